Source: an optimization exercise on an open RTL-to-GDS flow (aim: small area). Production flows keep margins and buffers that such runs may drop.
Where RTL was checked, it was by simulation tests only, not by an equivalence proof against the original.
Runs are listed by start time; runs that overlapped did not see each other's results, and the first one shown may already differ from the original design.
Not every run is shown, and edits may drop behaviour that the tests do not exercise.
Only the layout flow was run in runs 2, 10, 12 to 14, 18, 19, 26 and 29; the RTL was not checked for function there.
Power and IR drop assume default switching activity.

$ cat flow/config.mk
export PLATFORM = sky130hd
export DESIGN_NAME = pe_array
export DESIGN_NICKNAME = pe_array
export VERILOG_FILES = /design/flow/design.v
export SDC_FILE = /design/flow/constraint.sdc
export NUM_CORES = 4
export LEC_CHECK = 0
export CAP_MARGIN = 20
export CORE_MARGIN = 2
export CORE_UTILIZATION = 40
export SLEW_MARGIN = 20
$ cat flow/constraint.sdc
create_clock -name core_clock -period 6.0 [get_ports {clk_i}]
set_input_delay 1.2000 -clock core_clock [delete_from_list [all_inputs] [get_ports {clk_i}]]
set_output_delay 1.2000 -clock core_clock [all_outputs]
set_load 0.01 [all_outputs]
$ cat flow/design.v
module pe (
  input  clk_i,
  input  rst_ni,
  input  clr_i,   
  output clr_o,   
  input  [1:0] mode_i,  
  input  signed [8-1:0] srca_i,
  input  signed [8-1:0] srcb_i,
  output signed [8-1:0] srca_o,
  output signed [8-1:0] srcb_o,
  output signed [8-1:0] psum_o
);
  localparam STATE_IDLE    = 2'b00;
  localparam STATE_COMPUTE = 2'b01;
  localparam STATE_ACCUM   = 2'b10;
  reg [1:0] state_q, state_d;
  reg                     clr_q;
  reg [8-1:0]   srca_q, srcb_q;
  reg [8*2-1:0] ab_q;
  reg [8*2-1:0] psum_q;
  wire                     clr_d  = clr_i;
  wire [8-1:0]   srca_d = srca_i;
  wire [8-1:0]   srcb_d = srcb_i;
  wire [8*2-1:0] mult_result = srca_i * srcb_i;
  wire [8*2-1:0] srca_ext    = {{8{srca_i[8-1]}}, srca_i};  
  wire [8*2-1:0] max_result  = ($signed(psum_q) > $signed(srca_ext)) ? psum_q : srca_ext;
  reg [8*2-1:0] ab_d;
  reg [8*2-1:0] psum_d;
  always @(*) begin
    state_d = state_q;
    case (state_q)
      STATE_IDLE: begin
        state_d = STATE_COMPUTE;
      end
      STATE_COMPUTE: begin
        state_d = STATE_ACCUM;
      end
      STATE_ACCUM: begin
        state_d = STATE_COMPUTE;
      end
      default: state_d = STATE_IDLE;
    endcase
  end
  always @(*) begin
    ab_d   = 'd0;
    psum_d = psum_q;
    case (state_q)
      STATE_IDLE: begin
        ab_d   = 'd0;
        psum_d = 'd0;
      end
      STATE_COMPUTE: begin
        case (mode_i)
          2'b00: begin
            ab_d = mult_result;
          end
          2'b01: begin
            ab_d = max_result;
          end
          default: begin
            ab_d = mult_result;
          end
        endcase
        psum_d = clr_q ? 'd0 : psum_q;
      end
      STATE_ACCUM: begin
        case (mode_i)
          2'b00: begin
            ab_d   = ab_q;
            psum_d = ab_q + (clr_q ? 'd0 : psum_q);
          end
          2'b01: begin
            ab_d   = ab_q;
            psum_d = ab_q;  
          end
          default: begin
            ab_d   = ab_q;
            psum_d = ab_q + (clr_q ? 'd0 : psum_q);
          end
        endcase
      end
      default: begin
        ab_d   = 'd0;
        psum_d = 'd0;
      end
    endcase
  end
  assign clr_o  = clr_q;
  assign srca_o = srca_q;
  assign srcb_o = srcb_q;
  assign psum_o = psum_q[8+8-1:8];   
  always @(posedge clk_i or negedge rst_ni) begin
    if (!rst_ni) begin
      state_q <= STATE_IDLE;
    end else begin
      state_q <= state_d;
    end
  end
  always @(posedge clk_i or negedge rst_ni) begin
    if (!rst_ni) begin
      srca_q <= 'd0;
      srcb_q <= 'd0;
    end else begin
      srca_q <= srca_d;
      srcb_q <= srcb_d;
    end
  end
  always @(posedge clk_i or negedge rst_ni) begin
    if (!rst_ni) begin
      clr_q <= 1'b0;
    end else begin
      clr_q <= clr_d;
    end
  end
  always @(posedge clk_i or negedge rst_ni) begin
    if (!rst_ni) begin
      ab_q   <= 'd0;
      psum_q <= 'd0;
    end else begin
      ab_q   <= ab_d;
      psum_q <= psum_d;
    end
  end
endmodule
module pe_array(
  input  clk_i,
  input  rst_ni,
  input  clr_i,
  output clr_o,
  input  we_i,
  output we_o,
  input  [1:0] mode_i,
  input  [64-1:0] srca_word_i,
  output [64-1:0] srca_word_o,
  input  [8-1:0] srcb_i,
  output [64-1:0] wordp_o
);
  wire clr_q1, clr_q2, clr_q3, clr_q4, clr_q5, clr_q6, clr_q7;
  wire [8-1:0] srcb_q1, srcb_q2, srcb_q3, srcb_q4,
                         srcb_q5, srcb_q6, srcb_q7;
  reg  [64-1:0] wordp_q;
  wire [64-1:0] wordp_d;
  reg  [8+2-1:0] we_shift_reg_q;
  wire we0 = we_shift_reg_q[2+0];
  wire we1 = we_shift_reg_q[2+1];
  wire we2 = we_shift_reg_q[2+2];
  wire we3 = we_shift_reg_q[2+3];
  wire we4 = we_shift_reg_q[2+4];
  wire we5 = we_shift_reg_q[2+5];
  wire we6 = we_shift_reg_q[2+6];
  wire we7 = we_shift_reg_q[2+7];
  assign clr_o   = clr_q1;              
  assign we_o    = we_shift_reg_q[0];   
  assign wordp_o = wordp_q;             
  always @(posedge clk_i or negedge rst_ni) begin
    if (!rst_ni) begin
      we_shift_reg_q <= 'd0;
    end else begin
      we_shift_reg_q <= { we_shift_reg_q[8+2-2:0], we_i };   
    end
  end
  always @(posedge clk_i or negedge rst_ni) begin
    if (!rst_ni) begin
      wordp_q <= 'd0;
    end else begin
      if (we0) wordp_q[7:0] <= wordp_d[7:0];
      if (we1) wordp_q[15:8] <= wordp_d[15:8];
      if (we2) wordp_q[23:16] <= wordp_d[23:16];
      if (we3) wordp_q[31:24] <= wordp_d[31:24];
      if (we4) wordp_q[39:32] <= wordp_d[39:32];
      if (we5) wordp_q[47:40] <= wordp_d[47:40];
      if (we6) wordp_q[55:48] <= wordp_d[55:48];
      if (we7) wordp_q[63:56] <= wordp_d[63:56];
    end
  end
  pe pe0 (
    .clk_i (clk_i),
    .rst_ni(rst_ni),
    .clr_i (clr_i),
    .clr_o (clr_q1),
    .mode_i(mode_i),
    .srca_i(srca_word_i[7:0]),
    .srca_o(srca_word_o[7:0]),
    .srcb_i(srcb_i),
    .srcb_o(srcb_q1),
    .psum_o(wordp_d[7:0])
  );
  pe pe1 (
    .clk_i (clk_i),
    .rst_ni(rst_ni),
    .clr_i (clr_q1),
    .clr_o (clr_q2),
    .mode_i(mode_i),
    .srca_i(srca_word_i[15:8]),
    .srca_o(srca_word_o[15:8]),
    .srcb_i(srcb_q1),
    .srcb_o(srcb_q2),
    .psum_o(wordp_d[15:8])
  );
  pe pe2 (
    .clk_i (clk_i),
    .rst_ni(rst_ni),
    .clr_i (clr_q2),
    .clr_o (clr_q3),
    .mode_i(mode_i),
    .srca_i(srca_word_i[23:16]),
    .srca_o(srca_word_o[23:16]),
    .srcb_i(srcb_q2),
    .srcb_o(srcb_q3),
    .psum_o(wordp_d[23:16])
  );
  pe pe3 (
    .clk_i (clk_i),
    .rst_ni(rst_ni),
    .clr_i (clr_q3),
    .clr_o (clr_q4),
    .mode_i(mode_i),
    .srca_i(srca_word_i[31:24]),
    .srca_o(srca_word_o[31:24]),
    .srcb_i(srcb_q3),
    .srcb_o(srcb_q4),
    .psum_o(wordp_d[31:24])
  );
  pe pe4 (
    .clk_i (clk_i),
    .rst_ni(rst_ni),
    .clr_i (clr_q4),
    .clr_o (clr_q5),
    .mode_i(mode_i),
    .srca_i(srca_word_i[39:32]),
    .srca_o(srca_word_o[39:32]),
    .srcb_i(srcb_q4),
    .srcb_o(srcb_q5),
    .psum_o(wordp_d[39:32])
  );
  pe pe5 (
    .clk_i (clk_i),
    .rst_ni(rst_ni),
    .clr_i (clr_q5),
    .clr_o (clr_q6),
    .mode_i(mode_i),
    .srca_i(srca_word_i[47:40]),
    .srca_o(srca_word_o[47:40]),
    .srcb_i(srcb_q5),
    .srcb_o(srcb_q6),
    .psum_o(wordp_d[47:40])
  );
  pe pe6 (
    .clk_i (clk_i),
    .rst_ni(rst_ni),
    .clr_i (clr_q6),
    .clr_o (clr_q7),
    .mode_i(mode_i),
    .srca_i(srca_word_i[55:48]),
    .srca_o(srca_word_o[55:48]),
    .srcb_i(srcb_q6),
    .srcb_o(srcb_q7),
    .psum_o(wordp_d[55:48])
  );
  pe pe7 (
    .clk_i (clk_i),
    .rst_ni(rst_ni),
    .clr_i (clr_q7),
    .clr_o (),
    .mode_i(mode_i),
    .srca_i(srca_word_i[63:56]),
    .srca_o(srca_word_o[63:56]),
    .srcb_i(srcb_q7),
    .srcb_o(),
    .psum_o(wordp_d[63:56])
  );
endmodule
$ cat flow/run.sh
#!/bin/bash
# synth_recipe.tcl (not shown) runs the flow's synth.tcl, then flattens the netlist and writes it again
# the make line also repeats each setting of config.mk as NAME=value (left out here)
make -C /OpenROAD-flow-scripts/flow DESIGN_CONFIG=/design/flow/config.mk WORK_HOME=/design/flow/orfs CLKGATE_MAP_FILE= SYNTH_SCRIPT=/design/flow/synth_recipe.tcl finish
==> results of run 1 <==
worst register-to-register path, cell delays in order (launching register included):
cell and delay, ns:
dfrtp_1 0.56, and2_1 0.31, fa_1 0.49, inv_1 0.05, fa_1 0.50, inv_1 0.05, fa_1 0.55, inv_1 0.05
fa_1 0.48, inv_1 0.04, ha_1 0.28, a21oi_1 0.20, nor2b_1 0.07, o21a_1 0.18, o41ai_1 0.31, buf_4 0.19
nor3_1 0.05, o41ai_1 0.26, buf_4 0.17, o21ai_0 0.06
registers in the layout, indices dropped and copies added, names as in the netlist, 10 cells and up:
name	cells
pe7.ab_q	16
pe0.ab_q	16
pe3.ab_q	16
we_shift_reg_q	10
pe0.psum_q	16
pe5.ab_q	16
pe5.psum_q	16
pe3.psum_q	16
pe2.ab_q	16
pe1.psum_q	16
wordp_q	64
pe2.psum_q	16
pe7.psum_q	16
pe4.psum_q	16
pe6.psum_q	16
pe4.ab_q	16
pe6.ab_q	16
pe1.ab_q	16
area by class of cell:
cell class              instances  share of cell area
repair buffers                403              0.0654
inverters                     763              0.0514
clock inverters                33             0.00644
well taps                    1612              0.0362
clock buffers                  91              0.0352
multi-input cells            3802               0.593
flip-flops and latches        474               0.213
diodes                          3            0.000135
logic make-up (layout without fill, tap and decap cells):
group | count (synthesis) | in the layout
AO/OA/AOI/OAI | 1047 | 1047
XOR/XNOR | 234 | 234
adder cells (fa/ha/maj) | 958 | 958
buffers and inverters | 930 | 1290
flip-flops | 474 | 474
multiplexers | 105 | 105
other | 0 | 3
AND/OR/NAND/NOR | 1458 | 1458
cells in the final DEF, fill, tap and decap left out, types with 20 or more instances in the layout:
master	netlist	final
a211o_1	20	20
a211oi_1	30	30
a21o_1	126	126
a21oi_1	240	240
a22o_1	23	23
a22oi_1	95	95
a31oi_1	22	21
and2_1	342	342
buf_4	2	188
clkbuf_16	0	71
clkdlybuf4s50_1	0	206
dfrtp_1	474	474
fa_1	448	448
ha_1	510	510
inv_1	763	763
mux2_2	66	66
mux2i_1	39	39
nand2_1	434	434
nand2b_1	26	25
nand3_1	74	74
nand4_1	22	22
nor2_1	149	149
nor2b_1	281	280
nor3_1	42	42
o211ai_1	32	32
o21a_1	29	29
o21ai_0	233	233
o21bai_1	28	28
o31ai_1	21	21
or3_1	21	21
xnor2_1	161	161
xor2_1	73	73
power breakdown:
group | total (uW) | switching [uW] | internal [uW]
registers | 5600 | 1330 | 4270
clock network | 4210 | 1710 | 2500
logic | 15100 | 7800 | 7300
routing by layer:
layer | vias up | GRT usage
met3 | 167 | 0.0338
met2 | 637 | 0.337
met5 | - | 0
met4 | 0 | 0.0561
met1 | 17993 | 0.271
li1 | 17867 | -
stage by stage:
step                worst slack [ns]  instances
finish                         0.512       7181
global route                   0.252       7178
CTS                            0.560       7178
detailed placement            -0.148       7054
global placement              -0.119       7054
floorplan                      0.393       5206
worst min-delay path by stage:
stage / cells past startpoint / start / slack, ns / end
2_1_floorplan: 0 / we_shift_reg_q[1] / 0.33 / we_shift_reg_q[2]
6_report: 0 / we_shift_reg_q[1] / 0.35 / we_shift_reg_q[2]
3_5_place_dp: 0 / we_shift_reg_q[1] / 0.34 / we_shift_reg_q[2]
4_1_cts: 0 / we_shift_reg_q[1] / 0.35 / we_shift_reg_q[2]
3_3_place_gp: 0 / we_shift_reg_q[1] / 0.33 / we_shift_reg_q[2]
5_1_grt: 0 / we_shift_reg_q[1] / 0.36 / we_shift_reg_q[2]
==> impl_metrics.prom, run 1 <==
# TYPE chip_impl_metric gauge
chip_impl_info{name="outcome",value="complete, no violations"} 1
chip_impl_metric{name="placementRows",unit=""} 127
chip_impl_metric{name="wire_per_inst",unit="um"} 16.9
chip_impl_metric{name="grt_max_degree",unit=""} 138
chip_impl_metric{name="post_synth_xor_area_fraction",unit=""} 0.0423
chip_impl_metric{name="path_length_in_cells_of_the_critical_path",unit=""} 19
chip_impl_info{name="critPathTopFamily",value="adder cells"} 1
chip_impl_info{name="critical_path.endpoint",value="pe3.ab_q[15]"} 1
chip_impl_metric{name="synth.ff_latch_count",unit=""} 474
chip_impl_info{name="cts_tree",value="yes"} 1
chip_impl_metric{name="yosys.cell_types.count",unit=""} 82
chip_impl_metric{name="grt_first_pass_wirelength",unit="um"} 202000
chip_impl_metric{name="critical_path.max_stage_delay",unit="ns"} 0.55
chip_impl_metric{name="drt_first_iter_violations",unit=""} 1767
chip_impl_metric{name="synthAdderAreaFrac",unit=""} 0.317
chip_impl_metric{name="wl",unit="um"} 121000
chip_impl_metric{name="die_w",unit="um"} 352
chip_impl_metric{name="vias_per_cell",unit=""} 5.11
chip_impl_info{name="synth_top_flop_cell",value="dfrtp_1"} 1
chip_impl_metric{name="p_total",unit="uW"} 24900
chip_impl_metric{name="htree_num_levels",unit=""} 3
chip_impl_metric{name="p_leak",unit="uW"} 0.0269
chip_impl_info{name="timing.critical_path.to_type",value="flip-flop"} 1
chip_impl_metric{name="max_slew.worst_pin.slew",unit="ns"} 0.959
chip_impl_metric{name="final_hold_viol_count",unit=""} 0
chip_impl_metric{name="setup_tns",unit="ns"} 0
chip_impl_metric{name="timing.final.crit_share",unit=""} 0.915
chip_impl_metric{name="grt-ovfl-total",unit=""} 0
chip_impl_metric{name="cts_setup_buffers",unit=""} 0
chip_impl_metric{name="core_area",unit="sq mm"} 0.120
chip_impl_metric{name="drv_slew",unit=""} 0
chip_impl_info{name="highest-signal-layer",value="met4"} 1
chip_impl_info{name="post_synth_main_area_contributors",value="dfrtp_1, fa_1, ha_1"} 1
chip_impl_info{name="setup_repair_after_global_routing_missed_its_margin",value="false"} 1
chip_impl_metric{name="globalRouteTotalUtil",unit=""} 0.202
chip_impl_metric{name="detailed_place.area",unit="sq mm"} 0.0534
chip_impl_info{name="library_cell_with_the_highest_instance_count_after_synthesis",value="inv_1"} 1
chip_impl_metric{name="synth_async_sr_flop_share",unit=""} 1.00
chip_impl_metric{name="synth_compound_gate_area_share",unit=""} 0.142
chip_impl_metric{name="clk-insertion-delay-late",unit="ns"} 0.66
chip_impl_metric{name="cts_buffer_depth",unit=""} 3
chip_impl_metric{name="hpwl",unit="um"} 92200
chip_impl_metric{name="setup_violations",unit=""} 0
chip_impl_metric{name="design.die.area",unit="sq mm"} 0.124
chip_impl_info{name="timing.rr.start",value="pe5.srcb_q[0]"} 1
chip_impl_metric{name="rrSetupSlack",unit="ns"} 1.01
chip_impl_metric{name="fmaxAchievable",unit="MHz"} 182
chip_impl_metric{name="ff_latch_area",unit="sq mm"} 0.0119
chip_impl_metric{name="critical_path.n_buffers_inverters",unit=""} 6
chip_impl_metric{name="synth_top_area_share",unit=""} 0.245
chip_impl_metric{name="drive_gt1_frac",unit=""} 0.0738
chip_impl_info{name="crit_path_cell_trace",value="clkdlybuf4s50_1 > buf_4 > nand2_1 > fa_1 > inv_1 > fa_1 > fa_1 > inv_1 > fa_1 > inv_1 > ha_1 > or3_1 > o211a_1 > and4_1 > a2111oi_1 > buf_4 > o21ai_0 > xnor2_1 > o31ai_1"} 1
chip_impl_metric{name="clock_sinks",unit=""} 474
chip_impl_info{name="standard_cell_with_the_maximum_stage_delay_on_the_critical_path",value="fa_1"} 1
chip_impl_metric{name="whs",unit="ns"} 0.350
chip_impl_metric{name="finish.utilization",unit=""} 0.465
chip_impl_metric{name="required",unit="ns"} 6.55
chip_impl_metric{name="die_h",unit="um"} 352
chip_impl_info{name="setup.worst_path.start",value="srca_word_i[30]"} 1
chip_impl_metric{name="synthToLayoutAreaGrowth",unit="%"} 15.2
chip_impl_metric{name="total_drc_errors_in_the_routed_layout",unit=""} 0
chip_impl_metric{name="initial_drt_pass_iterations",unit=""} 7
chip_impl_metric{name="peakVddDrop",unit="uV"} 225
chip_impl_info{name="largest_family_of_logic_cells_by_synthesized_area",value="adder cells"} 1
chip_impl_metric{name="rr_worst_depth",unit=""} 19
chip_impl_info{name="synth.cells.most_frequent",value="inv_1, ha_1, dfrtp_1, fa_1, nand2_1"} 1
chip_impl_metric{name="cts_hold_buffers",unit=""} 0
chip_impl_metric{name="nFillCells",unit=""} 11394
chip_impl_info{name="ctsRootBufferMaster",value="clkbuf_16"} 1
chip_impl_metric{name="cts_inserted_buffers",unit=""} 68
chip_impl_metric{name="initial_antenna_violation_count",unit=""} 1
chip_impl_metric{name="synth_seq_area_share",unit=""} 0.245
chip_impl_info{name="worst_path_most_repeated_cell",value="fa_1"} 1
chip_impl_metric{name="cellPowerDensity",unit="mW/mm^2"} 447
chip_impl_metric{name="syn-instance-count",unit=""} 5206
chip_impl_metric{name="start_util",unit=""} 0.404
chip_impl_metric{name="slew_headroom",unit=""} 0.358
chip_impl_metric{name="multiInputGateArea",unit="sq mm"} 0.0330
chip_impl_metric{name="synth_simple_gate_area_share",unit=""} 0.157
chip_impl_metric{name="synth_mux_area_frac",unit=""} 0.0234
chip_impl_metric{name="clk_pin_slew_worst_paths",unit="ns"} 0.05
chip_impl_info{name="crit_type",value="in2reg"} 1
chip_impl_metric{name="synth_enable_flop_cells",unit=""} 0
chip_impl_info{name="synth_top_cell_by_area",value="dfrtp_1"} 1
chip_impl_metric{name="via_count",unit=""} 36664
chip_impl_metric{name="post_cts_resize_count",unit=""} 0
chip_impl_metric{name="num-nets-final",unit=""} 6548
chip_impl_metric{name="yosys_warnings",unit=""} 2
chip_impl_metric{name="dr_wl_met3",unit="um"} 5580
chip_impl_metric{name="drt-met1-wl",unit="um"} 55700
chip_impl_metric{name="fin_worst_skew",unit="ns"} 0.0360
chip_impl_metric{name="syn-mean-instance-area",unit="sq um"} 9.30
chip_impl_metric{name="worst_ep_arrival_time",unit="ns"} 6.04
chip_impl_metric{name="antenna_left",unit=""} 0
chip_impl_metric{name="critPathMaxFanout",unit=""} 6
chip_impl_info{name="hold_class",value="reg2reg"} 1
chip_impl_metric{name="syn_area",unit="sq mm"} 0.0484
chip_impl_metric{name="dr_wl_met2",unit="um"} 56800
chip_impl_metric{name="ios",unit=""} 208
chip_impl_metric{name="grt_pass1_vias",unit=""} 38031
chip_impl_metric{name="fin_area",unit="sq mm"} 0.0558
chip_impl_metric{name="final.min_clock_period",unit="ns"} 5.49
chip_impl_metric{name="place_congestion",unit=""} 0.834
chip_impl_info{name="critical_path.startpoint_type",value="input pin"} 1
chip_impl_metric{name="port-buffer-count",unit=""} 207
chip_impl_metric{name="max-cap-violations",unit=""} 0
chip_impl_info{name="regToRegEndpoint",value="pe6.ab_q[14]"} 1
==> inputs of run 2 (changes only) <==
==> flow/design.v (replaced) <==
module fa (input a, input b, input c, output s, output co);
  assign s  = a ^ b ^ c;
  assign co = (a & b) | (c & (a ^ b));
endmodule
module ha (input a, input b, output s, output co);
  assign s  = a ^ b;
  assign co = a & b;
endmodule
module pe (
  input         clk_i,
  input         comp_i,    
  input         acc_i,     
  input         accm_i,    
  input         accc_i,    
  input         add_i,     
  input         f_i,       
  input  [7:0]  a_i,       
  input  [7:0]  b_i,       
  output [7:0]  psum_o
);
  reg  [15:0] p_q;
  wire hi0 = ~|p_q[15:7];
  wire hi1 = &p_q[15:7];
  wire [7:0] x = {~p_q[7], p_q[6:0]};
  wire [7:0] y = {~a_i[7], a_i[6:0]};
  wire [8:0] lgt;
  assign lgt[0] = 1'b0;
  genvar i;
  generate for (i = 0; i < 8; i = i + 1) begin : g_cmp
    assign lgt[i+1] = (x[i] & ~y[i]) | (~(x[i] ^ y[i]) & lgt[i]);
  end endgenerate
  wire gt = (~p_q[15] & ~hi0) | ((hi0 | hi1) & lgt[8]);
  wire mgt = accm_i & gt;
  wire [7:0] bb = {{7{accc_i}} & b_i[7:1], (accc_i & b_i[0]) | (accm_i & ~gt)};
  wire z2 = mgt & add_i;
  wire z1 = comp_i | (acc_i & (add_i ^ mgt));
  wire [15:0] z = ({16{z1}} & p_q) | ({16{z2}} & {p_q[14:0], 1'b0});
  wire [15:0] sum;
  wire pp1;
  wire pp2;
  wire pp3;
  wire pp4;
  wire pp5;
  wire pp6;
  wire pp7;
  wire pp8;
  wire pp9;
  wire pp10;
  wire pp11;
  wire pp12;
  wire pp13;
  wire pp14;
  wire pp15;
  wire pp16;
  wire pp17;
  wire pp18;
  wire pp19;
  wire pp20;
  wire pp21;
  wire pp22;
  wire pp23;
  wire pp24;
  wire pp25;
  wire pp26;
  wire pp27;
  wire pp28;
  wire pp29;
  wire pp30;
  wire pp31;
  wire pp32;
  wire pp33;
  wire pp34;
  wire pp35;
  wire pp36;
  wire pp37;
  wire pp38;
  wire pp39;
  wire pp40;
  wire pp41;
  wire pp42;
  wire pp43;
  wire pp44;
  wire pp45;
  wire pp46;
  wire pp47;
  wire pp48;
  wire pp49;
  wire pp50;
  wire pp51;
  wire pp52;
  wire pp53;
  wire pp54;
  wire pp55;
  wire pp56;
  wire pp57;
  wire pp58;
  wire pp59;
  wire pp60;
  wire pp61;
  wire pp62;
  wire pp63;
  wire pp64;
  wire s65;
  wire c66;
  wire s67;
  wire c68;
  wire s69;
  wire c70;
  wire s71;
  wire c72;
  wire s73;
  wire c74;
  wire s75;
  wire c76;
  wire s77;
  wire c78;
  wire s79;
  wire c80;
  wire s81;
  wire c82;
  wire s83;
  wire c84;
  wire s85;
  wire c86;
  wire s87;
  wire c88;
  wire s89;
  wire c90;
  wire s91;
  wire c92;
  wire s93;
  wire c94;
  wire s95;
  wire c96;
  wire s97;
  wire c98;
  wire s99;
  wire c100;
  wire s101;
  wire c102;
  wire s103;
  wire c104;
  wire s105;
  wire c106;
  wire s107;
  wire c108;
  wire s109;
  wire c110;
  wire s111;
  wire c112;
  wire s113;
  wire c114;
  wire s115;
  wire c116;
  wire s117;
  wire c118;
  wire s119;
  wire c120;
  wire s121;
  wire c122;
  wire s123;
  wire c124;
  wire s125;
  wire c126;
  wire s127;
  wire c128;
  wire s129;
  wire c130;
  wire s131;
  wire c132;
  wire s133;
  wire c134;
  wire s135;
  wire c136;
  wire s137;
  wire c138;
  wire s139;
  wire c140;
  wire s141;
  wire c142;
  wire s143;
  wire c144;
  wire s145;
  wire c146;
  wire s147;
  wire c148;
  wire s149;
  wire c150;
  wire s151;
  wire c152;
  wire s153;
  wire c154;
  wire s155;
  wire c156;
  wire s157;
  wire c158;
  wire s159;
  wire c160;
  wire s161;
  wire c162;
  wire s163;
  wire c164;
  wire s165;
  wire c166;
  wire s167;
  wire c168;
  wire s169;
  wire c170;
  wire s171;
  wire c172;
  wire s173;
  wire c174;
  wire s175;
  wire c176;
  wire s177;
  wire c178;
  wire s179;
  wire c180;
  wire s181;
  wire c182;
  wire s183;
  wire c184;
  wire s185;
  wire c186;
  wire s187;
  wire c188;
  wire s189;
  wire c190;
  wire s191;
  wire c192;
  wire s193;
  wire c194;
  wire s195;
  wire c196;
  wire s197;
  wire c198;
  wire s199;
  wire c200;
  wire s201;
  wire c202;
  wire s203;
  wire c204;
  wire s205;
  wire c206;
  wire s207;
  wire c208;
  wire s209;
  wire c210;
  assign pp1 = (a_i[0] & bb[0]);
  assign pp2 = (a_i[0] & bb[1]);
  assign pp3 = (a_i[0] & bb[2]);
  assign pp4 = (a_i[0] & bb[3]);
  assign pp5 = (a_i[0] & bb[4]);
  assign pp6 = (a_i[0] & bb[5]);
  assign pp7 = (a_i[0] & bb[6]);
  assign pp8 = ~(a_i[0] & bb[7]);
  assign pp9 = (a_i[1] & bb[0]);
  assign pp10 = (a_i[1] & bb[1]);
  assign pp11 = (a_i[1] & bb[2]);
  assign pp12 = (a_i[1] & bb[3]);
  assign pp13 = (a_i[1] & bb[4]);
  assign pp14 = (a_i[1] & bb[5]);
  assign pp15 = (a_i[1] & bb[6]);
  assign pp16 = ~(a_i[1] & bb[7]);
  assign pp17 = (a_i[2] & bb[0]);
  assign pp18 = (a_i[2] & bb[1]);
  assign pp19 = (a_i[2] & bb[2]);
  assign pp20 = (a_i[2] & bb[3]);
  assign pp21 = (a_i[2] & bb[4]);
  assign pp22 = (a_i[2] & bb[5]);
  assign pp23 = (a_i[2] & bb[6]);
  assign pp24 = ~(a_i[2] & bb[7]);
  assign pp25 = (a_i[3] & bb[0]);
  assign pp26 = (a_i[3] & bb[1]);
  assign pp27 = (a_i[3] & bb[2]);
  assign pp28 = (a_i[3] & bb[3]);
  assign pp29 = (a_i[3] & bb[4]);
  assign pp30 = (a_i[3] & bb[5]);
  assign pp31 = (a_i[3] & bb[6]);
  assign pp32 = ~(a_i[3] & bb[7]);
  assign pp33 = (a_i[4] & bb[0]);
  assign pp34 = (a_i[4] & bb[1]);
  assign pp35 = (a_i[4] & bb[2]);
  assign pp36 = (a_i[4] & bb[3]);
  assign pp37 = (a_i[4] & bb[4]);
  assign pp38 = (a_i[4] & bb[5]);
  assign pp39 = (a_i[4] & bb[6]);
  assign pp40 = ~(a_i[4] & bb[7]);
  assign pp41 = (a_i[5] & bb[0]);
  assign pp42 = (a_i[5] & bb[1]);
  assign pp43 = (a_i[5] & bb[2]);
  assign pp44 = (a_i[5] & bb[3]);
  assign pp45 = (a_i[5] & bb[4]);
  assign pp46 = (a_i[5] & bb[5]);
  assign pp47 = (a_i[5] & bb[6]);
  assign pp48 = ~(a_i[5] & bb[7]);
  assign pp49 = (a_i[6] & bb[0]);
  assign pp50 = (a_i[6] & bb[1]);
  assign pp51 = (a_i[6] & bb[2]);
  assign pp52 = (a_i[6] & bb[3]);
  assign pp53 = (a_i[6] & bb[4]);
  assign pp54 = (a_i[6] & bb[5]);
  assign pp55 = (a_i[6] & bb[6]);
  assign pp56 = ~(a_i[6] & bb[7]);
  assign pp57 = ~(a_i[7] & bb[0]);
  assign pp58 = ~(a_i[7] & bb[1]);
  assign pp59 = ~(a_i[7] & bb[2]);
  assign pp60 = ~(a_i[7] & bb[3]);
  assign pp61 = ~(a_i[7] & bb[4]);
  assign pp62 = ~(a_i[7] & bb[5]);
  assign pp63 = ~(a_i[7] & bb[6]);
  assign pp64 = (a_i[7] & bb[7]);
  ha u_s65 (.a(pp6), .b(pp13), .s(s65), .co(c66));
  fa u_s67 (.a(pp7), .b(pp14), .c(pp21), .s(s67), .co(c68));
  ha u_s69 (.a(pp28), .b(pp35), .s(s69), .co(c70));
  fa u_s71 (.a(pp8), .b(pp15), .c(pp22), .s(s71), .co(c72));
  fa u_s73 (.a(pp29), .b(pp36), .c(pp43), .s(s73), .co(c74));
  ha u_s75 (.a(pp50), .b(pp57), .s(s75), .co(c76));
  fa u_s77 (.a(pp16), .b(pp23), .c(pp30), .s(s77), .co(c78));
  fa u_s79 (.a(pp37), .b(pp44), .c(pp51), .s(s79), .co(c80));
  fa u_s81 (.a(pp58), .b(1'b1), .c(z[8]), .s(s81), .co(c82));
  fa u_s83 (.a(pp24), .b(pp31), .c(pp38), .s(s83), .co(c84));
  fa u_s85 (.a(pp45), .b(pp52), .c(pp59), .s(s85), .co(c86));
  fa u_s87 (.a(pp32), .b(pp39), .c(pp46), .s(s87), .co(c88));
  ha u_s89 (.a(pp4), .b(pp11), .s(s89), .co(c90));
  fa u_s91 (.a(pp5), .b(pp12), .c(pp19), .s(s91), .co(c92));
  ha u_s93 (.a(pp26), .b(pp33), .s(s93), .co(c94));
  fa u_s95 (.a(s65), .b(pp20), .c(pp27), .s(s95), .co(c96));
  fa u_s97 (.a(pp34), .b(pp41), .c(z[5]), .s(s97), .co(c98));
  fa u_s99 (.a(s67), .b(s69), .c(pp42), .s(s99), .co(c100));
  fa u_s101 (.a(pp49), .b(z[6]), .c(c66), .s(s101), .co(c102));
  fa u_s103 (.a(s71), .b(s73), .c(s75), .s(s103), .co(c104));
  fa u_s105 (.a(z[7]), .b(c68), .c(c70), .s(s105), .co(c106));
  fa u_s107 (.a(s77), .b(s79), .c(s81), .s(s107), .co(c108));
  fa u_s109 (.a(c72), .b(c74), .c(c76), .s(s109), .co(c110));
  fa u_s111 (.a(s83), .b(s85), .c(z[9]), .s(s111), .co(c112));
  fa u_s113 (.a(c78), .b(c80), .c(c82), .s(s113), .co(c114));
  fa u_s115 (.a(s87), .b(pp53), .c(pp60), .s(s115), .co(c116));
  fa u_s117 (.a(z[10]), .b(c84), .c(c86), .s(s117), .co(c118));
  fa u_s119 (.a(pp40), .b(pp47), .c(pp54), .s(s119), .co(c120));
  fa u_s121 (.a(pp61), .b(z[11]), .c(c88), .s(s121), .co(c122));
  fa u_s123 (.a(pp48), .b(pp55), .c(pp62), .s(s123), .co(c124));
  ha u_s125 (.a(pp3), .b(pp10), .s(s125), .co(c126));
  fa u_s127 (.a(s89), .b(pp18), .c(pp25), .s(s127), .co(c128));
  fa u_s129 (.a(s91), .b(s93), .c(z[4]), .s(s129), .co(c130));
  fa u_s131 (.a(s95), .b(s97), .c(c92), .s(s131), .co(c132));
  fa u_s133 (.a(s99), .b(s101), .c(c96), .s(s133), .co(c134));
  fa u_s135 (.a(s103), .b(s105), .c(c100), .s(s135), .co(c136));
  fa u_s137 (.a(s107), .b(s109), .c(c104), .s(s137), .co(c138));
  fa u_s139 (.a(s111), .b(s113), .c(c108), .s(s139), .co(c140));
  fa u_s141 (.a(s115), .b(s117), .c(c112), .s(s141), .co(c142));
  fa u_s143 (.a(s119), .b(s121), .c(c116), .s(s143), .co(c144));
  fa u_s145 (.a(s123), .b(z[12]), .c(c120), .s(s145), .co(c146));
  fa u_s147 (.a(pp56), .b(pp63), .c(z[13]), .s(s147), .co(c148));
  ha u_s149 (.a(pp2), .b(pp9), .s(s149), .co(c150));
  fa u_s151 (.a(s125), .b(pp17), .c(z[2]), .s(s151), .co(c152));
  fa u_s153 (.a(s127), .b(z[3]), .c(c126), .s(s153), .co(c154));
  fa u_s155 (.a(s129), .b(c90), .c(c128), .s(s155), .co(c156));
  fa u_s157 (.a(s131), .b(c94), .c(c130), .s(s157), .co(c158));
  fa u_s159 (.a(s133), .b(c98), .c(c132), .s(s159), .co(c160));
  fa u_s161 (.a(s135), .b(c102), .c(c134), .s(s161), .co(c162));
  fa u_s163 (.a(s137), .b(c106), .c(c136), .s(s163), .co(c164));
  fa u_s165 (.a(s139), .b(c110), .c(c138), .s(s165), .co(c166));
  fa u_s167 (.a(s141), .b(c114), .c(c140), .s(s167), .co(c168));
  fa u_s169 (.a(s143), .b(c118), .c(c142), .s(s169), .co(c170));
  fa u_s171 (.a(s145), .b(c122), .c(c144), .s(s171), .co(c172));
  fa u_s173 (.a(s147), .b(c124), .c(c146), .s(s173), .co(c174));
  fa u_s175 (.a(pp64), .b(z[14]), .c(c148), .s(s175), .co(c176));
  assign s177 = 1'b1 ^ z[15];
  ha u_s179 (.a(pp1), .b(z[0]), .s(s179), .co(c180));
  fa u_s181 (.a(s149), .b(z[1]), .c(c180), .s(s181), .co(c182));
  fa u_s183 (.a(s151), .b(c150), .c(c182), .s(s183), .co(c184));
  fa u_s185 (.a(s153), .b(c152), .c(c184), .s(s185), .co(c186));
  fa u_s187 (.a(s155), .b(c154), .c(c186), .s(s187), .co(c188));
  fa u_s189 (.a(s157), .b(c156), .c(c188), .s(s189), .co(c190));
  fa u_s191 (.a(s159), .b(c158), .c(c190), .s(s191), .co(c192));
  fa u_s193 (.a(s161), .b(c160), .c(c192), .s(s193), .co(c194));
  fa u_s195 (.a(s163), .b(c162), .c(c194), .s(s195), .co(c196));
  fa u_s197 (.a(s165), .b(c164), .c(c196), .s(s197), .co(c198));
  fa u_s199 (.a(s167), .b(c166), .c(c198), .s(s199), .co(c200));
  fa u_s201 (.a(s169), .b(c168), .c(c200), .s(s201), .co(c202));
  fa u_s203 (.a(s171), .b(c170), .c(c202), .s(s203), .co(c204));
  fa u_s205 (.a(s173), .b(c172), .c(c204), .s(s205), .co(c206));
  fa u_s207 (.a(s175), .b(c174), .c(c206), .s(s207), .co(c208));
  assign s209 = s177 ^ c176 ^ c208;
  assign sum = {s209, s207, s205, s203, s201, s199, s197, s195, s193, s191, s189, s187, s185, s183, s181, s179};
  always @(posedge clk_i) p_q <= sum;
  assign psum_o = p_q[15:8] & {8{~(acc_i & f_i)}};
endmodule
module pe_array(
  input  clk_i,
  input  rst_ni,
  input  clr_i,
  output clr_o,
  input  we_i,
  output we_o,
  input  [1:0] mode_i,
  input  [64-1:0] srca_word_i,
  output [64-1:0] srca_word_o,
  input  [8-1:0] srcb_i,
  output [64-1:0] wordp_o
);
  reg         run_q, acc_q, m_q;
  reg  [63:0] srca_q;
  reg  [55:0] b_q;       
  reg  [7:0]  b8_q;
  reg  [8:1]  c_q;       
  reg         c9_q;
  reg  [9:0]  we_q;
  reg  [63:0] wordp_q;
  always @(posedge clk_i or negedge rst_ni) begin
    if (!rst_ni) begin
      run_q <= 1'b0; acc_q <= 1'b0; m_q <= 1'b0;
      srca_q <= 64'd0; b_q <= 56'd0; c_q <= 8'd0; we_q <= 10'd0;
    end else begin
      run_q  <= 1'b1;
      acc_q  <= run_q & ~acc_q;
      m_q    <= (mode_i == 2'b01);
      srca_q <= srca_word_i;
      b_q    <= {b_q[47:0], srcb_i};
      c_q    <= {c_q[7:1], clr_i};
      we_q   <= {we_q[8:0], we_i};
    end
  end
  always @(posedge clk_i) begin
    b8_q <= b_q[55:48];
    c9_q <= c_q[8];
  end
  wire [71:0] bop = {b8_q, b_q};
  wire [9:1]  cc  = {c9_q, c_q};
  wire [63:0] psum;
  wire comp = run_q & ~acc_q;
  wire accm = acc_q & m_q;
  wire accc = acc_q & ~m_q;
  wire accmax = (mode_i == 2'b01);
  genvar k;
  generate for (k = 0; k < 8; k = k + 1) begin : g_pe
    pe u_pe (
      .clk_i   (clk_i),
      .comp_i  (comp),
      .acc_i   (acc_q),
      .accm_i  (accm),
      .accc_i  (accc),
      .add_i   (~accmax & ~(cc[k+1] | cc[k+2])),
      .f_i     (cc[k+2]),
      .a_i     (srca_q[8*k+7:8*k]),
      .b_i     (bop[8*k+7:8*k]),
      .psum_o  (psum[8*k+7:8*k])
    );
    always @(posedge clk_i or negedge rst_ni) begin
      if (!rst_ni) wordp_q[8*k+7:8*k] <= 8'd0;
      else if (we_q[2+k]) wordp_q[8*k+7:8*k] <= psum[8*k+7:8*k];
    end
  end endgenerate
  assign clr_o       = c_q[1];
  assign we_o        = we_q[0];
  assign srca_word_o = srca_q;
  assign wordp_o     = wordp_q;
endmodule
--- a/flow/config.mk
+++ b/flow/config.mk
@@ -5,7 +5,9 @@
 export SDC_FILE = /design/flow/constraint.sdc
 export NUM_CORES = 4
 export LEC_CHECK = 0
+export ABC_AREA = 1
 export CAP_MARGIN = 20
 export CORE_MARGIN = 2
 export CORE_UTILIZATION = 40
 export SLEW_MARGIN = 20
+export SYNTH_HIERARCHICAL = 1
==> run 2 against run 1 <==
  * The layout now fails its checks (negative setup slack)
  * Combinational power down about 60%
  * Wire length down 39%
  * Highest routed layer unchanged
  * Cell count down 43%
  * Sequential share of layout area up 1.1 points
  * Clock skew down 0.024 ns
  * Non-clock buffer count up 257
  * Clock-buffer cell count down 34
  * Hold slack worse by 0.0044 ns
  * Power down 51%
  * Critical path depth up 20
  * Synthesized cell count down 52%
==> impl_metrics.prom, run 2 <==
# TYPE chip_impl_metric gauge
chip_impl_metric{name="slew_headroom",unit=""} 0.442
chip_impl_metric{name="fmaxAchievable",unit="MHz"} 129
chip_impl_info{name="synth_top_cell_by_area",value="fa_1"} 1
chip_impl_metric{name="die_h",unit="um"} 261
chip_impl_metric{name="design.die.area",unit="sq mm"} 0.0679
chip_impl_metric{name="peakVddDrop",unit="uV"} 264
chip_impl_metric{name="finish.utilization",unit=""} 0.538
chip_impl_metric{name="power.share.combinational",unit=""} 0.491
chip_impl_info{name="layout.cells.most_common",value="buf_4"} 1
chip_impl_metric{name="num-nets-final",unit=""} 3895
chip_impl_metric{name="worst_setup_slack_post_dpl",unit="ns"} -2.25
chip_impl_info{name="outcome",value="finished with violations"} 1
chip_impl_metric{name="synth.ff_latch_count",unit=""} 342
chip_impl_metric{name="cts_inserted_buffers",unit=""} 43
chip_impl_metric{name="grt_first_pass_wirelength",unit="um"} 119000
chip_impl_metric{name="p_seq_frac",unit=""} 0.280
chip_impl_info{name="critical_path.startpoint_type",value="flip-flop"} 1
chip_impl_metric{name="rrSetupSlack",unit="ns"} -1.74
chip_impl_metric{name="required",unit="ns"} 6.46
chip_impl_info{name="cts_tree",value="yes"} 1
chip_impl_metric{name="cellPowerDensity",unit="mW/mm^2"} 349
chip_impl_info{name="standard_cell_with_the_maximum_stage_delay_on_the_critical_path",value="dfrtp_1"} 1
chip_impl_metric{name="placed_cells_incl_taps",unit=""} 3980
chip_impl_metric{name="placementRows",unit=""} 94
chip_impl_metric{name="final_hold_viol_count",unit=""} 0
chip_impl_metric{name="critical_path.max_stage_delay",unit="ns"} 0.37
chip_impl_info{name="worst_path_most_repeated_cell",value="fa_2"} 1
chip_impl_metric{name="grt-ovfl-total",unit=""} 0
chip_impl_metric{name="worst_ep_arrival_time",unit="ns"} 8.20
chip_impl_metric{name="cell_depth_of_the_worst_hold_path",unit=""} 0
chip_impl_info{name="crit_type",value="reg2reg"} 1
chip_impl_info{name="synth.cells.most_frequent",value="fa_1, nor2_1, nand2_1, inv_1, dfrtp_1"} 1
chip_impl_metric{name="start_util",unit=""} 0.402
chip_impl_metric{name="yosys_warnings",unit=""} 8
chip_impl_info{name="post_synth_main_area_contributors",value="fa_1, dfrtp_1, dfxtp_1"} 1
chip_impl_metric{name="syn-instance-count",unit=""} 2520
chip_impl_metric{name="clock_sinks",unit=""} 342
chip_impl_metric{name="p_int",unit="uW"} 7630
chip_impl_metric{name="via_count",unit=""} 19943
chip_impl_info{name="failed_checks",value="negative setup slack"} 1
chip_impl_metric{name="place_congestion",unit=""} 0.952
chip_impl_metric{name="max-cap-violations",unit=""} 0
chip_impl_info{name="library_cell_with_the_highest_instance_count_after_synthesis",value="fa_1"} 1
chip_impl_metric{name="syn-mean-instance-area",unit="sq um"} 10.4
chip_impl_metric{name="synth_enable_flop_cells",unit=""} 0
chip_impl_info{name="synth_top_flop_cell",value="dfrtp_1"} 1
chip_impl_metric{name="globalRouteTotalUtil",unit=""} 0.227
chip_impl_metric{name="drt_first_iter_violations",unit=""} 1088
chip_impl_info{name="top_register",value="g_pe.u_pe.p_q"} 1
chip_impl_metric{name="ios",unit=""} 208
chip_impl_metric{name="final.min_clock_period",unit="ns"} 7.74
chip_impl_metric{name="wl",unit="um"} 74300
chip_impl_metric{name="largest_reg_flops",unit=""} 128
chip_impl_info{name="biggestRegsByFlops",value="g_pe.u_pe.p_q: 128 flops, srca_q: 64 flops, wordp_q: 64 flops"} 1
chip_impl_metric{name="htree_num_levels",unit=""} 2
chip_impl_metric{name="max_slew.worst_pin.slew",unit="ns"} 0.837
chip_impl_metric{name="die_w",unit="um"} 261
chip_impl_metric{name="drive_gt1_frac",unit=""} 0.239
chip_impl_metric{name="critPathMaxFanout",unit=""} 4
chip_impl_info{name="layout_common_cells",value="buf_4, nor2_1, fa_1"} 1
chip_impl_metric{name="switching_share",unit=""} 0.378
chip_impl_metric{name="vias_per_cell",unit=""} 4.88
chip_impl_metric{name="grt_max_degree",unit=""} 104
chip_impl_metric{name="cts_buffer_depth",unit=""} 3
chip_impl_metric{name="synth_seq_area_share",unit=""} 0.299
chip_impl_metric{name="timing.final.crit_share",unit=""} 1.29
chip_impl_metric{name="syn_area",unit="sq mm"} 0.0263
chip_impl_metric{name="netSwitchingPower",unit="uW"} 4640
chip_impl_metric{name="antenna_left",unit=""} 0
chip_impl_metric{name="fin_worst_skew",unit="ns"} 0.0124
chip_impl_metric{name="core_area",unit="sq mm"} 0.0654
chip_impl_metric{name="initial_antenna_violation_count",unit=""} 1
chip_impl_metric{name="worst_slack",unit="ns"} -1.74
chip_impl_metric{name="synth_async_sr_flop_share",unit=""} 0.599
chip_impl_metric{name="yosys.cell_types.count",unit=""} 26
chip_impl_info{name="timing.critical_path.to_type",value="flip-flop"} 1
chip_impl_metric{name="port-buffer-count",unit=""} 207
chip_impl_metric{name="clk_pin_slew_worst_paths",unit="ns"} 0.06
chip_impl_metric{name="p_leak",unit="uW"} 0.0165
chip_impl_metric{name="initial_drt_pass_iterations",unit=""} 7
chip_impl_info{name="setup_repair_after_global_routing_missed_its_margin",value="true"} 1
chip_impl_metric{name="diodes",unit=""} 0
chip_impl_metric{name="cts_hold_buffers",unit=""} 0
chip_impl_metric{name="power.share.clock",unit=""} 0.230
chip_impl_metric{name="hpwl",unit="um"} 62400
chip_impl_metric{name="rr_worst_depth",unit=""} 39
chip_impl_metric{name="total_drc_errors_in_the_routed_layout",unit=""} 0
chip_impl_info{name="hold_class",value="reg2reg"} 1
chip_impl_metric{name="synth_top_area_share",unit=""} 0.383
chip_impl_metric{name="drv_slew",unit=""} 0
chip_impl_info{name="ctsRootBufferMaster",value="clkbuf_16"} 1
chip_impl_metric{name="wire_per_inst",unit="um"} 18.2
chip_impl_metric{name="synthToLayoutAreaGrowth",unit="%"} 33.6
chip_impl_metric{name="finish.cell_count_without_fillers",unit=""} 4084
chip_impl_metric{name="grt_pass1_vias",unit=""} 21928
chip_impl_metric{name="setup_violations",unit=""} 48
chip_impl_metric{name="clk-insertion-delay-late",unit="ns"} 0.58
[run 2: worst paths after layout]
kind / from / to
min: we_q[1] / we_q[2]
min in group asynchronous: rst_ni / srca_q[49]
max: srca_q[17] / g_pe[2].u_pe.p_q[15]
max reg2reg: srca_q[17] / g_pe[2].u_pe.p_q[15]
max in group asynchronous: rst_ni / srca_q[47]
min reg2reg: we_q[1] / we_q[2]
[run 2: Yosys stat by module, one instance, submodules excluded]
module / area, sq um / flops+latches
pe_array: 6330 / 214
pe: 1140 / 16
fa: 20.0 / 0
ha: 12.5 / 0
[run 2: kinds of logic (layout without fill, tap and decap cells)]
| group | count (synthesis) | after routing | share of synthesized area |
|---|---|---|---|
| simple gates | 868 | 868 | 0.136 |
| fa+ha+maj | 632 | 632 | 0.444 |
| buf+inv | 389 | 1089 | 0.0578 |
| flops | 342 | 342 | 0.299 |
| compound gates | 264 | 264 | 0.0559 |
| xor+xnor | 16 | 16 | 0.00532 |
| other cells | 9 | 9 | 0.00128 |
[run 2: power groups by stage]
| stage | Sequential (uW) | Clock [uW] | Combinational (uW) |
|---|---|---|---|
| after floorplan | 3420 | 0 | 3600 |
| after global placement | 3450 | 0 | 5760 |
| after detailed placement | 3460 | 0 | 5960 |
| after CTS | 3430 | 2900 | 6050 |
| after global routing | 3500 | 2990 | 6820 |
| final | 3430 | 2820 | 6020 |
[run 2: area by class of cell]
class                      count  area [sq um]
timing repair buffer         660          5590
multi-input combinational   1789         17700
inverter                     349          1330
sequential                   342          7880
fill                        5783         30200
clock inverter                23           330
clock buffer                  57          1210
tap                          864          1080
[run 2: stage by stage]
step,power [uW],hold slack [ns],setup TNS [ns],cell area (sq um)
floorplan,7030,0.331,-42.26,26900
global placement,9200,0.336,-69.27,33100
detailed placement,9420,0.336,-72.37,33100
CTS,12400,0.349,-49.28,34900
global route,13300,0.367,-62.12,35200
finish,12300,0.346,-46.93,35200
[run 2: critical path, delay by kind of cell, from the launching register on]
family	cells	cell delay [ns]
adder cells (fa/ha/maj)	17	5.49
flip-flops	1	0.37
AND/OR/NAND/NOR	17	0.94
buffers and inverters	2	0.24
XOR/XNOR	2	0.30
AO/OA/AOI/OAI	1	0.24
[run 2: layer usage]
layer | share of wire | GRT usage | routed length [um] | vias up
li1 | - | - | - | 9218
met1 | 0.42 | 0.302 | 31500 | 9941
met2 | 0.49 | 0.384 | 36300 | 623
met3 | 0.048 | 0.0279 | 3590 | 161
met4 | 0.040 | 0.0825 | 2960 | 0
met5 | 0 | 0 | 0 | -
[run 2: what timing repair did]
item	in CTS	in global routing
pin swaps	14	27
setup buffers	16	8
gates resized for setup	35	33
setup endpoints to repair	48	56
==> inputs of run 3 (changes only) <==
==> flow/design.v (replaced) <==
module fa (input a, input b, input c, output s, output co);
  assign s  = a ^ b ^ c;
  assign co = (a & b) | (c & (a ^ b));
endmodule
module ha (input a, input b, output s, output co);
  assign s  = a ^ b;
  assign co = a & b;
endmodule
module pe (
  input         clk_i,
  input         comp_i,    
  input         acc_i,     
  input         accm_i,    
  input         accc_i,    
  input         max_i,     
  input         add_i,     
  input         f_i,       
  input  [7:0]  an_i,      
  input  [7:0]  a_i,       
  input  [7:0]  b_i,       
  output [7:0]  psum_o
);
  reg  [15:0] p_q;
  reg         gtm_q;       
  wire hi0 = ~|p_q[15:7];
  wire hi1 = &p_q[15:7];
  wire [7:0] x = {~p_q[7], p_q[6:0]};
  wire [7:0] y = {~an_i[7], an_i[6:0]};
  wire [8:0] lgt;
  assign lgt[0] = 1'b0;
  genvar i;
  generate for (i = 0; i < 8; i = i + 1) begin : g_cmp
    assign lgt[i+1] = (x[i] & ~y[i]) | (~(x[i] ^ y[i]) & lgt[i]);
  end endgenerate
  wire gt = (~p_q[15] & ~hi0) | ((hi0 | hi1) & lgt[8]);
  always @(posedge clk_i) gtm_q <= max_i & gt;
  wire [7:0] bb = {{7{accc_i}} & b_i[7:1], (accc_i & b_i[0]) | (accm_i & ~gtm_q)};
  wire z2 = acc_i & gtm_q & add_i;
  wire z1 = comp_i | (acc_i & (add_i ^ gtm_q));
  wire [15:0] z = ({16{z1}} & p_q) | ({16{z2}} & {p_q[14:0], 1'b0});
  wire [15:0] sum;
  wire pp1;
  wire pp2;
  wire pp3;
  wire pp4;
  wire pp5;
  wire pp6;
  wire pp7;
  wire pp8;
  wire pp9;
  wire pp10;
  wire pp11;
  wire pp12;
  wire pp13;
  wire pp14;
  wire pp15;
  wire pp16;
  wire pp17;
  wire pp18;
  wire pp19;
  wire pp20;
  wire pp21;
  wire pp22;
  wire pp23;
  wire pp24;
  wire pp25;
  wire pp26;
  wire pp27;
  wire pp28;
  wire pp29;
  wire pp30;
  wire pp31;
  wire pp32;
  wire pp33;
  wire pp34;
  wire pp35;
  wire pp36;
  wire pp37;
  wire pp38;
  wire pp39;
  wire pp40;
  wire pp41;
  wire pp42;
  wire pp43;
  wire pp44;
  wire pp45;
  wire pp46;
  wire pp47;
  wire pp48;
  wire pp49;
  wire pp50;
  wire pp51;
  wire pp52;
  wire pp53;
  wire pp54;
  wire pp55;
  wire pp56;
  wire pp57;
  wire pp58;
  wire pp59;
  wire pp60;
  wire pp61;
  wire pp62;
  wire pp63;
  wire pp64;
  wire s65;
  wire c66;
  wire s67;
  wire c68;
  wire s69;
  wire c70;
  wire s71;
  wire c72;
  wire s73;
  wire c74;
  wire s75;
  wire c76;
  wire s77;
  wire c78;
  wire s79;
  wire c80;
  wire s81;
  wire c82;
  wire s83;
  wire c84;
  wire s85;
  wire c86;
  wire s87;
  wire c88;
  wire s89;
  wire c90;
  wire s91;
  wire c92;
  wire s93;
  wire c94;
  wire s95;
  wire c96;
  wire s97;
  wire c98;
  wire s99;
  wire c100;
  wire s101;
  wire c102;
  wire s103;
  wire c104;
  wire s105;
  wire c106;
  wire s107;
  wire c108;
  wire s109;
  wire c110;
  wire s111;
  wire c112;
  wire s113;
  wire c114;
  wire s115;
  wire c116;
  wire s117;
  wire c118;
  wire s119;
  wire c120;
  wire s121;
  wire c122;
  wire s123;
  wire c124;
  wire s125;
  wire c126;
  wire s127;
  wire c128;
  wire s129;
  wire c130;
  wire s131;
  wire c132;
  wire s133;
  wire c134;
  wire s135;
  wire c136;
  wire s137;
  wire c138;
  wire s139;
  wire c140;
  wire s141;
  wire c142;
  wire s143;
  wire c144;
  wire s145;
  wire c146;
  wire s147;
  wire c148;
  wire s149;
  wire c150;
  wire s151;
  wire c152;
  wire s153;
  wire c154;
  wire s155;
  wire c156;
  wire s157;
  wire c158;
  wire s159;
  wire c160;
  wire s161;
  wire c162;
  wire s163;
  wire c164;
  wire s165;
  wire c166;
  wire s167;
  wire c168;
  wire s169;
  wire c170;
  wire s171;
  wire c172;
  wire s173;
  wire c174;
  wire s175;
  wire c176;
  wire s177;
  wire c178;
  wire s179;
  wire c180;
  wire s181;
  wire c182;
  wire s183;
  wire c184;
  wire s185;
  wire c186;
  wire s187;
  wire c188;
  wire s189;
  wire c190;
  wire s191;
  wire c192;
  wire o193;
  wire o194;
  wire p195;
  wire o196;
  wire p197;
  wire o198;
  wire p199;
  wire k200;
  wire s201;
  wire c202;
  wire s203;
  wire c204;
  wire s205;
  wire c206;
  wire s207;
  wire c208;
  wire o209;
  wire o210;
  wire p211;
  wire o212;
  wire p213;
  wire o214;
  wire p215;
  wire k216;
  wire s217;
  wire c218;
  wire s219;
  wire c220;
  wire s221;
  wire c222;
  wire s223;
  wire o224;
  wire o225;
  wire p226;
  wire o227;
  wire p228;
  wire o229;
  wire p230;
  wire o231;
  assign pp1 = a_i[0] & bb[0];
  assign pp2 = a_i[0] & bb[1];
  assign pp3 = a_i[0] & bb[2];
  assign pp4 = a_i[0] & bb[3];
  assign pp5 = a_i[0] & bb[4];
  assign pp6 = a_i[0] & bb[5];
  assign pp7 = a_i[0] & bb[6];
  assign pp8 = ~(a_i[0] & bb[7]);
  assign pp9 = a_i[1] & bb[0];
  assign pp10 = a_i[1] & bb[1];
  assign pp11 = a_i[1] & bb[2];
  assign pp12 = a_i[1] & bb[3];
  assign pp13 = a_i[1] & bb[4];
  assign pp14 = a_i[1] & bb[5];
  assign pp15 = a_i[1] & bb[6];
  assign pp16 = ~(a_i[1] & bb[7]);
  assign pp17 = a_i[2] & bb[0];
  assign pp18 = a_i[2] & bb[1];
  assign pp19 = a_i[2] & bb[2];
  assign pp20 = a_i[2] & bb[3];
  assign pp21 = a_i[2] & bb[4];
  assign pp22 = a_i[2] & bb[5];
  assign pp23 = a_i[2] & bb[6];
  assign pp24 = ~(a_i[2] & bb[7]);
  assign pp25 = a_i[3] & bb[0];
  assign pp26 = a_i[3] & bb[1];
  assign pp27 = a_i[3] & bb[2];
  assign pp28 = a_i[3] & bb[3];
  assign pp29 = a_i[3] & bb[4];
  assign pp30 = a_i[3] & bb[5];
  assign pp31 = a_i[3] & bb[6];
  assign pp32 = ~(a_i[3] & bb[7]);
  assign pp33 = a_i[4] & bb[0];
  assign pp34 = a_i[4] & bb[1];
  assign pp35 = a_i[4] & bb[2];
  assign pp36 = a_i[4] & bb[3];
  assign pp37 = a_i[4] & bb[4];
  assign pp38 = a_i[4] & bb[5];
  assign pp39 = a_i[4] & bb[6];
  assign pp40 = ~(a_i[4] & bb[7]);
  assign pp41 = a_i[5] & bb[0];
  assign pp42 = a_i[5] & bb[1];
  assign pp43 = a_i[5] & bb[2];
  assign pp44 = a_i[5] & bb[3];
  assign pp45 = a_i[5] & bb[4];
  assign pp46 = a_i[5] & bb[5];
  assign pp47 = a_i[5] & bb[6];
  assign pp48 = ~(a_i[5] & bb[7]);
  assign pp49 = a_i[6] & bb[0];
  assign pp50 = a_i[6] & bb[1];
  assign pp51 = a_i[6] & bb[2];
  assign pp52 = a_i[6] & bb[3];
  assign pp53 = a_i[6] & bb[4];
  assign pp54 = a_i[6] & bb[5];
  assign pp55 = a_i[6] & bb[6];
  assign pp56 = ~(a_i[6] & bb[7]);
  assign pp57 = ~(a_i[7] & bb[0]);
  assign pp58 = ~(a_i[7] & bb[1]);
  assign pp59 = ~(a_i[7] & bb[2]);
  assign pp60 = ~(a_i[7] & bb[3]);
  assign pp61 = ~(a_i[7] & bb[4]);
  assign pp62 = ~(a_i[7] & bb[5]);
  assign pp63 = ~(a_i[7] & bb[6]);
  assign pp64 = a_i[7] & bb[7];
  ha u_s65 (.a(pp14), .b(pp21), .s(s65), .co(c66));
  fa u_s67 (.a(pp15), .b(pp22), .c(pp29), .s(s67), .co(c68));
  ha u_s69 (.a(pp36), .b(pp43), .s(s69), .co(c70));
  fa u_s71 (.a(1'b1), .b(pp16), .c(pp23), .s(s71), .co(c72));
  fa u_s73 (.a(pp30), .b(pp37), .c(pp44), .s(s73), .co(c74));
  fa u_s75 (.a(pp24), .b(pp31), .c(pp38), .s(s75), .co(c76));
  ha u_s77 (.a(pp12), .b(pp19), .s(s77), .co(c78));
  fa u_s79 (.a(pp13), .b(pp20), .c(pp27), .s(s79), .co(c80));
  ha u_s81 (.a(pp34), .b(pp41), .s(s81), .co(c82));
  fa u_s83 (.a(pp28), .b(pp35), .c(pp42), .s(s83), .co(c84));
  fa u_s85 (.a(pp49), .b(pp7), .c(s65), .s(s85), .co(c86));
  fa u_s87 (.a(pp50), .b(pp57), .c(pp8), .s(s87), .co(c88));
  fa u_s89 (.a(c66), .b(s69), .c(s67), .s(s89), .co(c90));
  fa u_s91 (.a(pp51), .b(pp58), .c(c70), .s(s91), .co(c92));
  fa u_s93 (.a(c68), .b(s71), .c(s73), .s(s93), .co(c94));
  fa u_s95 (.a(pp45), .b(pp52), .c(pp59), .s(s95), .co(c96));
  fa u_s97 (.a(c72), .b(c74), .c(s75), .s(s97), .co(c98));
  fa u_s99 (.a(pp32), .b(pp39), .c(pp46), .s(s99), .co(c100));
  fa u_s101 (.a(pp53), .b(pp60), .c(c76), .s(s101), .co(c102));
  fa u_s103 (.a(pp40), .b(pp47), .c(pp54), .s(s103), .co(c104));
  ha u_s105 (.a(pp11), .b(pp18), .s(s105), .co(c106));
  fa u_s107 (.a(pp26), .b(pp33), .c(pp5), .s(s107), .co(c108));
  fa u_s109 (.a(pp6), .b(c78), .c(s81), .s(s109), .co(c110));
  fa u_s111 (.a(c82), .b(c80), .c(s83), .s(s111), .co(c112));
  fa u_s113 (.a(c84), .b(s87), .c(c86), .s(s113), .co(c114));
  fa u_s115 (.a(c88), .b(s91), .c(c90), .s(s115), .co(c116));
  fa u_s117 (.a(s95), .b(c92), .c(c94), .s(s117), .co(c118));
  fa u_s119 (.a(c96), .b(s99), .c(s101), .s(s119), .co(c120));
  fa u_s121 (.a(pp61), .b(c100), .c(s103), .s(s121), .co(c122));
  fa u_s123 (.a(pp48), .b(pp55), .c(pp62), .s(s123), .co(c124));
  ha u_s125 (.a(pp10), .b(pp17), .s(s125), .co(c126));
  fa u_s127 (.a(pp25), .b(pp4), .c(s105), .s(s127), .co(c128));
  fa u_s129 (.a(c106), .b(s77), .c(s107), .s(s129), .co(c130));
  fa u_s131 (.a(c108), .b(s79), .c(s109), .s(s131), .co(c132));
  fa u_s133 (.a(c110), .b(s85), .c(s111), .s(s133), .co(c134));
  fa u_s135 (.a(c112), .b(s89), .c(s113), .s(s135), .co(c136));
  fa u_s137 (.a(s93), .b(c114), .c(s115), .s(s137), .co(c138));
  fa u_s139 (.a(s97), .b(c116), .c(s117), .s(s139), .co(c140));
  fa u_s141 (.a(c98), .b(c118), .c(s119), .s(s141), .co(c142));
  fa u_s143 (.a(c102), .b(s121), .c(c120), .s(s143), .co(c144));
  fa u_s145 (.a(c104), .b(s123), .c(c122), .s(s145), .co(c146));
  fa u_s147 (.a(pp56), .b(pp63), .c(c124), .s(s147), .co(c148));
  fa u_s149 (.a(pp2), .b(pp9), .c(z[1]), .s(s149), .co(c150));
  fa u_s151 (.a(pp3), .b(s125), .c(z[2]), .s(s151), .co(c152));
  fa u_s153 (.a(c126), .b(s127), .c(z[3]), .s(s153), .co(c154));
  fa u_s155 (.a(c128), .b(s129), .c(z[4]), .s(s155), .co(c156));
  fa u_s157 (.a(c130), .b(s131), .c(z[5]), .s(s157), .co(c158));
  fa u_s159 (.a(c132), .b(s133), .c(z[6]), .s(s159), .co(c160));
  fa u_s161 (.a(c134), .b(s135), .c(z[7]), .s(s161), .co(c162));
  fa u_s163 (.a(c136), .b(s137), .c(z[8]), .s(s163), .co(c164));
  fa u_s165 (.a(c138), .b(s139), .c(z[9]), .s(s165), .co(c166));
  fa u_s167 (.a(c140), .b(s141), .c(z[10]), .s(s167), .co(c168));
  fa u_s169 (.a(c142), .b(s143), .c(z[11]), .s(s169), .co(c170));
  fa u_s171 (.a(s145), .b(c144), .c(z[12]), .s(s171), .co(c172));
  fa u_s173 (.a(s147), .b(c146), .c(z[13]), .s(s173), .co(c174));
  fa u_s175 (.a(pp64), .b(c148), .c(z[14]), .s(s175), .co(c176));
  ha u_s177 (.a(pp1), .b(z[0]), .s(s177), .co(c178));
  ha u_s179 (.a(s149), .b(c178), .s(s179), .co(c180));
  fa u_s181 (.a(c150), .b(s151), .c(c180), .s(s181), .co(c182));
  fa u_s183 (.a(c152), .b(s153), .c(c182), .s(s183), .co(c184));
  ha u_s185 (.a(c154), .b(s155), .s(s185), .co(c186));
  fa u_s187 (.a(c156), .b(s157), .c(c186), .s(s187), .co(c188));
  fa u_s189 (.a(c158), .b(s159), .c(c188), .s(s189), .co(c190));
  fa u_s191 (.a(c160), .b(s161), .c(c190), .s(s191), .co(c192));
  assign o193 = s185 ^ c184;
  assign o194 = s187 ^ (c184 & s185);
  assign p195 = s185 & s187;
  assign o196 = s189 ^ (c184 & p195);
  assign p197 = p195 & s189;
  assign o198 = s191 ^ (c184 & p197);
  assign p199 = p197 & s191;
  assign k200 = c192 | (c184 & p199);
  ha u_s201 (.a(c162), .b(s163), .s(s201), .co(c202));
  fa u_s203 (.a(c164), .b(s165), .c(c202), .s(s203), .co(c204));
  fa u_s205 (.a(c166), .b(s167), .c(c204), .s(s205), .co(c206));
  fa u_s207 (.a(c168), .b(s169), .c(c206), .s(s207), .co(c208));
  assign o209 = s201 ^ k200;
  assign o210 = s203 ^ (k200 & s201);
  assign p211 = s201 & s203;
  assign o212 = s205 ^ (k200 & p211);
  assign p213 = p211 & s205;
  assign o214 = s207 ^ (k200 & p213);
  assign p215 = p213 & s207;
  assign k216 = c208 | (k200 & p215);
  ha u_s217 (.a(c170), .b(s171), .s(s217), .co(c218));
  fa u_s219 (.a(c172), .b(s173), .c(c218), .s(s219), .co(c220));
  fa u_s221 (.a(c174), .b(s175), .c(c220), .s(s221), .co(c222));
  assign s223 = z[15] ^ c176 ^ c222;
  assign o224 = s217 ^ k216;
  assign o225 = s219 ^ (k216 & s217);
  assign p226 = s217 & s219;
  assign o227 = s221 ^ (k216 & p226);
  assign p228 = p226 & s221;
  assign o229 = s223 ^ (k216 & p228);
  assign p230 = p228 & s223;
  assign o231 = ~o229;
  assign sum = {o231, o227, o225, o224, o214, o212, o210, o209, o198, o196, o194, o193, s183, s181, s179, s177};
  always @(posedge clk_i) p_q <= sum;
  assign psum_o = p_q[15:8] & {8{~(acc_i & f_i)}};
endmodule
module pe_array(
  input  clk_i,
  input  rst_ni,
  input  clr_i,
  output clr_o,
  input  we_i,
  output we_o,
  input  [1:0] mode_i,
  input  [64-1:0] srca_word_i,
  output [64-1:0] srca_word_o,
  input  [8-1:0] srcb_i,
  output [64-1:0] wordp_o
);
  reg         run_q, acc_q, m_q;
  reg  [63:0] srca_q;
  reg  [55:0] b_q;       
  reg  [7:0]  b8_q;
  reg  [8:1]  c_q;       
  reg         c9_q;
  reg  [9:0]  we_q;
  reg  [63:0] wordp_q;
  always @(posedge clk_i or negedge rst_ni) begin
    if (!rst_ni) begin
      run_q <= 1'b0; acc_q <= 1'b0; m_q <= 1'b0;
      srca_q <= 64'd0; b_q <= 56'd0; c_q <= 8'd0; we_q <= 10'd0;
    end else begin
      run_q  <= 1'b1;
      acc_q  <= run_q & ~acc_q;
      m_q    <= (mode_i == 2'b01);
      srca_q <= srca_word_i;
      b_q    <= {b_q[47:0], srcb_i};
      c_q    <= {c_q[7:1], clr_i};
      we_q   <= {we_q[8:0], we_i};
    end
  end
  always @(posedge clk_i) begin
    b8_q <= b_q[55:48];
    c9_q <= c_q[8];
  end
  wire [71:0] bop = {b8_q, b_q};
  wire [9:1]  cc  = {c9_q, c_q};
  wire [63:0] psum;
  wire comp = run_q & ~acc_q;
  wire accm = acc_q & m_q;
  wire accc = acc_q & ~m_q;
  wire accmax = (mode_i == 2'b01);
  genvar k;
  generate for (k = 0; k < 8; k = k + 1) begin : g_pe
    pe u_pe (
      .clk_i   (clk_i),
      .comp_i  (comp),
      .acc_i   (acc_q),
      .accm_i  (accm),
      .accc_i  (accc),
      .max_i   (accmax),
      .add_i   (~accmax & ~(cc[k+1] | cc[k+2])),
      .f_i     (cc[k+2]),
      .an_i    (srca_word_i[8*k+7:8*k]),
      .a_i     (srca_q[8*k+7:8*k]),
      .b_i     (bop[8*k+7:8*k]),
      .psum_o  (psum[8*k+7:8*k])
    );
    always @(posedge clk_i or negedge rst_ni) begin
      if (!rst_ni) wordp_q[8*k+7:8*k] <= 8'd0;
      else if (we_q[2+k]) wordp_q[8*k+7:8*k] <= psum[8*k+7:8*k];
    end
  end endgenerate
  assign clr_o       = c_q[1];
  assign we_o        = we_q[0];
  assign srca_word_o = srca_q;
  assign wordp_o     = wordp_q;
endmodule
==> run 3 against run 2 <==
  * The run now finishes clean
  * Highest routed layer unchanged
  * Largest cell class unchanged
  * Die area grew 6.8%
  * Critical path type unchanged
  * Cell count shrank 0.98%
  * Non-clock buffer count shrank 404
  * Sequential cell count is 8 higher
  * Critical endpoint is now g_pe[3].u_pe.p_q[13]
  * Hold slack is essentially flat
  * Synthesized cell count grew 11%
  * Cell area shrank 5.7%
  * Clock-buffer cell count fell by 5
==> impl_metrics.prom, run 3 <==
# TYPE chip_impl_metric gauge
chip_impl_metric{name="grt-ovfl-total",unit=""} 0
chip_impl_metric{name="fin_worst_skew",unit="ns"} 0.0268
chip_impl_info{name="biggestRegsByFlops",value="g_pe.u_pe.p_q: 128 flops, srca_q: 64 flops, wordp_q: 64 flops"} 1
chip_impl_metric{name="placed_cells_incl_taps",unit=""} 3964
chip_impl_metric{name="max_slew.worst_pin.slew",unit="ns"} 0.859
chip_impl_metric{name="cts_inserted_buffers",unit=""} 43
chip_impl_metric{name="initial_antenna_violation_count",unit=""} 0
chip_impl_metric{name="initial_drt_pass_iterations",unit=""} 5
chip_impl_metric{name="fin_area",unit="sq mm"} 0.0332
chip_impl_info{name="hold_class",value="reg2reg"} 1
chip_impl_metric{name="start_util",unit=""} 0.403
chip_impl_metric{name="yosys_warnings",unit=""} 8
chip_impl_metric{name="slew_headroom",unit=""} 0.427
chip_impl_metric{name="critPathMaxFanout",unit=""} 57
chip_impl_metric{name="fmaxAchievable",unit="MHz"} 175
chip_impl_metric{name="synth_seq_area_share",unit=""} 0.286
chip_impl_metric{name="final.min_clock_period",unit="ns"} 5.73
chip_impl_metric{name="rr_worst_depth",unit=""} 17
chip_impl_info{name="critical_path.startpoint_type",value="flip-flop"} 1
chip_impl_info{name="hold_start",value="we_q[1]"} 1
chip_impl_metric{name="final_hold_viol_count",unit=""} 0
chip_impl_metric{name="synth_enable_flop_cells",unit=""} 0
chip_impl_metric{name="cell_depth_of_the_worst_hold_path",unit=""} 0
chip_impl_metric{name="placementRows",unit=""} 97
chip_impl_metric{name="via_count",unit=""} 19571
chip_impl_metric{name="wl",unit="um"} 69100
chip_impl_metric{name="htree_num_levels",unit=""} 2
chip_impl_metric{name="cts_setup_buffers",unit=""} 0
chip_impl_metric{name="clk-insertion-delay-late",unit="ns"} 0.59
chip_impl_metric{name="setup_violations",unit=""} 0
chip_impl_info{name="cts_tree",value="yes"} 1
chip_impl_metric{name="grt_max_degree",unit=""} 113
chip_impl_metric{name="setup_tns",unit="ns"} 0
chip_impl_metric{name="drv_slew",unit=""} 0
chip_impl_metric{name="required",unit="ns"} 6.47
chip_impl_info{name="timing.critical_path.to_type",value="flip-flop"} 1
chip_impl_metric{name="timing.final.crit_share",unit=""} 0.955
chip_impl_metric{name="synth.ff_latch_count",unit=""} 350
chip_impl_metric{name="place_congestion",unit=""} 0.902
chip_impl_metric{name="diodes",unit=""} 0
chip_impl_metric{name="power.share.clock",unit=""} 0.240
chip_impl_metric{name="syn_area",unit="sq mm"} 0.0281
chip_impl_metric{name="post_cts_resize_count",unit=""} 0
chip_impl_info{name="layout_common_cells",value="nor2_1, fa_1, inv_1"} 1
chip_impl_metric{name="globalRouteTotalUtil",unit=""} 0.200
chip_impl_info{name="worst_hold_path.endpoint",value="we_q[2]"} 1
chip_impl_metric{name="hpwl",unit="um"} 56400
chip_impl_metric{name="total_drc_errors_in_the_routed_layout",unit=""} 0
chip_impl_metric{name="cellPowerDensity",unit="mW/mm^2"} 360
chip_impl_metric{name="largest_reg_flops",unit=""} 128
chip_impl_metric{name="grt_pass1_vias",unit=""} 21505
chip_impl_metric{name="yosys.cell_types.count",unit=""} 28
chip_impl_metric{name="cts_hold_buffers",unit=""} 0
chip_impl_metric{name="die_h",unit="um"} 269
chip_impl_metric{name="synthToLayoutAreaGrowth",unit="%"} 17.9
chip_impl_info{name="outcome",value="complete, no violations"} 1
chip_impl_metric{name="syn-instance-count",unit=""} 2808
chip_impl_metric{name="design.die.area",unit="sq mm"} 0.0725
chip_impl_info{name="timing.rr.start",value="acc_q"} 1
chip_impl_metric{name="netSwitchingPower",unit="uW"} 4700
chip_impl_metric{name="wire_per_inst",unit="um"} 17.1
chip_impl_info{name="layout.cells.most_common",value="nor2_1"} 1
chip_impl_metric{name="grt_first_pass_wirelength",unit="um"} 115000
chip_impl_metric{name="vias_per_cell",unit=""} 4.84
chip_impl_metric{name="peakVddDrop",unit="uV"} 347
chip_impl_metric{name="synth_top_area_share",unit=""} 0.342
chip_impl_metric{name="clk_pin_slew_worst_paths",unit="ns"} 0.06
chip_impl_metric{name="cts_buffer_depth",unit=""} 3
chip_impl_info{name="library_cell_with_the_highest_instance_count_after_synthesis",value="nor2_1"} 1
chip_impl_metric{name="finish.cell_count_without_fillers",unit=""} 4044
chip_impl_metric{name="antenna_left",unit=""} 0
chip_impl_metric{name="p_int",unit="uW"} 7240
chip_impl_metric{name="power.share.combinational",unit=""} 0.465
chip_impl_info{name="top_register",value="g_pe.u_pe.p_q"} 1
chip_impl_metric{name="num-nets-final",unit=""} 3795
chip_impl_info{name="crit_type",value="reg2reg"} 1
chip_impl_info{name="regToRegEndpoint",value="g_pe[3].u_pe.p_q[13]"} 1
chip_impl_metric{name="detailed_place.area",unit="sq mm"} 0.0316
chip_impl_info{name="ctsRootBufferMaster",value="clkbuf_16"} 1
chip_impl_metric{name="drive_gt1_frac",unit=""} 0.0609
chip_impl_metric{name="clock_sinks",unit=""} 350
chip_impl_info{name="synth_top_flop_cell",value="dfrtp_1"} 1
chip_impl_metric{name="p_leak",unit="uW"} 0.0163
chip_impl_metric{name="syn-mean-instance-area",unit="sq um"} 10.0
chip_impl_metric{name="synth_async_sr_flop_share",unit=""} 0.586
chip_impl_info{name="synth_top_cell_by_area",value="fa_1"} 1
chip_impl_metric{name="ios",unit=""} 208
chip_impl_info{name="synth.cells.most_frequent",value="nor2_1, fa_1, inv_1, nand2_1, dfrtp_1"} 1
chip_impl_metric{name="finish.utilization",unit=""} 0.475
chip_impl_metric{name="worst_ep_arrival_time",unit="ns"} 6.20
chip_impl_metric{name="p_seq_frac",unit=""} 0.295
chip_impl_metric{name="max-cap-violations",unit=""} 0
chip_impl_info{name="post_synth_main_area_contributors",value="fa_1, dfrtp_1, dfxtp_1"} 1
chip_impl_metric{name="port-buffer-count",unit=""} 207
chip_impl_metric{name="switching_share",unit=""} 0.393
chip_impl_metric{name="core_area",unit="sq mm"} 0.0698
chip_impl_info{name="setup_repair_after_global_routing_missed_its_margin",value="false"} 1
chip_impl_metric{name="drt_first_iter_violations",unit=""} 1179
chip_impl_metric{name="rrSetupSlack",unit="ns"} 0.27
chip_impl_metric{name="die_w",unit="um"} 269
## run 3: worst max-delay path by stage
stage / cells after the start / start / slack, ns / to
global placement: 21 / mode_i[0] / 0.30 / g_pe[4].u_pe.p_q[13]
finish: 17 / acc_q / 0.27 / g_pe[3].u_pe.p_q[13]
global route: 17 / acc_q / 0.003 / g_pe[5].u_pe.p_q[13]
detailed placement: 17 / acc_q / 0.18 / g_pe[7].u_pe.p_q[13]
CTS: 17 / acc_q / 0.14 / g_pe[7].u_pe.p_q[13]
floorplan: 17 / acc_q / -0.02 / g_pe[0].u_pe.p_q[13]
## run 3: power groups by stage
| stage | Sequential, uW | Combinational, uW | Clock [uW] |
|---|---|---|---|
| after floorplan | 3470 | 4050 | 0 |
| after global placement | 3560 | 5520 | 0 |
| after detailed placement | 3550 | 5600 | 0 |
| after CTS | 3520 | 5660 | 2960 |
| after global routing | 3610 | 6380 | 3040 |
| final | 3520 | 5550 | 2860 |
## run 3: per-module statistics from Yosys, one instance, submodules excluded
| module | flops+latches | area (sq um) | cells | times used |
|---|---|---|---|---|
| ha | 0 | 12.5 | 1 | 88 |
| fa | 0 | 20.0 | 1 | 480 |
| pe | 17 | 1390 | 224 | 8 |
| pe_array | 214 | 6330 | 448 | 1 |
## run 3: layout make-up
| class | count | area (sq um) |
|---|---|---|
| flip-flops and latches | 350 | 8040 |
| repair buffers | 256 | 2490 |
| well taps | 940 | 1180 |
| clock inverters | 28 | 385 |
| inverters | 445 | 1670 |
| clock buffers | 52 | 1170 |
| fillers | 6553 | 36600 |
| multi-input cells | 1973 | 18200 |
## run 3: cells by family (layout without fill, tap and decap cells)
group                    after synthesis  in the layout  synth area share
AND/OR/NAND/NOR                      996            996             0.149
adder cells (fa/ha/maj)              648            648             0.416
buffers and inverters                485            781            0.0672
flip-flops                           350            350             0.286
AO/OA/AOI/OAI                        240            240            0.0559
XOR/XNOR                              80             80            0.0249
other                                  9              9           0.00120
## run 3: layer usage
| layer | global-route usage | share of wire | up-vias |
|---|---|---|---|
| met3 | 0.0398 | 0.058 | 99 |
| met1 | 0.254 | 0.41 | 9747 |
| met2 | 0.346 | 0.50 | 488 |
| li1 | - | - | 9237 |
| met5 | 0 | 0 | - |
| met4 | 0.0594 | 0.028 | 0 |
## run 3: per-stage QoR
step	hold slack [ns]	power, uW	worst slack, ns
3_5_place_dp	0.336	9150	0.177
2_1_floorplan	0.331	7520	-0.0167
3_3_place_gp	0.336	9080	0.300
5_1_grt	0.354	13000	0.00284
4_1_cts	0.350	12100	0.140
6_report	0.346	11900	0.271
## run 3: worst max-delay path, cell delays in order, from the launching register on
cell     delay (ns)
dfrtp_4        0.40
inv_1          0.06
nor2_4         0.18
buf_12         0.27
nand2_1        0.22
nor2_1         0.18
fa_1           0.45
fa_1           0.39
fa_1           0.50
fa_1           0.44
fa_1           0.47
ha_1           0.21
fa_1           0.38
fa_1           0.38
fa_1           0.50
a21o_4         0.25
ha_1           0.18
xor2_1         0.13
==> inputs of run 4 (changes only) <==
--- a/flow/config.mk
+++ b/flow/config.mk
@@ -8,6 +8,7 @@
 export ABC_AREA = 1
 export CAP_MARGIN = 20
 export CORE_MARGIN = 2
-export CORE_UTILIZATION = 40
+export CORE_UTILIZATION = 60
+export CTS_BUF_LIST = sky130_fd_sc_hd__clkbuf_4
 export SLEW_MARGIN = 20
 export SYNTH_HIERARCHICAL = 1
==> run 4 against run 3 <==
  * Core utilization rose by 22 points
  * Register-to-register slack got worse by 0.11 ns
  * Cell area fell by 2.2%
  * Clock-buffer cell count rose by 92
  * Still clean
  * Power fell by 4.0%
  * Combinational power rose by 0.7%
  * Largest power group unchanged
==> impl_metrics.prom, run 4 <==
# TYPE chip_impl_metric gauge
chip_impl_metric{name="cellPowerDensity",unit="mW/mm^2"} 353
chip_impl_metric{name="fmaxAchievable",unit="MHz"} 171
chip_impl_info{name="crit_path_cell_trace",value="inv_1 > nor2_4 > buf_12 > nand2_1 > nor2_1 > fa_1 > fa_1 > fa_1 > fa_1 > fa_1 > ha_1 > fa_1 > fa_1 > fa_1 > a21o_4 > ha_1 > xor2_1"} 1
chip_impl_info{name="outcome",value="complete, no violations"} 1
chip_impl_metric{name="grt_first_pass_wirelength",unit="um"} 114000
chip_impl_metric{name="clock_sinks",unit=""} 350
chip_impl_metric{name="slew_headroom",unit=""} 0.456
chip_impl_info{name="library_cell_with_the_highest_instance_count_after_synthesis",value="nor2_1"} 1
chip_impl_metric{name="hpwl",unit="um"} 55000
chip_impl_info{name="cts_tree",value="yes"} 1
chip_impl_metric{name="p_int",unit="uW"} 6740
chip_impl_metric{name="die_w",unit="um"} 221
chip_impl_metric{name="cts_inserted_buffers",unit=""} 97
chip_impl_metric{name="synth_enable_flop_cells",unit=""} 0
chip_impl_metric{name="clk-insertion-delay-late",unit="ns"} 0.87
chip_impl_info{name="layout_common_cells",value="nor2_1, fa_1, inv_1"} 1
chip_impl_metric{name="vias_per_cell",unit=""} 5.35
chip_impl_metric{name="start_util",unit=""} 0.606
chip_impl_info{name="hold_class",value="reg2reg"} 1
chip_impl_metric{name="placementRows",unit=""} 79
chip_impl_metric{name="max_slew.worst_pin.slew",unit="ns"} 0.816
chip_impl_metric{name="ios",unit=""} 208
chip_impl_metric{name="synth_seq_area_share",unit=""} 0.286
chip_impl_metric{name="max-cap-violations",unit=""} 0
chip_impl_metric{name="design.die.area",unit="sq mm"} 0.0486
chip_impl_metric{name="syn-mean-instance-area",unit="sq um"} 10.0
chip_impl_metric{name="wire_per_inst",unit="um"} 18.0
chip_impl_metric{name="grt_pass1_vias",unit=""} 22361
chip_impl_metric{name="yosys.cell_types.count",unit=""} 28
chip_impl_metric{name="grt-ovfl-total",unit=""} 0
chip_impl_metric{name="whs",unit="ns"} 0.356
chip_impl_info{name="synth_top_flop_cell",value="dfrtp_1"} 1
chip_impl_metric{name="timing.final.crit_share",unit=""} 0.973
chip_impl_info{name="post_synth_main_area_contributors",value="fa_1, dfrtp_1, dfxtp_1"} 1
chip_impl_metric{name="required",unit="ns"} 6.72
chip_impl_info{name="ctsRootBufferMaster",value="clkbuf_4"} 1
chip_impl_info{name="setup_repair_after_global_routing_missed_its_margin",value="true"} 1
chip_impl_metric{name="drive_gt1_frac",unit=""} 0.0839
chip_impl_metric{name="critPathMaxFanout",unit=""} 56
chip_impl_metric{name="core_area",unit="sq mm"} 0.0465
chip_impl_metric{name="initial_drt_pass_iterations",unit=""} 8
chip_impl_metric{name="place_congestion",unit=""} 0.998
chip_impl_metric{name="globalRouteTotalUtil",unit=""} 0.302
chip_impl_metric{name="switching_share",unit=""} 0.412
chip_impl_info{name="top_register",value="g_pe.u_pe.p_q"} 1
chip_impl_metric{name="antenna_left",unit=""} 0
chip_impl_metric{name="synth_async_sr_flop_share",unit=""} 0.586
chip_impl_metric{name="power.share.clock",unit=""} 0.204
chip_impl_metric{name="synth_top_area_share",unit=""} 0.342
chip_impl_metric{name="setup_violations",unit=""} 0
chip_impl_metric{name="yosys_warnings",unit=""} 8
chip_impl_metric{name="final_hold_viol_count",unit=""} 0
chip_impl_metric{name="worst_ep_arrival_time",unit="ns"} 6.56
chip_impl_metric{name="clk_pin_slew_worst_paths",unit="ns"} 0.06
chip_impl_metric{name="fin_area",unit="sq mm"} 0.0324
chip_impl_info{name="crit_type",value="reg2reg"} 1
chip_impl_metric{name="via_count",unit=""} 20348
chip_impl_info{name="synth.cells.most_frequent",value="nor2_1, fa_1, inv_1, nand2_1, dfrtp_1"} 1
chip_impl_metric{name="wl",unit="um"} 68300
chip_impl_metric{name="initial_antenna_violation_count",unit=""} 2
chip_impl_info{name="biggestRegsByFlops",value="g_pe.u_pe.p_q: 128 flops, srca_q: 64 flops, wordp_q: 64 flops"} 1
chip_impl_metric{name="critical_path.max_stage_delay",unit="ns"} 0.57
chip_impl_metric{name="die_h",unit="um"} 221
chip_impl_metric{name="drv_slew",unit=""} 0
chip_impl_info{name="synth_top_cell_by_area",value="fa_1"} 1
chip_impl_metric{name="finish.utilization",unit=""} 0.698
chip_impl_metric{name="peakVddDrop",unit="uV"} 336
chip_impl_metric{name="num-nets-final",unit=""} 3837
chip_impl_metric{name="synth.ff_latch_count",unit=""} 350
chip_impl_metric{name="fin_worst_skew",unit="ns"} 0.0559
chip_impl_metric{name="detailed_place.area",unit="sq mm"} 0.0311
chip_impl_metric{name="p_seq_frac",unit=""} 0.308
chip_impl_info{name="standard_cell_with_the_maximum_stage_delay_on_the_critical_path",value="fa_1"} 1
chip_impl_metric{name="total_drc_errors_in_the_routed_layout",unit=""} 0
chip_impl_metric{name="power.share.combinational",unit=""} 0.488
chip_impl_metric{name="largest_reg_flops",unit=""} 128
chip_impl_metric{name="setup_tns",unit="ns"} 0
chip_impl_metric{name="syn-instance-count",unit=""} 2808
chip_impl_info{name="critical_path.startpoint_type",value="flip-flop"} 1
chip_impl_metric{name="drt_first_iter_violations",unit=""} 1346
chip_impl_metric{name="cts_buffer_depth",unit=""} 3
chip_impl_metric{name="worst_slack",unit="ns"} 0.163
chip_impl_metric{name="p_leak",unit="uW"} 0.0162
chip_impl_metric{name="grt_max_degree",unit=""} 100
chip_impl_metric{name="htree_num_levels",unit=""} 3
chip_impl_metric{name="syn_area",unit="sq mm"} 0.0281
chip_impl_metric{name="worst_setup_slack_post_dpl",unit="ns"} 0.199
chip_impl_metric{name="multiInputGateArea",unit="sq mm"} 0.0182
chip_impl_info{name="worst_path_most_repeated_cell",value="fa_1"} 1
chip_impl_metric{name="nFillCells",unit=""} 3625
chip_impl_metric{name="final.min_clock_period",unit="ns"} 5.84
chip_impl_info{name="timing.critical_path.to_type",value="flip-flop"} 1
chip_impl_info{name="layout.cells.most_common",value="nor2_1"} 1
chip_impl_metric{name="netSwitchingPower",unit="uW"} 4720
chip_impl_metric{name="port-buffer-count",unit=""} 207
chip_impl_metric{name="synthToLayoutAreaGrowth",unit="%"} 15.3
chip_impl_metric{name="ff_latch_area",unit="sq mm"} 0.00804
[run 4: kinds of logic after synthesis]
group                      count (synthesis)  share of synthesized area
and+or+nand+nor                          996                      0.149
adders and majority gates                648                      0.416
xor gates and xnor gates                  80                     0.0249
other                                      9                    0.00120
buffers and inverters                    485                     0.0672
AOI/OAI and AO/OA                        240                     0.0559
DFF                                      350                      0.286
[run 4: metrics by stage]
step,instances,power (uW)
floorplan,2808,7520
global placement,3619,8960
detailed placement,3619,9160
CTS,3802,11600
global route,3805,12500
finish,3805,11500
[run 4: routing by layer]
metal | wire length (um) | GRT usage
met5 | 0 | 0
met4 | 2110 | 0.102
met3 | 3540 | 0.0561
met2 | 34900 | 0.515
met1 | 27800 | 0.390
[run 4: path summary, 6_finish.rpt]
kind,start,end,slack (ns),depth (start not counted)
setup reg to reg,acc_q,g_pe[1].u_pe.p_q[13],0.16,17
setup / recovery,acc_q,g_pe[1].u_pe.p_q[13],0.16,17
min in group asynchronous,rst_ni,srca_q[49],0.37,1
hold / removal,b_q[47],b_q[55],0.36,0
max in group asynchronous,rst_ni,b_q[20],4.28,2
hold reg to reg,b_q[47],b_q[55],0.36,0
[run 4: final cells by class]
| type | instances | area share |
|---|---|---|
| multi-input cells | 1973 | 0.562 |
| flip-flops and latches | 350 | 0.248 |
| repair buffers | 244 | 0.0738 |
| inverters | 445 | 0.0515 |
| clock buffers | 144 | 0.0333 |
| well taps | 607 | 0.0234 |
| clock inverters | 39 | 0.00775 |
| diodes | 3 | 0.000231 |
[run 4: critical path: cells and delay by family, from the launching register on]
family | cells | cell delay (ns)
AOI/OAI and AO/OA | 1 | 0.25
adders and majority gates | 10 | 4.02
buffers and inverters | 2 | 0.34
and+or+nand+nor | 3 | 0.51
xor gates and xnor gates | 1 | 0.14
DFF | 1 | 0.41
[run 4: power groups by stage]
stage,combinational (uW),clock [uW],sequential [uW]
CTS,5670,2400,3520
global route,6400,2530,3600
finish,5590,2330,3530
global placement,5410,0,3550
floorplan,4050,0,3470
detailed placement,5600,0,3560
[run 4: Yosys stat by module (local to each module, per instance)]
module    times used  flip-flops and latches  cell area (sq um)  cells inside
fa               480                       0               20.0             1
ha                88                       0               12.5             1
pe                 8                      17               1390           224
pe_array           1                     214               6330           448
[run 4: repair_timing]
action,CTS,global route
setup endpoints to repair,0,7
buffers inserted,0,0
hold buffers,0,0
gates resized for setup,0,10
==> inputs of run 5 (changes only) <==
--- a/flow/config.mk
+++ b/flow/config.mk
@@ -9,6 +9,7 @@
 export CAP_MARGIN = 20
 export CORE_MARGIN = 2
 export CORE_UTILIZATION = 60
-export CTS_BUF_LIST = sky130_fd_sc_hd__clkbuf_4
+export CTS_CLUSTER_DIAMETER = 100
+export CTS_CLUSTER_SIZE = 30
 export SLEW_MARGIN = 20
 export SYNTH_HIERARCHICAL = 1
==> run 5 against run 4 <==
  * Sequential power hardly changed
  * Synthesized area unchanged
  * Via count down 2.8%
  * Clock skew down 0.031 ns
  * First-iteration DRC count down 2.7%
  * Still clean
  * Die area stayed put
  * Hold slack got worse by 0.00059 ns
  * Wire length shrank 2.1%
==> impl_metrics.prom, run 5 <==
# TYPE chip_impl_metric gauge
chip_impl_metric{name="largest_reg_flops",unit=""} 128
chip_impl_metric{name="worst_slack",unit="ns"} 0.186
chip_impl_metric{name="ios",unit=""} 208
chip_impl_metric{name="hpwl",unit="um"} 55000
chip_impl_info{name="layout_common_cells",value="nor2_1, fa_1, inv_1"} 1
chip_impl_metric{name="syn-instance-count",unit=""} 2808
chip_impl_info{name="hold_class",value="reg2reg"} 1
chip_impl_info{name="outcome",value="complete, no violations"} 1
chip_impl_info{name="setup.worst_path.start",value="acc_q"} 1
chip_impl_metric{name="slew_headroom",unit=""} 0.454
chip_impl_info{name="biggestRegsByFlops",value="g_pe.u_pe.p_q: 128 flops, srca_q: 64 flops, wordp_q: 64 flops"} 1
chip_impl_metric{name="clk-insertion-delay-late",unit="ns"} 0.56
chip_impl_metric{name="synth.ff_latch_count",unit=""} 350
chip_impl_metric{name="wire_per_inst",unit="um"} 18.3
chip_impl_metric{name="htree_num_levels",unit=""} 1
chip_impl_metric{name="worst_ep_arrival_time",unit="ns"} 6.28
chip_impl_metric{name="cts_setup_buffers",unit=""} 0
chip_impl_metric{name="worst_setup_slack_post_dpl",unit="ns"} 0.199
chip_impl_metric{name="synth_seq_area_share",unit=""} 0.286
chip_impl_metric{name="grt_max_degree",unit=""} 100
chip_impl_metric{name="final.min_clock_period",unit="ns"} 5.81
chip_impl_info{name="layout.cells.most_common",value="nor2_1"} 1
chip_impl_metric{name="cts_hold_buffers",unit=""} 0
chip_impl_metric{name="grt_first_pass_wirelength",unit="um"} 111000
chip_impl_metric{name="synthToLayoutAreaGrowth",unit="%"} 12.6
chip_impl_info{name="regToRegEndpoint",value="g_pe[1].u_pe.p_q[13]"} 1
chip_impl_metric{name="whs",unit="ns"} 0.355
chip_impl_metric{name="synth_enable_flop_cells",unit=""} 0
chip_impl_metric{name="yosys.cell_types.count",unit=""} 28
chip_impl_metric{name="post_cts_resize_count",unit=""} 0
chip_impl_metric{name="critPathMaxFanout",unit=""} 56
chip_impl_metric{name="required",unit="ns"} 6.46
chip_impl_metric{name="power.share.combinational",unit=""} 0.526
chip_impl_metric{name="setup_violations",unit=""} 0
chip_impl_metric{name="start_util",unit=""} 0.606
chip_impl_info{name="synth_top_flop_cell",value="dfrtp_1"} 1
chip_impl_metric{name="fin_area",unit="sq mm"} 0.0317
chip_impl_metric{name="design.die.area",unit="sq mm"} 0.0486
chip_impl_metric{name="cellPowerDensity",unit="mW/mm^2"} 335
chip_impl_metric{name="peakVddDrop",unit="uV"} 368
chip_impl_info{name="setup_repair_after_global_routing_missed_its_margin",value="false"} 1
chip_impl_metric{name="grt-ovfl-total",unit=""} 0
chip_impl_metric{name="yosys_warnings",unit=""} 8
chip_impl_metric{name="via_count",unit=""} 19779
chip_impl_metric{name="initial_antenna_violation_count",unit=""} 0
chip_impl_metric{name="synth_top_area_share",unit=""} 0.342
chip_impl_metric{name="diodes",unit=""} 0
chip_impl_metric{name="clock_sinks",unit=""} 350
chip_impl_metric{name="timing.final.crit_share",unit=""} 0.969
chip_impl_info{name="cts_tree",value="yes"} 1
chip_impl_metric{name="rr_worst_depth",unit=""} 17
chip_impl_metric{name="drv_slew",unit=""} 0
chip_impl_info{name="timing.critical_path.to_type",value="flip-flop"} 1
chip_impl_metric{name="drt_first_iter_violations",unit=""} 1309
chip_impl_metric{name="core_area",unit="sq mm"} 0.0465
chip_impl_metric{name="antenna_left",unit=""} 0
chip_impl_metric{name="clk_pin_slew_worst_paths",unit="ns"} 0.11
chip_impl_info{name="post_synth_main_area_contributors",value="fa_1, dfrtp_1, dfxtp_1"} 1
chip_impl_metric{name="fin_worst_skew",unit="ns"} 0.0247
chip_impl_metric{name="total_drc_errors_in_the_routed_layout",unit=""} 0
chip_impl_info{name="ctsRootBufferMaster",value="clkbuf_16"} 1
chip_impl_metric{name="power.share.clock",unit=""} 0.142
chip_impl_metric{name="detailed_place.area",unit="sq mm"} 0.0311
chip_impl_metric{name="switching_share",unit=""} 0.423
chip_impl_metric{name="synth_async_sr_flop_share",unit=""} 0.586
chip_impl_metric{name="vias_per_cell",unit=""} 5.42
chip_impl_metric{name="max-cap-violations",unit=""} 0
chip_impl_metric{name="globalRouteTotalUtil",unit=""} 0.293
chip_impl_info{name="critical_path.endpoint",value="g_pe[1].u_pe.p_q[13]"} 1
chip_impl_metric{name="wl",unit="um"} 66900
chip_impl_metric{name="max_slew.worst_pin.slew",unit="ns"} 0.818
chip_impl_metric{name="placementRows",unit=""} 79
chip_impl_metric{name="p_total",unit="uW"} 10600
chip_impl_info{name="crit_type",value="reg2reg"} 1
chip_impl_metric{name="drive_gt1_frac",unit=""} 0.0420
chip_impl_metric{name="port-buffer-count",unit=""} 207
chip_impl_metric{name="p_int",unit="uW"} 6120
chip_impl_info{name="timing.rr.start",value="acc_q"} 1
chip_impl_metric{name="initial_drt_pass_iterations",unit=""} 6
chip_impl_metric{name="rrSetupSlack",unit="ns"} 0.19
chip_impl_metric{name="fmaxAchievable",unit="MHz"} 172
chip_impl_info{name="synth.cells.most_frequent",value="nor2_1, fa_1, inv_1, nand2_1, dfrtp_1"} 1
chip_impl_info{name="synth_top_cell_by_area",value="fa_1"} 1
chip_impl_metric{name="grt_pass1_vias",unit=""} 21565
chip_impl_metric{name="syn_area",unit="sq mm"} 0.0281
chip_impl_metric{name="die_h",unit="um"} 221
chip_impl_metric{name="die_w",unit="um"} 221
chip_impl_metric{name="place_congestion",unit=""} 0.998
chip_impl_metric{name="p_seq_frac",unit=""} 0.332
chip_impl_metric{name="netSwitchingPower",unit="uW"} 4490
chip_impl_info{name="library_cell_with_the_highest_instance_count_after_synthesis",value="nor2_1"} 1
chip_impl_metric{name="cts_buffer_depth",unit=""} 3
chip_impl_metric{name="cts_inserted_buffers",unit=""} 18
chip_impl_metric{name="syn-mean-instance-area",unit="sq um"} 10.0
chip_impl_metric{name="p_leak",unit="uW"} 0.0158
chip_impl_metric{name="num-nets-final",unit=""} 3758
chip_impl_info{name="top_register",value="g_pe.u_pe.p_q"} 1
chip_impl_metric{name="nFillCells",unit=""} 3672
chip_impl_metric{name="final_hold_viol_count",unit=""} 0
chip_impl_info{name="critical_path.startpoint_type",value="flip-flop"} 1
[run 5: kinds of logic (layout without fill, tap and decap cells)]
| group | after synthesis | count (layout) | synth area share |
|---|---|---|---|
| buffers and inverters | 485 | 721 | 0.0672 |
| xor gates and xnor gates | 80 | 80 | 0.0249 |
| adders and majority gates | 648 | 648 | 0.416 |
| other | 9 | 9 | 0.00120 |
| AOI/OAI and AO/OA | 240 | 240 | 0.0559 |
| DFF | 350 | 350 | 0.286 |
| and+or+nand+nor | 996 | 996 | 0.149 |
[run 5: metal layers]
metal,part of all wire,global-route usage,vias up
li1,-,-,9140
met1,0.41,0.386,9958
met2,0.51,0.502,554
met3,0.052,0.0437,127
met4,0.036,0.0929,0
met5,0,0,-
[run 5: how the worst min path moves through the flow]
stage	end	depth (start not counted)	start
floorplan	we_q[2]	0	we_q[1]
global placement	we_q[2]	0	we_q[1]
detailed placement	we_q[2]	0	we_q[1]
CTS	we_q[2]	0	we_q[1]
global route	we_q[2]	0	we_q[1]
finish	we_q[2]	0	we_q[1]
[run 5: layout make-up]
type | instances | area, sq um | share of cell area
clock buffer | 23 | 490 | 0.0155
clock inverter | 9 | 113 | 0.00355
inverter | 445 | 1670 | 0.0527
multi-input combinational | 1973 | 18200 | 0.575
sequential | 350 | 8040 | 0.254
tap | 607 | 759 | 0.0240
timing repair buffer | 244 | 2390 | 0.0755
[run 5: critical path, cell delays in order (launching register included)]
cell	delay (ns)
dfrtp_4	0.42
inv_1	0.06
nor2_4	0.17
buf_12	0.27
nand2_1	0.20
nor2_1	0.19
fa_1	0.42
fa_1	0.41
fa_1	0.46
fa_1	0.57
fa_1	0.45
ha_1	0.21
fa_1	0.39
fa_1	0.39
fa_1	0.50
a21o_4	0.25
ha_1	0.18
xor2_1	0.14
[run 5: Yosys stat by module (local to each module, per instance)]
module | cells inside | flip-flops and latches | cell area (sq um)
fa | 1 | 0 | 20.0
pe | 224 | 17 | 1390
pe_array | 448 | 214 | 6330
ha | 1 | 0 | 12.5
[run 5: per-stage QoR]
step / TNS, ns / util / cells
final: 0 / 0.682 / 3651
after CTS: 0 / 0.682 / 3651
after floorplan: -0.134 / - / 2808
after detailed placement: 0 / 0.669 / 3619
after global placement: 0 / 0.669 / 3619
after global routing: 0 / 0.682 / 3651
[run 5: power groups by stage]
stage | Sequential [uW] | Clock, uW | Combinational [uW]
after global routing | 3600 | 1630 | 6390
after floorplan | 3470 | 0 | 4050
after CTS | 3520 | 1550 | 5660
final | 3520 | 1510 | 5580
after global placement | 3550 | 0 | 5410
after detailed placement | 3560 | 0 | 5600
==> inputs of run 6 (changes only) <==
==> flow/flow/run.sh (new file) <==
#!/bin/bash
# The standard layout (standard synthesis, floorplan, placement, CTS, routing)
# with two changes in how the layout is made: the port buffers use the
# smallest buffer cell, and after global routing the resizer recovers area
# (downsizes cells) on paths with timing slack.
set -o pipefail
bash standard.sh "BUFFER_PORTS_ARGS=-buffer_cell sky130_fd_sc_hd__buf_1" RECOVER_POWER=100 finish > standard.log 2>&1
==> flow/standard.sh (new file) <==
#!/bin/bash
# synth_recipe.tcl (not shown) runs the flow's synth.tcl, then flattens the netlist and writes it again
# the make line also repeats each setting of config.mk as NAME=value (left out here)
make -C /OpenROAD-flow-scripts/flow DESIGN_CONFIG=/design/flow/config.mk WORK_HOME=/design/flow/orfs CLKGATE_MAP_FILE= SYNTH_SCRIPT=/design/flow/synth_recipe.tcl "${@:-finish}"
--- a/flow/config.mk
+++ b/flow/config.mk
@@ -9,7 +9,5 @@
 export CAP_MARGIN = 20
 export CORE_MARGIN = 2
 export CORE_UTILIZATION = 60
-export CTS_CLUSTER_DIAMETER = 100
-export CTS_CLUSTER_SIZE = 30
 export SLEW_MARGIN = 20
 export SYNTH_HIERARCHICAL = 1
removed: flow/run.sh
==> run 6 against run 5 <==
  * The layout now fails its checks (max-capacitance violations, max-slew violations)
  * Clock skew rose by 0.0045 ns
  * Die area unchanged
  * Combinational power fell by 4.8%
  * Worst setup slack improved by 0.063 ns
  * Critical path type unchanged
  * Critical endpoint unchanged
==> impl_metrics.prom, run 6 <==
# TYPE chip_impl_metric gauge
chip_impl_metric{name="cts_inserted_buffers",unit=""} 42
chip_impl_metric{name="synth_top_area_share",unit=""} 0.342
chip_impl_metric{name="start_util",unit=""} 0.606
chip_impl_info{name="top_register",value="g_pe.u_pe.p_q"} 1
chip_impl_metric{name="htree_num_levels",unit=""} 2
chip_impl_metric{name="drt_first_iter_violations",unit=""} 1215
chip_impl_info{name="post_synth_main_area_contributors",value="fa_1, dfrtp_1, dfxtp_1"} 1
chip_impl_metric{name="port-buffer-count",unit=""} 207
chip_impl_metric{name="detailed_place.area",unit="sq mm"} 0.0297
chip_impl_metric{name="worst_ep_arrival_time",unit="ns"} 6.21
chip_impl_metric{name="placementRows",unit=""} 79
chip_impl_info{name="synth_top_flop_cell",value="dfrtp_1"} 1
chip_impl_metric{name="whs",unit="ns"} 0.353
chip_impl_metric{name="place_congestion",unit=""} 0.966
chip_impl_metric{name="required",unit="ns"} 6.46
chip_impl_metric{name="grt-ovfl-total",unit=""} 0
chip_impl_metric{name="final.min_clock_period",unit="ns"} 5.75
chip_impl_metric{name="power.share.clock",unit=""} 0.239
chip_impl_metric{name="ios",unit=""} 208
chip_impl_metric{name="clock_sinks",unit=""} 350
chip_impl_metric{name="diodes",unit=""} 0
chip_impl_metric{name="largest_reg_flops",unit=""} 128
chip_impl_metric{name="cts_hold_buffers",unit=""} 0
chip_impl_info{name="layout_common_cells",value="nor2_1, fa_1, inv_1"} 1
chip_impl_metric{name="drv_slew",unit=""} 192
chip_impl_info{name="setup_repair_after_global_routing_missed_its_margin",value="true"} 1
chip_impl_info{name="failed_checks",value="max-capacitance violations, max-slew violations"} 1
chip_impl_metric{name="antenna_left",unit=""} 0
chip_impl_info{name="timing.critical_path.to_type",value="flip-flop"} 1
chip_impl_info{name="synth_top_cell_by_area",value="fa_1"} 1
chip_impl_metric{name="cts_setup_buffers",unit=""} 0
chip_impl_metric{name="core_area",unit="sq mm"} 0.0465
chip_impl_metric{name="via_count",unit=""} 19956
chip_impl_metric{name="netSwitchingPower",unit="uW"} 4670
chip_impl_metric{name="p_seq_frac",unit=""} 0.304
chip_impl_metric{name="p_leak",unit="uW"} 0.0156
chip_impl_metric{name="design.die.area",unit="sq mm"} 0.0486
chip_impl_info{name="standard_cell_with_the_maximum_stage_delay_on_the_critical_path",value="fa_1"} 1
chip_impl_metric{name="fin_area",unit="sq mm"} 0.0312
chip_impl_metric{name="p_total",unit="uW"} 11600
chip_impl_metric{name="slew_headroom",unit=""} -1.23
chip_impl_metric{name="peakVddDrop",unit="uV"} 322
chip_impl_info{name="worst_path_most_repeated_cell",value="fa_1"} 1
chip_impl_metric{name="initial_antenna_violation_count",unit=""} 1
chip_impl_metric{name="setup_violations",unit=""} 0
chip_impl_metric{name="synth_enable_flop_cells",unit=""} 0
chip_impl_metric{name="power.share.combinational",unit=""} 0.457
chip_impl_metric{name="wl",unit="um"} 67400
chip_impl_metric{name="grt_pass1_vias",unit=""} 21486
chip_impl_metric{name="grt_first_pass_wirelength",unit="um"} 111000
chip_impl_metric{name="globalRouteTotalUtil",unit=""} 0.294
chip_impl_info{name="crit_type",value="reg2reg"} 1
chip_impl_metric{name="timing.final.crit_share",unit=""} 0.958
chip_impl_metric{name="initial_drt_pass_iterations",unit=""} 5
chip_impl_metric{name="max-cap-violations",unit=""} 2
chip_impl_info{name="library_cell_with_the_highest_instance_count_after_synthesis",value="nor2_1"} 1
chip_impl_metric{name="num-nets-final",unit=""} 3778
chip_impl_info{name="ctsRootBufferMaster",value="clkbuf_16"} 1
chip_impl_info{name="synth.cells.most_frequent",value="nor2_1, fa_1, inv_1, nand2_1, dfrtp_1"} 1
chip_impl_metric{name="yosys.cell_types.count",unit=""} 28
chip_impl_metric{name="p_int",unit="uW"} 6950
chip_impl_metric{name="switching_share",unit=""} 0.402
chip_impl_metric{name="synthToLayoutAreaGrowth",unit="%"} 11.0
chip_impl_metric{name="wire_per_inst",unit="um"} 18.3
chip_impl_metric{name="critical_path.max_stage_delay",unit="ns"} 0.51
chip_impl_info{name="biggestRegsByFlops",value="g_pe.u_pe.p_q: 128 flops, srca_q: 64 flops, wordp_q: 64 flops"} 1
chip_impl_metric{name="die_w",unit="um"} 221
chip_impl_info{name="layout.cells.most_common",value="nor2_1"} 1
chip_impl_metric{name="nFillCells",unit=""} 3730
chip_impl_metric{name="clk_pin_slew_worst_paths",unit="ns"} 0.06
chip_impl_metric{name="syn-mean-instance-area",unit="sq um"} 10.0
chip_impl_metric{name="cts_buffer_depth",unit=""} 3
chip_impl_metric{name="synth.ff_latch_count",unit=""} 350
chip_impl_metric{name="drive_gt1_frac",unit=""} 0.0493
chip_impl_info{name="crit_path_cell_trace",value="inv_1 > nor2_4 > buf_12 > nand2_1 > nor2_1 > fa_1 > fa_1 > fa_1 > fa_1 > fa_1 > ha_1 > fa_1 > fa_1 > fa_1 > a21o_4 > ha_1 > xor2_1"} 1
chip_impl_metric{name="multiInputGateArea",unit="sq mm"} 0.0182
chip_impl_metric{name="final_hold_viol_count",unit=""} 0
chip_impl_metric{name="setup_tns",unit="ns"} 0
chip_impl_metric{name="syn-instance-count",unit=""} 2808
chip_impl_metric{name="hpwl",unit="um"} 54400
chip_impl_metric{name="die_h",unit="um"} 221
chip_impl_metric{name="synth_async_sr_flop_share",unit=""} 0.586
chip_impl_metric{name="ff_latch_area",unit="sq mm"} 0.00804
chip_impl_info{name="hold_class",value="reg2reg"} 1
chip_impl_metric{name="vias_per_cell",unit=""} 5.40
chip_impl_metric{name="grt_max_degree",unit=""} 129
chip_impl_metric{name="placed_cells_incl_taps",unit=""} 3613
chip_impl_metric{name="finish.cell_count_without_fillers",unit=""} 3693
chip_impl_metric{name="fmaxAchievable",unit="MHz"} 174
chip_impl_metric{name="clk-insertion-delay-late",unit="ns"} 0.59
chip_impl_metric{name="max_slew.worst_pin.slew",unit="ns"} 3.34
chip_impl_metric{name="fin_worst_skew",unit="ns"} 0.0293
chip_impl_metric{name="cellPowerDensity",unit="mW/mm^2"} 372
chip_impl_metric{name="yosys_warnings",unit=""} 8
chip_impl_info{name="outcome",value="finished with violations"} 1
chip_impl_metric{name="syn_area",unit="sq mm"} 0.0281
chip_impl_metric{name="synth_seq_area_share",unit=""} 0.286
chip_impl_metric{name="critPathMaxFanout",unit=""} 18
chip_impl_metric{name="total_drc_errors_in_the_routed_layout",unit=""} 0
chip_impl_info{name="cts_tree",value="yes"} 1
chip_impl_info{name="critical_path.startpoint_type",value="flip-flop"} 1
## run 6: cells by family after synthesis
logic type               after synthesis  synth area share
AO/OA/AOI/OAI                        240            0.0559
XOR/XNOR                              80            0.0249
adder cells (fa/ha/maj)              648             0.416
buffers and inverters                485            0.0672
flip-flops                           350             0.286
other                                  9           0.00120
AND/OR/NAND/NOR                      996             0.149
## run 6: per-module statistics from Yosys, one instance, submodules excluded
module	cell area, sq um	flops+latches	cells
pe	1390	17	224
pe_array	6330	214	448
fa	20.0	0	1
ha	12.5	0	1
## run 6: critical path: cells and delay by family (launching register included)
kind / cells / cell delay [ns]
and+or+nand+nor: 3 / 0.61
DFF: 1 / 0.41
buffers and inverters: 2 / 0.28
xor gates and xnor gates: 1 / 0.13
adders and majority gates: 10 / 3.94
AOI/OAI and AO/OA: 1 / 0.25
## run 6: cell type report
cell class                 count  share of cell area
multi-input combinational   1973               0.583
sequential                   350               0.257
inverter                     445              0.0535
clock buffer                  57              0.0371
timing repair buffer         240              0.0347
tap                          607              0.0243
clock inverter                21              0.0106
## run 6: path summary, 6_finish.rpt
kind                          from  slack [ns]  cells past startpoint              endpoint
max                          acc_q        0.25                     17  g_pe[1].u_pe.p_q[13]
min                        we_q[1]        0.35                      0               we_q[2]
max reg2reg                  acc_q        0.25                     17  g_pe[1].u_pe.p_q[13]
min reg2reg                we_q[1]        0.35                      0               we_q[2]
max in group asynchronous   rst_ni        1.18                      2                 acc_q
min in group asynchronous   rst_ni        0.73                      1            srca_q[33]
## run 6: routing by layer
metal,up-vias,part of all wire,global-route usage
met5,-,0.00019,0
met4,2,0.033,0.0969
li1,9191,-,-
met2,609,0.50,0.499
met3,138,0.057,0.0473
met1,10016,0.41,0.390
## run 6: power by group through the flow
| stage | combinational (uW) | clock (uW) | sequential, uW |
|---|---|---|---|
| after floorplan | 4050 | 0 | 3470 |
| after global placement | 5130 | 0 | 3550 |
| after detailed placement | 5320 | 0 | 3560 |
| after CTS | 5390 | 2830 | 3530 |
| after global routing | 6130 | 2930 | 3610 |
| final | 5310 | 2770 | 3530 |
## run 6: timing repair
action / 4_1_cts / 5_1_grt
hold endpoints to repair: 0 / 0
endpoints found under the setup margin: 0 / 7
gates resized for setup: 0 / 5
## run 6: metrics by stage
stage          setup slack [ns]   util
2_1_floorplan           -0.0167      -
4_1_cts                   0.129  0.672
6_report                  0.249  0.672
3_3_place_gp              0.244  0.640
3_5_place_dp              0.125  0.640
5_1_grt                 -0.0211  0.672
==> inputs of run 7 (changes only) <==
==> flow/run.sh (new file) <==
#!/bin/bash
# synth_recipe.tcl (not shown) runs the flow's synth.tcl, then flattens the netlist and writes it again
# the make line also repeats each setting of config.mk as NAME=value (left out here)
make -C /OpenROAD-flow-scripts/flow DESIGN_CONFIG=/design/flow/config.mk WORK_HOME=/design/flow/orfs CLKGATE_MAP_FILE= SYNTH_SCRIPT=/design/flow/synth_recipe.tcl finish
--- a/flow/config.mk
+++ b/flow/config.mk
@@ -9,5 +9,7 @@
 export CAP_MARGIN = 20
 export CORE_MARGIN = 2
 export CORE_UTILIZATION = 60
+export CTS_CLUSTER_DIAMETER = 70
+export CTS_CLUSTER_SIZE = 20
 export SLEW_MARGIN = 20
 export SYNTH_HIERARCHICAL = 1
removed: flow/flow/run.sh
removed: flow/standard.sh
==> run 7 against run 6 <==
  * The run now finishes clean
  * Hold slack better by 0.0049 ns
  * Combinational power up 5.3%
  * Die area unchanged
==> impl_metrics.prom, run 7 <==
# TYPE chip_impl_metric gauge
chip_impl_metric{name="rr_worst_depth",unit=""} 17
chip_impl_info{name="setup.worst_path.start",value="acc_q"} 1
chip_impl_info{name="post_synth_main_area_contributors",value="fa_1, dfrtp_1, dfxtp_1"} 1
chip_impl_metric{name="drt_first_iter_violations",unit=""} 1343
chip_impl_info{name="critical_path.endpoint",value="g_pe[1].u_pe.p_q[13]"} 1
chip_impl_metric{name="diodes",unit=""} 0
chip_impl_metric{name="p_leak",unit="uW"} 0.0160
chip_impl_metric{name="synth_seq_area_share",unit=""} 0.286
chip_impl_metric{name="via_count",unit=""} 19882
chip_impl_metric{name="largest_reg_flops",unit=""} 128
chip_impl_metric{name="syn-instance-count",unit=""} 2808
chip_impl_metric{name="fin_worst_skew",unit="ns"} 0.0205
chip_impl_metric{name="grt_max_degree",unit=""} 100
chip_impl_metric{name="max-cap-violations",unit=""} 0
chip_impl_info{name="layout.cells.most_common",value="nor2_1"} 1
chip_impl_metric{name="synth_enable_flop_cells",unit=""} 0
chip_impl_metric{name="placed_cells_incl_taps",unit=""} 3619
chip_impl_metric{name="start_util",unit=""} 0.606
chip_impl_info{name="setup_repair_after_global_routing_missed_its_margin",value="false"} 1
chip_impl_metric{name="design.die.area",unit="sq mm"} 0.0486
chip_impl_metric{name="finish.cell_count_without_fillers",unit=""} 3675
chip_impl_info{name="synth_top_cell_by_area",value="fa_1"} 1
chip_impl_metric{name="rrSetupSlack",unit="ns"} 0.17
chip_impl_metric{name="die_h",unit="um"} 221
chip_impl_metric{name="total_drc_errors_in_the_routed_layout",unit=""} 0
chip_impl_metric{name="globalRouteTotalUtil",unit=""} 0.294
chip_impl_metric{name="place_congestion",unit=""} 0.998
chip_impl_metric{name="num-nets-final",unit=""} 3770
chip_impl_metric{name="cts_hold_buffers",unit=""} 0
chip_impl_info{name="grt_busiest_layer",value="met2"} 1
chip_impl_metric{name="die_w",unit="um"} 221
chip_impl_metric{name="placementRows",unit=""} 79
chip_impl_info{name="synth_top_flop_cell",value="dfrtp_1"} 1
chip_impl_info{name="ctsRootBufferMaster",value="clkbuf_16"} 1
chip_impl_metric{name="grt-ovfl-total",unit=""} 0
chip_impl_metric{name="slew_headroom",unit=""} 0.458
chip_impl_metric{name="grt.met1_usage",unit=""} 0.382
chip_impl_metric{name="wl",unit="um"} 67400
chip_impl_metric{name="synth_top_area_share",unit=""} 0.342
chip_impl_metric{name="peakVddDrop",unit="uV"} 342
chip_impl_info{name="hold_class",value="reg2reg"} 1
chip_impl_info{name="library_cell_with_the_highest_instance_count_after_synthesis",value="nor2_1"} 1
chip_impl_info{name="cts_tree",value="yes"} 1
chip_impl_metric{name="synth_async_sr_flop_share",unit=""} 0.586
chip_impl_metric{name="port-buffer-count",unit=""} 207
chip_impl_metric{name="core_area",unit="sq mm"} 0.0465
chip_impl_metric{name="synthToLayoutAreaGrowth",unit="%"} 14.3
chip_impl_metric{name="final_hold_viol_count",unit=""} 0
chip_impl_metric{name="yosys_warnings",unit=""} 8
chip_impl_info{name="top_register",value="g_pe.u_pe.p_q"} 1
chip_impl_metric{name="worst_ep_arrival_time",unit="ns"} 6.32
chip_impl_metric{name="htree_num_levels",unit=""} 1
chip_impl_info{name="regToRegEndpoint",value="g_pe[1].u_pe.p_q[13]"} 1
chip_impl_metric{name="syn-mean-instance-area",unit="sq um"} 10.0
chip_impl_metric{name="hpwl",unit="um"} 55000
chip_impl_info{name="biggestRegsByFlops",value="g_pe.u_pe.p_q: 128 flops, srca_q: 64 flops, wordp_q: 64 flops"} 1
chip_impl_metric{name="initial_drt_pass_iterations",unit=""} 9
chip_impl_metric{name="grt_first_pass_wirelength",unit="um"} 112000
chip_impl_metric{name="ios",unit=""} 208
chip_impl_metric{name="critPathMaxFanout",unit=""} 56
chip_impl_metric{name="drive_gt1_frac",unit=""} 0.0495
chip_impl_metric{name="setup_violations",unit=""} 0
chip_impl_metric{name="clk_pin_slew_worst_paths",unit="ns"} 0.08
chip_impl_info{name="synth.cells.most_frequent",value="nor2_1, fa_1, inv_1, nand2_1, dfrtp_1"} 1
chip_impl_info{name="layout_common_cells",value="nor2_1, fa_1, inv_1"} 1
chip_impl_metric{name="cts_buffer_depth",unit=""} 3
chip_impl_metric{name="clk-insertion-delay-late",unit="ns"} 0.61
chip_impl_info{name="timing.rr.start",value="acc_q"} 1
chip_impl_info{name="crit_type",value="reg2reg"} 1
chip_impl_metric{name="final.min_clock_period",unit="ns"} 5.83
chip_impl_metric{name="fmaxAchievable",unit="MHz"} 172
chip_impl_metric{name="grt_pass1_vias",unit=""} 21770
chip_impl_metric{name="vias_per_cell",unit=""} 5.41
chip_impl_info{name="timing.critical_path.to_type",value="flip-flop"} 1
chip_impl_metric{name="timing.final.crit_share",unit=""} 0.972
chip_impl_metric{name="cellPowerDensity",unit="mW/mm^2"} 350
chip_impl_metric{name="synth.ff_latch_count",unit=""} 350
chip_impl_metric{name="antenna_left",unit=""} 0
chip_impl_metric{name="drv_slew",unit=""} 0
chip_impl_metric{name="gr_layer_usage_met2",unit=""} 0.506
chip_impl_metric{name="whs",unit="ns"} 0.358
chip_impl_info{name="outcome",value="complete, no violations"} 1
chip_impl_info{name="critical_path.startpoint_type",value="flip-flop"} 1
chip_impl_metric{name="grtUsageMet3",unit=""} 0.0488
chip_impl_metric{name="cts_inserted_buffers",unit=""} 30
chip_impl_metric{name="wire_per_inst",unit="um"} 18.3
chip_impl_metric{name="max_slew.worst_pin.slew",unit="ns"} 0.814
chip_impl_metric{name="required",unit="ns"} 6.49
chip_impl_metric{name="initial_antenna_violation_count",unit=""} 0
chip_impl_metric{name="syn_area",unit="sq mm"} 0.0281
chip_impl_metric{name="yosys.cell_types.count",unit=""} 28
chip_impl_metric{name="clock_sinks",unit=""} 350
## run 7: what timing repair did
action                                  CTS  global route
resized for setup                         0             3
endpoints found under the setup margin    0             2
setup buffers                             0             0
## run 7: critical path, cell delays in order (launching register included)
cell     delay [ns]
dfrtp_4        0.42
inv_1          0.06
nor2_4         0.17
buf_12         0.26
nand2_1        0.19
nor2_1         0.19
fa_1           0.42
fa_1           0.41
fa_1           0.46
fa_1           0.57
fa_1           0.45
ha_1           0.21
fa_1           0.39
fa_1           0.39
fa_1           0.50
a21o_4         0.25
ha_1           0.19
xor2_1         0.14
## run 7: metal layers
| metal | vias to the layer above | part of all wire |
|---|---|---|
| li1 | 9180 | - |
| met1 | 9981 | 0.40 |
| met4 | 0 | 0.038 |
| met5 | - | 0 |
| met2 | 578 | 0.50 |
| met3 | 143 | 0.057 |
## run 7: logic make-up after synthesis
family                     synth area share
xor gates and xnor gates             0.0249
buffers and inverters                0.0672
AOI/OAI and AO/OA                    0.0559
DFF                                   0.286
other                               0.00120
and+or+nand+nor                       0.149
adders and majority gates             0.416
## run 7: report_power, final
group	switching (uW)	internal [uW]
sequential	502	3030
clock	1040	1090
combinational	3120	2470
## run 7: final cells by class
class	count	area, sq um
fill	3607	14300
multi-input combinational	1973	18200
clock buffer	38	832
clock inverter	18	240
tap	607	759
timing repair buffer	244	2390
sequential	350	8040
inverter	445	1670
## run 7: through the flow
| step | total power, uW | util | worst slack [ns] | cell area (sq um) | TNS, ns |
|---|---|---|---|---|---|
| after floorplan | 7520 | - | -0.0167 | 28200 | -0.134 |
| after global placement | 8960 | 0.669 | 0.287 | 31100 | 0 |
| after global routing | 12300 | 0.692 | 0.000814 | 32200 | 0 |
| final | 11200 | 0.692 | 0.170 | 32200 | 0 |
| after detailed placement | 9160 | 0.669 | 0.199 | 31100 | 0 |
| after CTS | 11400 | 0.692 | 0.174 | 32100 | 0 |
## run 7: worst min path at each step
| stage | startpoint | to | slack (ns) | cells past startpoint |
|---|---|---|---|---|
| 2_1_floorplan | we_q[1] | we_q[2] | 0.33 | 0 |
| 3_3_place_gp | we_q[1] | we_q[2] | 0.33 | 0 |
| 3_5_place_dp | we_q[1] | we_q[2] | 0.34 | 0 |
| 4_1_cts | we_q[1] | we_q[2] | 0.36 | 0 |
| 5_1_grt | we_q[1] | we_q[2] | 0.36 | 0 |
| 6_report | we_q[1] | we_q[2] | 0.36 | 0 |
## run 7: Yosys stat by module (local to each module, per instance)
module | flops+latches | cells | times used
fa | 0 | 1 | 480
ha | 0 | 1 | 88
pe | 17 | 224 | 8
pe_array | 214 | 448 | 1
==> inputs of run 8 (changes only) <==
==> flow/flow/run.sh (new file) <==
#!/bin/bash
# The standard layout (standard synthesis, floorplan, placement, CTS, routing)
# with one change in how the layout is made: the port buffers use the
# smallest buffer cell (the resizer still upsizes any that need it).
set -o pipefail
bash standard.sh "BUFFER_PORTS_ARGS=-buffer_cell sky130_fd_sc_hd__buf_1" finish > standard.log 2>&1
==> flow/standard.sh (new file) <==
#!/bin/bash
# synth_recipe.tcl (not shown) runs the flow's synth.tcl, then flattens the netlist and writes it again
# the make line also repeats each setting of config.mk as NAME=value (left out here)
make -C /OpenROAD-flow-scripts/flow DESIGN_CONFIG=/design/flow/config.mk WORK_HOME=/design/flow/orfs CLKGATE_MAP_FILE= SYNTH_SCRIPT=/design/flow/synth_recipe.tcl "${@:-finish}"
removed: flow/run.sh
==> run 8 against run 7 <==
  * Clock power increased by 12%
  * Clock-buffer cell count unchanged
  * Still clean
  * Maximum frequency increased by 0.34%
  * Synthesized area unchanged
  * Sequential power about the same
  * Core utilization decreased by 2.4 points
  * Die area unchanged
  * Wire length decreased by 0.88%
==> impl_metrics.prom, run 8 <==
# TYPE chip_impl_metric gauge
chip_impl_metric{name="antenna_left",unit=""} 0
chip_impl_metric{name="fmaxAchievable",unit="MHz"} 172
chip_impl_info{name="library_cell_with_the_highest_instance_count_after_synthesis",value="nor2_1"} 1
chip_impl_info{name="synth_top_flop_cell",value="dfrtp_1"} 1
chip_impl_metric{name="syn-instance-count",unit=""} 2808
chip_impl_metric{name="cts_buffer_depth",unit=""} 3
chip_impl_metric{name="globalRouteTotalUtil",unit=""} 0.293
chip_impl_metric{name="drt_first_iter_violations",unit=""} 1318
chip_impl_metric{name="fin_worst_skew",unit="ns"} 0.0265
chip_impl_info{name="biggestRegsByFlops",value="g_pe.u_pe.p_q: 128 flops, srca_q: 64 flops, wordp_q: 64 flops"} 1
chip_impl_metric{name="place_congestion",unit=""} 0.966
chip_impl_metric{name="setup_tns",unit="ns"} 0
chip_impl_metric{name="worst_slack",unit="ns"} 0.189
chip_impl_info{name="top_register",value="g_pe.u_pe.p_q"} 1
chip_impl_info{name="cts_tree",value="yes"} 1
chip_impl_metric{name="p_leak",unit="uW"} 0.0155
chip_impl_metric{name="nFillCells",unit=""} 3736
chip_impl_metric{name="clk_pin_slew_worst_paths",unit="ns"} 0.08
chip_impl_metric{name="yosys_warnings",unit=""} 8
chip_impl_metric{name="ff_latch_area",unit="sq mm"} 0.00804
chip_impl_info{name="ctsRootBufferMaster",value="clkbuf_16"} 1
chip_impl_metric{name="via_count",unit=""} 19979
chip_impl_info{name="critical_path.startpoint_type",value="flip-flop"} 1
chip_impl_metric{name="p_seq_frac",unit=""} 0.314
chip_impl_metric{name="wire_per_inst",unit="um"} 18.2
chip_impl_info{name="outcome",value="complete, no violations"} 1
chip_impl_metric{name="clk-insertion-delay-late",unit="ns"} 0.57
chip_impl_metric{name="grt.met1_usage",unit=""} 0.390
chip_impl_metric{name="initial_antenna_violation_count",unit=""} 1
chip_impl_metric{name="power.share.clock",unit=""} 0.213
chip_impl_metric{name="timing.final.crit_share",unit=""} 0.968
chip_impl_metric{name="largest_reg_flops",unit=""} 128
chip_impl_info{name="layout.cells.most_common",value="nor2_1"} 1
chip_impl_metric{name="total_drc_errors_in_the_routed_layout",unit=""} 0
chip_impl_metric{name="grtUsageMet3",unit=""} 0.0454
chip_impl_metric{name="slew_headroom",unit=""} 0.454
chip_impl_metric{name="synth.ff_latch_count",unit=""} 350
chip_impl_metric{name="grt_first_pass_wirelength",unit="um"} 110000
chip_impl_info{name="crit_type",value="reg2reg"} 1
chip_impl_metric{name="syn_area",unit="sq mm"} 0.0281
chip_impl_metric{name="drv_slew",unit=""} 0
chip_impl_metric{name="syn-mean-instance-area",unit="sq um"} 10.0
chip_impl_metric{name="grt_pass1_vias",unit=""} 21432
chip_impl_info{name="post_synth_main_area_contributors",value="fa_1, dfrtp_1, dfxtp_1"} 1
chip_impl_metric{name="switching_share",unit=""} 0.422
chip_impl_metric{name="cellPowerDensity",unit="mW/mm^2"} 362
chip_impl_metric{name="cts_hold_buffers",unit=""} 0
chip_impl_metric{name="cts_setup_buffers",unit=""} 0
chip_impl_info{name="synth_top_cell_by_area",value="fa_1"} 1
chip_impl_metric{name="critPathMaxFanout",unit=""} 35
chip_impl_metric{name="final_hold_viol_count",unit=""} 0
chip_impl_info{name="grt_busiest_layer",value="met2"} 1
chip_impl_metric{name="die_w",unit="um"} 221
chip_impl_metric{name="die_h",unit="um"} 221
chip_impl_metric{name="post_cts_resize_count",unit=""} 0
chip_impl_metric{name="worst_ep_arrival_time",unit="ns"} 6.26
chip_impl_metric{name="multiInputGateArea",unit="sq mm"} 0.0182
chip_impl_metric{name="final.min_clock_period",unit="ns"} 5.81
chip_impl_metric{name="synthToLayoutAreaGrowth",unit="%"} 10.4
chip_impl_metric{name="synth_top_area_share",unit=""} 0.342
chip_impl_metric{name="clock_sinks",unit=""} 350
chip_impl_metric{name="detailed_place.area",unit="sq mm"} 0.0297
chip_impl_info{name="setup_repair_after_global_routing_missed_its_margin",value="true"} 1
chip_impl_metric{name="power.share.combinational",unit=""} 0.473
chip_impl_metric{name="grt-ovfl-total",unit=""} 0
chip_impl_metric{name="wl",unit="um"} 66800
chip_impl_metric{name="num-nets-final",unit=""} 3770
chip_impl_metric{name="drive_gt1_frac",unit=""} 0.0531
chip_impl_metric{name="placementRows",unit=""} 79
chip_impl_metric{name="synth_async_sr_flop_share",unit=""} 0.586
chip_impl_metric{name="p_int",unit="uW"} 6490
chip_impl_metric{name="grt_max_degree",unit=""} 129
chip_impl_metric{name="fin_area",unit="sq mm"} 0.0310
chip_impl_metric{name="vias_per_cell",unit=""} 5.43
chip_impl_metric{name="start_util",unit=""} 0.606
chip_impl_metric{name="max_slew.worst_pin.slew",unit="ns"} 0.819
chip_impl_metric{name="initial_drt_pass_iterations",unit=""} 8
chip_impl_info{name="timing.critical_path.to_type",value="flip-flop"} 1
chip_impl_metric{name="diodes",unit=""} 0
chip_impl_metric{name="gr_layer_usage_met2",unit=""} 0.496
chip_impl_metric{name="setup_violations",unit=""} 0
chip_impl_metric{name="cts_inserted_buffers",unit=""} 35
chip_impl_metric{name="port-buffer-count",unit=""} 207
chip_impl_metric{name="required",unit="ns"} 6.45
chip_impl_metric{name="synth_enable_flop_cells",unit=""} 0
chip_impl_metric{name="hpwl",unit="um"} 54400
chip_impl_metric{name="peakVddDrop",unit="uV"} 388
chip_impl_metric{name="yosys.cell_types.count",unit=""} 28
chip_impl_metric{name="synth_seq_area_share",unit=""} 0.286
chip_impl_metric{name="design.die.area",unit="sq mm"} 0.0486
chip_impl_metric{name="worst_setup_slack_post_dpl",unit="ns"} 0.125
chip_impl_info{name="hold_class",value="reg2reg"} 1
chip_impl_info{name="synth.cells.most_frequent",value="nor2_1, fa_1, inv_1, nand2_1, dfrtp_1"} 1
chip_impl_metric{name="ios",unit=""} 208
chip_impl_info{name="layout_common_cells",value="nor2_1, fa_1, inv_1"} 1
chip_impl_metric{name="core_area",unit="sq mm"} 0.0465
chip_impl_metric{name="max-cap-violations",unit=""} 0
chip_impl_metric{name="htree_num_levels",unit=""} 2
chip_impl_metric{name="netSwitchingPower",unit="uW"} 4740
[run 8: cell counts after synthesis]
No cell type changed its count.
[run 8: per-stage QoR]
stage	hold WS [ns]	utilization	power [uW]	std cells
floorplan	0.331	-	7520	2808
global placement	0.333	0.640	8680	3613
detailed placement	0.339	0.640	8870	3613
CTS	0.357	0.667	11300	3676
global route	0.373	0.668	12300	3677
finish	0.356	0.668	11200	3677
[run 8: worst paths after layout]
| check | slack (ns) | depth (start not counted) | from | end |
|---|---|---|---|---|
| setup / recovery | 0.19 | 17 | acc_q | g_pe[1].u_pe.p_q[13] |
| hold / removal | 0.36 | 0 | we_q[1] | we_q[2] |
| setup reg to reg | 0.19 | 17 | acc_q | g_pe[1].u_pe.p_q[13] |
| hold reg to reg | 0.36 | 0 | we_q[1] | we_q[2] |
| max in group asynchronous | 4.38 | 2 | rst_ni | b_q[19] |
| min in group asynchronous | 0.53 | 1 | rst_ni | srca_q[54] |
[run 8: layout make-up]
class | count | area share
Clock buffer | 38 | 0.0299
Inverter | 445 | 0.0538
Clock inverter | 25 | 0.0104
Multi-Input combinational cell | 1973 | 0.587
Timing Repair Buffer | 239 | 0.0351
Tap cell | 607 | 0.0245
Sequential cell | 350 | 0.259
[run 8: per-layer routing]
metal,vias to the layer above,routed length [um]
met4,2,2340
li1,9173,-
met5,-,13
met3,151,3650
met1,10057,27100
met2,596,33700
[run 8: power groups by stage]
stage / Sequential (uW) / Clock [uW] / Combinational, uW
after floorplan: 3470 / 0 / 4050
after global placement: 3550 / 0 / 5130
after detailed placement: 3560 / 0 / 5320
after CTS: 3520 / 2450 / 5370
after global routing: 3610 / 2540 / 6130
final: 3530 / 2390 / 5310
[run 8: per-module statistics from Yosys, one instance, submodules excluded]
module    cells  flops+latches  area, sq um
ha            1              0         12.5
pe_array    448            214         6330
pe          224             17         1390
fa            1              0         20.0
[run 8: critical path: stages (launching register included)]
cell	delay, ns
dfrtp_4	0.42
inv_1	0.06
nor2_4	0.24
buf_12	0.26
nand2_1	0.20
nor2_1	0.17
fa_1	0.47
fa_1	0.40
fa_1	0.51
fa_1	0.43
fa_1	0.48
ha_1	0.21
fa_1	0.38
fa_1	0.39
fa_1	0.50
a21o_4	0.25
ha_1	0.19
xor2_1	0.13
[run 8: kinds of logic after synthesis]
group	Yosys count	share of synthesized area
xor gates and xnor gates	80	0.0249
AOI/OAI and AO/OA	240	0.0559
buffers and inverters	485	0.0672
other	9	0.00120
DFF	350	0.286
adders and majority gates	648	0.416
and+or+nand+nor	996	0.149
==> inputs of run 9 (changes only) <==
==> flow/design.v (replaced) <==
module fa (input a, input b, input c, output s, output co);
  assign s  = a ^ b ^ c;
  assign co = (a & b) | (c & (a ^ b));
endmodule
module ha (input a, input b, output s, output co);
  assign s  = a ^ b;
  assign co = a & b;
endmodule
module pgt (input [15:0] p, input [7:0] a, output gt);
  wire hi0 = ~|p[15:7];
  wire hi1 = &p[15:7];
  wire [7:0] x = {~p[7], p[6:0]};
  wire [7:0] y = {~a[7], a[6:0]};
  wire [8:0] lgt;
  assign lgt[0] = 1'b0;
  genvar i;
  generate for (i = 0; i < 8; i = i + 1) begin : g_cmp
    assign lgt[i+1] = (x[i] & ~y[i]) | (x[i] & lgt[i]) | (~y[i] & lgt[i]);
  end endgenerate
  assign gt = (~p[15] & ~hi0) | ((hi0 | hi1) & lgt[8]);
endmodule
module pe_pair (
  input         clk_i,
  input         comp_i,    
  input         acc_i,     
  input         accm_i,    
  input         accc_i,    
  input         max_i,     
  input         adde_i,    
  input         addl_i,
  input         fe_i,      
  input         fl_i,
  input  [7:0]  ane_i,     
  input  [7:0]  anl_i,
  input  [7:0]  ae_i,      
  input  [7:0]  al_i,
  input  [7:0]  be_i,      
  input  [7:0]  bl_i,      
  output [7:0]  psume_o,
  output [7:0]  psuml_o
);
  reg  [15:0] pe_q, r1_q, r2_q;
  reg         gtme_q, gtml_q;  
  wire gte, gtl;
  pgt u_gte (.p(pe_q), .a(ane_i), .gt(gte));
  pgt u_gtl (.p(r1_q), .a(anl_i), .gt(gtl));
  always @(posedge clk_i) begin
    gtme_q <= max_i & gte;
    gtml_q <= max_i & gtl;
  end
  wire [7:0]  at = acc_i ? al_i : ane_i;
  wire [7:0]  bt = {({7{accc_i}} & bl_i[7:1]) | ({7{comp_i}} & be_i[7:1]),
                    (accc_i & bl_i[0]) | (accm_i & ~gtml_q) | (comp_i & be_i[0])};
  wire        z2l = acc_i & gtml_q & addl_i;
  wire        z1l = acc_i & (addl_i ^ gtml_q);
  wire [15:0] zt = ({16{z1l}} & r2_q) | ({16{z2l}} & {r2_q[14:0], 1'b0});
  wire [15:0] t;
  wire m_pp1;
  wire m_pp2;
  wire m_pp3;
  wire m_pp4;
  wire m_pp5;
  wire m_pp6;
  wire m_pp7;
  wire m_pp8;
  wire m_pp9;
  wire m_pp10;
  wire m_pp11;
  wire m_pp12;
  wire m_pp13;
  wire m_pp14;
  wire m_pp15;
  wire m_pp16;
  wire m_pp17;
  wire m_pp18;
  wire m_pp19;
  wire m_pp20;
  wire m_pp21;
  wire m_pp22;
  wire m_pp23;
  wire m_pp24;
  wire m_pp25;
  wire m_pp26;
  wire m_pp27;
  wire m_pp28;
  wire m_pp29;
  wire m_pp30;
  wire m_pp31;
  wire m_pp32;
  wire m_pp33;
  wire m_pp34;
  wire m_pp35;
  wire m_pp36;
  wire m_pp37;
  wire m_pp38;
  wire m_pp39;
  wire m_pp40;
  wire m_pp41;
  wire m_pp42;
  wire m_pp43;
  wire m_pp44;
  wire m_pp45;
  wire m_pp46;
  wire m_pp47;
  wire m_pp48;
  wire m_pp49;
  wire m_pp50;
  wire m_pp51;
  wire m_pp52;
  wire m_pp53;
  wire m_pp54;
  wire m_pp55;
  wire m_pp56;
  wire m_pp57;
  wire m_pp58;
  wire m_pp59;
  wire m_pp60;
  wire m_pp61;
  wire m_pp62;
  wire m_pp63;
  wire m_pp64;
  wire m_s65;
  wire m_c66;
  wire m_s67;
  wire m_c68;
  wire m_s69;
  wire m_c70;
  wire m_s71;
  wire m_c72;
  wire m_s73;
  wire m_c74;
  wire m_s75;
  wire m_c76;
  wire m_s77;
  wire m_c78;
  wire m_s79;
  wire m_c80;
  wire m_s81;
  wire m_c82;
  wire m_s83;
  wire m_c84;
  wire m_s85;
  wire m_c86;
  wire m_s87;
  wire m_c88;
  wire m_s89;
  wire m_c90;
  wire m_s91;
  wire m_c92;
  wire m_s93;
  wire m_c94;
  wire m_s95;
  wire m_c96;
  wire m_s97;
  wire m_c98;
  wire m_s99;
  wire m_c100;
  wire m_s101;
  wire m_c102;
  wire m_s103;
  wire m_c104;
  wire m_s105;
  wire m_c106;
  wire m_s107;
  wire m_c108;
  wire m_s109;
  wire m_c110;
  wire m_s111;
  wire m_c112;
  wire m_s113;
  wire m_c114;
  wire m_s115;
  wire m_c116;
  wire m_s117;
  wire m_c118;
  wire m_s119;
  wire m_c120;
  wire m_s121;
  wire m_c122;
  wire m_s123;
  wire m_c124;
  wire m_s125;
  wire m_c126;
  wire m_s127;
  wire m_c128;
  wire m_s129;
  wire m_c130;
  wire m_s131;
  wire m_c132;
  wire m_s133;
  wire m_c134;
  wire m_s135;
  wire m_c136;
  wire m_s137;
  wire m_c138;
  wire m_s139;
  wire m_c140;
  wire m_s141;
  wire m_c142;
  wire m_s143;
  wire m_c144;
  wire m_s145;
  wire m_c146;
  wire m_s147;
  wire m_c148;
  wire m_s149;
  wire m_c150;
  wire m_s151;
  wire m_c152;
  wire m_s153;
  wire m_c154;
  wire m_s155;
  wire m_c156;
  wire m_s157;
  wire m_c158;
  wire m_s159;
  wire m_c160;
  wire m_s161;
  wire m_c162;
  wire m_s163;
  wire m_c164;
  wire m_s165;
  wire m_c166;
  wire m_s167;
  wire m_c168;
  wire m_s169;
  wire m_c170;
  wire m_s171;
  wire m_c172;
  wire m_s173;
  wire m_c174;
  wire m_s175;
  wire m_c176;
  wire m_s177;
  wire m_c178;
  wire m_s179;
  wire m_c180;
  wire m_s181;
  wire m_c182;
  wire m_s183;
  wire m_c184;
  wire m_s185;
  wire m_c186;
  wire m_s187;
  wire m_c188;
  wire m_s189;
  wire m_c190;
  wire m_s191;
  wire m_c192;
  wire m_o193;
  wire m_o194;
  wire m_p195;
  wire m_o196;
  wire m_p197;
  wire m_o198;
  wire m_p199;
  wire m_k200;
  wire m_s201;
  wire m_c202;
  wire m_s203;
  wire m_c204;
  wire m_s205;
  wire m_c206;
  wire m_s207;
  wire m_c208;
  wire m_o209;
  wire m_o210;
  wire m_p211;
  wire m_o212;
  wire m_p213;
  wire m_o214;
  wire m_p215;
  wire m_k216;
  wire m_s217;
  wire m_c218;
  wire m_s219;
  wire m_c220;
  wire m_s221;
  wire m_c222;
  wire m_s223;
  wire m_o224;
  wire m_o225;
  wire m_p226;
  wire m_o227;
  wire m_p228;
  wire m_o229;
  wire m_p230;
  wire m_o231;
  assign m_pp1 = at[0] & bt[0];
  assign m_pp2 = at[0] & bt[1];
  assign m_pp3 = at[0] & bt[2];
  assign m_pp4 = at[0] & bt[3];
  assign m_pp5 = at[0] & bt[4];
  assign m_pp6 = at[0] & bt[5];
  assign m_pp7 = at[0] & bt[6];
  assign m_pp8 = ~(at[0] & bt[7]);
  assign m_pp9 = at[1] & bt[0];
  assign m_pp10 = at[1] & bt[1];
  assign m_pp11 = at[1] & bt[2];
  assign m_pp12 = at[1] & bt[3];
  assign m_pp13 = at[1] & bt[4];
  assign m_pp14 = at[1] & bt[5];
  assign m_pp15 = at[1] & bt[6];
  assign m_pp16 = ~(at[1] & bt[7]);
  assign m_pp17 = at[2] & bt[0];
  assign m_pp18 = at[2] & bt[1];
  assign m_pp19 = at[2] & bt[2];
  assign m_pp20 = at[2] & bt[3];
  assign m_pp21 = at[2] & bt[4];
  assign m_pp22 = at[2] & bt[5];
  assign m_pp23 = at[2] & bt[6];
  assign m_pp24 = ~(at[2] & bt[7]);
  assign m_pp25 = at[3] & bt[0];
  assign m_pp26 = at[3] & bt[1];
  assign m_pp27 = at[3] & bt[2];
  assign m_pp28 = at[3] & bt[3];
  assign m_pp29 = at[3] & bt[4];
  assign m_pp30 = at[3] & bt[5];
  assign m_pp31 = at[3] & bt[6];
  assign m_pp32 = ~(at[3] & bt[7]);
  assign m_pp33 = at[4] & bt[0];
  assign m_pp34 = at[4] & bt[1];
  assign m_pp35 = at[4] & bt[2];
  assign m_pp36 = at[4] & bt[3];
  assign m_pp37 = at[4] & bt[4];
  assign m_pp38 = at[4] & bt[5];
  assign m_pp39 = at[4] & bt[6];
  assign m_pp40 = ~(at[4] & bt[7]);
  assign m_pp41 = at[5] & bt[0];
  assign m_pp42 = at[5] & bt[1];
  assign m_pp43 = at[5] & bt[2];
  assign m_pp44 = at[5] & bt[3];
  assign m_pp45 = at[5] & bt[4];
  assign m_pp46 = at[5] & bt[5];
  assign m_pp47 = at[5] & bt[6];
  assign m_pp48 = ~(at[5] & bt[7]);
  assign m_pp49 = at[6] & bt[0];
  assign m_pp50 = at[6] & bt[1];
  assign m_pp51 = at[6] & bt[2];
  assign m_pp52 = at[6] & bt[3];
  assign m_pp53 = at[6] & bt[4];
  assign m_pp54 = at[6] & bt[5];
  assign m_pp55 = at[6] & bt[6];
  assign m_pp56 = ~(at[6] & bt[7]);
  assign m_pp57 = ~(at[7] & bt[0]);
  assign m_pp58 = ~(at[7] & bt[1]);
  assign m_pp59 = ~(at[7] & bt[2]);
  assign m_pp60 = ~(at[7] & bt[3]);
  assign m_pp61 = ~(at[7] & bt[4]);
  assign m_pp62 = ~(at[7] & bt[5]);
  assign m_pp63 = ~(at[7] & bt[6]);
  assign m_pp64 = at[7] & bt[7];
  ha u_m_s65 (.a(m_pp14), .b(m_pp21), .s(m_s65), .co(m_c66));
  fa u_m_s67 (.a(m_pp15), .b(m_pp22), .c(m_pp29), .s(m_s67), .co(m_c68));
  ha u_m_s69 (.a(m_pp36), .b(m_pp43), .s(m_s69), .co(m_c70));
  fa u_m_s71 (.a(1'b1), .b(m_pp16), .c(m_pp23), .s(m_s71), .co(m_c72));
  fa u_m_s73 (.a(m_pp30), .b(m_pp37), .c(m_pp44), .s(m_s73), .co(m_c74));
  fa u_m_s75 (.a(m_pp24), .b(m_pp31), .c(m_pp38), .s(m_s75), .co(m_c76));
  ha u_m_s77 (.a(m_pp12), .b(m_pp19), .s(m_s77), .co(m_c78));
  fa u_m_s79 (.a(m_pp13), .b(m_pp20), .c(m_pp27), .s(m_s79), .co(m_c80));
  ha u_m_s81 (.a(m_pp34), .b(m_pp41), .s(m_s81), .co(m_c82));
  fa u_m_s83 (.a(m_pp28), .b(m_pp35), .c(m_pp42), .s(m_s83), .co(m_c84));
  fa u_m_s85 (.a(m_pp49), .b(m_pp7), .c(m_s65), .s(m_s85), .co(m_c86));
  fa u_m_s87 (.a(m_pp50), .b(m_pp57), .c(m_pp8), .s(m_s87), .co(m_c88));
  fa u_m_s89 (.a(m_c66), .b(m_s69), .c(m_s67), .s(m_s89), .co(m_c90));
  fa u_m_s91 (.a(m_pp51), .b(m_pp58), .c(m_c70), .s(m_s91), .co(m_c92));
  fa u_m_s93 (.a(m_c68), .b(m_s71), .c(m_s73), .s(m_s93), .co(m_c94));
  fa u_m_s95 (.a(m_pp45), .b(m_pp52), .c(m_pp59), .s(m_s95), .co(m_c96));
  fa u_m_s97 (.a(m_c72), .b(m_c74), .c(m_s75), .s(m_s97), .co(m_c98));
  fa u_m_s99 (.a(m_pp32), .b(m_pp39), .c(m_pp46), .s(m_s99), .co(m_c100));
  fa u_m_s101 (.a(m_pp53), .b(m_pp60), .c(m_c76), .s(m_s101), .co(m_c102));
  fa u_m_s103 (.a(m_pp40), .b(m_pp47), .c(m_pp54), .s(m_s103), .co(m_c104));
  ha u_m_s105 (.a(m_pp11), .b(m_pp18), .s(m_s105), .co(m_c106));
  fa u_m_s107 (.a(m_pp26), .b(m_pp33), .c(m_pp5), .s(m_s107), .co(m_c108));
  fa u_m_s109 (.a(m_pp6), .b(m_c78), .c(m_s81), .s(m_s109), .co(m_c110));
  fa u_m_s111 (.a(m_c82), .b(m_c80), .c(m_s83), .s(m_s111), .co(m_c112));
  fa u_m_s113 (.a(m_c84), .b(m_s87), .c(m_c86), .s(m_s113), .co(m_c114));
  fa u_m_s115 (.a(m_c88), .b(m_s91), .c(m_c90), .s(m_s115), .co(m_c116));
  fa u_m_s117 (.a(m_s95), .b(m_c92), .c(m_c94), .s(m_s117), .co(m_c118));
  fa u_m_s119 (.a(m_c96), .b(m_s99), .c(m_s101), .s(m_s119), .co(m_c120));
  fa u_m_s121 (.a(m_pp61), .b(m_c100), .c(m_s103), .s(m_s121), .co(m_c122));
  fa u_m_s123 (.a(m_pp48), .b(m_pp55), .c(m_pp62), .s(m_s123), .co(m_c124));
  ha u_m_s125 (.a(m_pp10), .b(m_pp17), .s(m_s125), .co(m_c126));
  fa u_m_s127 (.a(m_pp25), .b(m_pp4), .c(m_s105), .s(m_s127), .co(m_c128));
  fa u_m_s129 (.a(m_c106), .b(m_s77), .c(m_s107), .s(m_s129), .co(m_c130));
  fa u_m_s131 (.a(m_c108), .b(m_s79), .c(m_s109), .s(m_s131), .co(m_c132));
  fa u_m_s133 (.a(m_c110), .b(m_s85), .c(m_s111), .s(m_s133), .co(m_c134));
  fa u_m_s135 (.a(m_c112), .b(m_s89), .c(m_s113), .s(m_s135), .co(m_c136));
  fa u_m_s137 (.a(m_s93), .b(m_c114), .c(m_s115), .s(m_s137), .co(m_c138));
  fa u_m_s139 (.a(m_s97), .b(m_c116), .c(m_s117), .s(m_s139), .co(m_c140));
  fa u_m_s141 (.a(m_c98), .b(m_c118), .c(m_s119), .s(m_s141), .co(m_c142));
  fa u_m_s143 (.a(m_c102), .b(m_s121), .c(m_c120), .s(m_s143), .co(m_c144));
  fa u_m_s145 (.a(m_c104), .b(m_s123), .c(m_c122), .s(m_s145), .co(m_c146));
  fa u_m_s147 (.a(m_pp56), .b(m_pp63), .c(m_c124), .s(m_s147), .co(m_c148));
  fa u_m_s149 (.a(m_pp2), .b(m_pp9), .c(zt[1]), .s(m_s149), .co(m_c150));
  fa u_m_s151 (.a(m_pp3), .b(m_s125), .c(zt[2]), .s(m_s151), .co(m_c152));
  fa u_m_s153 (.a(m_c126), .b(m_s127), .c(zt[3]), .s(m_s153), .co(m_c154));
  fa u_m_s155 (.a(m_c128), .b(m_s129), .c(zt[4]), .s(m_s155), .co(m_c156));
  fa u_m_s157 (.a(m_c130), .b(m_s131), .c(zt[5]), .s(m_s157), .co(m_c158));
  fa u_m_s159 (.a(m_c132), .b(m_s133), .c(zt[6]), .s(m_s159), .co(m_c160));
  fa u_m_s161 (.a(m_c134), .b(m_s135), .c(zt[7]), .s(m_s161), .co(m_c162));
  fa u_m_s163 (.a(m_c136), .b(m_s137), .c(zt[8]), .s(m_s163), .co(m_c164));
  fa u_m_s165 (.a(m_c138), .b(m_s139), .c(zt[9]), .s(m_s165), .co(m_c166));
  fa u_m_s167 (.a(m_c140), .b(m_s141), .c(zt[10]), .s(m_s167), .co(m_c168));
  fa u_m_s169 (.a(m_c142), .b(m_s143), .c(zt[11]), .s(m_s169), .co(m_c170));
  fa u_m_s171 (.a(m_s145), .b(m_c144), .c(zt[12]), .s(m_s171), .co(m_c172));
  fa u_m_s173 (.a(m_s147), .b(m_c146), .c(zt[13]), .s(m_s173), .co(m_c174));
  fa u_m_s175 (.a(m_pp64), .b(m_c148), .c(zt[14]), .s(m_s175), .co(m_c176));
  ha u_m_s177 (.a(m_pp1), .b(zt[0]), .s(m_s177), .co(m_c178));
  ha u_m_s179 (.a(m_s149), .b(m_c178), .s(m_s179), .co(m_c180));
  fa u_m_s181 (.a(m_c150), .b(m_s151), .c(m_c180), .s(m_s181), .co(m_c182));
  fa u_m_s183 (.a(m_c152), .b(m_s153), .c(m_c182), .s(m_s183), .co(m_c184));
  ha u_m_s185 (.a(m_c154), .b(m_s155), .s(m_s185), .co(m_c186));
  fa u_m_s187 (.a(m_c156), .b(m_s157), .c(m_c186), .s(m_s187), .co(m_c188));
  fa u_m_s189 (.a(m_c158), .b(m_s159), .c(m_c188), .s(m_s189), .co(m_c190));
  fa u_m_s191 (.a(m_c160), .b(m_s161), .c(m_c190), .s(m_s191), .co(m_c192));
  assign m_o193 = m_s185 ^ m_c184;
  assign m_o194 = m_s187 ^ (m_c184 & m_s185);
  assign m_p195 = m_s185 & m_s187;
  assign m_o196 = m_s189 ^ (m_c184 & m_p195);
  assign m_p197 = m_p195 & m_s189;
  assign m_o198 = m_s191 ^ (m_c184 & m_p197);
  assign m_p199 = m_p197 & m_s191;
  assign m_k200 = m_c192 | (m_c184 & m_p199);
  ha u_m_s201 (.a(m_c162), .b(m_s163), .s(m_s201), .co(m_c202));
  fa u_m_s203 (.a(m_c164), .b(m_s165), .c(m_c202), .s(m_s203), .co(m_c204));
  fa u_m_s205 (.a(m_c166), .b(m_s167), .c(m_c204), .s(m_s205), .co(m_c206));
  fa u_m_s207 (.a(m_c168), .b(m_s169), .c(m_c206), .s(m_s207), .co(m_c208));
  assign m_o209 = m_s201 ^ m_k200;
  assign m_o210 = m_s203 ^ (m_k200 & m_s201);
  assign m_p211 = m_s201 & m_s203;
  assign m_o212 = m_s205 ^ (m_k200 & m_p211);
  assign m_p213 = m_p211 & m_s205;
  assign m_o214 = m_s207 ^ (m_k200 & m_p213);
  assign m_p215 = m_p213 & m_s207;
  assign m_k216 = m_c208 | (m_k200 & m_p215);
  ha u_m_s217 (.a(m_c170), .b(m_s171), .s(m_s217), .co(m_c218));
  fa u_m_s219 (.a(m_c172), .b(m_s173), .c(m_c218), .s(m_s219), .co(m_c220));
  fa u_m_s221 (.a(m_c174), .b(m_s175), .c(m_c220), .s(m_s221), .co(m_c222));
  assign m_s223 = zt[15] ^ m_c176 ^ m_c222;
  assign m_o224 = m_s217 ^ m_k216;
  assign m_o225 = m_s219 ^ (m_k216 & m_s217);
  assign m_p226 = m_s217 & m_s219;
  assign m_o227 = m_s221 ^ (m_k216 & m_p226);
  assign m_p228 = m_p226 & m_s221;
  assign m_o229 = m_s223 ^ (m_k216 & m_p228);
  assign m_p230 = m_p228 & m_s223;
  assign m_o231 = ~m_o229;
  assign t = {m_o231, m_o227, m_o225, m_o224, m_o214, m_o212, m_o210, m_o209, m_o198, m_o196, m_o194, m_o193, m_s183, m_s181, m_s179, m_s177};
  wire        z2e = acc_i & gtme_q & adde_i;
  wire        z1e = comp_i | (acc_i & (adde_i ^ gtme_q));
  wire [15:0] ze = ({16{z1e}} & pe_q) | ({16{z2e}} & {pe_q[14:0], 1'b0});
  wire        mxe = accm_i & ~gtme_q;
  wire [15:0] xe = ({16{accc_i}} & r1_q) | ({16{mxe}} & {{8{ae_i[7]}}, ae_i});
  wire [15:0] pe_d;
  wire a_s1;
  wire a_c2;
  wire a_s3;
  wire a_c4;
  wire a_s5;
  wire a_c6;
  wire a_s7;
  wire a_c8;
  wire a_s9;
  wire a_c10;
  wire a_s11;
  wire a_c12;
  wire a_s13;
  wire a_c14;
  wire a_s15;
  wire a_c16;
  wire a_s17;
  wire a_c18;
  wire a_s19;
  wire a_c20;
  wire a_s21;
  wire a_c22;
  wire a_o23;
  wire a_o24;
  wire a_p25;
  wire a_o26;
  wire a_p27;
  wire a_o28;
  wire a_p29;
  wire a_o30;
  wire a_p31;
  wire a_k32;
  wire a_s33;
  wire a_c34;
  wire a_s35;
  wire a_c36;
  wire a_s37;
  wire a_c38;
  wire a_s39;
  wire a_c40;
  wire a_s41;
  wire a_o42;
  wire a_o43;
  wire a_p44;
  wire a_o45;
  wire a_p46;
  wire a_o47;
  wire a_p48;
  wire a_o49;
  wire a_p50;
  ha u_a_s1 (.a(xe[0]), .b(ze[0]), .s(a_s1), .co(a_c2));
  fa u_a_s3 (.a(xe[1]), .b(ze[1]), .c(a_c2), .s(a_s3), .co(a_c4));
  fa u_a_s5 (.a(xe[2]), .b(ze[2]), .c(a_c4), .s(a_s5), .co(a_c6));
  fa u_a_s7 (.a(xe[3]), .b(ze[3]), .c(a_c6), .s(a_s7), .co(a_c8));
  fa u_a_s9 (.a(xe[4]), .b(ze[4]), .c(a_c8), .s(a_s9), .co(a_c10));
  fa u_a_s11 (.a(xe[5]), .b(ze[5]), .c(a_c10), .s(a_s11), .co(a_c12));
  ha u_a_s13 (.a(xe[6]), .b(ze[6]), .s(a_s13), .co(a_c14));
  fa u_a_s15 (.a(xe[7]), .b(ze[7]), .c(a_c14), .s(a_s15), .co(a_c16));
  fa u_a_s17 (.a(xe[8]), .b(ze[8]), .c(a_c16), .s(a_s17), .co(a_c18));
  fa u_a_s19 (.a(xe[9]), .b(ze[9]), .c(a_c18), .s(a_s19), .co(a_c20));
  fa u_a_s21 (.a(xe[10]), .b(ze[10]), .c(a_c20), .s(a_s21), .co(a_c22));
  assign a_o23 = a_s13 ^ a_c12;
  assign a_o24 = a_s15 ^ (a_c12 & a_s13);
  assign a_p25 = a_s13 & a_s15;
  assign a_o26 = a_s17 ^ (a_c12 & a_p25);
  assign a_p27 = a_p25 & a_s17;
  assign a_o28 = a_s19 ^ (a_c12 & a_p27);
  assign a_p29 = a_p27 & a_s19;
  assign a_o30 = a_s21 ^ (a_c12 & a_p29);
  assign a_p31 = a_p29 & a_s21;
  assign a_k32 = a_c22 | (a_c12 & a_p31);
  ha u_a_s33 (.a(xe[11]), .b(ze[11]), .s(a_s33), .co(a_c34));
  fa u_a_s35 (.a(xe[12]), .b(ze[12]), .c(a_c34), .s(a_s35), .co(a_c36));
  fa u_a_s37 (.a(xe[13]), .b(ze[13]), .c(a_c36), .s(a_s37), .co(a_c38));
  fa u_a_s39 (.a(xe[14]), .b(ze[14]), .c(a_c38), .s(a_s39), .co(a_c40));
  assign a_s41 = xe[15] ^ ze[15] ^ a_c40;
  assign a_o42 = a_s33 ^ a_k32;
  assign a_o43 = a_s35 ^ (a_k32 & a_s33);
  assign a_p44 = a_s33 & a_s35;
  assign a_o45 = a_s37 ^ (a_k32 & a_p44);
  assign a_p46 = a_p44 & a_s37;
  assign a_o47 = a_s39 ^ (a_k32 & a_p46);
  assign a_p48 = a_p46 & a_s39;
  assign a_o49 = a_s41 ^ (a_k32 & a_p48);
  assign a_p50 = a_p48 & a_s41;
  assign pe_d = {a_o49, a_o47, a_o45, a_o43, a_o42, a_o30, a_o28, a_o26, a_o24, a_o23, a_s11, a_s9, a_s7, a_s5, a_s3, a_s1};
  always @(posedge clk_i) begin
    pe_q <= pe_d;
    r1_q <= t;
    r2_q <= r1_q;
  end
  wire [7:0] pl = acc_i ? r2_q[15:8] : r1_q[15:8];
  assign psume_o = pe_q[15:8] & {8{~(acc_i & fe_i)}};
  assign psuml_o = pl & {8{~(acc_i & fl_i)}};
endmodule
module pe_array(
  input  clk_i,
  input  rst_ni,
  input  clr_i,
  output clr_o,
  input  we_i,
  output we_o,
  input  [1:0] mode_i,
  input  [64-1:0] srca_word_i,
  output [64-1:0] srca_word_o,
  input  [8-1:0] srcb_i,
  output [64-1:0] wordp_o
);
  reg         run_q, acc_q, m_q;
  reg  [63:0] srca_q;
  reg  [55:0] b_q;       
  reg  [7:0]  b8_q;      
  reg  [8:1]  c_q;       
  reg         c9_q;
  reg  [9:0]  we_q;
  reg  [63:0] wordp_q;
  always @(posedge clk_i or negedge rst_ni) begin
    if (!rst_ni) begin
      run_q <= 1'b0; acc_q <= 1'b0; m_q <= 1'b0;
      srca_q <= 64'd0; b_q <= 56'd0; c_q <= 8'd0; we_q <= 10'd0;
    end else begin
      run_q  <= 1'b1;
      acc_q  <= run_q & ~acc_q;
      m_q    <= (mode_i == 2'b01);
      srca_q <= srca_word_i;
      b_q    <= {b_q[47:0], srcb_i};
      c_q    <= {c_q[7:1], clr_i};
      we_q   <= {we_q[8:0], we_i};
    end
  end
  always @(posedge clk_i) begin
    b8_q <= b_q[55:48];
    c9_q <= c_q[8];
  end
  wire [79:0] bop = {b8_q, b_q, srcb_i};   
  wire [9:1]  cc  = {c9_q, c_q};
  wire [63:0] psum;
  wire comp   = run_q & ~acc_q;
  wire accm   = acc_q & m_q;
  wire accc   = acc_q & ~m_q;
  wire accmax = (mode_i == 2'b01);
  genvar j, k;
  generate for (j = 0; j < 4; j = j + 1) begin : g_pair
    localparam E = 2 * j;
    localparam L = 2 * j + 1;
    pe_pair u_pair (
      .clk_i  (clk_i),
      .comp_i (comp),
      .acc_i  (acc_q),
      .accm_i (accm),
      .accc_i (accc),
      .max_i  (accmax),
      .adde_i (~accmax & ~(cc[E+1] | cc[E+2])),
      .addl_i (~accmax & ~(cc[L+1] | cc[L+2])),
      .fe_i   (cc[E+2]),
      .fl_i   (cc[L+2]),
      .ane_i  (srca_word_i[8*E+7:8*E]),
      .anl_i  (srca_word_i[8*L+7:8*L]),
      .ae_i   (srca_q[8*E+7:8*E]),
      .al_i   (srca_q[8*L+7:8*L]),
      .be_i   (bop[8*E+7:8*E]),
      .bl_i   (bop[8*L+15:8*L+8]),
      .psume_o(psum[8*E+7:8*E]),
      .psuml_o(psum[8*L+7:8*L])
    );
  end endgenerate
  generate for (k = 0; k < 8; k = k + 1) begin : g_out
    always @(posedge clk_i or negedge rst_ni) begin
      if (!rst_ni) wordp_q[8*k+7:8*k] <= 8'd0;
      else if (we_q[2+k]) wordp_q[8*k+7:8*k] <= psum[8*k+7:8*k];
    end
  end endgenerate
  assign clr_o       = c_q[1];
  assign we_o        = we_q[0];
  assign srca_word_o = srca_q;
  assign wordp_o     = wordp_q;
endmodule
==> flow/run.sh (new file) <==
#!/bin/bash
# synth_recipe.tcl (not shown) runs the flow's synth.tcl, then flattens the netlist and writes it again
# the make line also repeats each setting of config.mk as NAME=value (left out here)
make -C /OpenROAD-flow-scripts/flow DESIGN_CONFIG=/design/flow/config.mk WORK_HOME=/design/flow/orfs CLKGATE_MAP_FILE= SYNTH_SCRIPT=/design/flow/synth_recipe.tcl finish
removed: flow/flow/run.sh
removed: flow/standard.sh
==> run 9 against run 8 <==
  * Largest cell class unchanged
  * Critical endpoint is now g_pair[1].u_pair.r1_q[13]
  * Hold slack lost 0.014 ns
  * Combinational power grew 11%
  * Cell count grew 0.73%
  * Largest power group unchanged
  * Non-clock buffer count grew 148
  * Clock-buffer cell count shrank 2
  * Critical path type unchanged
==> impl_metrics.prom, run 9 <==
# TYPE chip_impl_metric gauge
chip_impl_metric{name="peakVddDrop",unit="uV"} 307
chip_impl_info{name="outcome",value="complete, no violations"} 1
chip_impl_metric{name="p_leak",unit="uW"} 0.0152
chip_impl_metric{name="drv_slew",unit=""} 0
chip_impl_metric{name="grt-ovfl-total",unit=""} 0
chip_impl_metric{name="nFillCells",unit=""} 3194
chip_impl_metric{name="antenna_left",unit=""} 0
chip_impl_metric{name="max_slew.worst_pin.slew",unit="ns"} 0.819
chip_impl_metric{name="synth_async_sr_flop_share",unit=""} 0.495
chip_impl_metric{name="yosys_warnings",unit=""} 8
chip_impl_metric{name="total_drc_errors_in_the_routed_layout",unit=""} 0
chip_impl_metric{name="rr_worst_depth",unit=""} 22
chip_impl_info{name="timing.rr.start",value="acc_q"} 1
chip_impl_metric{name="clk_pin_slew_worst_paths",unit="ns"} 0.09
chip_impl_metric{name="syn_area",unit="sq mm"} 0.0257
chip_impl_metric{name="detailed_place.area",unit="sq mm"} 0.0293
chip_impl_metric{name="cell_depth_of_the_worst_hold_path",unit=""} 0
chip_impl_info{name="synth.cells.most_frequent",value="inv_1, nand2_1, fa_1, nor2_1, dfxtp_1"} 1
chip_impl_info{name="cts_tree",value="yes"} 1
chip_impl_metric{name="fmaxAchievable",unit="MHz"} 171
chip_impl_metric{name="required",unit="ns"} 6.52
chip_impl_metric{name="start_util",unit=""} 0.610
chip_impl_info{name="critical_path.startpoint_type",value="flip-flop"} 1
chip_impl_metric{name="final.min_clock_period",unit="ns"} 5.83
chip_impl_metric{name="cts_buffer_depth",unit=""} 3
chip_impl_metric{name="design.die.area",unit="sq mm"} 0.0445
chip_impl_metric{name="htree_num_levels",unit=""} 1
chip_impl_metric{name="core_area",unit="sq mm"} 0.0421
chip_impl_info{name="setup_repair_after_global_routing_missed_its_margin",value="true"} 1
chip_impl_metric{name="yosys.cell_types.count",unit=""} 37
chip_impl_metric{name="timing.final.crit_share",unit=""} 0.972
chip_impl_metric{name="synthToLayoutAreaGrowth",unit="%"} 20.1
chip_impl_info{name="regToRegEndpoint",value="g_pair[1].u_pair.r1_q[13]"} 1
chip_impl_info{name="ctsRootBufferMaster",value="clkbuf_16"} 1
chip_impl_metric{name="hpwl",unit="um"} 51900
chip_impl_metric{name="finish.utilization",unit=""} 0.733
chip_impl_metric{name="cts_inserted_buffers",unit=""} 29
chip_impl_metric{name="place_congestion",unit=""} 0.954
chip_impl_metric{name="grt_pass1_vias",unit=""} 20702
chip_impl_metric{name="drt_first_iter_violations",unit=""} 1288
chip_impl_metric{name="fin_worst_skew",unit="ns"} 0.0209
chip_impl_metric{name="synth.ff_latch_count",unit=""} 414
chip_impl_metric{name="grt_first_pass_wirelength",unit="um"} 106000
chip_impl_metric{name="final_hold_viol_count",unit=""} 0
chip_impl_info{name="worst_hold_path.endpoint",value="b8_q[7]"} 1
chip_impl_metric{name="vias_per_cell",unit=""} 5.33
chip_impl_metric{name="die_h",unit="um"} 211
chip_impl_metric{name="initial_drt_pass_iterations",unit=""} 6
chip_impl_info{name="hold_start",value="b_q[55]"} 1
chip_impl_metric{name="clock_sinks",unit=""} 414
chip_impl_metric{name="clk-insertion-delay-late",unit="ns"} 0.60
chip_impl_metric{name="worst_ep_arrival_time",unit="ns"} 6.36
chip_impl_metric{name="grt_max_degree",unit=""} 95
chip_impl_metric{name="synth_seq_area_share",unit=""} 0.362
chip_impl_metric{name="initial_antenna_violation_count",unit=""} 3
chip_impl_metric{name="syn-instance-count",unit=""} 2780
chip_impl_metric{name="ios",unit=""} 208
chip_impl_metric{name="fin_area",unit="sq mm"} 0.0309
chip_impl_metric{name="wl",unit="um"} 65300
chip_impl_metric{name="die_w",unit="um"} 211
chip_impl_metric{name="drive_gt1_frac",unit=""} 0.157
chip_impl_info{name="layout_common_cells",value="inv_1, nand2_1, fa_1"} 1
chip_impl_metric{name="globalRouteTotalUtil",unit=""} 0.301
chip_impl_metric{name="cellPowerDensity",unit="mW/mm^2"} 400
chip_impl_metric{name="critPathMaxFanout",unit=""} 8
chip_impl_metric{name="wire_per_inst",unit="um"} 17.6
chip_impl_metric{name="num-nets-final",unit=""} 3584
chip_impl_info{name="library_cell_with_the_highest_instance_count_after_synthesis",value="inv_1"} 1
chip_impl_metric{name="synth_top_area_share",unit=""} 0.224
chip_impl_metric{name="port-buffer-count",unit=""} 207
chip_impl_metric{name="rrSetupSlack",unit="ns"} 0.17
chip_impl_metric{name="setup_violations",unit=""} 0
chip_impl_metric{name="via_count",unit=""} 19758
chip_impl_info{name="synth_top_flop_cell",value="dfxtp_1"} 1
chip_impl_info{name="crit_type",value="reg2reg"} 1
chip_impl_metric{name="slew_headroom",unit=""} 0.454
chip_impl_info{name="layout.cells.most_common",value="inv_1"} 1
chip_impl_info{name="synth_top_cell_by_area",value="fa_1"} 1
chip_impl_metric{name="synth_enable_flop_cells",unit=""} 0
chip_impl_metric{name="syn-mean-instance-area",unit="sq um"} 9.25
chip_impl_info{name="timing.critical_path.to_type",value="flip-flop"} 1
chip_impl_info{name="post_synth_main_area_contributors",value="fa_1, dfrtp_1, dfxtp_1"} 1
chip_impl_info{name="hold_class",value="reg2reg"} 1
chip_impl_metric{name="placementRows",unit=""} 75
chip_impl_metric{name="max-cap-violations",unit=""} 0
-- run 9: cells by family after synthesis --
logic type	after synthesis	share of synthesized area
other	5	0.000730
AO/OA/AOI/OAI	408	0.101
adder cells (fa/ha/maj)	364	0.261
buffers and inverters	641	0.102
XOR/XNOR	52	0.0177
multiplexers	4	0.00214
AND/OR/NAND/NOR	892	0.153
flip-flops	414	0.362
-- run 9: power breakdown --
part           total (uW)  internal, uW  switching [uW]
Combinational        5920          2660            3260
Clock                2150          1110            1040
Sequential           4280          3630             649
Total               12300          7400            4950
-- run 9: per-layer routing --
layer / vias up / GRT usage / part of all wire
met2: 523 / 0.513 / 0.49
met3: 114 / 0.0287 / 0.043
li1: 9390 / - / -
met1: 9727 / 0.410 / 0.43
met4: 4 / 0.0923 / 0.035
met5: - / 0 / 0.00038
-- run 9: critical path: stages (launching register included) --
cell     delay, ns
dfrtp_4       0.48
inv_2         0.06
nor2_4        0.20
buf_12        0.15
inv_2         0.08
o22ai_2       0.20
inv_1         0.11
buf_4         0.18
nor2_2        0.11
fa_1          0.43
fa_2          0.39
fa_1          0.49
fa_1          0.53
fa_1          0.52
fa_2          0.36
fa_2          0.37
fa_1          0.53
inv_1         0.05
nor2_2        0.11
nand2_2       0.08
nand2_4       0.10
ha_4          0.13
xor2_1        0.14
-- run 9: how the worst max path moves through the flow --
stage	from	endpoint	slack [ns]
after floorplan	srcb_i[5]	g_pair[0].u_pair.r1_q[13]	0.07
after global placement	srcb_i[6]	g_pair[0].u_pair.r1_q[13]	-0.65
after detailed placement	srca_word_i[33]	g_pair[2].u_pair.r1_q[13]	-0.74
after CTS	srca_word_i[35]	g_pair[2].u_pair.r1_q[13]	-0.0006
after global routing	acc_q	g_pair[2].u_pair.r1_q[13]	-0.06
final	acc_q	g_pair[1].u_pair.r1_q[13]	0.17
-- run 9: what timing repair did --
item,in CTS,in global routing
pin swaps,4,68
endpoints found under the setup margin,10,16
buffers inserted,1,21
resized for setup,20,102
hold buffers,0,0
gates cloned,0,2
-- run 9: through the flow --
step	worst slack, ns	hold slack (ns)	std cells	power (uW)	setup TNS, ns
after floorplan	0.0697	0.324	2780	8010	0
after global placement	-0.651	0.326	3627	9760	-10.46
after detailed placement	-0.744	0.329	3627	9940	-12.04
after CTS	-0.000614	0.344	3681	12200	-0.000614
after global routing	-0.0553	0.352	3703	13400	-0.187
final	0.166	0.342	3704	12300	0
-- run 9: final cells by class --
| class | instances | area [sq um] | share of cell area |
|---|---|---|---|
| Multi-Input combinational cell | 1725 | 14100 | 0.457 |
| Sequential cell | 414 | 9320 | 0.302 |
| Timing Repair Buffer | 387 | 3570 | 0.116 |
| Inverter | 585 | 2200 | 0.0713 |
| Clock buffer | 36 | 772 | 0.0250 |
| Tap cell | 539 | 674 | 0.0218 |
| Clock inverter | 17 | 233 | 0.00753 |
| Antenna cell | 1 | 2.50 | 0.0000810 |
-- run 9: modules after synthesis (local to each module, per instance) --
module    copies in the design  area [sq um]  flip-flops and latches  cells inside
ha                          56          12.5                       0             1
pe_pair                      4          2830                      50           407
pe_array                     1          6330                     214           448
fa                         288          20.0                       0             1
pgt                          8           201                       0            45
==> inputs of run 10 (changes only) <==
--- a/flow/design.v
+++ b/flow/design.v
@@ -21,10 +21,9 @@
 endmodule
 module pe_pair (
   input         clk_i,
-  input         comp_i,    
+  input         rst_ni,
+  input         run_i,     
   input         acc_i,     
-  input         accm_i,    
-  input         accc_i,    
   input         max_i,     
   input         adde_i,    
   input         addl_i,
@@ -40,6 +39,19 @@
   output [7:0]  psuml_o
 );
   reg  [15:0] pe_q, r1_q, r2_q;
+  reg         acc_q, comp_q, accc_q;
+  always @(posedge clk_i or negedge rst_ni) begin
+    if (!rst_ni) begin
+      acc_q <= 1'b0; comp_q <= 1'b0; accc_q <= 1'b0;
+    end else begin
+      acc_q  <= run_i & ~acc_i;
+      comp_q <= ~run_i | acc_i;
+      accc_q <= run_i & ~acc_i & ~max_i;
+    end
+  end
+  wire        comp = comp_q;
+  wire        accc = accc_q;
+  wire        accm = acc_q & ~accc_q;
   reg         gtme_q, gtml_q;  
   wire gte, gtl;
   pgt u_gte (.p(pe_q), .a(ane_i), .gt(gte));
@@ -48,11 +60,11 @@
     gtme_q <= max_i & gte;
     gtml_q <= max_i & gtl;
   end
-  wire [7:0]  at = acc_i ? al_i : ane_i;
-  wire [7:0]  bt = {({7{accc_i}} & bl_i[7:1]) | ({7{comp_i}} & be_i[7:1]),
-                    (accc_i & bl_i[0]) | (accm_i & ~gtml_q) | (comp_i & be_i[0])};
-  wire        z2l = acc_i & gtml_q & addl_i;
-  wire        z1l = acc_i & (addl_i ^ gtml_q);
+  wire [7:0]  at = acc_q ? al_i : ane_i;
+  wire [7:0]  bt = {({7{accc}} & bl_i[7:1]) | ({7{comp}} & be_i[7:1]),
+                    (accc & bl_i[0]) | (accm & ~gtml_q) | (comp & be_i[0])};
+  wire        z2l = acc_q & gtml_q & addl_i;
+  wire        z1l = acc_q & (addl_i ^ gtml_q);
   wire [15:0] zt = ({16{z1l}} & r2_q) | ({16{z2l}} & {r2_q[14:0], 1'b0});
   wire [15:0] t;
   wire m_pp1;
@@ -447,11 +459,11 @@
   assign m_p230 = m_p228 & m_s223;
   assign m_o231 = ~m_o229;
   assign t = {m_o231, m_o227, m_o225, m_o224, m_o214, m_o212, m_o210, m_o209, m_o198, m_o196, m_o194, m_o193, m_s183, m_s181, m_s179, m_s177};
-  wire        z2e = acc_i & gtme_q & adde_i;
-  wire        z1e = comp_i | (acc_i & (adde_i ^ gtme_q));
+  wire        z2e = acc_q & gtme_q & adde_i;
+  wire        z1e = comp | (acc_q & (adde_i ^ gtme_q));
   wire [15:0] ze = ({16{z1e}} & pe_q) | ({16{z2e}} & {pe_q[14:0], 1'b0});
-  wire        mxe = accm_i & ~gtme_q;
-  wire [15:0] xe = ({16{accc_i}} & r1_q) | ({16{mxe}} & {{8{ae_i[7]}}, ae_i});
+  wire        mxe = accm & ~gtme_q;
+  wire [15:0] xe = ({16{accc}} & r1_q) | ({16{mxe}} & {{8{ae_i[7]}}, ae_i});
   wire [15:0] pe_d;
   wire a_s1;
   wire a_c2;
@@ -544,9 +556,9 @@
     r1_q <= t;
     r2_q <= r1_q;
   end
-  wire [7:0] pl = acc_i ? r2_q[15:8] : r1_q[15:8];
-  assign psume_o = pe_q[15:8] & {8{~(acc_i & fe_i)}};
-  assign psuml_o = pl & {8{~(acc_i & fl_i)}};
+  wire [7:0] pl = acc_q ? r2_q[15:8] : r1_q[15:8];
+  assign psume_o = pe_q[15:8] & {8{~(acc_q & fe_i)}};
+  assign psuml_o = pl & {8{~(acc_q & fl_i)}};
 endmodule
 module pe_array(
   input  clk_i,
@@ -561,7 +573,7 @@
   input  [8-1:0] srcb_i,
   output [64-1:0] wordp_o
 );
-  reg         run_q, acc_q, m_q;
+  reg         run_q, acc_q;
   reg  [63:0] srca_q;
   reg  [55:0] b_q;       
   reg  [7:0]  b8_q;      
@@ -571,12 +583,11 @@
   reg  [63:0] wordp_q;
   always @(posedge clk_i or negedge rst_ni) begin
     if (!rst_ni) begin
-      run_q <= 1'b0; acc_q <= 1'b0; m_q <= 1'b0;
+      run_q <= 1'b0; acc_q <= 1'b0;
       srca_q <= 64'd0; b_q <= 56'd0; c_q <= 8'd0; we_q <= 10'd0;
     end else begin
       run_q  <= 1'b1;
       acc_q  <= run_q & ~acc_q;
-      m_q    <= (mode_i == 2'b01);
       srca_q <= srca_word_i;
       b_q    <= {b_q[47:0], srcb_i};
       c_q    <= {c_q[7:1], clr_i};
@@ -590,9 +601,6 @@
   wire [79:0] bop = {b8_q, b_q, srcb_i};   
   wire [9:1]  cc  = {c9_q, c_q};
   wire [63:0] psum;
-  wire comp   = run_q & ~acc_q;
-  wire accm   = acc_q & m_q;
-  wire accc   = acc_q & ~m_q;
   wire accmax = (mode_i == 2'b01);
   genvar j, k;
   generate for (j = 0; j < 4; j = j + 1) begin : g_pair
@@ -600,10 +608,9 @@
     localparam L = 2 * j + 1;
     pe_pair u_pair (
       .clk_i  (clk_i),
-      .comp_i (comp),
+      .rst_ni (rst_ni),
+      .run_i  (run_q),
       .acc_i  (acc_q),
-      .accm_i (accm),
-      .accc_i (accc),
       .max_i  (accmax),
       .adde_i (~accmax & ~(cc[E+1] | cc[E+2])),
       .addl_i (~accmax & ~(cc[L+1] | cc[L+2])),
==> flow/flow/run.sh (new file) <==
#!/bin/bash
# The standard layout (standard synthesis, floorplan, placement, CTS, routing)
# with one change in how the layout is made: the port buffers use the
# smallest buffer cell (the resizer still upsizes any that need it).
set -o pipefail
bash standard.sh "BUFFER_PORTS_ARGS=-buffer_cell sky130_fd_sc_hd__buf_1" finish > standard.log 2>&1
==> flow/standard.sh (new file) <==
#!/bin/bash
# synth_recipe.tcl (not shown) runs the flow's synth.tcl, then flattens the netlist and writes it again
# the make line also repeats each setting of config.mk as NAME=value (left out here)
make -C /OpenROAD-flow-scripts/flow DESIGN_CONFIG=/design/flow/config.mk WORK_HOME=/design/flow/orfs CLKGATE_MAP_FILE= SYNTH_SCRIPT=/design/flow/synth_recipe.tcl "${@:-finish}"
removed: flow/run.sh
==> run 10 against run 9 <==
  * Synthesized area is 0.25% higher
  * Hold slack better by 0.0022 ns
  * Clock skew is 0.0037 ns higher
  * Synthesized cell count increased by 2.4%
  * Critical path depth down 2
  * Non-clock buffer count is 39 lower
  * Register-to-register slack better by 0.12 ns
  * Via count decreased by 0.33%
  * Worst setup slack better by 0.061 ns
  * Wire length decreased by 5.0%
==> impl_metrics.prom, run 10 <==
# TYPE chip_impl_metric gauge
chip_impl_metric{name="cts_buffer_depth",unit=""} 3
chip_impl_info{name="critPathTopFamily",value="adder cells"} 1
chip_impl_metric{name="critical_path.n_buffers_inverters",unit=""} 4
chip_impl_info{name="timing.critical_path.to_type",value="flip-flop"} 1
chip_impl_metric{name="power.share.clock",unit=""} 0.162
chip_impl_metric{name="placed_cells_incl_taps",unit=""} 3682
chip_impl_metric{name="cts_hold_buffers",unit=""} 0
chip_impl_metric{name="htree_num_levels",unit=""} 1
chip_impl_metric{name="cts_inserted_buffers",unit=""} 31
chip_impl_info{name="synth_top_cell_by_area",value="fa_1"} 1
chip_impl_metric{name="grt-ovfl-total",unit=""} 0
chip_impl_metric{name="start_util",unit=""} 0.612
chip_impl_metric{name="critPathMaxFanout",unit=""} 5
chip_impl_info{name="ctsRootBufferMaster",value="clkbuf_16"} 1
chip_impl_metric{name="syn_area",unit="sq mm"} 0.0258
chip_impl_metric{name="final_hold_viol_count",unit=""} 0
chip_impl_metric{name="setup_violations",unit=""} 0
chip_impl_metric{name="drv_slew",unit=""} 0
chip_impl_metric{name="synth_enable_flop_cells",unit=""} 0
chip_impl_info{name="worst_path_most_repeated_cell",value="fa_1"} 1
chip_impl_metric{name="clk_pin_slew_worst_paths",unit="ns"} 0.08
chip_impl_info{name="layout.cells.most_common",value="inv_1"} 1
chip_impl_metric{name="antenna_left",unit=""} 0
chip_impl_metric{name="final.min_clock_period",unit="ns"} 5.77
chip_impl_metric{name="yosys_warnings",unit=""} 8
chip_impl_metric{name="netSwitchingPower",unit="uW"} 5700
chip_impl_metric{name="critical_path.max_stage_delay",unit="ns"} 0.51
chip_impl_metric{name="multiInputGateArea",unit="sq mm"} 0.0136
chip_impl_info{name="post_synth_main_area_contributors",value="fa_1, dfrtp_1, dfxtp_1"} 1
chip_impl_metric{name="p_leak",unit="uW"} 0.0148
chip_impl_metric{name="yosys.cell_types.count",unit=""} 37
chip_impl_metric{name="whs",unit="ns"} 0.345
chip_impl_metric{name="finish.cell_count_without_fillers",unit=""} 3740
chip_impl_metric{name="syn-mean-instance-area",unit="sq um"} 9.06
chip_impl_metric{name="drive_gt1_frac",unit=""} 0.0903
chip_impl_metric{name="syn-instance-count",unit=""} 2847
chip_impl_metric{name="placementRows",unit=""} 75
chip_impl_metric{name="grt_pass1_vias",unit=""} 20458
chip_impl_metric{name="fmaxAchievable",unit="MHz"} 173
chip_impl_metric{name="via_count",unit=""} 19693
chip_impl_metric{name="required",unit="ns"} 6.52
chip_impl_metric{name="wl",unit="um"} 62100
chip_impl_info{name="critical_path.startpoint_type",value="input pin"} 1
chip_impl_metric{name="wire_per_inst",unit="um"} 16.6
chip_impl_metric{name="peakVddDrop",unit="uV"} 334
chip_impl_info{name="crit_path_cell_trace",value="buf_1 > inv_1 > o21ai_1 > inv_1 > nor2_1 > fa_1 > fa_1 > fa_1 > fa_1 > fa_1 > ha_1 > fa_1 > fa_1 > fa_1 > inv_1 > nor2_1 > nand2_1 > nand2_2 > ha_1 > xor2_1"} 1
chip_impl_metric{name="fin_worst_skew",unit="ns"} 0.0246
chip_impl_metric{name="cellPowerDensity",unit="mW/mm^2"} 462
chip_impl_metric{name="worst_ep_arrival_time",unit="ns"} 6.29
chip_impl_metric{name="synth_seq_area_share",unit=""} 0.372
chip_impl_metric{name="drt_first_iter_violations",unit=""} 1381
chip_impl_info{name="synth.cells.most_frequent",value="inv_1, nand2_1, nor2_1, fa_1, dfrtp_1"} 1
chip_impl_info{name="library_cell_with_the_highest_instance_count_after_synthesis",value="inv_1"} 1
chip_impl_metric{name="clock_sinks",unit=""} 425
chip_impl_metric{name="slew_headroom",unit=""} 0.537
chip_impl_info{name="hold_class",value="reg2reg"} 1
chip_impl_metric{name="die_w",unit="um"} 211
chip_impl_metric{name="ff_latch_area",unit="sq mm"} 0.00960
chip_impl_info{name="synth_top_flop_cell",value="dfrtp_1"} 1
chip_impl_metric{name="initial_drt_pass_iterations",unit=""} 5
chip_impl_metric{name="timing.final.crit_share",unit=""} 0.962
chip_impl_metric{name="hpwl",unit="um"} 49800
chip_impl_metric{name="power.share.combinational",unit=""} 0.502
chip_impl_metric{name="num-nets-final",unit=""} 3618
chip_impl_metric{name="cts_setup_buffers",unit=""} 0
chip_impl_metric{name="initial_antenna_violation_count",unit=""} 3
chip_impl_metric{name="grt_first_pass_wirelength",unit="um"} 102000
chip_impl_metric{name="p_seq_frac",unit=""} 0.336
chip_impl_metric{name="ios",unit=""} 208
chip_impl_info{name="standard_cell_with_the_maximum_stage_delay_on_the_critical_path",value="fa_1"} 1
chip_impl_info{name="crit_type",value="in2reg"} 1
chip_impl_metric{name="design.die.area",unit="sq mm"} 0.0446
chip_impl_metric{name="nFillCells",unit=""} 3515
chip_impl_metric{name="vias_per_cell",unit=""} 5.27
chip_impl_metric{name="synthToLayoutAreaGrowth",unit="%"} 12.9
chip_impl_info{name="outcome",value="complete, no violations"} 1
chip_impl_metric{name="die_h",unit="um"} 211
chip_impl_metric{name="core_area",unit="sq mm"} 0.0421
chip_impl_metric{name="setup_tns",unit="ns"} 0
chip_impl_metric{name="switching_share",unit=""} 0.424
chip_impl_metric{name="port-buffer-count",unit=""} 207
chip_impl_metric{name="synth_async_sr_flop_share",unit=""} 0.508
chip_impl_metric{name="max-cap-violations",unit=""} 0
chip_impl_metric{name="max_slew.worst_pin.slew",unit="ns"} 0.693
chip_impl_metric{name="grt_max_degree",unit=""} 133
chip_impl_metric{name="synth_top_area_share",unit=""} 0.224
chip_impl_metric{name="place_congestion",unit=""} 0.903
chip_impl_metric{name="synth.ff_latch_count",unit=""} 425
chip_impl_metric{name="globalRouteTotalUtil",unit=""} 0.289
chip_impl_metric{name="clk-insertion-delay-late",unit="ns"} 0.61
chip_impl_metric{name="total_drc_errors_in_the_routed_layout",unit=""} 0
chip_impl_info{name="cts_tree",value="yes"} 1
chip_impl_info{name="layout_common_cells",value="inv_1, nand2_1, fa_1"} 1
chip_impl_metric{name="p_int",unit="uW"} 7740
run 10: cell types whose count changed in the layout (fill, tap and decap cells not counted), sizes merged, moves of 12 or more:
cell	before	now
o21ai	172	204
buf	179	347
clkdlybuf4s50	186	0
a21oi	24	12
inv	592	613
a32o	28	0
dlymetal6s2s	17	0
run 10: final cells by class:
class	count	share of cell area
flip-flops and latches	425	0.330
inverters	607	0.0784
repair buffers	348	0.0649
well taps	539	0.0232
clock buffers	41	0.0286
diodes	1	0.0000860
clock inverters	16	0.00675
multi-input cells	1763	0.468
run 10: cell families (layout without fill, tap and decap cells):
kind of cell,after synthesis,after routing,share of synthesized area
XOR/XNOR,48,48,0.0163
multiplexers,4,4,0.00155
other,5,6,0.000728
flip-flops,425,425,0.372
buffers and inverters,659,1012,0.102
AND/OR/NAND/NOR,926,926,0.150
adder cells (fa/ha/maj),364,364,0.261
AO/OA/AOI/OAI,416,416,0.0967
run 10: Yosys stat by module, one instance, submodules excluded:
module | cells | flops+latches | times used | area [sq um]
pe_array | 443 | 213 | 1 | 6290
pe_pair | 425 | 53 | 4 | 2850
pgt | 45 | 0 | 8 | 201
fa | 1 | 0 | 288 | 20.0
ha | 1 | 0 | 56 | 12.5
run 10: what timing repair did:
| item | in CTS | in global routing |
|---|---|---|
| gates resized for setup | 0 | 22 |
| endpoints found under the hold margin | 0 | 0 |
| endpoints found under the setup margin | 0 | 12 |
run 10: path summary, 6_finish.rpt:
kind	start	endpoint	slack, ns	depth (start not counted)
worst max-delay path	srca_word_i[50]	g_pair[3].u_pair.r1_q[13]	0.23	20
worst max register to register	g_pair[3].u_pair.accc_q	g_pair[3].u_pair.r1_q[13]	0.29	19
max in group asynchronous	rst_ni	g_pair[2].u_pair.acc_q	4.45	2
worst min-delay path	b_q[53]	b8_q[5]	0.34	0
worst min register to register	b_q[53]	b8_q[5]	0.34	0
min in group asynchronous	rst_ni	srca_q[35]	0.52	1
run 10: per-layer routing:
layer	wire, um	up-vias	GRT usage
met5	16	-	0
met2	29700	464	0.481
met4	1960	2	0.0867
met3	3110	117	0.0360
met1	27300	9638	0.401
li1	-	9472	-
run 10: metrics by stage:
stage | total power, uW | utilization | worst slack [ns] | cell area, sq um
4_1_cts | 13500 | 0.689 | 0.159 | 29000
2_1_floorplan | 9330 | - | 0.0656 | 25800
3_5_place_dp | 11300 | 0.664 | -0.452 | 28000
6_report | 13400 | 0.691 | 0.227 | 29100
5_1_grt | 14800 | 0.691 | -0.0161 | 29100
3_3_place_gp | 11000 | 0.664 | -0.360 | 28000
run 10: power groups by stage:
stage / registers, uW / clock network [uW] / logic, uW
finish: 4520 / 2180 / 6740
global placement: 4530 / 0 / 6480
CTS: 4500 / 2230 / 6790
floorplan: 4370 / 0 / 4960
detailed placement: 4540 / 0 / 6720
global route: 4630 / 2320 / 7810
==> inputs of run 11 (changes only) <==
==> flow/design.v: back to that of run 9 <==
==> run 11 against run 10 <==
  * Clock-buffer cell count down 2
  * Maximum frequency down 1.0%
  * Sequential cell count down 11
  * Synthesized area down 0.25%
  * Sequential power down 5.1%
  * Wire length up 4.0%
  * Largest cell class unchanged
==> impl_metrics.prom, run 11 <==
# TYPE chip_impl_metric gauge
chip_impl_info{name="outcome",value="complete, no violations"} 1
chip_impl_metric{name="synth.ff_latch_count",unit=""} 414
chip_impl_metric{name="core_area",unit="sq mm"} 0.0421
chip_impl_metric{name="grt-ovfl-total",unit=""} 0
chip_impl_metric{name="placed_cells_incl_taps",unit=""} 3616
chip_impl_metric{name="ff_latch_area",unit="sq mm"} 0.00932
chip_impl_metric{name="start_util",unit=""} 0.610
chip_impl_info{name="cts_tree",value="yes"} 1
chip_impl_metric{name="ios",unit=""} 208
chip_impl_metric{name="timing.final.crit_share",unit=""} 0.972
chip_impl_metric{name="p_total",unit="uW"} 11800
chip_impl_info{name="standard_cell_with_the_maximum_stage_delay_on_the_critical_path",value="fa_1"} 1
chip_impl_metric{name="htree_num_levels",unit=""} 1
chip_impl_metric{name="slew_headroom",unit=""} 0.370
chip_impl_metric{name="worst_ep_arrival_time",unit="ns"} 6.37
chip_impl_metric{name="drv_slew",unit=""} 0
chip_impl_metric{name="antenna_left",unit=""} 0
chip_impl_metric{name="netSwitchingPower",unit="uW"} 4900
chip_impl_metric{name="switching_share",unit=""} 0.414
chip_impl_info{name="post_synth_main_area_contributors",value="fa_1, dfrtp_1, dfxtp_1"} 1
chip_impl_metric{name="drt-met1-wl",unit="um"} 27500
chip_impl_metric{name="drt_first_iter_violations",unit=""} 1354
chip_impl_metric{name="placementRows",unit=""} 75
chip_impl_metric{name="syn_area",unit="sq mm"} 0.0257
chip_impl_metric{name="multiInputGateArea",unit="sq mm"} 0.0140
chip_impl_metric{name="clk_pin_slew_worst_paths",unit="ns"} 0.09
chip_impl_metric{name="critical_path.max_stage_delay",unit="ns"} 0.52
chip_impl_metric{name="wire_per_inst",unit="um"} 17.5
chip_impl_info{name="synth_top_flop_cell",value="dfxtp_1"} 1
chip_impl_info{name="layout.cells.most_common",value="inv_1"} 1
chip_impl_metric{name="hpwl",unit="um"} 51400
chip_impl_metric{name="num-nets-final",unit=""} 3561
chip_impl_metric{name="cts_buffer_depth",unit=""} 3
chip_impl_metric{name="grt_first_pass_wirelength",unit="um"} 103000
chip_impl_metric{name="grt_pass1_vias",unit=""} 20040
chip_impl_info{name="worst_path_most_repeated_cell",value="fa_1"} 1
chip_impl_metric{name="die_w",unit="um"} 211
chip_impl_metric{name="via_count",unit=""} 19584
chip_impl_info{name="critical_path.startpoint_type",value="flip-flop"} 1
chip_impl_metric{name="finish.cell_count_without_fillers",unit=""} 3684
chip_impl_metric{name="synth_seq_area_share",unit=""} 0.362
chip_impl_metric{name="final.min_clock_period",unit="ns"} 5.83
chip_impl_metric{name="syn-mean-instance-area",unit="sq um"} 9.25
chip_impl_metric{name="setup_violations",unit=""} 0
chip_impl_info{name="hold_class",value="reg2reg"} 1
chip_impl_info{name="critPathTopFamily",value="adder cells"} 1
chip_impl_metric{name="port-buffer-count",unit=""} 207
chip_impl_metric{name="initial_antenna_violation_count",unit=""} 4
chip_impl_metric{name="initial_drt_pass_iterations",unit=""} 5
chip_impl_info{name="layout_common_cells",value="inv_1, nand2_1, fa_1"} 1
chip_impl_metric{name="synthToLayoutAreaGrowth",unit="%"} 14.1
chip_impl_metric{name="cellPowerDensity",unit="mW/mm^2"} 404
chip_impl_info{name="synth_top_cell_by_area",value="fa_1"} 1
chip_impl_metric{name="die_h",unit="um"} 211
chip_impl_metric{name="syn-instance-count",unit=""} 2780
chip_impl_metric{name="p_seq_frac",unit=""} 0.362
chip_impl_metric{name="grt_max_degree",unit=""} 132
chip_impl_metric{name="max_slew.worst_pin.slew",unit="ns"} 0.945
chip_impl_metric{name="peakVddDrop",unit="uV"} 349
chip_impl_metric{name="design.die.area",unit="sq mm"} 0.0445
chip_impl_info{name="crit_type",value="reg2reg"} 1
chip_impl_metric{name="critical_path.n_buffers_inverters",unit=""} 6
chip_impl_metric{name="vias_per_cell",unit=""} 5.32
chip_impl_info{name="timing.critical_path.to_type",value="flip-flop"} 1
chip_impl_metric{name="dr_wl_met2",unit="um"} 31400
chip_impl_metric{name="total_drc_errors_in_the_routed_layout",unit=""} 0
chip_impl_metric{name="nFillCells",unit=""} 3378
chip_impl_metric{name="p_int",unit="uW"} 6940
chip_impl_info{name="library_cell_with_the_highest_instance_count_after_synthesis",value="inv_1"} 1
chip_impl_metric{name="yosys_warnings",unit=""} 8
chip_impl_metric{name="fin_worst_skew",unit="ns"} 0.0242
chip_impl_metric{name="cts_inserted_buffers",unit=""} 30
chip_impl_metric{name="critPathMaxFanout",unit=""} 8
chip_impl_metric{name="power.share.clock",unit=""} 0.182
chip_impl_metric{name="required",unit="ns"} 6.54
chip_impl_metric{name="synth_enable_flop_cells",unit=""} 0
chip_impl_metric{name="fmaxAchievable",unit="MHz"} 171
chip_impl_metric{name="final_hold_viol_count",unit=""} 0
chip_impl_metric{name="synth_async_sr_flop_share",unit=""} 0.495
chip_impl_info{name="highest-signal-layer",value="met5"} 1
chip_impl_metric{name="p_leak",unit="uW"} 0.0144
chip_impl_metric{name="synth_top_area_share",unit=""} 0.224
chip_impl_info{name="crit_path_cell_trace",value="inv_1 > nor2_4 > buf_12 > inv_2 > o22ai_4 > inv_2 > buf_4 > nor2_1 > fa_1 > fa_1 > fa_1 > fa_1 > fa_1 > fa_2 > fa_1 > fa_1 > inv_1 > nor2_2 > nand2_2 > nand2_4 > ha_1 > xor2_1"} 1
chip_impl_metric{name="yosys.cell_types.count",unit=""} 37
chip_impl_metric{name="clk-insertion-delay-late",unit="ns"} 0.61
chip_impl_metric{name="power.share.combinational",unit=""} 0.456
chip_impl_metric{name="wl",unit="um"} 64500
chip_impl_info{name="ctsRootBufferMaster",value="clkbuf_16"} 1
chip_impl_metric{name="max-cap-violations",unit=""} 0
chip_impl_metric{name="dr_wl_met3",unit="um"} 3260
chip_impl_metric{name="globalRouteTotalUtil",unit=""} 0.295
chip_impl_metric{name="place_congestion",unit=""} 0.968
chip_impl_metric{name="clock_sinks",unit=""} 414
chip_impl_info{name="synth.cells.most_frequent",value="inv_1, nand2_1, fa_1, nor2_1, dfxtp_1"} 1
chip_impl_metric{name="drive_gt1_frac",unit=""} 0.145
==> run 11: what timing repair did <==
action | CTS | global route
resized for setup | 10 | 64
endpoints found under the setup margin | 8 | 17
pin swaps | 2 | 17
setup buffers | 3 | 5
hold buffers | 0 | 0
cloned | 0 | 2
==> run 11: layout make-up <==
type,instances,area share
diodes,2,0.000171
clock buffers,39,0.0292
clock inverters,17,0.00610
inverters,585,0.0750
multi-input cells,1725,0.478
flip-flops and latches,414,0.317
well taps,539,0.0230
repair buffers,363,0.0709
==> run 11: worst paths after layout <==
kind | from | end | slack [ns] | cells after the start
max reg2reg | acc_q | g_pair[0].u_pair.r1_q[13] | 0.17 | 22
max | acc_q | g_pair[0].u_pair.r1_q[13] | 0.17 | 22
min | b_q[39] | b_q[47] | 0.33 | 0
max in group asynchronous | rst_ni | srca_q[17] | 4.41 | 2
min reg2reg | b_q[39] | b_q[47] | 0.33 | 0
min in group asynchronous | rst_ni | srca_q[39] | 0.43 | 1
==> run 11: metrics by stage <==
step	setup TNS, ns	util	setup WS [ns]	hold WS (ns)	instance area (sq um)
2_1_floorplan	0	-	0.0697	0.324	25700
3_3_place_gp	-2.72	0.662	-0.270	0.326	27900
3_5_place_dp	-4.90	0.662	-0.417	0.329	27900
4_1_cts	-0.00845	0.689	-0.00845	0.329	29000
5_1_grt	-0.0283	0.697	-0.0229	0.351	29300
6_report	0	0.697	0.168	0.329	29400
==> run 11: per-module statistics from Yosys, one instance, submodules excluded <==
| module | times used | cells inside |
|---|---|---|
| fa | 288 | 1 |
| ha | 56 | 1 |
| pe_array | 1 | 448 |
| pe_pair | 4 | 407 |
| pgt | 8 | 45 |
==> run 11: power groups by stage <==
stage / Clock, uW / Sequential, uW / Combinational, uW
after global placement: 0 / 4290 / 5100
after floorplan: 0 / 4170 / 3840
after global routing: 2300 / 4380 / 6160
final: 2150 / 4290 / 5400
after CTS: 2200 / 4270 / 5360
after detailed placement: 0 / 4310 / 5280
==> run 11: cell families after synthesis <==
group,synth area share
compound gates,0.101
xor+xnor,0.0177
fa+ha+maj,0.261
buf+inv,0.102
flops,0.362
mux,0.00214
other cells,0.000730
simple gates,0.153
==> run 11: per-layer routing <==
layer | vias up | track usage
met5 | - | 0
met4 | 4 | 0.0925
met3 | 128 | 0.0452
met2 | 529 | 0.497
met1 | 9568 | 0.394
li1 | 9355 | -
==> inputs of run 12 (changes only) <==
--- a/flow/design.v
+++ b/flow/design.v
@@ -21,10 +21,9 @@
 endmodule
 module pe_pair (
   input         clk_i,
-  input         comp_i,    
+  input         rst_ni,
+  input         run_i,     
   input         acc_i,     
-  input         accm_i,    
-  input         accc_i,    
   input         max_i,     
   input         adde_i,    
   input         addl_i,
@@ -34,12 +33,24 @@
   input  [7:0]  anl_i,
   input  [7:0]  ae_i,      
   input  [7:0]  al_i,
-  input  [7:0]  be_i,      
-  input  [7:0]  bl_i,      
+  input  [7:0]  b_i,       
   output [7:0]  psume_o,
   output [7:0]  psuml_o
 );
   reg  [15:0] pe_q, r1_q, r2_q;
+  reg         acc_q, comp_q, accc_q;   
+  always @(posedge clk_i or negedge rst_ni) begin
+    if (!rst_ni) begin
+      acc_q <= 1'b0; comp_q <= 1'b0; accc_q <= 1'b0;
+    end else begin
+      acc_q  <= run_i & ~acc_i;
+      comp_q <= ~run_i | acc_i;
+      accc_q <= run_i & ~acc_i & ~max_i;
+    end
+  end
+  wire        comp = comp_q;
+  wire        accc = accc_q;
+  wire        accm = acc_q & ~accc_q;
   reg         gtme_q, gtml_q;  
   wire gte, gtl;
   pgt u_gte (.p(pe_q), .a(ane_i), .gt(gte));
@@ -48,11 +59,11 @@
     gtme_q <= max_i & gte;
     gtml_q <= max_i & gtl;
   end
-  wire [7:0]  at = acc_i ? al_i : ane_i;
-  wire [7:0]  bt = {({7{accc_i}} & bl_i[7:1]) | ({7{comp_i}} & be_i[7:1]),
-                    (accc_i & bl_i[0]) | (accm_i & ~gtml_q) | (comp_i & be_i[0])};
-  wire        z2l = acc_i & gtml_q & addl_i;
-  wire        z1l = acc_i & (addl_i ^ gtml_q);
+  wire [7:0]  at = acc_q ? al_i : ane_i;
+  wire        bon = accc | comp;
+  wire [7:0]  bt = {{7{bon}} & b_i[7:1], (bon & b_i[0]) | (accm & ~gtml_q)};
+  wire        z2l = acc_q & gtml_q & addl_i;
+  wire        z1l = acc_q & (addl_i ^ gtml_q);
   wire [15:0] zt = ({16{z1l}} & r2_q) | ({16{z2l}} & {r2_q[14:0], 1'b0});
   wire [15:0] t;
   wire m_pp1;
@@ -447,11 +458,11 @@
   assign m_p230 = m_p228 & m_s223;
   assign m_o231 = ~m_o229;
   assign t = {m_o231, m_o227, m_o225, m_o224, m_o214, m_o212, m_o210, m_o209, m_o198, m_o196, m_o194, m_o193, m_s183, m_s181, m_s179, m_s177};
-  wire        z2e = acc_i & gtme_q & adde_i;
-  wire        z1e = comp_i | (acc_i & (adde_i ^ gtme_q));
+  wire        z2e = acc_q & gtme_q & adde_i;
+  wire        z1e = comp | (acc_q & (adde_i ^ gtme_q));
   wire [15:0] ze = ({16{z1e}} & pe_q) | ({16{z2e}} & {pe_q[14:0], 1'b0});
-  wire        mxe = accm_i & ~gtme_q;
-  wire [15:0] xe = ({16{accc_i}} & r1_q) | ({16{mxe}} & {{8{ae_i[7]}}, ae_i});
+  wire        mxe = accm & ~gtme_q;
+  wire [15:0] xe = ({16{accc}} & r1_q) | ({16{mxe}} & {{8{ae_i[7]}}, ae_i});
   wire [15:0] pe_d;
   wire a_s1;
   wire a_c2;
@@ -544,9 +555,9 @@
     r1_q <= t;
     r2_q <= r1_q;
   end
-  wire [7:0] pl = acc_i ? r2_q[15:8] : r1_q[15:8];
-  assign psume_o = pe_q[15:8] & {8{~(acc_i & fe_i)}};
-  assign psuml_o = pl & {8{~(acc_i & fl_i)}};
+  wire [7:0] pl = acc_q ? r2_q[15:8] : r1_q[15:8];
+  assign psume_o = pe_q[15:8] & {8{~(acc_q & fe_i)}};
+  assign psuml_o = pl & {8{~(acc_q & fl_i)}};
 endmodule
 module pe_array(
   input  clk_i,
@@ -561,22 +572,20 @@
   input  [8-1:0] srcb_i,
   output [64-1:0] wordp_o
 );
-  reg         run_q, acc_q, m_q;
+  reg         run_q, acc_q;
   reg  [63:0] srca_q;
   reg  [55:0] b_q;       
-  reg  [7:0]  b8_q;      
   reg  [8:1]  c_q;       
   reg         c9_q;
   reg  [9:0]  we_q;
   reg  [63:0] wordp_q;
   always @(posedge clk_i or negedge rst_ni) begin
     if (!rst_ni) begin
-      run_q <= 1'b0; acc_q <= 1'b0; m_q <= 1'b0;
+      run_q <= 1'b0; acc_q <= 1'b0;
       srca_q <= 64'd0; b_q <= 56'd0; c_q <= 8'd0; we_q <= 10'd0;
     end else begin
       run_q  <= 1'b1;
       acc_q  <= run_q & ~acc_q;
-      m_q    <= (mode_i == 2'b01);
       srca_q <= srca_word_i;
       b_q    <= {b_q[47:0], srcb_i};
       c_q    <= {c_q[7:1], clr_i};
@@ -584,26 +593,20 @@
     end
   end
   always @(posedge clk_i) begin
-    b8_q <= b_q[55:48];
     c9_q <= c_q[8];
   end
-  wire [79:0] bop = {b8_q, b_q, srcb_i};   
   wire [9:1]  cc  = {c9_q, c_q};
   wire [63:0] psum;
-  wire comp   = run_q & ~acc_q;
-  wire accm   = acc_q & m_q;
-  wire accc   = acc_q & ~m_q;
   wire accmax = (mode_i == 2'b01);
   genvar j, k;
   generate for (j = 0; j < 4; j = j + 1) begin : g_pair
-    localparam E = 2 * j;
-    localparam L = 2 * j + 1;
+    localparam E = 2 * j + 1;
+    localparam L = 2 * j;
     pe_pair u_pair (
       .clk_i  (clk_i),
-      .comp_i (comp),
+      .rst_ni (rst_ni),
+      .run_i  (run_q),
       .acc_i  (acc_q),
-      .accm_i (accm),
-      .accc_i (accc),
       .max_i  (accmax),
       .adde_i (~accmax & ~(cc[E+1] | cc[E+2])),
       .addl_i (~accmax & ~(cc[L+1] | cc[L+2])),
@@ -613,8 +616,7 @@
       .anl_i  (srca_word_i[8*L+7:8*L]),
       .ae_i   (srca_q[8*E+7:8*E]),
       .al_i   (srca_q[8*L+7:8*L]),
-      .be_i   (bop[8*E+7:8*E]),
-      .bl_i   (bop[8*L+15:8*L+8]),
+      .b_i    (b_q[8*E-1:8*E-8]),
       .psume_o(psum[8*E+7:8*E]),
       .psuml_o(psum[8*L+7:8*L])
     );
==> run 12 against run 11 <==
  * Clock-buffer cell count rose by 3
  * First-iteration DRC count fell by 18%
  * Sequential share of layout area rose by 1.4 points
  * Highest routed layer is now met4
  * Cell count fell by 1.2%
  * Power rose by 7.2%
  * Combinational power rose by 14%
  * Sequential cell count rose by 3
  * Worst setup slack improved by 0.046 ns
  * Largest power group unchanged
  * Clock power barely moved
==> impl_metrics.prom, run 12 <==
# TYPE chip_impl_metric gauge
chip_impl_info{name="ctsRootBufferMaster",value="clkbuf_16"} 1
chip_impl_metric{name="fin_area",unit="sq mm"} 0.0285
chip_impl_info{name="critical_path.startpoint_type",value="input pin"} 1
chip_impl_metric{name="synth_enable_flop_cells",unit=""} 0
chip_impl_info{name="standard_cell_with_the_maximum_stage_delay_on_the_critical_path",value="fa_1"} 1
chip_impl_metric{name="multiInputGateArea",unit="sq mm"} 0.0136
chip_impl_metric{name="port-buffer-count",unit=""} 207
chip_impl_metric{name="syn-mean-instance-area",unit="sq um"} 9.17
chip_impl_metric{name="final.min_clock_period",unit="ns"} 5.79
chip_impl_info{name="post_synth_main_area_contributors",value="fa_1, dfrtp_1, dfxtp_1"} 1
chip_impl_metric{name="grt_max_degree",unit=""} 163
chip_impl_metric{name="grt-ovfl-total",unit=""} 0
chip_impl_metric{name="placementRows",unit=""} 75
chip_impl_metric{name="num-nets-final",unit=""} 3518
chip_impl_metric{name="initial_drt_pass_iterations",unit=""} 6
chip_impl_info{name="crit_path_cell_trace",value="buf_1 > inv_1 > o21ai_2 > inv_2 > nor2_1 > fa_1 > fa_1 > fa_1 > fa_1 > fa_1 > ha_1 > fa_1 > fa_1 > fa_1 > inv_1 > nor2_1 > nand2_2 > nand2_2 > ha_1 > xor2_1"} 1
chip_impl_metric{name="required",unit="ns"} 6.54
chip_impl_info{name="synth_top_flop_cell",value="dfrtp_1"} 1
chip_impl_metric{name="total_drc_errors_in_the_routed_layout",unit=""} 0
chip_impl_metric{name="cellPowerDensity",unit="mW/mm^2"} 446
chip_impl_metric{name="max-cap-violations",unit=""} 0
chip_impl_metric{name="die_h",unit="um"} 210
chip_impl_metric{name="critPathMaxFanout",unit=""} 5
chip_impl_metric{name="peakVddDrop",unit="uV"} 334
chip_impl_metric{name="fin_worst_skew",unit="ns"} 0.0210
chip_impl_info{name="synth.cells.most_frequent",value="nand2_1, inv_1, fa_1, nor2_1, dfrtp_1"} 1
chip_impl_metric{name="cts_hold_buffers",unit=""} 0
chip_impl_metric{name="grt_first_pass_wirelength",unit="um"} 101000
chip_impl_metric{name="p_leak",unit="uW"} 0.0143
chip_impl_metric{name="ff_latch_area",unit="sq mm"} 0.00943
chip_impl_info{name="hold_class",value="reg2reg"} 1
chip_impl_info{name="outcome",value="complete, no violations"} 1
chip_impl_info{name="crit_type",value="in2reg"} 1
chip_impl_metric{name="synthToLayoutAreaGrowth",unit="%"} 12.4
chip_impl_metric{name="yosys_warnings",unit=""} 8
chip_impl_metric{name="fmaxAchievable",unit="MHz"} 173
chip_impl_metric{name="synth_seq_area_share",unit=""} 0.372
chip_impl_metric{name="nFillCells",unit=""} 3462
chip_impl_metric{name="setup_tns",unit="ns"} 0
chip_impl_info{name="timing.critical_path.to_type",value="flip-flop"} 1
chip_impl_metric{name="wire_per_inst",unit="um"} 16.5
chip_impl_info{name="worst_path_most_repeated_cell",value="fa_1"} 1
chip_impl_info{name="synth_top_cell_by_area",value="fa_1"} 1
chip_impl_metric{name="synth.ff_latch_count",unit=""} 417
chip_impl_metric{name="wl",unit="um"} 60000
chip_impl_metric{name="yosys.cell_types.count",unit=""} 38
chip_impl_metric{name="switching_share",unit=""} 0.420
chip_impl_metric{name="design.die.area",unit="sq mm"} 0.0439
chip_impl_metric{name="drive_gt1_frac",unit=""} 0.105
chip_impl_metric{name="start_util",unit=""} 0.605
chip_impl_metric{name="via_count",unit=""} 19077
chip_impl_metric{name="syn_area",unit="sq mm"} 0.0253
chip_impl_metric{name="synth_top_area_share",unit=""} 0.228
chip_impl_metric{name="place_congestion",unit=""} 0.982
chip_impl_metric{name="whs",unit="ns"} 0.343
chip_impl_metric{name="clk_pin_slew_worst_paths",unit="ns"} 0.09
chip_impl_metric{name="antenna_left",unit=""} 0
chip_impl_metric{name="htree_num_levels",unit=""} 1
chip_impl_metric{name="power.share.clock",unit=""} 0.168
chip_impl_info{name="layout.cells.most_common",value="nand2_1"} 1
chip_impl_info{name="layout_common_cells",value="nand2_1, inv_1, fa_1"} 1
chip_impl_metric{name="hpwl",unit="um"} 48300
chip_impl_metric{name="timing.final.crit_share",unit=""} 0.964
chip_impl_metric{name="drv_slew",unit=""} 0
chip_impl_metric{name="clk-insertion-delay-late",unit="ns"} 0.61
chip_impl_metric{name="clock_sinks",unit=""} 417
chip_impl_metric{name="initial_antenna_violation_count",unit=""} 0
chip_impl_info{name="cts_tree",value="yes"} 1
chip_impl_metric{name="setup_violations",unit=""} 0
chip_impl_info{name="library_cell_with_the_highest_instance_count_after_synthesis",value="nand2_1"} 1
chip_impl_metric{name="critical_path.max_stage_delay",unit="ns"} 0.52
chip_impl_metric{name="detailed_place.area",unit="sq mm"} 0.0275
chip_impl_metric{name="syn-instance-count",unit=""} 2763
chip_impl_metric{name="globalRouteTotalUtil",unit=""} 0.287
chip_impl_metric{name="vias_per_cell",unit=""} 5.24
chip_impl_metric{name="synth_async_sr_flop_share",unit=""} 0.518
chip_impl_metric{name="p_int",unit="uW"} 7370
chip_impl_metric{name="diodes",unit=""} 0
chip_impl_metric{name="worst_ep_arrival_time",unit="ns"} 6.33
chip_impl_metric{name="max_slew.worst_pin.slew",unit="ns"} 0.881
chip_impl_metric{name="cts_inserted_buffers",unit=""} 30
chip_impl_metric{name="netSwitchingPower",unit="uW"} 5330
chip_impl_metric{name="cts_buffer_depth",unit=""} 3
chip_impl_metric{name="slew_headroom",unit=""} 0.412
chip_impl_metric{name="die_w",unit="um"} 210
chip_impl_metric{name="grt_pass1_vias",unit=""} 20034
chip_impl_metric{name="core_area",unit="sq mm"} 0.0419
chip_impl_metric{name="ios",unit=""} 208
chip_impl_metric{name="p_seq_frac",unit=""} 0.347
chip_impl_metric{name="power.share.combinational",unit=""} 0.486
chip_impl_metric{name="final_hold_viol_count",unit=""} 0
chip_impl_metric{name="drt_first_iter_violations",unit=""} 1112
[run 12: cell types whose count changed after synthesis, moves of 11 or more]
cell / before / now
buf_2: 16 / 28
inv_2: 76 / 60
o21ai_2: 28 / 4
nor2_1: 274 / 285
o21ai_0: 123 / 151
nand2_1: 469 / 484
inv_1: 509 / 471
o22ai_1: 164 / 140
a32o_1: 28 / 0
o21ai_1: 21 / 45
nand3_1: 40 / 72
dfrtp_1: 205 / 216
[run 12: cells by family (layout without fill, tap and decap cells)]
group,after synthesis,after routing,share of synthesized area
and+or+nand+nor,958,958,0.161
buffers and inverters,583,919,0.0919
DFF,417,417,0.372
AOI/OAI and AO/OA,384,384,0.0903
adders and majority gates,364,364,0.265
xor gates and xnor gates,48,48,0.0166
other,5,5,0.000741
muxes,4,4,0.00217
[run 12: timing repair]
action                                  in CTS  in global routing
endpoints found under the setup margin       0                 14
gates resized for setup                      0                 11
setup buffers                                0                  0
[run 12: power groups by stage]
stage	registers, uW	clock network (uW)	logic [uW]
2_1_floorplan	4290	0	4540
5_1_grt	4510	2260	7150
3_3_place_gp	4420	0	5920
3_5_place_dp	4440	0	6130
4_1_cts	4400	2170	6190
6_report	4400	2130	6170
[run 12: per-module statistics from Yosys (local to each module, per instance)]
module	cell area, sq um	flip-flops and latches
pgt	201	0
pe_pair	2780	53
pe_array	6130	205
ha	12.5	0
fa	20.0	0
[run 12: routing by layer]
metal | up-vias | routed length, um | track usage | part of all wire
met4 | 0 | 1430 | 0.0643 | 0.024
met2 | 450 | 29200 | 0.493 | 0.49
met5 | - | 0 | 0 | 0
met1 | 9315 | 27000 | 0.397 | 0.45
met3 | 94 | 2450 | 0.0302 | 0.041
li1 | 9218 | - | - | -
[run 12: final cells by class]
type	instances	area share
inverters	531	0.0700
well taps	539	0.0237
flip-flops and latches	417	0.331
clock buffers	42	0.0301
clock inverters	13	0.00514
multi-input cells	1763	0.477
repair buffers	333	0.0624
[run 12: worst max-delay path: cells and delay by family]
kind                     cells  cell delay [ns]
AO/OA/AOI/OAI                1             0.16
XOR/XNOR                     1             0.14
buffers and inverters        4             0.42
adder cells (fa/ha/maj)     10             3.92
AND/OR/NAND/NOR              4             0.48
[run 12: worst paths after layout]
path	cells past startpoint	to	start	slack (ns)
max in group asynchronous	2	g_pair[1].u_pair.acc_q	rst_ni	4.37
worst min-delay path	0	b_q[16]	b_q[8]	0.34
worst max register to register	19	g_pair[3].u_pair.r1_q[13]	g_pair[3].u_pair.acc_q	0.29
min in group asynchronous	1	srca_q[44]	rst_ni	0.46
worst min register to register	0	b_q[16]	b_q[8]	0.34
worst max-delay path	20	g_pair[0].u_pair.r1_q[13]	srca_word_i[10]	0.21
[run 12: through the flow]
step	total power, uW	setup slack, ns	util	instances
6_report	12700	0.214	0.680	3638
5_1_grt	13900	-0.00232	0.680	3638
4_1_cts	12700	0.127	0.680	3638
3_5_place_dp	10600	-0.463	0.656	3583
3_3_place_gp	10300	-0.378	0.656	3583
2_1_floorplan	8830	0.0714	-	2763
==> inputs of run 13 (changes only) <==
--- a/flow/config.mk
+++ b/flow/config.mk
@@ -11,5 +11,6 @@
 export CORE_UTILIZATION = 60
 export CTS_CLUSTER_DIAMETER = 70
 export CTS_CLUSTER_SIZE = 20
+export GPL_TIMING_DRIVEN = 0
 export SLEW_MARGIN = 20
 export SYNTH_HIERARCHICAL = 1
==> run 13 against run 12 <==
  * Still clean
  * Non-clock buffer count fell by 61
  * Clock skew grew 0.0020 ns
  * Register-to-register slack got worse by 0.09 ns
  * Synthesized cell count unchanged
  * Largest power group unchanged
==> impl_metrics.prom, run 13 <==
# TYPE chip_impl_metric gauge
chip_impl_metric{name="drv_slew",unit=""} 0
chip_impl_metric{name="max-cap-violations",unit=""} 0
chip_impl_metric{name="total_drc_errors_in_the_routed_layout",unit=""} 0
chip_impl_metric{name="die_h",unit="um"} 210
chip_impl_metric{name="multiInputGateArea",unit="sq mm"} 0.0138
chip_impl_metric{name="timing.final.crit_share",unit=""} 0.978
chip_impl_metric{name="diodes",unit=""} 0
chip_impl_metric{name="start_util",unit=""} 0.605
chip_impl_metric{name="port-buffer-count",unit=""} 207
chip_impl_metric{name="synth_mux_area_frac",unit=""} 0.00217
chip_impl_metric{name="synthToLayoutAreaGrowth",unit="%"} 12.5
chip_impl_metric{name="drive_gt1_frac",unit=""} 0.102
chip_impl_metric{name="nFillCells",unit=""} 3428
chip_impl_metric{name="worst_ep_arrival_time",unit="ns"} 6.37
chip_impl_info{name="synth_top_cell_by_area",value="fa_1"} 1
chip_impl_metric{name="drt_first_iter_violations",unit=""} 1199
chip_impl_info{name="layout_common_cells",value="nand2_1, inv_1, fa_1"} 1
chip_impl_info{name="outcome",value="complete, no violations"} 1
chip_impl_metric{name="p_leak",unit="uW"} 0.0142
chip_impl_info{name="synth_top_flop_cell",value="dfrtp_1"} 1
chip_impl_metric{name="synth_async_sr_flop_share",unit=""} 0.518
chip_impl_metric{name="wl",unit="um"} 60200
chip_impl_info{name="library_cell_with_the_highest_instance_count_after_synthesis",value="nand2_1"} 1
chip_impl_metric{name="p_int",unit="uW"} 7530
chip_impl_metric{name="synth_compound_gate_area_share",unit=""} 0.0903
chip_impl_metric{name="via_count",unit=""} 18946
chip_impl_metric{name="ios",unit=""} 208
chip_impl_metric{name="yosys.cell_types.count",unit=""} 38
chip_impl_metric{name="finish.cell_count_without_fillers",unit=""} 3586
chip_impl_metric{name="gr_layer_usage_met2",unit=""} 0.479
chip_impl_metric{name="syn-instance-count",unit=""} 2763
chip_impl_metric{name="antenna_left",unit=""} 0
chip_impl_info{name="synth.cells.most_frequent",value="nand2_1, inv_1, fa_1, nor2_1, dfrtp_1"} 1
chip_impl_info{name="grt_busiest_layer",value="met2"} 1
chip_impl_info{name="critical_path.startpoint_type",value="input pin"} 1
chip_impl_metric{name="hpwl",unit="um"} 48900
chip_impl_metric{name="design.die.area",unit="sq mm"} 0.0439
chip_impl_metric{name="peakVddDrop",unit="uV"} 288
chip_impl_metric{name="cell_depth_of_the_worst_hold_path",unit=""} 0
chip_impl_metric{name="ff_latch_area",unit="sq mm"} 0.00943
chip_impl_info{name="ctsRootBufferMaster",value="clkbuf_16"} 1
chip_impl_metric{name="num-nets-final",unit=""} 3463
chip_impl_metric{name="setup_violations",unit=""} 0
chip_impl_metric{name="fin_worst_skew",unit="ns"} 0.0230
chip_impl_metric{name="synth_enable_flop_cells",unit=""} 0
chip_impl_metric{name="whs",unit="ns"} 0.346
chip_impl_metric{name="power.share.clock",unit=""} 0.197
chip_impl_metric{name="vias_per_cell",unit=""} 5.28
chip_impl_metric{name="synth.ff_latch_count",unit=""} 417
chip_impl_metric{name="place_congestion",unit=""} 0.904
chip_impl_metric{name="wire_per_inst",unit="um"} 16.8
chip_impl_info{name="largest_family_of_logic_cells_by_synthesized_area",value="adder cells"} 1
chip_impl_metric{name="slew_headroom",unit=""} 0.459
chip_impl_metric{name="synthAdderAreaFrac",unit=""} 0.265
chip_impl_metric{name="initial_drt_pass_iterations",unit=""} 5
chip_impl_metric{name="p_seq_frac",unit=""} 0.339
chip_impl_info{name="hold_class",value="reg2reg"} 1
chip_impl_metric{name="globalRouteTotalUtil",unit=""} 0.285
chip_impl_metric{name="synth_simple_gate_area_share",unit=""} 0.161
chip_impl_metric{name="clk-insertion-delay-late",unit="ns"} 0.57
chip_impl_metric{name="final.min_clock_period",unit="ns"} 5.87
chip_impl_metric{name="placed_cells_incl_taps",unit=""} 3516
chip_impl_metric{name="grtUsageMet3",unit=""} 0.0397
chip_impl_info{name="crit_type",value="in2reg"} 1
chip_impl_metric{name="htree_num_levels",unit=""} 2
chip_impl_metric{name="clk_pin_slew_worst_paths",unit="ns"} 0.08
chip_impl_info{name="cts_tree",value="yes"} 1
chip_impl_metric{name="synth_top_area_share",unit=""} 0.228
chip_impl_info{name="layout.cells.most_common",value="nand2_1"} 1
chip_impl_metric{name="yosys_warnings",unit=""} 8
chip_impl_metric{name="grt_max_degree",unit=""} 33
chip_impl_metric{name="initial_antenna_violation_count",unit=""} 0
chip_impl_metric{name="grt_pass1_vias",unit=""} 19632
chip_impl_metric{name="grt_first_pass_wirelength",unit="um"} 99400
chip_impl_metric{name="cts_inserted_buffers",unit=""} 36
chip_impl_metric{name="die_w",unit="um"} 210
chip_impl_metric{name="netSwitchingPower",unit="uW"} 5370
chip_impl_info{name="timing.critical_path.to_type",value="flip-flop"} 1
chip_impl_metric{name="cellPowerDensity",unit="mW/mm^2"} 453
chip_impl_metric{name="power.share.combinational",unit=""} 0.464
chip_impl_metric{name="core_area",unit="sq mm"} 0.0419
chip_impl_metric{name="syn-mean-instance-area",unit="sq um"} 9.17
chip_impl_metric{name="fmaxAchievable",unit="MHz"} 170
chip_impl_metric{name="cts_buffer_depth",unit=""} 3
chip_impl_metric{name="syn_area",unit="sq mm"} 0.0253
chip_impl_metric{name="grt.met1_usage",unit=""} 0.392
chip_impl_metric{name="placementRows",unit=""} 75
chip_impl_metric{name="final_hold_viol_count",unit=""} 0
chip_impl_metric{name="cts_hold_buffers",unit=""} 0
chip_impl_info{name="post_synth_main_area_contributors",value="fa_1, dfrtp_1, dfxtp_1"} 1
chip_impl_metric{name="synth_seq_area_share",unit=""} 0.372
chip_impl_metric{name="switching_share",unit=""} 0.416
chip_impl_metric{name="required",unit="ns"} 6.51
chip_impl_metric{name="clock_sinks",unit=""} 417
chip_impl_metric{name="post_synth_xor_area_fraction",unit=""} 0.0166
chip_impl_metric{name="critPathMaxFanout",unit=""} 7
chip_impl_metric{name="max_slew.worst_pin.slew",unit="ns"} 0.810
chip_impl_metric{name="grt-ovfl-total",unit=""} 0
chip_impl_metric{name="rr_worst_depth",unit=""} 21
==> run 13: cell types whose count changed in the layout (fill, tap and decap cells not counted), sizes merged <==
cell | previous run | this run
bufinv | 0 | 3
clkinv | 5 | 8
clkbuf | 43 | 51
buf | 332 | 262
inv | 539 | 543
==> run 13: cell families after synthesis <==
group,Yosys count
other,5
xor gates and xnor gates,48
and+or+nand+nor,958
buffers and inverters,583
muxes,4
AOI/OAI and AO/OA,384
DFF,417
adders and majority gates,364
==> run 13: per-layer routing <==
layer | up-vias | share of wire
li1 | 9132 | -
met4 | 0 | 0.026
met2 | 464 | 0.49
met1 | 9251 | 0.44
met3 | 99 | 0.047
met5 | - | 0
==> run 13: critical path: stages <==
cell and delay [ns]:
buf_2 0.14, inv_1 0.09, o21ai_2 0.17, inv_2 0.10, nor2_1 0.17, fa_1 0.47, fa_1 0.41, fa_1 0.54
fa_1 0.45, fa_1 0.48, ha_1 0.21, fa_1 0.38, fa_1 0.39, fa_1 0.52, inv_1 0.05, nor2_2 0.13
nand2_2 0.07, nand2_2 0.10, ha_1 0.16, xor2_1 0.13
==> run 13: power by group through the flow <==
stage | combinational [uW] | clock [uW] | sequential, uW
floorplan | 4540 | 0 | 4290
global placement | 5700 | 0 | 4400
detailed placement | 5930 | 0 | 4420
CTS | 5980 | 2600 | 4370
global route | 6930 | 2700 | 4480
finish | 5980 | 2540 | 4380
==> run 13: cell type report <==
class                      instances  area share
sequential                       417       0.331
buffer                            52      0.0131
clock inverter                    23      0.0106
clock buffer                      41      0.0338
timing repair buffer             220      0.0343
multi-input combinational       1763       0.484
inverter                         531      0.0701
tap                              539      0.0237
==> run 13: path summary, 6_finish.rpt <==
path                                        start                         to  slack, ns
setup / recovery                  srca_word_i[10]  g_pair[0].u_pair.r1_q[13]       0.13
hold / removal                            b_q[44]                    b_q[52]       0.35
setup reg to reg           g_pair[0].u_pair.acc_q  g_pair[0].u_pair.r1_q[13]       0.20
hold reg to reg                           b_q[44]                    b_q[52]       0.35
max in group asynchronous                  rst_ni                    b_q[20]       4.23
min in group asynchronous                  rst_ni                 srca_q[36]       0.55
==> run 13: per-module statistics from Yosys (local to each module, per instance) <==
module	cells	area, sq um
pe_array	435	6130
pe_pair	406	2780
pgt	45	201
fa	1	20.0
ha	1	12.5
==> run 13: per-stage QoR <==
stage	setup WS [ns]	area [sq um]	setup TNS [ns]	total power [uW]	util
2_1_floorplan	0.0714	25300	0	8830	-
5_1_grt	-0.00978	28500	-0.00978	14100	0.681
3_5_place_dp	-0.696	26900	-10.45	10400	0.644
4_1_cts	0.000820	28200	0	12900	0.675
6_report	0.135	28500	0	12900	0.681
3_3_place_gp	-6.78	26800	-1470.40	10100	0.640
==> run 13: repair_timing <==
item                       in CTS  in global routing
setup endpoints to repair       7                 16
pin swaps                       0                  6
gates resized for setup         9                 64
gates cloned                    0                  0
setup buffers                   0                  6
==> inputs of run 14 (changes only) <==
==> flow/design.v (replaced) <==
module fa (input a, input b, input c, output s, output co);
  assign s  = a ^ b ^ c;
  assign co = (a & b) | (c & (a ^ b));
endmodule
module ha (input a, input b, output s, output co);
  assign s  = a ^ b;
  assign co = a & b;
endmodule
module pe_array(
  input  clk_i,
  input  rst_ni,
  input  clr_i,
  output clr_o,
  input  we_i,
  output we_o,
  input  [1:0] mode_i,
  input  [64-1:0] srca_word_i,
  output [64-1:0] srca_word_o,
  input  [8-1:0] srcb_i,
  output [64-1:0] wordp_o
);
  reg         run_q, acc_q;
  reg  [63:0] srca_q;
  reg  [55:0] b_q;       
  reg  [8:1]  c_q;       
  reg         c9_q;
  reg  [9:0]  we_q;
  reg  [63:0] wordp_q;
  always @(posedge clk_i or negedge rst_ni) begin
    if (!rst_ni) begin
      run_q <= 1'b0; acc_q <= 1'b0;
      srca_q <= 64'd0; b_q <= 56'd0; c_q <= 8'd0; we_q <= 10'd0;
    end else begin
      run_q  <= 1'b1;
      acc_q  <= run_q & ~acc_q;
      srca_q <= srca_word_i;
      b_q    <= {b_q[47:0], srcb_i};
      c_q    <= {c_q[7:1], clr_i};
      we_q   <= {we_q[8:0], we_i};
    end
  end
  always @(posedge clk_i) c9_q <= c_q[8];
  wire [9:1]  cc  = {c9_q, c_q};
  wire [63:0] psum;
  wire        maxm = (mode_i == 2'b01);   
  function automatic pgt(input [15:0] p, input [7:0] a);
    reg [7:0] x, y;
    reg       c;
    integer   i;
    begin
      x = {~p[7], p[6:0]};
      y = {~a[7], a[6:0]};
      c = 1'b0;
      for (i = 0; i < 8; i = i + 1)
        c = (x[i] & ~y[i]) | (x[i] & c) | (~y[i] & c);
      pgt = (~p[15] & |p[15:7]) | ((~|p[15:7] | &p[15:7]) & c);
    end
  endfunction
  genvar j, k;
  generate for (j = 0; j < 4; j = j + 1) begin : g_pair
    localparam E = 2 * j + 1;
    localparam L = 2 * j;
    wire [7:0] ane = srca_word_i[8*E+7:8*E];   
    wire [7:0] anl = srca_word_i[8*L+7:8*L];
    wire [7:0] ae  = srca_q[8*E+7:8*E];        
    wire [7:0] al  = srca_q[8*L+7:8*L];
    wire [7:0] b   = b_q[8*E-1:8*E-8];         
    wire       adde = ~maxm & ~(cc[E+1] | cc[E+2]);
    wire       addl = ~maxm & ~(cc[L+1] | cc[L+2]);
    reg  [15:0] pe_q, r1_q, r2_q;
    reg         acc, comp, accc;
    always @(posedge clk_i or negedge rst_ni) begin
      if (!rst_ni) begin
        acc <= 1'b0; comp <= 1'b0; accc <= 1'b0;
      end else begin
        acc  <= run_q & ~acc_q;
        comp <= ~run_q | acc_q;
        accc <= run_q & ~acc_q & ~maxm;
      end
    end
    wire        accm = acc & ~accc;
    reg         gtme_q, gtml_q;  
    always @(posedge clk_i) begin
      gtme_q <= maxm & pgt(pe_q, ane);
      gtml_q <= maxm & pgt(r1_q, anl);
    end
    wire [7:0]  at = acc ? al : ane;
    wire        bon = accc | comp;
    wire [7:0]  bt = {{7{bon}} & b[7:1], (bon & b[0]) | (accm & ~gtml_q)};
    wire        z2l = acc & gtml_q & addl;
    wire        z1l = acc & (addl ^ gtml_q);
    wire [15:0] zt = ({16{z1l}} & r2_q) | ({16{z2l}} & {r2_q[14:0], 1'b0});
    wire [15:0] t;
    wire m_pp1;
    wire m_pp2;
    wire m_pp3;
    wire m_pp4;
    wire m_pp5;
    wire m_pp6;
    wire m_pp7;
    wire m_pp8;
    wire m_pp9;
    wire m_pp10;
    wire m_pp11;
    wire m_pp12;
    wire m_pp13;
    wire m_pp14;
    wire m_pp15;
    wire m_pp16;
    wire m_pp17;
    wire m_pp18;
    wire m_pp19;
    wire m_pp20;
    wire m_pp21;
    wire m_pp22;
    wire m_pp23;
    wire m_pp24;
    wire m_pp25;
    wire m_pp26;
    wire m_pp27;
    wire m_pp28;
    wire m_pp29;
    wire m_pp30;
    wire m_pp31;
    wire m_pp32;
    wire m_pp33;
    wire m_pp34;
    wire m_pp35;
    wire m_pp36;
    wire m_pp37;
    wire m_pp38;
    wire m_pp39;
    wire m_pp40;
    wire m_pp41;
    wire m_pp42;
    wire m_pp43;
    wire m_pp44;
    wire m_pp45;
    wire m_pp46;
    wire m_pp47;
    wire m_pp48;
    wire m_pp49;
    wire m_pp50;
    wire m_pp51;
    wire m_pp52;
    wire m_pp53;
    wire m_pp54;
    wire m_pp55;
    wire m_pp56;
    wire m_pp57;
    wire m_pp58;
    wire m_pp59;
    wire m_pp60;
    wire m_pp61;
    wire m_pp62;
    wire m_pp63;
    wire m_pp64;
    wire m_s65;
    wire m_c66;
    wire m_s67;
    wire m_c68;
    wire m_s69;
    wire m_c70;
    wire m_s71;
    wire m_c72;
    wire m_s73;
    wire m_c74;
    wire m_s75;
    wire m_c76;
    wire m_s77;
    wire m_c78;
    wire m_s79;
    wire m_c80;
    wire m_s81;
    wire m_c82;
    wire m_s83;
    wire m_c84;
    wire m_s85;
    wire m_c86;
    wire m_s87;
    wire m_c88;
    wire m_s89;
    wire m_c90;
    wire m_s91;
    wire m_c92;
    wire m_s93;
    wire m_c94;
    wire m_s95;
    wire m_c96;
    wire m_s97;
    wire m_c98;
    wire m_s99;
    wire m_c100;
    wire m_s101;
    wire m_c102;
    wire m_s103;
    wire m_c104;
    wire m_s105;
    wire m_c106;
    wire m_s107;
    wire m_c108;
    wire m_s109;
    wire m_c110;
    wire m_s111;
    wire m_c112;
    wire m_s113;
    wire m_c114;
    wire m_s115;
    wire m_c116;
    wire m_s117;
    wire m_c118;
    wire m_s119;
    wire m_c120;
    wire m_s121;
    wire m_c122;
    wire m_s123;
    wire m_c124;
    wire m_s125;
    wire m_c126;
    wire m_s127;
    wire m_c128;
    wire m_s129;
    wire m_c130;
    wire m_s131;
    wire m_c132;
    wire m_s133;
    wire m_c134;
    wire m_s135;
    wire m_c136;
    wire m_s137;
    wire m_c138;
    wire m_s139;
    wire m_c140;
    wire m_s141;
    wire m_c142;
    wire m_s143;
    wire m_c144;
    wire m_s145;
    wire m_c146;
    wire m_s147;
    wire m_c148;
    wire m_s149;
    wire m_c150;
    wire m_s151;
    wire m_c152;
    wire m_s153;
    wire m_c154;
    wire m_s155;
    wire m_c156;
    wire m_s157;
    wire m_c158;
    wire m_s159;
    wire m_c160;
    wire m_s161;
    wire m_c162;
    wire m_s163;
    wire m_c164;
    wire m_s165;
    wire m_c166;
    wire m_s167;
    wire m_c168;
    wire m_s169;
    wire m_c170;
    wire m_s171;
    wire m_c172;
    wire m_s173;
    wire m_c174;
    wire m_s175;
    wire m_c176;
    wire m_s177;
    wire m_c178;
    wire m_s179;
    wire m_c180;
    wire m_s181;
    wire m_c182;
    wire m_s183;
    wire m_c184;
    wire m_s185;
    wire m_c186;
    wire m_s187;
    wire m_c188;
    wire m_s189;
    wire m_c190;
    wire m_s191;
    wire m_c192;
    wire m_s193;
    wire m_c194;
    wire m_s195;
    wire m_c196;
    wire m_o197;
    wire m_o198;
    wire m_p199;
    wire m_o200;
    wire m_p201;
    wire m_o202;
    wire m_p203;
    wire m_o204;
    wire m_p205;
    wire m_k206;
    wire m_s207;
    wire m_c208;
    wire m_s209;
    wire m_c210;
    wire m_s211;
    wire m_c212;
    wire m_s213;
    wire m_c214;
    wire m_s215;
    wire m_c216;
    wire m_s217;
    wire m_o218;
    wire m_o219;
    wire m_p220;
    wire m_o221;
    wire m_p222;
    wire m_o223;
    wire m_p224;
    wire m_o225;
    wire m_p226;
    wire m_o227;
    wire m_p228;
    wire m_o229;
    assign m_pp1 = at[0] & bt[0];
    assign m_pp2 = at[0] & bt[1];
    assign m_pp3 = at[0] & bt[2];
    assign m_pp4 = at[0] & bt[3];
    assign m_pp5 = at[0] & bt[4];
    assign m_pp6 = at[0] & bt[5];
    assign m_pp7 = at[0] & bt[6];
    assign m_pp8 = ~(at[0] & bt[7]);
    assign m_pp9 = at[1] & bt[0];
    assign m_pp10 = at[1] & bt[1];
    assign m_pp11 = at[1] & bt[2];
    assign m_pp12 = at[1] & bt[3];
    assign m_pp13 = at[1] & bt[4];
    assign m_pp14 = at[1] & bt[5];
    assign m_pp15 = at[1] & bt[6];
    assign m_pp16 = ~(at[1] & bt[7]);
    assign m_pp17 = at[2] & bt[0];
    assign m_pp18 = at[2] & bt[1];
    assign m_pp19 = at[2] & bt[2];
    assign m_pp20 = at[2] & bt[3];
    assign m_pp21 = at[2] & bt[4];
    assign m_pp22 = at[2] & bt[5];
    assign m_pp23 = at[2] & bt[6];
    assign m_pp24 = ~(at[2] & bt[7]);
    assign m_pp25 = at[3] & bt[0];
    assign m_pp26 = at[3] & bt[1];
    assign m_pp27 = at[3] & bt[2];
    assign m_pp28 = at[3] & bt[3];
    assign m_pp29 = at[3] & bt[4];
    assign m_pp30 = at[3] & bt[5];
    assign m_pp31 = at[3] & bt[6];
    assign m_pp32 = ~(at[3] & bt[7]);
    assign m_pp33 = at[4] & bt[0];
    assign m_pp34 = at[4] & bt[1];
    assign m_pp35 = at[4] & bt[2];
    assign m_pp36 = at[4] & bt[3];
    assign m_pp37 = at[4] & bt[4];
    assign m_pp38 = at[4] & bt[5];
    assign m_pp39 = at[4] & bt[6];
    assign m_pp40 = ~(at[4] & bt[7]);
    assign m_pp41 = at[5] & bt[0];
    assign m_pp42 = at[5] & bt[1];
    assign m_pp43 = at[5] & bt[2];
    assign m_pp44 = at[5] & bt[3];
    assign m_pp45 = at[5] & bt[4];
    assign m_pp46 = at[5] & bt[5];
    assign m_pp47 = at[5] & bt[6];
    assign m_pp48 = ~(at[5] & bt[7]);
    assign m_pp49 = at[6] & bt[0];
    assign m_pp50 = at[6] & bt[1];
    assign m_pp51 = at[6] & bt[2];
    assign m_pp52 = at[6] & bt[3];
    assign m_pp53 = at[6] & bt[4];
    assign m_pp54 = at[6] & bt[5];
    assign m_pp55 = at[6] & bt[6];
    assign m_pp56 = ~(at[6] & bt[7]);
    assign m_pp57 = ~(at[7] & bt[0]);
    assign m_pp58 = ~(at[7] & bt[1]);
    assign m_pp59 = ~(at[7] & bt[2]);
    assign m_pp60 = ~(at[7] & bt[3]);
    assign m_pp61 = ~(at[7] & bt[4]);
    assign m_pp62 = ~(at[7] & bt[5]);
    assign m_pp63 = ~(at[7] & bt[6]);
    assign m_pp64 = at[7] & bt[7];
    ha u_m_s65 (.a(m_pp14), .b(m_pp21), .s(m_s65), .co(m_c66));
    fa u_m_s67 (.a(m_pp15), .b(m_pp22), .c(m_pp29), .s(m_s67), .co(m_c68));
    ha u_m_s69 (.a(m_pp36), .b(m_pp43), .s(m_s69), .co(m_c70));
    fa u_m_s71 (.a(1'b1), .b(m_pp16), .c(m_pp23), .s(m_s71), .co(m_c72));
    fa u_m_s73 (.a(m_pp30), .b(m_pp37), .c(m_pp44), .s(m_s73), .co(m_c74));
    fa u_m_s75 (.a(m_pp24), .b(m_pp31), .c(m_pp38), .s(m_s75), .co(m_c76));
    ha u_m_s77 (.a(m_pp12), .b(m_pp19), .s(m_s77), .co(m_c78));
    fa u_m_s79 (.a(m_pp13), .b(m_pp20), .c(m_pp27), .s(m_s79), .co(m_c80));
    ha u_m_s81 (.a(m_pp34), .b(m_pp41), .s(m_s81), .co(m_c82));
    fa u_m_s83 (.a(m_pp28), .b(m_pp35), .c(m_pp42), .s(m_s83), .co(m_c84));
    fa u_m_s85 (.a(m_pp49), .b(m_pp7), .c(m_s65), .s(m_s85), .co(m_c86));
    fa u_m_s87 (.a(m_pp50), .b(m_pp57), .c(m_pp8), .s(m_s87), .co(m_c88));
    fa u_m_s89 (.a(m_c66), .b(m_s69), .c(m_s67), .s(m_s89), .co(m_c90));
    fa u_m_s91 (.a(m_pp51), .b(m_pp58), .c(m_c70), .s(m_s91), .co(m_c92));
    fa u_m_s93 (.a(m_c68), .b(m_s71), .c(m_s73), .s(m_s93), .co(m_c94));
    fa u_m_s95 (.a(m_pp45), .b(m_pp52), .c(m_pp59), .s(m_s95), .co(m_c96));
    fa u_m_s97 (.a(m_c72), .b(m_c74), .c(m_s75), .s(m_s97), .co(m_c98));
    fa u_m_s99 (.a(m_pp32), .b(m_pp39), .c(m_pp46), .s(m_s99), .co(m_c100));
    fa u_m_s101 (.a(m_pp53), .b(m_pp60), .c(m_c76), .s(m_s101), .co(m_c102));
    fa u_m_s103 (.a(m_pp40), .b(m_pp47), .c(m_pp54), .s(m_s103), .co(m_c104));
    ha u_m_s105 (.a(m_pp11), .b(m_pp18), .s(m_s105), .co(m_c106));
    fa u_m_s107 (.a(m_pp26), .b(m_pp33), .c(m_pp5), .s(m_s107), .co(m_c108));
    fa u_m_s109 (.a(m_pp6), .b(m_c78), .c(m_s81), .s(m_s109), .co(m_c110));
    fa u_m_s111 (.a(m_c82), .b(m_c80), .c(m_s83), .s(m_s111), .co(m_c112));
    fa u_m_s113 (.a(m_c84), .b(m_s87), .c(m_c86), .s(m_s113), .co(m_c114));
    fa u_m_s115 (.a(m_c88), .b(m_s91), .c(m_c90), .s(m_s115), .co(m_c116));
    fa u_m_s117 (.a(m_s95), .b(m_c92), .c(m_c94), .s(m_s117), .co(m_c118));
    fa u_m_s119 (.a(m_c96), .b(m_s99), .c(m_s101), .s(m_s119), .co(m_c120));
    fa u_m_s121 (.a(m_pp61), .b(m_c100), .c(m_s103), .s(m_s121), .co(m_c122));
    fa u_m_s123 (.a(m_pp48), .b(m_pp55), .c(m_pp62), .s(m_s123), .co(m_c124));
    ha u_m_s125 (.a(m_pp10), .b(m_pp17), .s(m_s125), .co(m_c126));
    fa u_m_s127 (.a(m_pp25), .b(m_pp4), .c(m_s105), .s(m_s127), .co(m_c128));
    fa u_m_s129 (.a(m_c106), .b(m_s77), .c(m_s107), .s(m_s129), .co(m_c130));
    fa u_m_s131 (.a(m_c108), .b(m_s79), .c(m_s109), .s(m_s131), .co(m_c132));
    fa u_m_s133 (.a(m_c110), .b(m_s85), .c(m_s111), .s(m_s133), .co(m_c134));
    fa u_m_s135 (.a(m_c112), .b(m_s89), .c(m_s113), .s(m_s135), .co(m_c136));
    fa u_m_s137 (.a(m_s93), .b(m_c114), .c(m_s115), .s(m_s137), .co(m_c138));
    fa u_m_s139 (.a(m_s97), .b(m_c116), .c(m_s117), .s(m_s139), .co(m_c140));
    fa u_m_s141 (.a(m_c98), .b(m_c118), .c(m_s119), .s(m_s141), .co(m_c142));
    fa u_m_s143 (.a(m_c102), .b(m_s121), .c(m_c120), .s(m_s143), .co(m_c144));
    fa u_m_s145 (.a(m_c104), .b(m_s123), .c(m_c122), .s(m_s145), .co(m_c146));
    fa u_m_s147 (.a(m_pp56), .b(m_pp63), .c(m_c124), .s(m_s147), .co(m_c148));
    fa u_m_s149 (.a(m_pp2), .b(m_pp9), .c(zt[1]), .s(m_s149), .co(m_c150));
    fa u_m_s151 (.a(m_pp3), .b(m_s125), .c(zt[2]), .s(m_s151), .co(m_c152));
    fa u_m_s153 (.a(m_c126), .b(m_s127), .c(zt[3]), .s(m_s153), .co(m_c154));
    fa u_m_s155 (.a(m_c128), .b(m_s129), .c(zt[4]), .s(m_s155), .co(m_c156));
    fa u_m_s157 (.a(m_c130), .b(m_s131), .c(zt[5]), .s(m_s157), .co(m_c158));
    fa u_m_s159 (.a(m_c132), .b(m_s133), .c(zt[6]), .s(m_s159), .co(m_c160));
    fa u_m_s161 (.a(m_c134), .b(m_s135), .c(zt[7]), .s(m_s161), .co(m_c162));
    fa u_m_s163 (.a(m_c136), .b(m_s137), .c(zt[8]), .s(m_s163), .co(m_c164));
    fa u_m_s165 (.a(m_c138), .b(m_s139), .c(zt[9]), .s(m_s165), .co(m_c166));
    fa u_m_s167 (.a(m_c140), .b(m_s141), .c(zt[10]), .s(m_s167), .co(m_c168));
    fa u_m_s169 (.a(m_c142), .b(m_s143), .c(zt[11]), .s(m_s169), .co(m_c170));
    fa u_m_s171 (.a(m_s145), .b(m_c144), .c(zt[12]), .s(m_s171), .co(m_c172));
    fa u_m_s173 (.a(m_s147), .b(m_c146), .c(zt[13]), .s(m_s173), .co(m_c174));
    fa u_m_s175 (.a(m_pp64), .b(m_c148), .c(zt[14]), .s(m_s175), .co(m_c176));
    ha u_m_s177 (.a(m_pp1), .b(zt[0]), .s(m_s177), .co(m_c178));
    ha u_m_s179 (.a(m_s149), .b(m_c178), .s(m_s179), .co(m_c180));
    fa u_m_s181 (.a(m_c150), .b(m_s151), .c(m_c180), .s(m_s181), .co(m_c182));
    fa u_m_s183 (.a(m_c152), .b(m_s153), .c(m_c182), .s(m_s183), .co(m_c184));
    fa u_m_s185 (.a(m_c154), .b(m_s155), .c(m_c184), .s(m_s185), .co(m_c186));
    ha u_m_s187 (.a(m_c156), .b(m_s157), .s(m_s187), .co(m_c188));
    fa u_m_s189 (.a(m_c158), .b(m_s159), .c(m_c188), .s(m_s189), .co(m_c190));
    fa u_m_s191 (.a(m_c160), .b(m_s161), .c(m_c190), .s(m_s191), .co(m_c192));
    fa u_m_s193 (.a(m_c162), .b(m_s163), .c(m_c192), .s(m_s193), .co(m_c194));
    fa u_m_s195 (.a(m_c164), .b(m_s165), .c(m_c194), .s(m_s195), .co(m_c196));
    assign m_o197 = m_s187 ^ m_c186;
    assign m_o198 = m_s189 ^ (m_c186 & m_s187);
    assign m_p199 = m_s187 & m_s189;
    assign m_o200 = m_s191 ^ (m_c186 & m_p199);
    assign m_p201 = m_p199 & m_s191;
    assign m_o202 = m_s193 ^ (m_c186 & m_p201);
    assign m_p203 = m_p201 & m_s193;
    assign m_o204 = m_s195 ^ (m_c186 & m_p203);
    assign m_p205 = m_p203 & m_s195;
    assign m_k206 = m_c196 | (m_c186 & m_p205);
    ha u_m_s207 (.a(m_c166), .b(m_s167), .s(m_s207), .co(m_c208));
    fa u_m_s209 (.a(m_c168), .b(m_s169), .c(m_c208), .s(m_s209), .co(m_c210));
    fa u_m_s211 (.a(m_c170), .b(m_s171), .c(m_c210), .s(m_s211), .co(m_c212));
    fa u_m_s213 (.a(m_c172), .b(m_s173), .c(m_c212), .s(m_s213), .co(m_c214));
    fa u_m_s215 (.a(m_c174), .b(m_s175), .c(m_c214), .s(m_s215), .co(m_c216));
    assign m_s217 = zt[15] ^ m_c176 ^ m_c216;
    assign m_o218 = m_s207 ^ m_k206;
    assign m_o219 = m_s209 ^ (m_k206 & m_s207);
    assign m_p220 = m_s207 & m_s209;
    assign m_o221 = m_s211 ^ (m_k206 & m_p220);
    assign m_p222 = m_p220 & m_s211;
    assign m_o223 = m_s213 ^ (m_k206 & m_p222);
    assign m_p224 = m_p222 & m_s213;
    assign m_o225 = m_s215 ^ (m_k206 & m_p224);
    assign m_p226 = m_p224 & m_s215;
    assign m_o227 = m_s217 ^ (m_k206 & m_p226);
    assign m_p228 = m_p226 & m_s217;
    assign m_o229 = ~m_o227;
    assign t = {m_o229, m_o225, m_o223, m_o221, m_o219, m_o218, m_o204, m_o202, m_o200, m_o198, m_o197, m_s185, m_s183, m_s181, m_s179, m_s177};
    wire        z2e = acc & gtme_q & adde;
    wire        z1e = comp | (acc & (adde ^ gtme_q));
    wire [15:0] ze = ({16{z1e}} & pe_q) | ({16{z2e}} & {pe_q[14:0], 1'b0});
    wire        mxe = accm & ~gtme_q;
    wire [15:0] xe = ({16{accc}} & r1_q) | ({16{mxe}} & {{8{ae[7]}}, ae});
    wire [15:0] pe_d;
    wire a_s1;
    wire a_c2;
    wire a_s3;
    wire a_c4;
    wire a_s5;
    wire a_c6;
    wire a_s7;
    wire a_c8;
    wire a_s9;
    wire a_c10;
    wire a_s11;
    wire a_c12;
    wire a_s13;
    wire a_c14;
    wire a_s15;
    wire a_c16;
    wire a_s17;
    wire a_c18;
    wire a_s19;
    wire a_c20;
    wire a_s21;
    wire a_c22;
    wire a_s23;
    wire a_c24;
    wire a_s25;
    wire a_c26;
    wire a_s27;
    wire a_c28;
    wire a_s29;
    wire a_c30;
    wire a_s31;
    wire a_o32;
    wire a_o33;
    wire a_p34;
    wire a_o35;
    wire a_p36;
    wire a_o37;
    wire a_p38;
    wire a_o39;
    wire a_p40;
    wire a_o41;
    wire a_p42;
    wire a_o43;
    wire a_p44;
    wire a_o45;
    wire a_p46;
    ha u_a_s1 (.a(xe[0]), .b(ze[0]), .s(a_s1), .co(a_c2));
    fa u_a_s3 (.a(xe[1]), .b(ze[1]), .c(a_c2), .s(a_s3), .co(a_c4));
    fa u_a_s5 (.a(xe[2]), .b(ze[2]), .c(a_c4), .s(a_s5), .co(a_c6));
    fa u_a_s7 (.a(xe[3]), .b(ze[3]), .c(a_c6), .s(a_s7), .co(a_c8));
    fa u_a_s9 (.a(xe[4]), .b(ze[4]), .c(a_c8), .s(a_s9), .co(a_c10));
    fa u_a_s11 (.a(xe[5]), .b(ze[5]), .c(a_c10), .s(a_s11), .co(a_c12));
    fa u_a_s13 (.a(xe[6]), .b(ze[6]), .c(a_c12), .s(a_s13), .co(a_c14));
    fa u_a_s15 (.a(xe[7]), .b(ze[7]), .c(a_c14), .s(a_s15), .co(a_c16));
    ha u_a_s17 (.a(xe[8]), .b(ze[8]), .s(a_s17), .co(a_c18));
    fa u_a_s19 (.a(xe[9]), .b(ze[9]), .c(a_c18), .s(a_s19), .co(a_c20));
    fa u_a_s21 (.a(xe[10]), .b(ze[10]), .c(a_c20), .s(a_s21), .co(a_c22));
    fa u_a_s23 (.a(xe[11]), .b(ze[11]), .c(a_c22), .s(a_s23), .co(a_c24));
    fa u_a_s25 (.a(xe[12]), .b(ze[12]), .c(a_c24), .s(a_s25), .co(a_c26));
    fa u_a_s27 (.a(xe[13]), .b(ze[13]), .c(a_c26), .s(a_s27), .co(a_c28));
    fa u_a_s29 (.a(xe[14]), .b(ze[14]), .c(a_c28), .s(a_s29), .co(a_c30));
    assign a_s31 = xe[15] ^ ze[15] ^ a_c30;
    assign a_o32 = a_s17 ^ a_c16;
    assign a_o33 = a_s19 ^ (a_c16 & a_s17);
    assign a_p34 = a_s17 & a_s19;
    assign a_o35 = a_s21 ^ (a_c16 & a_p34);
    assign a_p36 = a_p34 & a_s21;
    assign a_o37 = a_s23 ^ (a_c16 & a_p36);
    assign a_p38 = a_p36 & a_s23;
    assign a_o39 = a_s25 ^ (a_c16 & a_p38);
    assign a_p40 = a_p38 & a_s25;
    assign a_o41 = a_s27 ^ (a_c16 & a_p40);
    assign a_p42 = a_p40 & a_s27;
    assign a_o43 = a_s29 ^ (a_c16 & a_p42);
    assign a_p44 = a_p42 & a_s29;
    assign a_o45 = a_s31 ^ (a_c16 & a_p44);
    assign a_p46 = a_p44 & a_s31;
    assign pe_d = {a_o45, a_o43, a_o41, a_o39, a_o37, a_o35, a_o33, a_o32, a_s15, a_s13, a_s11, a_s9, a_s7, a_s5, a_s3, a_s1};
    always @(posedge clk_i) begin
      pe_q <= pe_d;
      r1_q <= t;
      r2_q <= r1_q;
    end
    wire [7:0] pl = acc ? r2_q[15:8] : r1_q[15:8];
    assign psum[8*E+7:8*E] = pe_q[15:8] & {8{~(acc & cc[E+2])}};
    assign psum[8*L+7:8*L] = pl & {8{~(acc & cc[L+2])}};
  end endgenerate
  generate for (k = 0; k < 8; k = k + 1) begin : g_out
    always @(posedge clk_i or negedge rst_ni) begin
      if (!rst_ni) wordp_q[8*k+7:8*k] <= 8'd0;
      else if (we_q[2+k]) wordp_q[8*k+7:8*k] <= psum[8*k+7:8*k];
    end
  end endgenerate
  assign clr_o       = c_q[1];
  assign we_o        = we_q[0];
  assign srca_word_o = srca_q;
  assign wordp_o     = wordp_q;
endmodule
--- a/flow/config.mk
+++ b/flow/config.mk
@@ -11,6 +11,5 @@
 export CORE_UTILIZATION = 60
 export CTS_CLUSTER_DIAMETER = 70
 export CTS_CLUSTER_SIZE = 20
-export GPL_TIMING_DRIVEN = 0
 export SLEW_MARGIN = 20
 export SYNTH_HIERARCHICAL = 1
==> run 14 against run 13 <==
  * Hold slack better by 0.0036 ns
  * Cell area is 3.2% lower
  * Largest cell class unchanged
  * Combinational power is 2% higher
  * Still clean on timing, DRC and antenna
  * Worst setup slack gained 0.029 ns
  * Critical path depth shrank 1
  * Sequential share of layout area rose by 0.22 points
  * Core utilization increased by 1.6 points
  * Register-to-register slack worse by 0.04 ns
  * Critical path type is now reg2reg
  * Die area down 5.6%
  * Power is 2.8% lower
==> impl_metrics.prom, run 14 <==
# TYPE chip_impl_metric gauge
chip_impl_metric{name="grt_max_degree",unit=""} 147
chip_impl_metric{name="initial_drt_pass_iterations",unit=""} 8
chip_impl_metric{name="drv_slew",unit=""} 0
chip_impl_info{name="layout_common_cells",value="inv_1, nand2_1, fa_1"} 1
chip_impl_metric{name="finish.utilization",unit=""} 0.697
chip_impl_metric{name="start_util",unit=""} 0.604
chip_impl_metric{name="drt_first_iter_violations",unit=""} 1354
chip_impl_metric{name="whs",unit="ns"} 0.350
chip_impl_metric{name="synth.ff_latch_count",unit=""} 407
chip_impl_metric{name="max-cap-violations",unit=""} 0
chip_impl_info{name="synth_top_flop_cell",value="dfrtp_1"} 1
chip_impl_metric{name="yosys.cell_types.count",unit=""} 42
chip_impl_info{name="crit_path_cell_trace",value="buf_12 > o21ai_0 > buf_4 > nand2_1 > fa_1 > fa_1 > fa_1 > fa_1 > fa_1 > ha_2 > fa_2 > fa_2 > fa_2 > fa_1 > xor2_1 > inv_1 > nand2_1 > nand2_1 > xnor2_1"} 1
chip_impl_info{name="post_synth_main_area_contributors",value="fa_1, dfrtp_1, dfxtp_1"} 1
chip_impl_metric{name="clk-insertion-delay-late",unit="ns"} 0.60
chip_impl_metric{name="placed_cells_incl_taps",unit=""} 3328
chip_impl_metric{name="grt_first_pass_wirelength",unit="um"} 99400
chip_impl_metric{name="diodes",unit=""} 0
chip_impl_metric{name="die_w",unit="um"} 204
chip_impl_metric{name="required",unit="ns"} 6.48
chip_impl_metric{name="cts_inserted_buffers",unit=""} 30
chip_impl_metric{name="synthToLayoutAreaGrowth",unit="%"} 15.4
chip_impl_metric{name="placementRows",unit=""} 73
chip_impl_metric{name="wl",unit="um"} 61700
chip_impl_metric{name="port-buffer-count",unit=""} 207
chip_impl_metric{name="initial_antenna_violation_count",unit=""} 1
chip_impl_metric{name="clk_pin_slew_worst_paths",unit="ns"} 0.08
chip_impl_info{name="critPathTopFamily",value="adder cells"} 1
chip_impl_metric{name="critical_path.n_buffers_inverters",unit=""} 3
chip_impl_info{name="layout.cells.most_common",value="inv_1"} 1
chip_impl_metric{name="drive_gt1_frac",unit=""} 0.109
chip_impl_metric{name="critPathMaxFanout",unit=""} 18
chip_impl_metric{name="timing.final.crit_share",unit=""} 0.973
chip_impl_metric{name="synth_enable_flop_cells",unit=""} 0
chip_impl_metric{name="vias_per_cell",unit=""} 5.47
chip_impl_metric{name="num-nets-final",unit=""} 3274
chip_impl_info{name="critical_path.startpoint_type",value="flip-flop"} 1
chip_impl_info{name="synth_top_cell_by_area",value="fa_1"} 1
chip_impl_metric{name="hpwl",unit="um"} 48300
chip_impl_info{name="crit_type",value="reg2reg"} 1
chip_impl_metric{name="final_hold_viol_count",unit=""} 0
chip_impl_metric{name="die_h",unit="um"} 204
chip_impl_info{name="outcome",value="complete, no violations"} 1
chip_impl_metric{name="cts_buffer_depth",unit=""} 3
chip_impl_metric{name="slew_headroom",unit=""} 0.439
chip_impl_metric{name="cellPowerDensity",unit="mW/mm^2"} 455
chip_impl_metric{name="detailed_place.area",unit="sq mm"} 0.0264
chip_impl_metric{name="design.die.area",unit="sq mm"} 0.0414
chip_impl_metric{name="place_congestion",unit=""} 0.895
chip_impl_metric{name="syn-mean-instance-area",unit="sq um"} 9.59
chip_impl_metric{name="clock_sinks",unit=""} 407
chip_impl_info{name="standard_cell_with_the_maximum_stage_delay_on_the_critical_path",value="dfrtp_4"} 1
chip_impl_metric{name="fin_area",unit="sq mm"} 0.0276
chip_impl_metric{name="via_count",unit=""} 18533
chip_impl_metric{name="setup_violations",unit=""} 0
chip_impl_metric{name="synth_top_area_share",unit=""} 0.248
chip_impl_info{name="synth.cells.most_frequent",value="inv_1, nand2_1, fa_1, nor2_1, dfrtp_1"} 1
chip_impl_metric{name="finish.cell_count_without_fillers",unit=""} 3389
chip_impl_info{name="library_cell_with_the_highest_instance_count_after_synthesis",value="inv_1"} 1
chip_impl_metric{name="synth_async_sr_flop_share",unit=""} 0.506
chip_impl_metric{name="grt_pass1_vias",unit=""} 18927
chip_impl_metric{name="ios",unit=""} 208
chip_impl_metric{name="final.min_clock_period",unit="ns"} 5.84
chip_impl_metric{name="critical_path.max_stage_delay",unit="ns"} 0.58
chip_impl_metric{name="max_slew.worst_pin.slew",unit="ns"} 0.842
chip_impl_metric{name="fmaxAchievable",unit="MHz"} 171
chip_impl_metric{name="wire_per_inst",unit="um"} 18.2
chip_impl_metric{name="peakVddDrop",unit="uV"} 391
chip_impl_metric{name="antenna_left",unit=""} 0
chip_impl_metric{name="syn_area",unit="sq mm"} 0.0239
chip_impl_info{name="setup_repair_after_global_routing_missed_its_margin",value="false"} 1
chip_impl_metric{name="globalRouteTotalUtil",unit=""} 0.306
chip_impl_metric{name="synth_seq_area_share",unit=""} 0.384
chip_impl_info{name="timing.critical_path.to_type",value="flip-flop"} 1
chip_impl_metric{name="syn-instance-count",unit=""} 2490
chip_impl_metric{name="core_area",unit="sq mm"} 0.0395
chip_impl_info{name="worst_path_most_repeated_cell",value="fa_1"} 1
chip_impl_info{name="cts_tree",value="yes"} 1
chip_impl_metric{name="yosys_warnings",unit=""} 7
chip_impl_metric{name="p_leak",unit="uW"} 0.0133
chip_impl_info{name="hold_class",value="reg2reg"} 1
chip_impl_info{name="ctsRootBufferMaster",value="clkbuf_16"} 1
chip_impl_metric{name="worst_ep_arrival_time",unit="ns"} 6.32
chip_impl_metric{name="fin_worst_skew",unit="ns"} 0.0213
chip_impl_metric{name="total_drc_errors_in_the_routed_layout",unit=""} 0
chip_impl_metric{name="grt-ovfl-total",unit=""} 0
chip_impl_metric{name="htree_num_levels",unit=""} 1
## run 14: changes by cell type in the layout (fill, tap and decap cells not counted), moves of 17 or more
cell     delta
nand2_1   -148
buf_6      -17
o22ai_1    +28
buf_4     +149
buf_2      -30
nand2_2    -19
inv_1      -60
inv_2      -42
nand3_1    +48
ha_1       -20
## run 14: per-module statistics from Yosys (local to each module, per instance)
module    cell area [sq um]  times used  flops+latches
fa                     20.0         296              0
pe_array              17400           1            407
ha                     12.5          48              0
## run 14: per-layer routing
| metal | part of all wire | up-vias | GRT usage |
|---|---|---|---|
| met5 | 0 | - | 0 |
| met4 | 0.029 | 0 | 0.0819 |
| met3 | 0.068 | 103 | 0.0486 |
| met2 | 0.48 | 665 | 0.504 |
| met1 | 0.42 | 9143 | 0.428 |
| li1 | - | 8622 | - |
## run 14: final cells by class
type,instances,area (sq um)
multi-input combinational,1598,12900
fill,3136,12000
sequential,407,9180
timing repair buffer,373,2140
inverter,430,1620
clock buffer,40,830
tap,525,657
clock inverter,16,213
## run 14: cell families after synthesis
family,Yosys count,share of synthesized area
simple gates,799,0.142
mux,4,0.00168
fa+ha+maj,356,0.279
buf+inv,489,0.0799
other cells,1,0.000157
flops,407,0.384
xor+xnor,44,0.0161
compound gates,390,0.0966
## run 14: worst register-to-register path: stages (launching register included)
cell,delay (ns)
dfrtp_4,0.58
buf_12,0.20
o21ai_0,0.28
buf_4,0.17
nand2_1,0.06
fa_1,0.50
fa_1,0.44
fa_1,0.46
fa_1,0.40
fa_1,0.50
ha_2,0.19
fa_2,0.33
fa_2,0.34
fa_2,0.34
fa_1,0.38
xor2_1,0.21
inv_1,0.07
nand2_1,0.07
nand2_1,0.06
xnor2_1,0.13
## run 14: timing repair
item                       in CTS  in global routing
setup endpoints to repair       0                 24
hold buffers                    0                  0
gates resized for setup         0                 30
buffers inserted                0                  3
## run 14: power breakdown
| part | internal, uW | switching [uW] |
|---|---|---|
| clock | 1100 | 1080 |
| sequential | 3640 | 616 |
| combinational | 2630 | 3480 |
| total | 7370 | 5170 |
## run 14: per-stage QoR
stage / total power (uW) / setup TNS, ns / setup slack, ns
2_1_floorplan: 8410 / 0 / 0.00192
3_3_place_gp: 10100 / -7.20 / -0.427
3_5_place_dp: 10300 / -9.95 / -0.564
4_1_cts: 12600 / 0 / 0.00661
5_1_grt: 13700 / 0 / 0.000165
6_report: 12500 / 0 / 0.163
## run 14: worst paths after layout
check                                       start                 end  slack [ns]  cells after the start
worst max-delay path                g_pair[3].acc  g_pair[2].r1_q[15]        0.16                     19
worst min-delay path            g_pair[1].r1_q[6]   g_pair[1].r2_q[6]        0.35                      0
worst max register to register      g_pair[3].acc  g_pair[2].r1_q[15]        0.16                     19
worst min register to register  g_pair[1].r1_q[6]   g_pair[1].r2_q[6]        0.35                      0
max in group asynchronous                  rst_ni       g_pair[3].acc        4.49                      2
min in group asynchronous                  rst_ni         wordp_q[35]        0.44                      1
==> inputs of run 15 (changes only) <==
--- a/flow/design.v
+++ b/flow/design.v
@@ -283,43 +283,45 @@
     wire m_c190;
     wire m_s191;
     wire m_c192;
-    wire m_s193;
-    wire m_c194;
-    wire m_s195;
-    wire m_c196;
-    wire m_o197;
+    wire m_o193;
+    wire m_o194;
+    wire m_p195;
+    wire m_o196;
+    wire m_p197;
     wire m_o198;
     wire m_p199;
-    wire m_o200;
-    wire m_p201;
-    wire m_o202;
-    wire m_p203;
-    wire m_o204;
-    wire m_p205;
-    wire m_k206;
+    wire m_k200;
+    wire m_s201;
+    wire m_c202;
+    wire m_s203;
+    wire m_c204;
+    wire m_s205;
+    wire m_c206;
     wire m_s207;
     wire m_c208;
-    wire m_s209;
-    wire m_c210;
-    wire m_s211;
-    wire m_c212;
-    wire m_s213;
-    wire m_c214;
-    wire m_s215;
-    wire m_c216;
+    wire m_o209;
+    wire m_o210;
+    wire m_p211;
+    wire m_o212;
+    wire m_p213;
+    wire m_o214;
+    wire m_p215;
+    wire m_k216;
     wire m_s217;
-    wire m_o218;
-    wire m_o219;
-    wire m_p220;
-    wire m_o221;
-    wire m_p222;
-    wire m_o223;
-    wire m_p224;
+    wire m_c218;
+    wire m_s219;
+    wire m_c220;
+    wire m_s221;
+    wire m_c222;
+    wire m_s223;
+    wire m_o224;
     wire m_o225;
     wire m_p226;
     wire m_o227;
     wire m_p228;
     wire m_o229;
+    wire m_p230;
+    wire m_o231;
     assign m_pp1 = at[0] & bt[0];
     assign m_pp2 = at[0] & bt[1];
     assign m_pp3 = at[0] & bt[2];
@@ -444,41 +446,43 @@
     ha u_m_s179 (.a(m_s149), .b(m_c178), .s(m_s179), .co(m_c180));
     fa u_m_s181 (.a(m_c150), .b(m_s151), .c(m_c180), .s(m_s181), .co(m_c182));
     fa u_m_s183 (.a(m_c152), .b(m_s153), .c(m_c182), .s(m_s183), .co(m_c184));
-    fa u_m_s185 (.a(m_c154), .b(m_s155), .c(m_c184), .s(m_s185), .co(m_c186));
-    ha u_m_s187 (.a(m_c156), .b(m_s157), .s(m_s187), .co(m_c188));
+    ha u_m_s185 (.a(m_c154), .b(m_s155), .s(m_s185), .co(m_c186));
+    fa u_m_s187 (.a(m_c156), .b(m_s157), .c(m_c186), .s(m_s187), .co(m_c188));
     fa u_m_s189 (.a(m_c158), .b(m_s159), .c(m_c188), .s(m_s189), .co(m_c190));
     fa u_m_s191 (.a(m_c160), .b(m_s161), .c(m_c190), .s(m_s191), .co(m_c192));
-    fa u_m_s193 (.a(m_c162), .b(m_s163), .c(m_c192), .s(m_s193), .co(m_c194));
-    fa u_m_s195 (.a(m_c164), .b(m_s165), .c(m_c194), .s(m_s195), .co(m_c196));
-    assign m_o197 = m_s187 ^ m_c186;
-    assign m_o198 = m_s189 ^ (m_c186 & m_s187);
-    assign m_p199 = m_s187 & m_s189;
-    assign m_o200 = m_s191 ^ (m_c186 & m_p199);
-    assign m_p201 = m_p199 & m_s191;
-    assign m_o202 = m_s193 ^ (m_c186 & m_p201);
-    assign m_p203 = m_p201 & m_s193;
-    assign m_o204 = m_s195 ^ (m_c186 & m_p203);
-    assign m_p205 = m_p203 & m_s195;
-    assign m_k206 = m_c196 | (m_c186 & m_p205);
-    ha u_m_s207 (.a(m_c166), .b(m_s167), .s(m_s207), .co(m_c208));
-    fa u_m_s209 (.a(m_c168), .b(m_s169), .c(m_c208), .s(m_s209), .co(m_c210));
-    fa u_m_s211 (.a(m_c170), .b(m_s171), .c(m_c210), .s(m_s211), .co(m_c212));
-    fa u_m_s213 (.a(m_c172), .b(m_s173), .c(m_c212), .s(m_s213), .co(m_c214));
-    fa u_m_s215 (.a(m_c174), .b(m_s175), .c(m_c214), .s(m_s215), .co(m_c216));
-    assign m_s217 = zt[15] ^ m_c176 ^ m_c216;
-    assign m_o218 = m_s207 ^ m_k206;
-    assign m_o219 = m_s209 ^ (m_k206 & m_s207);
-    assign m_p220 = m_s207 & m_s209;
-    assign m_o221 = m_s211 ^ (m_k206 & m_p220);
-    assign m_p222 = m_p220 & m_s211;
-    assign m_o223 = m_s213 ^ (m_k206 & m_p222);
-    assign m_p224 = m_p222 & m_s213;
-    assign m_o225 = m_s215 ^ (m_k206 & m_p224);
-    assign m_p226 = m_p224 & m_s215;
-    assign m_o227 = m_s217 ^ (m_k206 & m_p226);
-    assign m_p228 = m_p226 & m_s217;
-    assign m_o229 = ~m_o227;
-    assign t = {m_o229, m_o225, m_o223, m_o221, m_o219, m_o218, m_o204, m_o202, m_o200, m_o198, m_o197, m_s185, m_s183, m_s181, m_s179, m_s177};
+    assign m_o193 = m_s185 ^ m_c184;
+    assign m_o194 = m_s187 ^ (m_c184 & m_s185);
+    assign m_p195 = m_s185 & m_s187;
+    assign m_o196 = m_s189 ^ (m_c184 & m_p195);
+    assign m_p197 = m_p195 & m_s189;
+    assign m_o198 = m_s191 ^ (m_c184 & m_p197);
+    assign m_p199 = m_p197 & m_s191;
+    assign m_k200 = m_c192 | (m_c184 & m_p199);
+    ha u_m_s201 (.a(m_c162), .b(m_s163), .s(m_s201), .co(m_c202));
+    fa u_m_s203 (.a(m_c164), .b(m_s165), .c(m_c202), .s(m_s203), .co(m_c204));
+    fa u_m_s205 (.a(m_c166), .b(m_s167), .c(m_c204), .s(m_s205), .co(m_c206));
+    fa u_m_s207 (.a(m_c168), .b(m_s169), .c(m_c206), .s(m_s207), .co(m_c208));
+    assign m_o209 = m_s201 ^ m_k200;
+    assign m_o210 = m_s203 ^ (m_k200 & m_s201);
+    assign m_p211 = m_s201 & m_s203;
+    assign m_o212 = m_s205 ^ (m_k200 & m_p211);
+    assign m_p213 = m_p211 & m_s205;
+    assign m_o214 = m_s207 ^ (m_k200 & m_p213);
+    assign m_p215 = m_p213 & m_s207;
+    assign m_k216 = m_c208 | (m_k200 & m_p215);
+    ha u_m_s217 (.a(m_c170), .b(m_s171), .s(m_s217), .co(m_c218));
+    fa u_m_s219 (.a(m_c172), .b(m_s173), .c(m_c218), .s(m_s219), .co(m_c220));
+    fa u_m_s221 (.a(m_c174), .b(m_s175), .c(m_c220), .s(m_s221), .co(m_c222));
+    assign m_s223 = zt[15] ^ m_c176 ^ m_c222;
+    assign m_o224 = m_s217 ^ m_k216;
+    assign m_o225 = m_s219 ^ (m_k216 & m_s217);
+    assign m_p226 = m_s217 & m_s219;
+    assign m_o227 = m_s221 ^ (m_k216 & m_p226);
+    assign m_p228 = m_p226 & m_s221;
+    assign m_o229 = m_s223 ^ (m_k216 & m_p228);
+    assign m_p230 = m_p228 & m_s223;
+    assign m_o231 = ~m_o229;
+    assign t = {m_o231, m_o227, m_o225, m_o224, m_o214, m_o212, m_o210, m_o209, m_o198, m_o196, m_o194, m_o193, m_s183, m_s181, m_s179, m_s177};
     wire        z2e = acc & gtme_q & adde;
     wire        z1e = comp | (acc & (adde ^ gtme_q));
     wire [15:0] ze = ({16{z1e}} & pe_q) | ({16{z2e}} & {pe_q[14:0], 1'b0});
@@ -507,62 +511,70 @@
     wire a_c20;
     wire a_s21;
     wire a_c22;
-    wire a_s23;
-    wire a_c24;
-    wire a_s25;
-    wire a_c26;
-    wire a_s27;
-    wire a_c28;
-    wire a_s29;
-    wire a_c30;
-    wire a_s31;
-    wire a_o32;
-    wire a_o33;
-    wire a_p34;
-    wire a_o35;
-    wire a_p36;
-    wire a_o37;
-    wire a_p38;
-    wire a_o39;
-    wire a_p40;
-    wire a_o41;
-    wire a_p42;
+    wire a_o23;
+    wire a_o24;
+    wire a_p25;
+    wire a_o26;
+    wire a_p27;
+    wire a_o28;
+    wire a_p29;
+    wire a_o30;
+    wire a_p31;
+    wire a_k32;
+    wire a_s33;
+    wire a_c34;
+    wire a_s35;
+    wire a_c36;
+    wire a_s37;
+    wire a_c38;
+    wire a_s39;
+    wire a_c40;
+    wire a_s41;
+    wire a_o42;
     wire a_o43;
     wire a_p44;
     wire a_o45;
     wire a_p46;
+    wire a_o47;
+    wire a_p48;
+    wire a_o49;
+    wire a_p50;
     ha u_a_s1 (.a(xe[0]), .b(ze[0]), .s(a_s1), .co(a_c2));
     fa u_a_s3 (.a(xe[1]), .b(ze[1]), .c(a_c2), .s(a_s3), .co(a_c4));
     fa u_a_s5 (.a(xe[2]), .b(ze[2]), .c(a_c4), .s(a_s5), .co(a_c6));
     fa u_a_s7 (.a(xe[3]), .b(ze[3]), .c(a_c6), .s(a_s7), .co(a_c8));
     fa u_a_s9 (.a(xe[4]), .b(ze[4]), .c(a_c8), .s(a_s9), .co(a_c10));
     fa u_a_s11 (.a(xe[5]), .b(ze[5]), .c(a_c10), .s(a_s11), .co(a_c12));
-    fa u_a_s13 (.a(xe[6]), .b(ze[6]), .c(a_c12), .s(a_s13), .co(a_c14));
+    ha u_a_s13 (.a(xe[6]), .b(ze[6]), .s(a_s13), .co(a_c14));
     fa u_a_s15 (.a(xe[7]), .b(ze[7]), .c(a_c14), .s(a_s15), .co(a_c16));
-    ha u_a_s17 (.a(xe[8]), .b(ze[8]), .s(a_s17), .co(a_c18));
+    fa u_a_s17 (.a(xe[8]), .b(ze[8]), .c(a_c16), .s(a_s17), .co(a_c18));
     fa u_a_s19 (.a(xe[9]), .b(ze[9]), .c(a_c18), .s(a_s19), .co(a_c20));
     fa u_a_s21 (.a(xe[10]), .b(ze[10]), .c(a_c20), .s(a_s21), .co(a_c22));
-    fa u_a_s23 (.a(xe[11]), .b(ze[11]), .c(a_c22), .s(a_s23), .co(a_c24));
-    fa u_a_s25 (.a(xe[12]), .b(ze[12]), .c(a_c24), .s(a_s25), .co(a_c26));
-    fa u_a_s27 (.a(xe[13]), .b(ze[13]), .c(a_c26), .s(a_s27), .co(a_c28));
-    fa u_a_s29 (.a(xe[14]), .b(ze[14]), .c(a_c28), .s(a_s29), .co(a_c30));
-    assign a_s31 = xe[15] ^ ze[15] ^ a_c30;
-    assign a_o32 = a_s17 ^ a_c16;
-    assign a_o33 = a_s19 ^ (a_c16 & a_s17);
-    assign a_p34 = a_s17 & a_s19;
-    assign a_o35 = a_s21 ^ (a_c16 & a_p34);
-    assign a_p36 = a_p34 & a_s21;
-    assign a_o37 = a_s23 ^ (a_c16 & a_p36);
-    assign a_p38 = a_p36 & a_s23;
-    assign a_o39 = a_s25 ^ (a_c16 & a_p38);
-    assign a_p40 = a_p38 & a_s25;
-    assign a_o41 = a_s27 ^ (a_c16 & a_p40);
-    assign a_p42 = a_p40 & a_s27;
-    assign a_o43 = a_s29 ^ (a_c16 & a_p42);
-    assign a_p44 = a_p42 & a_s29;
-    assign a_o45 = a_s31 ^ (a_c16 & a_p44);
-    assign a_p46 = a_p44 & a_s31;
-    assign pe_d = {a_o45, a_o43, a_o41, a_o39, a_o37, a_o35, a_o33, a_o32, a_s15, a_s13, a_s11, a_s9, a_s7, a_s5, a_s3, a_s1};
+    assign a_o23 = a_s13 ^ a_c12;
+    assign a_o24 = a_s15 ^ (a_c12 & a_s13);
+    assign a_p25 = a_s13 & a_s15;
+    assign a_o26 = a_s17 ^ (a_c12 & a_p25);
+    assign a_p27 = a_p25 & a_s17;
+    assign a_o28 = a_s19 ^ (a_c12 & a_p27);
+    assign a_p29 = a_p27 & a_s19;
+    assign a_o30 = a_s21 ^ (a_c12 & a_p29);
+    assign a_p31 = a_p29 & a_s21;
+    assign a_k32 = a_c22 | (a_c12 & a_p31);
+    ha u_a_s33 (.a(xe[11]), .b(ze[11]), .s(a_s33), .co(a_c34));
+    fa u_a_s35 (.a(xe[12]), .b(ze[12]), .c(a_c34), .s(a_s35), .co(a_c36));
+    fa u_a_s37 (.a(xe[13]), .b(ze[13]), .c(a_c36), .s(a_s37), .co(a_c38));
+    fa u_a_s39 (.a(xe[14]), .b(ze[14]), .c(a_c38), .s(a_s39), .co(a_c40));
+    assign a_s41 = xe[15] ^ ze[15] ^ a_c40;
+    assign a_o42 = a_s33 ^ a_k32;
+    assign a_o43 = a_s35 ^ (a_k32 & a_s33);
+    assign a_p44 = a_s33 & a_s35;
+    assign a_o45 = a_s37 ^ (a_k32 & a_p44);
+    assign a_p46 = a_p44 & a_s37;
+    assign a_o47 = a_s39 ^ (a_k32 & a_p46);
+    assign a_p48 = a_p46 & a_s39;
+    assign a_o49 = a_s41 ^ (a_k32 & a_p48);
+    assign a_p50 = a_p48 & a_s41;
+    assign pe_d = {a_o49, a_o47, a_o45, a_o43, a_o42, a_o30, a_o28, a_o26, a_o24, a_o23, a_s11, a_s9, a_s7, a_s5, a_s3, a_s1};
     always @(posedge clk_i) begin
       pe_q <= pe_d;
       r1_q <= t;
==> run 15 against run 14 <==
  * Cell count is 1.2% lower
  * Power shrank 4.2%
  * Hold slack lost 0.0066 ns
  * Sequential power about the same
  * Still clean
==> impl_metrics.prom, run 15 <==
# TYPE chip_impl_metric gauge
chip_impl_info{name="cts_tree",value="yes"} 1
chip_impl_metric{name="critical_path.max_stage_delay",unit="ns"} 0.52
chip_impl_metric{name="wire_per_inst",unit="um"} 17.5
chip_impl_metric{name="timing.final.crit_share",unit=""} 0.963
chip_impl_metric{name="nFillCells",unit=""} 3229
chip_impl_metric{name="initial_antenna_violation_count",unit=""} 1
chip_impl_metric{name="final.min_clock_period",unit="ns"} 5.78
chip_impl_metric{name="drt_first_iter_violations",unit=""} 1115
chip_impl_metric{name="fin_worst_skew",unit="ns"} 0.0196
chip_impl_metric{name="fin_area",unit="sq mm"} 0.0271
chip_impl_metric{name="required",unit="ns"} 6.53
chip_impl_metric{name="ios",unit=""} 208
chip_impl_info{name="crit_type",value="reg2reg"} 1
chip_impl_info{name="synth_top_flop_cell",value="dfrtp_1"} 1
chip_impl_metric{name="antenna_left",unit=""} 0
chip_impl_metric{name="initial_drt_pass_iterations",unit=""} 6
chip_impl_metric{name="slew_headroom",unit=""} 0.383
chip_impl_metric{name="p_total",unit="uW"} 12000
chip_impl_metric{name="drive_gt1_frac",unit=""} 0.0832
chip_impl_metric{name="critPathMaxFanout",unit=""} 28
chip_impl_metric{name="max-cap-violations",unit=""} 0
chip_impl_metric{name="yosys_warnings",unit=""} 7
chip_impl_info{name="critical_path.startpoint_type",value="flip-flop"} 1
chip_impl_metric{name="placementRows",unit=""} 73
chip_impl_metric{name="clk-insertion-delay-late",unit="ns"} 0.59
chip_impl_info{name="standard_cell_with_the_maximum_stage_delay_on_the_critical_path",value="fa_1"} 1
chip_impl_metric{name="core_area",unit="sq mm"} 0.0397
chip_impl_info{name="critPathTopFamily",value="adder cells"} 1
chip_impl_info{name="hold_class",value="reg2reg"} 1
chip_impl_info{name="library_cell_with_the_highest_instance_count_after_synthesis",value="inv_1"} 1
chip_impl_info{name="synth_top_cell_by_area",value="fa_1"} 1
chip_impl_metric{name="fmaxAchievable",unit="MHz"} 173
chip_impl_metric{name="syn-mean-instance-area",unit="sq um"} 9.63
chip_impl_metric{name="grt-ovfl-total",unit=""} 0
chip_impl_metric{name="globalRouteTotalUtil",unit=""} 0.289
chip_impl_metric{name="yosys.cell_types.count",unit=""} 47
chip_impl_metric{name="syn-instance-count",unit=""} 2510
chip_impl_metric{name="syn_area",unit="sq mm"} 0.0242
chip_impl_metric{name="detailed_place.area",unit="sq mm"} 0.0261
chip_impl_metric{name="finish.utilization",unit=""} 0.681
chip_impl_metric{name="design.die.area",unit="sq mm"} 0.0419
chip_impl_metric{name="cts_inserted_buffers",unit=""} 29
chip_impl_info{name="synth.cells.most_frequent",value="inv_1, nand2_1, fa_1, nor2_1, dfrtp_1"} 1
chip_impl_metric{name="vias_per_cell",unit=""} 5.40
chip_impl_metric{name="wl",unit="um"} 58700
chip_impl_info{name="ctsRootBufferMaster",value="clkbuf_16"} 1
chip_impl_metric{name="synth_seq_area_share",unit=""} 0.380
chip_impl_metric{name="grt_max_degree",unit=""} 153
chip_impl_metric{name="die_h",unit="um"} 205
chip_impl_metric{name="place_congestion",unit=""} 0.939
chip_impl_info{name="worst_path_most_repeated_cell",value="fa_1"} 1
chip_impl_metric{name="num-nets-final",unit=""} 3246
chip_impl_metric{name="grt_pass1_vias",unit=""} 18633
chip_impl_metric{name="total_drc_errors_in_the_routed_layout",unit=""} 0
chip_impl_metric{name="synth_async_sr_flop_share",unit=""} 0.506
chip_impl_metric{name="port-buffer-count",unit=""} 207
chip_impl_metric{name="whs",unit="ns"} 0.343
chip_impl_info{name="timing.critical_path.to_type",value="flip-flop"} 1
chip_impl_metric{name="synthToLayoutAreaGrowth",unit="%"} 12.0
chip_impl_info{name="crit_path_cell_trace",value="nor2_1 > inv_1 > buf_4 > nand2_1 > nor2_1 > fa_1 > fa_1 > fa_1 > fa_1 > fa_1 > ha_1 > fa_1 > fa_1 > fa_1 > nand3_1 > nand2_1 > ha_1 > xor2_1"} 1
chip_impl_metric{name="setup_violations",unit=""} 0
chip_impl_metric{name="via_count",unit=""} 18078
chip_impl_info{name="setup_repair_after_global_routing_missed_its_margin",value="true"} 1
chip_impl_metric{name="synth.ff_latch_count",unit=""} 407
chip_impl_metric{name="drv_slew",unit=""} 0
chip_impl_metric{name="htree_num_levels",unit=""} 1
chip_impl_metric{name="peakVddDrop",unit="uV"} 266
chip_impl_info{name="layout_common_cells",value="inv_1, nand2_1, fa_1"} 1
chip_impl_info{name="hold_start",value="g_pair[3].r1_q[4]"} 1
chip_impl_info{name="setup.worst_path.start",value="g_pair[0].accc"} 1
chip_impl_info{name="timing.rr.start",value="g_pair[0].accc"} 1
chip_impl_metric{name="synth_enable_flop_cells",unit=""} 0
chip_impl_metric{name="grt_first_pass_wirelength",unit="um"} 96000
chip_impl_metric{name="final_hold_viol_count",unit=""} 0
chip_impl_metric{name="cts_buffer_depth",unit=""} 3
chip_impl_metric{name="critical_path.n_buffers_inverters",unit=""} 2
chip_impl_metric{name="max_slew.worst_pin.slew",unit="ns"} 0.926
chip_impl_metric{name="p_leak",unit="uW"} 0.0132
chip_impl_metric{name="cellPowerDensity",unit="mW/mm^2"} 444
chip_impl_info{name="post_synth_main_area_contributors",value="fa_1, dfrtp_1, dfxtp_1"} 1
chip_impl_metric{name="synth_top_area_share",unit=""} 0.239
chip_impl_metric{name="clk_pin_slew_worst_paths",unit="ns"} 0.09
chip_impl_metric{name="hpwl",unit="um"} 46800
chip_impl_info{name="outcome",value="complete, no violations"} 1
chip_impl_metric{name="clock_sinks",unit=""} 407
chip_impl_metric{name="start_util",unit=""} 0.608
chip_impl_info{name="layout.cells.most_common",value="inv_1"} 1
chip_impl_metric{name="die_w",unit="um"} 205
chip_impl_metric{name="worst_ep_arrival_time",unit="ns"} 6.31
[run 15: cell types whose count changed after synthesis, moves of 14 or more]
cell     change
inv_2       +18
nand3_1     -14
o21ai_0     -29
nor2_1      -20
ha_1        +16
o21ai_1     +14
inv_1       -25
buf_2       -16
nand2_1     +56
[run 15: Yosys stat by module (local to each module, per instance)]
module	cell area (sq um)	cells	copies in the design
pe_array	17700	2166	1
ha	12.5	1	56
fa	20.0	1	288
[run 15: worst paths after layout]
kind	to	slack (ns)	cells past startpoint
setup reg to reg	g_pair[0].r1_q[13]	0.22	18
max in group asynchronous	srca_q[54]	4.54	2
setup / recovery	g_pair[0].r1_q[13]	0.22	18
hold / removal	g_pair[3].r2_q[4]	0.34	0
hold reg to reg	g_pair[3].r2_q[4]	0.34	0
min in group asynchronous	srca_q[34]	0.67	2
[run 15: area by class of cell]
type                       instances  area (sq um)  area share
multi-input combinational       1629         13100       0.482
timing repair buffer             314          1630      0.0602
antenna                            1          2.50   0.0000924
inverter                         423          1590      0.0588
sequential                       407          9180       0.339
clock inverter                    13           141     0.00522
clock buffer                      37           806      0.0298
tap                              525           657      0.0243
[run 15: logic make-up (layout without fill, tap and decap cells)]
kind of cell / after synthesis / count (layout) / synth area share
AND/OR/NAND/NOR: 824 / 824 / 0.147
buffers and inverters: 478 / 787 / 0.0807
flip-flops: 407 / 407 / 0.380
AO/OA/AOI/OAI: 371 / 371 / 0.0905
adder cells (fa/ha/maj): 364 / 364 / 0.278
XOR/XNOR: 61 / 61 / 0.0221
multiplexers: 4 / 4 / 0.00228
other: 1 / 6 / 0.000155
[run 15: power breakdown]
part           internal, uW  switching (uW)
Clock                   977            1030
Sequential             3640             619
Combinational          2480            3270
Total                  7090            4920
[run 15: worst reg2reg max path: cells and delay by family (launching register included)]
kind / cells / cell delay, ns
xor gates and xnor gates: 1 / 0.16
DFF: 1 / 0.45
buffers and inverters: 2 / 0.38
adders and majority gates: 10 / 3.96
and+or+nand+nor: 5 / 0.78
[run 15: stage by stage]
step           std cells  TNS [ns]  setup WS (ns)
2_1_floorplan       2514         0          0.109
3_3_place_gp        3295     -2.14         -0.213
3_5_place_dp        3295     -3.47         -0.271
4_1_cts             3345         0          0.102
5_1_grt             3348   -0.0495        -0.0271
6_report            3349         0          0.221
[run 15: what timing repair did]
| action | 4_1_cts | 5_1_grt |
|---|---|---|
| buffers inserted | 0 | 3 |
| hold buffers | 0 | 0 |
| gates resized for setup | 0 | 5 |
| setup endpoints to repair | 0 | 12 |
[run 15: metal layers]
layer / vias to the layer above / share of wire / track usage
met5: - / 0 / 0
met4: 0 / 0.026 / 0.0704
met3: 78 / 0.051 / 0.0387
met2: 465 / 0.49 / 0.487
met1: 8966 / 0.43 / 0.400
li1: 8569 / - / -
==> inputs of run 16 (changes only) <==
--- a/flow/config.mk
+++ b/flow/config.mk
@@ -9,7 +9,8 @@
 export CAP_MARGIN = 20
 export CORE_MARGIN = 2
 export CORE_UTILIZATION = 60
-export CTS_CLUSTER_DIAMETER = 70
-export CTS_CLUSTER_SIZE = 20
+export CTS_BUF_LIST = sky130_fd_sc_hd__clkbuf_8
+export CTS_CLUSTER_DIAMETER = 50
+export CTS_CLUSTER_SIZE = 12
 export SLEW_MARGIN = 20
 export SYNTH_HIERARCHICAL = 1
==> run 16 against run 15 <==
  * Combinational power hardly changed
  * Core utilization is essentially flat
  * Synthesized area unchanged
  * Clock skew increased by 0.0025 ns
  * Power about the same
  * Critical path type unchanged
==> impl_metrics.prom, run 16 <==
# TYPE chip_impl_metric gauge
chip_impl_metric{name="initial_antenna_violation_count",unit=""} 1
chip_impl_metric{name="total_drc_errors_in_the_routed_layout",unit=""} 0
chip_impl_metric{name="grt-ovfl-total",unit=""} 0
chip_impl_metric{name="critPathMaxFanout",unit=""} 13
chip_impl_info{name="timing.critical_path.to_type",value="flip-flop"} 1
chip_impl_metric{name="clock_sinks",unit=""} 407
chip_impl_metric{name="synth_async_sr_flop_share",unit=""} 0.506
chip_impl_info{name="layout_common_cells",value="inv_1, nand2_1, fa_1"} 1
chip_impl_metric{name="start_util",unit=""} 0.608
chip_impl_metric{name="clk-insertion-delay-late",unit="ns"} 0.64
chip_impl_metric{name="synth_top_area_share",unit=""} 0.239
chip_impl_metric{name="port-buffer-count",unit=""} 207
chip_impl_metric{name="worst_setup_slack_post_dpl",unit="ns"} -0.271
chip_impl_metric{name="peakVddDrop",unit="uV"} 325
chip_impl_metric{name="slew_headroom",unit=""} 0.413
chip_impl_metric{name="syn-instance-count",unit=""} 2510
chip_impl_info{name="outcome",value="complete, no violations"} 1
chip_impl_metric{name="design.die.area",unit="sq mm"} 0.0419
chip_impl_metric{name="placementRows",unit=""} 73
chip_impl_metric{name="drive_gt1_frac",unit=""} 0.0872
chip_impl_metric{name="gr_layer_usage_met2",unit=""} 0.479
chip_impl_metric{name="ff_latch_area",unit="sq mm"} 0.00918
chip_impl_metric{name="initial_drt_pass_iterations",unit=""} 7
chip_impl_metric{name="globalRouteTotalUtil",unit=""} 0.293
chip_impl_metric{name="place_congestion",unit=""} 0.939
chip_impl_metric{name="cellPowerDensity",unit="mW/mm^2"} 444
chip_impl_metric{name="path_length_in_cells_of_the_critical_path",unit=""} 18
chip_impl_metric{name="drv_slew",unit=""} 0
chip_impl_metric{name="die_h",unit="um"} 205
chip_impl_metric{name="hpwl",unit="um"} 46800
chip_impl_info{name="crit_path_cell_trace",value="buf_4 > o21ai_0 > buf_4 > inv_2 > nor2_1 > fa_1 > fa_1 > fa_1 > fa_1 > fa_1 > ha_1 > fa_1 > fa_1 > fa_1 > nand3_1 > nand2_1 > ha_1 > xor2_1"} 1
chip_impl_metric{name="grtUsageMet3",unit=""} 0.0449
chip_impl_metric{name="nFillCells",unit=""} 3238
chip_impl_metric{name="max_slew.worst_pin.slew",unit="ns"} 0.881
chip_impl_metric{name="synthToLayoutAreaGrowth",unit="%"} 12.1
chip_impl_metric{name="via_count",unit=""} 18203
chip_impl_info{name="worst_path_most_repeated_cell",value="fa_1"} 1
chip_impl_metric{name="fmaxAchievable",unit="MHz"} 173
chip_impl_metric{name="syn_area",unit="sq mm"} 0.0242
chip_impl_metric{name="final_hold_viol_count",unit=""} 0
chip_impl_metric{name="rr_worst_depth",unit=""} 18
chip_impl_metric{name="multiInputGateArea",unit="sq mm"} 0.0131
chip_impl_metric{name="htree_num_levels",unit=""} 2
chip_impl_metric{name="critical_path.n_buffers_inverters",unit=""} 3
chip_impl_metric{name="drt_first_iter_violations",unit=""} 928
chip_impl_metric{name="p_leak",unit="uW"} 0.0133
chip_impl_metric{name="die_w",unit="um"} 205
chip_impl_metric{name="grt_max_degree",unit=""} 153
chip_impl_metric{name="timing.final.crit_share",unit=""} 0.963
chip_impl_metric{name="fin_worst_skew",unit="ns"} 0.0221
chip_impl_metric{name="wl",unit="um"} 59200
chip_impl_info{name="crit_type",value="reg2reg"} 1
chip_impl_info{name="post_synth_main_area_contributors",value="fa_1, dfrtp_1, dfxtp_1"} 1
chip_impl_metric{name="num-nets-final",unit=""} 3261
chip_impl_metric{name="synth_enable_flop_cells",unit=""} 0
chip_impl_info{name="critPathTopFamily",value="adder cells"} 1
chip_impl_metric{name="finish.utilization",unit=""} 0.682
chip_impl_metric{name="critical_path.max_stage_delay",unit="ns"} 0.65
chip_impl_metric{name="antenna_left",unit=""} 0
chip_impl_metric{name="setup_violations",unit=""} 0
chip_impl_metric{name="synth_seq_area_share",unit=""} 0.380
chip_impl_info{name="grt_busiest_layer",value="met2"} 1
chip_impl_metric{name="ios",unit=""} 208
chip_impl_info{name="synth.cells.most_frequent",value="inv_1, nand2_1, fa_1, nor2_1, dfrtp_1"} 1
chip_impl_info{name="ctsRootBufferMaster",value="clkbuf_8"} 1
chip_impl_metric{name="cell_depth_of_the_worst_hold_path",unit=""} 0
chip_impl_metric{name="cts_inserted_buffers",unit=""} 46
chip_impl_info{name="library_cell_with_the_highest_instance_count_after_synthesis",value="inv_1"} 1
chip_impl_metric{name="setup_tns",unit="ns"} 0
chip_impl_metric{name="clk_pin_slew_worst_paths",unit="ns"} 0.09
chip_impl_metric{name="cts_hold_buffers",unit=""} 0
chip_impl_metric{name="synth.ff_latch_count",unit=""} 407
chip_impl_metric{name="grt_first_pass_wirelength",unit="um"} 96100
chip_impl_metric{name="required",unit="ns"} 6.51
chip_impl_metric{name="wire_per_inst",unit="um"} 17.5
chip_impl_info{name="synth_top_cell_by_area",value="fa_1"} 1
chip_impl_metric{name="syn-mean-instance-area",unit="sq um"} 9.63
chip_impl_metric{name="final.min_clock_period",unit="ns"} 5.78
chip_impl_info{name="synth_top_flop_cell",value="dfrtp_1"} 1
chip_impl_metric{name="vias_per_cell",unit=""} 5.38
chip_impl_metric{name="max-cap-violations",unit=""} 0
chip_impl_info{name="hold_class",value="reg2reg"} 1
chip_impl_metric{name="yosys.cell_types.count",unit=""} 47
chip_impl_metric{name="core_area",unit="sq mm"} 0.0397
chip_impl_metric{name="whs",unit="ns"} 0.340
chip_impl_metric{name="cts_buffer_depth",unit=""} 3
chip_impl_info{name="layout.cells.most_common",value="inv_1"} 1
chip_impl_info{name="cts_tree",value="yes"} 1
chip_impl_metric{name="grt.met1_usage",unit=""} 0.399
chip_impl_metric{name="grt_pass1_vias",unit=""} 18790
chip_impl_metric{name="worst_slack",unit="ns"} 0.224
chip_impl_metric{name="worst_ep_arrival_time",unit="ns"} 6.29
chip_impl_info{name="critical_path.startpoint_type",value="flip-flop"} 1
chip_impl_metric{name="yosys_warnings",unit=""} 7
chip_impl_metric{name="p_total",unit="uW"} 12000
chip_impl_info{name="standard_cell_with_the_maximum_stage_delay_on_the_critical_path",value="dfrtp_4"} 1
[run 16: cell counts after synthesis]
No cell type changed its count.
[run 16: Yosys stat by module, one instance, submodules excluded]
module,flip-flops and latches,times used,area [sq um]
fa,0,288,20.0
pe_array,407,1,17700
ha,0,56,12.5
[run 16: per-stage QoR]
stage / std cells / area, sq um
final: 3383 / 27100
after floorplan: 2514 / 24200
after CTS: 3381 / 27000
after global routing: 3382 / 27100
after global placement: 3295 / 26100
after detailed placement: 3295 / 26100
[run 16: worst paths after layout]
check                                endpoint  slack (ns)         startpoint
setup reg to reg           g_pair[3].r1_q[13]        0.22      g_pair[3].acc
min in group asynchronous          srca_q[34]        0.66             rst_ni
setup / recovery           g_pair[3].r1_q[13]        0.22      g_pair[3].acc
max in group asynchronous       g_pair[3].acc        4.60             rst_ni
hold / removal              g_pair[0].r2_q[1]        0.34  g_pair[0].r1_q[1]
hold reg to reg             g_pair[0].r2_q[1]        0.34  g_pair[0].r1_q[1]
[run 16: cells by family (layout without fill, tap and decap cells)]
kind of cell,count (synthesis),count (layout),synth area share
adders and majority gates,364,364,0.278
DFF,407,407,0.380
and+or+nand+nor,824,824,0.147
buffers and inverters,478,821,0.0807
muxes,4,4,0.00228
xor gates and xnor gates,61,61,0.0221
other,1,6,0.000155
AOI/OAI and AO/OA,371,371,0.0905
[run 16: worst reg2reg max path: cells and delay by family, from the launching register on]
family,cells,cell delay [ns]
fa+ha+maj,10,3.89
flops,1,0.65
buf+inv,3,0.46
simple gates,3,0.32
compound gates,1,0.22
xor+xnor,1,0.14
[run 16: final cells by class]
class,count,area share
antenna,1,0.0000924
tap,525,0.0243
sequential,407,0.339
inverter,423,0.0588
clock buffer,53,0.0269
clock inverter,33,0.00901
multi-input combinational,1629,0.482
timing repair buffer,312,0.0596
[run 16: layer usage]
metal,up-vias,share of wire
met5,-,0
li1,8605,-
met2,478,0.48
met3,115,0.050
met1,9005,0.43
met4,0,0.035
[run 16: where the power goes]
| group | internal [uW] | total, uW | switching (uW) | leakage (uW) |
|---|---|---|---|---|
| Sequential | 3640 | 4260 | 622 | 0.00414 |
| Clock | 957 | 2000 | 1050 | 0.000578 |
| Combinational | 2480 | 5750 | 3270 | 0.00860 |
| Total | 7070 | 12000 | 4940 | 0.0133 |
[run 16: timing repair]
action / in CTS / in global routing
setup buffers: 0 / 1
hold endpoints to repair: 0 / 0
gates resized for setup: 0 / 6
endpoints found under the setup margin: 0 / 12
==> inputs of run 17 (changes only) <==
--- a/flow/config.mk
+++ b/flow/config.mk
@@ -8,9 +8,8 @@
 export ABC_AREA = 1
 export CAP_MARGIN = 20
 export CORE_MARGIN = 2
-export CORE_UTILIZATION = 60
-export CTS_BUF_LIST = sky130_fd_sc_hd__clkbuf_8
-export CTS_CLUSTER_DIAMETER = 50
-export CTS_CLUSTER_SIZE = 12
+export CORE_UTILIZATION = 75
+export CTS_CLUSTER_DIAMETER = 70
+export CTS_CLUSTER_SIZE = 20
 export SLEW_MARGIN = 20
 export SYNTH_HIERARCHICAL = 1
==> run 17 against run 16 <==
  * Still clean on timing, DRC and antenna
  * Cell area fell by 1.4%
  * Sequential power rose by 0.9%
  * First-iteration DRC count rose by 70%
  * Critical endpoint is now g_pair[0].r1_q[13]
==> impl_metrics.prom, run 17 <==
# TYPE chip_impl_metric gauge
chip_impl_metric{name="p_total",unit="uW"} 12100
chip_impl_metric{name="drive_gt1_frac",unit=""} 0.0755
chip_impl_metric{name="synth_enable_flop_cells",unit=""} 0
chip_impl_metric{name="fmaxAchievable",unit="MHz"} 173
chip_impl_info{name="ctsRootBufferMaster",value="clkbuf_16"} 1
chip_impl_metric{name="ios",unit=""} 208
chip_impl_metric{name="power.share.combinational",unit=""} 0.485
chip_impl_metric{name="initial_drt_pass_iterations",unit=""} 5
chip_impl_metric{name="rrSetupSlack",unit="ns"} 0.22
chip_impl_metric{name="setup_violations",unit=""} 0
chip_impl_metric{name="yosys.cell_types.count",unit=""} 47
chip_impl_metric{name="die_w",unit="um"} 184
chip_impl_info{name="setup.worst_path.start",value="g_pair[0].accc"} 1
chip_impl_metric{name="synth_simple_gate_area_share",unit=""} 0.147
chip_impl_metric{name="max_slew.worst_pin.slew",unit="ns"} 0.876
chip_impl_info{name="crit_type",value="reg2reg"} 1
chip_impl_metric{name="clk_pin_slew_worst_paths",unit="ns"} 0.08
chip_impl_metric{name="drt_first_iter_violations",unit=""} 1573
chip_impl_metric{name="clk-insertion-delay-late",unit="ns"} 0.59
chip_impl_info{name="layout_common_cells",value="inv_1, nand2_1, fa_1"} 1
chip_impl_metric{name="worst_setup_slack_post_dpl",unit="ns"} -0.333
chip_impl_metric{name="cts_buffer_depth",unit=""} 3
chip_impl_metric{name="grt_max_degree",unit=""} 160
chip_impl_metric{name="whs",unit="ns"} 0.353
chip_impl_metric{name="peakVddDrop",unit="uV"} 356
chip_impl_metric{name="slew_headroom",unit=""} 0.416
chip_impl_metric{name="wl",unit="um"} 60400
chip_impl_metric{name="placementRows",unit=""} 65
chip_impl_metric{name="grt-ovfl-total",unit=""} 0
chip_impl_metric{name="hpwl",unit="um"} 46300
chip_impl_metric{name="fin_worst_skew",unit="ns"} 0.0181
chip_impl_metric{name="port-buffer-count",unit=""} 207
chip_impl_metric{name="clock_sinks",unit=""} 407
chip_impl_metric{name="p_leak",unit="uW"} 0.0131
chip_impl_metric{name="htree_num_levels",unit=""} 1
chip_impl_metric{name="core_area",unit="sq mm"} 0.0316
chip_impl_metric{name="worst_ep_arrival_time",unit="ns"} 6.25
chip_impl_metric{name="place_congestion",unit=""} 0.939
chip_impl_metric{name="synth_compound_gate_area_share",unit=""} 0.0905
chip_impl_metric{name="cts_inserted_buffers",unit=""} 27
chip_impl_metric{name="finish.utilization",unit=""} 0.844
chip_impl_metric{name="synth_seq_area_share",unit=""} 0.380
chip_impl_metric{name="grt_first_pass_wirelength",unit="um"} 99200
chip_impl_metric{name="vias_per_cell",unit=""} 5.88
chip_impl_metric{name="antenna_left",unit=""} 0
chip_impl_info{name="hold_class",value="reg2reg"} 1
chip_impl_metric{name="syn_area",unit="sq mm"} 0.0242
chip_impl_metric{name="netSwitchingPower",unit="uW"} 5040
chip_impl_metric{name="drv_slew",unit=""} 0
chip_impl_metric{name="synth_async_sr_flop_share",unit=""} 0.506
chip_impl_metric{name="cellPowerDensity",unit="mW/mm^2"} 454
chip_impl_info{name="synth_top_cell_by_area",value="fa_1"} 1
chip_impl_metric{name="post_synth_xor_area_fraction",unit=""} 0.0221
chip_impl_metric{name="diodes",unit=""} 0
chip_impl_metric{name="synth_top_area_share",unit=""} 0.239
chip_impl_metric{name="grt_pass1_vias",unit=""} 20060
chip_impl_metric{name="worst_slack",unit="ns"} 0.225
chip_impl_metric{name="syn-instance-count",unit=""} 2510
chip_impl_metric{name="wire_per_inst",unit="um"} 18.8
chip_impl_metric{name="final_hold_viol_count",unit=""} 0
chip_impl_metric{name="initial_antenna_violation_count",unit=""} 0
chip_impl_metric{name="fin_area",unit="sq mm"} 0.0267
chip_impl_metric{name="start_util",unit=""} 0.764
chip_impl_metric{name="total_drc_errors_in_the_routed_layout",unit=""} 0
chip_impl_info{name="layout.cells.most_common",value="inv_1"} 1
chip_impl_metric{name="die_h",unit="um"} 184
chip_impl_metric{name="switching_share",unit=""} 0.416
chip_impl_metric{name="timing.final.crit_share",unit=""} 0.963
chip_impl_metric{name="cell_depth_of_the_worst_hold_path",unit=""} 0
chip_impl_info{name="timing.critical_path.to_type",value="flip-flop"} 1
chip_impl_info{name="regToRegEndpoint",value="g_pair[0].r1_q[13]"} 1
chip_impl_info{name="critical_path.startpoint_type",value="flip-flop"} 1
chip_impl_metric{name="required",unit="ns"} 6.47
chip_impl_metric{name="synth.ff_latch_count",unit=""} 407
chip_impl_metric{name="synthToLayoutAreaGrowth",unit="%"} 10.5
chip_impl_metric{name="critPathMaxFanout",unit=""} 27
chip_impl_info{name="timing.rr.start",value="g_pair[0].accc"} 1
chip_impl_metric{name="max-cap-violations",unit=""} 0
chip_impl_info{name="cts_tree",value="yes"} 1
chip_impl_info{name="synth_top_flop_cell",value="dfrtp_1"} 1
chip_impl_metric{name="power.share.clock",unit=""} 0.160
chip_impl_metric{name="synth_mux_area_frac",unit=""} 0.00228
chip_impl_metric{name="num-nets-final",unit=""} 3229
chip_impl_metric{name="design.die.area",unit="sq mm"} 0.0337
chip_impl_metric{name="final.min_clock_period",unit="ns"} 5.78
chip_impl_metric{name="p_seq_frac",unit=""} 0.355
chip_impl_info{name="largest_family_of_logic_cells_by_synthesized_area",value="adder cells"} 1
chip_impl_metric{name="p_int",unit="uW"} 7080
chip_impl_metric{name="detailed_place.area",unit="sq mm"} 0.0258
chip_impl_info{name="critical_path.endpoint",value="g_pair[0].r1_q[13]"} 1
chip_impl_metric{name="via_count",unit=""} 18862
chip_impl_info{name="post_synth_main_area_contributors",value="fa_1, dfrtp_1, dfxtp_1"} 1
chip_impl_info{name="outcome",value="complete, no violations"} 1
chip_impl_metric{name="rr_worst_depth",unit=""} 18
chip_impl_metric{name="globalRouteTotalUtil",unit=""} 0.374
chip_impl_metric{name="syn-mean-instance-area",unit="sq um"} 9.63
chip_impl_metric{name="synthAdderAreaFrac",unit=""} 0.278
chip_impl_info{name="library_cell_with_the_highest_instance_count_after_synthesis",value="inv_1"} 1
chip_impl_info{name="synth.cells.most_frequent",value="inv_1, nand2_1, fa_1, nor2_1, dfrtp_1"} 1
chip_impl_metric{name="yosys_warnings",unit=""} 7
chip_impl_info{name="setup_repair_after_global_routing_missed_its_margin",value="true"} 1
run 17: logic make-up (layout without fill, tap and decap cells):
logic type | Yosys count | count (layout)
compound gates | 371 | 371
xor+xnor | 61 | 61
fa+ha+maj | 364 | 364
buf+inv | 478 | 771
flops | 407 | 407
mux | 4 | 4
other cells | 1 | 5
simple gates | 824 | 824
run 17: cell type report:
| type | instances | area, sq um |
|---|---|---|
| well taps | 402 | 503 |
| inverters | 423 | 1590 |
| flip-flops and latches | 407 | 9180 |
| clock inverters | 10 | 114 |
| clock buffers | 39 | 751 |
| multi-input cells | 1629 | 13100 |
| fillers | 1843 | 4930 |
| repair buffers | 299 | 1500 |
run 17: worst min path at each step:
| stage | end | slack (ns) | startpoint |
|---|---|---|---|
| floorplan | g_pair[0].r2_q[1] | 0.33 | g_pair[0].r1_q[1] |
| global placement | b_q[54] | 0.33 | b_q[46] |
| detailed placement | we_q[2] | 0.34 | we_q[1] |
| CTS | we_q[2] | 0.35 | we_q[1] |
| global route | g_pair[1].r2_q[4] | 0.36 | g_pair[1].r1_q[4] |
| finish | g_pair[1].r2_q[4] | 0.35 | g_pair[1].r1_q[4] |
run 17: power groups by stage:
stage	Sequential (uW)	Combinational, uW	Clock, uW
finish	4300	5880	1940
global route	4390	6640	2040
CTS	4280	5850	1940
detailed placement	4310	5770	0
global placement	4280	5390	0
floorplan	4180	4070	0
run 17: metrics by stage:
stage,cells,TNS [ns]
after floorplan,2514,0
after global placement,3160,-1.80
after detailed placement,3160,-4.21
after CTS,3209,0
after global routing,3209,-0.00773
final,3209,0
run 17: timing repair:
| item | in CTS | in global routing |
|---|---|---|
| setup endpoints to repair | 0 | 6 |
| resized for setup | 0 | 7 |
| buffers inserted | 0 | 0 |
| hold buffers | 0 | 0 |
run 17: per-module statistics from Yosys (local to each module, per instance):
module / cells inside / flip-flops and latches
pe_array: 2166 / 407
fa: 1 / 0
ha: 1 / 0
run 17: metal layers:
layer  track usage  vias up  part of all wire
met4         0.159        0             0.048
li1              -     8534                 -
met1         0.483     9283              0.39
met2         0.639      842              0.50
met3        0.0543      203             0.067
met5             0        -                 0
run 17: critical path: stages (launching register included):
cell and delay (ns):
dfrtp_1 0.45, nor2_1 0.08, inv_1 0.09, buf_4 0.30, nand2_1 0.26, nor2_1 0.22, fa_1 0.46, fa_1 0.40
fa_1 0.51, fa_1 0.43, fa_1 0.48, ha_1 0.21, fa_1 0.38, fa_1 0.40, fa_1 0.47, nand3_1 0.10
nand2_1 0.09, ha_1 0.20, xor2_1 0.13
==> inputs of run 18 (changes only) <==
--- a/flow/design.v
+++ b/flow/design.v
@@ -68,25 +68,24 @@
     wire       adde = ~maxm & ~(cc[E+1] | cc[E+2]);
     wire       addl = ~maxm & ~(cc[L+1] | cc[L+2]);
     reg  [15:0] pe_q, r1_q, r2_q;
-    reg         acc, comp, accc;
+    reg         acc, comp, accm;
     always @(posedge clk_i or negedge rst_ni) begin
       if (!rst_ni) begin
-        acc <= 1'b0; comp <= 1'b0; accc <= 1'b0;
+        acc <= 1'b0; comp <= 1'b0; accm <= 1'b0;
       end else begin
         acc  <= run_q & ~acc_q;
         comp <= ~run_q | acc_q;
-        accc <= run_q & ~acc_q & ~maxm;
+        accm <= run_q & ~acc_q & maxm;
       end
     end
-    wire        accm = acc & ~accc;
+    wire        accc = acc & ~accm;
     reg         gtme_q, gtml_q;  
     always @(posedge clk_i) begin
       gtme_q <= maxm & pgt(pe_q, ane);
       gtml_q <= maxm & pgt(r1_q, anl);
     end
-    wire [7:0]  at = acc ? al : ane;
-    wire        bon = accc | comp;
-    wire [7:0]  bt = {{7{bon}} & b[7:1], (bon & b[0]) | (accm & ~gtml_q)};
+    wire [7:0]  at = ({8{acc}} & al) | ({8{comp}} & ane);
+    wire [7:0]  bt = {{7{~accm}} & b[7:1], accm ? ~gtml_q : b[0]};
     wire        z2l = acc & gtml_q & addl;
     wire        z1l = acc & (addl ^ gtml_q);
     wire [15:0] zt = ({16{z1l}} & r2_q) | ({16{z2l}} & {r2_q[14:0], 1'b0});
--- a/flow/config.mk
+++ b/flow/config.mk
@@ -8,7 +8,7 @@
 export ABC_AREA = 1
 export CAP_MARGIN = 20
 export CORE_MARGIN = 2
-export CORE_UTILIZATION = 75
+export CORE_UTILIZATION = 85
 export CTS_CLUSTER_DIAMETER = 70
 export CTS_CLUSTER_SIZE = 20
 export SLEW_MARGIN = 20
==> run 18 against run 17 <==
  * The flow now stops in global routing (5_1_grt)
  * Synthesized cell count up 0.40%
  * Synthesized area down 0.12%
==> impl_metrics.prom, run 18 <==
# TYPE chip_impl_metric gauge
chip_impl_info{name="outcome",value="stopped before the end"} 1
chip_impl_info{name="stop_stage",value="global routing (5_1_grt)"} 1
chip_impl_info{name="run.stop_error",value="[ERROR GRT-0116] Global routing finished with congestion. Check the congestion regions in the DRC Viewer."} 1
chip_impl_metric{name="htree_num_levels",unit=""} 1
chip_impl_metric{name="syn-mean-instance-area",unit="sq um"} 9.58
chip_impl_metric{name="cts_buffer_depth",unit=""} 3
chip_impl_metric{name="grt_first_pass_wirelength",unit="um"} 166000
chip_impl_metric{name="start_util",unit=""} 0.866
chip_impl_info{name="post_synth_main_area_contributors",value="fa_1, dfrtp_1, dfxtp_1"} 1
chip_impl_metric{name="syn-instance-count",unit=""} 2520
chip_impl_info{name="synth.cells.most_frequent",value="inv_1, nand2_1, fa_1, nor2_1, dfrtp_1"} 1
chip_impl_metric{name="synth.ff_latch_count",unit=""} 407
chip_impl_metric{name="placementRows",unit=""} 61
chip_impl_metric{name="synth_top_area_share",unit=""} 0.239
chip_impl_info{name="ctsRootBufferMaster",value="clkbuf_16"} 1
chip_impl_metric{name="cts_inserted_buffers",unit=""} 26
chip_impl_metric{name="synth_async_sr_flop_share",unit=""} 0.506
chip_impl_metric{name="die_h",unit="um"} 173
chip_impl_metric{name="place_congestion",unit=""} 0.962
chip_impl_metric{name="worst_setup_slack_post_dpl",unit="ns"} -0.438
chip_impl_metric{name="grt-ovfl-total",unit=""} 91
chip_impl_info{name="synth_top_flop_cell",value="dfrtp_1"} 1
chip_impl_metric{name="grt_max_degree",unit=""} 134
chip_impl_metric{name="die_w",unit="um"} 173
chip_impl_metric{name="syn_area",unit="sq mm"} 0.0241
chip_impl_metric{name="clock_sinks",unit=""} 407
chip_impl_metric{name="port-buffer-count",unit=""} 207
chip_impl_metric{name="synth_seq_area_share",unit=""} 0.380
chip_impl_metric{name="ios",unit=""} 208
chip_impl_metric{name="yosys_warnings",unit=""} 7
chip_impl_metric{name="synth_enable_flop_cells",unit=""} 0
chip_impl_metric{name="grt_pass1_vias",unit=""} 28246
chip_impl_info{name="library_cell_with_the_highest_instance_count_after_synthesis",value="inv_1"} 1
chip_impl_info{name="synth_top_cell_by_area",value="fa_1"} 1
chip_impl_metric{name="yosys.cell_types.count",unit=""} 44
chip_impl_metric{name="detailed_place.area",unit="sq mm"} 0.0260
chip_impl_metric{name="globalRouteTotalUtil",unit=""} 0.743
chip_impl_metric{name="hpwl",unit="um"} 53100
## run 18: kinds of logic after synthesis
family | share of synthesized area
compound gates | 0.0950
xor+xnor | 0.0235
fa+ha+maj | 0.278
buf+inv | 0.0858
flops | 0.380
other cells | 0.000155
simple gates | 0.137
## run 18: worst min path at each step
stage                                 start                 to  slack (ns)
after floorplan           g_pair[0].r1_q[1]  g_pair[0].r2_q[1]        0.33
after global placement              b_q[27]            b_q[35]        0.33
after detailed placement            b_q[45]            b_q[53]        0.33
after CTS                           b_q[45]            b_q[53]        0.35
## run 18: through the flow
stage                     total power [uW]  instances  hold slack, ns
after CTS                            12700       3211           0.353
after detailed placement             10300       3164           0.335
after global placement                9520       3164           0.331
after floorplan                       8230       2524           0.331
## run 18: per-module statistics from Yosys (local to each module, per instance)
| module | copies in the design | flip-flops and latches | cells inside |
|---|---|---|---|
| fa | 288 | 0 | 1 |
| ha | 56 | 0 | 1 |
| pe_array | 1 | 407 | 2176 |
## run 18: power groups by stage
| stage | logic (uW) | clock network (uW) | registers [uW] |
|---|---|---|---|
| 2_1_floorplan | 4080 | 0 | 4150 |
| 3_3_place_gp | 5290 | 0 | 4230 |
| 3_5_place_dp | 5980 | 0 | 4290 |
| 4_1_cts | 6530 | 1870 | 4320 |
## run 18: what timing repair did
action | CTS
buffers inserted | 0
resized for setup | 5
endpoints found under the hold margin | 0
endpoints found under the setup margin | 11
hold buffers | 0
gates cloned | 0
## run 18: metal layers
layer,global-route usage,overflow
met3,0.516,3
met1,0.757,0
met4,0.796,48
met5,0.0673,0
met2,0.944,40
==> inputs of run 19 (changes only) <==
--- a/flow/config.mk
+++ b/flow/config.mk
@@ -8,7 +8,7 @@
 export ABC_AREA = 1
 export CAP_MARGIN = 20
 export CORE_MARGIN = 2
-export CORE_UTILIZATION = 85
+export CORE_UTILIZATION = 75
 export CTS_CLUSTER_DIAMETER = 70
 export CTS_CLUSTER_SIZE = 20
 export SLEW_MARGIN = 20
==> run 19 against run 18 <==
  * The run now finishes clean
  * Synthesized cell count is the same
  * Synthesized area did not move
==> impl_metrics.prom, run 19 <==
# TYPE chip_impl_metric gauge
chip_impl_metric{name="port-buffer-count",unit=""} 207
chip_impl_metric{name="finish.cell_count_without_fillers",unit=""} 3237
chip_impl_metric{name="nFillCells",unit=""} 1802
chip_impl_metric{name="die_w",unit="um"} 183
chip_impl_metric{name="final.min_clock_period",unit="ns"} 5.78
chip_impl_metric{name="cts_inserted_buffers",unit=""} 29
chip_impl_metric{name="htree_num_levels",unit=""} 1
chip_impl_info{name="cts_tree",value="yes"} 1
chip_impl_metric{name="syn-mean-instance-area",unit="sq um"} 9.58
chip_impl_metric{name="grt_pass1_vias",unit=""} 19878
chip_impl_info{name="regToRegEndpoint",value="g_pair[1].r1_q[13]"} 1
chip_impl_metric{name="timing.final.crit_share",unit=""} 0.964
chip_impl_metric{name="fmaxAchievable",unit="MHz"} 173
chip_impl_info{name="synth_top_cell_by_area",value="fa_1"} 1
chip_impl_metric{name="wire_per_inst",unit="um"} 18.6
chip_impl_metric{name="ios",unit=""} 208
chip_impl_metric{name="worst_ep_arrival_time",unit="ns"} 6.27
chip_impl_metric{name="synth_async_sr_flop_share",unit=""} 0.506
chip_impl_info{name="hold_start",value="g_pair[0].r1_q[1]"} 1
chip_impl_info{name="worst_hold_path.endpoint",value="g_pair[0].r2_q[1]"} 1
chip_impl_metric{name="required",unit="ns"} 6.49
chip_impl_info{name="critical_path.startpoint_type",value="flip-flop"} 1
chip_impl_metric{name="globalRouteTotalUtil",unit=""} 0.369
chip_impl_metric{name="synth_enable_flop_cells",unit=""} 0
chip_impl_metric{name="max_slew.worst_pin.slew",unit="ns"} 1.04
chip_impl_info{name="highest-signal-layer",value="met4"} 1
chip_impl_info{name="setup.worst_path.start",value="g_pair[0].accm"} 1
chip_impl_metric{name="critPathMaxFanout",unit=""} 68
chip_impl_info{name="library_cell_with_the_highest_instance_count_after_synthesis",value="inv_1"} 1
chip_impl_metric{name="cts_buffer_depth",unit=""} 3
chip_impl_metric{name="ff_latch_area",unit="sq mm"} 0.00918
chip_impl_metric{name="final_hold_viol_count",unit=""} 0
chip_impl_metric{name="initial_antenna_violation_count",unit=""} 0
chip_impl_metric{name="drv_slew",unit=""} 0
chip_impl_metric{name="yosys_warnings",unit=""} 7
chip_impl_metric{name="yosys.cell_types.count",unit=""} 44
chip_impl_info{name="crit_type",value="reg2reg"} 1
chip_impl_info{name="timing.rr.start",value="g_pair[0].accm"} 1
chip_impl_metric{name="place_congestion",unit=""} 0.942
chip_impl_metric{name="rr_worst_depth",unit=""} 16
chip_impl_metric{name="synthToLayoutAreaGrowth",unit="%"} 11.6
chip_impl_metric{name="drive_gt1_frac",unit=""} 0.0695
chip_impl_metric{name="clock_sinks",unit=""} 407
chip_impl_metric{name="syn_area",unit="sq mm"} 0.0241
chip_impl_metric{name="cts_setup_buffers",unit=""} 0
chip_impl_info{name="post_synth_main_area_contributors",value="fa_1, dfrtp_1, dfxtp_1"} 1
chip_impl_metric{name="placed_cells_incl_taps",unit=""} 3185
chip_impl_metric{name="cellPowerDensity",unit="mW/mm^2"} 451
chip_impl_metric{name="design.die.area",unit="sq mm"} 0.0336
chip_impl_info{name="layout_common_cells",value="inv_1, nand2_1, fa_1"} 1
chip_impl_metric{name="placementRows",unit=""} 65
chip_impl_metric{name="syn-instance-count",unit=""} 2520
chip_impl_metric{name="total_drc_errors_in_the_routed_layout",unit=""} 0
chip_impl_metric{name="clk_pin_slew_worst_paths",unit="ns"} 0.08
chip_impl_metric{name="drt-met1-wl",unit="um"} 23000
chip_impl_metric{name="core_area",unit="sq mm"} 0.0316
chip_impl_metric{name="setup_violations",unit=""} 0
chip_impl_metric{name="rrSetupSlack",unit="ns"} 0.22
chip_impl_metric{name="vias_per_cell",unit=""} 5.93
chip_impl_metric{name="diodes",unit=""} 0
chip_impl_info{name="setup_repair_after_global_routing_missed_its_margin",value="false"} 1
chip_impl_info{name="timing.critical_path.to_type",value="flip-flop"} 1
chip_impl_metric{name="cts_hold_buffers",unit=""} 0
chip_impl_metric{name="antenna_left",unit=""} 0
chip_impl_metric{name="grt_first_pass_wirelength",unit="um"} 97800
chip_impl_metric{name="via_count",unit=""} 19180
chip_impl_metric{name="fin_worst_skew",unit="ns"} 0.0189
chip_impl_metric{name="grt_max_degree",unit=""} 176
chip_impl_metric{name="max-cap-violations",unit=""} 0
chip_impl_info{name="synth_top_flop_cell",value="dfrtp_1"} 1
chip_impl_metric{name="cell_depth_of_the_worst_hold_path",unit=""} 0
chip_impl_metric{name="slew_headroom",unit=""} 0.304
chip_impl_metric{name="start_util",unit=""} 0.763
chip_impl_metric{name="drt_first_iter_violations",unit=""} 1514
chip_impl_info{name="layout.cells.most_common",value="inv_1"} 1
chip_impl_metric{name="synth_seq_area_share",unit=""} 0.380
chip_impl_info{name="synth.cells.most_frequent",value="inv_1, nand2_1, fa_1, nor2_1, dfrtp_1"} 1
chip_impl_metric{name="wl",unit="um"} 60100
chip_impl_metric{name="die_h",unit="um"} 183
chip_impl_info{name="ctsRootBufferMaster",value="clkbuf_16"} 1
chip_impl_info{name="outcome",value="complete, no violations"} 1
chip_impl_metric{name="num-nets-final",unit=""} 3256
chip_impl_metric{name="synth_top_area_share",unit=""} 0.239
chip_impl_metric{name="synth.ff_latch_count",unit=""} 407
chip_impl_metric{name="dr_wl_met3",unit="um"} 4750
chip_impl_metric{name="multiInputGateArea",unit="sq mm"} 0.0129
chip_impl_info{name="hold_class",value="reg2reg"} 1
chip_impl_metric{name="peakVddDrop",unit="uV"} 391
chip_impl_metric{name="p_leak",unit="uW"} 0.0134
chip_impl_metric{name="hpwl",unit="um"} 45600
chip_impl_metric{name="grt-ovfl-total",unit=""} 0
chip_impl_metric{name="dr_wl_met2",unit="um"} 29500
chip_impl_metric{name="initial_drt_pass_iterations",unit=""} 6
chip_impl_metric{name="post_cts_resize_count",unit=""} 0
chip_impl_metric{name="clk-insertion-delay-late",unit="ns"} 0.59
chip_impl_metric{name="p_total",unit="uW"} 12200
==> run 19: cell counts after synthesis <==
No cell type changed its count.
==> run 19: cell families (layout without fill, tap and decap cells) <==
group                      Yosys count  after routing  synth area share
AOI/OAI and AO/OA                  384            384            0.0950
xor gates and xnor gates            63             63            0.0235
and+or+nand+nor                    774            774             0.137
adders and majority gates          364            364             0.278
DFF                                407            407             0.380
other                                1              5          0.000155
buffers and inverters              527            838            0.0858
==> run 19: layout make-up <==
| class | count | share of cell area |
|---|---|---|
| clock buffers | 38 | 0.0289 |
| repair buffers | 315 | 0.0600 |
| well taps | 402 | 0.0187 |
| multi-input cells | 1590 | 0.479 |
| inverters | 471 | 0.0666 |
| flip-flops and latches | 407 | 0.341 |
| clock inverters | 14 | 0.00618 |
==> run 19: per-stage QoR <==
step | hold slack (ns) | setup WS, ns | instance area (sq um) | util | TNS [ns]
after floorplan | 0.331 | 0.175 | 24200 | - | 0
after global placement | 0.332 | -0.238 | 26000 | 0.821 | -1.54
after detailed placement | 0.335 | -0.357 | 26000 | 0.821 | -3.99
after CTS | 0.345 | 0.220 | 26900 | 0.851 | 0
after global routing | 0.352 | 0.0107 | 26900 | 0.852 | 0
final | 0.342 | 0.216 | 26900 | 0.852 | 0
==> run 19: worst max-delay path by stage <==
stage | slack (ns) | to
after global routing | 0.01 | g_pair[1].r1_q[13]
after CTS | 0.22 | g_pair[3].r1_q[13]
final | 0.22 | g_pair[1].r1_q[13]
after global placement | -0.24 | g_pair[3].r1_q[13]
after floorplan | 0.17 | g_pair[0].r1_q[13]
after detailed placement | -0.36 | g_pair[3].r1_q[13]
==> run 19: power breakdown <==
part,internal (uW),leakage (uW),total [uW],switching (uW)
Sequential,3630,0.00415,4250,620
Clock,995,0.000460,2030,1040
Combinational,2510,0.00875,5890,3380
Total,7130,0.0134,12200,5040
==> run 19: routing by layer <==
metal  vias up  track usage
li1       8594            -
met1      9362        0.480
met2      1018        0.619
met3       206       0.0594
met4         0        0.159
met5         -            0
==> run 19: Yosys stat by module, one instance, submodules excluded <==
module / cells / flops+latches
pe_array: 2176 / 407
fa: 1 / 0
ha: 1 / 0
==> run 19: worst max-delay path: stages, from the launching register on <==
cell and delay, ns:
dfrtp_1 0.41, bufinv_16 0.41, nand2_1 0.28, nor2_1 0.22, fa_1 0.43, fa_1 0.42
fa_1 0.52, fa_1 0.46, fa_1 0.49, ha_1 0.21, fa_1 0.39, fa_1 0.39
fa_1 0.48, nand3_1 0.12, nand2_1 0.10, ha_1 0.20, xor2_1 0.14
==> inputs of run 20 (changes only) <==
--- a/flow/design.v
+++ b/flow/design.v
@@ -67,7 +67,10 @@
     wire [7:0] b   = b_q[8*E-1:8*E-8];         
     wire       adde = ~maxm & ~(cc[E+1] | cc[E+2]);
     wire       addl = ~maxm & ~(cc[L+1] | cc[L+2]);
-    reg  [15:0] pe_q, r1_q, r2_q;
+    reg  [15:0] pe_n, r1_n, r2_n;
+    wire [15:0] pe_q = ~pe_n;
+    wire [15:0] r1_q = ~r1_n;
+    wire [15:0] r2_q = ~r2_n;
     reg         acc, comp, accm;
     always @(posedge clk_i or negedge rst_ni) begin
       if (!rst_ni) begin
@@ -575,9 +578,9 @@
     assign a_p50 = a_p48 & a_s41;
     assign pe_d = {a_o49, a_o47, a_o45, a_o43, a_o42, a_o30, a_o28, a_o26, a_o24, a_o23, a_s11, a_s9, a_s7, a_s5, a_s3, a_s1};
     always @(posedge clk_i) begin
-      pe_q <= pe_d;
-      r1_q <= t;
-      r2_q <= r1_q;
+      pe_n <= ~pe_d;
+      r1_n <= ~t;
+      r2_n <= r1_n;
     end
     wire [7:0] pl = acc ? r2_q[15:8] : r1_q[15:8];
     assign psum[8*E+7:8*E] = pe_q[15:8] & {8{~(acc & cc[E+2])}};
--- a/flow/config.mk
+++ b/flow/config.mk
@@ -6,10 +6,10 @@
 export NUM_CORES = 4
 export LEC_CHECK = 0
 export ABC_AREA = 1
-export CAP_MARGIN = 20
+export CAP_MARGIN = 0
 export CORE_MARGIN = 2
 export CORE_UTILIZATION = 75
 export CTS_CLUSTER_DIAMETER = 70
 export CTS_CLUSTER_SIZE = 20
-export SLEW_MARGIN = 20
+export SLEW_MARGIN = 0
 export SYNTH_HIERARCHICAL = 1
==> run 20 against run 19 <==
  * Still clean on timing, DRC and antenna
  * Die area is 0.86% lower
  * Cell area down 0.32%
  * Clock skew is 0.0032 ns lower
  * Global-route usage is 0.81 points higher
  * Sequential power is 4.9% higher
  * Power rose by 0.29%
  * First-iteration DRC count grew 7.4%
  * Sequential share of layout area grew 0.10 points
  * Hold slack improved by 0.0098 ns
  * Critical path depth rose by 2
  * Sequential cell count is the same
  * Largest cell class unchanged
==> impl_metrics.prom, run 20 <==
# TYPE chip_impl_metric gauge
chip_impl_metric{name="drive_gt1_frac",unit=""} 0.0692
chip_impl_metric{name="peakVddDrop",unit="uV"} 313
chip_impl_info{name="layout_common_cells",value="nand2_1, inv_1, fa_1"} 1
chip_impl_metric{name="hpwl",unit="um"} 45900
chip_impl_info{name="standard_cell_with_the_maximum_stage_delay_on_the_critical_path",value="fa_1"} 1
chip_impl_metric{name="worst_ep_arrival_time",unit="ns"} 6.22
chip_impl_info{name="synth_top_cell_by_area",value="fa_1"} 1
chip_impl_info{name="critPathTopFamily",value="adder cells"} 1
chip_impl_metric{name="synth_top_area_share",unit=""} 0.241
chip_impl_metric{name="synth_seq_area_share",unit=""} 0.384
chip_impl_metric{name="finish.utilization",unit=""} 0.853
chip_impl_metric{name="drv_slew",unit=""} 0
chip_impl_metric{name="fin_worst_skew",unit="ns"} 0.0158
chip_impl_metric{name="placementRows",unit=""} 65
chip_impl_metric{name="via_count",unit=""} 19064
chip_impl_info{name="regToRegEndpoint",value="g_pair[0].r1_n[13]"} 1
chip_impl_metric{name="clock_sinks",unit=""} 407
chip_impl_metric{name="power.share.combinational",unit=""} 0.471
chip_impl_metric{name="synth.ff_latch_count",unit=""} 407
chip_impl_metric{name="switching_share",unit=""} 0.408
chip_impl_metric{name="finish.cell_count_without_fillers",unit=""} 3233
chip_impl_metric{name="globalRouteTotalUtil",unit=""} 0.377
chip_impl_info{name="crit_type",value="reg2reg"} 1
chip_impl_info{name="timing.critical_path.to_type",value="flip-flop"} 1
chip_impl_metric{name="critical_path.max_stage_delay",unit="ns"} 0.52
chip_impl_info{name="outcome",value="complete, no violations"} 1
chip_impl_metric{name="power.share.clock",unit=""} 0.163
chip_impl_metric{name="drt_first_iter_violations",unit=""} 1626
chip_impl_metric{name="total_drc_errors_in_the_routed_layout",unit=""} 0
chip_impl_metric{name="syn-mean-instance-area",unit="sq um"} 9.55
chip_impl_info{name="ctsRootBufferMaster",value="clkbuf_16"} 1
chip_impl_metric{name="clk-insertion-delay-late",unit="ns"} 0.58
chip_impl_metric{name="die_w",unit="um"} 183
chip_impl_metric{name="initial_antenna_violation_count",unit=""} 0
chip_impl_metric{name="vias_per_cell",unit=""} 5.90
chip_impl_metric{name="critical_path.n_buffers_inverters",unit=""} 3
chip_impl_metric{name="p_total",unit="uW"} 12200
chip_impl_info{name="setup_repair_after_global_routing_missed_its_margin",value="false"} 1
chip_impl_metric{name="worst_slack",unit="ns"} 0.244
chip_impl_info{name="synth_top_flop_cell",value="dfrtp_1"} 1
chip_impl_metric{name="required",unit="ns"} 6.46
chip_impl_metric{name="synth_enable_flop_cells",unit=""} 0
chip_impl_metric{name="clk_pin_slew_worst_paths",unit="ns"} 0.08
chip_impl_metric{name="start_util",unit=""} 0.760
chip_impl_metric{name="die_h",unit="um"} 183
chip_impl_metric{name="p_leak",unit="uW"} 0.0132
chip_impl_info{name="crit_path_cell_trace",value="clkinv_1 > buf_4 > o22ai_1 > inv_1 > nor2_1 > fa_1 > fa_1 > fa_1 > fa_1 > fa_1 > ha_1 > fa_1 > fa_1 > fa_1 > nand3_1 > nand2_1 > ha_1 > xnor2_1"} 1
chip_impl_metric{name="ios",unit=""} 208
chip_impl_metric{name="syn_area",unit="sq mm"} 0.0239
chip_impl_metric{name="cts_hold_buffers",unit=""} 0
chip_impl_metric{name="place_congestion",unit=""} 0.937
chip_impl_metric{name="design.die.area",unit="sq mm"} 0.0333
chip_impl_metric{name="grt_first_pass_wirelength",unit="um"} 99300
chip_impl_metric{name="synth_async_sr_flop_share",unit=""} 0.506
chip_impl_metric{name="yosys_warnings",unit=""} 7
chip_impl_metric{name="diodes",unit=""} 0
chip_impl_metric{name="grt_max_degree",unit=""} 80
chip_impl_info{name="hold_class",value="reg2reg"} 1
chip_impl_metric{name="final_hold_viol_count",unit=""} 0
chip_impl_info{name="library_cell_with_the_highest_instance_count_after_synthesis",value="nand2_1"} 1
chip_impl_metric{name="grt-ovfl-total",unit=""} 0
chip_impl_info{name="cts_tree",value="yes"} 1
chip_impl_info{name="worst_hold_path.endpoint",value="b_q[55]"} 1
chip_impl_metric{name="wire_per_inst",unit="um"} 18.6
chip_impl_metric{name="p_seq_frac",unit=""} 0.365
chip_impl_metric{name="fmaxAchievable",unit="MHz"} 174
chip_impl_metric{name="yosys.cell_types.count",unit=""} 41
chip_impl_metric{name="num-nets-final",unit=""} 3252
chip_impl_metric{name="syn-instance-count",unit=""} 2505
chip_impl_metric{name="fin_area",unit="sq mm"} 0.0269
chip_impl_metric{name="max-cap-violations",unit=""} 0
chip_impl_info{name="synth.cells.most_frequent",value="nand2_1, inv_1, fa_1, nor2_1, dfrtp_1"} 1
chip_impl_metric{name="cellPowerDensity",unit="mW/mm^2"} 454
chip_impl_info{name="critical_path.startpoint_type",value="flip-flop"} 1
chip_impl_metric{name="core_area",unit="sq mm"} 0.0315
chip_impl_metric{name="setup_violations",unit=""} 0
chip_impl_metric{name="initial_drt_pass_iterations",unit=""} 5
chip_impl_metric{name="p_int",unit="uW"} 7220
chip_impl_metric{name="final.min_clock_period",unit="ns"} 5.76
chip_impl_info{name="timing.rr.start",value="g_pair[3].comp"} 1
chip_impl_metric{name="detailed_place.area",unit="sq mm"} 0.0259
chip_impl_info{name="layout.cells.most_common",value="nand2_1"} 1
chip_impl_metric{name="cell_depth_of_the_worst_hold_path",unit=""} 0
chip_impl_metric{name="htree_num_levels",unit=""} 1
chip_impl_metric{name="grt_pass1_vias",unit=""} 20147
chip_impl_metric{name="timing.final.crit_share",unit=""} 0.959
chip_impl_metric{name="cts_buffer_depth",unit=""} 3
chip_impl_info{name="worst_path_most_repeated_cell",value="fa_1"} 1
chip_impl_metric{name="critPathMaxFanout",unit=""} 18
chip_impl_metric{name="antenna_left",unit=""} 0
chip_impl_info{name="post_synth_main_area_contributors",value="fa_1, dfrtp_1, dfxtp_1"} 1
chip_impl_metric{name="synthToLayoutAreaGrowth",unit="%"} 12.3
chip_impl_metric{name="cts_inserted_buffers",unit=""} 28
chip_impl_metric{name="netSwitchingPower",unit="uW"} 4980
chip_impl_metric{name="rr_worst_depth",unit=""} 18
chip_impl_metric{name="port-buffer-count",unit=""} 207
chip_impl_metric{name="slew_headroom",unit=""} 0.347
chip_impl_metric{name="placed_cells_incl_taps",unit=""} 3182
chip_impl_metric{name="max_slew.worst_pin.slew",unit="ns"} 0.980
chip_impl_metric{name="wl",unit="um"} 60300
chip_impl_metric{name="worst_setup_slack_post_dpl",unit="ns"} -0.279
chip_impl_metric{name="rrSetupSlack",unit="ns"} 0.24
chip_impl_info{name="hold_start",value="b_q[47]"} 1
==> run 20: cell count changes in the layout (fill, tap and decap cells not counted), moves of 8 or more <==
cell | previous run | this run
a32o_1 | 8 | 0
and3_1 | 0 | 8
buf_4 | 106 | 114
inv_1 | 466 | 385
nand2_1 | 349 | 436
nand3_1 | 113 | 87
nand3b_1 | 0 | 26
nor2_1 | 250 | 265
nor4_1 | 5 | 14
o21ai_0 | 144 | 129
o22ai_1 | 196 | 175
or2_2 | 0 | 11
xnor2_1 | 8 | 28
xor2_1 | 53 | 28
==> run 20: how the worst max path moves through the flow <==
| stage | end | slack [ns] | from | depth (start not counted) |
|---|---|---|---|---|
| global placement | g_pair[2].r1_n[13] | -0.13 | srca_word_i[42] | 18 |
| finish | g_pair[0].r1_n[13] | 0.24 | g_pair[3].comp | 18 |
| floorplan | g_pair[0].r1_n[13] | 0.19 | srca_word_i[10] | 17 |
| detailed placement | g_pair[1].r1_n[13] | -0.28 | srca_word_i[27] | 18 |
| global route | g_pair[2].r1_n[15] | 0.005 | srca_word_i[41] | 20 |
| CTS | g_pair[2].r1_n[15] | 0.15 | g_pair[0].accm | 17 |
==> run 20: cells by family (layout without fill, tap and decap cells) <==
group,Yosys count,in the layout,share of synthesized area
buf+inv,443,765,0.0725
flops,407,407,0.384
fa+ha+maj,364,364,0.281
simple gates,886,886,0.158
other cells,1,5,0.000157
xor+xnor,56,56,0.0205
compound gates,348,348,0.0844
==> run 20: what timing repair did <==
item | CTS | global route
gates resized for setup | 0 | 4
setup buffers | 0 | 0
setup endpoints to repair | 0 | 15
==> run 20: area by class of cell <==
class / instances / area (sq um)
fillers: 1754 / 4610
clock buffers: 43 / 840
repair buffers: 326 / 1740
clock inverters: 8 / 103
multi-input cells: 1659 / 13000
flip-flops and latches: 407 / 9180
inverters: 388 / 1470
well taps: 402 / 503
==> run 20: per-module statistics from Yosys (local to each module, per instance) <==
module    cell area, sq um  flops+latches
ha                    12.5              0
pe_array             17500            407
fa                    20.0              0
==> run 20: power groups by stage <==
stage	Sequential [uW]	Clock [uW]	Combinational, uW
final	4460	1990	5750
after floorplan	4270	0	4010
after CTS	4420	2010	5720
after detailed placement	4460	0	5640
after global placement	4420	0	5240
after global routing	4550	2110	6540
==> run 20: per-stage QoR <==
stage	TNS (ns)	hold WS, ns
2_1_floorplan	0	0.331
6_report	0	0.352
3_5_place_dp	-3.48	0.335
4_1_cts	0	0.353
5_1_grt	0	0.362
3_3_place_gp	-0.907	0.331
==> run 20: routing by layer <==
metal,vias to the layer above,track usage,part of all wire
li1,8600,-,-
met3,188,0.0537,0.082
met4,0,0.139,0.039
met5,-,0,0
met1,9340,0.496,0.39
met2,936,0.645,0.49
==> inputs of run 21 (changes only) <==
--- a/flow/config.mk
+++ b/flow/config.mk
@@ -6,10 +6,10 @@
 export NUM_CORES = 4
 export LEC_CHECK = 0
 export ABC_AREA = 1
-export CAP_MARGIN = 0
+export CAP_MARGIN = 20
 export CORE_MARGIN = 2
 export CORE_UTILIZATION = 75
 export CTS_CLUSTER_DIAMETER = 70
 export CTS_CLUSTER_SIZE = 20
-export SLEW_MARGIN = 0
+export SLEW_MARGIN = 20
 export SYNTH_HIERARCHICAL = 1
==> run 21 against run 20 <==
  * Clock power is essentially flat
  * Non-clock buffer count is the same
  * Critical path depth is the same
  * Die area is the same
  * Largest cell class unchanged
  * Wire length is the same
  * Largest power group unchanged
  * Maximum frequency is the same
  * Still clean on timing, DRC and antenna
==> impl_metrics.prom, run 21 <==
# TYPE chip_impl_metric gauge
chip_impl_info{name="critical_path.startpoint_type",value="flip-flop"} 1
chip_impl_metric{name="yosys_warnings",unit=""} 7
chip_impl_metric{name="place_congestion",unit=""} 0.937
chip_impl_metric{name="vias_per_cell",unit=""} 5.90
chip_impl_metric{name="p_leak",unit="uW"} 0.0132
chip_impl_metric{name="syn_area",unit="sq mm"} 0.0239
chip_impl_metric{name="start_util",unit=""} 0.760
chip_impl_metric{name="max_slew.worst_pin.slew",unit="ns"} 0.980
chip_impl_info{name="outcome",value="complete, no violations"} 1
chip_impl_metric{name="required",unit="ns"} 6.46
chip_impl_metric{name="clk-insertion-delay-late",unit="ns"} 0.58
chip_impl_info{name="synth_top_cell_by_area",value="fa_1"} 1
chip_impl_metric{name="cts_setup_buffers",unit=""} 0
chip_impl_metric{name="num-nets-final",unit=""} 3252
chip_impl_info{name="layout.cells.most_common",value="nand2_1"} 1
chip_impl_info{name="timing.critical_path.to_type",value="flip-flop"} 1
chip_impl_metric{name="worst_ep_arrival_time",unit="ns"} 6.22
chip_impl_metric{name="setup_violations",unit=""} 0
chip_impl_metric{name="fin_area",unit="sq mm"} 0.0269
chip_impl_metric{name="synthToLayoutAreaGrowth",unit="%"} 12.3
chip_impl_info{name="hold_start",value="b_q[47]"} 1
chip_impl_metric{name="ff_latch_area",unit="sq mm"} 0.00918
chip_impl_info{name="worst_hold_path.endpoint",value="b_q[55]"} 1
chip_impl_metric{name="grt-ovfl-total",unit=""} 0
chip_impl_metric{name="initial_drt_pass_iterations",unit=""} 5
chip_impl_info{name="ctsRootBufferMaster",value="clkbuf_16"} 1
chip_impl_metric{name="finish.utilization",unit=""} 0.853
chip_impl_metric{name="drive_gt1_frac",unit=""} 0.0692
chip_impl_metric{name="globalRouteTotalUtil",unit=""} 0.377
chip_impl_metric{name="die_h",unit="um"} 183
chip_impl_metric{name="yosys.cell_types.count",unit=""} 41
chip_impl_metric{name="finish.cell_count_without_fillers",unit=""} 3233
chip_impl_metric{name="synth_enable_flop_cells",unit=""} 0
chip_impl_metric{name="drv_slew",unit=""} 0
chip_impl_metric{name="whs",unit="ns"} 0.352
chip_impl_metric{name="core_area",unit="sq mm"} 0.0315
chip_impl_metric{name="grt_pass1_vias",unit=""} 20147
chip_impl_metric{name="grt_max_degree",unit=""} 80
chip_impl_metric{name="max-cap-violations",unit=""} 0
chip_impl_metric{name="hpwl",unit="um"} 45900
chip_impl_info{name="synth.cells.most_frequent",value="nand2_1, inv_1, fa_1, nor2_1, dfrtp_1"} 1
chip_impl_metric{name="port-buffer-count",unit=""} 207
chip_impl_metric{name="fmaxAchievable",unit="MHz"} 174
chip_impl_metric{name="final_hold_viol_count",unit=""} 0
chip_impl_metric{name="critPathMaxFanout",unit=""} 18
chip_impl_metric{name="fin_worst_skew",unit="ns"} 0.0158
chip_impl_metric{name="synth_seq_area_share",unit=""} 0.384
chip_impl_metric{name="cellPowerDensity",unit="mW/mm^2"} 454
chip_impl_metric{name="antenna_left",unit=""} 0
chip_impl_metric{name="timing.final.crit_share",unit=""} 0.959
chip_impl_metric{name="rrSetupSlack",unit="ns"} 0.24
chip_impl_metric{name="multiInputGateArea",unit="sq mm"} 0.0130
chip_impl_metric{name="ios",unit=""} 208
chip_impl_metric{name="design.die.area",unit="sq mm"} 0.0333
chip_impl_metric{name="synth_async_sr_flop_share",unit=""} 0.506
chip_impl_metric{name="slew_headroom",unit=""} 0.347
chip_impl_info{name="layout_common_cells",value="nand2_1, inv_1, fa_1"} 1
chip_impl_metric{name="total_drc_errors_in_the_routed_layout",unit=""} 0
chip_impl_metric{name="placementRows",unit=""} 65
chip_impl_metric{name="htree_num_levels",unit=""} 1
chip_impl_info{name="crit_type",value="reg2reg"} 1
chip_impl_info{name="post_synth_main_area_contributors",value="fa_1, dfrtp_1, dfxtp_1"} 1
chip_impl_metric{name="die_w",unit="um"} 183
chip_impl_metric{name="clk_pin_slew_worst_paths",unit="ns"} 0.08
chip_impl_metric{name="synth_top_area_share",unit=""} 0.241
chip_impl_info{name="timing.rr.start",value="g_pair[3].comp"} 1
chip_impl_metric{name="cts_buffer_depth",unit=""} 3
chip_impl_metric{name="via_count",unit=""} 19064
chip_impl_info{name="synth_top_flop_cell",value="dfrtp_1"} 1
chip_impl_metric{name="synth.ff_latch_count",unit=""} 407
chip_impl_metric{name="cell_depth_of_the_worst_hold_path",unit=""} 0
chip_impl_info{name="setup_repair_after_global_routing_missed_its_margin",value="false"} 1
chip_impl_metric{name="grt_first_pass_wirelength",unit="um"} 99300
chip_impl_info{name="cts_tree",value="yes"} 1
chip_impl_metric{name="syn-instance-count",unit=""} 2505
chip_impl_metric{name="placed_cells_incl_taps",unit=""} 3182
chip_impl_metric{name="syn-mean-instance-area",unit="sq um"} 9.55
chip_impl_metric{name="final.min_clock_period",unit="ns"} 5.76
chip_impl_metric{name="cts_inserted_buffers",unit=""} 28
chip_impl_metric{name="wl",unit="um"} 60300
chip_impl_info{name="library_cell_with_the_highest_instance_count_after_synthesis",value="nand2_1"} 1
chip_impl_metric{name="nFillCells",unit=""} 1754
chip_impl_info{name="regToRegEndpoint",value="g_pair[0].r1_n[13]"} 1
chip_impl_metric{name="setup_tns",unit="ns"} 0
chip_impl_info{name="hold_class",value="reg2reg"} 1
chip_impl_metric{name="diodes",unit=""} 0
chip_impl_metric{name="initial_antenna_violation_count",unit=""} 0
chip_impl_metric{name="peakVddDrop",unit="uV"} 313
chip_impl_metric{name="drt_first_iter_violations",unit=""} 1626
chip_impl_metric{name="clock_sinks",unit=""} 407
chip_impl_metric{name="wire_per_inst",unit="um"} 18.6
chip_impl_metric{name="detailed_place.area",unit="sq mm"} 0.0259
chip_impl_metric{name="rr_worst_depth",unit=""} 18
[run 21: cell counts after synthesis]
Identical to the previous run, type by type.
[run 21: where the power goes]
part | leakage, uW | internal, uW | switching [uW]
logic | 0.00862 | 2590 | 3160
registers | 0.00415 | 3630 | 825
clock network | 0.000455 | 995 | 998
[run 21: critical path: stages, from the launching register on]
cell and delay [ns]:
dfrtp_1 0.36, clkinv_1 0.17, buf_4 0.29, o22ai_1 0.24, inv_1 0.11, nor2_1 0.14, fa_1 0.47, fa_1 0.41
fa_1 0.52, fa_1 0.45, fa_1 0.48, ha_1 0.20, fa_1 0.39, fa_1 0.40, fa_1 0.46, nand3_1 0.10
nand2_1 0.11, ha_1 0.22, xnor2_1 0.12
[run 21: repair_timing]
item / CTS / global route
hold buffers: 0 / 0
endpoints found under the hold margin: 0 / 0
endpoints found under the setup margin: 0 / 15
gates resized for setup: 0 / 4
[run 21: modules after synthesis (local to each module, per instance)]
module	flip-flops and latches	cells inside	copies in the design	area, sq um
fa	0	1	288	20.0
pe_array	407	2161	1	17500
ha	0	1	56	12.5
[run 21: how the worst max path moves through the flow]
stage / startpoint / to / slack [ns] / cells after the start
after floorplan: srca_word_i[10] / g_pair[0].r1_n[13] / 0.19 / 17
after global placement: srca_word_i[42] / g_pair[2].r1_n[13] / -0.13 / 18
after detailed placement: srca_word_i[27] / g_pair[1].r1_n[13] / -0.28 / 18
after CTS: g_pair[0].accm / g_pair[2].r1_n[15] / 0.15 / 17
after global routing: srca_word_i[41] / g_pair[2].r1_n[15] / 0.005 / 20
final: g_pair[3].comp / g_pair[0].r1_n[13] / 0.24 / 18
[run 21: cell families after synthesis]
kind of cell | synth area share
xor+xnor | 0.0205
compound gates | 0.0844
flops | 0.384
other cells | 0.000157
fa+ha+maj | 0.281
simple gates | 0.158
buf+inv | 0.0725
[run 21: cell type report]
type                       instances  area share
timing repair buffer             326      0.0647
clock inverter                     8     0.00382
sequential                       407       0.342
clock buffer                      43      0.0313
multi-input combinational       1659       0.485
inverter                         388      0.0547
tap                              402      0.0187
[run 21: through the flow]
step / power [uW] / setup WS [ns]
6_report: 12200 / 0.244
5_1_grt: 13200 / 0.00461
4_1_cts: 12200 / 0.151
3_5_place_dp: 10100 / -0.279
3_3_place_gp: 9670 / -0.129
2_1_floorplan: 8290 / 0.193
[run 21: metal layers]
| layer | global-route usage | routed length, um | share of wire |
|---|---|---|---|
| met1 | 0.496 | 23500 | 0.39 |
| met2 | 0.645 | 29500 | 0.49 |
| met3 | 0.0537 | 4940 | 0.082 |
| met4 | 0.139 | 2350 | 0.039 |
| met5 | 0 | 0 | 0 |
==> inputs of run 22 (changes only) <==
--- a/flow/config.mk
+++ b/flow/config.mk
@@ -9,7 +9,7 @@
 export CAP_MARGIN = 20
 export CORE_MARGIN = 2
 export CORE_UTILIZATION = 75
-export CTS_CLUSTER_DIAMETER = 70
-export CTS_CLUSTER_SIZE = 20
+export CTS_CLUSTER_DIAMETER = 60
+export CTS_CLUSTER_SIZE = 26
 export SLEW_MARGIN = 20
 export SYNTH_HIERARCHICAL = 1
==> run 22 against run 21 <==
  * Still clean on timing, DRC and antenna
  * Core utilization rose by 0.26 points
  * Critical path depth rose by 1
  * Clock-buffer cell count fell by 10
  * Synthesized cell count did not move
  * Synthesized area did not move
  * Combinational power barely moved
  * Wire length fell by 0.66%
  * Cell area rose by 0.31%
  * Clock power rose by 6%
==> impl_metrics.prom, run 22 <==
# TYPE chip_impl_metric gauge
chip_impl_info{name="outcome",value="complete, no violations"} 1
chip_impl_metric{name="core_area",unit="sq mm"} 0.0315
chip_impl_metric{name="synthToLayoutAreaGrowth",unit="%"} 12.6
chip_impl_metric{name="grt-ovfl-total",unit=""} 0
chip_impl_metric{name="cts_hold_buffers",unit=""} 0
chip_impl_metric{name="place_congestion",unit=""} 0.937
chip_impl_metric{name="timing.final.crit_share",unit=""} 0.962
chip_impl_metric{name="max_slew.worst_pin.slew",unit="ns"} 0.990
chip_impl_metric{name="fin_worst_skew",unit="ns"} 0.0212
chip_impl_info{name="layout.cells.most_common",value="nand2_1"} 1
chip_impl_info{name="cts_tree",value="yes"} 1
chip_impl_metric{name="worst_ep_arrival_time",unit="ns"} 6.31
chip_impl_metric{name="globalRouteTotalUtil",unit=""} 0.375
chip_impl_metric{name="syn-mean-instance-area",unit="sq um"} 9.55
chip_impl_metric{name="critPathMaxFanout",unit=""} 18
chip_impl_metric{name="power.share.combinational",unit=""} 0.467
chip_impl_metric{name="placed_cells_incl_taps",unit=""} 3182
chip_impl_metric{name="finish.cell_count_without_fillers",unit=""} 3236
chip_impl_metric{name="yosys.cell_types.count",unit=""} 41
chip_impl_info{name="crit_path_cell_trace",value="clkinv_1 > buf_4 > o22ai_1 > inv_1 > nor2_1 > fa_1 > fa_1 > fa_1 > fa_1 > fa_1 > fa_1 > fa_1 > fa_1 > nand3_1 > nand2_1 > nand2_1 > inv_1 > nand2_1 > nand2_1"} 1
chip_impl_metric{name="clk_pin_slew_worst_paths",unit="ns"} 0.09
chip_impl_metric{name="design.die.area",unit="sq mm"} 0.0333
chip_impl_metric{name="initial_drt_pass_iterations",unit=""} 7
chip_impl_metric{name="peakVddDrop",unit="uV"} 313
chip_impl_metric{name="port-buffer-count",unit=""} 207
chip_impl_metric{name="p_leak",unit="uW"} 0.0133
chip_impl_metric{name="total_drc_errors_in_the_routed_layout",unit=""} 0
chip_impl_metric{name="slew_headroom",unit=""} 0.340
chip_impl_metric{name="htree_num_levels",unit=""} 1
chip_impl_info{name="ctsRootBufferMaster",value="clkbuf_16"} 1
chip_impl_metric{name="synth.ff_latch_count",unit=""} 407
chip_impl_info{name="timing.critical_path.to_type",value="flip-flop"} 1
chip_impl_metric{name="final_hold_viol_count",unit=""} 0
chip_impl_info{name="layout_common_cells",value="nand2_1, inv_1, fa_1"} 1
chip_impl_info{name="post_synth_main_area_contributors",value="fa_1, dfrtp_1, dfxtp_1"} 1
chip_impl_metric{name="worst_slack",unit="ns"} 0.225
chip_impl_metric{name="fmaxAchievable",unit="MHz"} 173
chip_impl_metric{name="cell_depth_of_the_worst_hold_path",unit=""} 0
chip_impl_metric{name="vias_per_cell",unit=""} 5.91
chip_impl_metric{name="wl",unit="um"} 59900
chip_impl_info{name="library_cell_with_the_highest_instance_count_after_synthesis",value="nand2_1"} 1
chip_impl_metric{name="placementRows",unit=""} 65
chip_impl_metric{name="via_count",unit=""} 19137
chip_impl_metric{name="final.min_clock_period",unit="ns"} 5.77
chip_impl_info{name="worst_path_most_repeated_cell",value="fa_1"} 1
chip_impl_metric{name="switching_share",unit=""} 0.412
chip_impl_metric{name="setup_tns",unit="ns"} 0
chip_impl_metric{name="setup_violations",unit=""} 0
chip_impl_metric{name="synth_top_area_share",unit=""} 0.241
chip_impl_metric{name="wire_per_inst",unit="um"} 18.5
chip_impl_metric{name="cts_inserted_buffers",unit=""} 29
chip_impl_info{name="setup_repair_after_global_routing_missed_its_margin",value="false"} 1
chip_impl_metric{name="yosys_warnings",unit=""} 7
chip_impl_metric{name="power.share.clock",unit=""} 0.171
chip_impl_metric{name="initial_antenna_violation_count",unit=""} 0
chip_impl_metric{name="hpwl",unit="um"} 45900
chip_impl_metric{name="ff_latch_area",unit="sq mm"} 0.00918
chip_impl_metric{name="max-cap-violations",unit=""} 0
chip_impl_metric{name="synth_async_sr_flop_share",unit=""} 0.506
chip_impl_metric{name="required",unit="ns"} 6.53
chip_impl_metric{name="start_util",unit=""} 0.760
chip_impl_info{name="hold_class",value="reg2reg"} 1
chip_impl_info{name="synth_top_flop_cell",value="dfrtp_1"} 1
chip_impl_info{name="synth.cells.most_frequent",value="nand2_1, inv_1, fa_1, nor2_1, dfrtp_1"} 1
chip_impl_metric{name="syn_area",unit="sq mm"} 0.0239
chip_impl_metric{name="synth_enable_flop_cells",unit=""} 0
chip_impl_metric{name="drive_gt1_frac",unit=""} 0.0723
chip_impl_metric{name="multiInputGateArea",unit="sq mm"} 0.0130
chip_impl_metric{name="die_h",unit="um"} 183
chip_impl_metric{name="clock_sinks",unit=""} 407
chip_impl_metric{name="cellPowerDensity",unit="mW/mm^2"} 458
chip_impl_info{name="synth_top_cell_by_area",value="fa_1"} 1
chip_impl_metric{name="grt_pass1_vias",unit=""} 20246
chip_impl_metric{name="grt_max_degree",unit=""} 80
chip_impl_metric{name="critical_path.max_stage_delay",unit="ns"} 0.53
chip_impl_metric{name="num-nets-final",unit=""} 3253
chip_impl_metric{name="grt_first_pass_wirelength",unit="um"} 99000
chip_impl_metric{name="rr_worst_depth",unit=""} 19
chip_impl_metric{name="synth_seq_area_share",unit=""} 0.384
chip_impl_metric{name="ios",unit=""} 208
chip_impl_metric{name="syn-instance-count",unit=""} 2505
chip_impl_metric{name="diodes",unit=""} 0
chip_impl_metric{name="finish.utilization",unit=""} 0.856
chip_impl_info{name="critical_path.startpoint_type",value="flip-flop"} 1
chip_impl_info{name="standard_cell_with_the_maximum_stage_delay_on_the_critical_path",value="fa_1"} 1
chip_impl_metric{name="worst_setup_slack_post_dpl",unit="ns"} -0.279
chip_impl_metric{name="p_seq_frac",unit=""} 0.362
chip_impl_metric{name="cts_buffer_depth",unit=""} 3
chip_impl_metric{name="p_int",unit="uW"} 7260
chip_impl_metric{name="clk-insertion-delay-late",unit="ns"} 0.59
chip_impl_info{name="crit_type",value="reg2reg"} 1
chip_impl_metric{name="drt_first_iter_violations",unit=""} 1494
chip_impl_metric{name="die_w",unit="um"} 183
chip_impl_metric{name="drv_slew",unit=""} 0
chip_impl_metric{name="antenna_left",unit=""} 0
chip_impl_metric{name="netSwitchingPower",unit="uW"} 5080
chip_impl_metric{name="nFillCells",unit=""} 1753
run 22: cell counts after synthesis:
Identical to the previous run, type by type.
run 22: logic make-up (layout without fill, tap and decap cells):
| kind of cell | count (synthesis) | in the layout | synth area share |
|---|---|---|---|
| other | 1 | 5 | 0.000157 |
| adder cells (fa/ha/maj) | 364 | 364 | 0.281 |
| XOR/XNOR | 56 | 56 | 0.0205 |
| AND/OR/NAND/NOR | 886 | 886 | 0.158 |
| buffers and inverters | 443 | 768 | 0.0725 |
| flip-flops | 407 | 407 | 0.384 |
| AO/OA/AOI/OAI | 348 | 348 | 0.0844 |
run 22: metrics by stage:
step	hold slack, ns	instance area [sq um]	power [uW]
floorplan	0.331	23900	8290
global placement	0.331	25900	9670
detailed placement	0.335	25900	10100
CTS	0.352	26900	12300
global route	0.357	26900	13300
finish	0.346	26900	12300
run 22: path summary, 6_finish.rpt:
| kind | start | endpoint | slack, ns |
|---|---|---|---|
| max in group asynchronous | rst_ni | g_pair[3].acc | 4.28 |
| worst min register to register | b_q[44] | b_q[52] | 0.35 |
| min in group asynchronous | rst_ni | srca_q[44] | 0.77 |
| worst max-delay path | g_pair[3].comp | g_pair[1].r1_n[15] | 0.23 |
| worst min-delay path | b_q[44] | b_q[52] | 0.35 |
| worst max register to register | g_pair[3].comp | g_pair[1].r1_n[15] | 0.23 |
run 22: critical path, delay by kind of cell (launching register included):
family	cells	cell delay, ns
buffers and inverters	4	0.70
AOI/OAI and AO/OA	1	0.35
and+or+nand+nor	6	0.63
adders and majority gates	8	3.67
DFF	1	0.36
run 22: what timing repair did:
item                                    4_1_cts  5_1_grt
setup buffers                                 0        0
gates resized for setup                       0        5
endpoints found under the setup margin        0       13
run 22: cell type report:
type | instances | area share
repair buffers | 326 | 0.0645
clock inverters | 21 | 0.0103
inverters | 388 | 0.0545
multi-input cells | 1659 | 0.484
flip-flops and latches | 407 | 0.341
clock buffers | 33 | 0.0275
well taps | 402 | 0.0187
run 22: layer usage:
metal	up-vias	GRT usage	routed length (um)
li1	8608	-	-
met1	9363	0.498	23700
met2	983	0.641	29400
met3	183	0.0505	4520
met4	0	0.137	2360
met5	-	0	0
run 22: power by group through the flow:
stage                     clock [uW]  combinational [uW]  sequential [uW]
after global routing            2220                6540             4550
after global placement             0                5240             4420
after floorplan                    0                4010             4270
after detailed placement           0                5640             4460
final                           2110                5760             4460
after CTS                       2120                5750             4420
run 22: Yosys stat by module (local to each module, per instance):
module,times used,flip-flops and latches,cells inside,area (sq um)
ha,56,0,1,12.5
fa,288,0,1,20.0
pe_array,1,407,2161,17500
==> inputs of run 23 (changes only) <==
==> flow/config.mk (replaced) <==
export PLATFORM = sky130hd
export DESIGN_NAME = pe_array
export DESIGN_NICKNAME = pe_array
export VERILOG_FILES = /design/flow/design.v
export SDC_FILE = /design/flow/constraint.sdc
export NUM_CORES = 4
export LEC_CHECK = 0
export ABC_AREA = 0
export CAP_MARGIN = 20
export CORE_MARGIN = 2
export CORE_UTILIZATION = 75
export CTS_CLUSTER_DIAMETER = 70
export CTS_CLUSTER_SIZE = 20
export SLEW_MARGIN = 20
export SYNTH_HIERARCHICAL = 1
==> run 23 against run 22 <==
  * Critical path depth unchanged
  * Synthesized cell count decreased by 19%
  * Non-clock buffer count increased by 15
  * Clock-buffer cell count increased by 4
  * Sequential share of layout area increased by 0.86 points
  * Largest power group unchanged
  * Synthesized area decreased by 2.1%
  * Still clean on timing, DRC and antenna
  * Cell count decreased by 15%
  * Core utilization increased by 0.12 points
  * Maximum frequency decreased by 2.7%
  * Power increased by 1.2%
  * First-iteration DRC count decreased by 2.5%
==> impl_metrics.prom, run 23 <==
# TYPE chip_impl_metric gauge
chip_impl_metric{name="wire_per_inst",unit="um"} 22.3
chip_impl_metric{name="max_slew.worst_pin.slew",unit="ns"} 0.943
chip_impl_metric{name="start_util",unit=""} 0.764
chip_impl_metric{name="grt_pass1_vias",unit=""} 18702
chip_impl_metric{name="synth_enable_flop_cells",unit=""} 0
chip_impl_metric{name="drive_gt1_frac",unit=""} 0.126
chip_impl_metric{name="synthToLayoutAreaGrowth",unit="%"} 12.3
chip_impl_info{name="layout_common_cells",value="nor2_1, fa_1, buf_1"} 1
chip_impl_metric{name="die_w",unit="um"} 181
chip_impl_metric{name="gr_layer_usage_met2",unit=""} 0.642
chip_impl_metric{name="globalRouteTotalUtil",unit=""} 0.388
chip_impl_metric{name="hpwl",unit="um"} 46200
chip_impl_metric{name="power.share.clock",unit=""} 0.158
chip_impl_metric{name="clk_pin_slew_worst_paths",unit="ns"} 0.08
chip_impl_metric{name="worst_setup_slack_post_dpl",unit="ns"} -0.403
chip_impl_info{name="layout.cells.most_common",value="nor2_1"} 1
chip_impl_info{name="synth_top_flop_cell",value="dfrtp_1"} 1
chip_impl_metric{name="cts_buffer_depth",unit=""} 3
chip_impl_metric{name="syn_area",unit="sq mm"} 0.0234
chip_impl_metric{name="cts_inserted_buffers",unit=""} 28
chip_impl_metric{name="max-cap-violations",unit=""} 0
chip_impl_info{name="cts_tree",value="yes"} 1
chip_impl_metric{name="wl",unit="um"} 61100
chip_impl_info{name="outcome",value="complete, no violations"} 1
chip_impl_metric{name="ios",unit=""} 208
chip_impl_metric{name="fin_worst_skew",unit="ns"} 0.0195
chip_impl_info{name="crit_type",value="reg2reg"} 1
chip_impl_metric{name="num-nets-final",unit=""} 2761
chip_impl_metric{name="critPathMaxFanout",unit=""} 6
chip_impl_info{name="largest_family_of_logic_cells_by_synthesized_area",value="adder cells"} 1
chip_impl_metric{name="cellPowerDensity",unit="mW/mm^2"} 475
chip_impl_metric{name="diodes",unit=""} 0
chip_impl_metric{name="drv_slew",unit=""} 0
chip_impl_metric{name="synth.ff_latch_count",unit=""} 407
chip_impl_metric{name="fmaxAchievable",unit="MHz"} 168
chip_impl_metric{name="yosys.cell_types.count",unit=""} 58
chip_impl_metric{name="antenna_left",unit=""} 0
chip_impl_info{name="setup_repair_after_global_routing_missed_its_margin",value="true"} 1
chip_impl_metric{name="port-buffer-count",unit=""} 207
chip_impl_metric{name="detailed_place.area",unit="sq mm"} 0.0252
chip_impl_metric{name="yosys_warnings",unit=""} 7
chip_impl_info{name="ctsRootBufferMaster",value="clkbuf_16"} 1
chip_impl_metric{name="timing.final.crit_share",unit=""} 0.989
chip_impl_metric{name="final_hold_viol_count",unit=""} 0
chip_impl_metric{name="total_drc_errors_in_the_routed_layout",unit=""} 0
chip_impl_metric{name="post_synth_xor_area_fraction",unit=""} 0.0344
chip_impl_metric{name="synth_mux_area_frac",unit=""} 0.0188
chip_impl_metric{name="fin_area",unit="sq mm"} 0.0263
chip_impl_metric{name="drt_first_iter_violations",unit=""} 1457
chip_impl_metric{name="clk-insertion-delay-late",unit="ns"} 0.58
chip_impl_metric{name="p_total",unit="uW"} 12500
chip_impl_metric{name="peakVddDrop",unit="uV"} 386
chip_impl_metric{name="power.share.combinational",unit=""} 0.472
chip_impl_metric{name="htree_num_levels",unit=""} 1
chip_impl_metric{name="synth_top_area_share",unit=""} 0.246
chip_impl_metric{name="clock_sinks",unit=""} 407
chip_impl_info{name="synth.cells.most_frequent",value="nor2_1, fa_1, dfrtp_1, dfxtp_1, o22ai_1"} 1
chip_impl_info{name="library_cell_with_the_highest_instance_count_after_synthesis",value="nor2_1"} 1
chip_impl_metric{name="synth_async_sr_flop_share",unit=""} 0.506
chip_impl_metric{name="syn-mean-instance-area",unit="sq um"} 11.5
chip_impl_info{name="timing.rr.start",value="g_pair[3].acc"} 1
chip_impl_metric{name="setup_violations",unit=""} 0
chip_impl_metric{name="rrSetupSlack",unit="ns"} 0.06
chip_impl_metric{name="grtUsageMet3",unit=""} 0.0683
chip_impl_metric{name="initial_drt_pass_iterations",unit=""} 5
chip_impl_metric{name="synth_seq_area_share",unit=""} 0.392
chip_impl_info{name="setup.worst_path.start",value="g_pair[3].acc"} 1
chip_impl_info{name="hold_start",value="b_q[47]"} 1
chip_impl_metric{name="p_seq_frac",unit=""} 0.370
chip_impl_metric{name="grt_first_pass_wirelength",unit="um"} 99700
chip_impl_metric{name="final.min_clock_period",unit="ns"} 5.94
chip_impl_metric{name="die_h",unit="um"} 181
chip_impl_metric{name="worst_slack",unit="ns"} 0.0648
chip_impl_metric{name="grt_max_degree",unit=""} 98
chip_impl_info{name="hold_class",value="reg2reg"} 1
chip_impl_metric{name="cts_hold_buffers",unit=""} 0
chip_impl_metric{name="worst_ep_arrival_time",unit="ns"} 6.41
chip_impl_metric{name="place_congestion",unit=""} 0.965
chip_impl_metric{name="syn-instance-count",unit=""} 2035
chip_impl_info{name="timing.critical_path.to_type",value="flip-flop"} 1
chip_impl_metric{name="synthAdderAreaFrac",unit=""} 0.289
chip_impl_metric{name="synth_compound_gate_area_share",unit=""} 0.115
chip_impl_metric{name="required",unit="ns"} 6.47
chip_impl_info{name="grt_busiest_layer",value="met2"} 1
chip_impl_metric{name="initial_antenna_violation_count",unit=""} 1
chip_impl_metric{name="via_count",unit=""} 17559
chip_impl_metric{name="grt.met1_usage",unit=""} 0.522
chip_impl_metric{name="netSwitchingPower",unit="uW"} 5010
chip_impl_metric{name="p_leak",unit="uW"} 0.0113
chip_impl_info{name="critical_path.startpoint_type",value="flip-flop"} 1
chip_impl_metric{name="switching_share",unit=""} 0.401
chip_impl_metric{name="core_area",unit="sq mm"} 0.0307
chip_impl_metric{name="p_int",unit="uW"} 7470
chip_impl_metric{name="synth_simple_gate_area_share",unit=""} 0.119
chip_impl_metric{name="slew_headroom",unit=""} 0.372
chip_impl_metric{name="grt-ovfl-total",unit=""} 0
chip_impl_info{name="synth_top_cell_by_area",value="fa_1"} 1
chip_impl_metric{name="design.die.area",unit="sq mm"} 0.0327
chip_impl_info{name="post_synth_main_area_contributors",value="fa_1, dfrtp_1, dfxtp_1"} 1
chip_impl_metric{name="placementRows",unit=""} 64
chip_impl_metric{name="vias_per_cell",unit=""} 6.42
[run 23: changes by cell type in the layout (fill, tap and decap cells not counted), moves of 18 or more]
cell	change
nand3_1	-79
o21a_1	+21
nand3b_1	-18
a21oi_1	+23
nor2_1	+35
mux2_2	+32
o221ai_1	+21
o22ai_1	-46
o21ai_0	-45
inv_1	-315
xnor2_1	+30
a22oi_2	+28
nand2_1	-376
nand2b_1	+78
[run 23: path summary, 6_finish.rpt]
check / to / cells after the start
min in group asynchronous: srca_q[40] / 1
min: b_q[55] / 0
min reg2reg: b_q[55] / 0
max in group asynchronous: wordp_q[23] / 2
max: g_pair[2].r1_n[12] / 19
max reg2reg: g_pair[2].r1_n[12] / 19
[run 23: through the flow]
| step | instances | utilization | hold WS (ns) | setup TNS [ns] |
|---|---|---|---|---|
| floorplan | 2039 | - | 0.331 | 0 |
| global placement | 2675 | 0.823 | 0.331 | -2.04 |
| detailed placement | 2675 | 0.823 | 0.335 | -4.32 |
| CTS | 2727 | 0.852 | 0.340 | 0 |
| global route | 2737 | 0.857 | 0.347 | -0.176 |
| finish | 2737 | 0.857 | 0.350 | 0 |
[run 23: metal layers]
layer,part of all wire,up-vias,routed length (um)
met5,0.00025,-,15
met4,0.041,2,2480
met3,0.088,198,5370
met2,0.49,981,30200
met1,0.38,8834,23100
li1,-,7544,-
[run 23: Yosys stat by module (local to each module, per instance)]
module / copies in the design / flip-flops and latches
pe_array: 1 / 407
ha: 56 / 0
fa: 288 / 0
[run 23: logic make-up after synthesis]
| group | after synthesis |
|---|---|
| other | 1 |
| adder cells (fa/ha/maj) | 368 |
| XOR/XNOR | 84 |
| AND/OR/NAND/NOR | 574 |
| buffers and inverters | 161 |
| AO/OA/AOI/OAI | 400 |
| flip-flops | 407 |
| multiplexers | 40 |
[run 23: critical path, cell delays in order, from the launching register on]
cell	delay [ns]
dfrtp_4	0.55
buf_12	0.17
buf_4	0.13
a22oi_2	0.29
buf_4	0.17
nor2_2	0.03
fa_1	0.47
fa_2	0.36
fa_1	0.46
fa_1	0.52
fa_1	0.52
ha_2	0.20
fa_2	0.34
fa_2	0.35
fa_1	0.49
and4_1	0.19
a21oi_2	0.21
inv_1	0.10
ha_4	0.26
inv_1	0.03
[run 23: power by group through the flow]
stage / clock [uW] / sequential, uW / combinational, uW
6_report: 1980 / 4610 / 5890
5_1_grt: 2090 / 4700 / 6620
4_1_cts: 1980 / 4560 / 5720
3_5_place_dp: 0 / 4590 / 5570
3_3_place_gp: 0 / 4550 / 5250
2_1_floorplan: 0 / 4340 / 3980
[run 23: layout make-up]
cell class	count	area (sq um)
timing repair buffer	341	1850
fill	1609	4380
multi-input combinational	1471	13600
sequential	407	9180
clock buffer	37	754
tap	396	495
inverter	70	263
clock inverter	15	156
[run 23: timing repair]
action | CTS | global route
buffers inserted | 0 | 10
setup endpoints to repair | 0 | 8
endpoints found under the hold margin | 0 | 0
resized for setup | 0 | 22
==> inputs of run 24 (changes only) <==
--- a/flow/config.mk
+++ b/flow/config.mk
@@ -11,5 +11,6 @@
 export CORE_UTILIZATION = 75
 export CTS_CLUSTER_DIAMETER = 70
 export CTS_CLUSTER_SIZE = 20
+export GPL_TIMING_DRIVEN = 0
 export SLEW_MARGIN = 20
 export SYNTH_HIERARCHICAL = 1
==> run 24 against run 23 <==
  * The layout now fails its checks (negative setup slack)
  * Die area stayed put
  * Sequential share of layout area down 0.36 points
  * Via count up 2.2%
  * Register-to-register slack lost 0.09 ns
  * Sequential power shrank 1%
  * Combinational power shrank 4.1%
  * Critical path depth down 1
  * Critical endpoint is now g_pair[1].r1_n[13]
==> impl_metrics.prom, run 24 <==
# TYPE chip_impl_metric gauge
chip_impl_info{name="outcome",value="finished with violations"} 1
chip_impl_info{name="failed_checks",value="negative setup slack"} 1
chip_impl_metric{name="required",unit="ns"} 6.46
chip_impl_metric{name="cts_inserted_buffers",unit=""} 28
chip_impl_metric{name="grt_pass1_vias",unit=""} 18435
chip_impl_metric{name="worst_ep_arrival_time",unit="ns"} 6.49
chip_impl_metric{name="clk-insertion-delay-late",unit="ns"} 0.58
chip_impl_info{name="layout_common_cells",value="nor2_1, fa_1, buf_1"} 1
chip_impl_metric{name="globalRouteTotalUtil",unit=""} 0.396
chip_impl_metric{name="total_drc_errors_in_the_routed_layout",unit=""} 0
chip_impl_info{name="synth.cells.most_frequent",value="nor2_1, fa_1, dfrtp_1, dfxtp_1, o22ai_1"} 1
chip_impl_metric{name="slew_headroom",unit=""} 0.574
chip_impl_metric{name="die_h",unit="um"} 181
chip_impl_metric{name="cts_hold_buffers",unit=""} 0
chip_impl_metric{name="worst_setup_slack_post_dpl",unit="ns"} -0.752
chip_impl_metric{name="fmaxAchievable",unit="MHz"} 166
chip_impl_metric{name="antenna_left",unit=""} 0
chip_impl_info{name="setup_repair_after_global_routing_missed_its_margin",value="true"} 1
chip_impl_metric{name="syn-mean-instance-area",unit="sq um"} 11.5
chip_impl_info{name="ctsRootBufferMaster",value="clkbuf_16"} 1
chip_impl_metric{name="synth_seq_area_share",unit=""} 0.392
chip_impl_info{name="post_synth_main_area_contributors",value="fa_1, dfrtp_1, dfxtp_1"} 1
chip_impl_metric{name="ios",unit=""} 208
chip_impl_metric{name="critPathMaxFanout",unit=""} 10
chip_impl_metric{name="die_w",unit="um"} 181
chip_impl_metric{name="final_hold_viol_count",unit=""} 0
chip_impl_info{name="synth_top_cell_by_area",value="fa_1"} 1
chip_impl_metric{name="drt_first_iter_violations",unit=""} 1666
chip_impl_metric{name="worst_slack",unit="ns"} -0.0262
chip_impl_info{name="layout.cells.most_common",value="nor2_1"} 1
chip_impl_info{name="library_cell_with_the_highest_instance_count_after_synthesis",value="nor2_1"} 1
chip_impl_metric{name="vias_per_cell",unit=""} 6.54
chip_impl_metric{name="max_slew.worst_pin.slew",unit="ns"} 0.640
chip_impl_metric{name="setup_violations",unit=""} 1
chip_impl_metric{name="ff_latch_area",unit="sq mm"} 0.00918
chip_impl_metric{name="htree_num_levels",unit=""} 1
chip_impl_metric{name="timing.final.crit_share",unit=""} 1.00
chip_impl_info{name="crit_path_cell_trace",value="buf_12 > buf_12 > a22oi_2 > nor2_2 > fa_1 > fa_2 > fa_1 > fa_1 > fa_1 > ha_2 > fa_2 > fa_2 > fa_1 > and4_1 > a21oi_2 > inv_1 > ha_1 > xnor2_1"} 1
chip_impl_metric{name="grt_first_pass_wirelength",unit="um"} 100000
chip_impl_info{name="standard_cell_with_the_maximum_stage_delay_on_the_critical_path",value="fa_1"} 1
chip_impl_info{name="timing.critical_path.to_type",value="flip-flop"} 1
chip_impl_metric{name="start_util",unit=""} 0.764
chip_impl_metric{name="critical_path.max_stage_delay",unit="ns"} 0.55
chip_impl_metric{name="p_total",unit="uW"} 12400
chip_impl_metric{name="core_area",unit="sq mm"} 0.0307
chip_impl_metric{name="peakVddDrop",unit="uV"} 438
chip_impl_metric{name="clock_sinks",unit=""} 407
chip_impl_metric{name="yosys_warnings",unit=""} 7
chip_impl_metric{name="drive_gt1_frac",unit=""} 0.124
chip_impl_metric{name="fin_worst_skew",unit="ns"} 0.0165
chip_impl_metric{name="grt-ovfl-total",unit=""} 0
chip_impl_metric{name="nFillCells",unit=""} 1551
chip_impl_metric{name="multiInputGateArea",unit="sq mm"} 0.0137
chip_impl_metric{name="grt_max_degree",unit=""} 36
chip_impl_metric{name="synth_async_sr_flop_share",unit=""} 0.506
chip_impl_metric{name="cellPowerDensity",unit="mW/mm^2"} 466
chip_impl_metric{name="synthToLayoutAreaGrowth",unit="%"} 13.4
chip_impl_info{name="worst_path_most_repeated_cell",value="fa_1"} 1
chip_impl_metric{name="design.die.area",unit="sq mm"} 0.0327
chip_impl_metric{name="num-nets-final",unit=""} 2771
chip_impl_metric{name="syn-instance-count",unit=""} 2035
chip_impl_metric{name="max-cap-violations",unit=""} 0
chip_impl_metric{name="diodes",unit=""} 0
chip_impl_info{name="critical_path.startpoint_type",value="flip-flop"} 1
chip_impl_metric{name="cts_buffer_depth",unit=""} 3
chip_impl_metric{name="wire_per_inst",unit="um"} 23.5
chip_impl_metric{name="clk_pin_slew_worst_paths",unit="ns"} 0.08
chip_impl_info{name="cts_tree",value="yes"} 1
chip_impl_metric{name="wl",unit="um"} 64600
chip_impl_metric{name="whs",unit="ns"} 0.349
chip_impl_info{name="hold_class",value="reg2reg"} 1
chip_impl_metric{name="p_leak",unit="uW"} 0.0114
chip_impl_metric{name="syn_area",unit="sq mm"} 0.0234
chip_impl_metric{name="finish.cell_count_without_fillers",unit=""} 2747
chip_impl_metric{name="synth_enable_flop_cells",unit=""} 0
chip_impl_metric{name="placementRows",unit=""} 64
chip_impl_metric{name="drv_slew",unit=""} 0
chip_impl_info{name="crit_type",value="reg2reg"} 1
chip_impl_metric{name="place_congestion",unit=""} 0.908
chip_impl_metric{name="via_count",unit=""} 17953
chip_impl_metric{name="synth.ff_latch_count",unit=""} 407
chip_impl_metric{name="hpwl",unit="um"} 46100
chip_impl_metric{name="port-buffer-count",unit=""} 207
chip_impl_metric{name="yosys.cell_types.count",unit=""} 58
chip_impl_metric{name="synth_top_area_share",unit=""} 0.246
chip_impl_metric{name="placed_cells_incl_taps",unit=""} 2648
chip_impl_metric{name="setup_tns",unit="ns"} -0.0262
chip_impl_metric{name="final.min_clock_period",unit="ns"} 6.03
chip_impl_metric{name="initial_drt_pass_iterations",unit=""} 8
chip_impl_info{name="synth_top_flop_cell",value="dfrtp_1"} 1
chip_impl_metric{name="initial_antenna_violation_count",unit=""} 0
[run 24: modules after synthesis, one instance, submodules excluded]
module	cells	times used	flops+latches	area, sq um
fa	1	288	0	20.0
ha	1	56	0	12.5
pe_array	1691	1	407	17000
[run 24: worst paths after layout]
path,to,cells past startpoint,slack (ns),from
hold reg to reg,b_q[51],0,0.35,b_q[43]
setup / recovery,g_pair[1].r1_n[13],18,-0.03,g_pair[3].acc
min in group asynchronous,srca_q[44],1,0.61,rst_ni
max in group asynchronous,srca_q[15],4,4.31,rst_ni
setup reg to reg,g_pair[1].r1_n[13],18,-0.03,g_pair[3].acc
hold / removal,b_q[51],0,0.35,b_q[43]
[run 24: where the power goes]
group | internal [uW] | leakage [uW] | switching, uW
combinational | 2700 | 0.00676 | 2950
sequential | 3650 | 0.00412 | 912
clock | 1130 | 0.000486 | 1020
[run 24: area by class of cell]
type	instances	area share
tap	396	0.0187
inverter	70	0.00990
timing repair buffer	279	0.0531
clock inverter	13	0.00787
buffer	72	0.0191
multi-input combinational	1471	0.516
sequential	407	0.346
clock buffer	39	0.0299
[run 24: metrics by stage]
step,area [sq um],util
6_report,26600,0.866
4_1_cts,26100,0.850
2_1_floorplan,23400,-
3_3_place_gp,24700,0.806
5_1_grt,26600,0.866
3_5_place_dp,24800,0.810
[run 24: kinds of logic after synthesis]
kind of cell,share of synthesized area
AND/OR/NAND/NOR,0.119
flip-flops,0.392
AO/OA/AOI/OAI,0.115
adder cells (fa/ha/maj),0.289
buffers and inverters,0.0319
XOR/XNOR,0.0344
multiplexers,0.0188
other,0.000160
[run 24: repair_timing]
item | in CTS | in global routing
pin swaps | 16 | 33
endpoints found under the setup margin | 20 | 16
gates resized for setup | 26 | 56
buffers inserted | 25 | 41
[run 24: per-layer routing]
metal  share of wire  track usage  up-vias
li1                -            -     7587
met1            0.37        0.525     8952
met2            0.47        0.622     1155
met3           0.096       0.0877      259
met4           0.056        0.204        0
met5               0            0        -
[run 24: worst max-delay path, delay by kind of cell (launching register included)]
| family | cells | cell delay [ns] |
|---|---|---|
| buf+inv | 3 | 0.40 |
| xor+xnor | 1 | 0.12 |
| fa+ha+maj | 10 | 4.16 |
| compound gates | 2 | 0.51 |
| simple gates | 2 | 0.27 |
| flops | 1 | 0.44 |
==> inputs of run 25 (changes only) <==
--- a/flow/config.mk
+++ b/flow/config.mk
@@ -11,6 +11,6 @@
 export CORE_UTILIZATION = 75
 export CTS_CLUSTER_DIAMETER = 70
 export CTS_CLUSTER_SIZE = 20
-export GPL_TIMING_DRIVEN = 0
+export SETUP_SLACK_MARGIN = 0.1
 export SLEW_MARGIN = 20
 export SYNTH_HIERARCHICAL = 1
==> run 25 against run 24 <==
  * Now clean on timing, DRC and antenna
  * Wire length fell by 7.8%
  * Die area is the same
  * Power fell by 2.3%
  * Clock skew increased by 0.0033 ns
  * Largest cell class unchanged
  * Largest power group unchanged
  * Highest routed layer is now met5
==> impl_metrics.prom, run 25 <==
# TYPE chip_impl_metric gauge
chip_impl_metric{name="via_count",unit=""} 17375
chip_impl_metric{name="hpwl",unit="um"} 45700
chip_impl_info{name="library_cell_with_the_highest_instance_count_after_synthesis",value="nor2_1"} 1
chip_impl_metric{name="cellPowerDensity",unit="mW/mm^2"} 464
chip_impl_metric{name="fmaxAchievable",unit="MHz"} 175
chip_impl_metric{name="clock_sinks",unit=""} 407
chip_impl_metric{name="grt_pass1_vias",unit=""} 18332
chip_impl_info{name="layout.cells.most_common",value="nor2_1"} 1
chip_impl_metric{name="drv_slew",unit=""} 0
chip_impl_info{name="post_synth_main_area_contributors",value="fa_1, dfrtp_1, dfxtp_1"} 1
chip_impl_info{name="cts_tree",value="yes"} 1
chip_impl_metric{name="cts_inserted_buffers",unit=""} 26
chip_impl_metric{name="drt_first_iter_violations",unit=""} 1682
chip_impl_metric{name="grt-ovfl-total",unit=""} 0
chip_impl_metric{name="drive_gt1_frac",unit=""} 0.114
chip_impl_metric{name="nFillCells",unit=""} 1690
chip_impl_info{name="worst_path_most_repeated_cell",value="fa_1"} 1
chip_impl_metric{name="synthToLayoutAreaGrowth",unit="%"} 11.1
chip_impl_metric{name="vias_per_cell",unit=""} 6.40
chip_impl_metric{name="fin_worst_skew",unit="ns"} 0.0198
chip_impl_metric{name="synth_async_sr_flop_share",unit=""} 0.506
chip_impl_metric{name="worst_ep_arrival_time",unit="ns"} 6.17
chip_impl_metric{name="syn-mean-instance-area",unit="sq um"} 11.5
chip_impl_metric{name="placementRows",unit=""} 64
chip_impl_metric{name="synth.ff_latch_count",unit=""} 407
chip_impl_metric{name="synth_enable_flop_cells",unit=""} 0
chip_impl_metric{name="whs",unit="ns"} 0.353
chip_impl_metric{name="design.die.area",unit="sq mm"} 0.0327
chip_impl_info{name="crit_type",value="in2reg"} 1
chip_impl_metric{name="num-nets-final",unit=""} 2741
chip_impl_metric{name="yosys_warnings",unit=""} 7
chip_impl_metric{name="placed_cells_incl_taps",unit=""} 2664
chip_impl_info{name="timing.critical_path.to_type",value="flip-flop"} 1
chip_impl_metric{name="core_area",unit="sq mm"} 0.0307
chip_impl_metric{name="total_drc_errors_in_the_routed_layout",unit=""} 0
chip_impl_metric{name="htree_num_levels",unit=""} 1
chip_impl_metric{name="slew_headroom",unit=""} 0.368
chip_impl_info{name="crit_path_cell_trace",value="buf_1 > a22oi_2 > nor2_1 > fa_1 > fa_2 > fa_1 > fa_1 > fa_1 > ha_2 > fa_2 > fa_2 > fa_1 > and4_1 > a21oi_2 > inv_1 > ha_1 > xnor2_1"} 1
chip_impl_metric{name="peakVddDrop",unit="uV"} 385
chip_impl_metric{name="yosys.cell_types.count",unit=""} 58
chip_impl_metric{name="wl",unit="um"} 59500
chip_impl_metric{name="power.share.combinational",unit=""} 0.468
chip_impl_metric{name="clk-insertion-delay-late",unit="ns"} 0.57
chip_impl_metric{name="grt.met1_usage",unit=""} 0.522
chip_impl_metric{name="port-buffer-count",unit=""} 207
chip_impl_metric{name="place_congestion",unit=""} 0.965
chip_impl_metric{name="antenna_left",unit=""} 0
chip_impl_metric{name="grt_max_degree",unit=""} 98
chip_impl_metric{name="final_hold_viol_count",unit=""} 0
chip_impl_metric{name="initial_antenna_violation_count",unit=""} 1
chip_impl_metric{name="diodes",unit=""} 0
chip_impl_info{name="synth_top_cell_by_area",value="fa_1"} 1
chip_impl_metric{name="final.min_clock_period",unit="ns"} 5.71
chip_impl_metric{name="worst_setup_slack_post_dpl",unit="ns"} -0.286
chip_impl_info{name="grt_busiest_layer",value="met2"} 1
chip_impl_metric{name="syn-instance-count",unit=""} 2035
chip_impl_info{name="layout_common_cells",value="nor2_1, fa_1, buf_1"} 1
chip_impl_metric{name="p_total",unit="uW"} 12100
chip_impl_metric{name="die_h",unit="um"} 181
chip_impl_metric{name="max_slew.worst_pin.slew",unit="ns"} 0.948
chip_impl_info{name="critical_path.startpoint_type",value="input pin"} 1
chip_impl_metric{name="syn_area",unit="sq mm"} 0.0234
chip_impl_info{name="synth.cells.most_frequent",value="nor2_1, fa_1, dfrtp_1, dfxtp_1, o22ai_1"} 1
chip_impl_metric{name="finish.cell_count_without_fillers",unit=""} 2715
chip_impl_metric{name="wire_per_inst",unit="um"} 21.9
chip_impl_info{name="hold_class",value="reg2reg"} 1
chip_impl_metric{name="setup_violations",unit=""} 0
chip_impl_metric{name="p_seq_frac",unit=""} 0.380
chip_impl_metric{name="p_leak",unit="uW"} 0.0111
chip_impl_info{name="ctsRootBufferMaster",value="clkbuf_16"} 1
chip_impl_metric{name="switching_share",unit=""} 0.398
chip_impl_metric{name="clk_pin_slew_worst_paths",unit="ns"} 0.09
chip_impl_metric{name="die_w",unit="um"} 181
chip_impl_metric{name="globalRouteTotalUtil",unit=""} 0.381
chip_impl_metric{name="power.share.clock",unit=""} 0.152
chip_impl_metric{name="grtUsageMet3",unit=""} 0.0627
chip_impl_metric{name="p_int",unit="uW"} 7270
chip_impl_metric{name="synth_top_area_share",unit=""} 0.246
chip_impl_metric{name="setup_tns",unit="ns"} 0
chip_impl_info{name="synth_top_flop_cell",value="dfrtp_1"} 1
chip_impl_metric{name="gr_layer_usage_met2",unit=""} 0.619
chip_impl_metric{name="synth_seq_area_share",unit=""} 0.392
chip_impl_metric{name="timing.final.crit_share",unit=""} 0.952
chip_impl_metric{name="grt_first_pass_wirelength",unit="um"} 98200
chip_impl_metric{name="cts_buffer_depth",unit=""} 3
chip_impl_info{name="standard_cell_with_the_maximum_stage_delay_on_the_critical_path",value="fa_1"} 1
chip_impl_info{name="outcome",value="complete, no violations"} 1
chip_impl_metric{name="ios",unit=""} 208
chip_impl_metric{name="max-cap-violations",unit=""} 0
chip_impl_metric{name="worst_slack",unit="ns"} 0.289
chip_impl_metric{name="critical_path.max_stage_delay",unit="ns"} 0.54
chip_impl_metric{name="required",unit="ns"} 6.46
chip_impl_metric{name="netSwitchingPower",unit="uW"} 4800
chip_impl_metric{name="initial_drt_pass_iterations",unit=""} 7
chip_impl_metric{name="critPathMaxFanout",unit=""} 5
chip_impl_info{name="setup_repair_after_global_routing_missed_its_margin",value="true"} 1
chip_impl_metric{name="start_util",unit=""} 0.764
-- run 25: cell count changes in the layout (fill, tap and decap cells not counted), sizes merged --
cell,change
clkinv,-1
clkinvlp,-1
bufinv,-4
clkbuf,-25
inv,-1
-- run 25: routing by layer --
layer | vias up | part of all wire
met5 | - | 0.00022
met4 | 2 | 0.046
met3 | 202 | 0.085
met2 | 953 | 0.49
met1 | 8712 | 0.38
li1 | 7506 | -
-- run 25: through the flow --
stage	utilization	cell area, sq um
after floorplan	-	23500
after global routing	0.848	26000
after detailed placement	0.821	25200
after CTS	0.848	26000
final	0.848	26000
after global placement	0.821	25200
-- run 25: layout make-up --
cell class                      count  area, sq um  share of cell area
Multi-Input combinational cell   1471        13600               0.521
Sequential cell                   407         9190               0.353
Timing Repair Buffer              323         1700              0.0654
Clock buffer                       42          753              0.0289
Tap cell                          396          495              0.0190
Inverter                           70          263              0.0101
Clock inverter                      6         56.3             0.00216
-- run 25: power groups by stage --
stage	combinational, uW	sequential (uW)	clock, uW
finish	5650	4590	1840
global route	6340	4680	1960
CTS	5630	4550	1850
detailed placement	5530	4580	0
global placement	5240	4550	0
floorplan	4030	4340	0
-- run 25: per-module statistics from Yosys, one instance, submodules excluded --
module / times used / flip-flops and latches
pe_array: 1 / 407
fa: 288 / 0
ha: 56 / 0
-- run 25: timing repair --
action | 4_1_cts | 5_1_grt
hold buffers | 0 | 0
gates resized for setup | 0 | 2
setup endpoints to repair | 0 | 8
buffers inserted | 0 | 3
-- run 25: critical path: cells and delay by family --
kind	cells	cell delay [ns]
simple gates	2	0.30
compound gates	2	0.49
buf+inv	2	0.19
fa+ha+maj	10	3.85
xor+xnor	1	0.12
-- run 25: logic make-up (layout without fill, tap and decap cells) --
| family | count (synthesis) | count (layout) | share of synthesized area |
|---|---|---|---|
| AND/OR/NAND/NOR | 574 | 574 | 0.119 |
| flip-flops | 407 | 407 | 0.392 |
| AO/OA/AOI/OAI | 400 | 400 | 0.115 |
| adder cells (fa/ha/maj) | 368 | 368 | 0.289 |
| buffers and inverters | 161 | 441 | 0.0319 |
| XOR/XNOR | 84 | 84 | 0.0344 |
| multiplexers | 40 | 40 | 0.0188 |
| other | 1 | 5 | 0.000160 |
-- run 25: worst paths after layout --
path | start | to | slack, ns | cells past startpoint
worst max-delay path | srca_word_i[27] | g_pair[1].r1_n[13] | 0.29 | 17
worst min-delay path | b_q[9] | b_q[17] | 0.35 | 0
worst max register to register | g_pair[3].acc | g_pair[1].r1_n[13] | 0.32 | 17
worst min register to register | b_q[9] | b_q[17] | 0.35 | 0
max in group asynchronous | rst_ni | wordp_q[27] | 3.98 | 2
min in group asynchronous | rst_ni | srca_q[32] | 0.73 | 1
==> inputs of run 26 (changes only) <==
--- a/flow/design.v
+++ b/flow/design.v
@@ -285,32 +285,32 @@
     wire m_c190;
     wire m_s191;
     wire m_c192;
-    wire m_o193;
-    wire m_o194;
-    wire m_p195;
+    wire m_s193;
+    wire m_c194;
+    wire m_o195;
     wire m_o196;
     wire m_p197;
     wire m_o198;
     wire m_p199;
-    wire m_k200;
-    wire m_s201;
-    wire m_c202;
+    wire m_o200;
+    wire m_p201;
+    wire m_k202;
     wire m_s203;
     wire m_c204;
     wire m_s205;
     wire m_c206;
     wire m_s207;
     wire m_c208;
-    wire m_o209;
-    wire m_o210;
-    wire m_p211;
+    wire m_s209;
+    wire m_c210;
+    wire m_o211;
     wire m_o212;
     wire m_p213;
     wire m_o214;
     wire m_p215;
-    wire m_k216;
-    wire m_s217;
-    wire m_c218;
+    wire m_o216;
+    wire m_p217;
+    wire m_k218;
     wire m_s219;
     wire m_c220;
     wire m_s221;
@@ -322,8 +322,6 @@
     wire m_o227;
     wire m_p228;
     wire m_o229;
-    wire m_p230;
-    wire m_o231;
     assign m_pp1 = at[0] & bt[0];
     assign m_pp2 = at[0] & bt[1];
     assign m_pp3 = at[0] & bt[2];
@@ -448,43 +446,41 @@
     ha u_m_s179 (.a(m_s149), .b(m_c178), .s(m_s179), .co(m_c180));
     fa u_m_s181 (.a(m_c150), .b(m_s151), .c(m_c180), .s(m_s181), .co(m_c182));
     fa u_m_s183 (.a(m_c152), .b(m_s153), .c(m_c182), .s(m_s183), .co(m_c184));
-    ha u_m_s185 (.a(m_c154), .b(m_s155), .s(m_s185), .co(m_c186));
-    fa u_m_s187 (.a(m_c156), .b(m_s157), .c(m_c186), .s(m_s187), .co(m_c188));
+    fa u_m_s185 (.a(m_c154), .b(m_s155), .c(m_c184), .s(m_s185), .co(m_c186));
+    ha u_m_s187 (.a(m_c156), .b(m_s157), .s(m_s187), .co(m_c188));
     fa u_m_s189 (.a(m_c158), .b(m_s159), .c(m_c188), .s(m_s189), .co(m_c190));
     fa u_m_s191 (.a(m_c160), .b(m_s161), .c(m_c190), .s(m_s191), .co(m_c192));
-    assign m_o193 = m_s185 ^ m_c184;
-    assign m_o194 = m_s187 ^ (m_c184 & m_s185);
-    assign m_p195 = m_s185 & m_s187;
-    assign m_o196 = m_s189 ^ (m_c184 & m_p195);
-    assign m_p197 = m_p195 & m_s189;
-    assign m_o198 = m_s191 ^ (m_c184 & m_p197);
+    fa u_m_s193 (.a(m_c162), .b(m_s163), .c(m_c192), .s(m_s193), .co(m_c194));
+    assign m_o195 = m_s187 ^ m_c186;
+    assign m_o196 = m_s189 ^ (m_c186 & m_s187);
+    assign m_p197 = m_s187 & m_s189;
+    assign m_o198 = m_s191 ^ (m_c186 & m_p197);
     assign m_p199 = m_p197 & m_s191;
-    assign m_k200 = m_c192 | (m_c184 & m_p199);
-    ha u_m_s201 (.a(m_c162), .b(m_s163), .s(m_s201), .co(m_c202));
-    fa u_m_s203 (.a(m_c164), .b(m_s165), .c(m_c202), .s(m_s203), .co(m_c204));
+    assign m_o200 = m_s193 ^ (m_c186 & m_p199);
+    assign m_p201 = m_p199 & m_s193;
+    assign m_k202 = m_c194 | (m_c186 & m_p201);
+    ha u_m_s203 (.a(m_c164), .b(m_s165), .s(m_s203), .co(m_c204));
     fa u_m_s205 (.a(m_c166), .b(m_s167), .c(m_c204), .s(m_s205), .co(m_c206));
     fa u_m_s207 (.a(m_c168), .b(m_s169), .c(m_c206), .s(m_s207), .co(m_c208));
-    assign m_o209 = m_s201 ^ m_k200;
-    assign m_o210 = m_s203 ^ (m_k200 & m_s201);
-    assign m_p211 = m_s201 & m_s203;
-    assign m_o212 = m_s205 ^ (m_k200 & m_p211);
-    assign m_p213 = m_p211 & m_s205;
-    assign m_o214 = m_s207 ^ (m_k200 & m_p213);
+    fa u_m_s209 (.a(m_c170), .b(m_s171), .c(m_c208), .s(m_s209), .co(m_c210));
+    assign m_o211 = m_s203 ^ m_k202;
+    assign m_o212 = m_s205 ^ (m_k202 & m_s203);
+    assign m_p213 = m_s203 & m_s205;
+    assign m_o214 = m_s207 ^ (m_k202 & m_p213);
     assign m_p215 = m_p213 & m_s207;
-    assign m_k216 = m_c208 | (m_k200 & m_p215);
-    ha u_m_s217 (.a(m_c170), .b(m_s171), .s(m_s217), .co(m_c218));
-    fa u_m_s219 (.a(m_c172), .b(m_s173), .c(m_c218), .s(m_s219), .co(m_c220));
+    assign m_o216 = m_s209 ^ (m_k202 & m_p215);
+    assign m_p217 = m_p215 & m_s209;
+    assign m_k218 = m_c210 | (m_k202 & m_p217);
+    ha u_m_s219 (.a(m_c172), .b(m_s173), .s(m_s219), .co(m_c220));
     fa u_m_s221 (.a(m_c174), .b(m_s175), .c(m_c220), .s(m_s221), .co(m_c222));
     assign m_s223 = zt[15] ^ m_c176 ^ m_c222;
-    assign m_o224 = m_s217 ^ m_k216;
-    assign m_o225 = m_s219 ^ (m_k216 & m_s217);
-    assign m_p226 = m_s217 & m_s219;
-    assign m_o227 = m_s221 ^ (m_k216 & m_p226);
-    assign m_p228 = m_p226 & m_s221;
-    assign m_o229 = m_s223 ^ (m_k216 & m_p228);
-    assign m_p230 = m_p228 & m_s223;
-    assign m_o231 = ~m_o229;
-    assign t = {m_o231, m_o227, m_o225, m_o224, m_o214, m_o212, m_o210, m_o209, m_o198, m_o196, m_o194, m_o193, m_s183, m_s181, m_s179, m_s177};
+    assign m_o224 = m_s219 ^ m_k218;
+    assign m_o225 = m_s221 ^ (m_k218 & m_s219);
+    assign m_p226 = m_s219 & m_s221;
+    assign m_o227 = m_s223 ^ (m_k218 & m_p226);
+    assign m_p228 = m_p226 & m_s223;
+    assign m_o229 = ~m_o227;
+    assign t = {m_o229, m_o225, m_o224, m_o216, m_o214, m_o212, m_o211, m_o200, m_o198, m_o196, m_o195, m_s185, m_s183, m_s181, m_s179, m_s177};
     wire        z2e = acc & gtme_q & adde;
     wire        z1e = comp | (acc & (adde ^ gtme_q));
     wire [15:0] ze = ({16{z1e}} & pe_q) | ({16{z2e}} & {pe_q[14:0], 1'b0});
@@ -513,28 +509,28 @@
     wire a_c20;
     wire a_s21;
     wire a_c22;
-    wire a_o23;
-    wire a_o24;
-    wire a_p25;
+    wire a_s23;
+    wire a_c24;
+    wire a_o25;
     wire a_o26;
     wire a_p27;
     wire a_o28;
     wire a_p29;
     wire a_o30;
     wire a_p31;
-    wire a_k32;
-    wire a_s33;
-    wire a_c34;
-    wire a_s35;
-    wire a_c36;
+    wire a_o32;
+    wire a_p33;
+    wire a_o34;
+    wire a_p35;
+    wire a_k36;
     wire a_s37;
     wire a_c38;
     wire a_s39;
     wire a_c40;
     wire a_s41;
-    wire a_o42;
-    wire a_o43;
-    wire a_p44;
+    wire a_c42;
+    wire a_s43;
+    wire a_o44;
     wire a_o45;
     wire a_p46;
     wire a_o47;
@@ -552,31 +548,31 @@
     fa u_a_s17 (.a(xe[8]), .b(ze[8]), .c(a_c16), .s(a_s17), .co(a_c18));
     fa u_a_s19 (.a(xe[9]), .b(ze[9]), .c(a_c18), .s(a_s19), .co(a_c20));
     fa u_a_s21 (.a(xe[10]), .b(ze[10]), .c(a_c20), .s(a_s21), .co(a_c22));
-    assign a_o23 = a_s13 ^ a_c12;
-    assign a_o24 = a_s15 ^ (a_c12 & a_s13);
-    assign a_p25 = a_s13 & a_s15;
-    assign a_o26 = a_s17 ^ (a_c12 & a_p25);
-    assign a_p27 = a_p25 & a_s17;
-    assign a_o28 = a_s19 ^ (a_c12 & a_p27);
-    assign a_p29 = a_p27 & a_s19;
-    assign a_o30 = a_s21 ^ (a_c12 & a_p29);
-    assign a_p31 = a_p29 & a_s21;
-    assign a_k32 = a_c22 | (a_c12 & a_p31);
-    ha u_a_s33 (.a(xe[11]), .b(ze[11]), .s(a_s33), .co(a_c34));
-    fa u_a_s35 (.a(xe[12]), .b(ze[12]), .c(a_c34), .s(a_s35), .co(a_c36));
-    fa u_a_s37 (.a(xe[13]), .b(ze[13]), .c(a_c36), .s(a_s37), .co(a_c38));
-    fa u_a_s39 (.a(xe[14]), .b(ze[14]), .c(a_c38), .s(a_s39), .co(a_c40));
-    assign a_s41 = xe[15] ^ ze[15] ^ a_c40;
-    assign a_o42 = a_s33 ^ a_k32;
-    assign a_o43 = a_s35 ^ (a_k32 & a_s33);
-    assign a_p44 = a_s33 & a_s35;
-    assign a_o45 = a_s37 ^ (a_k32 & a_p44);
-    assign a_p46 = a_p44 & a_s37;
-    assign a_o47 = a_s39 ^ (a_k32 & a_p46);
-    assign a_p48 = a_p46 & a_s39;
-    assign a_o49 = a_s41 ^ (a_k32 & a_p48);
-    assign a_p50 = a_p48 & a_s41;
-    assign pe_d = {a_o49, a_o47, a_o45, a_o43, a_o42, a_o30, a_o28, a_o26, a_o24, a_o23, a_s11, a_s9, a_s7, a_s5, a_s3, a_s1};
+    fa u_a_s23 (.a(xe[11]), .b(ze[11]), .c(a_c22), .s(a_s23), .co(a_c24));
+    assign a_o25 = a_s13 ^ a_c12;
+    assign a_o26 = a_s15 ^ (a_c12 & a_s13);
+    assign a_p27 = a_s13 & a_s15;
+    assign a_o28 = a_s17 ^ (a_c12 & a_p27);
+    assign a_p29 = a_p27 & a_s17;
+    assign a_o30 = a_s19 ^ (a_c12 & a_p29);
+    assign a_p31 = a_p29 & a_s19;
+    assign a_o32 = a_s21 ^ (a_c12 & a_p31);
+    assign a_p33 = a_p31 & a_s21;
+    assign a_o34 = a_s23 ^ (a_c12 & a_p33);
+    assign a_p35 = a_p33 & a_s23;
+    assign a_k36 = a_c24 | (a_c12 & a_p35);
+    ha u_a_s37 (.a(xe[12]), .b(ze[12]), .s(a_s37), .co(a_c38));
+    fa u_a_s39 (.a(xe[13]), .b(ze[13]), .c(a_c38), .s(a_s39), .co(a_c40));
+    fa u_a_s41 (.a(xe[14]), .b(ze[14]), .c(a_c40), .s(a_s41), .co(a_c42));
+    assign a_s43 = xe[15] ^ ze[15] ^ a_c42;
+    assign a_o44 = a_s37 ^ a_k36;
+    assign a_o45 = a_s39 ^ (a_k36 & a_s37);
+    assign a_p46 = a_s37 & a_s39;
+    assign a_o47 = a_s41 ^ (a_k36 & a_p46);
+    assign a_p48 = a_p46 & a_s41;
+    assign a_o49 = a_s43 ^ (a_k36 & a_p48);
+    assign a_p50 = a_p48 & a_s43;
+    assign pe_d = {a_o49, a_o47, a_o45, a_o44, a_o34, a_o32, a_o30, a_o28, a_o26, a_o25, a_s11, a_s9, a_s7, a_s5, a_s3, a_s1};
     always @(posedge clk_i) begin
       pe_n <= ~pe_d;
       r1_n <= ~t;
==> run 26 against run 25 <==
  * Still clean on timing, DRC and antenna
  * Sequential share of layout area decreased by 0.22 points
  * Critical path depth unchanged
  * Synthesized cell count unchanged
  * Sequential cell count unchanged
  * Synthesized area shrank 0.19%
  * Cell area up 0.59%
==> impl_metrics.prom, run 26 <==
# TYPE chip_impl_metric gauge
chip_impl_info{name="synth.cells.most_frequent",value="nor2_1, fa_1, dfrtp_1, dfxtp_1, o22ai_1"} 1
chip_impl_info{name="outcome",value="complete, no violations"} 1
chip_impl_metric{name="max-cap-violations",unit=""} 0
chip_impl_metric{name="synth_top_area_share",unit=""} 0.247
chip_impl_metric{name="initial_drt_pass_iterations",unit=""} 5
chip_impl_metric{name="synth.ff_latch_count",unit=""} 407
chip_impl_metric{name="fin_worst_skew",unit="ns"} 0.0186
chip_impl_metric{name="syn-mean-instance-area",unit="sq um"} 11.5
chip_impl_metric{name="p_int",unit="uW"} 7300
chip_impl_metric{name="initial_antenna_violation_count",unit=""} 1
chip_impl_metric{name="finish.utilization",unit=""} 0.853
chip_impl_metric{name="grt_pass1_vias",unit=""} 18748
chip_impl_metric{name="timing.final.crit_share",unit=""} 0.973
chip_impl_metric{name="yosys.cell_types.count",unit=""} 57
chip_impl_metric{name="syn-instance-count",unit=""} 2035
chip_impl_info{name="crit_type",value="reg2reg"} 1
chip_impl_metric{name="p_seq_frac",unit=""} 0.375
chip_impl_metric{name="switching_share",unit=""} 0.405
chip_impl_metric{name="antenna_left",unit=""} 0
chip_impl_metric{name="cellPowerDensity",unit="mW/mm^2"} 468
chip_impl_metric{name="diodes",unit=""} 0
chip_impl_metric{name="port-buffer-count",unit=""} 207
chip_impl_metric{name="netSwitchingPower",unit="uW"} 4960
chip_impl_info{name="critPathTopFamily",value="adder cells"} 1
chip_impl_metric{name="critical_path.n_buffers_inverters",unit=""} 3
chip_impl_metric{name="max_slew.worst_pin.slew",unit="ns"} 0.909
chip_impl_metric{name="design.die.area",unit="sq mm"} 0.0326
chip_impl_metric{name="wire_per_inst",unit="um"} 22.1
chip_impl_metric{name="vias_per_cell",unit=""} 6.41
chip_impl_metric{name="die_h",unit="um"} 181
chip_impl_metric{name="clk_pin_slew_worst_paths",unit="ns"} 0.08
chip_impl_metric{name="power.share.combinational",unit=""} 0.474
chip_impl_metric{name="slew_headroom",unit=""} 0.394
chip_impl_info{name="standard_cell_with_the_maximum_stage_delay_on_the_critical_path",value="dfrtp_4"} 1
chip_impl_metric{name="clock_sinks",unit=""} 407
chip_impl_metric{name="drt_first_iter_violations",unit=""} 1513
chip_impl_metric{name="synth_async_sr_flop_share",unit=""} 0.506
chip_impl_info{name="synth_top_cell_by_area",value="fa_1"} 1
chip_impl_metric{name="fmaxAchievable",unit="MHz"} 171
chip_impl_metric{name="worst_slack",unit="ns"} 0.161
chip_impl_metric{name="power.share.clock",unit=""} 0.151
chip_impl_metric{name="drv_slew",unit=""} 0
chip_impl_metric{name="grt_max_degree",unit=""} 169
chip_impl_metric{name="start_util",unit=""} 0.762
chip_impl_metric{name="synthToLayoutAreaGrowth",unit="%"} 12.0
chip_impl_metric{name="critPathMaxFanout",unit=""} 6
chip_impl_info{name="library_cell_with_the_highest_instance_count_after_synthesis",value="nor2_1"} 1
chip_impl_info{name="worst_path_most_repeated_cell",value="fa_1"} 1
chip_impl_info{name="hold_class",value="reg2reg"} 1
chip_impl_info{name="crit_path_cell_trace",value="buf_2 > a22oi_2 > buf_4 > buf_4 > nor2_1 > fa_1 > fa_1 > fa_1 > fa_1 > fa_1 > fa_2 > fa_2 > fa_1 > nand2_1 > o31ai_4 > nand3_1 > xnor2_1"} 1
chip_impl_metric{name="detailed_place.area",unit="sq mm"} 0.0253
chip_impl_metric{name="setup_violations",unit=""} 0
chip_impl_metric{name="final_hold_viol_count",unit=""} 0
chip_impl_metric{name="place_congestion",unit=""} 0.931
chip_impl_metric{name="cts_hold_buffers",unit=""} 0
chip_impl_metric{name="cts_buffer_depth",unit=""} 3
chip_impl_info{name="synth_top_flop_cell",value="dfrtp_1"} 1
chip_impl_metric{name="worst_ep_arrival_time",unit="ns"} 6.29
chip_impl_metric{name="yosys_warnings",unit=""} 7
chip_impl_metric{name="core_area",unit="sq mm"} 0.0307
chip_impl_metric{name="num-nets-final",unit=""} 2753
chip_impl_metric{name="final.min_clock_period",unit="ns"} 5.84
chip_impl_metric{name="wl",unit="um"} 60200
chip_impl_metric{name="worst_setup_slack_post_dpl",unit="ns"} -0.410
chip_impl_info{name="cts_tree",value="yes"} 1
chip_impl_metric{name="drive_gt1_frac",unit=""} 0.122
chip_impl_info{name="critical_path.startpoint_type",value="flip-flop"} 1
chip_impl_metric{name="grt_first_pass_wirelength",unit="um"} 98600
chip_impl_metric{name="globalRouteTotalUtil",unit=""} 0.383
chip_impl_metric{name="fin_area",unit="sq mm"} 0.0262
chip_impl_metric{name="htree_num_levels",unit=""} 1
chip_impl_metric{name="critical_path.max_stage_delay",unit="ns"} 0.57
chip_impl_info{name="post_synth_main_area_contributors",value="fa_1, dfrtp_1, dfxtp_1"} 1
chip_impl_metric{name="grt-ovfl-total",unit=""} 0
chip_impl_metric{name="peakVddDrop",unit="uV"} 558
chip_impl_metric{name="die_w",unit="um"} 181
chip_impl_metric{name="hpwl",unit="um"} 45700
chip_impl_info{name="layout_common_cells",value="nor2_1, fa_1, buf_1"} 1
chip_impl_metric{name="synth_seq_area_share",unit=""} 0.393
chip_impl_metric{name="required",unit="ns"} 6.45
chip_impl_metric{name="placementRows",unit=""} 64
chip_impl_metric{name="ios",unit=""} 208
chip_impl_info{name="ctsRootBufferMaster",value="clkbuf_16"} 1
chip_impl_info{name="setup_repair_after_global_routing_missed_its_margin",value="true"} 1
chip_impl_metric{name="clk-insertion-delay-late",unit="ns"} 0.57
chip_impl_metric{name="p_leak",unit="uW"} 0.0112
chip_impl_info{name="layout.cells.most_common",value="nor2_1"} 1
chip_impl_info{name="timing.critical_path.to_type",value="flip-flop"} 1
chip_impl_metric{name="via_count",unit=""} 17464
chip_impl_metric{name="syn_area",unit="sq mm"} 0.0234
chip_impl_metric{name="synth_enable_flop_cells",unit=""} 0
chip_impl_metric{name="cts_inserted_buffers",unit=""} 27
chip_impl_metric{name="total_drc_errors_in_the_routed_layout",unit=""} 0
==> run 26: cell families (layout without fill, tap and decap cells) <==
kind of cell               count (synthesis)  after routing  synth area share
xor gates and xnor gates                  80             80            0.0330
other                                      1              5          0.000160
AOI/OAI and AO/OA                        400            400             0.115
DFF                                      407            407             0.393
muxes                                     40             40            0.0188
buffers and inverters                    169            460            0.0332
and+or+nand+nor                          570            570             0.118
adders and majority gates                368            368             0.289
==> run 26: routing by layer <==
metal  wire [um]  track usage
met5           0            0
met2       29800        0.635
met4        2680        0.163
met1       23000        0.517
met3        4600       0.0532
==> run 26: timing repair <==
action	in CTS	in global routing
hold endpoints to repair	0	0
endpoints found under the setup margin	3	12
resized for setup	0	5
buffers inserted	1	6
cloned	0	1
pin swaps	1	7
==> run 26: Yosys stat by module (local to each module, per instance) <==
module,flops+latches,cell area [sq um]
fa,0,20.0
ha,0,12.5
pe_array,407,16900
==> run 26: final timing paths <==
path / from / endpoint / slack (ns) / cells after the start
max in group asynchronous: rst_ni / g_pair[3].acc / 3.99 / 2
min in group asynchronous: rst_ni / srca_q[47] / 0.64 / 1
worst max-delay path: g_pair[3].acc / g_pair[1].r1_n[15] / 0.16 / 17
worst min-delay path: b_q[41] / b_q[49] / 0.35 / 0
worst min register to register: b_q[41] / b_q[49] / 0.35 / 0
worst max register to register: g_pair[3].acc / g_pair[1].r1_n[15] / 0.16 / 17
==> run 26: stage by stage <==
step           cells  total power [uW]  hold slack, ns  setup TNS, ns
3_5_place_dp    2670             10200           0.335          -3.12
2_1_floorplan   2039              8380           0.331              0
4_1_cts         2719             12200           0.351              0
3_3_place_gp    2670              9820           0.331          -1.39
5_1_grt         2726             13200           0.357              0
6_report        2726             12300           0.352              0
==> run 26: power groups by stage <==
| stage | combinational, uW | clock, uW | sequential (uW) |
|---|---|---|---|
| after CTS | 5740 | 1860 | 4560 |
| final | 5810 | 1850 | 4600 |
| after global placement | 5280 | 0 | 4540 |
| after detailed placement | 5600 | 0 | 4590 |
| after global routing | 6500 | 1960 | 4690 |
| after floorplan | 4040 | 0 | 4340 |
==> run 26: final cells by class <==
class | instances | area, sq um
multi-input cells | 1463 | 13600
flip-flops and latches | 407 | 9180
fillers | 1690 | 4490
repair buffers | 334 | 1810
clock buffers | 38 | 727
well taps | 396 | 495
inverters | 78 | 293
clock inverters | 10 | 90.1
==> inputs of run 27 (changes only) <==
==> flow/design.v: back to that of run 20 <==
--- a/flow/config.mk
+++ b/flow/config.mk
@@ -11,6 +11,6 @@
 export CORE_UTILIZATION = 75
 export CTS_CLUSTER_DIAMETER = 70
 export CTS_CLUSTER_SIZE = 20
-export SETUP_SLACK_MARGIN = 0.1
+export SETUP_SLACK_MARGIN = 0.2
 export SLEW_MARGIN = 20
 export SYNTH_HIERARCHICAL = 1
==> run 27 against run 26 <==
  * Largest power group unchanged
  * Hold slack improved by 0.0010 ns
  * Still clean on timing, DRC and antenna
  * Critical path depth stayed put
  * Highest routed layer is now met5
  * Sequential cell count is the same
  * Sequential power is essentially flat
  * Via count fell by 0.10%
  * Largest cell class unchanged
  * Wire length is 0.48% lower
==> impl_metrics.prom, run 27 <==
# TYPE chip_impl_metric gauge
chip_impl_metric{name="synth_enable_flop_cells",unit=""} 0
chip_impl_metric{name="post_synth_xor_area_fraction",unit=""} 0.0344
chip_impl_metric{name="p_total",unit="uW"} 12100
chip_impl_metric{name="clk-insertion-delay-late",unit="ns"} 0.58
chip_impl_metric{name="finish.cell_count_without_fillers",unit=""} 2727
chip_impl_info{name="synth_top_flop_cell",value="dfrtp_1"} 1
chip_impl_metric{name="globalRouteTotalUtil",unit=""} 0.381
chip_impl_metric{name="clock_sinks",unit=""} 407
chip_impl_metric{name="initial_drt_pass_iterations",unit=""} 5
chip_impl_metric{name="diodes",unit=""} 0
chip_impl_metric{name="timing.final.crit_share",unit=""} 0.945
chip_impl_metric{name="synthAdderAreaFrac",unit=""} 0.289
chip_impl_metric{name="worst_slack",unit="ns"} 0.328
chip_impl_info{name="outcome",value="complete, no violations"} 1
chip_impl_metric{name="cellPowerDensity",unit="mW/mm^2"} 465
chip_impl_metric{name="die_w",unit="um"} 181
chip_impl_metric{name="critical_path.max_stage_delay",unit="ns"} 0.53
chip_impl_info{name="layout.cells.most_common",value="nor2_1"} 1
chip_impl_metric{name="synth_mux_area_frac",unit=""} 0.0188
chip_impl_metric{name="yosys.cell_types.count",unit=""} 58
chip_impl_metric{name="wire_per_inst",unit="um"} 22.0
chip_impl_metric{name="wl",unit="um"} 59900
chip_impl_info{name="synth.cells.most_frequent",value="nor2_1, fa_1, dfrtp_1, dfxtp_1, o22ai_1"} 1
chip_impl_info{name="layout_common_cells",value="nor2_1, fa_1, buf_1"} 1
chip_impl_metric{name="place_congestion",unit=""} 0.965
chip_impl_metric{name="peakVddDrop",unit="uV"} 388
chip_impl_metric{name="rrSetupSlack",unit="ns"} 0.33
chip_impl_metric{name="port-buffer-count",unit=""} 207
chip_impl_metric{name="setup_violations",unit=""} 0
chip_impl_metric{name="synthToLayoutAreaGrowth",unit="%"} 11.6
chip_impl_metric{name="grt-ovfl-total",unit=""} 0
chip_impl_metric{name="start_util",unit=""} 0.764
chip_impl_metric{name="synth_seq_area_share",unit=""} 0.392
chip_impl_metric{name="synth_async_sr_flop_share",unit=""} 0.506
chip_impl_info{name="cts_tree",value="yes"} 1
chip_impl_metric{name="syn-instance-count",unit=""} 2035
chip_impl_metric{name="fin_worst_skew",unit="ns"} 0.0204
chip_impl_info{name="setup_repair_after_global_routing_missed_its_margin",value="true"} 1
chip_impl_metric{name="drv_slew",unit=""} 0
chip_impl_info{name="timing.critical_path.to_type",value="flip-flop"} 1
chip_impl_info{name="largest_family_of_logic_cells_by_synthesized_area",value="adder cells"} 1
chip_impl_metric{name="critPathMaxFanout",unit=""} 15
chip_impl_info{name="standard_cell_with_the_maximum_stage_delay_on_the_critical_path",value="dfrtp_4"} 1
chip_impl_metric{name="final.min_clock_period",unit="ns"} 5.67
chip_impl_metric{name="syn_area",unit="sq mm"} 0.0234
chip_impl_info{name="worst_hold_path.endpoint",value="we_q[2]"} 1
chip_impl_metric{name="grt_max_degree",unit=""} 98
chip_impl_info{name="synth_top_cell_by_area",value="fa_1"} 1
chip_impl_info{name="ctsRootBufferMaster",value="clkbuf_16"} 1
chip_impl_info{name="critical_path.startpoint_type",value="flip-flop"} 1
chip_impl_metric{name="worst_setup_slack_post_dpl",unit="ns"} -0.286
chip_impl_metric{name="die_h",unit="um"} 181
chip_impl_info{name="crit_type",value="reg2reg"} 1
chip_impl_metric{name="synth_top_area_share",unit=""} 0.246
chip_impl_metric{name="ios",unit=""} 208
chip_impl_metric{name="placed_cells_incl_taps",unit=""} 2664
chip_impl_metric{name="design.die.area",unit="sq mm"} 0.0327
chip_impl_metric{name="cts_inserted_buffers",unit=""} 26
chip_impl_metric{name="cell_depth_of_the_worst_hold_path",unit=""} 0
chip_impl_info{name="post_synth_main_area_contributors",value="fa_1, dfrtp_1, dfxtp_1"} 1
chip_impl_metric{name="grt_pass1_vias",unit=""} 18332
chip_impl_info{name="regToRegEndpoint",value="g_pair[3].r1_n[13]"} 1
chip_impl_metric{name="nFillCells",unit=""} 1652
chip_impl_metric{name="via_count",unit=""} 17446
chip_impl_metric{name="synth_simple_gate_area_share",unit=""} 0.119
chip_impl_info{name="hold_class",value="reg2reg"} 1
chip_impl_metric{name="placementRows",unit=""} 64
chip_impl_metric{name="final_hold_viol_count",unit=""} 0
chip_impl_metric{name="htree_num_levels",unit=""} 1
chip_impl_metric{name="synth_compound_gate_area_share",unit=""} 0.115
chip_impl_metric{name="hpwl",unit="um"} 45700
chip_impl_metric{name="syn-mean-instance-area",unit="sq um"} 11.5
chip_impl_metric{name="required",unit="ns"} 6.47
chip_impl_metric{name="yosys_warnings",unit=""} 7
chip_impl_metric{name="vias_per_cell",unit=""} 6.40
chip_impl_metric{name="grt_first_pass_wirelength",unit="um"} 98200
chip_impl_metric{name="drt_first_iter_violations",unit=""} 1646
chip_impl_metric{name="max_slew.worst_pin.slew",unit="ns"} 0.933
chip_impl_info{name="library_cell_with_the_highest_instance_count_after_synthesis",value="nor2_1"} 1
chip_impl_metric{name="drive_gt1_frac",unit=""} 0.124
chip_impl_metric{name="num-nets-final",unit=""} 2753
chip_impl_info{name="crit_path_cell_trace",value="buf_12 > a22oi_2 > nor2_2 > fa_1 > fa_2 > fa_1 > fa_1 > fa_1 > ha_2 > fa_2 > fa_2 > fa_1 > and4_1 > a21oi_2 > inv_1 > ha_1 > xnor2_1"} 1
chip_impl_metric{name="max-cap-violations",unit=""} 0
chip_impl_metric{name="clk_pin_slew_worst_paths",unit="ns"} 0.09
chip_impl_info{name="timing.rr.start",value="g_pair[3].acc"} 1
chip_impl_metric{name="cts_buffer_depth",unit=""} 3
chip_impl_info{name="worst_path_most_repeated_cell",value="fa_1"} 1
chip_impl_metric{name="fmaxAchievable",unit="MHz"} 176
chip_impl_metric{name="total_drc_errors_in_the_routed_layout",unit=""} 0
chip_impl_metric{name="antenna_left",unit=""} 0
chip_impl_metric{name="p_leak",unit="uW"} 0.0112
chip_impl_info{name="hold_start",value="we_q[1]"} 1
chip_impl_metric{name="synth.ff_latch_count",unit=""} 407
chip_impl_metric{name="worst_ep_arrival_time",unit="ns"} 6.14
chip_impl_metric{name="slew_headroom",unit=""} 0.378
chip_impl_metric{name="core_area",unit="sq mm"} 0.0307
chip_impl_metric{name="rr_worst_depth",unit=""} 17
chip_impl_metric{name="initial_antenna_violation_count",unit=""} 1
## run 27: changes by cell type in the layout (fill, tap and decap cells not counted), moves of 8 or more
cell / previous run / this run
a31o_2: 0 / 8
nand3_1: 16 / 8
nand2b_2: 2 / 10
inv_1: 78 / 70
and3_1: 8 / 16
xnor2_1: 50 / 58
## run 27: kinds of logic (layout without fill, tap and decap cells)
logic type | Yosys count | count (layout)
AO/OA/AOI/OAI | 400 | 400
AND/OR/NAND/NOR | 574 | 574
XOR/XNOR | 84 | 84
other | 1 | 5
multiplexers | 40 | 40
buffers and inverters | 161 | 453
flip-flops | 407 | 407
adder cells (fa/ha/maj) | 368 | 368
## run 27: report_power, final
part	switching, uW	internal, uW	total [uW]
registers	933	3650	4590
clock network	962	881	1840
logic	2930	2790	5720
## run 27: Yosys stat by module (local to each module, per instance)
module,times used,flip-flops and latches,cells inside
pe_array,1,407,1691
fa,288,0,1
ha,56,0,1
## run 27: how the worst max path moves through the flow
stage          cells after the start                  to  slack [ns]       startpoint
3_5_place_dp                      17  g_pair[1].r1_n[13]       -0.29  srca_word_i[27]
6_report                          17  g_pair[3].r1_n[13]        0.33    g_pair[3].acc
3_3_place_gp                      17  g_pair[1].r1_n[13]       -0.16  srca_word_i[27]
5_1_grt                           17  g_pair[3].r1_n[13]        0.15    g_pair[3].acc
2_1_floorplan                     16  g_pair[0].r1_n[13]        0.08  srca_word_i[11]
4_1_cts                           17  g_pair[1].r1_n[13]        0.23    g_pair[3].acc
## run 27: what timing repair did
action / 4_1_cts / 5_1_grt
setup endpoints to repair: 0 / 13
buffers inserted: 0 / 15
hold buffers: 0 / 0
gates resized for setup: 0 / 14
## run 27: final cells by class
cell class	instances	area, sq um	area share
clock buffer	42	753	0.0288
clock inverter	6	56.3	0.00215
inverter	70	263	0.0101
multi-input combinational	1471	13600	0.520
sequential	407	9190	0.351
tap	396	495	0.0190
timing repair buffer	335	1790	0.0685
## run 27: stage by stage
| stage | setup TNS, ns | util | hold slack [ns] | cell area [sq um] |
|---|---|---|---|---|
| floorplan | 0 | - | 0.331 | 23500 |
| global placement | -0.826 | 0.821 | 0.332 | 25200 |
| detailed placement | -2.35 | 0.821 | 0.335 | 25200 |
| CTS | 0 | 0.848 | 0.354 | 26000 |
| global route | 0 | 0.852 | 0.358 | 26100 |
| finish | 0 | 0.852 | 0.353 | 26100 |
## run 27: critical path, delay by kind of cell, from the launching register on
| kind | cells | cell delay (ns) |
|---|---|---|
| adder cells (fa/ha/maj) | 10 | 3.86 |
| AO/OA/AOI/OAI | 2 | 0.54 |
| flip-flops | 1 | 0.53 |
| AND/OR/NAND/NOR | 2 | 0.25 |
| buffers and inverters | 2 | 0.24 |
| XOR/XNOR | 1 | 0.13 |
## run 27: metal layers
layer | track usage | up-vias | wire (um)
li1 | - | 7522 | -
met1 | 0.522 | 8794 | 22600
met2 | 0.619 | 930 | 29300
met3 | 0.0627 | 198 | 5210
met4 | 0.151 | 2 | 2740
met5 | 0 | - | 13
==> inputs of run 28 (changes only) <==
==> flow/flow/run.sh (replaced) <==
#!/bin/bash
# The standard layout (standard synthesis, floorplan, placement, CTS, routing)
# with two changes in how the layout is made: the port buffers use the
# smallest buffer cell (the resizer still upsizes any that need it), and
# clock tree synthesis adds no dummy loads for balancing.
set -o pipefail
bash standard.sh "BUFFER_PORTS_ARGS=-buffer_cell sky130_fd_sc_hd__buf_1" \
  "CTS_ARGS=-sink_clustering_enable -repair_clock_nets -sink_clustering_size 20 -sink_clustering_max_diameter 70 -dont_use_dummy_load" \
  finish > standard.log 2>&1
--- a/flow/config.mk
+++ b/flow/config.mk
@@ -11,6 +11,6 @@
 export CORE_UTILIZATION = 75
 export CTS_CLUSTER_DIAMETER = 70
 export CTS_CLUSTER_SIZE = 20
-export SETUP_SLACK_MARGIN = 0.2
+export SETUP_SLACK_MARGIN = 0.1
 export SLEW_MARGIN = 20
 export SYNTH_HIERARCHICAL = 1
==> run 28 against run 27 <==
  * First-iteration DRC count shrank 3.1%
  * Wire length fell by 1.2%
  * Global-route usage down 0.47 points
  * Register-to-register slack about the same
  * Maximum frequency shrank 0.54%
  * Via count shrank 0.48%
  * Critical path type is now in2reg
  * Largest cell class unchanged
==> impl_metrics.prom, run 28 <==
# TYPE chip_impl_metric gauge
chip_impl_info{name="outcome",value="complete, no violations"} 1
chip_impl_metric{name="globalRouteTotalUtil",unit=""} 0.376
chip_impl_metric{name="placed_cells_incl_taps",unit=""} 2664
chip_impl_metric{name="final.min_clock_period",unit="ns"} 5.70
chip_impl_metric{name="critPathMaxFanout",unit=""} 5
chip_impl_metric{name="die_w",unit="um"} 181
chip_impl_info{name="critical_path.startpoint_type",value="input pin"} 1
chip_impl_metric{name="final_hold_viol_count",unit=""} 0
chip_impl_metric{name="cell_depth_of_the_worst_hold_path",unit=""} 0
chip_impl_metric{name="drt-met1-wl",unit="um"} 23000
chip_impl_info{name="synth.cells.most_frequent",value="nor2_1, fa_1, dfrtp_1, dfxtp_1, o22ai_1"} 1
chip_impl_metric{name="yosys.cell_types.count",unit=""} 58
chip_impl_info{name="crit_type",value="in2reg"} 1
chip_impl_metric{name="htree_num_levels",unit=""} 1
chip_impl_metric{name="wl",unit="um"} 59200
chip_impl_metric{name="synth_seq_area_share",unit=""} 0.392
chip_impl_metric{name="diodes",unit=""} 0
chip_impl_metric{name="required",unit="ns"} 6.46
chip_impl_metric{name="syn-mean-instance-area",unit="sq um"} 11.5
chip_impl_info{name="hold_class",value="reg2reg"} 1
chip_impl_metric{name="clock_sinks",unit=""} 407
chip_impl_info{name="layout_common_cells",value="nor2_1, fa_1, buf_1"} 1
chip_impl_info{name="ctsRootBufferMaster",value="clkbuf_16"} 1
chip_impl_info{name="worst_hold_path.endpoint",value="b_q[50]"} 1
chip_impl_metric{name="peakVddDrop",unit="uV"} 388
chip_impl_metric{name="drt_first_iter_violations",unit=""} 1595
chip_impl_info{name="cts_tree",value="yes"} 1
chip_impl_metric{name="vias_per_cell",unit=""} 6.45
chip_impl_metric{name="via_count",unit=""} 17362
chip_impl_metric{name="max-cap-violations",unit=""} 0
chip_impl_metric{name="fmaxAchievable",unit="MHz"} 175
chip_impl_metric{name="synth_enable_flop_cells",unit=""} 0
chip_impl_metric{name="setup_violations",unit=""} 0
chip_impl_metric{name="grt_first_pass_wirelength",unit="um"} 97200
chip_impl_metric{name="worst_setup_slack_post_dpl",unit="ns"} -0.286
chip_impl_metric{name="cts_buffer_depth",unit=""} 3
chip_impl_metric{name="die_h",unit="um"} 181
chip_impl_info{name="timing.critical_path.to_type",value="flip-flop"} 1
chip_impl_metric{name="rr_worst_depth",unit=""} 17
chip_impl_metric{name="max_slew.worst_pin.slew",unit="ns"} 0.913
chip_impl_metric{name="synth_top_area_share",unit=""} 0.246
chip_impl_info{name="synth_top_flop_cell",value="dfrtp_1"} 1
chip_impl_metric{name="p_total",unit="uW"} 11900
chip_impl_metric{name="start_util",unit=""} 0.764
chip_impl_metric{name="total_drc_errors_in_the_routed_layout",unit=""} 0
chip_impl_metric{name="grt-ovfl-total",unit=""} 0
chip_impl_metric{name="core_area",unit="sq mm"} 0.0307
chip_impl_info{name="setup_repair_after_global_routing_missed_its_margin",value="false"} 1
chip_impl_info{name="layout.cells.most_common",value="nor2_1"} 1
chip_impl_metric{name="synthToLayoutAreaGrowth",unit="%"} 10.4
chip_impl_metric{name="cts_inserted_buffers",unit=""} 26
chip_impl_metric{name="port-buffer-count",unit=""} 207
chip_impl_metric{name="synth_async_sr_flop_share",unit=""} 0.506
chip_impl_metric{name="hpwl",unit="um"} 45700
chip_impl_metric{name="yosys_warnings",unit=""} 7
chip_impl_metric{name="fin_worst_skew",unit="ns"} 0.0426
chip_impl_metric{name="worst_slack",unit="ns"} 0.297
chip_impl_metric{name="timing.final.crit_share",unit=""} 0.951
chip_impl_metric{name="place_congestion",unit=""} 0.965
chip_impl_metric{name="grt_max_degree",unit=""} 98
chip_impl_metric{name="antenna_left",unit=""} 0
chip_impl_metric{name="grt_pass1_vias",unit=""} 18272
chip_impl_metric{name="finish.cell_count_without_fillers",unit=""} 2692
chip_impl_info{name="library_cell_with_the_highest_instance_count_after_synthesis",value="nor2_1"} 1
chip_impl_metric{name="rrSetupSlack",unit="ns"} 0.32
chip_impl_metric{name="placementRows",unit=""} 64
chip_impl_metric{name="cellPowerDensity",unit="mW/mm^2"} 459
chip_impl_metric{name="setup_tns",unit="ns"} 0
chip_impl_info{name="synth_top_cell_by_area",value="fa_1"} 1
chip_impl_metric{name="clk-insertion-delay-late",unit="ns"} 0.57
chip_impl_info{name="highest-signal-layer",value="met5"} 1
chip_impl_info{name="regToRegEndpoint",value="g_pair[2].r1_n[13]"} 1
chip_impl_metric{name="initial_antenna_violation_count",unit=""} 2
chip_impl_metric{name="cts_hold_buffers",unit=""} 0
chip_impl_info{name="timing.rr.start",value="g_pair[0].accm"} 1
chip_impl_metric{name="worst_ep_arrival_time",unit="ns"} 6.16
chip_impl_metric{name="design.die.area",unit="sq mm"} 0.0327
chip_impl_metric{name="clk_pin_slew_worst_paths",unit="ns"} 0.08
chip_impl_metric{name="ios",unit=""} 208
chip_impl_metric{name="syn-instance-count",unit=""} 2035
chip_impl_metric{name="drive_gt1_frac",unit=""} 0.111
chip_impl_metric{name="drv_slew",unit=""} 0
chip_impl_metric{name="num-nets-final",unit=""} 2740
chip_impl_info{name="hold_start",value="b_q[42]"} 1
chip_impl_metric{name="dr_wl_met2",unit="um"} 28600
chip_impl_metric{name="dr_wl_met3",unit="um"} 4800
chip_impl_metric{name="synth.ff_latch_count",unit=""} 407
chip_impl_metric{name="p_leak",unit="uW"} 0.0111
chip_impl_metric{name="wire_per_inst",unit="um"} 22.0
chip_impl_metric{name="syn_area",unit="sq mm"} 0.0234
chip_impl_metric{name="initial_drt_pass_iterations",unit=""} 5
chip_impl_info{name="post_synth_main_area_contributors",value="fa_1, dfrtp_1, dfxtp_1"} 1
chip_impl_metric{name="slew_headroom",unit=""} 0.390
-- run 28: cell count changes in the layout (fill, tap and decap cells not counted), moves of 2 or more --
cell and change:
clkbuf_1 -14, buf_4 -13, nand2b_1 +8, nand2b_2 -8
clkbuf_16 -2, inv_6 -2, nor2_1 +2, nor2_2 -2
-- run 28: critical path, cell delays in order --
cell and delay, ns:
buf_1 0.13, a22oi_2 0.30, nor2_1 0.12, fa_1 0.51, fa_2 0.37, fa_1 0.47
fa_1 0.54, fa_1 0.43, ha_2 0.19, fa_2 0.34, fa_2 0.34, fa_1 0.46
and4_1 0.18, a21oi_2 0.19, inv_1 0.06, ha_1 0.19, xnor2_1 0.12
-- run 28: modules after synthesis (local to each module, per instance) --
module | cells | times used | area [sq um] | flops+latches
pe_array | 1691 | 1 | 17000 | 407
fa | 1 | 288 | 20.0 | 0
ha | 1 | 56 | 12.5 | 0
-- run 28: final cells by class --
type / count / area (sq um)
clock buffers: 26 / 651
fillers: 1721 / 4810
inverters: 70 / 263
multi-input cells: 1471 / 13600
flip-flops and latches: 407 / 9190
well taps: 396 / 495
repair buffers: 322 / 1690
-- run 28: what timing repair did --
action	4_1_cts	5_1_grt
resized for setup	0	2
setup endpoints to repair	0	8
buffers inserted	0	2
endpoints found under the hold margin	0	0
-- run 28: how the worst max path moves through the flow --
stage                    start            endpoint  slack (ns)  cells past startpoint
2_1_floorplan  srca_word_i[11]  g_pair[0].r1_n[13]        0.08                     16
3_3_place_gp   srca_word_i[27]  g_pair[1].r1_n[13]       -0.16                     17
3_5_place_dp   srca_word_i[27]  g_pair[1].r1_n[13]       -0.29                     17
4_1_cts          g_pair[3].acc  g_pair[1].r1_n[13]        0.24                     17
5_1_grt         g_pair[0].accm  g_pair[2].r1_n[15]        0.10                     16
6_report       srca_word_i[27]  g_pair[1].r1_n[13]        0.30                     17
-- run 28: power by group --
part           internal, uW  switching [uW]  leakage [uW]
Clock                   765             885      0.000320
Combinational          2740            2900       0.00662
Sequential             3650             924       0.00412
Total                  7160            4700        0.0111
-- run 28: routing by layer --
layer,vias up,global-route usage
met3,188,0.0629
met1,8760,0.515
met4,4,0.158
met2,934,0.606
met5,-,0
li1,7476,-
-- run 28: kinds of logic after synthesis --
group | Yosys count | share of synthesized area
buffers and inverters | 161 | 0.0319
other | 1 | 0.000160
AO/OA/AOI/OAI | 400 | 0.115
AND/OR/NAND/NOR | 574 | 0.119
multiplexers | 40 | 0.0188
XOR/XNOR | 84 | 0.0344
flip-flops | 407 | 0.392
adder cells (fa/ha/maj) | 368 | 0.289
-- run 28: through the flow --
stage / hold WS, ns / cell area [sq um] / util
after CTS: 0.353 / 25800 / 0.842
after floorplan: 0.331 / 23500 / -
final: 0.351 / 25900 / 0.843
after global placement: 0.332 / 25200 / 0.821
after detailed placement: 0.335 / 25200 / 0.821
after global routing: 0.358 / 25900 / 0.843
==> inputs of run 29 (changes only) <==
==> flow/design.v: back to that of run 26 <==
==> run 29 against run 28 <==
  * Critical path depth did not move
  * Maximum frequency is 2.6% lower
  * Synthesized cell count is the same
  * Non-clock buffer count rose by 14
  * Sequential power about the same
  * Register-to-register slack worse by 0.18 ns
  * First-iteration DRC count down 5.4%
  * Critical path type is now reg2reg
  * Largest power group unchanged
==> impl_metrics.prom, run 29 <==
# TYPE chip_impl_metric gauge
chip_impl_info{name="synth_top_flop_cell",value="dfrtp_1"} 1
chip_impl_info{name="crit_path_cell_trace",value="buf_2 > a22oi_2 > buf_4 > buf_4 > nor2_1 > fa_1 > fa_1 > fa_1 > fa_1 > fa_1 > fa_2 > fa_2 > fa_1 > nand2_1 > o31ai_4 > ha_2 > inv_1"} 1
chip_impl_metric{name="num-nets-final",unit=""} 2755
chip_impl_metric{name="synth_async_sr_flop_share",unit=""} 0.506
chip_impl_metric{name="diodes",unit=""} 0
chip_impl_info{name="hold_class",value="reg2reg"} 1
chip_impl_metric{name="fin_area",unit="sq mm"} 0.0261
chip_impl_metric{name="synthToLayoutAreaGrowth",unit="%"} 11.5
chip_impl_metric{name="detailed_place.area",unit="sq mm"} 0.0253
chip_impl_metric{name="critical_path.n_buffers_inverters",unit=""} 4
chip_impl_info{name="setup_repair_after_global_routing_missed_its_margin",value="true"} 1
chip_impl_metric{name="via_count",unit=""} 17454
chip_impl_metric{name="setup_tns",unit="ns"} 0
chip_impl_metric{name="fin_worst_skew",unit="ns"} 0.0434
chip_impl_metric{name="ios",unit=""} 208
chip_impl_metric{name="place_congestion",unit=""} 0.931
chip_impl_metric{name="initial_drt_pass_iterations",unit=""} 6
chip_impl_metric{name="max-cap-violations",unit=""} 0
chip_impl_info{name="cts_tree",value="yes"} 1
chip_impl_metric{name="wire_per_inst",unit="um"} 22.2
chip_impl_info{name="library_cell_with_the_highest_instance_count_after_synthesis",value="nor2_1"} 1
chip_impl_metric{name="antenna_left",unit=""} 0
chip_impl_metric{name="max_slew.worst_pin.slew",unit="ns"} 0.898
chip_impl_metric{name="total_drc_errors_in_the_routed_layout",unit=""} 0
chip_impl_metric{name="final.min_clock_period",unit="ns"} 5.86
chip_impl_metric{name="cts_inserted_buffers",unit=""} 27
chip_impl_metric{name="drv_slew",unit=""} 0
chip_impl_info{name="ctsRootBufferMaster",value="clkbuf_16"} 1
chip_impl_metric{name="worst_setup_slack_post_dpl",unit="ns"} -0.410
chip_impl_info{name="synth_top_cell_by_area",value="fa_1"} 1
chip_impl_metric{name="setup_violations",unit=""} 0
chip_impl_metric{name="final_hold_viol_count",unit=""} 0
chip_impl_metric{name="p_total",unit="uW"} 12100
chip_impl_metric{name="port-buffer-count",unit=""} 207
chip_impl_metric{name="worst_slack",unit="ns"} 0.144
chip_impl_metric{name="synth_enable_flop_cells",unit=""} 0
chip_impl_metric{name="core_area",unit="sq mm"} 0.0307
chip_impl_metric{name="vias_per_cell",unit=""} 6.45
chip_impl_info{name="crit_type",value="reg2reg"} 1
chip_impl_metric{name="syn-mean-instance-area",unit="sq um"} 11.5
chip_impl_metric{name="die_h",unit="um"} 181
chip_impl_metric{name="whs",unit="ns"} 0.325
chip_impl_metric{name="peakVddDrop",unit="uV"} 564
chip_impl_metric{name="grt-ovfl-total",unit=""} 0
chip_impl_metric{name="nFillCells",unit=""} 1690
chip_impl_metric{name="syn_area",unit="sq mm"} 0.0234
chip_impl_metric{name="cellPowerDensity",unit="mW/mm^2"} 464
chip_impl_info{name="layout_common_cells",value="nor2_1, fa_1, buf_1"} 1
chip_impl_metric{name="hpwl",unit="um"} 45700
chip_impl_metric{name="critPathMaxFanout",unit=""} 6
chip_impl_metric{name="p_leak",unit="uW"} 0.0112
chip_impl_info{name="layout.cells.most_common",value="nor2_1"} 1
chip_impl_metric{name="globalRouteTotalUtil",unit=""} 0.380
chip_impl_info{name="timing.critical_path.to_type",value="flip-flop"} 1
chip_impl_metric{name="start_util",unit=""} 0.762
chip_impl_metric{name="yosys.cell_types.count",unit=""} 57
chip_impl_metric{name="cts_hold_buffers",unit=""} 0
chip_impl_metric{name="drt-met1-wl",unit="um"} 22900
chip_impl_metric{name="cts_buffer_depth",unit=""} 3
chip_impl_metric{name="grt_pass1_vias",unit=""} 18670
chip_impl_info{name="post_synth_main_area_contributors",value="fa_1, dfrtp_1, dfxtp_1"} 1
chip_impl_info{name="worst_path_most_repeated_cell",value="fa_1"} 1
chip_impl_info{name="highest-signal-layer",value="met4"} 1
chip_impl_metric{name="wl",unit="um"} 60100
chip_impl_metric{name="synth_seq_area_share",unit=""} 0.393
chip_impl_metric{name="critical_path.max_stage_delay",unit="ns"} 0.57
chip_impl_metric{name="drt_first_iter_violations",unit=""} 1509
chip_impl_metric{name="dr_wl_met3",unit="um"} 4790
chip_impl_metric{name="htree_num_levels",unit=""} 1
chip_impl_info{name="standard_cell_with_the_maximum_stage_delay_on_the_critical_path",value="dfrtp_4"} 1
chip_impl_metric{name="required",unit="ns"} 6.51
chip_impl_metric{name="clk-insertion-delay-late",unit="ns"} 0.57
chip_impl_metric{name="die_w",unit="um"} 181
chip_impl_metric{name="grt_max_degree",unit=""} 169
chip_impl_metric{name="grt_first_pass_wirelength",unit="um"} 97700
chip_impl_metric{name="clock_sinks",unit=""} 407
chip_impl_metric{name="syn-instance-count",unit=""} 2035
chip_impl_metric{name="initial_antenna_violation_count",unit=""} 1
chip_impl_metric{name="synth_top_area_share",unit=""} 0.247
chip_impl_info{name="critPathTopFamily",value="adder cells"} 1
chip_impl_info{name="synth.cells.most_frequent",value="nor2_1, fa_1, dfrtp_1, dfxtp_1, o22ai_1"} 1
chip_impl_metric{name="drive_gt1_frac",unit=""} 0.120
chip_impl_metric{name="placementRows",unit=""} 64
chip_impl_info{name="critical_path.startpoint_type",value="flip-flop"} 1
chip_impl_metric{name="slew_headroom",unit=""} 0.402
chip_impl_metric{name="design.die.area",unit="sq mm"} 0.0326
chip_impl_metric{name="synth.ff_latch_count",unit=""} 407
chip_impl_metric{name="dr_wl_met2",unit="um"} 29500
chip_impl_metric{name="fmaxAchievable",unit="MHz"} 171
chip_impl_metric{name="timing.final.crit_share",unit=""} 0.976
chip_impl_info{name="outcome",value="complete, no violations"} 1
chip_impl_metric{name="yosys_warnings",unit=""} 7
chip_impl_metric{name="worst_ep_arrival_time",unit="ns"} 6.37
chip_impl_metric{name="clk_pin_slew_worst_paths",unit="ns"} 0.08
==> run 29: kinds of logic (layout without fill, tap and decap cells) <==
group                    count (synthesis)  in the layout  share of synthesized area
AO/OA/AOI/OAI                          400            400                      0.115
multiplexers                            40             40                     0.0188
XOR/XNOR                                80             80                     0.0330
adder cells (fa/ha/maj)                368            368                      0.289
flip-flops                             407            407                      0.393
buffers and inverters                  169            441                     0.0332
other                                    1              5                   0.000160
AND/OR/NAND/NOR                        570            570                      0.118
==> run 29: cell type report <==
cell class / count / area (sq um) / area share
Clock buffer: 27 / 676 / 0.0259
Inverter: 78 / 293 / 0.0112
Multi-Input combinational cell: 1463 / 13600 / 0.521
Tap cell: 396 / 495 / 0.0190
Sequential cell: 407 / 9190 / 0.353
Timing Repair Buffer: 336 / 1830 / 0.0701
==> run 29: metrics by stage <==
stage	cells	utilization
6_report	2707	0.850
5_1_grt	2707	0.850
4_1_cts	2698	0.846
3_5_place_dp	2670	0.823
3_3_place_gp	2670	0.823
2_1_floorplan	2039	-
==> run 29: power breakdown <==
group	switching (uW)	internal (uW)	total, uW	leakage, uW
clock network	890	793	1680	0.000333
logic	3040	2770	5810	0.00674
registers	951	3650	4600	0.00412
total	4880	7220	12100	0.0112
==> run 29: repair_timing <==
| action | CTS | global route |
|---|---|---|
| pin swaps | 1 | 3 |
| gates cloned | 0 | 1 |
| hold endpoints to repair | 0 | 0 |
| setup endpoints to repair | 3 | 12 |
| buffers inserted | 1 | 8 |
| resized for setup | 0 | 7 |
==> run 29: worst reg2reg max path: stages (launching register included) <==
cell     delay [ns]
dfrtp_4        0.57
buf_2          0.21
a22oi_2        0.16
buf_4          0.17
buf_4          0.12
nor2_1         0.04
fa_1           0.47
fa_1           0.55
fa_1           0.45
fa_1           0.55
fa_1           0.47
fa_2           0.38
fa_2           0.36
fa_1           0.56
nand2_1        0.10
o31ai_4        0.27
ha_2           0.31
inv_1          0.05
==> run 29: final timing paths <==
kind / startpoint / endpoint / slack (ns) / cells after the start
max in group asynchronous: rst_ni / g_pair[3].comp / 4.00 / 2
min in group asynchronous: rst_ni / srca_q[47] / 0.63 / 1
min: b_q[44] / b_q[52] / 0.32 / 0
min reg2reg: b_q[44] / b_q[52] / 0.32 / 0
max reg2reg: g_pair[3].acc / g_pair[1].r1_n[13] / 0.14 / 17
max: g_pair[3].acc / g_pair[1].r1_n[13] / 0.14 / 17
==> run 29: per-layer routing <==
metal	track usage	up-vias
met5	0	-
met1	0.510	8760
li1	-	7506
met3	0.0548	219
met4	0.159	0
met2	0.630	969
==> run 29: modules after synthesis (local to each module, per instance) <==
module / cell area [sq um] / cells inside
fa: 20.0 / 1
pe_array: 16900 / 1691
ha: 12.5 / 1
==> inputs of run 30 (changes only) <==
==> flow/design.v: back to that of run 20 <==
--- a/flow/flow/run.sh
+++ b/flow/flow/run.sh
@@ -5,5 +5,5 @@
 # clock tree synthesis adds no dummy loads for balancing.
 set -o pipefail
 bash standard.sh "BUFFER_PORTS_ARGS=-buffer_cell sky130_fd_sc_hd__buf_1" \
-  "CTS_ARGS=-sink_clustering_enable -repair_clock_nets -sink_clustering_size 20 -sink_clustering_max_diameter 70 -dont_use_dummy_load" \
+  "CTS_ARGS=-sink_clustering_enable -repair_clock_nets -sink_clustering_size 30 -sink_clustering_max_diameter 60 -dont_use_dummy_load" \
   finish > standard.log 2>&1
==> run 30 against run 29 <==
  * Hold slack better by 0.022 ns
  * Power is 0.94% lower
  * Sequential power hardly changed
  * Register-to-register slack better by 0.15 ns
  * Critical endpoint unchanged
  * Largest power group unchanged
==> impl_metrics.prom, run 30 <==
# TYPE chip_impl_metric gauge
chip_impl_metric{name="detailed_place.area",unit="sq mm"} 0.0252
chip_impl_metric{name="clk_pin_slew_worst_paths",unit="ns"} 0.06
chip_impl_metric{name="ios",unit=""} 208
chip_impl_metric{name="placementRows",unit=""} 64
chip_impl_metric{name="globalRouteTotalUtil",unit=""} 0.375
chip_impl_metric{name="yosys.cell_types.count",unit=""} 58
chip_impl_metric{name="place_congestion",unit=""} 0.965
chip_impl_metric{name="setup_tns",unit="ns"} 0
chip_impl_metric{name="p_leak",unit="uW"} 0.0111
chip_impl_metric{name="syn-mean-instance-area",unit="sq um"} 11.5
chip_impl_metric{name="initial_drt_pass_iterations",unit=""} 6
chip_impl_metric{name="final.min_clock_period",unit="ns"} 5.73
chip_impl_metric{name="via_count",unit=""} 17318
chip_impl_metric{name="grt_first_pass_wirelength",unit="um"} 97100
chip_impl_metric{name="num-nets-final",unit=""} 2745
chip_impl_metric{name="drv_slew",unit=""} 0
chip_impl_info{name="hold_class",value="reg2reg"} 1
chip_impl_metric{name="finish.utilization",unit=""} 0.846
chip_impl_metric{name="clock_sinks",unit=""} 407
chip_impl_info{name="setup_repair_after_global_routing_missed_its_margin",value="false"} 1
chip_impl_metric{name="fin_worst_skew",unit="ns"} 0.0502
chip_impl_metric{name="max_slew.worst_pin.slew",unit="ns"} 0.956
chip_impl_info{name="post_synth_main_area_contributors",value="fa_1, dfrtp_1, dfxtp_1"} 1
chip_impl_metric{name="slew_headroom",unit=""} 0.363
chip_impl_metric{name="synthToLayoutAreaGrowth",unit="%"} 10.9
chip_impl_info{name="cts_tree",value="yes"} 1
chip_impl_metric{name="grt_pass1_vias",unit=""} 18371
chip_impl_metric{name="peakVddDrop",unit="uV"} 382
chip_impl_metric{name="syn-instance-count",unit=""} 2035
chip_impl_metric{name="wl",unit="um"} 58800
chip_impl_info{name="timing.critical_path.to_type",value="flip-flop"} 1
chip_impl_metric{name="synth_async_sr_flop_share",unit=""} 0.506
chip_impl_info{name="outcome",value="complete, no violations"} 1
chip_impl_metric{name="die_w",unit="um"} 181
chip_impl_info{name="crit_type",value="in2reg"} 1
chip_impl_metric{name="start_util",unit=""} 0.764
chip_impl_metric{name="yosys_warnings",unit=""} 7
chip_impl_metric{name="required",unit="ns"} 6.46
chip_impl_info{name="synth_top_cell_by_area",value="fa_1"} 1
chip_impl_metric{name="worst_slack",unit="ns"} 0.267
chip_impl_metric{name="syn_area",unit="sq mm"} 0.0234
chip_impl_metric{name="final_hold_viol_count",unit=""} 0
chip_impl_metric{name="worst_ep_arrival_time",unit="ns"} 6.19
chip_impl_info{name="ctsRootBufferMaster",value="clkbuf_16"} 1
chip_impl_info{name="library_cell_with_the_highest_instance_count_after_synthesis",value="nor2_1"} 1
chip_impl_info{name="synth.cells.most_frequent",value="nor2_1, fa_1, dfrtp_1, dfxtp_1, o22ai_1"} 1
chip_impl_info{name="layout_common_cells",value="nor2_1, fa_1, buf_1"} 1
chip_impl_metric{name="worst_setup_slack_post_dpl",unit="ns"} -0.286
chip_impl_metric{name="die_h",unit="um"} 181
chip_impl_metric{name="synth_seq_area_share",unit=""} 0.392
chip_impl_metric{name="diodes",unit=""} 0
chip_impl_metric{name="clk-insertion-delay-late",unit="ns"} 0.59
chip_impl_metric{name="htree_num_levels",unit=""} 1
chip_impl_metric{name="cts_buffer_depth",unit=""} 3
chip_impl_metric{name="timing.final.crit_share",unit=""} 0.955
chip_impl_metric{name="cellPowerDensity",unit="mW/mm^2"} 461
chip_impl_metric{name="hpwl",unit="um"} 45700
chip_impl_metric{name="setup_violations",unit=""} 0
chip_impl_metric{name="port-buffer-count",unit=""} 207
chip_impl_metric{name="core_area",unit="sq mm"} 0.0307
chip_impl_metric{name="antenna_left",unit=""} 0
chip_impl_info{name="synth_top_flop_cell",value="dfrtp_1"} 1
chip_impl_metric{name="design.die.area",unit="sq mm"} 0.0327
chip_impl_metric{name="initial_antenna_violation_count",unit=""} 3
chip_impl_metric{name="critPathMaxFanout",unit=""} 5
chip_impl_metric{name="drt_first_iter_violations",unit=""} 1583
chip_impl_metric{name="total_drc_errors_in_the_routed_layout",unit=""} 0
chip_impl_info{name="layout.cells.most_common",value="nor2_1"} 1
chip_impl_metric{name="nFillCells",unit=""} 1712
chip_impl_metric{name="drive_gt1_frac",unit=""} 0.113
chip_impl_metric{name="grt-ovfl-total",unit=""} 0
chip_impl_metric{name="synth_enable_flop_cells",unit=""} 0
chip_impl_metric{name="fin_area",unit="sq mm"} 0.0260
chip_impl_metric{name="synth_top_area_share",unit=""} 0.246
chip_impl_metric{name="grt_max_degree",unit=""} 98
chip_impl_metric{name="cts_inserted_buffers",unit=""} 30
chip_impl_metric{name="max-cap-violations",unit=""} 0
chip_impl_info{name="critical_path.startpoint_type",value="input pin"} 1
chip_impl_metric{name="fmaxAchievable",unit="MHz"} 174
chip_impl_metric{name="vias_per_cell",unit=""} 6.42
chip_impl_metric{name="wire_per_inst",unit="um"} 21.8
chip_impl_metric{name="synth.ff_latch_count",unit=""} 407
## run 30: cell count changes in the layout (fill, tap and decap cells not counted), moves of 5 or more
cell      before  now
xnor2_1       50   58
nor2_1       297  302
a31o_2         0    8
nand2b_1      78   84
nand3_1       16    8
inv_1         78   70
and3_1         8   16
buf_4        122  112
nor2_2         5    0
## run 30: layer usage
metal / GRT usage / up-vias / part of all wire
li1: - / 7497 / -
met1: 0.516 / 8719 / 0.38
met2: 0.608 / 925 / 0.49
met3: 0.0576 / 173 / 0.084
met4: 0.153 / 4 / 0.046
met5: 0 / - / 0.00044
## run 30: final timing paths
path,cells after the start,slack [ns],startpoint,to
max,17,0.27,srca_word_i[27],g_pair[1].r1_n[13]
min,0,0.35,we_q[1],we_q[2]
max reg2reg,17,0.29,g_pair[3].acc,g_pair[1].r1_n[13]
min reg2reg,0,0.35,we_q[1],we_q[2]
max in group asynchronous,2,3.99,rst_ni,wordp_q[62]
min in group asynchronous,1,0.73,rst_ni,wordp_q[1]
## run 30: repair_timing
item / 4_1_cts / 5_1_grt
hold buffers: 0 / 0
endpoints found under the setup margin: 0 / 6
setup buffers: 0 / 3
gates resized for setup: 0 / 1
## run 30: layout make-up
class                   count  area [sq um]  area share
repair buffers            323          1700      0.0655
multi-input cells        1471         13600       0.522
inverters                  70           263      0.0101
flip-flops and latches    407          9190       0.354
well taps                 396           495      0.0191
clock buffers              30           751      0.0289
## run 30: cell families (layout without fill, tap and decap cells)
kind of cell    after synthesis  after routing  synth area share
buf+inv                     161            423            0.0319
compound gates              400            400             0.115
xor+xnor                     84             84            0.0344
fa+ha+maj                   368            368             0.289
other cells                   1              5          0.000160
mux                          40             40            0.0188
flops                       407            407             0.392
simple gates                574            574             0.119
## run 30: modules after synthesis (local to each module, per instance)
module    area (sq um)  flops+latches  cells
fa                20.0              0      1
ha                12.5              0      1
pe_array         17000            407   1691
## run 30: power by group
part | leakage [uW] | switching [uW] | internal (uW)
sequential | 0.00412 | 929 | 3660
clock | 0.000370 | 890 | 875
combinational | 0.00662 | 2900 | 2730
total | 0.0111 | 4720 | 7260
## run 30: critical path, cell delays in order
cell	delay (ns)
buf_1	0.13
a22oi_2	0.31
nor2_1	0.12
fa_1	0.51
fa_2	0.37
fa_1	0.48
fa_1	0.55
fa_1	0.43
ha_2	0.19
fa_2	0.34
fa_2	0.34
fa_1	0.46
and4_1	0.19
a21oi_2	0.20
inv_1	0.06
ha_1	0.18
xnor2_1	0.12
## run 30: through the flow
| stage | std cells | power (uW) | hold WS, ns |
|---|---|---|---|
| floorplan | 2039 | 8380 | 0.331 |
| global placement | 2664 | 9790 | 0.332 |
| finish | 2697 | 12000 | 0.347 |
| CTS | 2694 | 12000 | 0.348 |
| detailed placement | 2664 | 10100 | 0.335 |
| global route | 2697 | 12900 | 0.351 |

re-timing with driven ports:
The results above use ideal ports. As a check the final layouts listed here were re-extracted and re-timed, cells and wires unchanged.
Step 1: set_driving_cell puts a clkbuf_16 on clk_i and a buf_2 on each other input, an assumption about the parent block.
Step 2 also shifts input and output timing later by t, the mid clock arrival at the registers, as if the neighbouring blocks saw the same clock.
Slacks: no drivers / after step 1 / after step 2; pairs: no drivers / after step 1.
run	t (ns)	slack for setup (ns)	hold WS [ns]	slew at the worst register clock pin (ns)
run 1	0.708	0.512 / 0.448 / -0.260	0.350 / 0.350 / 0.350	0.07 / 0.07
run 2	0.639	-1.737 / -1.737 / -2.224	0.346 / 0.346 / 0.346	0.06 / 0.06
run 3	0.638	0.271 / 0.271 / 0.243	0.346 / 0.346 / 0.346	0.07 / 0.07
run 4	0.903	0.163 / 0.163 / 0.163	0.356 / 0.356 / 0.356	0.08 / 0.08
run 5	0.611	0.186 / 0.186 / 0.186	0.355 / 0.355 / 0.355	0.12 / 0.12
run 6	0.631	0.249 / 0.249 / 0.119	0.353 / 0.353 / 0.353	0.06 / 0.06
run 7	0.652	0.170 / 0.170 / 0.170	0.358 / 0.358 / 0.358	0.08 / 0.08
run 8	0.615	0.189 / 0.189 / 0.189	0.356 / 0.356 / 0.356	0.08 / 0.08
run 9	0.643	0.166 / 0.166 / -0.432	0.342 / 0.342 / 0.342	0.09 / 0.09
run 10	0.651	0.227 / 0.257 / -0.394	0.345 / 0.345 / 0.345	0.09 / 0.09
run 11	0.657	0.168 / 0.168 / -0.257	0.329 / 0.329 / 0.329	0.09 / 0.09
run 12	0.661	0.214 / 0.245 / -0.416	0.343 / 0.343 / 0.343	0.09 / 0.09
run 13	0.614	0.135 / 0.170 / -0.444	0.346 / 0.346 / 0.346	0.09 / 0.09
run 14	0.641	0.163 / 0.163 / -0.440	0.350 / 0.350 / 0.350	0.09 / 0.09
run 15	0.637	0.221 / 0.221 / -0.272	0.343 / 0.343 / 0.343	0.09 / 0.09
run 16	0.681	0.224 / 0.224 / -0.264	0.340 / 0.340 / 0.340	0.09 / 0.09
run 17	0.632	0.225 / 0.225 / -0.304	0.353 / 0.353 / 0.353	0.09 / 0.09
run 19	0.631	0.216 / 0.216 / -0.350	0.342 / 0.342 / 0.342	0.09 / 0.09
run 20	0.621	0.244 / 0.244 / -0.322	0.352 / 0.352 / 0.352	0.09 / 0.09
run 21	0.621	0.244 / 0.244 / -0.322	0.352 / 0.352 / 0.352	0.09 / 0.09
run 22	0.639	0.225 / 0.225 / -0.333	0.346 / 0.346 / 0.346	0.10 / 0.10
run 23	0.628	0.065 / 0.065 / -0.366	0.350 / 0.350 / 0.350	0.09 / 0.09
run 24	0.631	-0.026 / -0.026 / -0.599	0.349 / 0.349 / 0.349	0.09 / 0.09
run 25	0.616	0.289 / 0.318 / -0.295	0.353 / 0.353 / 0.353	0.09 / 0.09
run 26	0.616	0.161 / 0.161 / -0.379	0.352 / 0.352 / 0.352	0.09 / 0.09
run 27	0.619	0.328 / 0.328 / -0.251	0.353 / 0.353 / 0.353	0.09 / 0.09
run 28	0.601	0.297 / 0.319 / -0.270	0.351 / 0.351 / 0.351	0.09 / 0.09
run 29	0.607	0.144 / 0.144 / -0.379	0.325 / 0.325 / 0.325	0.09 / 0.09
run 30	0.625	0.267 / 0.290 / -0.324	0.347 / 0.347 / 0.347	0.09 / 0.09
Met with ideal ports but missed after step 2: setup timing in 21 of these runs. The setup slack of run 1, which loses most, moves by -0.064 ns with the drivers and by -0.772 ns with both steps.
